This is an optimization exercise on Yosys and OpenROAD, whose aim is small area, not a production implementation.
At most, simulation tests tie the RTL to the original design; equivalence was not proved.
The runs stand in the order in which they began. Some may have run side by side, so a run need not build on the results above it, and the first need not be the original design.
Some runs may be left out. An edit can pass the tests and still lose a function that they never use.
Function not checked in runs 1 to 4, 9 and 14: the RTL went through the layout flow alone.

## flow/run.sh

```bash
#!/bin/bash
# synth_recipe.tcl (not shown) runs the flow's synth.tcl, then flattens the netlist and writes it again
# the make line also repeats each setting of config.mk as NAME=value (left out here)
make -C /OpenROAD-flow-scripts/flow DESIGN_CONFIG=/design/flow/config.mk WORK_HOME=/design/flow/orfs CLKGATE_MAP_FILE= SYNTH_SCRIPT=/design/flow/synth_recipe.tcl finish
```

## flow/config.mk

```make
export PLATFORM = sky130hd
export DESIGN_NAME = DgLk_LockChannel
export DESIGN_NICKNAME = DgLk_LockChannel
export VERILOG_FILES = /design/flow/design.v
export SDC_FILE = /design/flow/constraint.sdc
export NUM_CORES = 4
export LEC_CHECK = 0
export ABC_AREA = 1
export CAP_MARGIN = 20
export CORE_MARGIN = 2
export CORE_UTILIZATION = 40
export SLEW_MARGIN = 20
export SYNTH_HIERARCHICAL = 1
export SYNTH_MINIMUM_KEEP_SIZE = 0
```

## flow/constraint.sdc

```tcl
create_clock -name core_clock -period 5.5 [get_ports {i_clkp}]
set_input_delay 1.1000 -clock core_clock [delete_from_list [all_inputs] [get_ports {i_clkp}]]
set_output_delay 1.1000 -clock core_clock [all_outputs]
set_load 0.01 [all_outputs]
```

## flow/design.v

```verilog
`timescale 1ns / 1ps
module dglk_filt_core (
    input  wire [15:0] a0,
    input  wire [15:0] adc,
    input  wire [15:0] y,
    output wire [15:0] ynew
);
wire n1;
wire n2;
wire n3;
wire n4;
wire n5;
wire n6;
wire n7;
wire n8;
wire n9;
wire n10;
wire n11;
wire n12;
wire n13;
wire n14;
wire n15;
wire n16;
wire n17;
wire n18;
wire n19;
wire n20;
wire n21;
wire n22;
wire n23;
wire n24;
wire n25;
wire n26;
wire n27;
wire n28;
wire n29;
wire n30;
wire n31;
wire n32;
wire n33;
wire n34;
wire n35;
wire n36;
wire n37;
wire n38;
wire n39;
wire n40;
wire n41;
wire n42;
wire n43;
wire n44;
wire n45;
wire n46;
wire n47;
wire n48;
wire n49;
wire n50;
wire n51;
wire n52;
wire n53;
wire n54;
wire n55;
wire n56;
wire n57;
wire n58;
wire n59;
wire n60;
wire n61;
wire n62;
wire n63;
wire n64;
wire n65;
wire n66;
wire n67;
wire n68;
wire n69;
wire n70;
wire n71;
wire n72;
wire n73;
wire n74;
wire n75;
wire n76;
wire n77;
wire n78;
wire n79;
wire n80;
wire n81;
wire n82;
wire n83;
wire n84;
wire n85;
wire n86;
wire n87;
wire n88;
wire n89;
wire n90;
wire n91;
wire n92;
wire n93;
wire n94;
wire n95;
wire n96;
wire n97;
wire n98;
wire n99;
wire n100;
wire n101;
wire n102;
wire n103;
wire n104;
wire n105;
wire n106;
wire n107;
wire n108;
wire n109;
wire n110;
wire n111;
wire n112;
wire n113;
wire n114;
wire n115;
wire n116;
wire n117;
wire n118;
wire n119;
wire n120;
wire n121;
wire n122;
wire n123;
wire n124;
wire n125;
wire n126;
wire n127;
wire n128;
wire n129;
wire n130;
wire n131;
wire n132;
wire n133;
wire n134;
wire n135;
wire n136;
wire n137;
wire n138;
wire n139;
wire n140;
wire n141;
wire n142;
wire n143;
wire n144;
wire n145;
wire n146;
wire n147;
wire n148;
wire n149;
wire n150;
wire n151;
wire n152;
wire n153;
wire n154;
wire n155;
wire n156;
wire n157;
wire n158;
wire n159;
wire n160;
wire n161;
wire n162;
wire n163;
wire n164;
wire n165;
wire n166;
wire n167;
wire n168;
wire n169;
wire n170;
wire n171;
wire n172;
wire n173;
wire n174;
wire n175;
wire n176;
wire n177;
wire n178;
wire n179;
wire n180;
wire n181;
wire n182;
wire n183;
wire n184;
wire n185;
wire n186;
wire n187;
wire n188;
wire n189;
wire n190;
wire n191;
wire n192;
wire n193;
wire n194;
wire n195;
wire n196;
wire n197;
wire n198;
wire n199;
wire n200;
wire n201;
wire n202;
wire n203;
wire n204;
wire n205;
wire n206;
wire n207;
wire n208;
wire n209;
wire n210;
wire n211;
wire n212;
wire n213;
wire n214;
wire n215;
wire n216;
wire n217;
wire n218;
wire n219;
wire n220;
wire n221;
wire n222;
wire n223;
wire n224;
wire n225;
wire n226;
wire n227;
wire n228;
wire n229;
wire n230;
wire n231;
wire n232;
wire n233;
wire n234;
wire n235;
wire n236;
wire n237;
wire n238;
wire n239;
wire n240;
wire n241;
wire n242;
wire n243;
wire n244;
wire n245;
wire n246;
wire n247;
wire n248;
wire n249;
wire n250;
wire n251;
wire n252;
wire n253;
wire n254;
wire n255;
wire n256;
wire n257;
wire n258;
wire n259;
wire n260;
wire n261;
wire n262;
wire n263;
wire n264;
wire n265;
wire n266;
wire n267;
wire n268;
wire n269;
wire n270;
wire n271;
wire n272;
wire n273;
wire n274;
wire n275;
wire n276;
wire n277;
wire n278;
wire n279;
wire n280;
wire n281;
wire n282;
wire n283;
wire n284;
wire n285;
wire n286;
wire n287;
wire n288;
wire n289;
wire n290;
wire n291;
wire n292;
wire n293;
wire n294;
wire n295;
wire n296;
wire n297;
wire n298;
wire n299;
wire n300;
wire n301;
wire n302;
wire n303;
wire n304;
wire n305;
wire n306;
wire n307;
wire n308;
wire n309;
wire n310;
wire n311;
wire n312;
wire n313;
wire n314;
wire n315;
wire n316;
wire n317;
wire n318;
wire n319;
wire n320;
wire n321;
wire n322;
wire n323;
wire n324;
wire n325;
wire n326;
wire n327;
wire n328;
wire n329;
wire n330;
wire n331;
wire n332;
wire n333;
wire n334;
wire n335;
wire n336;
wire n337;
wire n338;
wire n339;
wire n340;
wire n341;
wire n342;
wire n343;
wire n344;
wire n345;
wire n346;
wire n347;
wire n348;
wire n349;
wire n350;
wire n351;
wire n352;
wire n353;
wire n354;
wire n355;
wire n356;
wire n357;
wire n358;
wire n359;
wire n360;
wire n361;
wire n362;
wire n363;
wire n364;
wire n365;
wire n366;
wire n367;
wire n368;
wire n369;
wire n370;
wire n371;
wire n372;
wire n373;
wire n374;
wire n375;
wire n376;
wire n377;
wire n378;
wire n379;
wire n380;
wire n381;
wire n382;
wire n383;
wire n384;
wire n385;
wire n386;
wire n387;
wire n388;
wire n389;
wire n390;
wire n391;
wire n392;
wire n393;
wire n394;
wire n395;
wire n396;
wire n397;
wire n398;
wire n399;
wire n400;
wire n401;
wire n402;
wire n403;
wire n404;
wire n405;
wire n406;
wire n407;
wire n408;
wire n409;
wire n410;
wire n411;
wire n412;
wire n413;
wire n414;
wire n415;
wire n416;
wire n417;
wire n418;
wire n419;
wire n420;
wire n421;
wire n422;
wire n423;
wire n424;
wire n425;
wire n426;
wire n427;
wire n428;
wire n429;
wire n430;
wire n431;
wire n432;
wire n433;
wire n434;
wire n435;
wire n436;
wire n437;
wire n438;
wire n439;
wire n440;
wire n441;
wire n442;
wire n443;
wire n444;
wire n445;
wire n446;
wire n447;
wire n448;
wire n449;
wire n450;
wire n451;
wire n452;
wire n453;
wire n454;
wire n455;
wire n456;
wire n457;
wire n458;
wire n459;
wire n460;
wire n461;
wire n462;
wire n463;
wire n464;
wire n465;
wire n466;
wire n467;
wire n468;
wire n469;
wire n470;
wire n471;
wire n472;
wire n473;
wire n474;
wire n475;
wire n476;
wire n477;
wire n478;
wire n479;
wire n480;
wire n481;
wire n482;
wire n483;
wire n484;
wire n485;
wire n486;
wire n487;
wire n488;
wire n489;
wire n490;
wire n491;
wire n492;
wire n493;
wire n494;
wire n495;
wire n496;
wire n497;
wire n498;
wire n499;
wire n500;
wire n501;
wire n502;
wire n503;
wire n504;
wire n505;
wire n506;
wire n507;
wire n508;
wire n509;
wire n510;
wire n511;
wire n512;
wire n513;
wire n514;
wire n515;
wire n516;
wire n517;
wire n518;
wire n519;
wire n520;
wire n521;
wire n522;
wire n523;
wire n524;
wire n525;
wire n526;
wire n527;
wire n528;
wire n529;
wire n530;
wire n531;
wire n532;
wire n533;
wire n534;
wire n535;
wire n536;
wire n537;
wire n538;
wire n539;
wire n540;
wire n541;
wire n542;
wire n543;
wire n544;
wire n545;
wire n546;
wire n547;
wire n548;
wire n549;
wire n550;
wire n551;
wire n552;
wire n553;
wire n554;
wire n555;
wire n556;
wire n557;
wire n558;
wire n559;
wire n560;
wire n561;
wire n562;
wire n563;
wire n564;
wire n565;
wire n566;
wire n567;
wire n568;
wire n569;
wire n570;
wire n571;
wire n572;
wire n573;
wire n574;
wire n575;
wire n576;
wire n577;
wire n578;
wire n579;
wire n580;
wire n581;
wire n582;
wire n583;
wire n584;
wire n585;
wire n586;
wire s587;
wire c588;
wire s589;
wire c590;
wire s591;
wire c592;
wire s593;
wire c594;
wire s595;
wire c596;
wire s597;
wire c598;
wire s599;
wire c600;
wire s601;
wire c602;
wire s603;
wire c604;
wire s605;
wire c606;
wire s607;
wire c608;
wire s609;
wire c610;
wire s611;
wire c612;
wire s613;
wire c614;
wire s615;
wire c616;
wire s617;
wire c618;
wire s619;
wire c620;
wire s621;
wire c622;
wire s623;
wire c624;
wire s625;
wire c626;
wire s627;
wire c628;
wire s629;
wire c630;
wire s631;
wire c632;
wire s633;
wire c634;
wire s635;
wire c636;
wire s637;
wire c638;
wire s639;
wire c640;
wire s641;
wire c642;
wire s643;
wire c644;
wire s645;
wire c646;
wire s647;
wire c648;
wire s649;
wire c650;
wire s651;
wire c652;
wire s653;
wire c654;
wire s655;
wire c656;
wire s657;
wire c658;
wire s659;
wire c660;
wire s661;
wire c662;
wire s663;
wire c664;
wire s665;
wire c666;
wire s667;
wire c668;
wire s669;
wire c670;
wire s671;
wire c672;
wire s673;
wire c674;
wire s675;
wire c676;
wire s677;
wire c678;
wire s679;
wire c680;
wire s681;
wire c682;
wire s683;
wire c684;
wire t685;
wire s686;
wire c687;
wire s688;
wire c689;
wire s690;
wire c691;
wire s692;
wire c693;
wire s694;
wire c695;
wire s696;
wire c697;
wire s698;
wire c699;
wire s700;
wire c701;
wire s702;
wire c703;
wire s704;
wire c705;
wire s706;
wire c707;
wire s708;
wire c709;
wire s710;
wire c711;
wire s712;
wire c713;
wire s714;
wire c715;
wire s716;
wire c717;
wire s718;
wire c719;
wire s720;
wire c721;
wire s722;
wire c723;
wire s724;
wire c725;
wire s726;
wire c727;
wire s728;
wire c729;
wire s730;
wire c731;
wire s732;
wire c733;
wire s734;
wire c735;
wire s736;
wire c737;
wire s738;
wire c739;
wire s740;
wire c741;
wire s742;
wire c743;
wire s744;
wire c745;
wire s746;
wire c747;
wire s748;
wire c749;
wire s750;
wire c751;
wire s752;
wire c753;
wire s754;
wire c755;
wire s756;
wire c757;
wire s758;
wire c759;
wire s760;
wire c761;
wire s762;
wire c763;
wire s764;
wire c765;
wire s766;
wire c767;
wire s768;
wire c769;
wire s770;
wire c771;
wire s772;
wire c773;
wire s774;
wire c775;
wire s776;
wire c777;
wire s778;
wire c779;
wire s780;
wire c781;
wire s782;
wire c783;
wire t784;
wire s785;
wire c786;
wire s787;
wire c788;
wire s789;
wire c790;
wire s791;
wire c792;
wire s793;
wire c794;
wire s795;
wire c796;
wire s797;
wire c798;
wire s799;
wire c800;
wire s801;
wire c802;
wire s803;
wire c804;
wire s805;
wire c806;
wire s807;
wire c808;
wire s809;
wire c810;
wire s811;
wire c812;
wire s813;
wire c814;
wire s815;
wire c816;
wire s817;
wire c818;
wire s819;
wire c820;
wire s821;
wire c822;
wire s823;
wire c824;
wire s825;
wire c826;
wire s827;
wire c828;
wire s829;
wire c830;
wire s831;
wire c832;
wire s833;
wire c834;
wire s835;
wire c836;
wire s837;
wire c838;
wire s839;
wire c840;
wire s841;
wire c842;
wire s843;
wire c844;
wire s845;
wire c846;
wire s847;
wire c848;
wire s849;
wire c850;
wire s851;
wire c852;
wire s853;
wire c854;
wire s855;
wire c856;
wire s857;
wire c858;
wire s859;
wire c860;
wire s861;
wire c862;
wire s863;
wire c864;
wire s865;
wire c866;
wire s867;
wire c868;
wire s869;
wire c870;
wire s871;
wire c872;
wire s873;
wire c874;
wire s875;
wire c876;
wire s877;
wire c878;
wire s879;
wire c880;
wire s881;
wire c882;
wire s883;
wire c884;
wire s885;
wire c886;
wire s887;
wire c888;
wire s889;
wire c890;
wire s891;
wire c892;
wire s893;
wire c894;
wire s895;
wire c896;
wire s897;
wire c898;
wire s899;
wire c900;
wire s901;
wire c902;
wire s903;
wire c904;
wire s905;
wire c906;
wire s907;
wire c908;
wire s909;
wire c910;
wire s911;
wire c912;
wire s913;
wire c914;
wire s915;
wire c916;
wire s917;
wire c918;
wire s919;
wire c920;
wire s921;
wire c922;
wire s923;
wire c924;
wire s925;
wire c926;
wire s927;
wire c928;
wire s929;
wire c930;
wire s931;
wire c932;
wire s933;
wire c934;
wire s935;
wire c936;
wire s937;
wire c938;
wire s939;
wire c940;
wire s941;
wire c942;
wire s943;
wire c944;
wire s945;
wire c946;
wire s947;
wire c948;
wire s949;
wire c950;
wire s951;
wire c952;
wire s953;
wire c954;
wire s955;
wire c956;
wire s957;
wire c958;
wire s959;
wire c960;
wire s961;
wire c962;
wire s963;
wire c964;
wire s965;
wire c966;
wire s967;
wire c968;
wire s969;
wire c970;
wire s971;
wire c972;
wire s973;
wire c974;
wire s975;
wire c976;
wire s977;
wire c978;
wire s979;
wire c980;
wire s981;
wire c982;
wire s983;
wire c984;
wire s985;
wire c986;
wire s987;
wire c988;
wire s989;
wire c990;
wire s991;
wire c992;
wire s993;
wire c994;
wire s995;
wire c996;
wire s997;
wire c998;
wire s999;
wire c1000;
wire s1001;
wire c1002;
wire s1003;
wire c1004;
wire s1005;
wire c1006;
wire s1007;
wire c1008;
wire s1009;
wire c1010;
wire s1011;
wire c1012;
wire s1013;
wire c1014;
wire s1015;
wire c1016;
wire s1017;
wire c1018;
wire n1019;
wire s1020;
wire c1021;
wire s1022;
wire c1023;
wire s1024;
wire c1025;
wire s1026;
wire c1027;
wire s1028;
wire c1029;
wire s1030;
wire c1031;
wire s1032;
wire c1033;
wire s1034;
wire c1035;
wire s1036;
wire c1037;
wire s1038;
wire c1039;
wire s1040;
wire c1041;
wire s1042;
wire c1043;
wire s1044;
wire c1045;
wire s1046;
wire c1047;
wire s1048;
wire c1049;
wire s1050;
wire c1051;
wire s1052;
wire c1053;
wire s1054;
wire c1055;
wire s1056;
wire c1057;
wire s1058;
wire c1059;
wire s1060;
wire c1061;
wire s1062;
wire c1063;
wire s1064;
wire c1065;
wire s1066;
wire c1067;
wire s1068;
wire c1069;
wire s1070;
wire c1071;
wire s1072;
wire c1073;
wire s1074;
wire c1075;
wire s1076;
wire c1077;
wire s1078;
wire c1079;
wire s1080;
wire c1081;
wire s1082;
wire c1083;
assign n1 = a0[1] & ~a0[0];
assign n2 = a0[2] ^ a0[1];
assign n3 = (a0[3] & ~a0[2] & ~a0[1]) | (~a0[3] & a0[2] & a0[1]);
assign n4 = a0[4] ^ a0[3];
assign n5 = (a0[5] & ~a0[4] & ~a0[3]) | (~a0[5] & a0[4] & a0[3]);
assign n6 = a0[6] ^ a0[5];
assign n7 = (a0[7] & ~a0[6] & ~a0[5]) | (~a0[7] & a0[6] & a0[5]);
assign n8 = a0[8] ^ a0[7];
assign n9 = (a0[9] & ~a0[8] & ~a0[7]) | (~a0[9] & a0[8] & a0[7]);
assign n10 = a0[10] ^ a0[9];
assign n11 = (a0[11] & ~a0[10] & ~a0[9]) | (~a0[11] & a0[10] & a0[9]);
assign n12 = a0[12] ^ a0[11];
assign n13 = (a0[13] & ~a0[12] & ~a0[11]) | (~a0[13] & a0[12] & a0[11]);
assign n14 = a0[14] ^ a0[13];
assign n15 = (a0[15] & ~a0[14] & ~a0[13]) | (~a0[15] & a0[14] & a0[13]);
assign n16 = ~a0[1];
assign n17 = ~a0[3];
assign n18 = ~a0[5];
assign n19 = ~a0[7];
assign n20 = ~a0[9];
assign n21 = ~a0[11];
assign n22 = ~a0[13];
assign n23 = |a0[12:0];
assign n24 = a0[14] ^ a0[13];
assign n25 = (~a0[15] & ~a0[14] & ~a0[13]) | (a0[15] & a0[14] & a0[13]);
assign n26 = a0[15] | (~a0[14] & ~a0[13] & ~n23);
assign n27 = a0[0] & adc[0];
assign n28 = n27 ^ a0[1];
assign n29 = (a0[0] & adc[1]) | (n1 & adc[0]);
assign n30 = n29 ^ a0[1];
assign n31 = (a0[0] & adc[2]) | (n1 & adc[1]);
assign n32 = n31 ^ a0[1];
assign n33 = (a0[0] & adc[3]) | (n1 & adc[2]);
assign n34 = n33 ^ a0[1];
assign n35 = (a0[0] & adc[4]) | (n1 & adc[3]);
assign n36 = n35 ^ a0[1];
assign n37 = (a0[0] & adc[5]) | (n1 & adc[4]);
assign n38 = n37 ^ a0[1];
assign n39 = (a0[0] & adc[6]) | (n1 & adc[5]);
assign n40 = n39 ^ a0[1];
assign n41 = (a0[0] & adc[7]) | (n1 & adc[6]);
assign n42 = n41 ^ a0[1];
assign n43 = (a0[0] & adc[8]) | (n1 & adc[7]);
assign n44 = n43 ^ a0[1];
assign n45 = (a0[0] & adc[9]) | (n1 & adc[8]);
assign n46 = n45 ^ a0[1];
assign n47 = (a0[0] & adc[10]) | (n1 & adc[9]);
assign n48 = n47 ^ a0[1];
assign n49 = (a0[0] & adc[11]) | (n1 & adc[10]);
assign n50 = n49 ^ a0[1];
assign n51 = (a0[0] & adc[12]) | (n1 & adc[11]);
assign n52 = n51 ^ a0[1];
assign n53 = (a0[0] & adc[13]) | (n1 & adc[12]);
assign n54 = n53 ^ a0[1];
assign n55 = (a0[0] & adc[14]) | (n1 & adc[13]);
assign n56 = n55 ^ a0[1];
assign n57 = (a0[0] & adc[15]) | (n1 & adc[14]);
assign n58 = n57 ^ a0[1];
assign n59 = (a0[0] & adc[15]) | (n1 & adc[15]);
assign n60 = n59 ^ a0[1];
assign n61 = ~n60;
assign n62 = n2 & adc[0];
assign n63 = n62 ^ a0[3];
assign n64 = (n2 & adc[1]) | (n3 & adc[0]);
assign n65 = n64 ^ a0[3];
assign n66 = (n2 & adc[2]) | (n3 & adc[1]);
assign n67 = n66 ^ a0[3];
assign n68 = (n2 & adc[3]) | (n3 & adc[2]);
assign n69 = n68 ^ a0[3];
assign n70 = (n2 & adc[4]) | (n3 & adc[3]);
assign n71 = n70 ^ a0[3];
assign n72 = (n2 & adc[5]) | (n3 & adc[4]);
assign n73 = n72 ^ a0[3];
assign n74 = (n2 & adc[6]) | (n3 & adc[5]);
assign n75 = n74 ^ a0[3];
assign n76 = (n2 & adc[7]) | (n3 & adc[6]);
assign n77 = n76 ^ a0[3];
assign n78 = (n2 & adc[8]) | (n3 & adc[7]);
assign n79 = n78 ^ a0[3];
assign n80 = (n2 & adc[9]) | (n3 & adc[8]);
assign n81 = n80 ^ a0[3];
assign n82 = (n2 & adc[10]) | (n3 & adc[9]);
assign n83 = n82 ^ a0[3];
assign n84 = (n2 & adc[11]) | (n3 & adc[10]);
assign n85 = n84 ^ a0[3];
assign n86 = (n2 & adc[12]) | (n3 & adc[11]);
assign n87 = n86 ^ a0[3];
assign n88 = (n2 & adc[13]) | (n3 & adc[12]);
assign n89 = n88 ^ a0[3];
assign n90 = (n2 & adc[14]) | (n3 & adc[13]);
assign n91 = n90 ^ a0[3];
assign n92 = (n2 & adc[15]) | (n3 & adc[14]);
assign n93 = n92 ^ a0[3];
assign n94 = (n2 & adc[15]) | (n3 & adc[15]);
assign n95 = n94 ^ a0[3];
assign n96 = ~n95;
assign n97 = n4 & adc[0];
assign n98 = n97 ^ a0[5];
assign n99 = (n4 & adc[1]) | (n5 & adc[0]);
assign n100 = n99 ^ a0[5];
assign n101 = (n4 & adc[2]) | (n5 & adc[1]);
assign n102 = n101 ^ a0[5];
assign n103 = (n4 & adc[3]) | (n5 & adc[2]);
assign n104 = n103 ^ a0[5];
assign n105 = (n4 & adc[4]) | (n5 & adc[3]);
assign n106 = n105 ^ a0[5];
assign n107 = (n4 & adc[5]) | (n5 & adc[4]);
assign n108 = n107 ^ a0[5];
assign n109 = (n4 & adc[6]) | (n5 & adc[5]);
assign n110 = n109 ^ a0[5];
assign n111 = (n4 & adc[7]) | (n5 & adc[6]);
assign n112 = n111 ^ a0[5];
assign n113 = (n4 & adc[8]) | (n5 & adc[7]);
assign n114 = n113 ^ a0[5];
assign n115 = (n4 & adc[9]) | (n5 & adc[8]);
assign n116 = n115 ^ a0[5];
assign n117 = (n4 & adc[10]) | (n5 & adc[9]);
assign n118 = n117 ^ a0[5];
assign n119 = (n4 & adc[11]) | (n5 & adc[10]);
assign n120 = n119 ^ a0[5];
assign n121 = (n4 & adc[12]) | (n5 & adc[11]);
assign n122 = n121 ^ a0[5];
assign n123 = (n4 & adc[13]) | (n5 & adc[12]);
assign n124 = n123 ^ a0[5];
assign n125 = (n4 & adc[14]) | (n5 & adc[13]);
assign n126 = n125 ^ a0[5];
assign n127 = (n4 & adc[15]) | (n5 & adc[14]);
assign n128 = n127 ^ a0[5];
assign n129 = (n4 & adc[15]) | (n5 & adc[15]);
assign n130 = n129 ^ a0[5];
assign n131 = ~n130;
assign n132 = n6 & adc[0];
assign n133 = n132 ^ a0[7];
assign n134 = (n6 & adc[1]) | (n7 & adc[0]);
assign n135 = n134 ^ a0[7];
assign n136 = (n6 & adc[2]) | (n7 & adc[1]);
assign n137 = n136 ^ a0[7];
assign n138 = (n6 & adc[3]) | (n7 & adc[2]);
assign n139 = n138 ^ a0[7];
assign n140 = (n6 & adc[4]) | (n7 & adc[3]);
assign n141 = n140 ^ a0[7];
assign n142 = (n6 & adc[5]) | (n7 & adc[4]);
assign n143 = n142 ^ a0[7];
assign n144 = (n6 & adc[6]) | (n7 & adc[5]);
assign n145 = n144 ^ a0[7];
assign n146 = (n6 & adc[7]) | (n7 & adc[6]);
assign n147 = n146 ^ a0[7];
assign n148 = (n6 & adc[8]) | (n7 & adc[7]);
assign n149 = n148 ^ a0[7];
assign n150 = (n6 & adc[9]) | (n7 & adc[8]);
assign n151 = n150 ^ a0[7];
assign n152 = (n6 & adc[10]) | (n7 & adc[9]);
assign n153 = n152 ^ a0[7];
assign n154 = (n6 & adc[11]) | (n7 & adc[10]);
assign n155 = n154 ^ a0[7];
assign n156 = (n6 & adc[12]) | (n7 & adc[11]);
assign n157 = n156 ^ a0[7];
assign n158 = (n6 & adc[13]) | (n7 & adc[12]);
assign n159 = n158 ^ a0[7];
assign n160 = (n6 & adc[14]) | (n7 & adc[13]);
assign n161 = n160 ^ a0[7];
assign n162 = (n6 & adc[15]) | (n7 & adc[14]);
assign n163 = n162 ^ a0[7];
assign n164 = (n6 & adc[15]) | (n7 & adc[15]);
assign n165 = n164 ^ a0[7];
assign n166 = ~n165;
assign n167 = n8 & adc[0];
assign n168 = n167 ^ a0[9];
assign n169 = (n8 & adc[1]) | (n9 & adc[0]);
assign n170 = n169 ^ a0[9];
assign n171 = (n8 & adc[2]) | (n9 & adc[1]);
assign n172 = n171 ^ a0[9];
assign n173 = (n8 & adc[3]) | (n9 & adc[2]);
assign n174 = n173 ^ a0[9];
assign n175 = (n8 & adc[4]) | (n9 & adc[3]);
assign n176 = n175 ^ a0[9];
assign n177 = (n8 & adc[5]) | (n9 & adc[4]);
assign n178 = n177 ^ a0[9];
assign n179 = (n8 & adc[6]) | (n9 & adc[5]);
assign n180 = n179 ^ a0[9];
assign n181 = (n8 & adc[7]) | (n9 & adc[6]);
assign n182 = n181 ^ a0[9];
assign n183 = (n8 & adc[8]) | (n9 & adc[7]);
assign n184 = n183 ^ a0[9];
assign n185 = (n8 & adc[9]) | (n9 & adc[8]);
assign n186 = n185 ^ a0[9];
assign n187 = (n8 & adc[10]) | (n9 & adc[9]);
assign n188 = n187 ^ a0[9];
assign n189 = (n8 & adc[11]) | (n9 & adc[10]);
assign n190 = n189 ^ a0[9];
assign n191 = (n8 & adc[12]) | (n9 & adc[11]);
assign n192 = n191 ^ a0[9];
assign n193 = (n8 & adc[13]) | (n9 & adc[12]);
assign n194 = n193 ^ a0[9];
assign n195 = (n8 & adc[14]) | (n9 & adc[13]);
assign n196 = n195 ^ a0[9];
assign n197 = (n8 & adc[15]) | (n9 & adc[14]);
assign n198 = n197 ^ a0[9];
assign n199 = (n8 & adc[15]) | (n9 & adc[15]);
assign n200 = n199 ^ a0[9];
assign n201 = ~n200;
assign n202 = n10 & adc[0];
assign n203 = n202 ^ a0[11];
assign n204 = (n10 & adc[1]) | (n11 & adc[0]);
assign n205 = n204 ^ a0[11];
assign n206 = (n10 & adc[2]) | (n11 & adc[1]);
assign n207 = n206 ^ a0[11];
assign n208 = (n10 & adc[3]) | (n11 & adc[2]);
assign n209 = n208 ^ a0[11];
assign n210 = (n10 & adc[4]) | (n11 & adc[3]);
assign n211 = n210 ^ a0[11];
assign n212 = (n10 & adc[5]) | (n11 & adc[4]);
assign n213 = n212 ^ a0[11];
assign n214 = (n10 & adc[6]) | (n11 & adc[5]);
assign n215 = n214 ^ a0[11];
assign n216 = (n10 & adc[7]) | (n11 & adc[6]);
assign n217 = n216 ^ a0[11];
assign n218 = (n10 & adc[8]) | (n11 & adc[7]);
assign n219 = n218 ^ a0[11];
assign n220 = (n10 & adc[9]) | (n11 & adc[8]);
assign n221 = n220 ^ a0[11];
assign n222 = (n10 & adc[10]) | (n11 & adc[9]);
assign n223 = n222 ^ a0[11];
assign n224 = (n10 & adc[11]) | (n11 & adc[10]);
assign n225 = n224 ^ a0[11];
assign n226 = (n10 & adc[12]) | (n11 & adc[11]);
assign n227 = n226 ^ a0[11];
assign n228 = (n10 & adc[13]) | (n11 & adc[12]);
assign n229 = n228 ^ a0[11];
assign n230 = (n10 & adc[14]) | (n11 & adc[13]);
assign n231 = n230 ^ a0[11];
assign n232 = (n10 & adc[15]) | (n11 & adc[14]);
assign n233 = n232 ^ a0[11];
assign n234 = (n10 & adc[15]) | (n11 & adc[15]);
assign n235 = n234 ^ a0[11];
assign n236 = ~n235;
assign n237 = n12 & adc[0];
assign n238 = n237 ^ a0[13];
assign n239 = (n12 & adc[1]) | (n13 & adc[0]);
assign n240 = n239 ^ a0[13];
assign n241 = (n12 & adc[2]) | (n13 & adc[1]);
assign n242 = n241 ^ a0[13];
assign n243 = (n12 & adc[3]) | (n13 & adc[2]);
assign n244 = n243 ^ a0[13];
assign n245 = (n12 & adc[4]) | (n13 & adc[3]);
assign n246 = n245 ^ a0[13];
assign n247 = (n12 & adc[5]) | (n13 & adc[4]);
assign n248 = n247 ^ a0[13];
assign n249 = (n12 & adc[6]) | (n13 & adc[5]);
assign n250 = n249 ^ a0[13];
assign n251 = (n12 & adc[7]) | (n13 & adc[6]);
assign n252 = n251 ^ a0[13];
assign n253 = (n12 & adc[8]) | (n13 & adc[7]);
assign n254 = n253 ^ a0[13];
assign n255 = (n12 & adc[9]) | (n13 & adc[8]);
assign n256 = n255 ^ a0[13];
assign n257 = (n12 & adc[10]) | (n13 & adc[9]);
assign n258 = n257 ^ a0[13];
assign n259 = (n12 & adc[11]) | (n13 & adc[10]);
assign n260 = n259 ^ a0[13];
assign n261 = (n12 & adc[12]) | (n13 & adc[11]);
assign n262 = n261 ^ a0[13];
assign n263 = (n12 & adc[13]) | (n13 & adc[12]);
assign n264 = n263 ^ a0[13];
assign n265 = (n12 & adc[14]) | (n13 & adc[13]);
assign n266 = n265 ^ a0[13];
assign n267 = (n12 & adc[15]) | (n13 & adc[14]);
assign n268 = n267 ^ a0[13];
assign n269 = (n12 & adc[15]) | (n13 & adc[15]);
assign n270 = n269 ^ a0[13];
assign n271 = ~n270;
assign n272 = n14 & adc[0];
assign n273 = n272 ^ a0[15];
assign n274 = (n14 & adc[1]) | (n15 & adc[0]);
assign n275 = n274 ^ a0[15];
assign n276 = (n14 & adc[2]) | (n15 & adc[1]);
assign n277 = n276 ^ a0[15];
assign n278 = (n14 & adc[3]) | (n15 & adc[2]);
assign n279 = n278 ^ a0[15];
assign n280 = (n14 & adc[4]) | (n15 & adc[3]);
assign n281 = n280 ^ a0[15];
assign n282 = (n14 & adc[5]) | (n15 & adc[4]);
assign n283 = n282 ^ a0[15];
assign n284 = (n14 & adc[6]) | (n15 & adc[5]);
assign n285 = n284 ^ a0[15];
assign n286 = (n14 & adc[7]) | (n15 & adc[6]);
assign n287 = n286 ^ a0[15];
assign n288 = (n14 & adc[8]) | (n15 & adc[7]);
assign n289 = n288 ^ a0[15];
assign n290 = (n14 & adc[9]) | (n15 & adc[8]);
assign n291 = n290 ^ a0[15];
assign n292 = (n14 & adc[10]) | (n15 & adc[9]);
assign n293 = n292 ^ a0[15];
assign n294 = (n14 & adc[11]) | (n15 & adc[10]);
assign n295 = n294 ^ a0[15];
assign n296 = (n14 & adc[12]) | (n15 & adc[11]);
assign n297 = n296 ^ a0[15];
assign n298 = (n14 & adc[13]) | (n15 & adc[12]);
assign n299 = n298 ^ a0[15];
assign n300 = (n14 & adc[14]) | (n15 & adc[13]);
assign n301 = n300 ^ a0[15];
assign n302 = (n14 & adc[15]) | (n15 & adc[14]);
assign n303 = n302 ^ a0[15];
assign n304 = (n14 & adc[15]) | (n15 & adc[15]);
assign n305 = n304 ^ a0[15];
assign n306 = ~n305;
assign n307 = a0[0] & y[0];
assign n308 = n307 ^ n16;
assign n309 = (a0[0] & y[1]) | (n1 & y[0]);
assign n310 = n309 ^ n16;
assign n311 = (a0[0] & y[2]) | (n1 & y[1]);
assign n312 = n311 ^ n16;
assign n313 = (a0[0] & y[3]) | (n1 & y[2]);
assign n314 = n313 ^ n16;
assign n315 = (a0[0] & y[4]) | (n1 & y[3]);
assign n316 = n315 ^ n16;
assign n317 = (a0[0] & y[5]) | (n1 & y[4]);
assign n318 = n317 ^ n16;
assign n319 = (a0[0] & y[6]) | (n1 & y[5]);
assign n320 = n319 ^ n16;
assign n321 = (a0[0] & y[7]) | (n1 & y[6]);
assign n322 = n321 ^ n16;
assign n323 = (a0[0] & y[8]) | (n1 & y[7]);
assign n324 = n323 ^ n16;
assign n325 = (a0[0] & y[9]) | (n1 & y[8]);
assign n326 = n325 ^ n16;
assign n327 = (a0[0] & y[10]) | (n1 & y[9]);
assign n328 = n327 ^ n16;
assign n329 = (a0[0] & y[11]) | (n1 & y[10]);
assign n330 = n329 ^ n16;
assign n331 = (a0[0] & y[12]) | (n1 & y[11]);
assign n332 = n331 ^ n16;
assign n333 = (a0[0] & y[13]) | (n1 & y[12]);
assign n334 = n333 ^ n16;
assign n335 = (a0[0] & y[14]) | (n1 & y[13]);
assign n336 = n335 ^ n16;
assign n337 = (a0[0] & y[15]) | (n1 & y[14]);
assign n338 = n337 ^ n16;
assign n339 = (a0[0] & y[15]) | (n1 & y[15]);
assign n340 = n339 ^ n16;
assign n341 = ~n340;
assign n342 = n2 & y[0];
assign n343 = n342 ^ n17;
assign n344 = (n2 & y[1]) | (n3 & y[0]);
assign n345 = n344 ^ n17;
assign n346 = (n2 & y[2]) | (n3 & y[1]);
assign n347 = n346 ^ n17;
assign n348 = (n2 & y[3]) | (n3 & y[2]);
assign n349 = n348 ^ n17;
assign n350 = (n2 & y[4]) | (n3 & y[3]);
assign n351 = n350 ^ n17;
assign n352 = (n2 & y[5]) | (n3 & y[4]);
assign n353 = n352 ^ n17;
assign n354 = (n2 & y[6]) | (n3 & y[5]);
assign n355 = n354 ^ n17;
assign n356 = (n2 & y[7]) | (n3 & y[6]);
assign n357 = n356 ^ n17;
assign n358 = (n2 & y[8]) | (n3 & y[7]);
assign n359 = n358 ^ n17;
assign n360 = (n2 & y[9]) | (n3 & y[8]);
assign n361 = n360 ^ n17;
assign n362 = (n2 & y[10]) | (n3 & y[9]);
assign n363 = n362 ^ n17;
assign n364 = (n2 & y[11]) | (n3 & y[10]);
assign n365 = n364 ^ n17;
assign n366 = (n2 & y[12]) | (n3 & y[11]);
assign n367 = n366 ^ n17;
assign n368 = (n2 & y[13]) | (n3 & y[12]);
assign n369 = n368 ^ n17;
assign n370 = (n2 & y[14]) | (n3 & y[13]);
assign n371 = n370 ^ n17;
assign n372 = (n2 & y[15]) | (n3 & y[14]);
assign n373 = n372 ^ n17;
assign n374 = (n2 & y[15]) | (n3 & y[15]);
assign n375 = n374 ^ n17;
assign n376 = ~n375;
assign n377 = n4 & y[0];
assign n378 = n377 ^ n18;
assign n379 = (n4 & y[1]) | (n5 & y[0]);
assign n380 = n379 ^ n18;
assign n381 = (n4 & y[2]) | (n5 & y[1]);
assign n382 = n381 ^ n18;
assign n383 = (n4 & y[3]) | (n5 & y[2]);
assign n384 = n383 ^ n18;
assign n385 = (n4 & y[4]) | (n5 & y[3]);
assign n386 = n385 ^ n18;
assign n387 = (n4 & y[5]) | (n5 & y[4]);
assign n388 = n387 ^ n18;
assign n389 = (n4 & y[6]) | (n5 & y[5]);
assign n390 = n389 ^ n18;
assign n391 = (n4 & y[7]) | (n5 & y[6]);
assign n392 = n391 ^ n18;
assign n393 = (n4 & y[8]) | (n5 & y[7]);
assign n394 = n393 ^ n18;
assign n395 = (n4 & y[9]) | (n5 & y[8]);
assign n396 = n395 ^ n18;
assign n397 = (n4 & y[10]) | (n5 & y[9]);
assign n398 = n397 ^ n18;
assign n399 = (n4 & y[11]) | (n5 & y[10]);
assign n400 = n399 ^ n18;
assign n401 = (n4 & y[12]) | (n5 & y[11]);
assign n402 = n401 ^ n18;
assign n403 = (n4 & y[13]) | (n5 & y[12]);
assign n404 = n403 ^ n18;
assign n405 = (n4 & y[14]) | (n5 & y[13]);
assign n406 = n405 ^ n18;
assign n407 = (n4 & y[15]) | (n5 & y[14]);
assign n408 = n407 ^ n18;
assign n409 = (n4 & y[15]) | (n5 & y[15]);
assign n410 = n409 ^ n18;
assign n411 = ~n410;
assign n412 = n6 & y[0];
assign n413 = n412 ^ n19;
assign n414 = (n6 & y[1]) | (n7 & y[0]);
assign n415 = n414 ^ n19;
assign n416 = (n6 & y[2]) | (n7 & y[1]);
assign n417 = n416 ^ n19;
assign n418 = (n6 & y[3]) | (n7 & y[2]);
assign n419 = n418 ^ n19;
assign n420 = (n6 & y[4]) | (n7 & y[3]);
assign n421 = n420 ^ n19;
assign n422 = (n6 & y[5]) | (n7 & y[4]);
assign n423 = n422 ^ n19;
assign n424 = (n6 & y[6]) | (n7 & y[5]);
assign n425 = n424 ^ n19;
assign n426 = (n6 & y[7]) | (n7 & y[6]);
assign n427 = n426 ^ n19;
assign n428 = (n6 & y[8]) | (n7 & y[7]);
assign n429 = n428 ^ n19;
assign n430 = (n6 & y[9]) | (n7 & y[8]);
assign n431 = n430 ^ n19;
assign n432 = (n6 & y[10]) | (n7 & y[9]);
assign n433 = n432 ^ n19;
assign n434 = (n6 & y[11]) | (n7 & y[10]);
assign n435 = n434 ^ n19;
assign n436 = (n6 & y[12]) | (n7 & y[11]);
assign n437 = n436 ^ n19;
assign n438 = (n6 & y[13]) | (n7 & y[12]);
assign n439 = n438 ^ n19;
assign n440 = (n6 & y[14]) | (n7 & y[13]);
assign n441 = n440 ^ n19;
assign n442 = (n6 & y[15]) | (n7 & y[14]);
assign n443 = n442 ^ n19;
assign n444 = (n6 & y[15]) | (n7 & y[15]);
assign n445 = n444 ^ n19;
assign n446 = ~n445;
assign n447 = n8 & y[0];
assign n448 = n447 ^ n20;
assign n449 = (n8 & y[1]) | (n9 & y[0]);
assign n450 = n449 ^ n20;
assign n451 = (n8 & y[2]) | (n9 & y[1]);
assign n452 = n451 ^ n20;
assign n453 = (n8 & y[3]) | (n9 & y[2]);
assign n454 = n453 ^ n20;
assign n455 = (n8 & y[4]) | (n9 & y[3]);
assign n456 = n455 ^ n20;
assign n457 = (n8 & y[5]) | (n9 & y[4]);
assign n458 = n457 ^ n20;
assign n459 = (n8 & y[6]) | (n9 & y[5]);
assign n460 = n459 ^ n20;
assign n461 = (n8 & y[7]) | (n9 & y[6]);
assign n462 = n461 ^ n20;
assign n463 = (n8 & y[8]) | (n9 & y[7]);
assign n464 = n463 ^ n20;
assign n465 = (n8 & y[9]) | (n9 & y[8]);
assign n466 = n465 ^ n20;
assign n467 = (n8 & y[10]) | (n9 & y[9]);
assign n468 = n467 ^ n20;
assign n469 = (n8 & y[11]) | (n9 & y[10]);
assign n470 = n469 ^ n20;
assign n471 = (n8 & y[12]) | (n9 & y[11]);
assign n472 = n471 ^ n20;
assign n473 = (n8 & y[13]) | (n9 & y[12]);
assign n474 = n473 ^ n20;
assign n475 = (n8 & y[14]) | (n9 & y[13]);
assign n476 = n475 ^ n20;
assign n477 = (n8 & y[15]) | (n9 & y[14]);
assign n478 = n477 ^ n20;
assign n479 = (n8 & y[15]) | (n9 & y[15]);
assign n480 = n479 ^ n20;
assign n481 = ~n480;
assign n482 = n10 & y[0];
assign n483 = n482 ^ n21;
assign n484 = (n10 & y[1]) | (n11 & y[0]);
assign n485 = n484 ^ n21;
assign n486 = (n10 & y[2]) | (n11 & y[1]);
assign n487 = n486 ^ n21;
assign n488 = (n10 & y[3]) | (n11 & y[2]);
assign n489 = n488 ^ n21;
assign n490 = (n10 & y[4]) | (n11 & y[3]);
assign n491 = n490 ^ n21;
assign n492 = (n10 & y[5]) | (n11 & y[4]);
assign n493 = n492 ^ n21;
assign n494 = (n10 & y[6]) | (n11 & y[5]);
assign n495 = n494 ^ n21;
assign n496 = (n10 & y[7]) | (n11 & y[6]);
assign n497 = n496 ^ n21;
assign n498 = (n10 & y[8]) | (n11 & y[7]);
assign n499 = n498 ^ n21;
assign n500 = (n10 & y[9]) | (n11 & y[8]);
assign n501 = n500 ^ n21;
assign n502 = (n10 & y[10]) | (n11 & y[9]);
assign n503 = n502 ^ n21;
assign n504 = (n10 & y[11]) | (n11 & y[10]);
assign n505 = n504 ^ n21;
assign n506 = (n10 & y[12]) | (n11 & y[11]);
assign n507 = n506 ^ n21;
assign n508 = (n10 & y[13]) | (n11 & y[12]);
assign n509 = n508 ^ n21;
assign n510 = (n10 & y[14]) | (n11 & y[13]);
assign n511 = n510 ^ n21;
assign n512 = (n10 & y[15]) | (n11 & y[14]);
assign n513 = n512 ^ n21;
assign n514 = (n10 & y[15]) | (n11 & y[15]);
assign n515 = n514 ^ n21;
assign n516 = ~n515;
assign n517 = n12 & y[0];
assign n518 = n517 ^ n22;
assign n519 = (n12 & y[1]) | (n13 & y[0]);
assign n520 = n519 ^ n22;
assign n521 = (n12 & y[2]) | (n13 & y[1]);
assign n522 = n521 ^ n22;
assign n523 = (n12 & y[3]) | (n13 & y[2]);
assign n524 = n523 ^ n22;
assign n525 = (n12 & y[4]) | (n13 & y[3]);
assign n526 = n525 ^ n22;
assign n527 = (n12 & y[5]) | (n13 & y[4]);
assign n528 = n527 ^ n22;
assign n529 = (n12 & y[6]) | (n13 & y[5]);
assign n530 = n529 ^ n22;
assign n531 = (n12 & y[7]) | (n13 & y[6]);
assign n532 = n531 ^ n22;
assign n533 = (n12 & y[8]) | (n13 & y[7]);
assign n534 = n533 ^ n22;
assign n535 = (n12 & y[9]) | (n13 & y[8]);
assign n536 = n535 ^ n22;
assign n537 = (n12 & y[10]) | (n13 & y[9]);
assign n538 = n537 ^ n22;
assign n539 = (n12 & y[11]) | (n13 & y[10]);
assign n540 = n539 ^ n22;
assign n541 = (n12 & y[12]) | (n13 & y[11]);
assign n542 = n541 ^ n22;
assign n543 = (n12 & y[13]) | (n13 & y[12]);
assign n544 = n543 ^ n22;
assign n545 = (n12 & y[14]) | (n13 & y[13]);
assign n546 = n545 ^ n22;
assign n547 = (n12 & y[15]) | (n13 & y[14]);
assign n548 = n547 ^ n22;
assign n549 = (n12 & y[15]) | (n13 & y[15]);
assign n550 = n549 ^ n22;
assign n551 = ~n550;
assign n552 = n24 & y[0];
assign n553 = n552 ^ n26;
assign n554 = (n24 & y[1]) | (n25 & y[0]);
assign n555 = n554 ^ n26;
assign n556 = (n24 & y[2]) | (n25 & y[1]);
assign n557 = n556 ^ n26;
assign n558 = (n24 & y[3]) | (n25 & y[2]);
assign n559 = n558 ^ n26;
assign n560 = (n24 & y[4]) | (n25 & y[3]);
assign n561 = n560 ^ n26;
assign n562 = (n24 & y[5]) | (n25 & y[4]);
assign n563 = n562 ^ n26;
assign n564 = (n24 & y[6]) | (n25 & y[5]);
assign n565 = n564 ^ n26;
assign n566 = (n24 & y[7]) | (n25 & y[6]);
assign n567 = n566 ^ n26;
assign n568 = (n24 & y[8]) | (n25 & y[7]);
assign n569 = n568 ^ n26;
assign n570 = (n24 & y[9]) | (n25 & y[8]);
assign n571 = n570 ^ n26;
assign n572 = (n24 & y[10]) | (n25 & y[9]);
assign n573 = n572 ^ n26;
assign n574 = (n24 & y[11]) | (n25 & y[10]);
assign n575 = n574 ^ n26;
assign n576 = (n24 & y[12]) | (n25 & y[11]);
assign n577 = n576 ^ n26;
assign n578 = (n24 & y[13]) | (n25 & y[12]);
assign n579 = n578 ^ n26;
assign n580 = (n24 & y[14]) | (n25 & y[13]);
assign n581 = n580 ^ n26;
assign n582 = (n24 & y[15]) | (n25 & y[14]);
assign n583 = n582 ^ n26;
assign n584 = (n24 & y[15]) | (n25 & y[15]);
assign n585 = n584 ^ n26;
assign n586 = ~n585;
dglk_ha ha1 (.a(n48), .b(n79), .s(s587), .co(c588));
dglk_ha ha2 (.a(n50), .b(n81), .s(s589), .co(c590));
dglk_fa fa1 (.a(n52), .b(n83), .c(n114), .s(s591), .co(c592));
dglk_ha ha3 (.a(n145), .b(n176), .s(s593), .co(c594));
dglk_fa fa2 (.a(n54), .b(n85), .c(n116), .s(s595), .co(c596));
dglk_ha ha4 (.a(n147), .b(n178), .s(s597), .co(c598));
dglk_fa fa3 (.a(n56), .b(n87), .c(n118), .s(s599), .co(c600));
dglk_fa fa4 (.a(n149), .b(n180), .c(n211), .s(s601), .co(c602));
dglk_ha ha5 (.a(n242), .b(n273), .s(s603), .co(c604));
dglk_ha ha6 (.a(n40), .b(n71), .s(s605), .co(c606));
dglk_ha ha7 (.a(n42), .b(n73), .s(s607), .co(c608));
dglk_fa fa5 (.a(n44), .b(n75), .c(n106), .s(s609), .co(c610));
dglk_ha ha8 (.a(n137), .b(n168), .s(s611), .co(c612));
dglk_fa fa6 (.a(n46), .b(n77), .c(n108), .s(s613), .co(c614));
dglk_ha ha9 (.a(n139), .b(n170), .s(s615), .co(c616));
dglk_fa fa7 (.a(n110), .b(n141), .c(n172), .s(s617), .co(c618));
dglk_fa fa8 (.a(n203), .b(a0[11]), .c(s587), .s(s619), .co(c620));
dglk_fa fa9 (.a(n112), .b(n143), .c(n174), .s(s621), .co(c622));
dglk_fa fa10 (.a(n205), .b(c588), .c(s589), .s(s623), .co(c624));
dglk_fa fa11 (.a(n207), .b(n238), .c(a0[13]), .s(s625), .co(c626));
dglk_fa fa12 (.a(c590), .b(s591), .c(s593), .s(s627), .co(c628));
dglk_fa fa13 (.a(n209), .b(n240), .c(c592), .s(s629), .co(c630));
dglk_fa fa14 (.a(c594), .b(s595), .c(s597), .s(s631), .co(c632));
dglk_fa fa15 (.a(a0[15]), .b(c596), .c(c598), .s(s633), .co(c634));
dglk_fa fa16 (.a(s599), .b(s601), .c(s603), .s(s635), .co(c636));
dglk_ha ha10 (.a(n36), .b(n67), .s(s637), .co(c638));
dglk_ha ha11 (.a(n38), .b(n69), .s(s639), .co(c640));
dglk_fa fa17 (.a(n102), .b(n133), .c(a0[7]), .s(s641), .co(c642));
dglk_fa fa18 (.a(n104), .b(n135), .c(c606), .s(s643), .co(c644));
dglk_fa fa19 (.a(a0[9]), .b(c608), .c(s609), .s(s645), .co(c646));
dglk_fa fa20 (.a(c610), .b(c612), .c(s613), .s(s647), .co(c648));
dglk_fa fa21 (.a(c614), .b(c616), .c(s617), .s(s649), .co(c650));
dglk_fa fa22 (.a(c618), .b(c620), .c(s621), .s(s651), .co(c652));
dglk_fa fa23 (.a(c622), .b(c624), .c(s625), .s(s653), .co(c654));
dglk_fa fa24 (.a(c626), .b(c628), .c(s629), .s(s655), .co(c656));
dglk_fa fa25 (.a(c630), .b(c632), .c(s633), .s(s657), .co(c658));
dglk_ha ha12 (.a(n32), .b(n63), .s(s659), .co(c660));
dglk_ha ha13 (.a(n34), .b(n65), .s(s661), .co(c662));
dglk_fa fa26 (.a(n98), .b(a0[5]), .c(s637), .s(s663), .co(c664));
dglk_fa fa27 (.a(n100), .b(c638), .c(s639), .s(s665), .co(c666));
dglk_fa fa28 (.a(s605), .b(c640), .c(s641), .s(s667), .co(c668));
dglk_fa fa29 (.a(s607), .b(c642), .c(s643), .s(s669), .co(c670));
dglk_fa fa30 (.a(s611), .b(c644), .c(s645), .s(s671), .co(c672));
dglk_fa fa31 (.a(s615), .b(c646), .c(s647), .s(s673), .co(c674));
dglk_fa fa32 (.a(s619), .b(c648), .c(s649), .s(s675), .co(c676));
dglk_fa fa33 (.a(s623), .b(c650), .c(s651), .s(s677), .co(c678));
dglk_fa fa34 (.a(s627), .b(c652), .c(s653), .s(s679), .co(c680));
dglk_fa fa35 (.a(s631), .b(c654), .c(s655), .s(s681), .co(c682));
dglk_fa fa36 (.a(s635), .b(c656), .c(s657), .s(s683), .co(c684));
wire [15:0] t685_v = {1'b0, {c682, c680, c678, c676, c674, c672, c670, c668, c666, c664, c662, c660, a0[3], n30, n28}} + {1'b0, {s683, s681, s679, s677, s675, s673, s671, s669, s667, s665, s663, s661, s659, 1'b0, a0[1]}};
assign t685 = t685_v[15];
dglk_ha ha14 (.a(n328), .b(n359), .s(s686), .co(c687));
dglk_ha ha15 (.a(n330), .b(n361), .s(s688), .co(c689));
dglk_fa fa37 (.a(n332), .b(n363), .c(n394), .s(s690), .co(c691));
dglk_ha ha16 (.a(n425), .b(n456), .s(s692), .co(c693));
dglk_fa fa38 (.a(n334), .b(n365), .c(n396), .s(s694), .co(c695));
dglk_ha ha17 (.a(n427), .b(n458), .s(s696), .co(c697));
dglk_fa fa39 (.a(n336), .b(n367), .c(n398), .s(s698), .co(c699));
dglk_fa fa40 (.a(n429), .b(n460), .c(n491), .s(s700), .co(c701));
dglk_ha ha18 (.a(n522), .b(n553), .s(s702), .co(c703));
dglk_ha ha19 (.a(n320), .b(n351), .s(s704), .co(c705));
dglk_ha ha20 (.a(n322), .b(n353), .s(s706), .co(c707));
dglk_fa fa41 (.a(n324), .b(n355), .c(n386), .s(s708), .co(c709));
dglk_ha ha21 (.a(n417), .b(n448), .s(s710), .co(c711));
dglk_fa fa42 (.a(n326), .b(n357), .c(n388), .s(s712), .co(c713));
dglk_ha ha22 (.a(n419), .b(n450), .s(s714), .co(c715));
dglk_fa fa43 (.a(n390), .b(n421), .c(n452), .s(s716), .co(c717));
dglk_fa fa44 (.a(n483), .b(n21), .c(s686), .s(s718), .co(c719));
dglk_fa fa45 (.a(n392), .b(n423), .c(n454), .s(s720), .co(c721));
dglk_fa fa46 (.a(n485), .b(c687), .c(s688), .s(s722), .co(c723));
dglk_fa fa47 (.a(n487), .b(n518), .c(n22), .s(s724), .co(c725));
dglk_fa fa48 (.a(c689), .b(s690), .c(s692), .s(s726), .co(c727));
dglk_fa fa49 (.a(n489), .b(n520), .c(c691), .s(s728), .co(c729));
dglk_fa fa50 (.a(c693), .b(s694), .c(s696), .s(s730), .co(c731));
dglk_fa fa51 (.a(n26), .b(c695), .c(c697), .s(s732), .co(c733));
dglk_fa fa52 (.a(s698), .b(s700), .c(s702), .s(s734), .co(c735));
dglk_ha ha23 (.a(n316), .b(n347), .s(s736), .co(c737));
dglk_ha ha24 (.a(n318), .b(n349), .s(s738), .co(c739));
dglk_fa fa53 (.a(n382), .b(n413), .c(n19), .s(s740), .co(c741));
dglk_fa fa54 (.a(n384), .b(n415), .c(c705), .s(s742), .co(c743));
dglk_fa fa55 (.a(n20), .b(c707), .c(s708), .s(s744), .co(c745));
dglk_fa fa56 (.a(c709), .b(c711), .c(s712), .s(s746), .co(c747));
dglk_fa fa57 (.a(c713), .b(c715), .c(s716), .s(s748), .co(c749));
dglk_fa fa58 (.a(c717), .b(c719), .c(s720), .s(s750), .co(c751));
dglk_fa fa59 (.a(c721), .b(c723), .c(s724), .s(s752), .co(c753));
dglk_fa fa60 (.a(c725), .b(c727), .c(s728), .s(s754), .co(c755));
dglk_fa fa61 (.a(c729), .b(c731), .c(s732), .s(s756), .co(c757));
dglk_ha ha25 (.a(n312), .b(n343), .s(s758), .co(c759));
dglk_ha ha26 (.a(n314), .b(n345), .s(s760), .co(c761));
dglk_fa fa62 (.a(n378), .b(n18), .c(s736), .s(s762), .co(c763));
dglk_fa fa63 (.a(n380), .b(c737), .c(s738), .s(s764), .co(c765));
dglk_fa fa64 (.a(s704), .b(c739), .c(s740), .s(s766), .co(c767));
dglk_fa fa65 (.a(s706), .b(c741), .c(s742), .s(s768), .co(c769));
dglk_fa fa66 (.a(s710), .b(c743), .c(s744), .s(s770), .co(c771));
dglk_fa fa67 (.a(s714), .b(c745), .c(s746), .s(s772), .co(c773));
dglk_fa fa68 (.a(s718), .b(c747), .c(s748), .s(s774), .co(c775));
dglk_fa fa69 (.a(s722), .b(c749), .c(s750), .s(s776), .co(c777));
dglk_fa fa70 (.a(s726), .b(c751), .c(s752), .s(s778), .co(c779));
dglk_fa fa71 (.a(s730), .b(c753), .c(s754), .s(s780), .co(c781));
dglk_fa fa72 (.a(s734), .b(c755), .c(s756), .s(s782), .co(c783));
wire [15:0] t784_v = {1'b0, {c781, c779, c777, c775, c773, c771, c769, c767, c765, c763, c761, c759, n17, n310, n308}} + {1'b0, {s782, s780, s778, s776, s774, s772, s770, s768, s766, s764, s762, s760, s758, 1'b0, n16}};
assign t784 = t784_v[15];
dglk_fa fa73 (.a(c600), .b(c602), .c(c604), .s(s785), .co(c786));
dglk_fa fa74 (.a(c634), .b(c636), .c(c658), .s(s787), .co(c788));
dglk_fa fa75 (.a(c684), .b(n58), .c(n89), .s(s789), .co(c790));
dglk_fa fa76 (.a(n120), .b(n151), .c(n182), .s(s791), .co(c792));
dglk_fa fa77 (.a(n213), .b(n244), .c(n275), .s(s793), .co(c794));
dglk_fa fa78 (.a(c699), .b(c701), .c(c703), .s(s795), .co(c796));
dglk_ha ha27 (.a(c733), .b(c735), .s(s797), .co(c798));
dglk_fa fa79 (.a(n61), .b(n91), .c(n122), .s(s799), .co(c800));
dglk_fa fa80 (.a(n153), .b(n184), .c(n215), .s(s801), .co(c802));
dglk_fa fa81 (.a(c757), .b(c783), .c(n338), .s(s803), .co(c804));
dglk_fa fa82 (.a(n369), .b(n400), .c(n431), .s(s805), .co(c806));
dglk_fa fa83 (.a(n462), .b(n493), .c(n524), .s(s807), .co(c808));
dglk_fa fa84 (.a(n246), .b(n277), .c(n341), .s(s809), .co(c810));
dglk_fa fa85 (.a(n371), .b(n402), .c(n433), .s(s811), .co(c812));
dglk_fa fa86 (.a(n464), .b(n495), .c(n526), .s(s813), .co(c814));
dglk_fa fa87 (.a(n557), .b(c786), .c(c788), .s(s815), .co(c816));
dglk_ha ha28 (.a(c790), .b(c792), .s(s817), .co(c818));
dglk_fa fa88 (.a(n93), .b(n124), .c(n155), .s(s819), .co(c820));
dglk_fa fa89 (.a(n186), .b(n217), .c(n248), .s(s821), .co(c822));
dglk_fa fa90 (.a(n279), .b(n373), .c(n404), .s(s823), .co(c824));
dglk_fa fa91 (.a(n435), .b(n466), .c(n497), .s(s825), .co(c826));
dglk_ha ha29 (.a(n528), .b(n559), .s(s827), .co(c828));
dglk_fa fa92 (.a(n96), .b(n126), .c(n157), .s(s829), .co(c830));
dglk_fa fa93 (.a(n188), .b(n219), .c(n250), .s(s831), .co(c832));
dglk_fa fa94 (.a(n281), .b(n376), .c(n406), .s(s833), .co(c834));
dglk_ha ha30 (.a(n437), .b(n468), .s(s835), .co(c836));
dglk_fa fa95 (.a(n128), .b(n159), .c(n190), .s(s837), .co(c838));
dglk_ha ha31 (.a(n221), .b(n252), .s(s839), .co(c840));
dglk_fa fa96 (.a(n131), .b(n161), .c(n192), .s(s841), .co(c842));
dglk_fa fa97 (.a(n555), .b(t685), .c(t784), .s(s843), .co(c844));
dglk_fa fa98 (.a(s785), .b(s787), .c(s789), .s(s845), .co(c846));
dglk_fa fa99 (.a(c794), .b(c796), .c(c798), .s(s847), .co(c848));
dglk_fa fa100 (.a(s799), .b(s801), .c(c804), .s(s849), .co(c850));
dglk_fa fa101 (.a(c806), .b(c808), .c(s809), .s(s851), .co(c852));
assign s853 = ~(c800 ^ c802);
assign c854 = c800 | c802;
dglk_fa fa102 (.a(c810), .b(c812), .c(c814), .s(s855), .co(c856));
dglk_fa fa103 (.a(c816), .b(c818), .c(s819), .s(s857), .co(c858));
dglk_ha ha32 (.a(s821), .b(s823), .s(s859), .co(c860));
dglk_fa fa104 (.a(n499), .b(n530), .c(n561), .s(s861), .co(c862));
assign s863 = ~(c820 ^ c822);
assign c864 = c820 | c822;
dglk_fa fa105 (.a(c824), .b(c826), .c(c828), .s(s865), .co(c866));
dglk_fa fa106 (.a(s829), .b(s831), .c(s833), .s(s867), .co(c868));
dglk_fa fa107 (.a(n283), .b(n408), .c(n439), .s(s869), .co(c870));
dglk_fa fa108 (.a(n470), .b(n501), .c(n532), .s(s871), .co(c872));
dglk_fa fa109 (.a(n563), .b(c830), .c(c832), .s(s873), .co(c874));
dglk_fa fa110 (.a(c834), .b(c836), .c(s837), .s(s875), .co(c876));
dglk_fa fa111 (.a(n223), .b(n254), .c(n285), .s(s877), .co(c878));
dglk_fa fa112 (.a(n411), .b(n441), .c(n472), .s(s879), .co(c880));
dglk_fa fa113 (.a(n503), .b(n534), .c(n565), .s(s881), .co(c882));
assign s883 = ~(c838 ^ c840);
assign c884 = c838 | c840;
dglk_fa fa114 (.a(n163), .b(n194), .c(n225), .s(s885), .co(c886));
dglk_fa fa115 (.a(n256), .b(n287), .c(n443), .s(s887), .co(c888));
dglk_fa fa116 (.a(n474), .b(n505), .c(n536), .s(s889), .co(c890));
dglk_fa fa117 (.a(n166), .b(n196), .c(n227), .s(s891), .co(c892));
dglk_fa fa118 (.a(n258), .b(n289), .c(n446), .s(s893), .co(c894));
dglk_ha ha33 (.a(n476), .b(n507), .s(s895), .co(c896));
dglk_fa fa119 (.a(n198), .b(n229), .c(n260), .s(s897), .co(c898));
dglk_ha ha34 (.a(n201), .b(n231), .s(s899), .co(c900));
dglk_fa fa120 (.a(s791), .b(s793), .c(s795), .s(s901), .co(c902));
dglk_ha ha35 (.a(s797), .b(s803), .s(s903), .co(c904));
dglk_fa fa121 (.a(s811), .b(s813), .c(s815), .s(s905), .co(c906));
dglk_fa fa122 (.a(s817), .b(c844), .c(c846), .s(s907), .co(c908));
dglk_ha ha36 (.a(s847), .b(s849), .s(s909), .co(c910));
dglk_fa fa123 (.a(s825), .b(s827), .c(c848), .s(s911), .co(c912));
dglk_fa fa124 (.a(c850), .b(c852), .c(s853), .s(s913), .co(c914));
dglk_fa fa125 (.a(s855), .b(s857), .c(s859), .s(s915), .co(c916));
dglk_fa fa126 (.a(s835), .b(c854), .c(c856), .s(s917), .co(c918));
dglk_fa fa127 (.a(c858), .b(c860), .c(s861), .s(s919), .co(c920));
dglk_fa fa128 (.a(s863), .b(s865), .c(s867), .s(s921), .co(c922));
dglk_fa fa129 (.a(s839), .b(c862), .c(c864), .s(s923), .co(c924));
dglk_fa fa130 (.a(c866), .b(c868), .c(s869), .s(s925), .co(c926));
dglk_fa fa131 (.a(s871), .b(s873), .c(s875), .s(s927), .co(c928));
dglk_fa fa132 (.a(s841), .b(c870), .c(c872), .s(s929), .co(c930));
dglk_fa fa133 (.a(c874), .b(c876), .c(s877), .s(s931), .co(c932));
dglk_fa fa134 (.a(s879), .b(s881), .c(s883), .s(s933), .co(c934));
dglk_fa fa135 (.a(n567), .b(c842), .c(c878), .s(s935), .co(c936));
dglk_fa fa136 (.a(c880), .b(c882), .c(c884), .s(s937), .co(c938));
dglk_fa fa137 (.a(s885), .b(s887), .c(s889), .s(s939), .co(c940));
assign s941 = ~(n538 ^ n569);
assign c942 = n538 | n569;
dglk_fa fa138 (.a(c886), .b(c888), .c(c890), .s(s943), .co(c944));
dglk_fa fa139 (.a(s891), .b(s893), .c(s895), .s(s945), .co(c946));
dglk_fa fa140 (.a(n291), .b(n478), .c(n509), .s(s947), .co(c948));
dglk_fa fa141 (.a(n540), .b(n571), .c(c892), .s(s949), .co(c950));
dglk_fa fa142 (.a(c894), .b(c896), .c(s897), .s(s951), .co(c952));
dglk_fa fa143 (.a(n262), .b(n293), .c(n481), .s(s953), .co(c954));
dglk_fa fa144 (.a(n511), .b(n542), .c(n573), .s(s955), .co(c956));
assign s957 = ~(c898 ^ s899);
assign c958 = c898 | s899;
dglk_fa fa145 (.a(n233), .b(n264), .c(n295), .s(s959), .co(c960));
dglk_fa fa146 (.a(n513), .b(n544), .c(n575), .s(s961), .co(c962));
dglk_fa fa147 (.a(n236), .b(n266), .c(n297), .s(s963), .co(c964));
dglk_ha ha37 (.a(n516), .b(n546), .s(s965), .co(c966));
dglk_fa fa148 (.a(s805), .b(s807), .c(s843), .s(s967), .co(c968));
dglk_fa fa149 (.a(s851), .b(c902), .c(c904), .s(s969), .co(c970));
dglk_ha ha38 (.a(s905), .b(s907), .s(s971), .co(c972));
dglk_fa fa150 (.a(c906), .b(c908), .c(c910), .s(s973), .co(c974));
dglk_fa fa151 (.a(s911), .b(s913), .c(s915), .s(s975), .co(c976));
dglk_fa fa152 (.a(c912), .b(c914), .c(c916), .s(s977), .co(c978));
dglk_fa fa153 (.a(s917), .b(s919), .c(s921), .s(s979), .co(c980));
dglk_fa fa154 (.a(c918), .b(c920), .c(c922), .s(s981), .co(c982));
dglk_fa fa155 (.a(s923), .b(s925), .c(s927), .s(s983), .co(c984));
dglk_fa fa156 (.a(c924), .b(c926), .c(c928), .s(s985), .co(c986));
dglk_fa fa157 (.a(s929), .b(s931), .c(s933), .s(s987), .co(c988));
dglk_fa fa158 (.a(c930), .b(c932), .c(c934), .s(s989), .co(c990));
dglk_fa fa159 (.a(s935), .b(s937), .c(s939), .s(s991), .co(c992));
dglk_fa fa160 (.a(c936), .b(c938), .c(c940), .s(s993), .co(c994));
dglk_fa fa161 (.a(s941), .b(s943), .c(s945), .s(s995), .co(c996));
dglk_fa fa162 (.a(c942), .b(c944), .c(c946), .s(s997), .co(c998));
dglk_fa fa163 (.a(s947), .b(s949), .c(s951), .s(s999), .co(c1000));
dglk_fa fa164 (.a(c948), .b(c950), .c(c952), .s(s1001), .co(c1002));
dglk_fa fa165 (.a(s953), .b(s955), .c(s957), .s(s1003), .co(c1004));
dglk_fa fa166 (.a(c900), .b(c954), .c(c956), .s(s1005), .co(c1006));
dglk_fa fa167 (.a(c958), .b(s959), .c(s961), .s(s1007), .co(c1008));
assign s1009 = ~(n577 ^ c960);
assign c1010 = n577 | c960;
dglk_fa fa168 (.a(c962), .b(s963), .c(s965), .s(s1011), .co(c1012));
dglk_fa fa169 (.a(n268), .b(n299), .c(n548), .s(s1013), .co(c1014));
dglk_fa fa170 (.a(n579), .b(c964), .c(c966), .s(s1015), .co(c1016));
dglk_fa fa171 (.a(n271), .b(n301), .c(n551), .s(s1017), .co(c1018));
assign n1019 = ~n581;
dglk_ha ha39 (.a(s845), .b(s901), .s(s1020), .co(c1021));
dglk_fa fa172 (.a(s909), .b(c968), .c(s969), .s(s1022), .co(c1023));
dglk_fa fa173 (.a(c970), .b(c972), .c(s973), .s(s1024), .co(c1025));
dglk_fa fa174 (.a(c974), .b(c976), .c(s977), .s(s1026), .co(c1027));
dglk_fa fa175 (.a(c978), .b(c980), .c(s981), .s(s1028), .co(c1029));
dglk_fa fa176 (.a(c982), .b(c984), .c(s985), .s(s1030), .co(c1031));
dglk_fa fa177 (.a(c986), .b(c988), .c(s989), .s(s1032), .co(c1033));
dglk_fa fa178 (.a(c990), .b(c992), .c(s993), .s(s1034), .co(c1035));
dglk_fa fa179 (.a(c994), .b(c996), .c(s997), .s(s1036), .co(c1037));
dglk_fa fa180 (.a(c998), .b(c1000), .c(s1001), .s(s1038), .co(c1039));
dglk_fa fa181 (.a(c1002), .b(c1004), .c(s1005), .s(s1040), .co(c1041));
dglk_fa fa182 (.a(c1006), .b(c1008), .c(s1009), .s(s1042), .co(c1043));
dglk_fa fa183 (.a(c1010), .b(c1012), .c(s1013), .s(s1044), .co(c1045));
dglk_fa fa184 (.a(c1014), .b(c1016), .c(s1017), .s(s1046), .co(c1047));
dglk_fa fa185 (.a(n303), .b(n583), .c(c1018), .s(s1048), .co(c1049));
dglk_ha ha40 (.a(n306), .b(n586), .s(s1050), .co(c1051));
dglk_ha ha41 (.a(s903), .b(s967), .s(s1052), .co(c1053));
dglk_fa fa186 (.a(s971), .b(c1021), .c(s1022), .s(s1054), .co(c1055));
dglk_fa fa187 (.a(s975), .b(c1023), .c(s1024), .s(s1056), .co(c1057));
dglk_fa fa188 (.a(s979), .b(c1025), .c(s1026), .s(s1058), .co(c1059));
dglk_fa fa189 (.a(s983), .b(c1027), .c(s1028), .s(s1060), .co(c1061));
dglk_fa fa190 (.a(s987), .b(c1029), .c(s1030), .s(s1062), .co(c1063));
dglk_fa fa191 (.a(s991), .b(c1031), .c(s1032), .s(s1064), .co(c1065));
dglk_fa fa192 (.a(s995), .b(c1033), .c(s1034), .s(s1066), .co(c1067));
dglk_fa fa193 (.a(s999), .b(c1035), .c(s1036), .s(s1068), .co(c1069));
dglk_fa fa194 (.a(s1003), .b(c1037), .c(s1038), .s(s1070), .co(c1071));
dglk_fa fa195 (.a(s1007), .b(c1039), .c(s1040), .s(s1072), .co(c1073));
dglk_fa fa196 (.a(s1011), .b(c1041), .c(s1042), .s(s1074), .co(c1075));
dglk_fa fa197 (.a(s1015), .b(c1043), .c(s1044), .s(s1076), .co(c1077));
dglk_fa fa198 (.a(n1019), .b(c1045), .c(s1046), .s(s1078), .co(c1079));
dglk_fa fa199 (.a(n581), .b(c1047), .c(s1048), .s(s1080), .co(c1081));
assign s1082 = ~(c1049 ^ s1050);
assign c1083 = c1049 | s1050;
assign ynew = {c1081, c1079, c1077, c1075, c1073, c1071, c1069, c1067, c1065, c1063, c1061, c1059, c1057, c1055, c1053, s1020} + {s1082, s1080, s1078, s1076, s1074, s1072, s1070, s1068, s1066, s1064, s1062, s1060, s1058, s1056, s1054, s1052};
endmodule
module dglk_fa (input wire a, input wire b, input wire c, output wire s, output wire co);
assign s  = a ^ b ^ c;
assign co = (a & b) | (c & (a ^ b));
endmodule
module dglk_ha (input wire a, input wire b, output wire s, output wire co);
assign s  = a ^ b;
assign co = a & b;
endmodule
`timescale 1ns / 1ps
module dglk_pid_core (
    input  wire [15:0] e0,
    input  wire [15:0] e1,
    input  wire [15:0] e2,
    input  wire [15:0] k0,
    input  wire [15:0] k1,
    input  wire [15:0] k2,
    input  wire [31:0] f,
    output wire [31:0] fnext
);
wire n1;
wire n2;
wire n3;
wire n4;
wire n5;
wire n6;
wire n7;
wire n8;
wire n9;
wire n10;
wire n11;
wire n12;
wire n13;
wire n14;
wire n15;
wire n16;
wire n17;
wire n18;
wire n19;
wire n20;
wire n21;
wire n22;
wire n23;
wire n24;
wire n25;
wire n26;
wire n27;
wire n28;
wire n29;
wire n30;
wire n31;
wire n32;
wire n33;
wire n34;
wire n35;
wire n36;
wire n37;
wire n38;
wire n39;
wire n40;
wire n41;
wire n42;
wire n43;
wire n44;
wire n45;
wire n46;
wire n47;
wire n48;
wire n49;
wire n50;
wire n51;
wire n52;
wire n53;
wire n54;
wire n55;
wire n56;
wire n57;
wire n58;
wire n59;
wire n60;
wire n61;
wire n62;
wire n63;
wire n64;
wire n65;
wire n66;
wire n67;
wire n68;
wire n69;
wire n70;
wire n71;
wire n72;
wire n73;
wire n74;
wire n75;
wire n76;
wire n77;
wire n78;
wire n79;
wire n80;
wire n81;
wire n82;
wire n83;
wire n84;
wire n85;
wire n86;
wire n87;
wire n88;
wire n89;
wire n90;
wire n91;
wire n92;
wire n93;
wire n94;
wire n95;
wire n96;
wire n97;
wire n98;
wire n99;
wire n100;
wire n101;
wire n102;
wire n103;
wire n104;
wire n105;
wire n106;
wire n107;
wire n108;
wire n109;
wire n110;
wire n111;
wire n112;
wire n113;
wire n114;
wire n115;
wire n116;
wire n117;
wire n118;
wire n119;
wire n120;
wire n121;
wire n122;
wire n123;
wire n124;
wire n125;
wire n126;
wire n127;
wire n128;
wire n129;
wire n130;
wire n131;
wire n132;
wire n133;
wire n134;
wire n135;
wire n136;
wire n137;
wire n138;
wire n139;
wire n140;
wire n141;
wire n142;
wire n143;
wire n144;
wire n145;
wire n146;
wire n147;
wire n148;
wire n149;
wire n150;
wire n151;
wire n152;
wire n153;
wire n154;
wire n155;
wire n156;
wire n157;
wire n158;
wire n159;
wire n160;
wire n161;
wire n162;
wire n163;
wire n164;
wire n165;
wire n166;
wire n167;
wire n168;
wire n169;
wire n170;
wire n171;
wire n172;
wire n173;
wire n174;
wire n175;
wire n176;
wire n177;
wire n178;
wire n179;
wire n180;
wire n181;
wire n182;
wire n183;
wire n184;
wire n185;
wire n186;
wire n187;
wire n188;
wire n189;
wire n190;
wire n191;
wire n192;
wire n193;
wire n194;
wire n195;
wire n196;
wire n197;
wire n198;
wire n199;
wire n200;
wire n201;
wire n202;
wire n203;
wire n204;
wire n205;
wire n206;
wire n207;
wire n208;
wire n209;
wire n210;
wire n211;
wire n212;
wire n213;
wire n214;
wire n215;
wire n216;
wire n217;
wire n218;
wire n219;
wire n220;
wire n221;
wire n222;
wire n223;
wire n224;
wire n225;
wire n226;
wire n227;
wire n228;
wire n229;
wire n230;
wire n231;
wire n232;
wire n233;
wire n234;
wire n235;
wire n236;
wire n237;
wire n238;
wire n239;
wire n240;
wire n241;
wire n242;
wire n243;
wire n244;
wire n245;
wire n246;
wire n247;
wire n248;
wire n249;
wire n250;
wire n251;
wire n252;
wire n253;
wire n254;
wire n255;
wire n256;
wire n257;
wire n258;
wire n259;
wire n260;
wire n261;
wire n262;
wire n263;
wire n264;
wire n265;
wire n266;
wire n267;
wire n268;
wire n269;
wire n270;
wire n271;
wire n272;
wire n273;
wire n274;
wire n275;
wire n276;
wire n277;
wire n278;
wire n279;
wire n280;
wire n281;
wire n282;
wire n283;
wire n284;
wire n285;
wire n286;
wire n287;
wire n288;
wire n289;
wire n290;
wire n291;
wire n292;
wire n293;
wire n294;
wire n295;
wire n296;
wire n297;
wire n298;
wire n299;
wire n300;
wire n301;
wire n302;
wire n303;
wire n304;
wire n305;
wire n306;
wire n307;
wire n308;
wire n309;
wire n310;
wire n311;
wire n312;
wire n313;
wire n314;
wire n315;
wire n316;
wire n317;
wire n318;
wire n319;
wire n320;
wire n321;
wire n322;
wire n323;
wire n324;
wire n325;
wire n326;
wire n327;
wire n328;
wire n329;
wire n330;
wire n331;
wire n332;
wire n333;
wire n334;
wire n335;
wire n336;
wire n337;
wire n338;
wire n339;
wire n340;
wire n341;
wire n342;
wire n343;
wire n344;
wire n345;
wire n346;
wire n347;
wire n348;
wire n349;
wire n350;
wire n351;
wire n352;
wire n353;
wire n354;
wire n355;
wire n356;
wire n357;
wire n358;
wire n359;
wire n360;
wire n361;
wire n362;
wire n363;
wire n364;
wire n365;
wire n366;
wire n367;
wire n368;
wire n369;
wire n370;
wire n371;
wire n372;
wire n373;
wire n374;
wire n375;
wire n376;
wire n377;
wire n378;
wire n379;
wire n380;
wire n381;
wire n382;
wire n383;
wire n384;
wire n385;
wire n386;
wire n387;
wire n388;
wire n389;
wire n390;
wire n391;
wire n392;
wire n393;
wire n394;
wire n395;
wire n396;
wire n397;
wire n398;
wire n399;
wire n400;
wire n401;
wire n402;
wire n403;
wire n404;
wire n405;
wire n406;
wire n407;
wire n408;
wire n409;
wire n410;
wire n411;
wire n412;
wire n413;
wire n414;
wire n415;
wire n416;
wire n417;
wire n418;
wire n419;
wire n420;
wire n421;
wire n422;
wire n423;
wire n424;
wire n425;
wire n426;
wire n427;
wire n428;
wire n429;
wire n430;
wire n431;
wire n432;
wire n433;
wire n434;
wire n435;
wire n436;
wire n437;
wire n438;
wire n439;
wire n440;
wire n441;
wire n442;
wire n443;
wire n444;
wire n445;
wire n446;
wire n447;
wire n448;
wire n449;
wire n450;
wire n451;
wire n452;
wire n453;
wire n454;
wire n455;
wire n456;
wire n457;
wire n458;
wire n459;
wire n460;
wire n461;
wire n462;
wire n463;
wire n464;
wire n465;
wire n466;
wire n467;
wire n468;
wire n469;
wire n470;
wire n471;
wire n472;
wire n473;
wire n474;
wire n475;
wire n476;
wire n477;
wire n478;
wire n479;
wire n480;
wire n481;
wire n482;
wire n483;
wire n484;
wire n485;
wire n486;
wire n487;
wire n488;
wire n489;
wire n490;
wire n491;
wire n492;
wire n493;
wire n494;
wire n495;
wire n496;
wire n497;
wire n498;
wire n499;
wire n500;
wire n501;
wire n502;
wire n503;
wire n504;
wire n505;
wire n506;
wire n507;
wire n508;
wire n509;
wire n510;
wire n511;
wire n512;
wire n513;
wire n514;
wire n515;
wire n516;
wire n517;
wire n518;
wire n519;
wire n520;
wire n521;
wire n522;
wire n523;
wire n524;
wire n525;
wire n526;
wire n527;
wire n528;
wire n529;
wire n530;
wire n531;
wire n532;
wire n533;
wire n534;
wire n535;
wire n536;
wire n537;
wire n538;
wire n539;
wire n540;
wire n541;
wire n542;
wire n543;
wire n544;
wire n545;
wire n546;
wire n547;
wire n548;
wire n549;
wire n550;
wire n551;
wire n552;
wire n553;
wire n554;
wire n555;
wire n556;
wire n557;
wire n558;
wire n559;
wire n560;
wire n561;
wire n562;
wire n563;
wire n564;
wire n565;
wire n566;
wire n567;
wire n568;
wire n569;
wire n570;
wire n571;
wire n572;
wire n573;
wire n574;
wire n575;
wire n576;
wire n577;
wire n578;
wire n579;
wire n580;
wire n581;
wire n582;
wire n583;
wire n584;
wire n585;
wire n586;
wire n587;
wire n588;
wire n589;
wire n590;
wire n591;
wire n592;
wire n593;
wire n594;
wire n595;
wire n596;
wire n597;
wire n598;
wire n599;
wire n600;
wire n601;
wire n602;
wire n603;
wire n604;
wire n605;
wire n606;
wire n607;
wire n608;
wire n609;
wire n610;
wire n611;
wire n612;
wire n613;
wire n614;
wire n615;
wire n616;
wire n617;
wire n618;
wire n619;
wire n620;
wire n621;
wire n622;
wire n623;
wire n624;
wire n625;
wire n626;
wire n627;
wire n628;
wire n629;
wire n630;
wire n631;
wire n632;
wire n633;
wire n634;
wire n635;
wire n636;
wire n637;
wire n638;
wire n639;
wire n640;
wire n641;
wire n642;
wire n643;
wire n644;
wire n645;
wire n646;
wire n647;
wire n648;
wire n649;
wire n650;
wire n651;
wire n652;
wire n653;
wire n654;
wire n655;
wire n656;
wire n657;
wire n658;
wire n659;
wire n660;
wire n661;
wire n662;
wire n663;
wire n664;
wire n665;
wire n666;
wire n667;
wire n668;
wire n669;
wire n670;
wire n671;
wire n672;
wire n673;
wire n674;
wire n675;
wire n676;
wire n677;
wire n678;
wire n679;
wire n680;
wire n681;
wire n682;
wire n683;
wire n684;
wire n685;
wire n686;
wire n687;
wire n688;
wire n689;
wire n690;
wire n691;
wire n692;
wire n693;
wire n694;
wire n695;
wire n696;
wire n697;
wire n698;
wire n699;
wire n700;
wire n701;
wire n702;
wire n703;
wire n704;
wire n705;
wire n706;
wire n707;
wire n708;
wire n709;
wire n710;
wire n711;
wire n712;
wire n713;
wire n714;
wire n715;
wire n716;
wire n717;
wire n718;
wire n719;
wire n720;
wire n721;
wire n722;
wire n723;
wire n724;
wire n725;
wire n726;
wire n727;
wire n728;
wire n729;
wire n730;
wire n731;
wire n732;
wire n733;
wire n734;
wire n735;
wire n736;
wire n737;
wire n738;
wire n739;
wire n740;
wire n741;
wire n742;
wire n743;
wire n744;
wire n745;
wire n746;
wire n747;
wire n748;
wire n749;
wire n750;
wire n751;
wire n752;
wire n753;
wire n754;
wire n755;
wire n756;
wire n757;
wire n758;
wire n759;
wire n760;
wire n761;
wire n762;
wire n763;
wire n764;
wire n765;
wire n766;
wire n767;
wire n768;
wire n769;
wire n770;
wire n771;
wire n772;
wire n773;
wire n774;
wire n775;
wire n776;
wire n777;
wire n778;
wire n779;
wire n780;
wire n781;
wire n782;
wire n783;
wire n784;
wire n785;
wire n786;
wire n787;
wire n788;
wire n789;
wire n790;
wire n791;
wire n792;
wire n793;
wire n794;
wire n795;
wire n796;
wire n797;
wire n798;
wire n799;
wire n800;
wire n801;
wire n802;
wire n803;
wire n804;
wire n805;
wire n806;
wire n807;
wire n808;
wire n809;
wire n810;
wire n811;
wire n812;
wire n813;
wire n814;
wire n815;
wire n816;
wire n817;
wire n818;
wire n819;
wire n820;
wire n821;
wire n822;
wire n823;
wire n824;
wire n825;
wire n826;
wire n827;
wire n828;
wire n829;
wire n830;
wire n831;
wire n832;
wire n833;
wire n834;
wire n835;
wire n836;
wire n837;
wire n838;
wire n839;
wire n840;
wire n841;
wire n842;
wire n843;
wire n844;
wire n845;
wire n846;
wire n847;
wire n848;
wire n849;
wire n850;
wire n851;
wire n852;
wire n853;
wire n854;
wire n855;
wire n856;
wire n857;
wire n858;
wire n859;
wire n860;
wire n861;
wire n862;
wire n863;
wire n864;
wire n865;
wire n866;
wire n867;
wire n868;
wire n869;
wire n870;
wire n871;
wire n872;
wire n873;
wire n874;
wire n875;
wire n876;
wire n877;
wire n878;
wire n879;
wire n880;
wire n881;
wire n882;
wire n883;
wire n884;
wire n885;
wire s886;
wire c887;
wire s888;
wire c889;
wire s890;
wire c891;
wire s892;
wire c893;
wire s894;
wire c895;
wire s896;
wire c897;
wire s898;
wire c899;
wire s900;
wire c901;
wire s902;
wire c903;
wire s904;
wire c905;
wire s906;
wire c907;
wire s908;
wire c909;
wire s910;
wire c911;
wire s912;
wire c913;
wire s914;
wire c915;
wire s916;
wire c917;
wire s918;
wire c919;
wire s920;
wire c921;
wire s922;
wire c923;
wire s924;
wire c925;
wire s926;
wire c927;
wire s928;
wire c929;
wire s930;
wire c931;
wire s932;
wire c933;
wire s934;
wire c935;
wire s936;
wire c937;
wire s938;
wire c939;
wire s940;
wire c941;
wire s942;
wire c943;
wire s944;
wire c945;
wire s946;
wire c947;
wire s948;
wire c949;
wire s950;
wire c951;
wire s952;
wire c953;
wire s954;
wire c955;
wire s956;
wire c957;
wire s958;
wire c959;
wire s960;
wire c961;
wire s962;
wire c963;
wire s964;
wire c965;
wire s966;
wire c967;
wire s968;
wire c969;
wire s970;
wire c971;
wire s972;
wire c973;
wire s974;
wire c975;
wire s976;
wire c977;
wire s978;
wire c979;
wire s980;
wire c981;
wire s982;
wire c983;
wire s984;
wire c985;
wire s986;
wire c987;
wire s988;
wire c989;
wire s990;
wire c991;
wire s992;
wire c993;
wire s994;
wire c995;
wire s996;
wire c997;
wire s998;
wire c999;
wire s1000;
wire c1001;
wire s1002;
wire c1003;
wire s1004;
wire c1005;
wire s1006;
wire c1007;
wire s1008;
wire c1009;
wire s1010;
wire c1011;
wire s1012;
wire c1013;
wire s1014;
wire c1015;
wire s1016;
wire c1017;
wire s1018;
wire c1019;
wire s1020;
wire c1021;
wire s1022;
wire c1023;
wire s1024;
wire c1025;
wire s1026;
wire c1027;
wire s1028;
wire c1029;
wire s1030;
wire c1031;
wire s1032;
wire c1033;
wire s1034;
wire c1035;
wire s1036;
wire c1037;
wire s1038;
wire c1039;
wire s1040;
wire c1041;
wire s1042;
wire c1043;
wire s1044;
wire c1045;
wire s1046;
wire c1047;
wire s1048;
wire c1049;
wire s1050;
wire c1051;
wire s1052;
wire c1053;
wire s1054;
wire c1055;
wire s1056;
wire c1057;
wire s1058;
wire c1059;
wire s1060;
wire c1061;
wire s1062;
wire c1063;
wire s1064;
wire c1065;
wire s1066;
wire c1067;
wire s1068;
wire c1069;
wire s1070;
wire c1071;
wire s1072;
wire c1073;
wire s1074;
wire c1075;
wire s1076;
wire c1077;
wire s1078;
wire c1079;
wire s1080;
wire c1081;
wire s1082;
wire c1083;
wire s1084;
wire c1085;
wire s1086;
wire c1087;
wire s1088;
wire c1089;
wire s1090;
wire c1091;
wire s1092;
wire c1093;
wire s1094;
wire c1095;
wire s1096;
wire c1097;
wire s1098;
wire c1099;
wire s1100;
wire c1101;
wire s1102;
wire c1103;
wire s1104;
wire c1105;
wire s1106;
wire c1107;
wire s1108;
wire c1109;
wire s1110;
wire c1111;
wire s1112;
wire c1113;
wire s1114;
wire c1115;
wire s1116;
wire c1117;
wire s1118;
wire c1119;
wire s1120;
wire c1121;
wire s1122;
wire c1123;
wire s1124;
wire c1125;
wire s1126;
wire c1127;
wire s1128;
wire c1129;
wire s1130;
wire c1131;
wire s1132;
wire c1133;
wire s1134;
wire c1135;
wire s1136;
wire c1137;
wire s1138;
wire c1139;
wire s1140;
wire c1141;
wire s1142;
wire c1143;
wire s1144;
wire c1145;
wire s1146;
wire c1147;
wire s1148;
wire c1149;
wire s1150;
wire c1151;
wire s1152;
wire c1153;
wire s1154;
wire c1155;
wire s1156;
wire c1157;
wire s1158;
wire c1159;
wire s1160;
wire c1161;
wire s1162;
wire c1163;
wire s1164;
wire c1165;
wire s1166;
wire c1167;
wire s1168;
wire c1169;
wire s1170;
wire c1171;
wire s1172;
wire c1173;
wire s1174;
wire c1175;
wire s1176;
wire c1177;
wire s1178;
wire c1179;
wire s1180;
wire c1181;
wire s1182;
wire c1183;
wire s1184;
wire c1185;
wire s1186;
wire c1187;
wire s1188;
wire c1189;
wire s1190;
wire c1191;
wire s1192;
wire c1193;
wire s1194;
wire c1195;
wire s1196;
wire c1197;
wire s1198;
wire c1199;
wire s1200;
wire c1201;
wire s1202;
wire c1203;
wire s1204;
wire c1205;
wire s1206;
wire c1207;
wire s1208;
wire c1209;
wire s1210;
wire c1211;
wire s1212;
wire c1213;
wire s1214;
wire c1215;
wire s1216;
wire c1217;
wire s1218;
wire c1219;
wire s1220;
wire c1221;
wire s1222;
wire c1223;
wire s1224;
wire c1225;
wire s1226;
wire c1227;
wire s1228;
wire c1229;
wire s1230;
wire c1231;
wire s1232;
wire c1233;
wire s1234;
wire c1235;
wire s1236;
wire c1237;
wire s1238;
wire c1239;
wire s1240;
wire c1241;
wire s1242;
wire c1243;
wire s1244;
wire c1245;
wire s1246;
wire c1247;
wire s1248;
wire c1249;
wire s1250;
wire c1251;
wire s1252;
wire c1253;
wire s1254;
wire c1255;
wire s1256;
wire c1257;
wire s1258;
wire c1259;
wire s1260;
wire c1261;
wire s1262;
wire c1263;
wire s1264;
wire c1265;
wire s1266;
wire c1267;
wire s1268;
wire c1269;
wire s1270;
wire c1271;
wire s1272;
wire c1273;
wire s1274;
wire c1275;
wire s1276;
wire c1277;
wire s1278;
wire c1279;
wire s1280;
wire c1281;
wire s1282;
wire c1283;
wire s1284;
wire c1285;
wire s1286;
wire c1287;
wire s1288;
wire c1289;
wire s1290;
wire c1291;
wire s1292;
wire c1293;
wire s1294;
wire c1295;
wire s1296;
wire c1297;
wire s1298;
wire c1299;
wire s1300;
wire c1301;
wire s1302;
wire c1303;
wire s1304;
wire c1305;
wire s1306;
wire c1307;
wire s1308;
wire c1309;
wire s1310;
wire c1311;
wire s1312;
wire c1313;
wire s1314;
wire c1315;
wire s1316;
wire c1317;
wire s1318;
wire c1319;
wire s1320;
wire c1321;
wire s1322;
wire c1323;
wire s1324;
wire c1325;
wire s1326;
wire c1327;
wire s1328;
wire c1329;
wire s1330;
wire c1331;
wire s1332;
wire c1333;
wire s1334;
wire c1335;
wire s1336;
wire c1337;
wire s1338;
wire c1339;
wire s1340;
wire c1341;
wire s1342;
wire c1343;
wire s1344;
wire c1345;
wire s1346;
wire c1347;
wire s1348;
wire c1349;
wire s1350;
wire c1351;
wire s1352;
wire c1353;
wire s1354;
wire c1355;
wire s1356;
wire c1357;
wire s1358;
wire c1359;
wire s1360;
wire c1361;
wire s1362;
wire c1363;
wire s1364;
wire c1365;
wire s1366;
wire c1367;
wire s1368;
wire c1369;
wire s1370;
wire c1371;
wire s1372;
wire c1373;
wire s1374;
wire c1375;
wire s1376;
wire c1377;
wire s1378;
wire c1379;
wire s1380;
wire c1381;
wire s1382;
wire c1383;
wire s1384;
wire c1385;
wire s1386;
wire c1387;
wire s1388;
wire c1389;
wire s1390;
wire c1391;
wire s1392;
wire c1393;
wire s1394;
wire c1395;
wire s1396;
wire c1397;
wire s1398;
wire c1399;
wire s1400;
wire c1401;
wire s1402;
wire c1403;
wire s1404;
wire c1405;
wire s1406;
wire c1407;
wire s1408;
wire c1409;
wire s1410;
wire c1411;
wire s1412;
wire c1413;
wire s1414;
wire c1415;
wire s1416;
wire c1417;
wire s1418;
wire c1419;
wire s1420;
wire c1421;
wire s1422;
wire c1423;
wire s1424;
wire c1425;
wire s1426;
wire c1427;
wire s1428;
wire c1429;
wire s1430;
wire c1431;
wire s1432;
wire c1433;
wire s1434;
wire c1435;
wire s1436;
wire c1437;
wire s1438;
wire c1439;
wire s1440;
wire c1441;
wire s1442;
wire c1443;
wire s1444;
wire c1445;
wire s1446;
wire c1447;
wire s1448;
wire c1449;
wire s1450;
wire c1451;
wire s1452;
wire c1453;
wire s1454;
wire c1455;
wire s1456;
wire c1457;
wire s1458;
wire c1459;
wire s1460;
wire c1461;
wire s1462;
wire c1463;
wire s1464;
wire c1465;
wire s1466;
wire c1467;
wire s1468;
wire c1469;
wire s1470;
wire c1471;
wire s1472;
wire c1473;
wire s1474;
wire c1475;
wire s1476;
wire c1477;
wire s1478;
wire c1479;
wire s1480;
wire c1481;
wire s1482;
wire c1483;
wire s1484;
wire c1485;
wire s1486;
wire c1487;
wire s1488;
wire c1489;
wire s1490;
wire c1491;
wire s1492;
wire c1493;
wire s1494;
wire c1495;
wire s1496;
wire c1497;
wire s1498;
wire c1499;
wire s1500;
wire c1501;
wire s1502;
wire c1503;
wire s1504;
wire c1505;
wire s1506;
wire c1507;
wire s1508;
wire c1509;
wire s1510;
wire c1511;
wire s1512;
wire c1513;
wire s1514;
wire c1515;
wire s1516;
wire c1517;
wire s1518;
wire c1519;
wire s1520;
wire c1521;
wire s1522;
wire c1523;
wire s1524;
wire c1525;
wire s1526;
wire c1527;
wire s1528;
wire c1529;
wire s1530;
wire c1531;
wire s1532;
wire c1533;
wire s1534;
wire c1535;
wire s1536;
wire c1537;
wire s1538;
wire c1539;
wire s1540;
wire c1541;
wire s1542;
wire c1543;
wire s1544;
wire c1545;
wire s1546;
wire c1547;
wire s1548;
wire c1549;
wire s1550;
wire c1551;
wire s1552;
wire c1553;
wire s1554;
wire c1555;
wire s1556;
wire c1557;
wire s1558;
wire c1559;
wire s1560;
wire c1561;
wire s1562;
wire c1563;
wire s1564;
wire c1565;
wire s1566;
wire c1567;
wire s1568;
wire c1569;
wire s1570;
wire c1571;
wire s1572;
wire c1573;
wire s1574;
wire c1575;
wire s1576;
wire c1577;
wire s1578;
wire c1579;
wire s1580;
wire c1581;
wire s1582;
wire c1583;
wire s1584;
wire c1585;
wire s1586;
wire c1587;
wire s1588;
wire c1589;
wire s1590;
wire c1591;
wire s1592;
wire c1593;
wire s1594;
wire c1595;
wire s1596;
wire c1597;
wire s1598;
wire c1599;
wire s1600;
wire c1601;
wire s1602;
wire c1603;
wire s1604;
wire c1605;
wire s1606;
wire c1607;
wire s1608;
wire c1609;
wire s1610;
wire c1611;
wire s1612;
wire c1613;
wire s1614;
wire c1615;
wire s1616;
wire c1617;
wire s1618;
wire c1619;
wire s1620;
wire c1621;
wire s1622;
wire c1623;
wire s1624;
wire c1625;
wire s1626;
wire c1627;
wire s1628;
wire c1629;
wire s1630;
wire c1631;
wire s1632;
wire c1633;
wire s1634;
wire c1635;
wire s1636;
wire c1637;
wire s1638;
wire c1639;
wire s1640;
wire c1641;
wire s1642;
wire c1643;
wire s1644;
wire c1645;
wire s1646;
wire c1647;
wire s1648;
wire c1649;
wire s1650;
wire c1651;
wire s1652;
wire c1653;
wire s1654;
wire c1655;
wire s1656;
wire c1657;
wire s1658;
wire c1659;
wire s1660;
wire c1661;
wire s1662;
wire c1663;
wire s1664;
wire c1665;
wire s1666;
wire c1667;
wire s1668;
wire c1669;
wire s1670;
wire c1671;
wire s1672;
wire c1673;
wire s1674;
wire c1675;
wire s1676;
wire c1677;
wire s1678;
wire c1679;
wire s1680;
wire c1681;
wire s1682;
wire c1683;
wire s1684;
wire c1685;
wire s1686;
wire c1687;
wire s1688;
wire c1689;
wire s1690;
wire c1691;
wire s1692;
wire c1693;
wire s1694;
wire c1695;
wire s1696;
wire c1697;
wire s1698;
wire c1699;
wire s1700;
wire c1701;
wire s1702;
wire c1703;
wire s1704;
wire c1705;
wire s1706;
wire c1707;
wire s1708;
wire c1709;
wire s1710;
wire c1711;
wire s1712;
wire c1713;
wire s1714;
wire c1715;
wire s1716;
wire c1717;
wire s1718;
wire c1719;
wire s1720;
wire c1721;
assign n1 = e0[1] & ~e0[0];
assign n2 = e0[2] ^ e0[1];
assign n3 = (e0[3] & ~e0[2] & ~e0[1]) | (~e0[3] & e0[2] & e0[1]);
assign n4 = e0[4] ^ e0[3];
assign n5 = (e0[5] & ~e0[4] & ~e0[3]) | (~e0[5] & e0[4] & e0[3]);
assign n6 = e0[6] ^ e0[5];
assign n7 = (e0[7] & ~e0[6] & ~e0[5]) | (~e0[7] & e0[6] & e0[5]);
assign n8 = e0[8] ^ e0[7];
assign n9 = (e0[9] & ~e0[8] & ~e0[7]) | (~e0[9] & e0[8] & e0[7]);
assign n10 = e0[10] ^ e0[9];
assign n11 = (e0[11] & ~e0[10] & ~e0[9]) | (~e0[11] & e0[10] & e0[9]);
assign n12 = e0[12] ^ e0[11];
assign n13 = (e0[13] & ~e0[12] & ~e0[11]) | (~e0[13] & e0[12] & e0[11]);
assign n14 = e0[14] ^ e0[13];
assign n15 = (e0[15] & ~e0[14] & ~e0[13]) | (~e0[15] & e0[14] & e0[13]);
assign n16 = e0[0] & k0[0];
assign n17 = n16 ^ e0[1];
assign n18 = (e0[0] & k0[1]) | (n1 & k0[0]);
assign n19 = n18 ^ e0[1];
assign n20 = (e0[0] & k0[2]) | (n1 & k0[1]);
assign n21 = n20 ^ e0[1];
assign n22 = (e0[0] & k0[3]) | (n1 & k0[2]);
assign n23 = n22 ^ e0[1];
assign n24 = (e0[0] & k0[4]) | (n1 & k0[3]);
assign n25 = n24 ^ e0[1];
assign n26 = (e0[0] & k0[5]) | (n1 & k0[4]);
assign n27 = n26 ^ e0[1];
assign n28 = (e0[0] & k0[6]) | (n1 & k0[5]);
assign n29 = n28 ^ e0[1];
assign n30 = (e0[0] & k0[7]) | (n1 & k0[6]);
assign n31 = n30 ^ e0[1];
assign n32 = (e0[0] & k0[8]) | (n1 & k0[7]);
assign n33 = n32 ^ e0[1];
assign n34 = (e0[0] & k0[9]) | (n1 & k0[8]);
assign n35 = n34 ^ e0[1];
assign n36 = (e0[0] & k0[10]) | (n1 & k0[9]);
assign n37 = n36 ^ e0[1];
assign n38 = (e0[0] & k0[11]) | (n1 & k0[10]);
assign n39 = n38 ^ e0[1];
assign n40 = (e0[0] & k0[12]) | (n1 & k0[11]);
assign n41 = n40 ^ e0[1];
assign n42 = (e0[0] & k0[13]) | (n1 & k0[12]);
assign n43 = n42 ^ e0[1];
assign n44 = (e0[0] & k0[14]) | (n1 & k0[13]);
assign n45 = n44 ^ e0[1];
assign n46 = (e0[0] & k0[15]) | (n1 & k0[14]);
assign n47 = n46 ^ e0[1];
assign n48 = (e0[0] & k0[15]) | (n1 & k0[15]);
assign n49 = n48 ^ e0[1];
assign n50 = ~n49;
assign n51 = n2 & k0[0];
assign n52 = n51 ^ e0[3];
assign n53 = (n2 & k0[1]) | (n3 & k0[0]);
assign n54 = n53 ^ e0[3];
assign n55 = (n2 & k0[2]) | (n3 & k0[1]);
assign n56 = n55 ^ e0[3];
assign n57 = (n2 & k0[3]) | (n3 & k0[2]);
assign n58 = n57 ^ e0[3];
assign n59 = (n2 & k0[4]) | (n3 & k0[3]);
assign n60 = n59 ^ e0[3];
assign n61 = (n2 & k0[5]) | (n3 & k0[4]);
assign n62 = n61 ^ e0[3];
assign n63 = (n2 & k0[6]) | (n3 & k0[5]);
assign n64 = n63 ^ e0[3];
assign n65 = (n2 & k0[7]) | (n3 & k0[6]);
assign n66 = n65 ^ e0[3];
assign n67 = (n2 & k0[8]) | (n3 & k0[7]);
assign n68 = n67 ^ e0[3];
assign n69 = (n2 & k0[9]) | (n3 & k0[8]);
assign n70 = n69 ^ e0[3];
assign n71 = (n2 & k0[10]) | (n3 & k0[9]);
assign n72 = n71 ^ e0[3];
assign n73 = (n2 & k0[11]) | (n3 & k0[10]);
assign n74 = n73 ^ e0[3];
assign n75 = (n2 & k0[12]) | (n3 & k0[11]);
assign n76 = n75 ^ e0[3];
assign n77 = (n2 & k0[13]) | (n3 & k0[12]);
assign n78 = n77 ^ e0[3];
assign n79 = (n2 & k0[14]) | (n3 & k0[13]);
assign n80 = n79 ^ e0[3];
assign n81 = (n2 & k0[15]) | (n3 & k0[14]);
assign n82 = n81 ^ e0[3];
assign n83 = (n2 & k0[15]) | (n3 & k0[15]);
assign n84 = n83 ^ e0[3];
assign n85 = ~n84;
assign n86 = n4 & k0[0];
assign n87 = n86 ^ e0[5];
assign n88 = (n4 & k0[1]) | (n5 & k0[0]);
assign n89 = n88 ^ e0[5];
assign n90 = (n4 & k0[2]) | (n5 & k0[1]);
assign n91 = n90 ^ e0[5];
assign n92 = (n4 & k0[3]) | (n5 & k0[2]);
assign n93 = n92 ^ e0[5];
assign n94 = (n4 & k0[4]) | (n5 & k0[3]);
assign n95 = n94 ^ e0[5];
assign n96 = (n4 & k0[5]) | (n5 & k0[4]);
assign n97 = n96 ^ e0[5];
assign n98 = (n4 & k0[6]) | (n5 & k0[5]);
assign n99 = n98 ^ e0[5];
assign n100 = (n4 & k0[7]) | (n5 & k0[6]);
assign n101 = n100 ^ e0[5];
assign n102 = (n4 & k0[8]) | (n5 & k0[7]);
assign n103 = n102 ^ e0[5];
assign n104 = (n4 & k0[9]) | (n5 & k0[8]);
assign n105 = n104 ^ e0[5];
assign n106 = (n4 & k0[10]) | (n5 & k0[9]);
assign n107 = n106 ^ e0[5];
assign n108 = (n4 & k0[11]) | (n5 & k0[10]);
assign n109 = n108 ^ e0[5];
assign n110 = (n4 & k0[12]) | (n5 & k0[11]);
assign n111 = n110 ^ e0[5];
assign n112 = (n4 & k0[13]) | (n5 & k0[12]);
assign n113 = n112 ^ e0[5];
assign n114 = (n4 & k0[14]) | (n5 & k0[13]);
assign n115 = n114 ^ e0[5];
assign n116 = (n4 & k0[15]) | (n5 & k0[14]);
assign n117 = n116 ^ e0[5];
assign n118 = (n4 & k0[15]) | (n5 & k0[15]);
assign n119 = n118 ^ e0[5];
assign n120 = ~n119;
assign n121 = n6 & k0[0];
assign n122 = n121 ^ e0[7];
assign n123 = (n6 & k0[1]) | (n7 & k0[0]);
assign n124 = n123 ^ e0[7];
assign n125 = (n6 & k0[2]) | (n7 & k0[1]);
assign n126 = n125 ^ e0[7];
assign n127 = (n6 & k0[3]) | (n7 & k0[2]);
assign n128 = n127 ^ e0[7];
assign n129 = (n6 & k0[4]) | (n7 & k0[3]);
assign n130 = n129 ^ e0[7];
assign n131 = (n6 & k0[5]) | (n7 & k0[4]);
assign n132 = n131 ^ e0[7];
assign n133 = (n6 & k0[6]) | (n7 & k0[5]);
assign n134 = n133 ^ e0[7];
assign n135 = (n6 & k0[7]) | (n7 & k0[6]);
assign n136 = n135 ^ e0[7];
assign n137 = (n6 & k0[8]) | (n7 & k0[7]);
assign n138 = n137 ^ e0[7];
assign n139 = (n6 & k0[9]) | (n7 & k0[8]);
assign n140 = n139 ^ e0[7];
assign n141 = (n6 & k0[10]) | (n7 & k0[9]);
assign n142 = n141 ^ e0[7];
assign n143 = (n6 & k0[11]) | (n7 & k0[10]);
assign n144 = n143 ^ e0[7];
assign n145 = (n6 & k0[12]) | (n7 & k0[11]);
assign n146 = n145 ^ e0[7];
assign n147 = (n6 & k0[13]) | (n7 & k0[12]);
assign n148 = n147 ^ e0[7];
assign n149 = (n6 & k0[14]) | (n7 & k0[13]);
assign n150 = n149 ^ e0[7];
assign n151 = (n6 & k0[15]) | (n7 & k0[14]);
assign n152 = n151 ^ e0[7];
assign n153 = (n6 & k0[15]) | (n7 & k0[15]);
assign n154 = n153 ^ e0[7];
assign n155 = ~n154;
assign n156 = n8 & k0[0];
assign n157 = n156 ^ e0[9];
assign n158 = (n8 & k0[1]) | (n9 & k0[0]);
assign n159 = n158 ^ e0[9];
assign n160 = (n8 & k0[2]) | (n9 & k0[1]);
assign n161 = n160 ^ e0[9];
assign n162 = (n8 & k0[3]) | (n9 & k0[2]);
assign n163 = n162 ^ e0[9];
assign n164 = (n8 & k0[4]) | (n9 & k0[3]);
assign n165 = n164 ^ e0[9];
assign n166 = (n8 & k0[5]) | (n9 & k0[4]);
assign n167 = n166 ^ e0[9];
assign n168 = (n8 & k0[6]) | (n9 & k0[5]);
assign n169 = n168 ^ e0[9];
assign n170 = (n8 & k0[7]) | (n9 & k0[6]);
assign n171 = n170 ^ e0[9];
assign n172 = (n8 & k0[8]) | (n9 & k0[7]);
assign n173 = n172 ^ e0[9];
assign n174 = (n8 & k0[9]) | (n9 & k0[8]);
assign n175 = n174 ^ e0[9];
assign n176 = (n8 & k0[10]) | (n9 & k0[9]);
assign n177 = n176 ^ e0[9];
assign n178 = (n8 & k0[11]) | (n9 & k0[10]);
assign n179 = n178 ^ e0[9];
assign n180 = (n8 & k0[12]) | (n9 & k0[11]);
assign n181 = n180 ^ e0[9];
assign n182 = (n8 & k0[13]) | (n9 & k0[12]);
assign n183 = n182 ^ e0[9];
assign n184 = (n8 & k0[14]) | (n9 & k0[13]);
assign n185 = n184 ^ e0[9];
assign n186 = (n8 & k0[15]) | (n9 & k0[14]);
assign n187 = n186 ^ e0[9];
assign n188 = (n8 & k0[15]) | (n9 & k0[15]);
assign n189 = n188 ^ e0[9];
assign n190 = ~n189;
assign n191 = n10 & k0[0];
assign n192 = n191 ^ e0[11];
assign n193 = (n10 & k0[1]) | (n11 & k0[0]);
assign n194 = n193 ^ e0[11];
assign n195 = (n10 & k0[2]) | (n11 & k0[1]);
assign n196 = n195 ^ e0[11];
assign n197 = (n10 & k0[3]) | (n11 & k0[2]);
assign n198 = n197 ^ e0[11];
assign n199 = (n10 & k0[4]) | (n11 & k0[3]);
assign n200 = n199 ^ e0[11];
assign n201 = (n10 & k0[5]) | (n11 & k0[4]);
assign n202 = n201 ^ e0[11];
assign n203 = (n10 & k0[6]) | (n11 & k0[5]);
assign n204 = n203 ^ e0[11];
assign n205 = (n10 & k0[7]) | (n11 & k0[6]);
assign n206 = n205 ^ e0[11];
assign n207 = (n10 & k0[8]) | (n11 & k0[7]);
assign n208 = n207 ^ e0[11];
assign n209 = (n10 & k0[9]) | (n11 & k0[8]);
assign n210 = n209 ^ e0[11];
assign n211 = (n10 & k0[10]) | (n11 & k0[9]);
assign n212 = n211 ^ e0[11];
assign n213 = (n10 & k0[11]) | (n11 & k0[10]);
assign n214 = n213 ^ e0[11];
assign n215 = (n10 & k0[12]) | (n11 & k0[11]);
assign n216 = n215 ^ e0[11];
assign n217 = (n10 & k0[13]) | (n11 & k0[12]);
assign n218 = n217 ^ e0[11];
assign n219 = (n10 & k0[14]) | (n11 & k0[13]);
assign n220 = n219 ^ e0[11];
assign n221 = (n10 & k0[15]) | (n11 & k0[14]);
assign n222 = n221 ^ e0[11];
assign n223 = (n10 & k0[15]) | (n11 & k0[15]);
assign n224 = n223 ^ e0[11];
assign n225 = ~n224;
assign n226 = n12 & k0[0];
assign n227 = n226 ^ e0[13];
assign n228 = (n12 & k0[1]) | (n13 & k0[0]);
assign n229 = n228 ^ e0[13];
assign n230 = (n12 & k0[2]) | (n13 & k0[1]);
assign n231 = n230 ^ e0[13];
assign n232 = (n12 & k0[3]) | (n13 & k0[2]);
assign n233 = n232 ^ e0[13];
assign n234 = (n12 & k0[4]) | (n13 & k0[3]);
assign n235 = n234 ^ e0[13];
assign n236 = (n12 & k0[5]) | (n13 & k0[4]);
assign n237 = n236 ^ e0[13];
assign n238 = (n12 & k0[6]) | (n13 & k0[5]);
assign n239 = n238 ^ e0[13];
assign n240 = (n12 & k0[7]) | (n13 & k0[6]);
assign n241 = n240 ^ e0[13];
assign n242 = (n12 & k0[8]) | (n13 & k0[7]);
assign n243 = n242 ^ e0[13];
assign n244 = (n12 & k0[9]) | (n13 & k0[8]);
assign n245 = n244 ^ e0[13];
assign n246 = (n12 & k0[10]) | (n13 & k0[9]);
assign n247 = n246 ^ e0[13];
assign n248 = (n12 & k0[11]) | (n13 & k0[10]);
assign n249 = n248 ^ e0[13];
assign n250 = (n12 & k0[12]) | (n13 & k0[11]);
assign n251 = n250 ^ e0[13];
assign n252 = (n12 & k0[13]) | (n13 & k0[12]);
assign n253 = n252 ^ e0[13];
assign n254 = (n12 & k0[14]) | (n13 & k0[13]);
assign n255 = n254 ^ e0[13];
assign n256 = (n12 & k0[15]) | (n13 & k0[14]);
assign n257 = n256 ^ e0[13];
assign n258 = (n12 & k0[15]) | (n13 & k0[15]);
assign n259 = n258 ^ e0[13];
assign n260 = ~n259;
assign n261 = n14 & k0[0];
assign n262 = n261 ^ e0[15];
assign n263 = (n14 & k0[1]) | (n15 & k0[0]);
assign n264 = n263 ^ e0[15];
assign n265 = (n14 & k0[2]) | (n15 & k0[1]);
assign n266 = n265 ^ e0[15];
assign n267 = (n14 & k0[3]) | (n15 & k0[2]);
assign n268 = n267 ^ e0[15];
assign n269 = (n14 & k0[4]) | (n15 & k0[3]);
assign n270 = n269 ^ e0[15];
assign n271 = (n14 & k0[5]) | (n15 & k0[4]);
assign n272 = n271 ^ e0[15];
assign n273 = (n14 & k0[6]) | (n15 & k0[5]);
assign n274 = n273 ^ e0[15];
assign n275 = (n14 & k0[7]) | (n15 & k0[6]);
assign n276 = n275 ^ e0[15];
assign n277 = (n14 & k0[8]) | (n15 & k0[7]);
assign n278 = n277 ^ e0[15];
assign n279 = (n14 & k0[9]) | (n15 & k0[8]);
assign n280 = n279 ^ e0[15];
assign n281 = (n14 & k0[10]) | (n15 & k0[9]);
assign n282 = n281 ^ e0[15];
assign n283 = (n14 & k0[11]) | (n15 & k0[10]);
assign n284 = n283 ^ e0[15];
assign n285 = (n14 & k0[12]) | (n15 & k0[11]);
assign n286 = n285 ^ e0[15];
assign n287 = (n14 & k0[13]) | (n15 & k0[12]);
assign n288 = n287 ^ e0[15];
assign n289 = (n14 & k0[14]) | (n15 & k0[13]);
assign n290 = n289 ^ e0[15];
assign n291 = (n14 & k0[15]) | (n15 & k0[14]);
assign n292 = n291 ^ e0[15];
assign n293 = (n14 & k0[15]) | (n15 & k0[15]);
assign n294 = n293 ^ e0[15];
assign n295 = ~n294;
assign n296 = e1[1] & ~e1[0];
assign n297 = e1[2] ^ e1[1];
assign n298 = (e1[3] & ~e1[2] & ~e1[1]) | (~e1[3] & e1[2] & e1[1]);
assign n299 = e1[4] ^ e1[3];
assign n300 = (e1[5] & ~e1[4] & ~e1[3]) | (~e1[5] & e1[4] & e1[3]);
assign n301 = e1[6] ^ e1[5];
assign n302 = (e1[7] & ~e1[6] & ~e1[5]) | (~e1[7] & e1[6] & e1[5]);
assign n303 = e1[8] ^ e1[7];
assign n304 = (e1[9] & ~e1[8] & ~e1[7]) | (~e1[9] & e1[8] & e1[7]);
assign n305 = e1[10] ^ e1[9];
assign n306 = (e1[11] & ~e1[10] & ~e1[9]) | (~e1[11] & e1[10] & e1[9]);
assign n307 = e1[12] ^ e1[11];
assign n308 = (e1[13] & ~e1[12] & ~e1[11]) | (~e1[13] & e1[12] & e1[11]);
assign n309 = e1[14] ^ e1[13];
assign n310 = (e1[15] & ~e1[14] & ~e1[13]) | (~e1[15] & e1[14] & e1[13]);
assign n311 = e1[0] & k1[0];
assign n312 = n311 ^ e1[1];
assign n313 = (e1[0] & k1[1]) | (n296 & k1[0]);
assign n314 = n313 ^ e1[1];
assign n315 = (e1[0] & k1[2]) | (n296 & k1[1]);
assign n316 = n315 ^ e1[1];
assign n317 = (e1[0] & k1[3]) | (n296 & k1[2]);
assign n318 = n317 ^ e1[1];
assign n319 = (e1[0] & k1[4]) | (n296 & k1[3]);
assign n320 = n319 ^ e1[1];
assign n321 = (e1[0] & k1[5]) | (n296 & k1[4]);
assign n322 = n321 ^ e1[1];
assign n323 = (e1[0] & k1[6]) | (n296 & k1[5]);
assign n324 = n323 ^ e1[1];
assign n325 = (e1[0] & k1[7]) | (n296 & k1[6]);
assign n326 = n325 ^ e1[1];
assign n327 = (e1[0] & k1[8]) | (n296 & k1[7]);
assign n328 = n327 ^ e1[1];
assign n329 = (e1[0] & k1[9]) | (n296 & k1[8]);
assign n330 = n329 ^ e1[1];
assign n331 = (e1[0] & k1[10]) | (n296 & k1[9]);
assign n332 = n331 ^ e1[1];
assign n333 = (e1[0] & k1[11]) | (n296 & k1[10]);
assign n334 = n333 ^ e1[1];
assign n335 = (e1[0] & k1[12]) | (n296 & k1[11]);
assign n336 = n335 ^ e1[1];
assign n337 = (e1[0] & k1[13]) | (n296 & k1[12]);
assign n338 = n337 ^ e1[1];
assign n339 = (e1[0] & k1[14]) | (n296 & k1[13]);
assign n340 = n339 ^ e1[1];
assign n341 = (e1[0] & k1[15]) | (n296 & k1[14]);
assign n342 = n341 ^ e1[1];
assign n343 = (e1[0] & k1[15]) | (n296 & k1[15]);
assign n344 = n343 ^ e1[1];
assign n345 = ~n344;
assign n346 = n297 & k1[0];
assign n347 = n346 ^ e1[3];
assign n348 = (n297 & k1[1]) | (n298 & k1[0]);
assign n349 = n348 ^ e1[3];
assign n350 = (n297 & k1[2]) | (n298 & k1[1]);
assign n351 = n350 ^ e1[3];
assign n352 = (n297 & k1[3]) | (n298 & k1[2]);
assign n353 = n352 ^ e1[3];
assign n354 = (n297 & k1[4]) | (n298 & k1[3]);
assign n355 = n354 ^ e1[3];
assign n356 = (n297 & k1[5]) | (n298 & k1[4]);
assign n357 = n356 ^ e1[3];
assign n358 = (n297 & k1[6]) | (n298 & k1[5]);
assign n359 = n358 ^ e1[3];
assign n360 = (n297 & k1[7]) | (n298 & k1[6]);
assign n361 = n360 ^ e1[3];
assign n362 = (n297 & k1[8]) | (n298 & k1[7]);
assign n363 = n362 ^ e1[3];
assign n364 = (n297 & k1[9]) | (n298 & k1[8]);
assign n365 = n364 ^ e1[3];
assign n366 = (n297 & k1[10]) | (n298 & k1[9]);
assign n367 = n366 ^ e1[3];
assign n368 = (n297 & k1[11]) | (n298 & k1[10]);
assign n369 = n368 ^ e1[3];
assign n370 = (n297 & k1[12]) | (n298 & k1[11]);
assign n371 = n370 ^ e1[3];
assign n372 = (n297 & k1[13]) | (n298 & k1[12]);
assign n373 = n372 ^ e1[3];
assign n374 = (n297 & k1[14]) | (n298 & k1[13]);
assign n375 = n374 ^ e1[3];
assign n376 = (n297 & k1[15]) | (n298 & k1[14]);
assign n377 = n376 ^ e1[3];
assign n378 = (n297 & k1[15]) | (n298 & k1[15]);
assign n379 = n378 ^ e1[3];
assign n380 = ~n379;
assign n381 = n299 & k1[0];
assign n382 = n381 ^ e1[5];
assign n383 = (n299 & k1[1]) | (n300 & k1[0]);
assign n384 = n383 ^ e1[5];
assign n385 = (n299 & k1[2]) | (n300 & k1[1]);
assign n386 = n385 ^ e1[5];
assign n387 = (n299 & k1[3]) | (n300 & k1[2]);
assign n388 = n387 ^ e1[5];
assign n389 = (n299 & k1[4]) | (n300 & k1[3]);
assign n390 = n389 ^ e1[5];
assign n391 = (n299 & k1[5]) | (n300 & k1[4]);
assign n392 = n391 ^ e1[5];
assign n393 = (n299 & k1[6]) | (n300 & k1[5]);
assign n394 = n393 ^ e1[5];
assign n395 = (n299 & k1[7]) | (n300 & k1[6]);
assign n396 = n395 ^ e1[5];
assign n397 = (n299 & k1[8]) | (n300 & k1[7]);
assign n398 = n397 ^ e1[5];
assign n399 = (n299 & k1[9]) | (n300 & k1[8]);
assign n400 = n399 ^ e1[5];
assign n401 = (n299 & k1[10]) | (n300 & k1[9]);
assign n402 = n401 ^ e1[5];
assign n403 = (n299 & k1[11]) | (n300 & k1[10]);
assign n404 = n403 ^ e1[5];
assign n405 = (n299 & k1[12]) | (n300 & k1[11]);
assign n406 = n405 ^ e1[5];
assign n407 = (n299 & k1[13]) | (n300 & k1[12]);
assign n408 = n407 ^ e1[5];
assign n409 = (n299 & k1[14]) | (n300 & k1[13]);
assign n410 = n409 ^ e1[5];
assign n411 = (n299 & k1[15]) | (n300 & k1[14]);
assign n412 = n411 ^ e1[5];
assign n413 = (n299 & k1[15]) | (n300 & k1[15]);
assign n414 = n413 ^ e1[5];
assign n415 = ~n414;
assign n416 = n301 & k1[0];
assign n417 = n416 ^ e1[7];
assign n418 = (n301 & k1[1]) | (n302 & k1[0]);
assign n419 = n418 ^ e1[7];
assign n420 = (n301 & k1[2]) | (n302 & k1[1]);
assign n421 = n420 ^ e1[7];
assign n422 = (n301 & k1[3]) | (n302 & k1[2]);
assign n423 = n422 ^ e1[7];
assign n424 = (n301 & k1[4]) | (n302 & k1[3]);
assign n425 = n424 ^ e1[7];
assign n426 = (n301 & k1[5]) | (n302 & k1[4]);
assign n427 = n426 ^ e1[7];
assign n428 = (n301 & k1[6]) | (n302 & k1[5]);
assign n429 = n428 ^ e1[7];
assign n430 = (n301 & k1[7]) | (n302 & k1[6]);
assign n431 = n430 ^ e1[7];
assign n432 = (n301 & k1[8]) | (n302 & k1[7]);
assign n433 = n432 ^ e1[7];
assign n434 = (n301 & k1[9]) | (n302 & k1[8]);
assign n435 = n434 ^ e1[7];
assign n436 = (n301 & k1[10]) | (n302 & k1[9]);
assign n437 = n436 ^ e1[7];
assign n438 = (n301 & k1[11]) | (n302 & k1[10]);
assign n439 = n438 ^ e1[7];
assign n440 = (n301 & k1[12]) | (n302 & k1[11]);
assign n441 = n440 ^ e1[7];
assign n442 = (n301 & k1[13]) | (n302 & k1[12]);
assign n443 = n442 ^ e1[7];
assign n444 = (n301 & k1[14]) | (n302 & k1[13]);
assign n445 = n444 ^ e1[7];
assign n446 = (n301 & k1[15]) | (n302 & k1[14]);
assign n447 = n446 ^ e1[7];
assign n448 = (n301 & k1[15]) | (n302 & k1[15]);
assign n449 = n448 ^ e1[7];
assign n450 = ~n449;
assign n451 = n303 & k1[0];
assign n452 = n451 ^ e1[9];
assign n453 = (n303 & k1[1]) | (n304 & k1[0]);
assign n454 = n453 ^ e1[9];
assign n455 = (n303 & k1[2]) | (n304 & k1[1]);
assign n456 = n455 ^ e1[9];
assign n457 = (n303 & k1[3]) | (n304 & k1[2]);
assign n458 = n457 ^ e1[9];
assign n459 = (n303 & k1[4]) | (n304 & k1[3]);
assign n460 = n459 ^ e1[9];
assign n461 = (n303 & k1[5]) | (n304 & k1[4]);
assign n462 = n461 ^ e1[9];
assign n463 = (n303 & k1[6]) | (n304 & k1[5]);
assign n464 = n463 ^ e1[9];
assign n465 = (n303 & k1[7]) | (n304 & k1[6]);
assign n466 = n465 ^ e1[9];
assign n467 = (n303 & k1[8]) | (n304 & k1[7]);
assign n468 = n467 ^ e1[9];
assign n469 = (n303 & k1[9]) | (n304 & k1[8]);
assign n470 = n469 ^ e1[9];
assign n471 = (n303 & k1[10]) | (n304 & k1[9]);
assign n472 = n471 ^ e1[9];
assign n473 = (n303 & k1[11]) | (n304 & k1[10]);
assign n474 = n473 ^ e1[9];
assign n475 = (n303 & k1[12]) | (n304 & k1[11]);
assign n476 = n475 ^ e1[9];
assign n477 = (n303 & k1[13]) | (n304 & k1[12]);
assign n478 = n477 ^ e1[9];
assign n479 = (n303 & k1[14]) | (n304 & k1[13]);
assign n480 = n479 ^ e1[9];
assign n481 = (n303 & k1[15]) | (n304 & k1[14]);
assign n482 = n481 ^ e1[9];
assign n483 = (n303 & k1[15]) | (n304 & k1[15]);
assign n484 = n483 ^ e1[9];
assign n485 = ~n484;
assign n486 = n305 & k1[0];
assign n487 = n486 ^ e1[11];
assign n488 = (n305 & k1[1]) | (n306 & k1[0]);
assign n489 = n488 ^ e1[11];
assign n490 = (n305 & k1[2]) | (n306 & k1[1]);
assign n491 = n490 ^ e1[11];
assign n492 = (n305 & k1[3]) | (n306 & k1[2]);
assign n493 = n492 ^ e1[11];
assign n494 = (n305 & k1[4]) | (n306 & k1[3]);
assign n495 = n494 ^ e1[11];
assign n496 = (n305 & k1[5]) | (n306 & k1[4]);
assign n497 = n496 ^ e1[11];
assign n498 = (n305 & k1[6]) | (n306 & k1[5]);
assign n499 = n498 ^ e1[11];
assign n500 = (n305 & k1[7]) | (n306 & k1[6]);
assign n501 = n500 ^ e1[11];
assign n502 = (n305 & k1[8]) | (n306 & k1[7]);
assign n503 = n502 ^ e1[11];
assign n504 = (n305 & k1[9]) | (n306 & k1[8]);
assign n505 = n504 ^ e1[11];
assign n506 = (n305 & k1[10]) | (n306 & k1[9]);
assign n507 = n506 ^ e1[11];
assign n508 = (n305 & k1[11]) | (n306 & k1[10]);
assign n509 = n508 ^ e1[11];
assign n510 = (n305 & k1[12]) | (n306 & k1[11]);
assign n511 = n510 ^ e1[11];
assign n512 = (n305 & k1[13]) | (n306 & k1[12]);
assign n513 = n512 ^ e1[11];
assign n514 = (n305 & k1[14]) | (n306 & k1[13]);
assign n515 = n514 ^ e1[11];
assign n516 = (n305 & k1[15]) | (n306 & k1[14]);
assign n517 = n516 ^ e1[11];
assign n518 = (n305 & k1[15]) | (n306 & k1[15]);
assign n519 = n518 ^ e1[11];
assign n520 = ~n519;
assign n521 = n307 & k1[0];
assign n522 = n521 ^ e1[13];
assign n523 = (n307 & k1[1]) | (n308 & k1[0]);
assign n524 = n523 ^ e1[13];
assign n525 = (n307 & k1[2]) | (n308 & k1[1]);
assign n526 = n525 ^ e1[13];
assign n527 = (n307 & k1[3]) | (n308 & k1[2]);
assign n528 = n527 ^ e1[13];
assign n529 = (n307 & k1[4]) | (n308 & k1[3]);
assign n530 = n529 ^ e1[13];
assign n531 = (n307 & k1[5]) | (n308 & k1[4]);
assign n532 = n531 ^ e1[13];
assign n533 = (n307 & k1[6]) | (n308 & k1[5]);
assign n534 = n533 ^ e1[13];
assign n535 = (n307 & k1[7]) | (n308 & k1[6]);
assign n536 = n535 ^ e1[13];
assign n537 = (n307 & k1[8]) | (n308 & k1[7]);
assign n538 = n537 ^ e1[13];
assign n539 = (n307 & k1[9]) | (n308 & k1[8]);
assign n540 = n539 ^ e1[13];
assign n541 = (n307 & k1[10]) | (n308 & k1[9]);
assign n542 = n541 ^ e1[13];
assign n543 = (n307 & k1[11]) | (n308 & k1[10]);
assign n544 = n543 ^ e1[13];
assign n545 = (n307 & k1[12]) | (n308 & k1[11]);
assign n546 = n545 ^ e1[13];
assign n547 = (n307 & k1[13]) | (n308 & k1[12]);
assign n548 = n547 ^ e1[13];
assign n549 = (n307 & k1[14]) | (n308 & k1[13]);
assign n550 = n549 ^ e1[13];
assign n551 = (n307 & k1[15]) | (n308 & k1[14]);
assign n552 = n551 ^ e1[13];
assign n553 = (n307 & k1[15]) | (n308 & k1[15]);
assign n554 = n553 ^ e1[13];
assign n555 = ~n554;
assign n556 = n309 & k1[0];
assign n557 = n556 ^ e1[15];
assign n558 = (n309 & k1[1]) | (n310 & k1[0]);
assign n559 = n558 ^ e1[15];
assign n560 = (n309 & k1[2]) | (n310 & k1[1]);
assign n561 = n560 ^ e1[15];
assign n562 = (n309 & k1[3]) | (n310 & k1[2]);
assign n563 = n562 ^ e1[15];
assign n564 = (n309 & k1[4]) | (n310 & k1[3]);
assign n565 = n564 ^ e1[15];
assign n566 = (n309 & k1[5]) | (n310 & k1[4]);
assign n567 = n566 ^ e1[15];
assign n568 = (n309 & k1[6]) | (n310 & k1[5]);
assign n569 = n568 ^ e1[15];
assign n570 = (n309 & k1[7]) | (n310 & k1[6]);
assign n571 = n570 ^ e1[15];
assign n572 = (n309 & k1[8]) | (n310 & k1[7]);
assign n573 = n572 ^ e1[15];
assign n574 = (n309 & k1[9]) | (n310 & k1[8]);
assign n575 = n574 ^ e1[15];
assign n576 = (n309 & k1[10]) | (n310 & k1[9]);
assign n577 = n576 ^ e1[15];
assign n578 = (n309 & k1[11]) | (n310 & k1[10]);
assign n579 = n578 ^ e1[15];
assign n580 = (n309 & k1[12]) | (n310 & k1[11]);
assign n581 = n580 ^ e1[15];
assign n582 = (n309 & k1[13]) | (n310 & k1[12]);
assign n583 = n582 ^ e1[15];
assign n584 = (n309 & k1[14]) | (n310 & k1[13]);
assign n585 = n584 ^ e1[15];
assign n586 = (n309 & k1[15]) | (n310 & k1[14]);
assign n587 = n586 ^ e1[15];
assign n588 = (n309 & k1[15]) | (n310 & k1[15]);
assign n589 = n588 ^ e1[15];
assign n590 = ~n589;
assign n591 = e2[1] & ~e2[0];
assign n592 = e2[2] ^ e2[1];
assign n593 = (e2[3] & ~e2[2] & ~e2[1]) | (~e2[3] & e2[2] & e2[1]);
assign n594 = e2[4] ^ e2[3];
assign n595 = (e2[5] & ~e2[4] & ~e2[3]) | (~e2[5] & e2[4] & e2[3]);
assign n596 = e2[6] ^ e2[5];
assign n597 = (e2[7] & ~e2[6] & ~e2[5]) | (~e2[7] & e2[6] & e2[5]);
assign n598 = e2[8] ^ e2[7];
assign n599 = (e2[9] & ~e2[8] & ~e2[7]) | (~e2[9] & e2[8] & e2[7]);
assign n600 = e2[10] ^ e2[9];
assign n601 = (e2[11] & ~e2[10] & ~e2[9]) | (~e2[11] & e2[10] & e2[9]);
assign n602 = e2[12] ^ e2[11];
assign n603 = (e2[13] & ~e2[12] & ~e2[11]) | (~e2[13] & e2[12] & e2[11]);
assign n604 = e2[14] ^ e2[13];
assign n605 = (e2[15] & ~e2[14] & ~e2[13]) | (~e2[15] & e2[14] & e2[13]);
assign n606 = e2[0] & k2[0];
assign n607 = n606 ^ e2[1];
assign n608 = (e2[0] & k2[1]) | (n591 & k2[0]);
assign n609 = n608 ^ e2[1];
assign n610 = (e2[0] & k2[2]) | (n591 & k2[1]);
assign n611 = n610 ^ e2[1];
assign n612 = (e2[0] & k2[3]) | (n591 & k2[2]);
assign n613 = n612 ^ e2[1];
assign n614 = (e2[0] & k2[4]) | (n591 & k2[3]);
assign n615 = n614 ^ e2[1];
assign n616 = (e2[0] & k2[5]) | (n591 & k2[4]);
assign n617 = n616 ^ e2[1];
assign n618 = (e2[0] & k2[6]) | (n591 & k2[5]);
assign n619 = n618 ^ e2[1];
assign n620 = (e2[0] & k2[7]) | (n591 & k2[6]);
assign n621 = n620 ^ e2[1];
assign n622 = (e2[0] & k2[8]) | (n591 & k2[7]);
assign n623 = n622 ^ e2[1];
assign n624 = (e2[0] & k2[9]) | (n591 & k2[8]);
assign n625 = n624 ^ e2[1];
assign n626 = (e2[0] & k2[10]) | (n591 & k2[9]);
assign n627 = n626 ^ e2[1];
assign n628 = (e2[0] & k2[11]) | (n591 & k2[10]);
assign n629 = n628 ^ e2[1];
assign n630 = (e2[0] & k2[12]) | (n591 & k2[11]);
assign n631 = n630 ^ e2[1];
assign n632 = (e2[0] & k2[13]) | (n591 & k2[12]);
assign n633 = n632 ^ e2[1];
assign n634 = (e2[0] & k2[14]) | (n591 & k2[13]);
assign n635 = n634 ^ e2[1];
assign n636 = (e2[0] & k2[15]) | (n591 & k2[14]);
assign n637 = n636 ^ e2[1];
assign n638 = (e2[0] & k2[15]) | (n591 & k2[15]);
assign n639 = n638 ^ e2[1];
assign n640 = ~n639;
assign n641 = n592 & k2[0];
assign n642 = n641 ^ e2[3];
assign n643 = (n592 & k2[1]) | (n593 & k2[0]);
assign n644 = n643 ^ e2[3];
assign n645 = (n592 & k2[2]) | (n593 & k2[1]);
assign n646 = n645 ^ e2[3];
assign n647 = (n592 & k2[3]) | (n593 & k2[2]);
assign n648 = n647 ^ e2[3];
assign n649 = (n592 & k2[4]) | (n593 & k2[3]);
assign n650 = n649 ^ e2[3];
assign n651 = (n592 & k2[5]) | (n593 & k2[4]);
assign n652 = n651 ^ e2[3];
assign n653 = (n592 & k2[6]) | (n593 & k2[5]);
assign n654 = n653 ^ e2[3];
assign n655 = (n592 & k2[7]) | (n593 & k2[6]);
assign n656 = n655 ^ e2[3];
assign n657 = (n592 & k2[8]) | (n593 & k2[7]);
assign n658 = n657 ^ e2[3];
assign n659 = (n592 & k2[9]) | (n593 & k2[8]);
assign n660 = n659 ^ e2[3];
assign n661 = (n592 & k2[10]) | (n593 & k2[9]);
assign n662 = n661 ^ e2[3];
assign n663 = (n592 & k2[11]) | (n593 & k2[10]);
assign n664 = n663 ^ e2[3];
assign n665 = (n592 & k2[12]) | (n593 & k2[11]);
assign n666 = n665 ^ e2[3];
assign n667 = (n592 & k2[13]) | (n593 & k2[12]);
assign n668 = n667 ^ e2[3];
assign n669 = (n592 & k2[14]) | (n593 & k2[13]);
assign n670 = n669 ^ e2[3];
assign n671 = (n592 & k2[15]) | (n593 & k2[14]);
assign n672 = n671 ^ e2[3];
assign n673 = (n592 & k2[15]) | (n593 & k2[15]);
assign n674 = n673 ^ e2[3];
assign n675 = ~n674;
assign n676 = n594 & k2[0];
assign n677 = n676 ^ e2[5];
assign n678 = (n594 & k2[1]) | (n595 & k2[0]);
assign n679 = n678 ^ e2[5];
assign n680 = (n594 & k2[2]) | (n595 & k2[1]);
assign n681 = n680 ^ e2[5];
assign n682 = (n594 & k2[3]) | (n595 & k2[2]);
assign n683 = n682 ^ e2[5];
assign n684 = (n594 & k2[4]) | (n595 & k2[3]);
assign n685 = n684 ^ e2[5];
assign n686 = (n594 & k2[5]) | (n595 & k2[4]);
assign n687 = n686 ^ e2[5];
assign n688 = (n594 & k2[6]) | (n595 & k2[5]);
assign n689 = n688 ^ e2[5];
assign n690 = (n594 & k2[7]) | (n595 & k2[6]);
assign n691 = n690 ^ e2[5];
assign n692 = (n594 & k2[8]) | (n595 & k2[7]);
assign n693 = n692 ^ e2[5];
assign n694 = (n594 & k2[9]) | (n595 & k2[8]);
assign n695 = n694 ^ e2[5];
assign n696 = (n594 & k2[10]) | (n595 & k2[9]);
assign n697 = n696 ^ e2[5];
assign n698 = (n594 & k2[11]) | (n595 & k2[10]);
assign n699 = n698 ^ e2[5];
assign n700 = (n594 & k2[12]) | (n595 & k2[11]);
assign n701 = n700 ^ e2[5];
assign n702 = (n594 & k2[13]) | (n595 & k2[12]);
assign n703 = n702 ^ e2[5];
assign n704 = (n594 & k2[14]) | (n595 & k2[13]);
assign n705 = n704 ^ e2[5];
assign n706 = (n594 & k2[15]) | (n595 & k2[14]);
assign n707 = n706 ^ e2[5];
assign n708 = (n594 & k2[15]) | (n595 & k2[15]);
assign n709 = n708 ^ e2[5];
assign n710 = ~n709;
assign n711 = n596 & k2[0];
assign n712 = n711 ^ e2[7];
assign n713 = (n596 & k2[1]) | (n597 & k2[0]);
assign n714 = n713 ^ e2[7];
assign n715 = (n596 & k2[2]) | (n597 & k2[1]);
assign n716 = n715 ^ e2[7];
assign n717 = (n596 & k2[3]) | (n597 & k2[2]);
assign n718 = n717 ^ e2[7];
assign n719 = (n596 & k2[4]) | (n597 & k2[3]);
assign n720 = n719 ^ e2[7];
assign n721 = (n596 & k2[5]) | (n597 & k2[4]);
assign n722 = n721 ^ e2[7];
assign n723 = (n596 & k2[6]) | (n597 & k2[5]);
assign n724 = n723 ^ e2[7];
assign n725 = (n596 & k2[7]) | (n597 & k2[6]);
assign n726 = n725 ^ e2[7];
assign n727 = (n596 & k2[8]) | (n597 & k2[7]);
assign n728 = n727 ^ e2[7];
assign n729 = (n596 & k2[9]) | (n597 & k2[8]);
assign n730 = n729 ^ e2[7];
assign n731 = (n596 & k2[10]) | (n597 & k2[9]);
assign n732 = n731 ^ e2[7];
assign n733 = (n596 & k2[11]) | (n597 & k2[10]);
assign n734 = n733 ^ e2[7];
assign n735 = (n596 & k2[12]) | (n597 & k2[11]);
assign n736 = n735 ^ e2[7];
assign n737 = (n596 & k2[13]) | (n597 & k2[12]);
assign n738 = n737 ^ e2[7];
assign n739 = (n596 & k2[14]) | (n597 & k2[13]);
assign n740 = n739 ^ e2[7];
assign n741 = (n596 & k2[15]) | (n597 & k2[14]);
assign n742 = n741 ^ e2[7];
assign n743 = (n596 & k2[15]) | (n597 & k2[15]);
assign n744 = n743 ^ e2[7];
assign n745 = ~n744;
assign n746 = n598 & k2[0];
assign n747 = n746 ^ e2[9];
assign n748 = (n598 & k2[1]) | (n599 & k2[0]);
assign n749 = n748 ^ e2[9];
assign n750 = (n598 & k2[2]) | (n599 & k2[1]);
assign n751 = n750 ^ e2[9];
assign n752 = (n598 & k2[3]) | (n599 & k2[2]);
assign n753 = n752 ^ e2[9];
assign n754 = (n598 & k2[4]) | (n599 & k2[3]);
assign n755 = n754 ^ e2[9];
assign n756 = (n598 & k2[5]) | (n599 & k2[4]);
assign n757 = n756 ^ e2[9];
assign n758 = (n598 & k2[6]) | (n599 & k2[5]);
assign n759 = n758 ^ e2[9];
assign n760 = (n598 & k2[7]) | (n599 & k2[6]);
assign n761 = n760 ^ e2[9];
assign n762 = (n598 & k2[8]) | (n599 & k2[7]);
assign n763 = n762 ^ e2[9];
assign n764 = (n598 & k2[9]) | (n599 & k2[8]);
assign n765 = n764 ^ e2[9];
assign n766 = (n598 & k2[10]) | (n599 & k2[9]);
assign n767 = n766 ^ e2[9];
assign n768 = (n598 & k2[11]) | (n599 & k2[10]);
assign n769 = n768 ^ e2[9];
assign n770 = (n598 & k2[12]) | (n599 & k2[11]);
assign n771 = n770 ^ e2[9];
assign n772 = (n598 & k2[13]) | (n599 & k2[12]);
assign n773 = n772 ^ e2[9];
assign n774 = (n598 & k2[14]) | (n599 & k2[13]);
assign n775 = n774 ^ e2[9];
assign n776 = (n598 & k2[15]) | (n599 & k2[14]);
assign n777 = n776 ^ e2[9];
assign n778 = (n598 & k2[15]) | (n599 & k2[15]);
assign n779 = n778 ^ e2[9];
assign n780 = ~n779;
assign n781 = n600 & k2[0];
assign n782 = n781 ^ e2[11];
assign n783 = (n600 & k2[1]) | (n601 & k2[0]);
assign n784 = n783 ^ e2[11];
assign n785 = (n600 & k2[2]) | (n601 & k2[1]);
assign n786 = n785 ^ e2[11];
assign n787 = (n600 & k2[3]) | (n601 & k2[2]);
assign n788 = n787 ^ e2[11];
assign n789 = (n600 & k2[4]) | (n601 & k2[3]);
assign n790 = n789 ^ e2[11];
assign n791 = (n600 & k2[5]) | (n601 & k2[4]);
assign n792 = n791 ^ e2[11];
assign n793 = (n600 & k2[6]) | (n601 & k2[5]);
assign n794 = n793 ^ e2[11];
assign n795 = (n600 & k2[7]) | (n601 & k2[6]);
assign n796 = n795 ^ e2[11];
assign n797 = (n600 & k2[8]) | (n601 & k2[7]);
assign n798 = n797 ^ e2[11];
assign n799 = (n600 & k2[9]) | (n601 & k2[8]);
assign n800 = n799 ^ e2[11];
assign n801 = (n600 & k2[10]) | (n601 & k2[9]);
assign n802 = n801 ^ e2[11];
assign n803 = (n600 & k2[11]) | (n601 & k2[10]);
assign n804 = n803 ^ e2[11];
assign n805 = (n600 & k2[12]) | (n601 & k2[11]);
assign n806 = n805 ^ e2[11];
assign n807 = (n600 & k2[13]) | (n601 & k2[12]);
assign n808 = n807 ^ e2[11];
assign n809 = (n600 & k2[14]) | (n601 & k2[13]);
assign n810 = n809 ^ e2[11];
assign n811 = (n600 & k2[15]) | (n601 & k2[14]);
assign n812 = n811 ^ e2[11];
assign n813 = (n600 & k2[15]) | (n601 & k2[15]);
assign n814 = n813 ^ e2[11];
assign n815 = ~n814;
assign n816 = n602 & k2[0];
assign n817 = n816 ^ e2[13];
assign n818 = (n602 & k2[1]) | (n603 & k2[0]);
assign n819 = n818 ^ e2[13];
assign n820 = (n602 & k2[2]) | (n603 & k2[1]);
assign n821 = n820 ^ e2[13];
assign n822 = (n602 & k2[3]) | (n603 & k2[2]);
assign n823 = n822 ^ e2[13];
assign n824 = (n602 & k2[4]) | (n603 & k2[3]);
assign n825 = n824 ^ e2[13];
assign n826 = (n602 & k2[5]) | (n603 & k2[4]);
assign n827 = n826 ^ e2[13];
assign n828 = (n602 & k2[6]) | (n603 & k2[5]);
assign n829 = n828 ^ e2[13];
assign n830 = (n602 & k2[7]) | (n603 & k2[6]);
assign n831 = n830 ^ e2[13];
assign n832 = (n602 & k2[8]) | (n603 & k2[7]);
assign n833 = n832 ^ e2[13];
assign n834 = (n602 & k2[9]) | (n603 & k2[8]);
assign n835 = n834 ^ e2[13];
assign n836 = (n602 & k2[10]) | (n603 & k2[9]);
assign n837 = n836 ^ e2[13];
assign n838 = (n602 & k2[11]) | (n603 & k2[10]);
assign n839 = n838 ^ e2[13];
assign n840 = (n602 & k2[12]) | (n603 & k2[11]);
assign n841 = n840 ^ e2[13];
assign n842 = (n602 & k2[13]) | (n603 & k2[12]);
assign n843 = n842 ^ e2[13];
assign n844 = (n602 & k2[14]) | (n603 & k2[13]);
assign n845 = n844 ^ e2[13];
assign n846 = (n602 & k2[15]) | (n603 & k2[14]);
assign n847 = n846 ^ e2[13];
assign n848 = (n602 & k2[15]) | (n603 & k2[15]);
assign n849 = n848 ^ e2[13];
assign n850 = ~n849;
assign n851 = n604 & k2[0];
assign n852 = n851 ^ e2[15];
assign n853 = (n604 & k2[1]) | (n605 & k2[0]);
assign n854 = n853 ^ e2[15];
assign n855 = (n604 & k2[2]) | (n605 & k2[1]);
assign n856 = n855 ^ e2[15];
assign n857 = (n604 & k2[3]) | (n605 & k2[2]);
assign n858 = n857 ^ e2[15];
assign n859 = (n604 & k2[4]) | (n605 & k2[3]);
assign n860 = n859 ^ e2[15];
assign n861 = (n604 & k2[5]) | (n605 & k2[4]);
assign n862 = n861 ^ e2[15];
assign n863 = (n604 & k2[6]) | (n605 & k2[5]);
assign n864 = n863 ^ e2[15];
assign n865 = (n604 & k2[7]) | (n605 & k2[6]);
assign n866 = n865 ^ e2[15];
assign n867 = (n604 & k2[8]) | (n605 & k2[7]);
assign n868 = n867 ^ e2[15];
assign n869 = (n604 & k2[9]) | (n605 & k2[8]);
assign n870 = n869 ^ e2[15];
assign n871 = (n604 & k2[10]) | (n605 & k2[9]);
assign n872 = n871 ^ e2[15];
assign n873 = (n604 & k2[11]) | (n605 & k2[10]);
assign n874 = n873 ^ e2[15];
assign n875 = (n604 & k2[12]) | (n605 & k2[11]);
assign n876 = n875 ^ e2[15];
assign n877 = (n604 & k2[13]) | (n605 & k2[12]);
assign n878 = n877 ^ e2[15];
assign n879 = (n604 & k2[14]) | (n605 & k2[13]);
assign n880 = n879 ^ e2[15];
assign n881 = (n604 & k2[15]) | (n605 & k2[14]);
assign n882 = n881 ^ e2[15];
assign n883 = (n604 & k2[15]) | (n605 & k2[15]);
assign n884 = n883 ^ e2[15];
assign n885 = ~n884;
dglk_fa fa1 (.a(f[10]), .b(n37), .c(n68), .s(s886), .co(c887));
dglk_ha ha1 (.a(n99), .b(n130), .s(s888), .co(c889));
dglk_fa fa2 (.a(f[11]), .b(n39), .c(n70), .s(s890), .co(c891));
dglk_fa fa3 (.a(f[12]), .b(n41), .c(n72), .s(s892), .co(c893));
dglk_fa fa4 (.a(n103), .b(n134), .c(n165), .s(s894), .co(c895));
dglk_fa fa5 (.a(n196), .b(n227), .c(e0[13]), .s(s896), .co(c897));
dglk_ha ha2 (.a(n336), .b(n367), .s(s898), .co(c899));
dglk_fa fa6 (.a(f[13]), .b(n43), .c(n74), .s(s900), .co(c901));
dglk_fa fa7 (.a(n105), .b(n136), .c(n167), .s(s902), .co(c903));
dglk_fa fa8 (.a(n198), .b(n229), .c(n338), .s(s904), .co(c905));
dglk_ha ha3 (.a(n369), .b(n400), .s(s906), .co(c907));
dglk_fa fa9 (.a(f[14]), .b(n45), .c(n76), .s(s908), .co(c909));
dglk_fa fa10 (.a(n107), .b(n138), .c(n169), .s(s910), .co(c911));
dglk_fa fa11 (.a(n200), .b(n231), .c(n262), .s(s912), .co(c913));
dglk_fa fa12 (.a(e0[15]), .b(n340), .c(n371), .s(s914), .co(c915));
dglk_fa fa13 (.a(n402), .b(n433), .c(n464), .s(s916), .co(c917));
dglk_fa fa14 (.a(n495), .b(n526), .c(n557), .s(s918), .co(c919));
dglk_ha ha4 (.a(e1[15]), .b(n635), .s(s920), .co(c921));
dglk_fa fa15 (.a(f[15]), .b(n47), .c(n78), .s(s922), .co(c923));
dglk_fa fa16 (.a(n109), .b(n140), .c(n171), .s(s924), .co(c925));
dglk_fa fa17 (.a(n202), .b(n233), .c(n264), .s(s926), .co(c927));
dglk_fa fa18 (.a(n342), .b(n373), .c(n404), .s(s928), .co(c929));
dglk_fa fa19 (.a(n435), .b(n466), .c(n497), .s(s930), .co(c931));
dglk_fa fa20 (.a(n528), .b(n559), .c(n637), .s(s932), .co(c933));
dglk_ha ha5 (.a(n668), .b(n699), .s(s934), .co(c935));
dglk_fa fa21 (.a(f[16]), .b(n50), .c(n80), .s(s936), .co(c937));
dglk_fa fa22 (.a(n111), .b(n142), .c(n173), .s(s938), .co(c939));
dglk_fa fa23 (.a(n204), .b(n235), .c(n266), .s(s940), .co(c941));
dglk_fa fa24 (.a(n345), .b(n375), .c(n406), .s(s942), .co(c943));
dglk_fa fa25 (.a(n437), .b(n468), .c(n499), .s(s944), .co(c945));
dglk_fa fa26 (.a(n530), .b(n561), .c(n640), .s(s946), .co(c947));
dglk_fa fa27 (.a(n670), .b(n701), .c(n732), .s(s948), .co(c949));
dglk_fa fa28 (.a(f[17]), .b(n82), .c(n113), .s(s950), .co(c951));
dglk_fa fa29 (.a(n144), .b(n175), .c(n206), .s(s952), .co(c953));
dglk_fa fa30 (.a(n237), .b(n268), .c(n377), .s(s954), .co(c955));
dglk_fa fa31 (.a(n408), .b(n439), .c(n470), .s(s956), .co(c957));
dglk_fa fa32 (.a(n501), .b(n532), .c(n563), .s(s958), .co(c959));
dglk_fa fa33 (.a(f[18]), .b(n85), .c(n115), .s(s960), .co(c961));
dglk_fa fa34 (.a(n146), .b(n177), .c(n208), .s(s962), .co(c963));
dglk_fa fa35 (.a(n239), .b(n270), .c(n380), .s(s964), .co(c965));
dglk_fa fa36 (.a(n410), .b(n441), .c(n472), .s(s966), .co(c967));
dglk_fa fa37 (.a(f[19]), .b(n117), .c(n148), .s(s968), .co(c969));
dglk_fa fa38 (.a(n179), .b(n210), .c(n241), .s(s970), .co(c971));
dglk_fa fa39 (.a(f[20]), .b(n120), .c(n150), .s(s972), .co(c973));
dglk_fa fa40 (.a(f[6]), .b(n29), .c(n60), .s(s974), .co(c975));
dglk_ha ha6 (.a(n91), .b(n122), .s(s976), .co(c977));
dglk_fa fa41 (.a(f[7]), .b(n31), .c(n62), .s(s978), .co(c979));
dglk_fa fa42 (.a(f[8]), .b(n33), .c(n64), .s(s980), .co(c981));
dglk_fa fa43 (.a(n95), .b(n126), .c(n157), .s(s982), .co(c983));
dglk_fa fa44 (.a(e0[9]), .b(n328), .c(n359), .s(s984), .co(c985));
dglk_ha ha7 (.a(n390), .b(n421), .s(s986), .co(c987));
dglk_fa fa45 (.a(f[9]), .b(n35), .c(n66), .s(s988), .co(c989));
dglk_fa fa46 (.a(n97), .b(n128), .c(n159), .s(s990), .co(c991));
dglk_fa fa47 (.a(n330), .b(n361), .c(n392), .s(s992), .co(c993));
dglk_ha ha8 (.a(n423), .b(n454), .s(s994), .co(c995));
dglk_fa fa48 (.a(n161), .b(n192), .c(e0[11]), .s(s996), .co(c997));
dglk_fa fa49 (.a(n332), .b(n363), .c(n394), .s(s998), .co(c999));
dglk_fa fa50 (.a(n425), .b(n456), .c(n487), .s(s1000), .co(c1001));
dglk_fa fa51 (.a(e1[11]), .b(n627), .c(n658), .s(s1002), .co(c1003));
dglk_fa fa52 (.a(n689), .b(n720), .c(n751), .s(s1004), .co(c1005));
dglk_fa fa53 (.a(n101), .b(n132), .c(n163), .s(s1006), .co(c1007));
dglk_fa fa54 (.a(n194), .b(n334), .c(n365), .s(s1008), .co(c1009));
dglk_fa fa55 (.a(n396), .b(n427), .c(n458), .s(s1010), .co(c1011));
dglk_fa fa56 (.a(n489), .b(n629), .c(n660), .s(s1012), .co(c1013));
dglk_fa fa57 (.a(n691), .b(n722), .c(n753), .s(s1014), .co(c1015));
dglk_ha ha9 (.a(n784), .b(c887), .s(s1016), .co(c1017));
dglk_fa fa58 (.a(n398), .b(n429), .c(n460), .s(s1018), .co(c1019));
dglk_fa fa59 (.a(n491), .b(n522), .c(e1[13]), .s(s1020), .co(c1021));
dglk_fa fa60 (.a(n631), .b(n662), .c(n693), .s(s1022), .co(c1023));
dglk_fa fa61 (.a(n724), .b(n755), .c(n786), .s(s1024), .co(c1025));
dglk_fa fa62 (.a(n817), .b(e2[13]), .c(c891), .s(s1026), .co(c1027));
dglk_fa fa63 (.a(s892), .b(s894), .c(s896), .s(s1028), .co(c1029));
dglk_fa fa64 (.a(n431), .b(n462), .c(n493), .s(s1030), .co(c1031));
dglk_fa fa65 (.a(n524), .b(n633), .c(n664), .s(s1032), .co(c1033));
dglk_fa fa66 (.a(n695), .b(n726), .c(n757), .s(s1034), .co(c1035));
dglk_fa fa67 (.a(n788), .b(n819), .c(c893), .s(s1036), .co(c1037));
dglk_fa fa68 (.a(c895), .b(c897), .c(c899), .s(s1038), .co(c1039));
dglk_fa fa69 (.a(s900), .b(s902), .c(s904), .s(s1040), .co(c1041));
dglk_fa fa70 (.a(n666), .b(n697), .c(n728), .s(s1042), .co(c1043));
dglk_fa fa71 (.a(n759), .b(n790), .c(n821), .s(s1044), .co(c1045));
dglk_fa fa72 (.a(n852), .b(e2[15]), .c(c901), .s(s1046), .co(c1047));
dglk_fa fa73 (.a(c903), .b(c905), .c(c907), .s(s1048), .co(c1049));
dglk_fa fa74 (.a(s908), .b(s910), .c(s912), .s(s1050), .co(c1051));
dglk_fa fa75 (.a(s914), .b(s916), .c(s918), .s(s1052), .co(c1053));
dglk_fa fa76 (.a(n730), .b(n761), .c(n792), .s(s1054), .co(c1055));
dglk_fa fa77 (.a(n823), .b(n854), .c(c909), .s(s1056), .co(c1057));
dglk_fa fa78 (.a(c911), .b(c913), .c(c915), .s(s1058), .co(c1059));
dglk_fa fa79 (.a(c917), .b(c919), .c(c921), .s(s1060), .co(c1061));
dglk_fa fa80 (.a(s922), .b(s924), .c(s926), .s(s1062), .co(c1063));
dglk_fa fa81 (.a(s928), .b(s930), .c(s932), .s(s1064), .co(c1065));
dglk_fa fa82 (.a(n763), .b(n794), .c(n825), .s(s1066), .co(c1067));
assign s1068 = ~(n856 ^ c923);
assign c1069 = n856 | c923;
dglk_fa fa83 (.a(c925), .b(c927), .c(c929), .s(s1070), .co(c1071));
dglk_fa fa84 (.a(c931), .b(c933), .c(c935), .s(s1072), .co(c1073));
dglk_fa fa85 (.a(s936), .b(s938), .c(s940), .s(s1074), .co(c1075));
dglk_fa fa86 (.a(s942), .b(s944), .c(s946), .s(s1076), .co(c1077));
dglk_fa fa87 (.a(n672), .b(n703), .c(n734), .s(s1078), .co(c1079));
dglk_fa fa88 (.a(n765), .b(n796), .c(n827), .s(s1080), .co(c1081));
dglk_fa fa89 (.a(n858), .b(c937), .c(c939), .s(s1082), .co(c1083));
dglk_fa fa90 (.a(c941), .b(c943), .c(c945), .s(s1084), .co(c1085));
dglk_fa fa91 (.a(c947), .b(c949), .c(s950), .s(s1086), .co(c1087));
dglk_fa fa92 (.a(s952), .b(s954), .c(s956), .s(s1088), .co(c1089));
dglk_fa fa93 (.a(n503), .b(n534), .c(n565), .s(s1090), .co(c1091));
dglk_fa fa94 (.a(n675), .b(n705), .c(n736), .s(s1092), .co(c1093));
dglk_fa fa95 (.a(n767), .b(n798), .c(n829), .s(s1094), .co(c1095));
dglk_fa fa96 (.a(n860), .b(c951), .c(c953), .s(s1096), .co(c1097));
dglk_fa fa97 (.a(c955), .b(c957), .c(c959), .s(s1098), .co(c1099));
dglk_fa fa98 (.a(s960), .b(s962), .c(s964), .s(s1100), .co(c1101));
dglk_fa fa99 (.a(n272), .b(n412), .c(n443), .s(s1102), .co(c1103));
dglk_fa fa100 (.a(n474), .b(n505), .c(n536), .s(s1104), .co(c1105));
dglk_fa fa101 (.a(n567), .b(n707), .c(n738), .s(s1106), .co(c1107));
dglk_fa fa102 (.a(n769), .b(n800), .c(n831), .s(s1108), .co(c1109));
dglk_fa fa103 (.a(n862), .b(c961), .c(c963), .s(s1110), .co(c1111));
dglk_fa fa104 (.a(c965), .b(c967), .c(s968), .s(s1112), .co(c1113));
dglk_fa fa105 (.a(n181), .b(n212), .c(n243), .s(s1114), .co(c1115));
dglk_fa fa106 (.a(n274), .b(n415), .c(n445), .s(s1116), .co(c1117));
dglk_fa fa107 (.a(n476), .b(n507), .c(n538), .s(s1118), .co(c1119));
dglk_fa fa108 (.a(n569), .b(n710), .c(n740), .s(s1120), .co(c1121));
dglk_fa fa109 (.a(n771), .b(n802), .c(n833), .s(s1122), .co(c1123));
dglk_fa fa110 (.a(n864), .b(c969), .c(c971), .s(s1124), .co(c1125));
dglk_fa fa111 (.a(f[21]), .b(n152), .c(n183), .s(s1126), .co(c1127));
dglk_fa fa112 (.a(n214), .b(n245), .c(n276), .s(s1128), .co(c1129));
dglk_fa fa113 (.a(n447), .b(n478), .c(n509), .s(s1130), .co(c1131));
dglk_fa fa114 (.a(n540), .b(n571), .c(n742), .s(s1132), .co(c1133));
dglk_fa fa115 (.a(n773), .b(n804), .c(n835), .s(s1134), .co(c1135));
dglk_fa fa116 (.a(f[22]), .b(n155), .c(n185), .s(s1136), .co(c1137));
dglk_fa fa117 (.a(n216), .b(n247), .c(n278), .s(s1138), .co(c1139));
dglk_fa fa118 (.a(n450), .b(n480), .c(n511), .s(s1140), .co(c1141));
dglk_fa fa119 (.a(n542), .b(n573), .c(n745), .s(s1142), .co(c1143));
dglk_fa fa120 (.a(f[23]), .b(n187), .c(n218), .s(s1144), .co(c1145));
dglk_fa fa121 (.a(n249), .b(n280), .c(n482), .s(s1146), .co(c1147));
dglk_fa fa122 (.a(f[24]), .b(n190), .c(n220), .s(s1148), .co(c1149));
dglk_ha ha10 (.a(f[2]), .b(n21), .s(s1150), .co(c1151));
dglk_fa fa123 (.a(f[4]), .b(n25), .c(n56), .s(s1152), .co(c1153));
dglk_fa fa124 (.a(n87), .b(e0[5]), .c(n320), .s(s1154), .co(c1155));
dglk_fa fa125 (.a(f[5]), .b(n27), .c(n58), .s(s1156), .co(c1157));
dglk_ha ha11 (.a(n89), .b(n322), .s(s1158), .co(c1159));
dglk_fa fa126 (.a(e0[7]), .b(n324), .c(n355), .s(s1160), .co(c1161));
dglk_fa fa127 (.a(n386), .b(n417), .c(e1[7]), .s(s1162), .co(c1163));
dglk_fa fa128 (.a(n619), .b(n650), .c(n681), .s(s1164), .co(c1165));
dglk_fa fa129 (.a(n93), .b(n124), .c(n326), .s(s1166), .co(c1167));
dglk_fa fa130 (.a(n357), .b(n388), .c(n419), .s(s1168), .co(c1169));
dglk_fa fa131 (.a(n621), .b(n652), .c(n683), .s(s1170), .co(c1171));
dglk_ha ha12 (.a(n714), .b(c975), .s(s1172), .co(c1173));
dglk_fa fa132 (.a(n452), .b(e1[9]), .c(n623), .s(s1174), .co(c1175));
dglk_fa fa133 (.a(n654), .b(n685), .c(n716), .s(s1176), .co(c1177));
dglk_fa fa134 (.a(n747), .b(e2[9]), .c(c979), .s(s1178), .co(c1179));
dglk_fa fa135 (.a(s980), .b(s982), .c(s984), .s(s1180), .co(c1181));
dglk_fa fa136 (.a(n625), .b(n656), .c(n687), .s(s1182), .co(c1183));
dglk_fa fa137 (.a(n718), .b(n749), .c(c981), .s(s1184), .co(c1185));
dglk_fa fa138 (.a(c983), .b(c985), .c(c987), .s(s1186), .co(c1187));
dglk_fa fa139 (.a(s988), .b(s990), .c(s992), .s(s1188), .co(c1189));
dglk_fa fa140 (.a(n782), .b(e2[11]), .c(s886), .s(s1190), .co(c1191));
dglk_fa fa141 (.a(s888), .b(c989), .c(c991), .s(s1192), .co(c1193));
dglk_fa fa142 (.a(c993), .b(c995), .c(s996), .s(s1194), .co(c1195));
dglk_fa fa143 (.a(s998), .b(s1000), .c(s1002), .s(s1196), .co(c1197));
dglk_fa fa144 (.a(c889), .b(s890), .c(c997), .s(s1198), .co(c1199));
dglk_fa fa145 (.a(c999), .b(c1001), .c(c1003), .s(s1200), .co(c1201));
dglk_fa fa146 (.a(c1005), .b(s1006), .c(s1008), .s(s1202), .co(c1203));
dglk_fa fa147 (.a(s1010), .b(s1012), .c(s1014), .s(s1204), .co(c1205));
dglk_fa fa148 (.a(s898), .b(c1007), .c(c1009), .s(s1206), .co(c1207));
dglk_fa fa149 (.a(c1011), .b(c1013), .c(c1015), .s(s1208), .co(c1209));
dglk_fa fa150 (.a(c1017), .b(s1018), .c(s1020), .s(s1210), .co(c1211));
dglk_fa fa151 (.a(s1022), .b(s1024), .c(s1026), .s(s1212), .co(c1213));
dglk_fa fa152 (.a(s906), .b(c1019), .c(c1021), .s(s1214), .co(c1215));
dglk_fa fa153 (.a(c1023), .b(c1025), .c(c1027), .s(s1216), .co(c1217));
dglk_fa fa154 (.a(c1029), .b(s1030), .c(s1032), .s(s1218), .co(c1219));
dglk_fa fa155 (.a(s1034), .b(s1036), .c(s1038), .s(s1220), .co(c1221));
dglk_fa fa156 (.a(s920), .b(c1031), .c(c1033), .s(s1222), .co(c1223));
dglk_fa fa157 (.a(c1035), .b(c1037), .c(c1039), .s(s1224), .co(c1225));
dglk_fa fa158 (.a(c1041), .b(s1042), .c(s1044), .s(s1226), .co(c1227));
dglk_fa fa159 (.a(s1046), .b(s1048), .c(s1050), .s(s1228), .co(c1229));
dglk_fa fa160 (.a(s934), .b(c1043), .c(c1045), .s(s1230), .co(c1231));
dglk_fa fa161 (.a(c1047), .b(c1049), .c(c1051), .s(s1232), .co(c1233));
dglk_fa fa162 (.a(c1053), .b(s1054), .c(s1056), .s(s1234), .co(c1235));
dglk_fa fa163 (.a(s1058), .b(s1060), .c(s1062), .s(s1236), .co(c1237));
dglk_fa fa164 (.a(s948), .b(c1055), .c(c1057), .s(s1238), .co(c1239));
dglk_fa fa165 (.a(c1059), .b(c1061), .c(c1063), .s(s1240), .co(c1241));
dglk_fa fa166 (.a(c1065), .b(s1066), .c(s1068), .s(s1242), .co(c1243));
dglk_fa fa167 (.a(s1070), .b(s1072), .c(s1074), .s(s1244), .co(c1245));
dglk_fa fa168 (.a(s958), .b(c1067), .c(c1069), .s(s1246), .co(c1247));
dglk_fa fa169 (.a(c1071), .b(c1073), .c(c1075), .s(s1248), .co(c1249));
dglk_fa fa170 (.a(c1077), .b(s1078), .c(s1080), .s(s1250), .co(c1251));
dglk_fa fa171 (.a(s1082), .b(s1084), .c(s1086), .s(s1252), .co(c1253));
dglk_fa fa172 (.a(s966), .b(c1079), .c(c1081), .s(s1254), .co(c1255));
dglk_fa fa173 (.a(c1083), .b(c1085), .c(c1087), .s(s1256), .co(c1257));
dglk_fa fa174 (.a(c1089), .b(s1090), .c(s1092), .s(s1258), .co(c1259));
dglk_fa fa175 (.a(s1094), .b(s1096), .c(s1098), .s(s1260), .co(c1261));
dglk_fa fa176 (.a(s970), .b(c1091), .c(c1093), .s(s1262), .co(c1263));
dglk_fa fa177 (.a(c1095), .b(c1097), .c(c1099), .s(s1264), .co(c1265));
dglk_fa fa178 (.a(c1101), .b(s1102), .c(s1104), .s(s1266), .co(c1267));
dglk_fa fa179 (.a(s1106), .b(s1108), .c(s1110), .s(s1268), .co(c1269));
dglk_fa fa180 (.a(s972), .b(c1103), .c(c1105), .s(s1270), .co(c1271));
dglk_fa fa181 (.a(c1107), .b(c1109), .c(c1111), .s(s1272), .co(c1273));
dglk_fa fa182 (.a(c1113), .b(s1114), .c(s1116), .s(s1274), .co(c1275));
dglk_fa fa183 (.a(s1118), .b(s1120), .c(s1122), .s(s1276), .co(c1277));
dglk_fa fa184 (.a(n866), .b(c973), .c(c1115), .s(s1278), .co(c1279));
dglk_fa fa185 (.a(c1117), .b(c1119), .c(c1121), .s(s1280), .co(c1281));
dglk_fa fa186 (.a(c1123), .b(c1125), .c(s1126), .s(s1282), .co(c1283));
dglk_fa fa187 (.a(s1128), .b(s1130), .c(s1132), .s(s1284), .co(c1285));
dglk_fa fa188 (.a(n775), .b(n806), .c(n837), .s(s1286), .co(c1287));
dglk_fa fa189 (.a(n868), .b(c1127), .c(c1129), .s(s1288), .co(c1289));
dglk_fa fa190 (.a(c1131), .b(c1133), .c(c1135), .s(s1290), .co(c1291));
dglk_fa fa191 (.a(s1136), .b(s1138), .c(s1140), .s(s1292), .co(c1293));
dglk_fa fa192 (.a(n513), .b(n544), .c(n575), .s(s1294), .co(c1295));
dglk_fa fa193 (.a(n777), .b(n808), .c(n839), .s(s1296), .co(c1297));
dglk_fa fa194 (.a(n870), .b(c1137), .c(c1139), .s(s1298), .co(c1299));
dglk_fa fa195 (.a(c1141), .b(c1143), .c(s1144), .s(s1300), .co(c1301));
dglk_fa fa196 (.a(n251), .b(n282), .c(n485), .s(s1302), .co(c1303));
dglk_fa fa197 (.a(n515), .b(n546), .c(n577), .s(s1304), .co(c1305));
dglk_fa fa198 (.a(n780), .b(n810), .c(n841), .s(s1306), .co(c1307));
dglk_fa fa199 (.a(n872), .b(c1145), .c(c1147), .s(s1308), .co(c1309));
dglk_fa fa200 (.a(f[25]), .b(n222), .c(n253), .s(s1310), .co(c1311));
dglk_fa fa201 (.a(n284), .b(n517), .c(n548), .s(s1312), .co(c1313));
dglk_fa fa202 (.a(n579), .b(n812), .c(n843), .s(s1314), .co(c1315));
dglk_fa fa203 (.a(f[26]), .b(n225), .c(n255), .s(s1316), .co(c1317));
dglk_fa fa204 (.a(n286), .b(n520), .c(n550), .s(s1318), .co(c1319));
dglk_ha ha13 (.a(f[0]), .b(n17), .s(s1320), .co(c1321));
dglk_fa fa205 (.a(n52), .b(e0[3]), .c(n316), .s(s1322), .co(c1323));
dglk_ha ha14 (.a(n347), .b(e1[3]), .s(s1324), .co(c1325));
dglk_fa fa206 (.a(f[3]), .b(n23), .c(n54), .s(s1326), .co(c1327));
dglk_fa fa207 (.a(n318), .b(n349), .c(n613), .s(s1328), .co(c1329));
dglk_fa fa208 (.a(n351), .b(n382), .c(e1[5]), .s(s1330), .co(c1331));
dglk_fa fa209 (.a(n615), .b(n646), .c(n677), .s(s1332), .co(c1333));
dglk_ha ha15 (.a(e2[5]), .b(s1152), .s(s1334), .co(c1335));
dglk_fa fa210 (.a(n353), .b(n384), .c(n617), .s(s1336), .co(c1337));
dglk_fa fa211 (.a(n648), .b(n679), .c(c1153), .s(s1338), .co(c1339));
dglk_fa fa212 (.a(c1155), .b(s1156), .c(s1158), .s(s1340), .co(c1341));
dglk_fa fa213 (.a(n712), .b(e2[7]), .c(s974), .s(s1342), .co(c1343));
dglk_fa fa214 (.a(s976), .b(c1157), .c(c1159), .s(s1344), .co(c1345));
dglk_fa fa215 (.a(s1160), .b(s1162), .c(s1164), .s(s1346), .co(c1347));
dglk_fa fa216 (.a(c977), .b(s978), .c(c1161), .s(s1348), .co(c1349));
dglk_fa fa217 (.a(c1163), .b(c1165), .c(s1166), .s(s1350), .co(c1351));
dglk_fa fa218 (.a(s1168), .b(s1170), .c(s1172), .s(s1352), .co(c1353));
dglk_fa fa219 (.a(s986), .b(c1167), .c(c1169), .s(s1354), .co(c1355));
dglk_fa fa220 (.a(c1171), .b(c1173), .c(s1174), .s(s1356), .co(c1357));
dglk_fa fa221 (.a(s1176), .b(s1178), .c(s1180), .s(s1358), .co(c1359));
dglk_fa fa222 (.a(s994), .b(c1175), .c(c1177), .s(s1360), .co(c1361));
dglk_fa fa223 (.a(c1179), .b(c1181), .c(s1182), .s(s1362), .co(c1363));
dglk_fa fa224 (.a(s1184), .b(s1186), .c(s1188), .s(s1364), .co(c1365));
dglk_fa fa225 (.a(s1004), .b(c1183), .c(c1185), .s(s1366), .co(c1367));
dglk_fa fa226 (.a(c1187), .b(c1189), .c(s1190), .s(s1368), .co(c1369));
dglk_fa fa227 (.a(s1192), .b(s1194), .c(s1196), .s(s1370), .co(c1371));
dglk_fa fa228 (.a(s1016), .b(c1191), .c(c1193), .s(s1372), .co(c1373));
dglk_fa fa229 (.a(c1195), .b(c1197), .c(s1198), .s(s1374), .co(c1375));
dglk_fa fa230 (.a(s1200), .b(s1202), .c(s1204), .s(s1376), .co(c1377));
dglk_fa fa231 (.a(s1028), .b(c1199), .c(c1201), .s(s1378), .co(c1379));
dglk_fa fa232 (.a(c1203), .b(c1205), .c(s1206), .s(s1380), .co(c1381));
dglk_fa fa233 (.a(s1208), .b(s1210), .c(s1212), .s(s1382), .co(c1383));
dglk_fa fa234 (.a(s1040), .b(c1207), .c(c1209), .s(s1384), .co(c1385));
dglk_fa fa235 (.a(c1211), .b(c1213), .c(s1214), .s(s1386), .co(c1387));
dglk_fa fa236 (.a(s1216), .b(s1218), .c(s1220), .s(s1388), .co(c1389));
dglk_fa fa237 (.a(s1052), .b(c1215), .c(c1217), .s(s1390), .co(c1391));
dglk_fa fa238 (.a(c1219), .b(c1221), .c(s1222), .s(s1392), .co(c1393));
dglk_fa fa239 (.a(s1224), .b(s1226), .c(s1228), .s(s1394), .co(c1395));
dglk_fa fa240 (.a(s1064), .b(c1223), .c(c1225), .s(s1396), .co(c1397));
dglk_fa fa241 (.a(c1227), .b(c1229), .c(s1230), .s(s1398), .co(c1399));
dglk_fa fa242 (.a(s1232), .b(s1234), .c(s1236), .s(s1400), .co(c1401));
dglk_fa fa243 (.a(s1076), .b(c1231), .c(c1233), .s(s1402), .co(c1403));
dglk_fa fa244 (.a(c1235), .b(c1237), .c(s1238), .s(s1404), .co(c1405));
dglk_fa fa245 (.a(s1240), .b(s1242), .c(s1244), .s(s1406), .co(c1407));
dglk_fa fa246 (.a(s1088), .b(c1239), .c(c1241), .s(s1408), .co(c1409));
dglk_fa fa247 (.a(c1243), .b(c1245), .c(s1246), .s(s1410), .co(c1411));
dglk_fa fa248 (.a(s1248), .b(s1250), .c(s1252), .s(s1412), .co(c1413));
dglk_fa fa249 (.a(s1100), .b(c1247), .c(c1249), .s(s1414), .co(c1415));
dglk_fa fa250 (.a(c1251), .b(c1253), .c(s1254), .s(s1416), .co(c1417));
dglk_fa fa251 (.a(s1256), .b(s1258), .c(s1260), .s(s1418), .co(c1419));
dglk_fa fa252 (.a(s1112), .b(c1255), .c(c1257), .s(s1420), .co(c1421));
dglk_fa fa253 (.a(c1259), .b(c1261), .c(s1262), .s(s1422), .co(c1423));
dglk_fa fa254 (.a(s1264), .b(s1266), .c(s1268), .s(s1424), .co(c1425));
dglk_fa fa255 (.a(s1124), .b(c1263), .c(c1265), .s(s1426), .co(c1427));
dglk_fa fa256 (.a(c1267), .b(c1269), .c(s1270), .s(s1428), .co(c1429));
dglk_fa fa257 (.a(s1272), .b(s1274), .c(s1276), .s(s1430), .co(c1431));
dglk_fa fa258 (.a(s1134), .b(c1271), .c(c1273), .s(s1432), .co(c1433));
dglk_fa fa259 (.a(c1275), .b(c1277), .c(s1278), .s(s1434), .co(c1435));
dglk_fa fa260 (.a(s1280), .b(s1282), .c(s1284), .s(s1436), .co(c1437));
dglk_fa fa261 (.a(s1142), .b(c1279), .c(c1281), .s(s1438), .co(c1439));
dglk_fa fa262 (.a(c1283), .b(c1285), .c(s1286), .s(s1440), .co(c1441));
dglk_fa fa263 (.a(s1288), .b(s1290), .c(s1292), .s(s1442), .co(c1443));
dglk_fa fa264 (.a(s1146), .b(c1287), .c(c1289), .s(s1444), .co(c1445));
dglk_fa fa265 (.a(c1291), .b(c1293), .c(s1294), .s(s1446), .co(c1447));
dglk_fa fa266 (.a(s1296), .b(s1298), .c(s1300), .s(s1448), .co(c1449));
dglk_fa fa267 (.a(s1148), .b(c1295), .c(c1297), .s(s1450), .co(c1451));
dglk_fa fa268 (.a(c1299), .b(c1301), .c(s1302), .s(s1452), .co(c1453));
dglk_fa fa269 (.a(s1304), .b(s1306), .c(s1308), .s(s1454), .co(c1455));
dglk_fa fa270 (.a(n874), .b(c1149), .c(c1303), .s(s1456), .co(c1457));
dglk_fa fa271 (.a(c1305), .b(c1307), .c(c1309), .s(s1458), .co(c1459));
dglk_fa fa272 (.a(s1310), .b(s1312), .c(s1314), .s(s1460), .co(c1461));
dglk_fa fa273 (.a(n581), .b(n815), .c(n845), .s(s1462), .co(c1463));
dglk_fa fa274 (.a(n876), .b(c1311), .c(c1313), .s(s1464), .co(c1465));
dglk_fa fa275 (.a(c1315), .b(s1316), .c(s1318), .s(s1466), .co(c1467));
dglk_fa fa276 (.a(f[27]), .b(n257), .c(n288), .s(s1468), .co(c1469));
dglk_fa fa277 (.a(n552), .b(n583), .c(n847), .s(s1470), .co(c1471));
dglk_fa fa278 (.a(n878), .b(c1317), .c(c1319), .s(s1472), .co(c1473));
dglk_fa fa279 (.a(f[28]), .b(n260), .c(n290), .s(s1474), .co(c1475));
dglk_fa fa280 (.a(n555), .b(n585), .c(n850), .s(s1476), .co(c1477));
dglk_fa fa281 (.a(e0[1]), .b(n312), .c(e1[1]), .s(s1478), .co(c1479));
dglk_fa fa282 (.a(f[1]), .b(n19), .c(n314), .s(s1480), .co(c1481));
dglk_fa fa283 (.a(n611), .b(n642), .c(e2[3]), .s(s1482), .co(c1483));
dglk_ha ha16 (.a(s1150), .b(s1322), .s(s1484), .co(c1485));
dglk_fa fa284 (.a(n644), .b(c1151), .c(c1323), .s(s1486), .co(c1487));
dglk_fa fa285 (.a(c1325), .b(s1326), .c(s1328), .s(s1488), .co(c1489));
dglk_fa fa286 (.a(s1154), .b(c1327), .c(c1329), .s(s1490), .co(c1491));
dglk_fa fa287 (.a(s1330), .b(s1332), .c(s1334), .s(s1492), .co(c1493));
dglk_fa fa288 (.a(c1331), .b(c1333), .c(c1335), .s(s1494), .co(c1495));
dglk_fa fa289 (.a(s1336), .b(s1338), .c(s1340), .s(s1496), .co(c1497));
dglk_fa fa290 (.a(c1337), .b(c1339), .c(c1341), .s(s1498), .co(c1499));
dglk_fa fa291 (.a(s1342), .b(s1344), .c(s1346), .s(s1500), .co(c1501));
dglk_fa fa292 (.a(c1343), .b(c1345), .c(c1347), .s(s1502), .co(c1503));
dglk_fa fa293 (.a(s1348), .b(s1350), .c(s1352), .s(s1504), .co(c1505));
dglk_fa fa294 (.a(c1349), .b(c1351), .c(c1353), .s(s1506), .co(c1507));
dglk_fa fa295 (.a(s1354), .b(s1356), .c(s1358), .s(s1508), .co(c1509));
dglk_fa fa296 (.a(c1355), .b(c1357), .c(c1359), .s(s1510), .co(c1511));
dglk_fa fa297 (.a(s1360), .b(s1362), .c(s1364), .s(s1512), .co(c1513));
dglk_fa fa298 (.a(c1361), .b(c1363), .c(c1365), .s(s1514), .co(c1515));
dglk_fa fa299 (.a(s1366), .b(s1368), .c(s1370), .s(s1516), .co(c1517));
dglk_fa fa300 (.a(c1367), .b(c1369), .c(c1371), .s(s1518), .co(c1519));
dglk_fa fa301 (.a(s1372), .b(s1374), .c(s1376), .s(s1520), .co(c1521));
dglk_fa fa302 (.a(c1373), .b(c1375), .c(c1377), .s(s1522), .co(c1523));
dglk_fa fa303 (.a(s1378), .b(s1380), .c(s1382), .s(s1524), .co(c1525));
dglk_fa fa304 (.a(c1379), .b(c1381), .c(c1383), .s(s1526), .co(c1527));
dglk_fa fa305 (.a(s1384), .b(s1386), .c(s1388), .s(s1528), .co(c1529));
dglk_fa fa306 (.a(c1385), .b(c1387), .c(c1389), .s(s1530), .co(c1531));
dglk_fa fa307 (.a(s1390), .b(s1392), .c(s1394), .s(s1532), .co(c1533));
dglk_fa fa308 (.a(c1391), .b(c1393), .c(c1395), .s(s1534), .co(c1535));
dglk_fa fa309 (.a(s1396), .b(s1398), .c(s1400), .s(s1536), .co(c1537));
dglk_fa fa310 (.a(c1397), .b(c1399), .c(c1401), .s(s1538), .co(c1539));
dglk_fa fa311 (.a(s1402), .b(s1404), .c(s1406), .s(s1540), .co(c1541));
dglk_fa fa312 (.a(c1403), .b(c1405), .c(c1407), .s(s1542), .co(c1543));
dglk_fa fa313 (.a(s1408), .b(s1410), .c(s1412), .s(s1544), .co(c1545));
dglk_fa fa314 (.a(c1409), .b(c1411), .c(c1413), .s(s1546), .co(c1547));
dglk_fa fa315 (.a(s1414), .b(s1416), .c(s1418), .s(s1548), .co(c1549));
dglk_fa fa316 (.a(c1415), .b(c1417), .c(c1419), .s(s1550), .co(c1551));
dglk_fa fa317 (.a(s1420), .b(s1422), .c(s1424), .s(s1552), .co(c1553));
dglk_fa fa318 (.a(c1421), .b(c1423), .c(c1425), .s(s1554), .co(c1555));
dglk_fa fa319 (.a(s1426), .b(s1428), .c(s1430), .s(s1556), .co(c1557));
dglk_fa fa320 (.a(c1427), .b(c1429), .c(c1431), .s(s1558), .co(c1559));
dglk_fa fa321 (.a(s1432), .b(s1434), .c(s1436), .s(s1560), .co(c1561));
dglk_fa fa322 (.a(c1433), .b(c1435), .c(c1437), .s(s1562), .co(c1563));
dglk_fa fa323 (.a(s1438), .b(s1440), .c(s1442), .s(s1564), .co(c1565));
dglk_fa fa324 (.a(c1439), .b(c1441), .c(c1443), .s(s1566), .co(c1567));
dglk_fa fa325 (.a(s1444), .b(s1446), .c(s1448), .s(s1568), .co(c1569));
dglk_fa fa326 (.a(c1445), .b(c1447), .c(c1449), .s(s1570), .co(c1571));
dglk_fa fa327 (.a(s1450), .b(s1452), .c(s1454), .s(s1572), .co(c1573));
dglk_fa fa328 (.a(c1451), .b(c1453), .c(c1455), .s(s1574), .co(c1575));
dglk_fa fa329 (.a(s1456), .b(s1458), .c(s1460), .s(s1576), .co(c1577));
dglk_fa fa330 (.a(c1457), .b(c1459), .c(c1461), .s(s1578), .co(c1579));
dglk_fa fa331 (.a(s1462), .b(s1464), .c(s1466), .s(s1580), .co(c1581));
dglk_fa fa332 (.a(c1463), .b(c1465), .c(c1467), .s(s1582), .co(c1583));
dglk_fa fa333 (.a(s1468), .b(s1470), .c(s1472), .s(s1584), .co(c1585));
dglk_fa fa334 (.a(n880), .b(c1469), .c(c1471), .s(s1586), .co(c1587));
dglk_fa fa335 (.a(c1473), .b(s1474), .c(s1476), .s(s1588), .co(c1589));
dglk_fa fa336 (.a(f[29]), .b(n292), .c(n587), .s(s1590), .co(c1591));
dglk_fa fa337 (.a(n882), .b(c1475), .c(c1477), .s(s1592), .co(c1593));
dglk_fa fa338 (.a(f[30]), .b(n295), .c(n590), .s(s1594), .co(c1595));
dglk_ha ha17 (.a(n607), .b(e2[1]), .s(s1596), .co(c1597));
dglk_fa fa339 (.a(n609), .b(c1321), .c(c1479), .s(s1598), .co(c1599));
dglk_fa fa340 (.a(s1324), .b(c1481), .c(s1482), .s(s1600), .co(c1601));
dglk_fa fa341 (.a(c1483), .b(c1485), .c(s1486), .s(s1602), .co(c1603));
dglk_fa fa342 (.a(c1487), .b(c1489), .c(s1490), .s(s1604), .co(c1605));
dglk_fa fa343 (.a(c1491), .b(c1493), .c(s1494), .s(s1606), .co(c1607));
dglk_fa fa344 (.a(c1495), .b(c1497), .c(s1498), .s(s1608), .co(c1609));
dglk_fa fa345 (.a(c1499), .b(c1501), .c(s1502), .s(s1610), .co(c1611));
dglk_fa fa346 (.a(c1503), .b(c1505), .c(s1506), .s(s1612), .co(c1613));
dglk_fa fa347 (.a(c1507), .b(c1509), .c(s1510), .s(s1614), .co(c1615));
dglk_fa fa348 (.a(c1511), .b(c1513), .c(s1514), .s(s1616), .co(c1617));
dglk_fa fa349 (.a(c1515), .b(c1517), .c(s1518), .s(s1618), .co(c1619));
dglk_fa fa350 (.a(c1519), .b(c1521), .c(s1522), .s(s1620), .co(c1621));
dglk_fa fa351 (.a(c1523), .b(c1525), .c(s1526), .s(s1622), .co(c1623));
dglk_fa fa352 (.a(c1527), .b(c1529), .c(s1530), .s(s1624), .co(c1625));
dglk_fa fa353 (.a(c1531), .b(c1533), .c(s1534), .s(s1626), .co(c1627));
dglk_fa fa354 (.a(c1535), .b(c1537), .c(s1538), .s(s1628), .co(c1629));
dglk_fa fa355 (.a(c1539), .b(c1541), .c(s1542), .s(s1630), .co(c1631));
dglk_fa fa356 (.a(c1543), .b(c1545), .c(s1546), .s(s1632), .co(c1633));
dglk_fa fa357 (.a(c1547), .b(c1549), .c(s1550), .s(s1634), .co(c1635));
dglk_fa fa358 (.a(c1551), .b(c1553), .c(s1554), .s(s1636), .co(c1637));
dglk_fa fa359 (.a(c1555), .b(c1557), .c(s1558), .s(s1638), .co(c1639));
dglk_fa fa360 (.a(c1559), .b(c1561), .c(s1562), .s(s1640), .co(c1641));
dglk_fa fa361 (.a(c1563), .b(c1565), .c(s1566), .s(s1642), .co(c1643));
dglk_fa fa362 (.a(c1567), .b(c1569), .c(s1570), .s(s1644), .co(c1645));
dglk_fa fa363 (.a(c1571), .b(c1573), .c(s1574), .s(s1646), .co(c1647));
dglk_fa fa364 (.a(c1575), .b(c1577), .c(s1578), .s(s1648), .co(c1649));
dglk_fa fa365 (.a(c1579), .b(c1581), .c(s1582), .s(s1650), .co(c1651));
dglk_fa fa366 (.a(c1583), .b(c1585), .c(s1586), .s(s1652), .co(c1653));
dglk_fa fa367 (.a(c1587), .b(c1589), .c(s1590), .s(s1654), .co(c1655));
dglk_fa fa368 (.a(n885), .b(c1591), .c(c1593), .s(s1656), .co(c1657));
dglk_ha ha18 (.a(s1320), .b(s1478), .s(s1658), .co(c1659));
dglk_fa fa369 (.a(s1480), .b(c1597), .c(s1598), .s(s1660), .co(c1661));
dglk_fa fa370 (.a(s1484), .b(c1599), .c(s1600), .s(s1662), .co(c1663));
dglk_fa fa371 (.a(s1488), .b(c1601), .c(s1602), .s(s1664), .co(c1665));
dglk_fa fa372 (.a(s1492), .b(c1603), .c(s1604), .s(s1666), .co(c1667));
dglk_fa fa373 (.a(s1496), .b(c1605), .c(s1606), .s(s1668), .co(c1669));
dglk_fa fa374 (.a(s1500), .b(c1607), .c(s1608), .s(s1670), .co(c1671));
dglk_fa fa375 (.a(s1504), .b(c1609), .c(s1610), .s(s1672), .co(c1673));
dglk_fa fa376 (.a(s1508), .b(c1611), .c(s1612), .s(s1674), .co(c1675));
dglk_fa fa377 (.a(s1512), .b(c1613), .c(s1614), .s(s1676), .co(c1677));
dglk_fa fa378 (.a(s1516), .b(c1615), .c(s1616), .s(s1678), .co(c1679));
dglk_fa fa379 (.a(s1520), .b(c1617), .c(s1618), .s(s1680), .co(c1681));
dglk_fa fa380 (.a(s1524), .b(c1619), .c(s1620), .s(s1682), .co(c1683));
dglk_fa fa381 (.a(s1528), .b(c1621), .c(s1622), .s(s1684), .co(c1685));
dglk_fa fa382 (.a(s1532), .b(c1623), .c(s1624), .s(s1686), .co(c1687));
dglk_fa fa383 (.a(s1536), .b(c1625), .c(s1626), .s(s1688), .co(c1689));
dglk_fa fa384 (.a(s1540), .b(c1627), .c(s1628), .s(s1690), .co(c1691));
dglk_fa fa385 (.a(s1544), .b(c1629), .c(s1630), .s(s1692), .co(c1693));
dglk_fa fa386 (.a(s1548), .b(c1631), .c(s1632), .s(s1694), .co(c1695));
dglk_fa fa387 (.a(s1552), .b(c1633), .c(s1634), .s(s1696), .co(c1697));
dglk_fa fa388 (.a(s1556), .b(c1635), .c(s1636), .s(s1698), .co(c1699));
dglk_fa fa389 (.a(s1560), .b(c1637), .c(s1638), .s(s1700), .co(c1701));
dglk_fa fa390 (.a(s1564), .b(c1639), .c(s1640), .s(s1702), .co(c1703));
dglk_fa fa391 (.a(s1568), .b(c1641), .c(s1642), .s(s1704), .co(c1705));
dglk_fa fa392 (.a(s1572), .b(c1643), .c(s1644), .s(s1706), .co(c1707));
dglk_fa fa393 (.a(s1576), .b(c1645), .c(s1646), .s(s1708), .co(c1709));
dglk_fa fa394 (.a(s1580), .b(c1647), .c(s1648), .s(s1710), .co(c1711));
dglk_fa fa395 (.a(s1584), .b(c1649), .c(s1650), .s(s1712), .co(c1713));
dglk_fa fa396 (.a(s1588), .b(c1651), .c(s1652), .s(s1714), .co(c1715));
dglk_fa fa397 (.a(s1592), .b(c1653), .c(s1654), .s(s1716), .co(c1717));
dglk_fa fa398 (.a(s1594), .b(c1655), .c(s1656), .s(s1718), .co(c1719));
dglk_fa fa399 (.a(f[31]), .b(c1595), .c(c1657), .s(s1720), .co(c1721));
assign fnext = {c1719, c1717, c1715, c1713, c1711, c1709, c1707, c1705, c1703, c1701, c1699, c1697, c1695, c1693, c1691, c1689, c1687, c1685, c1683, c1681, c1679, c1677, c1675, c1673, c1671, c1669, c1667, c1665, c1663, c1661, c1659, s1596} + {s1720, s1718, s1716, s1714, s1712, s1710, s1708, s1706, s1704, s1702, s1700, s1698, s1696, s1694, s1692, s1690, s1688, s1686, s1684, s1682, s1680, s1678, s1676, s1674, s1672, s1670, s1668, s1666, s1664, s1662, s1660, s1658};
endmodule
`timescale 1ns / 1ps
module DgLk_LockChannel (
    input  wire        i_clkp,
    input  wire        i_rstn,
    input  wire [15:0] i_a0,      
    input  wire [15:0] i_adc,     
    input  wire [15:0] i_rt,      
    input  wire [15:0] i_k0,      
    input  wire [15:0] i_k1,      
    input  wire [15:0] i_k2,      
    input  wire [4:0]  i_shift,   
    input  wire [31:0] i_min,     
    input  wire [31:0] i_max,     
    output wire [15:0] o_filt,    
    output wire [31:0] o_ut       
);
reg [2:0] cnt;
always @(posedge i_clkp or negedge i_rstn)
  if (!i_rstn)          cnt <= 3'd0;
  else if (cnt != 3'd7) cnt <= cnt + 3'd1;
reg  [15:0] a0_r, adc_r;             
reg  [15:0] y1, y2, y3, y4, y5;      
reg  [15:0] y0;                      
wire [15:0] ynew;                    
dglk_filt_core u_filt (.a0(a0_r), .adc(adc_r), .y(y0), .ynew(ynew));
always @(posedge i_clkp) begin
  a0_r <= i_a0;  adc_r <= i_adc;
  y5 <= ynew; y4 <= y5; y3 <= y4; y2 <= y3; y1 <= y2;
end
always @(posedge i_clkp or negedge i_rstn)
  if (!i_rstn) y0 <= 16'd0;
  else         y0 <= (cnt[2] & cnt[1]) ? y1 : 16'd0;
assign o_filt = y0;
reg  [15:0] k0_r, k1_r, k2_r;        
reg  [4:0]  shift_r;                 
reg  [15:0] e1, e2, e3, e4;          
reg  [31:0] f;                       
reg  [31:0] d1, d2, d3, d4, d5, d6, d7;    
reg  [31:0] r1, r2;                  
wire [31:0] fnext;
dglk_pid_core u_pid (.e0(e2), .e1(e3), .e2(e4), .k0(k0_r), .k1(k1_r), .k2(k2_r),
                     .f(f), .fnext(fnext));
wire [63:0] f_ext = {{32{f[31]}}, f};
wire [63:0] f_sh  = f_ext >> shift_r;
wire [31:0] sv = (cnt == 3'd7) ? d7 : 32'd0;
wire signed [31:0] s_sv = sv, s_min = i_min, s_max = i_max;
reg  [31:0] lim;
always @* begin
  if (s_min > s_max)                        lim = 32'd0;
  else if (i_min == 32'd0 && i_max == 32'd0) lim = sv;
  else if (s_sv < s_min)                    lim = i_min;
  else if (s_sv > s_max)                    lim = i_max;
  else                                      lim = sv;
end
always @(posedge i_clkp) begin
  k0_r <= i_k0; k1_r <= i_k1; k2_r <= i_k2; shift_r <= i_shift;
  d1 <= f_sh[31:0]; d2 <= d1; d3 <= d2; d4 <= d3; d5 <= d4; d6 <= d5; d7 <= d6;
end
always @(posedge i_clkp or negedge i_rstn)
  if (!i_rstn) begin
    e1 <= 16'd0; e2 <= 16'd0; e3 <= 16'd0; e4 <= 16'd0;
    f  <= 32'd0;
    r1 <= 32'd0; r2 <= 32'd0;
  end else begin
    e1 <= i_rt - y0; e2 <= e1; e3 <= e2; e4 <= e3;
    f  <= fnext;
    r1 <= lim; r2 <= r1;
  end
assign o_ut = r2;
endmodule
```

==> flow_summary_export.csv, run 1 <==
group,metric,value,unit
logic_synthesis,synth.distinct_cells,58,
worst_setup_path,endpoint_kind,"flip-flop",
routing,first_pass_iters,6,
clocking,cts_hold_buf,0,
routing,wire_per_inst,21.01,microns
routing,drt-total-wl,171000,microns
logic_synthesis,ys_warn_count,7,
routing,ant_nets,0,
layout,n_fill_cell,11630,
die,die_h,359.3,microns
placement,placed_cells,7987,
sta,hold_violations,0,
layout,fin_nets,7449,
sta,finalCritPeriodShare,125.6,%
sta,worst_pin_slew,951.8,ps
routing,drc_errors,0,
sta,final_max_slew_viol_count,0,
logic_synthesis,seq_area_frac_synth,24.29,%
run,drv_cap,0,
die,rows,130,
sta,period_minus_slack,6906,ps
routing,drt-initial-drc-count,3533,
layout,layoutNonFillerInstCount,8136,
clocking,clk_pin_slew,60,ps
layout,drive_above_1_share,21.63,%
clocking,clkLatencyLatePin,700,ps
worst_setup_path,cpMostUsedCell,"nand2_1",
logic_synthesis,synth_top_area_share,23.82,%
sta,rsz0062_at_grt,"true",
worst_setup_path,worst_setup_path_start_kind,"flip-flop",
sta,maxSlewHeadroom,36.46,%
die,chipWidth,359.3,microns
sta,layout_setup_ws,-1406,ps
global_route,grt_overflow,0,
worst_setup_path,arrival,7450,ps
clocking,cts_buffer_depth,3,
logic_synthesis,synth_area_leader_cell,"fa_1",
die,core_area,0.1254,sq mm
clocking,htree_levels,3,
global_route,grt_max_degree,106,
placement,io_buffers,214,
global_route,grt_pass1_wl,260400,microns
routing,viasPerCell,5.273,
placement,gp_congestion,0.9644,
global_route,grtUsageTotal,26.26,%
worst_setup_path,slowest_delay,550,ps
worst_setup_path,crit_slowest_cell,"fa_2",
layout,regArea,0.01230,sq mm
logic_synthesis,syn_inst,5894,
die,start_util,40.27,%
clocking,root_buffer,"clkbuf_16",
worst_setup_path,cp_max_fo,4,
logic_synthesis,async_flop_share,31.51,%
logic_synthesis,mappedNetlistArea,0.05050,sq mm
worst_setup_path,required,6040,ps
layout,multi_input_area,0.03620,sq mm
logic_synthesis,synth_area_leaders,"fa_1 (24%), dfxtp_1 (15%), nand2_1 (11%)",
layout,syn_to_final_growth,24.46,%
die,die_area,0.1291,sq mm
die,ios,215,
sta,tns,-26480,ps
clocking,cts_buffers,66,
clocking,cts_tree,"yes",
clocking,clkSinkCount,568,
run_status,status,"complete, but fails checks",
sta,skew,80.58,ps
layout,diodes,0,
global_route,antenna_found_initial,1,
placement,dpl.hpwl,137500,microns
hold_path,hp-class,"reg2reg",
routing,vias,42900,
run_status,violations,"negative setup slack",
global_route,grt_pass1_vias,43410,
sta,setup_violations,36,
logic_synthesis,syn_avg_cell_area,8.569,sq um
logic_synthesis,synth_seq_cells,568,
logic_synthesis,synth_edf_count,0,
sta,fmax,0.1448,GHz
logic_synthesis,syn-num-nets,6910,
logic_synthesis,synth_top_flop_cell,"dfxtp_1",
worst_setup_path,critPathKind,"reg2reg",
cells in the final DEF, fill, tap and decap left out, types with 148 or more instances in the layout:
cell type,synthesis,layout
buf_4,42,527
clkdlybuf4s50_1,0,213
dfrtp_1,179,169
dfxtp_1,389,381
fa_1,601,471
ha_1,248,220
inv_1,678,641
nand2_1,1489,1355
o21ai_0,157,155
o22ai_1,477,410
o22ai_2,94,148
xor2_1,452,432
Yosys cell counts (all sizes together), types with 25 or more instances:
cell       n
nand2   1538
inv      713
fa       601
o22ai    571
xor2     452
dfxtp    389
ha       248
buf      237
dfrtp    179
o21ai    176
nor2     166
nand3    157
a21oi    130
clkbuf   100
nand4     56
a31oi     28
or2       25
critical path: cells and delay by family, from the launching register on:
family	cells	cell delay (ps)
fa+ha+maj	11	4600
simple gates	13	1180
flops	1	370
buf+inv	3	340
compound gates	3	300
repair_timing:
action,4_1_cts,5_1_grt
cloned,3,0
resized for setup,312,196
pin swaps,162,112
endpoints found under the setup margin,39,40
buffers inserted,19,9
per-layer routing:
layer | vias to the layer above | part of all wire [%] | global-route usage [%]
li1 | 20040 | - | -
met1 | 20890 | 42 | 34.17
met2 | 1622 | 47 | 43.87
met3 | 345 | 6.1 | 3.326
met4 | 0 | 4.9 | 11.33
met5 | - | 0 | 0
cells by family after synthesis:
logic type | count (synthesis) | synth area share [%]
adders and majority gates | 849 | 29.97
and+or+nand+nor | 1981 | 16.21
xor gates and xnor gates | 461 | 7.995
AOI/OAI and AO/OA | 950 | 12.31
DFF | 568 | 24.29
buffers and inverters | 1073 | 8.988
muxes | 12 | 0.2428
modules after synthesis (local to each module, per instance):
| module | flops+latches | cells inside |
|---|---|---|
| dglk_fa | 0 | 1 |
| DgLk_LockChannel | 568 | 1835 |
| dglk_ha | 0 | 1 |
| dglk_filt_core | 0 | 1716 |
| dglk_pid_core | 0 | 1686 |
cell type report:
cell class | instances | area share, %
Inverter | 736 | 4.441
Clock buffer | 79 | 2.801
Timing Repair Buffer | 805 | 11.48
Tap cell | 1650 | 3.284
Sequential cell | 568 | 19.57
Multi-Input combinational cell | 4256 | 57.59
Clock inverter | 42 | 0.8420
final timing paths:
kind / to / cells past startpoint / startpoint / slack (ps)
setup / recovery: y5[9] / 30 / a0_r[1] / -1410
hold / removal: y2[3] / 0 / y3[3] / 300
hold reg to reg: y2[3] / 0 / y3[3] / 300
setup reg to reg: y5[9] / 30 / a0_r[1] / -1410
max in group asynchronous: r1[29] / 2 / i_rstn / 4050
min in group asynchronous: e4[1] / 1 / i_rstn / 370
stage by stage:
step	instance area [sq um]	setup slack [ps]	hold slack [ps]	util, %
floorplan	51260	-1101	309.6	-
global placement	58310	-1657	310.4	46.50
detailed placement	58310	-1673	312.1	46.50
CTS	61900	-1392	292.1	49.36
global route	62860	-1673	315.2	50.12
finish	62860	-1406	295.1	50.12
Power of run 1 is left out: the tool's default activity adds up to more than one toggle a clock period on the data nets, which glitch-free logic cannot reach.
## Run 2: large edit since run 1, in outline
flow/design.v: 5053 -> 4010 lines; modules unchanged: 2
  dglk_filt_core: edited, 1936 -> 1612 lines, not shown
  dglk_ppb: new, 3 lines
  dglk_pid_core: edited, 3037 -> 2314 lines, shown in part
  DgLk_LockChannel: edited, 69 -> 70 lines
==> module dglk_ppb as of run 2 <==
module dglk_ppb (input wire one, input wire two, input wire neg, input wire m0, input wire m1, output wire p);
assign p = ((one & m0) | (two & m1)) ^ neg;
endmodule
==> module dglk_pid_core, changes in run 2, first 150 of 4198 lines <==
@@ -6,6 +6,8 @@
     input  wire [15:0] k1,
     input  wire [15:0] k2,
-    input  wire [31:0] f,
-    output wire [31:0] fnext
+    input  wire [31:0] fs,
+    input  wire [31:0] fc,
+    output wire [31:0] fs_n,
+    output wire [31:0] fc_n
 );
 wire n1;
@@ -26,153 +28,153 @@
 wire n16;
 wire n17;
-wire n18;
-wire n19;
-wire n20;
-wire n21;
-wire n22;
-wire n23;
-wire n24;
-wire n25;
-wire n26;
-wire n27;
-wire n28;
-wire n29;
-wire n30;
-wire n31;
-wire n32;
-wire n33;
+wire p18;
+wire p19;
+wire p20;
+wire p21;
+wire p22;
+wire p23;
+wire p24;
+wire p25;
+wire p26;
+wire p27;
+wire p28;
+wire p29;
+wire p30;
+wire p31;
+wire p32;
+wire p33;
 wire n34;
 wire n35;
 wire n36;
-wire n37;
-wire n38;
-wire n39;
-wire n40;
-wire n41;
-wire n42;
-wire n43;
-wire n44;
-wire n45;
-wire n46;
-wire n47;
-wire n48;
-wire n49;
-wire n50;
-wire n51;
-wire n52;
+wire p37;
+wire p38;
+wire p39;
+wire p40;
+wire p41;
+wire p42;
+wire p43;
+wire p44;
+wire p45;
+wire p46;
+wire p47;
+wire p48;
+wire p49;
+wire p50;
+wire p51;
+wire p52;
 wire n53;
 wire n54;
 wire n55;
-wire n56;
-wire n57;
-wire n58;
-wire n59;
-wire n60;
-wire n61;
-wire n62;
-wire n63;
-wire n64;
-wire n65;
-wire n66;
-wire n67;
-wire n68;
-wire n69;
-wire n70;
-wire n71;
+wire p56;
+wire p57;
+wire p58;
+wire p59;
+wire p60;
+wire p61;
+wire p62;
+wire p63;
+wire p64;
+wire p65;
+wire p66;
+wire p67;
+wire p68;
+wire p69;
+wire p70;
+wire p71;
 wire n72;
 wire n73;
 wire n74;
-wire n75;
-wire n76;
-wire n77;
-wire n78;
-wire n79;
-wire n80;
-wire n81;
-wire n82;
-wire n83;
-wire n84;
-wire n85;
-wire n86;
-wire n87;
-wire n88;
-wire n89;
-wire n90;
+wire p75;
+wire p76;
+wire p77;
+wire p78;
+wire p79;
+wire p80;
+wire p81;
+wire p82;
+wire p83;
+wire p84;
+wire p85;
+wire p86;
+wire p87;
+wire p88;
+wire p89;
==> module DgLk_LockChannel, changes in run 2 <==
@@ -34,10 +34,11 @@
 reg  [4:0]  shift_r;                 
 reg  [15:0] e1, e2, e3, e4;          
-reg  [31:0] f;                       
+reg  [31:0] fs, fc;                  
 reg  [31:0] d1, d2, d3, d4, d5, d6, d7;    
 reg  [31:0] r1, r2;                  
-wire [31:0] fnext;
+wire [31:0] fs_n, fc_n;
 dglk_pid_core u_pid (.e0(e2), .e1(e3), .e2(e4), .k0(k0_r), .k1(k1_r), .k2(k2_r),
-                     .f(f), .fnext(fnext));
+                     .fs(fs), .fc(fc), .fs_n(fs_n), .fc_n(fc_n));
+wire [31:0] f     = fs + {fc[30:0], 1'b0};
 wire [63:0] f_ext = {{32{f[31]}}, f};
 wire [63:0] f_sh  = f_ext >> shift_r;
@@ -59,9 +60,9 @@
   if (!i_rstn) begin
     e1 <= 16'd0; e2 <= 16'd0; e3 <= 16'd0; e4 <= 16'd0;
-    f  <= 32'd0;
+    fs <= 32'd0; fc <= 32'd0;
     r1 <= 32'd0; r2 <= 32'd0;
   end else begin
     e1 <= i_rt - y0; e2 <= e1; e3 <= e2; e4 <= e3;
-    f  <= fnext;
+    fs <= fs_n; fc <= fc_n;
     r1 <= lim; r2 <= r1;
   end
--- a/flow/config.mk
+++ b/flow/config.mk
@@ -6,5 +6,4 @@
 export NUM_CORES = 4
 export LEC_CHECK = 0
-export ABC_AREA = 1
 export CAP_MARGIN = 20
 export CORE_MARGIN = 2
==> flow_summary_export.csv, run 2 <==
group,metric,value,unit
global_route,grt_max_degree,101,
worst_setup_path,crit_slowest_cell,"fa_1",
worst_setup_path,endpoint_kind,"flip-flop",
hold_path,hp-class,"reg2reg",
clocking,clk_pin_slew,70,ps
layout,final_util,48.77,%
routing,drt-initial-drc-count,2691,
layout,fin_nets,5877,
worst_setup_path,worst_setup_path_start_kind,"flip-flop",
sta,finalCritPeriodShare,112.1,%
global_route,grt_overflow,0,
sta,maxSlewHeadroom,31.45,%
layout,syn_to_final_growth,20.87,%
sta,hold_violations,0,
die,die_area,0.1317,sq mm
routing,first_pass_iters,5,
worst_setup_path,cp-startpoint,"a0_r[7]",
logic_synthesis,ys_warn_count,7,
die,die_h,362.9,microns
clocking,htree_levels,3,
layout,regArea,0.01308,sq mm
logic_synthesis,mappedNetlistArea,0.05152,sq mm
die,core_area,0.1277,sq mm
clocking,cts_hold_buf,0,
routing,ant_nets,0,
worst_setup_path,slowest_delay,540,ps
layout,drive_above_1_share,29.38,%
sta,layout_setup_ws,-664.9,ps
global_route,grtUsageMet1,33.82,%
worst_setup_path,endpoint,"y5[9]",
sta,skew,38.73,ps
die,rows,131,
layout,multi_input_area,0.03767,sq mm
worst_setup_path,critPathKind,"reg2reg",
routing,drt-total-wl,157000,microns
clocking,cts_buffer_depth,3,
worst_setup_path,cpMostUsedCell,"ha_4",
global_route,grt_pass1_vias,38860,
sta,worst_pin_slew,1026,ps
placement,dpl.hpwl,127400,microns
routing,viasPerCell,5.570,
layout,layout_common_cells,"xnor2_1 (705), a22oi_2 (640), fa_1 (607)",
logic_synthesis,syn_inst,4269,
layout,fin_area,0.06227,sq mm
run_status,violations,"negative setup slack",
routing,vias,36580,
placement,placed_area,0.05927,sq mm
sta,period_minus_slack,6165,ps
worst_setup_path,r2r_setup_slack,-660,ps
die,ios,215,
run_status,status,"complete, but fails checks",
worst_setup_path,rr_worst_depth,27,
layout,diodes,0,
global_route,busiest_layer,"met2",
logic_synthesis,syn_avg_cell_area,12.07,sq um
sta,rsz0062_at_grt,"true",
sta,setup_violations,13,
placement,placed_cells,6424,
global_route,use_met3,4.749,%
die,start_util,40.35,%
run,drv_cap,0,
worst_setup_path,reg2reg_from,"a0_r[7]",
clocking,cts_tree,"yes",
worst_setup_path,r2r-end,"y5[9]",
sta,final_max_slew_viol_count,0,
clocking,clkSinkCount,599,
global_route,use_met2,37.83,%
clocking,clkLatencyLatePin,680,ps
worst_setup_path,required,6070,ps
global_route,grt_pass1_wl,241900,microns
global_route,antenna_found_initial,3,
sta,holdWs,298.5,ps
layout,n_fill_cell,11400,
clocking,root_buffer,"clkbuf_16",
worst_setup_path,arrival,6740,ps
worst_setup_path,cp_max_fo,4,
sta,fmax,0.1622,GHz
placement,gp_congestion,0.9653,
logic_synthesis,syn-num-nets,5296,
routing,drc_errors,0,
die,chipWidth,362.9,microns
routing,wire_per_inst,23.90,microns
global_route,grtUsageTotal,24.09,%
layout,layout_commonest_cell,"xnor2_1",
placement,io_buffers,214,
clocking,cts_buffers,70,
layout,layoutNonFillerInstCount,6567,
[run 2: worst min-delay path by stage]
stage,startpoint,endpoint,depth (start not counted)
floorplan,d1[0],d2[0],0
global placement,d4[23],d5[23],0
detailed placement,d1[15],d2[15],0
CTS,y3[12],y2[12],0
global route,y3[12],y2[12],0
finish,y3[12],y2[12],0
[run 2: cell type report]
class	instances	share of cell area, %
timing repair buffer	666	9.851
clock inverter	36	0.7655
multi-input combinational	3300	60.50
clock buffer	91	3.223
inverter	213	1.314
tap	1662	3.339
sequential	599	21.01
[run 2: critical path, delay by kind of cell (launching register included)]
kind	cells	cell delay [ps]
AOI/OAI and AO/OA	7	1260
xor gates and xnor gates	2	320
adders and majority gates	9	2660
buffers and inverters	3	340
DFF	1	370
and+or+nand+nor	6	1100
[run 2: per-stage QoR]
stage               TNS (ps)  worst slack [ps]
floorplan             -20610             -1683
global placement       -6000            -688.1
detailed placement     -6362            -677.7
CTS                    -5868            -608.1
global route           -9638            -929.1
finish                 -6469            -664.9
[run 2: routing by layer]
metal  up-vias  share of wire [%]
met5         -              0.054
met4         8                2.5
met3       229                7.3
met2      1291                 46
met1     18730                 45
li1      16320                  -
[run 2: timing repair]
action                                 in CTS  in global routing
setup endpoints to repair                  14                 14
pin swaps                                  17                 22
gates cloned                                0                  0
endpoints found under the hold margin       0                  0
setup buffers                               7                  9
gates resized for setup                    41                 28
Power of run 2 is left out for the same reason.
==> run 3: changes to the inputs <==
--- a/flow/design.v
+++ b/flow/design.v
@@ -434,104 +434,104 @@
 wire s427;
 wire c428;
-wire t429;
-wire s430;
-wire c431;
-wire s432;
-wire c433;
-wire s434;
-wire c435;
-wire s436;
-wire c437;
-wire s438;
-wire c439;
-wire s440;
-wire c441;
-wire s442;
-wire c443;
-wire s444;
-wire c445;
-wire s446;
-wire c447;
-wire s448;
-wire c449;
-wire s450;
-wire c451;
-wire s452;
-wire c453;
-wire s454;
-wire c455;
-wire s456;
-wire c457;
-wire s458;
-wire c459;
-wire s460;
-wire c461;
-wire s462;
-wire c463;
-wire s464;
-wire c465;
-wire s466;
-wire c467;
-wire s468;
-wire c469;
-wire s470;
-wire c471;
-wire s472;
-wire c473;
-wire s474;
-wire c475;
-wire s476;
-wire c477;
-wire s478;
-wire c479;
-wire s480;
-wire c481;
-wire s482;
-wire c483;
-wire s484;
-wire c485;
-wire s486;
-wire c487;
-wire s488;
-wire c489;
-wire s490;
-wire c491;
-wire s492;
-wire c493;
-wire s494;
-wire c495;
-wire s496;
-wire c497;
-wire s498;
-wire c499;
-wire s500;
-wire c501;
-wire s502;
-wire c503;
-wire s504;
-wire c505;
-wire s506;
-wire c507;
-wire s508;
-wire c509;
-wire s510;
-wire c511;
-wire s512;
-wire c513;
-wire s514;
-wire c515;
-wire s516;
-wire c517;
-wire s518;
-wire c519;
-wire s520;
-wire c521;
-wire s522;
-wire c523;
-wire s524;
-wire c525;
-wire s526;
-wire c527;
-wire t528;
+wire n429;
+wire n430;
+wire n431;
+wire n432;
+wire n433;
+wire n434;
+wire n435;
+wire n436;
+wire n437;
+wire n438;
+wire n439;
+wire n440;
+wire n441;
+wire n442;
+wire n443;
+wire n444;
+wire n445;
+wire n446;
+wire n447;
+wire n448;
+wire n449;
+wire n450;
+wire n451;
+wire n452;
+wire n453;
+wire n454;
+wire n455;
+wire n456;
+wire n457;
+wire n458;
+wire n459;
+wire n460;
+wire n461;
+wire n462;
+wire n463;
+wire n464;
+wire n465;
+wire n466;
+wire n467;
+wire n468;
+wire n469;
+wire n470;
+wire n471;
+wire n472;
+wire n473;
+wire n474;
+wire n475;
+wire n476;
+wire n477;
+wire n478;
+wire n479;
+wire n480;
+wire n481;
+wire n482;
+wire n483;
+wire n484;
+wire n485;
+wire n486;
+wire n487;
+wire n488;
+wire n489;
+wire n490;
+wire n491;
+wire n492;
+wire n493;
+wire n494;
+wire n495;
+wire n496;
+wire n497;
+wire n498;
+wire s499;
+wire c500;
+wire s501;
+wire c502;
+wire s503;
+wire c504;
+wire s505;
+wire c506;
+wire s507;
+wire c508;
+wire s509;
+wire c510;
+wire s511;
+wire c512;
+wire s513;
+wire c514;
+wire s515;
+wire c516;
+wire s517;
+wire c518;
+wire s519;
+wire c520;
+wire s521;
+wire c522;
+wire s523;
+wire c524;
+wire s525;
+wire c526;
+wire s527;
+wire c528;
 wire s529;
 wire c530;
@@ -602,74 +602,74 @@
 wire s595;
 wire c596;
-wire s597;
-wire c598;
-wire s599;
-wire c600;
-wire s601;
-wire c602;
-wire s603;
-wire c604;
-wire s605;
-wire c606;
-wire s607;
-wire c608;
-wire s609;
-wire c610;
-wire s611;
-wire c612;
-wire s613;
-wire c614;
-wire s615;
-wire c616;
-wire s617;
-wire c618;
-wire s619;
-wire c620;
-wire s621;
-wire c622;
-wire s623;
-wire c624;
-wire s625;
-wire c626;
-wire s627;
-wire c628;
-wire s629;
-wire c630;
-wire s631;
-wire c632;
-wire s633;
-wire c634;
-wire s635;
-wire c636;
-wire s637;
-wire c638;
-wire s639;
-wire c640;
-wire s641;
-wire c642;
-wire s643;
-wire c644;
-wire s645;
-wire c646;
-wire s647;
-wire c648;
-wire s649;
-wire c650;
-wire s651;
-wire c652;
-wire s653;
-wire c654;
-wire s655;
-wire c656;
-wire s657;
-wire c658;
-wire s659;
-wire c660;
-wire s661;
-wire c662;
-wire s663;
-wire c664;
-wire s665;
-wire c666;
+wire n597;
+wire n598;
+wire n599;
+wire n600;
+wire n601;
+wire n602;
+wire n603;
+wire n604;
+wire n605;
+wire n606;
+wire n607;
+wire n608;
+wire n609;
+wire n610;
+wire n611;
+wire n612;
+wire n613;
+wire n614;
+wire n615;
+wire n616;
+wire n617;
+wire n618;
+wire n619;
+wire n620;
+wire n621;
+wire n622;
+wire n623;
+wire n624;
+wire n625;
+wire n626;
+wire n627;
+wire n628;
+wire n629;
+wire n630;
+wire n631;
+wire n632;
+wire n633;
+wire n634;
+wire n635;
+wire n636;
+wire n637;
+wire n638;
+wire n639;
+wire n640;
+wire n641;
+wire n642;
+wire n643;
+wire n644;
+wire n645;
+wire n646;
+wire n647;
+wire n648;
+wire n649;
+wire n650;
+wire n651;
+wire n652;
+wire n653;
+wire n654;
+wire n655;
+wire n656;
+wire n657;
+wire n658;
+wire n659;
+wire n660;
+wire n661;
+wire n662;
+wire n663;
+wire n664;
+wire n665;
+wire n666;
 wire s667;
 wire c668;
@@ -850,85 +850,224 @@
 wire s843;
 wire c844;
-wire n845;
-wire n846;
-wire n847;
-wire n848;
-wire n849;
-wire n850;
-wire n851;
-wire n852;
-wire n853;
-wire n854;
-wire n855;
-wire n856;
-wire n857;
-wire n858;
-wire n859;
-wire n860;
-wire n861;
-wire n862;
-wire n863;
-wire n864;
-wire n865;
-wire n866;
-wire n867;
-wire n868;
-wire n869;
-wire n870;
-wire n871;
-wire n872;
-wire n873;
-wire n874;
-wire n875;
-wire n876;
-wire n877;
-wire n878;
-wire n879;
-wire n880;
-wire n881;
-wire n882;
-wire n883;
-wire n884;
-wire n885;
-wire n886;
-wire n887;
-wire n888;
-wire n889;
-wire n890;
-wire n891;
-wire n892;
-wire n893;
-wire n894;
-wire n895;
-wire n896;
-wire n897;
-wire n898;
-wire n899;
-wire n900;
-wire n901;
-wire n902;
-wire n903;
-wire n904;
-wire n905;
-wire n906;
-wire n907;
-wire n908;
-wire n909;
-wire n910;
-wire n911;
-wire n912;
-wire n913;
-wire n914;
-wire n915;
-wire n916;
-wire n917;
-wire n918;
-wire n919;
-wire n920;
-wire n921;
-wire n922;
-wire n923;
-wire n924;
-wire n925;
+wire s845;
+wire c846;
+wire s847;
+wire c848;
+wire s849;
+wire c850;
+wire s851;
+wire c852;
+wire s853;
+wire c854;
+wire s855;
+wire c856;
+wire s857;
+wire c858;
+wire s859;
+wire c860;
+wire s861;
+wire c862;
+wire s863;
+wire c864;
+wire s865;
+wire c866;
+wire s867;
+wire c868;
+wire s869;
+wire c870;
+wire s871;
+wire c872;
+wire s873;
+wire c874;
+wire s875;
+wire c876;
+wire s877;
+wire c878;
+wire s879;
+wire c880;
+wire s881;
+wire c882;
+wire s883;
+wire c884;
+wire s885;
+wire c886;
+wire s887;
+wire c888;
+wire s889;
+wire c890;
+wire s891;
+wire c892;
+wire s893;
+wire c894;
+wire s895;
+wire c896;
+wire s897;
+wire c898;
+wire s899;
+wire c900;
+wire s901;
+wire c902;
+wire s903;
+wire c904;
+wire s905;
+wire c906;
+wire s907;
+wire c908;
+wire s909;
+wire c910;
+wire s911;
+wire c912;
+wire s913;
+wire c914;
+wire s915;
+wire c916;
+wire s917;
+wire c918;
+wire s919;
+wire c920;
+wire s921;
+wire c922;
+wire s923;
+wire c924;
+wire s925;
+wire c926;
+wire s927;
+wire c928;
+wire s929;
+wire c930;
+wire s931;
+wire c932;
+wire s933;
+wire c934;
+wire s935;
+wire c936;
+wire s937;
+wire c938;
+wire s939;
+wire c940;
+wire s941;
+wire c942;
+wire s943;
+wire c944;
+wire s945;
+wire c946;
+wire s947;
+wire c948;
+wire s949;
+wire c950;
+wire n951;
+wire n952;
+wire n953;
+wire n954;
+wire n955;
+wire n956;
+wire n957;
+wire n958;
+wire n959;
+wire n960;
+wire n961;
+wire n962;
+wire n963;
+wire n964;
+wire n965;
+wire n966;
+wire n967;
+wire n968;
+wire n969;
+wire n970;
+wire n971;
+wire n972;
+wire n973;
+wire n974;
+wire n975;
+wire n976;
+wire n977;
+wire n978;
+wire n979;
+wire n980;
+wire n981;
+wire n982;
+wire n983;
+wire n984;
+wire n985;
+wire n986;
+wire n987;
+wire n988;
+wire n989;
+wire n990;
+wire n991;
+wire n992;
+wire n993;
+wire n994;
+wire n995;
+wire n996;
+wire n997;
+wire n998;
+wire n999;
+wire n1000;
+wire n1001;
+wire n1002;
+wire n1003;
+wire n1004;
+wire n1005;
+wire n1006;
+wire n1007;
+wire n1008;
+wire n1009;
+wire n1010;
+wire n1011;
+wire n1012;
+wire n1013;
+wire n1014;
+wire n1015;
+wire n1016;
+wire n1017;
+wire n1018;
+wire n1019;
+wire n1020;
+wire n1021;
+wire n1022;
+wire n1023;
+wire n1024;
+wire n1025;
+wire n1026;
+wire n1027;
+wire n1028;
+wire n1029;
+wire n1030;
+wire n1031;
+wire n1032;
+wire n1033;
+wire n1034;
+wire n1035;
+wire n1036;
+wire n1037;
+wire n1038;
+wire n1039;
+wire n1040;
+wire n1041;
+wire n1042;
+wire n1043;
+wire n1044;
+wire n1045;
+wire n1046;
+wire n1047;
+wire n1048;
+wire n1049;
+wire n1050;
+wire n1051;
+wire n1052;
+wire n1053;
+wire n1054;
+wire n1055;
+wire n1056;
+wire n1057;
+wire n1058;
+wire n1059;
+wire n1060;
+wire n1061;
+wire n1062;
+wire n1063;
+wire n1064;
 assign n1 = a0[1] & ~a0[0];
 assign n2 = a0[2] ^ a0[1];
@@ -1310,305 +1449,458 @@
 dglk_fa fa36 (.a(s421), .b(c410), .c(s423), .s(s425), .co(c426));
 dglk_ha ha13 (.a(c412), .b(s425), .s(s427), .co(c428));
-wire [15:0] t429_v = {1'b0, {c414, s411, c390, c380, s377, s367, c354, s351, s345, s339, s335, c332, n47, p29, n28}} + {1'b0, {s427, s413, s401, s389, s379, s369, s361, s353, s347, s341, s337, s333, s331, 1'b0, a0[1]}};
-assign t429 = t429_v[15];
-dglk_ha ha14 (.a(n17), .b(p182), .s(s430), .co(c431));
-dglk_ha ha15 (.a(p183), .b(p200), .s(s432), .co(c433));
-dglk_fa fa37 (.a(n18), .b(p184), .c(p201), .s(s434), .co(c435));
-dglk_ha ha16 (.a(n218), .b(c433), .s(s436), .co(c437));
-dglk_fa fa38 (.a(p185), .b(p202), .c(p219), .s(s438), .co(c439));
-dglk_ha ha17 (.a(c437), .b(c435), .s(s440), .co(c441));
-dglk_fa fa39 (.a(n19), .b(p186), .c(p203), .s(s442), .co(c443));
-dglk_fa fa40 (.a(p220), .b(n237), .c(c439), .s(s444), .co(c445));
-dglk_ha ha18 (.a(s442), .b(c441), .s(s446), .co(c447));
-dglk_fa fa41 (.a(p187), .b(p204), .c(p221), .s(s448), .co(c449));
-dglk_fa fa42 (.a(p238), .b(c443), .c(s448), .s(s450), .co(c451));
-dglk_ha ha19 (.a(c445), .b(c447), .s(s452), .co(c453));
-dglk_fa fa43 (.a(n20), .b(p188), .c(p205), .s(s454), .co(c455));
-dglk_fa fa44 (.a(p222), .b(p239), .c(n256), .s(s456), .co(c457));
-dglk_fa fa45 (.a(c449), .b(s454), .c(s456), .s(s458), .co(c459));
-dglk_ha ha20 (.a(c451), .b(s458), .s(s460), .co(c461));
-dglk_fa fa46 (.a(p189), .b(p206), .c(p223), .s(s462), .co(c463));
-dglk_fa fa47 (.a(p240), .b(p257), .c(c455), .s(s464), .co(c465));
-dglk_fa fa48 (.a(c457), .b(s462), .c(c459), .s(s466), .co(c467));
-dglk_ha ha21 (.a(s464), .b(c461), .s(s468), .co(c469));
-dglk_fa fa49 (.a(n21), .b(p190), .c(p207), .s(s470), .co(c471));
-dglk_fa fa50 (.a(p224), .b(p241), .c(p258), .s(s472), .co(c473));
-dglk_fa fa51 (.a(n275), .b(c463), .c(s470), .s(s474), .co(c475));
-dglk_fa fa52 (.a(s472), .b(c465), .c(s474), .s(s476), .co(c477));
-dglk_ha ha22 (.a(c467), .b(c469), .s(s478), .co(c479));
-dglk_fa fa53 (.a(p191), .b(p208), .c(p225), .s(s480), .co(c481));
-dglk_fa fa54 (.a(p242), .b(p259), .c(p276), .s(s482), .co(c483));
-dglk_fa fa55 (.a(c471), .b(c473), .c(s480), .s(s484), .co(c485));
-dglk_fa fa56 (.a(s482), .b(c475), .c(s484), .s(s486), .co(c487));
-dglk_ha ha23 (.a(c477), .b(s486), .s(s488), .co(c489));
-dglk_fa fa57 (.a(n22), .b(p192), .c(p209), .s(s490), .co(c491));
-dglk_fa fa58 (.a(p226), .b(p243), .c(p260), .s(s492), .co(c493));
-dglk_fa fa59 (.a(p277), .b(n294), .c(c481), .s(s494), .co(c495));
-dglk_fa fa60 (.a(c483), .b(s490), .c(s492), .s(s496), .co(c497));
-dglk_fa fa61 (.a(c485), .b(s494), .c(s496), .s(s498), .co(c499));
-dglk_ha ha24 (.a(c487), .b(s498), .s(s500), .co(c501));
-dglk_fa fa62 (.a(p193), .b(p210), .c(p227), .s(s502), .co(c503));
-dglk_fa fa63 (.a(p244), .b(p261), .c(p278), .s(s504), .co(c505));
-dglk_fa fa64 (.a(p295), .b(c491), .c(c493), .s(s506), .co(c507));
-dglk_fa fa65 (.a(s502), .b(s504), .c(c495), .s(s508), .co(c509));
-dglk_fa fa66 (.a(c497), .b(s506), .c(s508), .s(s510), .co(c511));
-dglk_ha ha25 (.a(c499), .b(c501), .s(s512), .co(c513));
-dglk_fa fa67 (.a(n26), .b(p194), .c(p211), .s(s514), .co(c515));
-dglk_fa fa68 (.a(p228), .b(p245), .c(p262), .s(s516), .co(c517));
-dglk_fa fa69 (.a(p279), .b(p296), .c(n313), .s(s518), .co(c519));
-dglk_fa fa70 (.a(c503), .b(c505), .c(s514), .s(s520), .co(c521));
-dglk_fa fa71 (.a(s516), .b(s518), .c(c507), .s(s522), .co(c523));
-dglk_fa fa72 (.a(s520), .b(c509), .c(s522), .s(s524), .co(c525));
-dglk_ha ha26 (.a(c511), .b(s524), .s(s526), .co(c527));
-wire [15:0] t528_v = {1'b0, {c513, s510, c489, c479, s476, s466, c453, s450, s444, s438, s434, c431, n199, p181, n180}} + {1'b0, {s526, s512, s500, s488, s478, s468, s460, s452, s446, s440, s436, s432, s430, 1'b0, n16}};
-assign t528 = t528_v[15];
-dglk_fa fa73 (.a(p43), .b(p60), .c(p77), .s(s529), .co(c530));
-dglk_fa fa74 (.a(p94), .b(p111), .c(p128), .s(s531), .co(c532));
-dglk_fa fa75 (.a(p145), .b(p162), .c(p195), .s(s533), .co(c534));
-dglk_fa fa76 (.a(p212), .b(p229), .c(p246), .s(s535), .co(c536));
-dglk_fa fa77 (.a(p263), .b(p280), .c(p297), .s(s537), .co(c538));
-dglk_fa fa78 (.a(p314), .b(c416), .c(c418), .s(s539), .co(c540));
-dglk_fa fa79 (.a(c420), .b(c515), .c(c517), .s(s541), .co(c542));
-dglk_fa fa80 (.a(c519), .b(s529), .c(s531), .s(s543), .co(c544));
-dglk_fa fa81 (.a(s533), .b(s535), .c(s537), .s(s545), .co(c546));
-dglk_fa fa82 (.a(c422), .b(c521), .c(s539), .s(s547), .co(c548));
-dglk_fa fa83 (.a(s541), .b(s543), .c(s545), .s(s549), .co(c550));
-dglk_fa fa84 (.a(c424), .b(c523), .c(s547), .s(s551), .co(c552));
-dglk_fa fa85 (.a(s549), .b(c426), .c(c525), .s(s553), .co(c554));
-dglk_fa fa86 (.a(s551), .b(c428), .c(c527), .s(s555), .co(c556));
-dglk_ha ha27 (.a(s553), .b(s555), .s(s557), .co(c558));
-dglk_fa fa87 (.a(p61), .b(p78), .c(p95), .s(s559), .co(c560));
-dglk_fa fa88 (.a(p112), .b(p129), .c(p146), .s(s561), .co(c562));
-dglk_fa fa89 (.a(p163), .b(p213), .c(p230), .s(s563), .co(c564));
-dglk_fa fa90 (.a(p247), .b(p264), .c(p281), .s(s565), .co(c566));
-dglk_fa fa91 (.a(p298), .b(p315), .c(n45), .s(s567), .co(c568));
-dglk_fa fa92 (.a(n197), .b(c530), .c(c532), .s(s569), .co(c570));
-dglk_fa fa93 (.a(c534), .b(c536), .c(c538), .s(s571), .co(c572));
-dglk_fa fa94 (.a(s559), .b(s561), .c(s563), .s(s573), .co(c574));
-dglk_fa fa95 (.a(s565), .b(s567), .c(c540), .s(s575), .co(c576));
-dglk_fa fa96 (.a(c542), .b(c544), .c(c546), .s(s577), .co(c578));
-dglk_fa fa97 (.a(s569), .b(s571), .c(s573), .s(s579), .co(c580));
-dglk_fa fa98 (.a(c548), .b(s575), .c(c550), .s(s581), .co(c582));
-dglk_fa fa99 (.a(s577), .b(s579), .c(c552), .s(s583), .co(c584));
-dglk_fa fa100 (.a(s581), .b(c554), .c(s583), .s(s585), .co(c586));
-dglk_ha ha28 (.a(c556), .b(c558), .s(s587), .co(c588));
-assign s589 = ~(p62 ^ p79);
-assign c590 = p62 | p79;
-dglk_fa fa101 (.a(p96), .b(p113), .c(p130), .s(s591), .co(c592));
-dglk_fa fa102 (.a(p147), .b(p164), .c(p214), .s(s593), .co(c594));
-dglk_fa fa103 (.a(p231), .b(p248), .c(p265), .s(s595), .co(c596));
-dglk_fa fa104 (.a(p282), .b(p299), .c(p316), .s(s597), .co(c598));
-dglk_fa fa105 (.a(s589), .b(c560), .c(c562), .s(s599), .co(c600));
-dglk_fa fa106 (.a(c564), .b(c566), .c(c568), .s(s601), .co(c602));
-dglk_fa fa107 (.a(s591), .b(s593), .c(s595), .s(s603), .co(c604));
-dglk_fa fa108 (.a(s597), .b(c570), .c(c572), .s(s605), .co(c606));
-dglk_fa fa109 (.a(c574), .b(s599), .c(s601), .s(s607), .co(c608));
-dglk_fa fa110 (.a(s603), .b(c576), .c(c578), .s(s609), .co(c610));
-dglk_fa fa111 (.a(s605), .b(c580), .c(s607), .s(s611), .co(c612));
-dglk_fa fa112 (.a(c582), .b(s609), .c(s611), .s(s613), .co(c614));
-dglk_fa fa113 (.a(c584), .b(s613), .c(c586), .s(s615), .co(c616));
-assign s617 = ~(p80 ^ p97);
-assign c618 = p80 | p97;
-dglk_fa fa114 (.a(p114), .b(p131), .c(p148), .s(s619), .co(c620));
-dglk_fa fa115 (.a(p165), .b(p232), .c(p249), .s(s621), .co(c622));
-dglk_fa fa116 (.a(p266), .b(p283), .c(p300), .s(s623), .co(c624));
-dglk_fa fa117 (.a(p317), .b(n64), .c(n216), .s(s625), .co(c626));
-dglk_fa fa118 (.a(c590), .b(s617), .c(c592), .s(s627), .co(c628));
-dglk_fa fa119 (.a(c594), .b(c596), .c(c598), .s(s629), .co(c630));
-dglk_fa fa120 (.a(s619), .b(s621), .c(s623), .s(s631), .co(c632));
-dglk_fa fa121 (.a(s625), .b(c600), .c(c602), .s(s633), .co(c634));
-dglk_fa fa122 (.a(c604), .b(s627), .c(s629), .s(s635), .co(c636));
-dglk_fa fa123 (.a(s631), .b(c606), .c(c608), .s(s637), .co(c638));
-dglk_fa fa124 (.a(s633), .b(s635), .c(c610), .s(s639), .co(c640));
-dglk_fa fa125 (.a(c612), .b(s637), .c(s639), .s(s641), .co(c642));
-dglk_ha ha29 (.a(c614), .b(s641), .s(s643), .co(c644));
-dglk_fa fa126 (.a(p81), .b(p98), .c(p115), .s(s645), .co(c646));
-dglk_fa fa127 (.a(p132), .b(p149), .c(p166), .s(s647), .co(c648));
-dglk_fa fa128 (.a(p233), .b(p250), .c(p267), .s(s649), .co(c650));
-dglk_fa fa129 (.a(p284), .b(p301), .c(p318), .s(s651), .co(c652));
-dglk_fa fa130 (.a(c618), .b(c620), .c(c622), .s(s653), .co(c654));
-dglk_fa fa131 (.a(c624), .b(c626), .c(s645), .s(s655), .co(c656));
-dglk_fa fa132 (.a(s647), .b(s649), .c(s651), .s(s657), .co(c658));
-dglk_fa fa133 (.a(c628), .b(c630), .c(c632), .s(s659), .co(c660));
-dglk_fa fa134 (.a(s653), .b(s655), .c(s657), .s(s661), .co(c662));
-dglk_fa fa135 (.a(c634), .b(c636), .c(s659), .s(s663), .co(c664));
-dglk_fa fa136 (.a(s661), .b(c638), .c(s663), .s(s665), .co(c666));
-dglk_fa fa137 (.a(c640), .b(s665), .c(c642), .s(s667), .co(c668));
-assign s669 = ~(p99 ^ p116);
-assign c670 = p99 | p116;
-dglk_fa fa138 (.a(p133), .b(p150), .c(p167), .s(s671), .co(c672));
-dglk_fa fa139 (.a(p251), .b(p268), .c(p285), .s(s673), .co(c674));
-dglk_fa fa140 (.a(p302), .b(p319), .c(n83), .s(s675), .co(c676));
-dglk_fa fa141 (.a(n235), .b(s669), .c(c646), .s(s677), .co(c678));
-dglk_fa fa142 (.a(c648), .b(c650), .c(c652), .s(s679), .co(c680));
-dglk_fa fa143 (.a(s671), .b(s673), .c(s675), .s(s681), .co(c682));
-dglk_fa fa144 (.a(c654), .b(c656), .c(c658), .s(s683), .co(c684));
-dglk_fa fa145 (.a(s677), .b(s679), .c(s681), .s(s685), .co(c686));
-dglk_fa fa146 (.a(c660), .b(c662), .c(s683), .s(s687), .co(c688));
-dglk_fa fa147 (.a(s685), .b(c664), .c(s687), .s(s689), .co(c690));
-dglk_ha ha30 (.a(c666), .b(s689), .s(s691), .co(c692));
-dglk_fa fa148 (.a(p100), .b(p117), .c(p134), .s(s693), .co(c694));
-dglk_fa fa149 (.a(p151), .b(p168), .c(p252), .s(s695), .co(c696));
-dglk_fa fa150 (.a(p269), .b(p286), .c(p303), .s(s697), .co(c698));
-dglk_fa fa151 (.a(p320), .b(c670), .c(c672), .s(s699), .co(c700));
-dglk_fa fa152 (.a(c674), .b(c676), .c(s693), .s(s701), .co(c702));
-dglk_fa fa153 (.a(s695), .b(s697), .c(c678), .s(s703), .co(c704));
-dglk_fa fa154 (.a(c680), .b(s699), .c(c682), .s(s705), .co(c706));
-dglk_fa fa155 (.a(s701), .b(c684), .c(s703), .s(s707), .co(c708));
-dglk_fa fa156 (.a(c686), .b(s705), .c(c688), .s(s709), .co(c710));
-dglk_fa fa157 (.a(s707), .b(c690), .c(s709), .s(s711), .co(c712));
-assign s713 = ~(p118 ^ p135);
-assign c714 = p118 | p135;
-dglk_fa fa158 (.a(p152), .b(p169), .c(p270), .s(s715), .co(c716));
-dglk_fa fa159 (.a(p287), .b(p304), .c(p321), .s(s717), .co(c718));
-dglk_fa fa160 (.a(n102), .b(n254), .c(s713), .s(s719), .co(c720));
-dglk_fa fa161 (.a(c694), .b(c696), .c(c698), .s(s721), .co(c722));
-dglk_fa fa162 (.a(s715), .b(s717), .c(s719), .s(s723), .co(c724));
-dglk_fa fa163 (.a(c700), .b(c702), .c(s721), .s(s725), .co(c726));
-dglk_fa fa164 (.a(s723), .b(c704), .c(c706), .s(s727), .co(c728));
-dglk_fa fa165 (.a(s725), .b(c708), .c(s727), .s(s729), .co(c730));
-dglk_ha ha31 (.a(c710), .b(s729), .s(s731), .co(c732));
-dglk_fa fa166 (.a(p119), .b(p136), .c(p153), .s(s733), .co(c734));
-dglk_fa fa167 (.a(p170), .b(p271), .c(p288), .s(s735), .co(c736));
-dglk_fa fa168 (.a(p305), .b(p322), .c(c714), .s(s737), .co(c738));
-dglk_fa fa169 (.a(c716), .b(c718), .c(s733), .s(s739), .co(c740));
-dglk_fa fa170 (.a(s735), .b(s737), .c(c720), .s(s741), .co(c742));
-dglk_fa fa171 (.a(c722), .b(s739), .c(c724), .s(s743), .co(c744));
-dglk_fa fa172 (.a(s741), .b(c726), .c(s743), .s(s745), .co(c746));
-dglk_fa fa173 (.a(c728), .b(s745), .c(c730), .s(s747), .co(c748));
-assign s749 = ~(p137 ^ p154);
-assign c750 = p137 | p154;
-dglk_fa fa174 (.a(p171), .b(p289), .c(p306), .s(s751), .co(c752));
-dglk_fa fa175 (.a(p323), .b(n121), .c(n273), .s(s753), .co(c754));
-dglk_fa fa176 (.a(s749), .b(c734), .c(c736), .s(s755), .co(c756));
-dglk_fa fa177 (.a(s751), .b(s753), .c(c738), .s(s757), .co(c758));
-dglk_fa fa178 (.a(c740), .b(s755), .c(c742), .s(s759), .co(c760));
-dglk_fa fa179 (.a(s757), .b(c744), .c(s759), .s(s761), .co(c762));
-dglk_ha ha32 (.a(c746), .b(s761), .s(s763), .co(c764));
-dglk_fa fa180 (.a(p138), .b(p155), .c(p172), .s(s765), .co(c766));
-dglk_fa fa181 (.a(p290), .b(p307), .c(p324), .s(s767), .co(c768));
-dglk_fa fa182 (.a(c750), .b(c752), .c(c754), .s(s769), .co(c770));
-dglk_fa fa183 (.a(s765), .b(s767), .c(c756), .s(s771), .co(c772));
-dglk_fa fa184 (.a(s769), .b(c758), .c(s771), .s(s773), .co(c774));
-dglk_fa fa185 (.a(c760), .b(s773), .c(c762), .s(s775), .co(c776));
-assign s777 = ~(p156 ^ p173);
-assign c778 = p156 | p173;
-dglk_fa fa186 (.a(p308), .b(p325), .c(n140), .s(s779), .co(c780));
-dglk_fa fa187 (.a(n292), .b(s777), .c(c766), .s(s781), .co(c782));
-dglk_fa fa188 (.a(c768), .b(s779), .c(c770), .s(s783), .co(c784));
-dglk_fa fa189 (.a(s781), .b(c772), .c(s783), .s(s785), .co(c786));
-dglk_ha ha33 (.a(c774), .b(s785), .s(s787), .co(c788));
-dglk_fa fa190 (.a(p157), .b(p174), .c(p309), .s(s789), .co(c790));
-dglk_fa fa191 (.a(p326), .b(c778), .c(c780), .s(s791), .co(c792));
-dglk_fa fa192 (.a(s789), .b(c782), .c(s791), .s(s793), .co(c794));
-dglk_fa fa193 (.a(c784), .b(s793), .c(c786), .s(s795), .co(c796));
-assign s797 = ~(p175 ^ p327);
-assign c798 = p175 | p327;
-dglk_fa fa194 (.a(n159), .b(n311), .c(s797), .s(s799), .co(c800));
-dglk_fa fa195 (.a(c790), .b(s799), .c(c792), .s(s801), .co(c802));
-dglk_ha ha34 (.a(c794), .b(s801), .s(s803), .co(c804));
-dglk_fa fa196 (.a(p176), .b(p328), .c(c798), .s(s805), .co(c806));
-dglk_fa fa197 (.a(s805), .b(c800), .c(c802), .s(s807), .co(c808));
-assign s809 = ~(n178 ^ n330);
-assign c810 = n178 | n330;
-dglk_ha ha35 (.a(s809), .b(c806), .s(s811), .co(c812));
-dglk_ha ha36 (.a(s557), .b(t528), .s(s813), .co(c814));
-dglk_ha ha37 (.a(s585), .b(s587), .s(s815), .co(c816));
-dglk_ha ha38 (.a(c588), .b(s615), .s(s817), .co(c818));
-dglk_ha ha39 (.a(c616), .b(s643), .s(s819), .co(c820));
-dglk_ha ha40 (.a(c644), .b(s667), .s(s821), .co(c822));
-dglk_ha ha41 (.a(c668), .b(s691), .s(s823), .co(c824));
-dglk_ha ha42 (.a(c692), .b(s711), .s(s825), .co(c826));
-dglk_ha ha43 (.a(c712), .b(s731), .s(s827), .co(c828));
-dglk_ha ha44 (.a(c732), .b(s747), .s(s829), .co(c830));
-dglk_ha ha45 (.a(c748), .b(s763), .s(s831), .co(c832));
-dglk_ha ha46 (.a(c764), .b(s775), .s(s833), .co(c834));
-dglk_ha ha47 (.a(c776), .b(s787), .s(s835), .co(c836));
-dglk_ha ha48 (.a(c788), .b(s795), .s(s837), .co(c838));
-dglk_ha ha49 (.a(c796), .b(s803), .s(s839), .co(c840));
-dglk_ha ha50 (.a(c804), .b(s807), .s(s841), .co(c842));
-dglk_ha ha51 (.a(c808), .b(s811), .s(s843), .co(c844));
-assign n845 = c814 | (s813 & t429);
-assign n846 = c816 | (s815 & n845);
-assign n847 = s815 & s813;
-assign n848 = c820 | (s819 & c818);
-assign n849 = s819 & s817;
-assign n850 = c824 | (s823 & c822);
-assign n851 = s823 & s821;
-assign n852 = c828 | (s827 & c826);
-assign n853 = s827 & s825;
-assign n854 = c832 | (s831 & c830);
-assign n855 = s831 & s829;
-assign n856 = c836 | (s835 & c834);
-assign n857 = s835 & s833;
-assign n858 = c840 | (s839 & c838);
-assign n859 = s839 & s837;
-assign n860 = c844 | (s843 & c842);
-assign n861 = s843 & s841;
-assign n862 = c818 | (s817 & n846);
-assign n863 = s817 & n847;
-assign n864 = n848 | (n849 & n846);
-assign n865 = n849 & n847;
-assign n866 = c826 | (s825 & n850);
-assign n867 = s825 & n851;
-assign n868 = n852 | (n853 & n850);
-assign n869 = n853 & n851;
-assign n870 = c834 | (s833 & n854);
-assign n871 = s833 & n855;
-assign n872 = n856 | (n857 & n854);
-assign n873 = n857 & n855;
-assign n874 = c842 | (s841 & n858);
-assign n875 = s841 & n859;
-assign n876 = n860 | (n861 & n858);
-assign n877 = n861 & n859;
-assign n878 = c822 | (s821 & n864);
-assign n879 = s821 & n865;
-assign n880 = n850 | (n851 & n864);
-assign n881 = n851 & n865;
-assign n882 = n866 | (n867 & n864);
-assign n883 = n867 & n865;
-assign n884 = n868 | (n869 & n864);
-assign n885 = n869 & n865;
-assign n886 = c838 | (s837 & n872);
-assign n887 = s837 & n873;
-assign n888 = n858 | (n859 & n872);
-assign n889 = n859 & n873;
-assign n890 = n874 | (n875 & n872);
-assign n891 = n875 & n873;
-assign n892 = n876 | (n877 & n872);
-assign n893 = n877 & n873;
-assign n894 = c830 | (s829 & n884);
-assign n895 = s829 & n885;
-assign n896 = n854 | (n855 & n884);
-assign n897 = n855 & n885;
-assign n898 = n870 | (n871 & n884);
-assign n899 = n871 & n885;
-assign n900 = n872 | (n873 & n884);
-assign n901 = n873 & n885;
-assign n902 = n886 | (n887 & n884);
-assign n903 = n887 & n885;
-assign n904 = n888 | (n889 & n884);
-assign n905 = n889 & n885;
-assign n906 = n890 | (n891 & n884);
-assign n907 = n891 & n885;
-assign n908 = n892 | (n893 & n884);
-assign n909 = n893 & n885;
-assign n910 = s813 ^ t429;
-assign n911 = s815 ^ n845;
-assign n912 = s817 ^ n846;
-assign n913 = s819 ^ n862;
-assign n914 = s821 ^ n864;
-assign n915 = s823 ^ n878;
-assign n916 = s825 ^ n880;
-assign n917 = s827 ^ n882;
-assign n918 = s829 ^ n884;
-assign n919 = s831 ^ n894;
-assign n920 = s833 ^ n896;
-assign n921 = s835 ^ n898;
-assign n922 = s837 ^ n900;
-assign n923 = s839 ^ n902;
-assign n924 = s841 ^ n904;
-assign n925 = s843 ^ n906;
-assign ynew = {n925, n924, n923, n922, n921, n920, n919, n918, n917, n916, n915, n914, n913, n912, n911, n910};
+assign n429 = n28 & a0[1];
+assign n430 = n28 | a0[1];
+assign n431 = n28 ^ a0[1];
+assign n432 = n47 & s331;
+assign n433 = n47 | s331;
+assign n434 = n47 ^ s331;
+assign n435 = c332 & s333;
+assign n436 = c332 | s333;
+assign n437 = c332 ^ s333;
+assign n438 = s335 & s337;
+assign n439 = s335 | s337;
+assign n440 = s335 ^ s337;
+assign n441 = s339 & s341;
+assign n442 = s339 | s341;
+assign n443 = s339 ^ s341;
+assign n444 = s345 & s347;
+assign n445 = s345 | s347;
+assign n446 = s345 ^ s347;
+assign n447 = s351 & s353;
+assign n448 = s351 | s353;
+assign n449 = s351 ^ s353;
+assign n450 = c354 & s361;
+assign n451 = c354 | s361;
+assign n452 = c354 ^ s361;
+assign n453 = s367 & s369;
+assign n454 = s367 | s369;
+assign n455 = s367 ^ s369;
+assign n456 = s377 & s379;
+assign n457 = s377 | s379;
+assign n458 = s377 ^ s379;
+assign n459 = c380 & s389;
+assign n460 = c380 | s389;
+assign n461 = c380 ^ s389;
+assign n462 = c390 & s401;
+assign n463 = c390 | s401;
+assign n464 = c390 ^ s401;
+assign n465 = s411 & s413;
+assign n466 = s411 | s413;
+assign n467 = s411 ^ s413;
+assign n468 = c414 & s427;
+assign n469 = c414 | s427;
+assign n470 = c414 ^ s427;
+assign n471 = p29 & n429;
+assign n472 = p29 & n430;
+assign n473 = n435 | (n436 & n432);
+assign n474 = n436 & n433;
+assign n475 = n441 | (n442 & n438);
+assign n476 = n442 & n439;
+assign n477 = n447 | (n448 & n444);
+assign n478 = n448 & n445;
+assign n479 = n453 | (n454 & n450);
+assign n480 = n454 & n451;
+assign n481 = n459 | (n460 & n456);
+assign n482 = n460 & n457;
+assign n483 = n465 | (n466 & n462);
+assign n484 = n466 & n463;
+assign n485 = n473 | (n474 & n471);
+assign n486 = n474 & n472;
+assign n487 = n477 | (n478 & n475);
+assign n488 = n478 & n476;
+assign n489 = n481 | (n482 & n479);
+assign n490 = n482 & n480;
+assign n491 = n468 | (n469 & n483);
+assign n492 = n469 & n484;
+assign n493 = n487 | (n488 & n485);
+assign n494 = n488 & n486;
+assign n495 = n491 | (n492 & n489);
+assign n496 = n492 & n490;
+assign n497 = n495 | (n496 & n493);
+assign n498 = n496 & n494;
+dglk_ha ha14 (.a(n17), .b(p182), .s(s499), .co(c500));
+dglk_ha ha15 (.a(p183), .b(p200), .s(s501), .co(c502));
+dglk_fa fa37 (.a(n18), .b(p184), .c(p201), .s(s503), .co(c504));
+dglk_ha ha16 (.a(n218), .b(c502), .s(s505), .co(c506));
+dglk_fa fa38 (.a(p185), .b(p202), .c(p219), .s(s507), .co(c508));
+dglk_ha ha17 (.a(c506), .b(c504), .s(s509), .co(c510));
+dglk_fa fa39 (.a(n19), .b(p186), .c(p203), .s(s511), .co(c512));
+dglk_fa fa40 (.a(p220), .b(n237), .c(c508), .s(s513), .co(c514));
+dglk_ha ha18 (.a(s511), .b(c510), .s(s515), .co(c516));
+dglk_fa fa41 (.a(p187), .b(p204), .c(p221), .s(s517), .co(c518));
+dglk_fa fa42 (.a(p238), .b(c512), .c(s517), .s(s519), .co(c520));
+dglk_ha ha19 (.a(c514), .b(c516), .s(s521), .co(c522));
+dglk_fa fa43 (.a(n20), .b(p188), .c(p205), .s(s523), .co(c524));
+dglk_fa fa44 (.a(p222), .b(p239), .c(n256), .s(s525), .co(c526));
+dglk_fa fa45 (.a(c518), .b(s523), .c(s525), .s(s527), .co(c528));
+dglk_ha ha20 (.a(c520), .b(s527), .s(s529), .co(c530));
+dglk_fa fa46 (.a(p189), .b(p206), .c(p223), .s(s531), .co(c532));
+dglk_fa fa47 (.a(p240), .b(p257), .c(c524), .s(s533), .co(c534));
+dglk_fa fa48 (.a(c526), .b(s531), .c(c528), .s(s535), .co(c536));
+dglk_ha ha21 (.a(s533), .b(c530), .s(s537), .co(c538));
+dglk_fa fa49 (.a(n21), .b(p190), .c(p207), .s(s539), .co(c540));
+dglk_fa fa50 (.a(p224), .b(p241), .c(p258), .s(s541), .co(c542));
+dglk_fa fa51 (.a(n275), .b(c532), .c(s539), .s(s543), .co(c544));
+dglk_fa fa52 (.a(s541), .b(c534), .c(s543), .s(s545), .co(c546));
+dglk_ha ha22 (.a(c536), .b(c538), .s(s547), .co(c548));
+dglk_fa fa53 (.a(p191), .b(p208), .c(p225), .s(s549), .co(c550));
+dglk_fa fa54 (.a(p242), .b(p259), .c(p276), .s(s551), .co(c552));
+dglk_fa fa55 (.a(c540), .b(c542), .c(s549), .s(s553), .co(c554));
+dglk_fa fa56 (.a(s551), .b(c544), .c(s553), .s(s555), .co(c556));
+dglk_ha ha23 (.a(c546), .b(s555), .s(s557), .co(c558));
+dglk_fa fa57 (.a(n22), .b(p192), .c(p209), .s(s559), .co(c560));
+dglk_fa fa58 (.a(p226), .b(p243), .c(p260), .s(s561), .co(c562));
+dglk_fa fa59 (.a(p277), .b(n294), .c(c550), .s(s563), .co(c564));
+dglk_fa fa60 (.a(c552), .b(s559), .c(s561), .s(s565), .co(c566));
+dglk_fa fa61 (.a(c554), .b(s563), .c(s565), .s(s567), .co(c568));
+dglk_ha ha24 (.a(c556), .b(s567), .s(s569), .co(c570));
+dglk_fa fa62 (.a(p193), .b(p210), .c(p227), .s(s571), .co(c572));
+dglk_fa fa63 (.a(p244), .b(p261), .c(p278), .s(s573), .co(c574));
+dglk_fa fa64 (.a(p295), .b(c560), .c(c562), .s(s575), .co(c576));
+dglk_fa fa65 (.a(s571), .b(s573), .c(c564), .s(s577), .co(c578));
+dglk_fa fa66 (.a(c566), .b(s575), .c(s577), .s(s579), .co(c580));
+dglk_ha ha25 (.a(c568), .b(c570), .s(s581), .co(c582));
+dglk_fa fa67 (.a(n26), .b(p194), .c(p211), .s(s583), .co(c584));
+dglk_fa fa68 (.a(p228), .b(p245), .c(p262), .s(s585), .co(c586));
+dglk_fa fa69 (.a(p279), .b(p296), .c(n313), .s(s587), .co(c588));
+dglk_fa fa70 (.a(c572), .b(c574), .c(s583), .s(s589), .co(c590));
+dglk_fa fa71 (.a(s585), .b(s587), .c(c576), .s(s591), .co(c592));
+dglk_fa fa72 (.a(s589), .b(c578), .c(s591), .s(s593), .co(c594));
+dglk_ha ha26 (.a(c580), .b(s593), .s(s595), .co(c596));
+assign n597 = n180 & n16;
+assign n598 = n180 | n16;
+assign n599 = n180 ^ n16;
+assign n600 = n199 & s499;
+assign n601 = n199 | s499;
+assign n602 = n199 ^ s499;
+assign n603 = c500 & s501;
+assign n604 = c500 | s501;
+assign n605 = c500 ^ s501;
+assign n606 = s503 & s505;
+assign n607 = s503 | s505;
+assign n608 = s503 ^ s505;
+assign n609 = s507 & s509;
+assign n610 = s507 | s509;
+assign n611 = s507 ^ s509;
+assign n612 = s513 & s515;
+assign n613 = s513 | s515;
+assign n614 = s513 ^ s515;
+assign n615 = s519 & s521;
+assign n616 = s519 | s521;
+assign n617 = s519 ^ s521;
+assign n618 = c522 & s529;
+assign n619 = c522 | s529;
+assign n620 = c522 ^ s529;
+assign n621 = s535 & s537;
+assign n622 = s535 | s537;
+assign n623 = s535 ^ s537;
+assign n624 = s545 & s547;
+assign n625 = s545 | s547;
+assign n626 = s545 ^ s547;
+assign n627 = c548 & s557;
+assign n628 = c548 | s557;
+assign n629 = c548 ^ s557;
+assign n630 = c558 & s569;
+assign n631 = c558 | s569;
+assign n632 = c558 ^ s569;
+assign n633 = s579 & s581;
+assign n634 = s579 | s581;
+assign n635 = s579 ^ s581;
+assign n636 = c582 & s595;
+assign n637 = c582 | s595;
+assign n638 = c582 ^ s595;
+assign n639 = p181 & n597;
+assign n640 = p181 & n598;
+assign n641 = n603 | (n604 & n600);
+assign n642 = n604 & n601;
+assign n643 = n609 | (n610 & n606);
+assign n644 = n610 & n607;
+assign n645 = n615 | (n616 & n612);
+assign n646 = n616 & n613;
+assign n647 = n621 | (n622 & n618);
+assign n648 = n622 & n619;
+assign n649 = n627 | (n628 & n624);
+assign n650 = n628 & n625;
+assign n651 = n633 | (n634 & n630);
+assign n652 = n634 & n631;
+assign n653 = n641 | (n642 & n639);
+assign n654 = n642 & n640;
+assign n655 = n645 | (n646 & n643);
+assign n656 = n646 & n644;
+assign n657 = n649 | (n650 & n647);
+assign n658 = n650 & n648;
+assign n659 = n636 | (n637 & n651);
+assign n660 = n637 & n652;
+assign n661 = n655 | (n656 & n653);
+assign n662 = n656 & n654;
+assign n663 = n659 | (n660 & n657);
+assign n664 = n660 & n658;
+assign n665 = n663 | (n664 & n661);
+assign n666 = n664 & n662;
+dglk_fa fa73 (.a(p43), .b(p60), .c(p77), .s(s667), .co(c668));
+dglk_fa fa74 (.a(p94), .b(p111), .c(p128), .s(s669), .co(c670));
+dglk_fa fa75 (.a(p145), .b(p162), .c(p195), .s(s671), .co(c672));
+dglk_fa fa76 (.a(p212), .b(p229), .c(p246), .s(s673), .co(c674));
+dglk_fa fa77 (.a(p263), .b(p280), .c(p297), .s(s675), .co(c676));
+dglk_fa fa78 (.a(p314), .b(c416), .c(c418), .s(s677), .co(c678));
+dglk_fa fa79 (.a(c420), .b(c584), .c(c586), .s(s679), .co(c680));
+dglk_fa fa80 (.a(c588), .b(s667), .c(s669), .s(s681), .co(c682));
+dglk_fa fa81 (.a(s671), .b(s673), .c(s675), .s(s683), .co(c684));
+dglk_fa fa82 (.a(c422), .b(c590), .c(s677), .s(s685), .co(c686));
+dglk_fa fa83 (.a(s679), .b(s681), .c(s683), .s(s687), .co(c688));
+dglk_fa fa84 (.a(c424), .b(c592), .c(s685), .s(s689), .co(c690));
+dglk_fa fa85 (.a(s687), .b(c426), .c(c594), .s(s691), .co(c692));
+dglk_fa fa86 (.a(s689), .b(c428), .c(c596), .s(s693), .co(c694));
+dglk_ha ha27 (.a(s691), .b(s693), .s(s695), .co(c696));
+dglk_fa fa87 (.a(p61), .b(p78), .c(p95), .s(s697), .co(c698));
+dglk_fa fa88 (.a(p112), .b(p129), .c(p146), .s(s699), .co(c700));
+dglk_fa fa89 (.a(p163), .b(p213), .c(p230), .s(s701), .co(c702));
+dglk_fa fa90 (.a(p247), .b(p264), .c(p281), .s(s703), .co(c704));
+dglk_fa fa91 (.a(p298), .b(p315), .c(n45), .s(s705), .co(c706));
+dglk_fa fa92 (.a(n197), .b(c668), .c(c670), .s(s707), .co(c708));
+dglk_fa fa93 (.a(c672), .b(c674), .c(c676), .s(s709), .co(c710));
+dglk_fa fa94 (.a(s697), .b(s699), .c(s701), .s(s711), .co(c712));
+dglk_fa fa95 (.a(s703), .b(s705), .c(c678), .s(s713), .co(c714));
+dglk_fa fa96 (.a(c680), .b(c682), .c(c684), .s(s715), .co(c716));
+dglk_fa fa97 (.a(s707), .b(s709), .c(s711), .s(s717), .co(c718));
+dglk_fa fa98 (.a(c686), .b(s713), .c(c688), .s(s719), .co(c720));
+dglk_fa fa99 (.a(s715), .b(s717), .c(c690), .s(s721), .co(c722));
+dglk_fa fa100 (.a(s719), .b(c692), .c(s721), .s(s723), .co(c724));
+dglk_ha ha28 (.a(c694), .b(c696), .s(s725), .co(c726));
+assign s727 = ~(p62 ^ p79);
+assign c728 = p62 | p79;
+dglk_fa fa101 (.a(p96), .b(p113), .c(p130), .s(s729), .co(c730));
+dglk_fa fa102 (.a(p147), .b(p164), .c(p214), .s(s731), .co(c732));
+dglk_fa fa103 (.a(p231), .b(p248), .c(p265), .s(s733), .co(c734));
+dglk_fa fa104 (.a(p282), .b(p299), .c(p316), .s(s735), .co(c736));
+dglk_fa fa105 (.a(s727), .b(c698), .c(c700), .s(s737), .co(c738));
+dglk_fa fa106 (.a(c702), .b(c704), .c(c706), .s(s739), .co(c740));
+dglk_fa fa107 (.a(s729), .b(s731), .c(s733), .s(s741), .co(c742));
+dglk_fa fa108 (.a(s735), .b(c708), .c(c710), .s(s743), .co(c744));
+dglk_fa fa109 (.a(c712), .b(s737), .c(s739), .s(s745), .co(c746));
+dglk_fa fa110 (.a(s741), .b(c714), .c(c716), .s(s747), .co(c748));
+dglk_fa fa111 (.a(s743), .b(c718), .c(s745), .s(s749), .co(c750));
+dglk_fa fa112 (.a(c720), .b(s747), .c(s749), .s(s751), .co(c752));
+dglk_fa fa113 (.a(c722), .b(s751), .c(c724), .s(s753), .co(c754));
+assign s755 = ~(p80 ^ p97);
+assign c756 = p80 | p97;
+dglk_fa fa114 (.a(p114), .b(p131), .c(p148), .s(s757), .co(c758));
+dglk_fa fa115 (.a(p165), .b(p232), .c(p249), .s(s759), .co(c760));
+dglk_fa fa116 (.a(p266), .b(p283), .c(p300), .s(s761), .co(c762));
+dglk_fa fa117 (.a(p317), .b(n64), .c(n216), .s(s763), .co(c764));
+dglk_fa fa118 (.a(c728), .b(s755), .c(c730), .s(s765), .co(c766));
+dglk_fa fa119 (.a(c732), .b(c734), .c(c736), .s(s767), .co(c768));
+dglk_fa fa120 (.a(s757), .b(s759), .c(s761), .s(s769), .co(c770));
+dglk_fa fa121 (.a(s763), .b(c738), .c(c740), .s(s771), .co(c772));
+dglk_fa fa122 (.a(c742), .b(s765), .c(s767), .s(s773), .co(c774));
+dglk_fa fa123 (.a(s769), .b(c744), .c(c746), .s(s775), .co(c776));
+dglk_fa fa124 (.a(s771), .b(s773), .c(c748), .s(s777), .co(c778));
+dglk_fa fa125 (.a(c750), .b(s775), .c(s777), .s(s779), .co(c780));
+dglk_ha ha29 (.a(c752), .b(s779), .s(s781), .co(c782));
+dglk_fa fa126 (.a(p81), .b(p98), .c(p115), .s(s783), .co(c784));
+dglk_fa fa127 (.a(p132), .b(p149), .c(p166), .s(s785), .co(c786));
+dglk_fa fa128 (.a(p233), .b(p250), .c(p267), .s(s787), .co(c788));
+dglk_fa fa129 (.a(p284), .b(p301), .c(p318), .s(s789), .co(c790));
+dglk_fa fa130 (.a(c756), .b(c758), .c(c760), .s(s791), .co(c792));
+dglk_fa fa131 (.a(c762), .b(c764), .c(s783), .s(s793), .co(c794));
+dglk_fa fa132 (.a(s785), .b(s787), .c(s789), .s(s795), .co(c796));
+dglk_fa fa133 (.a(c766), .b(c768), .c(c770), .s(s797), .co(c798));
+dglk_fa fa134 (.a(s791), .b(s793), .c(s795), .s(s799), .co(c800));
+dglk_fa fa135 (.a(c772), .b(c774), .c(s797), .s(s801), .co(c802));
+dglk_fa fa136 (.a(s799), .b(c776), .c(s801), .s(s803), .co(c804));
+dglk_fa fa137 (.a(c778), .b(s803), .c(c780), .s(s805), .co(c806));
+assign s807 = ~(p99 ^ p116);
+assign c808 = p99 | p116;
+dglk_fa fa138 (.a(p133), .b(p150), .c(p167), .s(s809), .co(c810));
+dglk_fa fa139 (.a(p251), .b(p268), .c(p285), .s(s811), .co(c812));
+dglk_fa fa140 (.a(p302), .b(p319), .c(n83), .s(s813), .co(c814));
+dglk_fa fa141 (.a(n235), .b(s807), .c(c784), .s(s815), .co(c816));
+dglk_fa fa142 (.a(c786), .b(c788), .c(c790), .s(s817), .co(c818));
+dglk_fa fa143 (.a(s809), .b(s811), .c(s813), .s(s819), .co(c820));
+dglk_fa fa144 (.a(c792), .b(c794), .c(c796), .s(s821), .co(c822));
+dglk_fa fa145 (.a(s815), .b(s817), .c(s819), .s(s823), .co(c824));
+dglk_fa fa146 (.a(c798), .b(c800), .c(s821), .s(s825), .co(c826));
+dglk_fa fa147 (.a(s823), .b(c802), .c(s825), .s(s827), .co(c828));
+dglk_ha ha30 (.a(c804), .b(s827), .s(s829), .co(c830));
+dglk_fa fa148 (.a(p100), .b(p117), .c(p134), .s(s831), .co(c832));
+dglk_fa fa149 (.a(p151), .b(p168), .c(p252), .s(s833), .co(c834));
+dglk_fa fa150 (.a(p269), .b(p286), .c(p303), .s(s835), .co(c836));
+dglk_fa fa151 (.a(p320), .b(c808), .c(c810), .s(s837), .co(c838));
+dglk_fa fa152 (.a(c812), .b(c814), .c(s831), .s(s839), .co(c840));
+dglk_fa fa153 (.a(s833), .b(s835), .c(c816), .s(s841), .co(c842));
+dglk_fa fa154 (.a(c818), .b(s837), .c(c820), .s(s843), .co(c844));
+dglk_fa fa155 (.a(s839), .b(c822), .c(s841), .s(s845), .co(c846));
+dglk_fa fa156 (.a(c824), .b(s843), .c(c826), .s(s847), .co(c848));
+dglk_fa fa157 (.a(s845), .b(c828), .c(s847), .s(s849), .co(c850));
+assign s851 = ~(p118 ^ p135);
+assign c852 = p118 | p135;
+dglk_fa fa158 (.a(p152), .b(p169), .c(p270), .s(s853), .co(c854));
+dglk_fa fa159 (.a(p287), .b(p304), .c(p321), .s(s855), .co(c856));
+dglk_fa fa160 (.a(n102), .b(n254), .c(s851), .s(s857), .co(c858));
+dglk_fa fa161 (.a(c832), .b(c834), .c(c836), .s(s859), .co(c860));
+dglk_fa fa162 (.a(s853), .b(s855), .c(s857), .s(s861), .co(c862));
+dglk_fa fa163 (.a(c838), .b(c840), .c(s859), .s(s863), .co(c864));
+dglk_fa fa164 (.a(s861), .b(c842), .c(c844), .s(s865), .co(c866));
+dglk_fa fa165 (.a(s863), .b(c846), .c(s865), .s(s867), .co(c868));
+dglk_ha ha31 (.a(c848), .b(s867), .s(s869), .co(c870));
+dglk_fa fa166 (.a(p119), .b(p136), .c(p153), .s(s871), .co(c872));
+dglk_fa fa167 (.a(p170), .b(p271), .c(p288), .s(s873), .co(c874));
+dglk_fa fa168 (.a(p305), .b(p322), .c(c852), .s(s875), .co(c876));
+dglk_fa fa169 (.a(c854), .b(c856), .c(s871), .s(s877), .co(c878));
+dglk_fa fa170 (.a(s873), .b(s875), .c(c858), .s(s879), .co(c880));
+dglk_fa fa171 (.a(c860), .b(s877), .c(c862), .s(s881), .co(c882));
+dglk_fa fa172 (.a(s879), .b(c864), .c(s881), .s(s883), .co(c884));
+dglk_fa fa173 (.a(c866), .b(s883), .c(c868), .s(s885), .co(c886));
+assign s887 = ~(p137 ^ p154);
+assign c888 = p137 | p154;
+dglk_fa fa174 (.a(p171), .b(p289), .c(p306), .s(s889), .co(c890));
+dglk_fa fa175 (.a(p323), .b(n121), .c(n273), .s(s891), .co(c892));
+dglk_fa fa176 (.a(s887), .b(c872), .c(c874), .s(s893), .co(c894));
+dglk_fa fa177 (.a(s889), .b(s891), .c(c876), .s(s895), .co(c896));
+dglk_fa fa178 (.a(c878), .b(s893), .c(c880), .s(s897), .co(c898));
+dglk_fa fa179 (.a(s895), .b(c882), .c(s897), .s(s899), .co(c900));
+dglk_ha ha32 (.a(c884), .b(s899), .s(s901), .co(c902));
+dglk_fa fa180 (.a(p138), .b(p155), .c(p172), .s(s903), .co(c904));
+dglk_fa fa181 (.a(p290), .b(p307), .c(p324), .s(s905), .co(c906));
+dglk_fa fa182 (.a(c888), .b(c890), .c(c892), .s(s907), .co(c908));
+dglk_fa fa183 (.a(s903), .b(s905), .c(c894), .s(s909), .co(c910));
+dglk_fa fa184 (.a(s907), .b(c896), .c(s909), .s(s911), .co(c912));
+dglk_fa fa185 (.a(c898), .b(s911), .c(c900), .s(s913), .co(c914));
+assign s915 = ~(p156 ^ p173);
+assign c916 = p156 | p173;
+dglk_fa fa186 (.a(p308), .b(p325), .c(n140), .s(s917), .co(c918));
+dglk_fa fa187 (.a(n292), .b(s915), .c(c904), .s(s919), .co(c920));
+dglk_fa fa188 (.a(c906), .b(s917), .c(c908), .s(s921), .co(c922));
+dglk_fa fa189 (.a(s919), .b(c910), .c(s921), .s(s923), .co(c924));
+dglk_ha ha33 (.a(c912), .b(s923), .s(s925), .co(c926));
+dglk_fa fa190 (.a(p157), .b(p174), .c(p309), .s(s927), .co(c928));
+dglk_fa fa191 (.a(p326), .b(c916), .c(c918), .s(s929), .co(c930));
+dglk_fa fa192 (.a(s927), .b(c920), .c(s929), .s(s931), .co(c932));
+dglk_fa fa193 (.a(c922), .b(s931), .c(c924), .s(s933), .co(c934));
+assign s935 = ~(p175 ^ p327);
+assign c936 = p175 | p327;
+dglk_fa fa194 (.a(n159), .b(n311), .c(s935), .s(s937), .co(c938));
+dglk_fa fa195 (.a(c928), .b(s937), .c(c930), .s(s939), .co(c940));
+dglk_ha ha34 (.a(c932), .b(s939), .s(s941), .co(c942));
+dglk_fa fa196 (.a(p176), .b(p328), .c(c936), .s(s943), .co(c944));
+dglk_fa fa197 (.a(s943), .b(c938), .c(c940), .s(s945), .co(c946));
+assign s947 = ~(n178 ^ n330);
+assign c948 = n178 | n330;
+dglk_ha ha35 (.a(s947), .b(c944), .s(s949), .co(c950));
+assign n951 = s695 & n665;
+assign n952 = s695 | n665;
+assign n953 = s695 ^ n665;
+assign n954 = s723 & s725;
+assign n955 = s723 | s725;
+assign n956 = s723 ^ s725;
+assign n957 = c726 & s753;
+assign n958 = c726 | s753;
+assign n959 = c726 ^ s753;
+assign n960 = c754 & s781;
+assign n961 = c754 | s781;
+assign n962 = c754 ^ s781;
+assign n963 = c782 & s805;
+assign n964 = c782 | s805;
+assign n965 = c782 ^ s805;
+assign n966 = c806 & s829;
+assign n967 = c806 | s829;
+assign n968 = c806 ^ s829;
+assign n969 = c830 & s849;
+assign n970 = c830 | s849;
+assign n971 = c830 ^ s849;
+assign n972 = c850 & s869;
+assign n973 = c850 | s869;
+assign n974 = c850 ^ s869;
+assign n975 = c870 & s885;
+assign n976 = c870 | s885;
+assign n977 = c870 ^ s885;
+assign n978 = c886 & s901;
+assign n979 = c886 | s901;
+assign n980 = c886 ^ s901;
+assign n981 = c902 & s913;
+assign n982 = c902 | s913;
+assign n983 = c902 ^ s913;
+assign n984 = c914 & s925;
+assign n985 = c914 | s925;
+assign n986 = c914 ^ s925;
+assign n987 = c926 & s933;
+assign n988 = c926 | s933;
+assign n989 = c926 ^ s933;
+assign n990 = c934 & s941;
+assign n991 = c934 | s941;
+assign n992 = c934 ^ s941;
+assign n993 = c942 & s945;
+assign n994 = c942 | s945;
+assign n995 = c942 ^ s945;
+assign n996 = c946 & s949;
+assign n997 = c946 | s949;
+assign n998 = c946 ^ s949;
+assign n999 = n951 | (n952 & n497);
+assign n1000 = n954 | (n955 & n999);
+assign n1001 = n960 | (n961 & n957);
+assign n1002 = n961 & n958;
+assign n1003 = n966 | (n967 & n963);
+assign n1004 = n967 & n964;
+assign n1005 = n972 | (n973 & n969);
+assign n1006 = n973 & n970;
+assign n1007 = n978 | (n979 & n975);
+assign n1008 = n979 & n976;
+assign n1009 = n984 | (n985 & n981);
+assign n1010 = n985 & n982;
+assign n1011 = n990 | (n991 & n987);
+assign n1012 = n991 & n988;
+assign n1013 = n996 | (n997 & n993);
+assign n1014 = n997 & n994;
+assign n1015 = n957 | (n958 & n1000);
+assign n1016 = n1001 | (n1002 & n1000);
+assign n1017 = n969 | (n970 & n1003);
+assign n1018 = n970 & n1004;
+assign n1019 = n1005 | (n1006 & n1003);
+assign n1020 = n1006 & n1004;
+assign n1021 = n981 | (n982 & n1007);
+assign n1022 = n982 & n1008;
+assign n1023 = n1009 | (n1010 & n1007);
+assign n1024 = n1010 & n1008;
+assign n1025 = n993 | (n994 & n1011);
+assign n1026 = n994 & n1012;
+assign n1027 = n1013 | (n1014 & n1011);
+assign n1028 = n1014 & n1012;
+assign n1029 = n963 | (n964 & n1016);
+assign n1030 = n1003 | (n1004 & n1016);
+assign n1031 = n1017 | (n1018 & n1016);
+assign n1032 = n1019 | (n1020 & n1016);
+assign n1033 = n987 | (n988 & n1023);
+assign n1034 = n988 & n1024;
+assign n1035 = n1011 | (n1012 & n1023);
+assign n1036 = n1012 & n1024;
+assign n1037 = n1025 | (n1026 & n1023);
+assign n1038 = n1026 & n1024;
+assign n1039 = n1027 | (n1028 & n1023);
+assign n1040 = n1028 & n1024;
+assign n1041 = n975 | (n976 & n1032);
+assign n1042 = n1007 | (n1008 & n1032);
+assign n1043 = n1021 | (n1022 & n1032);
+assign n1044 = n1023 | (n1024 & n1032);
+assign n1045 = n1033 | (n1034 & n1032);
+assign n1046 = n1035 | (n1036 & n1032);
+assign n1047 = n1037 | (n1038 & n1032);
+assign n1048 = n1039 | (n1040 & n1032);
+assign n1049 = n953 ^ n497;
+assign n1050 = n956 ^ n999;
+assign n1051 = n959 ^ n1000;
+assign n1052 = n962 ^ n1015;
+assign n1053 = n965 ^ n1016;
+assign n1054 = n968 ^ n1029;
+assign n1055 = n971 ^ n1030;
+assign n1056 = n974 ^ n1031;
+assign n1057 = n977 ^ n1032;
+assign n1058 = n980 ^ n1041;
+assign n1059 = n983 ^ n1042;
+assign n1060 = n986 ^ n1043;
+assign n1061 = n989 ^ n1044;
+assign n1062 = n992 ^ n1045;
+assign n1063 = n995 ^ n1046;
+assign n1064 = n998 ^ n1047;
+assign ynew = {n1064, n1063, n1062, n1061, n1060, n1059, n1058, n1057, n1056, n1055, n1054, n1053, n1052, n1051, n1050, n1049};
 endmodule
 module dglk_fa (input wire a, input wire b, input wire c, output wire s, output wire co);
==> flow_summary_export.csv, run 3 <==
group,metric,value,unit
run_status,status,"complete, but fails checks",
run_status,violations,"negative setup slack",
layout,layout_commonest_cell,"xnor2_1",
logic_synthesis,mappedNetlistArea,0.05180,sq mm
clocking,clkLatencyLatePin,700,ps
layout,layout_common_cells,"xnor2_1 (692), a22oi_2 (640), fa_1 (583)",
die,ios,215,
routing,drc_errors,0,
logic_synthesis,syn_avg_cell_area,11.94,sq um
sta,hold_violations,0,
routing,drt-total-wl,158500,microns
sta,setup_violations,12,
hold_path,whs_path_depth,0,
run,drv_cap,0,
worst_setup_path,cp_max_fo,8,
clocking,clk_pin_slew,70,ps
placement,dp_worst_setup_slack,-574.3,ps
sta,finalCritPeriodShare,107.0,%
worst_setup_path,required,6050,ps
routing,vias,37430,
die,die_area,0.1324,sq mm
clocking,cts_buffers,71,
logic_synthesis,ys_warn_count,7,
sta,fmax,0.1700,GHz
sta,worst_pin_slew,1138,ps
sta,period_minus_slack,5883,ps
global_route,antenna_found_initial,1,
hold_path,min_from,"y2[1]",
routing,wire_per_inst,23.42,microns
layout,drive_above_1_share,30.61,%
die,chipWidth,363.9,microns
worst_setup_path,arrival,6440,ps
sta,layout_setup_ws,-383.0,ps
routing,ant_nets,0,
sta,rsz0062_at_grt,"true",
logic_synthesis,syn-num-nets,5348,
routing,first_pass_iters,5,
global_route,grt_max_degree,89,
worst_setup_path,crit_slowest_cell,"fa_1",
die,die_h,363.9,microns
routing,viasPerCell,5.531,
worst_setup_path,r2r_setup_slack,-380,ps
routing,drt-initial-drc-count,2673,
die,rows,132,
hold_path,hp-class,"reg2reg",
worst_setup_path,reg2reg_from,"a0_r[3]",
layout,layoutNonFillerInstCount,6767,
worst_setup_path,slowest_delay,530,ps
global_route,grt_overflow,0,
worst_setup_path,cpMostUsedCell,"fa_2",
clocking,htree_levels,3,
placement,placed_cells,6593,
die,core_area,0.1290,sq mm
placement,io_buffers,214,
die,start_util,40.16,%
layout,fin_nets,5977,
clocking,cts_hold_buf,0,
sta,maxSlewHeadroom,23.71,%
worst_setup_path,rr_worst_depth,21,
worst_setup_path,crit_chain,"buf_12 -> xor2_4 -> buf_12 -> a22oi_2 -> xnor2_2 -> fa_2 -> fa_2 -> fa_2 -> fa_2 -> fa_1 -> fa_2 -> fa_1 -> inv_2 -> ha_4 -> nor3_4 -> o21ai_4 -> a21oi_2 -> nor2_2 -> o21ba_1 -> fa_1 -> xnor2_1",
clocking,root_buffer,"clkbuf_16",
global_route,grt_pass1_wl,244500,microns
worst_setup_path,critPathKind,"reg2reg",
placement,dpl.hpwl,126200,microns
clocking,cts_buffer_depth,3,
hold_path,min_to,"y1[1]",
placement,gp_congestion,0.8921,
logic_synthesis,syn_inst,4337,
sta,skew,72.31,ps
layout,syn_to_final_growth,22.50,%
worst_setup_path,path_buf_inv,3,
global_route,grt_pass1_vias,39740,
worst_setup_path,endpoint_kind,"flip-flop",
worst_setup_path,cp_top_family,"adder cells",
sta,final_max_slew_viol_count,0,
worst_setup_path,r2r-end,"y5[9]",
global_route,grtUsageTotal,24.30,%
worst_setup_path,worst_setup_path_start_kind,"flip-flop",
clocking,clkSinkCount,599,
clocking,cts_tree,"yes",
-- run 3: changes by cell type in the layout (fill, tap and decap cells not counted), moves of 6 or more --
cell / before / now
fa_2: 22 / 51
inv_1: 206 / 243
buf_12: 43 / 62
xnor2_2: 12 / 22
ha_4: 14 / 6
clkbuf_8: 7 / 13
ha_1: 213 / 199
nor2_1: 95 / 105
buf_4: 395 / 415
xnor2_1: 705 / 692
nand2_1: 176 / 169
fa_1: 607 / 583
-- run 3: metrics by stage --
stage               utilization, %  cell area [sq um]  TNS (ps)  hold slack [ps]
finish                       49.19              63450     -2966            286.7
global route                 49.19              63450     -5301            309.1
CTS                          48.97              63160     -2980            292.0
detailed placement           46.51              59990     -4291            312.1
global placement             46.51              59990     -2854            309.8
floorplan                        -              52420    -18960            309.6
-- run 3: worst register-to-register path, stage by stage (launching register included) --
cell	delay, ps
dfxtp_4	370
buf_12	140
xor2_4	190
buf_12	160
a22oi_2	200
xnor2_2	150
fa_2	520
fa_2	400
fa_2	390
fa_2	410
fa_1	470
fa_2	350
fa_1	530
inv_2	60
ha_4	170
nor3_4	220
o21ai_4	100
a21oi_2	150
nor2_2	50
o21ba_1	190
fa_1	390
xnor2_1	130
-- run 3: layout make-up --
type	instances	area [sq um]
Timing Repair Buffer	712	6769
Inverter	253	968.4
Multi-Input combinational cell	3329	37990
Clock inverter	33	419.2
Antenna cell	1	2.502
Clock buffer	98	2029
Tap cell	1742	2180
Sequential cell	599	13100
Fill cell	11560	65530
-- run 3: repair_timing --
item	4_1_cts	5_1_grt
pin swaps	48	37
buffers inserted	36	8
resized for setup	91	46
cloned	1	0
setup endpoints to repair	12	13
-- run 3: how the worst max path moves through the flow --
stage             to  depth (start not counted)  slack, ps     from
2_1_floorplan  y5[9]                         23      -1660  a0_r[1]
3_3_place_gp   y5[8]                         23       -450  a0_r[3]
3_5_place_dp   y5[8]                         23       -570  a0_r[3]
4_1_cts        y5[8]                         22       -420  a0_r[6]
5_1_grt        y5[8]                         27       -560  a0_r[3]
6_report       y5[9]                         21       -380  a0_r[3]
-- run 3: metal layers --
layer  vias up  GRT usage (%)  part of all wire, %
met2      1349          38.94                   47
met1     19200          33.49                   44
met5         -              0                    0
li1      16620              -                    -
met3       264          3.692                  6.2
met4         0          8.323                  3.4
Power of run 3 is left out for the same reason.
==> run 4: changes to the inputs <==
--- a/flow/config.mk
+++ b/flow/config.mk
@@ -8,5 +8,6 @@
 export CAP_MARGIN = 20
 export CORE_MARGIN = 2
-export CORE_UTILIZATION = 40
+export CORE_UTILIZATION = 60
+export PLACE_DENSITY = 0.7
 export SLEW_MARGIN = 20
 export SYNTH_HIERARCHICAL = 1
==> flow_summary_export.csv, run 4 <==
group,metric,value,unit
clocking,cts_buffers,60,
sta,fmax,0.1692,GHz
clocking,clk_pin_slew,70,ps
layout,regArea,0.01310,sq mm
placement,dpl.hpwl,120700,microns
logic_synthesis,mappedNetlistArea,0.05180,sq mm
global_route,grt_pass1_wl,234100,microns
worst_setup_path,crit_slowest_cell,"fa_1",
logic_synthesis,syn_inst,4337,
placement,io_buffers,214,
die,rows,107,
die,start_util,60.65,%
routing,viasPerCell,6.190,
logic_synthesis,syn-num-nets,5348,
layout,diodes,0,
layout,layout_common_cells,"xnor2_1 (698), a22oi_2 (641), fa_1 (588)",
run_status,status,"complete, but fails checks",
sta,rsz0062_at_grt,"true",
placement,dp_worst_setup_slack,-477.5,ps
worst_setup_path,required,6060,ps
layout,layout_commonest_cell,"xnor2_1",
worst_setup_path,cpMostUsedCell,"fa_2",
clocking,clkLatencyLatePin,690,ps
layout,n_fill_cell,6181,
die,die_h,297.8,microns
sta,maxSlewHeadroom,38.50,%
routing,wire_per_inst,24.66,microns
clocking,clkSinkCount,599,
worst_setup_path,arrival,6470,ps
routing,drc_errors,0,
worst_setup_path,endpoint_kind,"flip-flop",
sta,skew,29.38,ps
worst_setup_path,crit_chain,"buf_4 -> nor3_2 -> buf_4 -> a41o_1 -> buf_12 -> fa_1 -> fa_2 -> fa_1 -> fa_2 -> fa_1 -> ha_1 -> inv_2 -> fa_2 -> inv_2 -> fa_2 -> nor2b_4 -> o21ai_4 -> a21oi_2 -> nor2_1 -> o21ba_1 -> fa_2 -> inv_1",
worst_setup_path,worst_setup_path_start_kind,"flip-flop",
worst_setup_path,path_buf_inv,6,
global_route,antenna_found_initial,0,
global_route,grt_pass1_vias,39460,
layout,fin_nets,5946,
die,chipWidth,297.8,microns
logic_synthesis,ys_warn_count,7,
run_status,violations,"negative setup slack",
worst_setup_path,cp_top_family,"adder cells",
die,die_area,0.08870,sq mm
clocking,root_buffer,"clkbuf_16",
sta,worst_pin_slew,921.5,ps
run,drv_cap,0,
worst_setup_path,critPathKind,"reg2reg",
routing,first_pass_iters,5,
routing,topRoutingLayerUsed,"met4",
clocking,cts_buffer_depth,3,
sta,setup_violations,12,
global_route,grtUsageTotal,34.28,%
layout,drive_above_1_share,29.86,%
routing,met1Wirelength,64170,microns
layout,final_util,72.69,%
routing,vias,37950,
sta,period_minus_slack,5910,ps
routing,drt-total-wl,151200,microns
routing,met2_length,69420,microns
sta,final_max_slew_viol_count,0,
worst_setup_path,cp_max_fo,7,
die,ios,215,
sta,hold_violations,0,
placement,gp_congestion,0.9505,
sta,layout_setup_ws,-410.1,ps
worst_setup_path,slowest_delay,600,ps
layout,multi_input_area,0.03785,sq mm
layout,syn_to_final_growth,19.85,%
clocking,cts_hold_buf,0,
routing,dr_wl_met3,13310,microns
clocking,cts_tree,"yes",
sta,finalCritPeriodShare,107.5,%
die,core_area,0.08541,sq mm
routing,ant_nets,0,
clocking,htree_levels,2,
routing,drt-initial-drc-count,3556,
global_route,grt_overflow,0,
logic_synthesis,syn_avg_cell_area,11.94,sq um
global_route,grt_max_degree,87,
hold_path,hp-class,"reg2reg",
run 4: path summary, 6_finish.rpt:
path | start | end | slack [ps] | cells past startpoint
setup / recovery | a0_r[1] | y5[8] | -410 | 22
hold / removal | d4[2] | d5[2] | 320 | 0
setup reg to reg | a0_r[1] | y5[8] | -410 | 22
hold reg to reg | d4[2] | d5[2] | 320 | 0
max in group asynchronous | i_rstn | r2[1] | 3940 | 2
min in group asynchronous | i_rstn | e4[4] | 400 | 1
run 4: layout make-up:
type                    count  area share [%]
multi-input cells        3329           60.97
flip-flops and latches    599           21.09
repair buffers            692           10.56
clock buffers              88           2.965
well taps                1144           2.306
inverters                 253           1.560
clock inverters            26          0.5522
run 4: what timing repair did:
action / CTS / global route
hold endpoints to repair: 0 / 0
gates resized for setup: 61 / 52
setup endpoints to repair: 12 / 14
pin swaps: 12 / 21
buffers inserted: 17 / 17
gates cloned: 2 / 0
run 4: through the flow:
step	area, sq um	std cells	hold WS [ps]	TNS, ps
4_1_cts	61700	6114	318.8	-1892
6_report	62080	6131	315.9	-2605
3_3_place_gp	59070	5981	309.7	-2712
3_5_place_dp	59070	5981	312.1	-3362
5_1_grt	62080	6131	320.1	-4671
2_1_floorplan	52420	4337	309.6	-18960
run 4: per-layer routing:
metal,vias to the layer above,global-route usage (%)
met5,-,0
li1,16540,-
met4,0,9.787
met1,19340,48.95
met3,251,6.913
met2,1820,53.21
Power of run 4 is left out for the same reason.
==> run 5: changes to the inputs <==
--- a/flow/design.v
+++ b/flow/design.v
@@ -4,5 +4,7 @@
     input  wire [15:0] adc,
     input  wire [15:0] y,
-    output wire [15:0] ynew
+    output wire [15:0] ra,
+    output wire [15:0] rb,
+    output wire rc
 );
 wire n1;
@@ -956,118 +958,4 @@
 wire s949;
 wire c950;
-wire n951;
-wire n952;
-wire n953;
-wire n954;
-wire n955;
-wire n956;
-wire n957;
-wire n958;
-wire n959;
-wire n960;
-wire n961;
-wire n962;
-wire n963;
-wire n964;
-wire n965;
-wire n966;
-wire n967;
-wire n968;
-wire n969;
-wire n970;
-wire n971;
-wire n972;
-wire n973;
-wire n974;
-wire n975;
-wire n976;
-wire n977;
-wire n978;
-wire n979;
-wire n980;
-wire n981;
-wire n982;
-wire n983;
-wire n984;
-wire n985;
-wire n986;
-wire n987;
-wire n988;
-wire n989;
-wire n990;
-wire n991;
-wire n992;
-wire n993;
-wire n994;
-wire n995;
-wire n996;
-wire n997;
-wire n998;
-wire n999;
-wire n1000;
-wire n1001;
-wire n1002;
-wire n1003;
-wire n1004;
-wire n1005;
-wire n1006;
-wire n1007;
-wire n1008;
-wire n1009;
-wire n1010;
-wire n1011;
-wire n1012;
-wire n1013;
-wire n1014;
-wire n1015;
-wire n1016;
-wire n1017;
-wire n1018;
-wire n1019;
-wire n1020;
-wire n1021;
-wire n1022;
-wire n1023;
-wire n1024;
-wire n1025;
-wire n1026;
-wire n1027;
-wire n1028;
-wire n1029;
-wire n1030;
-wire n1031;
-wire n1032;
-wire n1033;
-wire n1034;
-wire n1035;
-wire n1036;
-wire n1037;
-wire n1038;
-wire n1039;
-wire n1040;
-wire n1041;
-wire n1042;
-wire n1043;
-wire n1044;
-wire n1045;
-wire n1046;
-wire n1047;
-wire n1048;
-wire n1049;
-wire n1050;
-wire n1051;
-wire n1052;
-wire n1053;
-wire n1054;
-wire n1055;
-wire n1056;
-wire n1057;
-wire n1058;
-wire n1059;
-wire n1060;
-wire n1061;
-wire n1062;
-wire n1063;
-wire n1064;
 assign n1 = a0[1] & ~a0[0];
 assign n2 = a0[2] ^ a0[1];
@@ -1788,119 +1676,243 @@
 assign c948 = n178 | n330;
 dglk_ha ha35 (.a(s947), .b(c944), .s(s949), .co(c950));
-assign n951 = s695 & n665;
-assign n952 = s695 | n665;
-assign n953 = s695 ^ n665;
-assign n954 = s723 & s725;
-assign n955 = s723 | s725;
-assign n956 = s723 ^ s725;
-assign n957 = c726 & s753;
-assign n958 = c726 | s753;
-assign n959 = c726 ^ s753;
-assign n960 = c754 & s781;
-assign n961 = c754 | s781;
-assign n962 = c754 ^ s781;
-assign n963 = c782 & s805;
-assign n964 = c782 | s805;
-assign n965 = c782 ^ s805;
-assign n966 = c806 & s829;
-assign n967 = c806 | s829;
-assign n968 = c806 ^ s829;
-assign n969 = c830 & s849;
-assign n970 = c830 | s849;
-assign n971 = c830 ^ s849;
-assign n972 = c850 & s869;
-assign n973 = c850 | s869;
-assign n974 = c850 ^ s869;
-assign n975 = c870 & s885;
-assign n976 = c870 | s885;
-assign n977 = c870 ^ s885;
-assign n978 = c886 & s901;
-assign n979 = c886 | s901;
-assign n980 = c886 ^ s901;
-assign n981 = c902 & s913;
-assign n982 = c902 | s913;
-assign n983 = c902 ^ s913;
-assign n984 = c914 & s925;
-assign n985 = c914 | s925;
-assign n986 = c914 ^ s925;
-assign n987 = c926 & s933;
-assign n988 = c926 | s933;
-assign n989 = c926 ^ s933;
-assign n990 = c934 & s941;
-assign n991 = c934 | s941;
-assign n992 = c934 ^ s941;
-assign n993 = c942 & s945;
-assign n994 = c942 | s945;
-assign n995 = c942 ^ s945;
-assign n996 = c946 & s949;
-assign n997 = c946 | s949;
-assign n998 = c946 ^ s949;
-assign n999 = n951 | (n952 & n497);
-assign n1000 = n954 | (n955 & n999);
-assign n1001 = n960 | (n961 & n957);
-assign n1002 = n961 & n958;
-assign n1003 = n966 | (n967 & n963);
-assign n1004 = n967 & n964;
-assign n1005 = n972 | (n973 & n969);
-assign n1006 = n973 & n970;
-assign n1007 = n978 | (n979 & n975);
-assign n1008 = n979 & n976;
-assign n1009 = n984 | (n985 & n981);
-assign n1010 = n985 & n982;
-assign n1011 = n990 | (n991 & n987);
-assign n1012 = n991 & n988;
-assign n1013 = n996 | (n997 & n993);
-assign n1014 = n997 & n994;
-assign n1015 = n957 | (n958 & n1000);
-assign n1016 = n1001 | (n1002 & n1000);
-assign n1017 = n969 | (n970 & n1003);
-assign n1018 = n970 & n1004;
-assign n1019 = n1005 | (n1006 & n1003);
-assign n1020 = n1006 & n1004;
-assign n1021 = n981 | (n982 & n1007);
-assign n1022 = n982 & n1008;
-assign n1023 = n1009 | (n1010 & n1007);
-assign n1024 = n1010 & n1008;
-assign n1025 = n993 | (n994 & n1011);
-assign n1026 = n994 & n1012;
-assign n1027 = n1013 | (n1014 & n1011);
-assign n1028 = n1014 & n1012;
-assign n1029 = n963 | (n964 & n1016);
-assign n1030 = n1003 | (n1004 & n1016);
-assign n1031 = n1017 | (n1018 & n1016);
-assign n1032 = n1019 | (n1020 & n1016);
-assign n1033 = n987 | (n988 & n1023);
-assign n1034 = n988 & n1024;
-assign n1035 = n1011 | (n1012 & n1023);
-assign n1036 = n1012 & n1024;
-assign n1037 = n1025 | (n1026 & n1023);
-assign n1038 = n1026 & n1024;
-assign n1039 = n1027 | (n1028 & n1023);
-assign n1040 = n1028 & n1024;
-assign n1041 = n975 | (n976 & n1032);
-assign n1042 = n1007 | (n1008 & n1032);
-assign n1043 = n1021 | (n1022 & n1032);
-assign n1044 = n1023 | (n1024 & n1032);
-assign n1045 = n1033 | (n1034 & n1032);
-assign n1046 = n1035 | (n1036 & n1032);
-assign n1047 = n1037 | (n1038 & n1032);
-assign n1048 = n1039 | (n1040 & n1032);
-assign n1049 = n953 ^ n497;
-assign n1050 = n956 ^ n999;
-assign n1051 = n959 ^ n1000;
-assign n1052 = n962 ^ n1015;
-assign n1053 = n965 ^ n1016;
-assign n1054 = n968 ^ n1029;
-assign n1055 = n971 ^ n1030;
-assign n1056 = n974 ^ n1031;
-assign n1057 = n977 ^ n1032;
-assign n1058 = n980 ^ n1041;
-assign n1059 = n983 ^ n1042;
-assign n1060 = n986 ^ n1043;
-assign n1061 = n989 ^ n1044;
-assign n1062 = n992 ^ n1045;
-assign n1063 = n995 ^ n1046;
-assign n1064 = n998 ^ n1047;
-assign ynew = {n1064, n1063, n1062, n1061, n1060, n1059, n1058, n1057, n1056, n1055, n1054, n1053, n1052, n1051, n1050, n1049};
+assign ra = {c946, c942, c934, c926, c914, c902, c886, c870, c850, c830, c806, c782, c754, c726, s723, s695};
+assign rb = {s949, s945, s941, s933, s925, s913, s901, s885, s869, s849, s829, s805, s781, s753, s725, n665};
+assign rc = n497;
+endmodule
+module dglk_filt_add (
+    input  wire [15:0] ra,
+    input  wire [15:0] rb,
+    input  wire rc,
+    output wire [15:0] ynew
+);
+wire n1;
+wire n2;
+wire n3;
+wire n4;
+wire n5;
+wire n6;
+wire n7;
+wire n8;
+wire n9;
+wire n10;
+wire n11;
+wire n12;
+wire n13;
+wire n14;
+wire n15;
+wire n16;
+wire n17;
+wire n18;
+wire n19;
+wire n20;
+wire n21;
+wire n22;
+wire n23;
+wire n24;
+wire n25;
+wire n26;
+wire n27;
+wire n28;
+wire n29;
+wire n30;
+wire n31;
+wire n32;
+wire n33;
+wire n34;
+wire n35;
+wire n36;
+wire n37;
+wire n38;
+wire n39;
+wire n40;
+wire n41;
+wire n42;
+wire n43;
+wire n44;
+wire n45;
+wire n46;
+wire n47;
+wire n48;
+wire n49;
+wire n50;
+wire n51;
+wire n52;
+wire n53;
+wire n54;
+wire n55;
+wire n56;
+wire n57;
+wire n58;
+wire n59;
+wire n60;
+wire n61;
+wire n62;
+wire n63;
+wire n64;
+wire n65;
+wire n66;
+wire n67;
+wire n68;
+wire n69;
+wire n70;
+wire n71;
+wire n72;
+wire n73;
+wire n74;
+wire n75;
+wire n76;
+wire n77;
+wire n78;
+wire n79;
+wire n80;
+wire n81;
+wire n82;
+wire n83;
+wire n84;
+wire n85;
+wire n86;
+wire n87;
+wire n88;
+wire n89;
+wire n90;
+wire n91;
+wire n92;
+wire n93;
+wire n94;
+wire n95;
+wire n96;
+wire n97;
+wire n98;
+wire n99;
+wire n100;
+wire n101;
+wire n102;
+wire n103;
+wire n104;
+wire n105;
+wire n106;
+wire n107;
+wire n108;
+wire n109;
+wire n110;
+wire n111;
+wire n112;
+wire n113;
+wire n114;
+assign n1 = ra[0] & rb[0];
+assign n2 = ra[0] | rb[0];
+assign n3 = ra[0] ^ rb[0];
+assign n4 = ra[1] & rb[1];
+assign n5 = ra[1] | rb[1];
+assign n6 = ra[1] ^ rb[1];
+assign n7 = ra[2] & rb[2];
+assign n8 = ra[2] | rb[2];
+assign n9 = ra[2] ^ rb[2];
+assign n10 = ra[3] & rb[3];
+assign n11 = ra[3] | rb[3];
+assign n12 = ra[3] ^ rb[3];
+assign n13 = ra[4] & rb[4];
+assign n14 = ra[4] | rb[4];
+assign n15 = ra[4] ^ rb[4];
+assign n16 = ra[5] & rb[5];
+assign n17 = ra[5] | rb[5];
+assign n18 = ra[5] ^ rb[5];
+assign n19 = ra[6] & rb[6];
+assign n20 = ra[6] | rb[6];
+assign n21 = ra[6] ^ rb[6];
+assign n22 = ra[7] & rb[7];
+assign n23 = ra[7] | rb[7];
+assign n24 = ra[7] ^ rb[7];
+assign n25 = ra[8] & rb[8];
+assign n26 = ra[8] | rb[8];
+assign n27 = ra[8] ^ rb[8];
+assign n28 = ra[9] & rb[9];
+assign n29 = ra[9] | rb[9];
+assign n30 = ra[9] ^ rb[9];
+assign n31 = ra[10] & rb[10];
+assign n32 = ra[10] | rb[10];
+assign n33 = ra[10] ^ rb[10];
+assign n34 = ra[11] & rb[11];
+assign n35 = ra[11] | rb[11];
+assign n36 = ra[11] ^ rb[11];
+assign n37 = ra[12] & rb[12];
+assign n38 = ra[12] | rb[12];
+assign n39 = ra[12] ^ rb[12];
+assign n40 = ra[13] & rb[13];
+assign n41 = ra[13] | rb[13];
+assign n42 = ra[13] ^ rb[13];
+assign n43 = ra[14] & rb[14];
+assign n44 = ra[14] | rb[14];
+assign n45 = ra[14] ^ rb[14];
+assign n46 = ra[15] & rb[15];
+assign n47 = ra[15] | rb[15];
+assign n48 = ra[15] ^ rb[15];
+assign n49 = n1 | (n2 & rc);
+assign n50 = n4 | (n5 & n49);
+assign n51 = n10 | (n11 & n7);
+assign n52 = n11 & n8;
+assign n53 = n16 | (n17 & n13);
+assign n54 = n17 & n14;
+assign n55 = n22 | (n23 & n19);
+assign n56 = n23 & n20;
+assign n57 = n28 | (n29 & n25);
+assign n58 = n29 & n26;
+assign n59 = n34 | (n35 & n31);
+assign n60 = n35 & n32;
+assign n61 = n40 | (n41 & n37);
+assign n62 = n41 & n38;
+assign n63 = n46 | (n47 & n43);
+assign n64 = n47 & n44;
+assign n65 = n7 | (n8 & n50);
+assign n66 = n51 | (n52 & n50);
+assign n67 = n19 | (n20 & n53);
+assign n68 = n20 & n54;
+assign n69 = n55 | (n56 & n53);
+assign n70 = n56 & n54;
+assign n71 = n31 | (n32 & n57);
+assign n72 = n32 & n58;
+assign n73 = n59 | (n60 & n57);
+assign n74 = n60 & n58;
+assign n75 = n43 | (n44 & n61);
+assign n76 = n44 & n62;
+assign n77 = n63 | (n64 & n61);
+assign n78 = n64 & n62;
+assign n79 = n13 | (n14 & n66);
+assign n80 = n53 | (n54 & n66);
+assign n81 = n67 | (n68 & n66);
+assign n82 = n69 | (n70 & n66);
+assign n83 = n37 | (n38 & n73);
+assign n84 = n38 & n74;
+assign n85 = n61 | (n62 & n73);
+assign n86 = n62 & n74;
+assign n87 = n75 | (n76 & n73);
+assign n88 = n76 & n74;
+assign n89 = n77 | (n78 & n73);
+assign n90 = n78 & n74;
+assign n91 = n25 | (n26 & n82);
+assign n92 = n57 | (n58 & n82);
+assign n93 = n71 | (n72 & n82);
+assign n94 = n73 | (n74 & n82);
+assign n95 = n83 | (n84 & n82);
+assign n96 = n85 | (n86 & n82);
+assign n97 = n87 | (n88 & n82);
+assign n98 = n89 | (n90 & n82);
+assign n99 = n3 ^ rc;
+assign n100 = n6 ^ n49;
+assign n101 = n9 ^ n50;
+assign n102 = n12 ^ n65;
+assign n103 = n15 ^ n66;
+assign n104 = n18 ^ n79;
+assign n105 = n21 ^ n80;
+assign n106 = n24 ^ n81;
+assign n107 = n27 ^ n82;
+assign n108 = n30 ^ n91;
+assign n109 = n33 ^ n92;
+assign n110 = n36 ^ n93;
+assign n111 = n39 ^ n94;
+assign n112 = n42 ^ n95;
+assign n113 = n45 ^ n96;
+assign n114 = n48 ^ n97;
+assign ynew = {n114, n113, n112, n111, n110, n109, n108, n107, n106, n105, n104, n103, n102, n101, n100, n99};
 endmodule
 module dglk_fa (input wire a, input wire b, input wire c, output wire s, output wire co);
@@ -4251,11 +4263,16 @@
   else if (cnt != 3'd7) cnt <= cnt + 3'd1;
 reg  [15:0] a0_r, adc_r;             
-reg  [15:0] y1, y2, y3, y4, y5;      
+reg  [15:0] y1, y2, y3, y4;          
 reg  [15:0] y0;                      
-wire [15:0] ynew;                    
-dglk_filt_core u_filt (.a0(a0_r), .adc(adc_r), .y(y0), .ynew(ynew));
+reg  [15:0] ra, rb;                  
+reg         rc;
+wire [15:0] ra_n, rb_n, ynew;
+wire        rc_n;
+dglk_filt_core u_filt (.a0(a0_r), .adc(adc_r), .y(y0), .ra(ra_n), .rb(rb_n), .rc(rc_n));
+dglk_filt_add  u_fadd (.ra(ra), .rb(rb), .rc(rc), .ynew(ynew));
 always @(posedge i_clkp) begin
   a0_r <= i_a0;  adc_r <= i_adc;
-  y5 <= ynew; y4 <= y5; y3 <= y4; y2 <= y3; y1 <= y2;
+  ra <= ra_n; rb <= rb_n; rc <= rc_n;
+  y4 <= ynew; y3 <= y4; y2 <= y3; y1 <= y2;
 end
 always @(posedge i_clkp or negedge i_rstn)
==> flow_summary_export.csv, run 5 <==
group,metric,value,unit
run_status,status,"no timing/DRC/antenna violations",
logic_synthesis,syn_avg_cell_area,11.93,sq um
global_route,antenna_found_initial,1,
clocking,cts_buffers,69,
layout,fin_nets,5743,
global_route,use_met2,52.13,%
global_route,grtUsageTotal,34.36,%
layout,diodes,0,
clocking,clkSinkCount,616,
logic_synthesis,mappedNetlistArea,0.05245,sq mm
logic_synthesis,syn_inst,4395,
clocking,root_buffer,"clkbuf_16",
global_route,busiest_layer,"met2",
logic_synthesis,syn-num-nets,5406,
sta,final_max_slew_viol_count,0,
clocking,clk_pin_slew,60,ps
placement,io_buffers,214,
sta,period_minus_slack,5383,ps
sta,maxSlewHeadroom,21.79,%
worst_setup_path,critPathKind,"reg2reg",
routing,ant_nets,0,
worst_setup_path,slowest_delay,590,ps
sta,fmax,0.1858,GHz
hold_path,hp-class,"reg2reg",
global_route,grt_pass1_vias,39060,
die,chipWidth,299.7,microns
worst_setup_path,worst_setup_path_start_kind,"flip-flop",
worst_setup_path,crit_slowest_cell,"o22ai_2",
global_route,grt_max_degree,103,
worst_setup_path,required,6000,ps
die,die_h,299.7,microns
clocking,clkLatencyLatePin,650,ps
placement,dp_worst_setup_slack,252.1,ps
sta,worst_pin_slew,1169,ps
run,drv_cap,0,
routing,drt-initial-drc-count,3416,
worst_setup_path,cp_max_fo,9,
worst_setup_path,endpoint_kind,"flip-flop",
routing,first_pass_iters,5,
clocking,post_cts_buffers,0,
routing,wire_per_inst,25.43,microns
sta,rsz0062_at_grt,"false",
clocking,cts_resized,0,
clocking,cts_hold_buf,0,
global_route,grtUsageMet1,47.87,%
clocking,htree_levels,3,
global_route,use_met3,8.052,%
routing,drc_errors,0,
die,ios,215,
layout,regArea,0.01342,sq mm
worst_setup_path,crit_chain,"or2b_1 -> o22ai_2 -> buf_4 -> a22oi_2 -> xnor2_1 -> fa_1 -> fa_1 -> fa_1 -> fa_1 -> fa_1 -> fa_1 -> fa_1",
routing,viasPerCell,6.265,
die,rows,108,
layout,syn_to_final_growth,14.28,%
global_route,grt_overflow,0,
layout,drive_above_1_share,24.64,%
die,core_area,0.08675,sq mm
worst_setup_path,arrival,5880,ps
layout,n_fill_cell,6565,
sta,hold_violations,0,
placement,dpl.hpwl,117900,microns
layout,multi_input_area,0.03750,sq mm
die,die_area,0.08979,sq mm
sta,finalCritPeriodShare,97.86,%
placement,gp_congestion,0.9484,
worst_setup_path,cpMostUsedCell,"fa_1",
layout,layout_common_cells,"xnor2_1 (712), a22oi_2 (640), fa_1 (615)",
routing,vias,37230,
clocking,cts_tree,"yes",
clocking,cts_buffer_depth,3,
sta,skew,29.33,ps
die,start_util,60.45,%
routing,drt-total-wl,151100,microns
layout,layout_commonest_cell,"xnor2_1",
sta,layout_setup_ws,117.5,ps
sta,setup_violations,0,
global_route,grt_pass1_wl,234400,microns
logic_synthesis,ys_warn_count,7,
[run 5: metal layers]
| layer | wire length, microns | part of all wire [%] |
|---|---|---|
| met5 | 0 | 0 |
| met4 | 6179 | 4.1 |
| met3 | 13440 | 8.9 |
| met2 | 68190 | 45 |
| met1 | 63320 | 42 |
[run 5: area by class of cell]
type	instances	share of cell area (%)
clock buffer	88	3.365
multi-input combinational	3337	62.56
sequential	616	22.40
timing repair buffer	454	6.797
inverter	254	1.616
tap	1155	2.411
clock inverter	39	0.8517
[run 5: path summary, 6_finish.rpt]
check                          to  depth (start not counted)    from  slack [ps]
setup / recovery           fc[20]                         12   e4[5]         120
hold / removal             d7[14]                          0  d6[14]         310
setup reg to reg           fc[20]                         12   e4[5]         120
hold reg to reg            d7[14]                          0  d6[14]         310
max in group asynchronous  e2[13]                          2  i_rstn        3780
min in group asynchronous   fs[1]                          1  i_rstn         480
[run 5: critical path, delay by kind of cell (launching register included)]
family                   cells  cell delay (ps)
buffers and inverters        1              280
XOR/XNOR                     1              310
adder cells (fa/ha/maj)      7             3210
AND/OR/NAND/NOR              1              270
AO/OA/AOI/OAI                2              660
flip-flops                   1              500
[run 5: stage by stage]
step                instances  hold slack [ps]  utilization [%]  TNS (ps)  area, sq um
floorplan                4395            309.6                -    -191.0        53010
global placement         5816            309.9            66.17         0        57410
detailed placement       5816            312.1            66.17         0        57410
CTS                      5943            304.5            69.09         0        59940
global route             5943            311.3            69.09         0        59940
finish                   5943            306.2            69.09         0        59940
Power of run 5 is left out for the same reason.
==> run 6: changes to the inputs <==
--- a/flow/config.mk
+++ b/flow/config.mk
@@ -6,9 +6,10 @@
 export NUM_CORES = 4
 export LEC_CHECK = 0
-export CAP_MARGIN = 20
+export CAP_MARGIN = 5
 export CORE_MARGIN = 2
 export CORE_UTILIZATION = 60
+export CTS_BUF_LIST = sky130_fd_sc_hd__clkbuf_8
 export PLACE_DENSITY = 0.7
-export SLEW_MARGIN = 20
+export SLEW_MARGIN = 5
 export SYNTH_HIERARCHICAL = 1
 export SYNTH_MINIMUM_KEEP_SIZE = 0
==> flow_summary_export.csv, run 6 <==
group,metric,value,unit
sta,rsz0062_at_grt,"false",
worst_setup_path,critPathKind,"reg2reg",
die,die_area,0.08979,sq mm
layout,layout_common_cells,"xnor2_1 (712), a22oi_2 (640), fa_1 (615)",
routing,ant_nets,0,
placement,dpl.hpwl,117900,microns
worst_setup_path,slowest_delay,600,ps
clocking,cts_resized,0,
hold_path,hp-class,"reg2reg",
worst_setup_path,worst_setup_path_start_kind,"flip-flop",
die,die_h,299.7,microns
logic_synthesis,syn-num-nets,5406,
sta,fmax,0.1855,GHz
run_status,status,"no timing/DRC/antenna violations",
sta,finalCritPeriodShare,98.00,%
clocking,cts_buffer_depth,3,
logic_synthesis,mappedNetlistArea,0.05245,sq mm
worst_setup_path,cp_max_fo,9,
global_route,grt_max_degree,103,
global_route,grtUsageMet1,48.13,%
clocking,clkLatencyLatePin,820,ps
clocking,htree_levels,3,
worst_setup_path,crit_chain,"or2b_1 -> o22ai_2 -> buf_4 -> a22oi_2 -> xnor2_1 -> fa_1 -> fa_1 -> fa_1 -> fa_1 -> fa_1 -> fa_1 -> fa_1",
clocking,cts_tree,"yes",
sta,skew,76.03,ps
global_route,use_met2,52.12,%
routing,drc_errors,0,
global_route,antenna_found_initial,2,
global_route,grt_pass1_vias,39100,
sta,setup_violations,0,
layout,layout_commonest_cell,"xnor2_1",
die,rows,108,
clocking,post_cts_buffers,0,
layout,fin_nets,5773,
clocking,cts_hold_buf,0,
layout,drive_above_1_share,25.18,%
worst_setup_path,endpoint_kind,"flip-flop",
worst_setup_path,arrival,6030,ps
die,ios,215,
global_route,grt_overflow,0,
logic_synthesis,syn_inst,4395,
die,core_area,0.08675,sq mm
layout,final_util,68.88,%
worst_setup_path,required,6140,ps
clocking,root_buffer,"clkbuf_8",
routing,vias,37350,
die,start_util,60.45,%
sta,hold_violations,0,
routing,viasPerCell,6.222,
sta,final_max_slew_viol_count,0,
layout,layoutNonFillerInstCount,6002,
clocking,clkSinkCount,616,
placement,gp_congestion,0.9484,
sta,worst_pin_slew,1175,ps
sta,period_minus_slack,5390,ps
routing,first_pass_iters,5,
die,chipWidth,299.7,microns
layout,syn_to_final_growth,13.94,%
clocking,clk_pin_slew,70,ps
clocking,cts_buffers,99,
global_route,use_met3,7.712,%
run,drv_cap,0,
global_route,grt_pass1_wl,234300,microns
sta,holdWs,251.2,ps
global_route,busiest_layer,"met2",
logic_synthesis,ys_warn_count,7,
routing,drt-initial-drc-count,3284,
worst_setup_path,cpMostUsedCell,"fa_1",
routing,drt-total-wl,151300,microns
placement,placed_cells,5816,
routing,wire_per_inst,25.20,microns
global_route,grtUsageTotal,34.33,%
placement,io_buffers,214,
logic_synthesis,syn_avg_cell_area,11.93,sq um
worst_setup_path,crit_slowest_cell,"o22ai_2",
sta,maxSlewHeadroom,21.38,%
[run 6: cell count changes in the layout (fill, tap and decap cells not counted), sizes merged]
| cell | delta |
|---|---|
| inv | +18 |
| bufinv | +5 |
| diode | +1 |
| clkinv | -10 |
| clkbuf | +39 |
| clkinvlp | +6 |
[run 6: worst max-delay path: cells and delay by family, from the launching register on]
kind,cells,cell delay [ps]
DFF,1,510
adders and majority gates,7,3170
buffers and inverters,1,280
and+or+nand+nor,1,270
AOI/OAI and AO/OA,2,670
xor gates and xnor gates,1,310
[run 6: layout make-up]
type / instances / area, sq um
clock inverter: 58 / 599.3
antenna: 1 / 2.502
sequential: 616 / 13420
tap: 1155 / 1445
multi-input combinational: 3337 / 37500
fill: 6611 / 27000
inverter: 254 / 968.4
clock buffer: 127 / 1748
timing repair buffer: 454 / 4074
[run 6: per-layer routing]
layer | routed length (microns) | vias to the layer above | share of wire (%)
li1 | - | 16270 | -
met5 | 0 | - | 0
met3 | 12680 | 309 | 8.4
met1 | 64290 | 19120 | 42
met2 | 68360 | 1657 | 45
met4 | 5940 | 0 | 3.9
[run 6: stage by stage]
step	cell area [sq um]	setup slack, ps	TNS (ps)
final	59760	109.7	0
after global routing	59760	40.89	0
after CTS	59750	181.1	0
after detailed placement	57410	252.1	0
after global placement	57410	366.2	0
after floorplan	53010	-144.2	-191.0
[run 6: worst paths after layout]
| kind | startpoint | to | slack (ps) | depth (start not counted) |
|---|---|---|---|---|
| max | e4[5] | fc[20] | 110 | 12 |
| min | d1[13] | d2[13] | 250 | 0 |
| max reg2reg | e4[5] | fc[20] | 110 | 12 |
| min reg2reg | d1[13] | d2[13] | 250 | 0 |
| max in group asynchronous | i_rstn | e2[7] | 3930 | 2 |
| min in group asynchronous | i_rstn | e4[1] | 340 | 1 |
Power of run 6 is left out for the same reason.
==> run 7: changes to the inputs <==
==> flow/flow/run.sh (new file) <==
#!/bin/bash
# Layout with the standard flow (standard.sh, unchanged synthesis), plus:
#  - ports buffered with the smallest buffer instead of the default delay cell,
#  - power recovery after global routing, which sizes down gates off the critical paths.
# Each tool's output is in orfs/logs/; make's own output goes to flow_make.log here.
set -euo pipefail
bash standard.sh \
  "BUFFER_PORTS_ARGS=-buffer_cell sky130_fd_sc_hd__buf_1" \
  RECOVER_POWER=100 \
  finish > flow_make.log 2>&1
==> flow/standard.sh (new file) <==
#!/bin/bash
# synth_recipe.tcl (not shown) runs the flow's synth.tcl, then flattens the netlist and writes it again
# the make line also repeats each setting of config.mk as NAME=value (left out here)
make -C /OpenROAD-flow-scripts/flow DESIGN_CONFIG=/design/flow/config.mk WORK_HOME=/design/flow/orfs CLKGATE_MAP_FILE= SYNTH_SCRIPT=/design/flow/synth_recipe.tcl "${@:-finish}"
removed: flow/run.sh
==> flow_summary_export.csv, run 7 <==
group,metric,value,unit
run_status,status,"complete, but fails checks",
run_status,violations,"max-capacitance violations, max-slew violations",
sta,finalCritPeriodShare,97.19,%
clocking,clk_pin_slew,70,ps
worst_setup_path,r2r-end,"fc[20]",
clocking,clkSinkCount,616,
worst_setup_path,arrival,5980,ps
clocking,cts_tree,"yes",
layout,drive_above_1_share,24.50,%
logic_synthesis,mappedNetlistArea,0.05245,sq mm
clocking,root_buffer,"clkbuf_8",
layout,layout_commonest_cell,"xnor2_1",
global_route,grtUsageTotal,33.83,%
placement,io_buffers,214,
sta,maxSlewHeadroom,-42.78,%
run,drv_cap,3,
clocking,post_cts_buffers,0,
logic_synthesis,syn_inst,4395,
layout,syn_to_final_growth,11.11,%
hold_path,hp-class,"reg2reg",
logic_synthesis,ys_warn_count,7,
routing,vias,37360,
worst_setup_path,endpoint_kind,"flip-flop",
layout,fin_nets,5805,
routing,ant_nets,0,
global_route,grt_pass1_vias,39020,
placement,placed_area,0.05623,sq mm
clocking,clkLatencyLatePin,810,ps
worst_setup_path,cp_max_fo,9,
logic_synthesis,syn-num-nets,5406,
die,core_area,0.08675,sq mm
placement,dpl.hpwl,117100,microns
layout,n_fill_cell,6729,
clocking,cts_resized,0,
clocking,cts_hold_buf,0,
layout,layoutNonFillerInstCount,6034,
placement,gp_congestion,0.9600,
worst_setup_path,cp-startpoint,"e3[7]",
clocking,cts_buffers,99,
global_route,grt_overflow,0,
global_route,grt_pass1_wl,232000,microns
logic_synthesis,syn_avg_cell_area,11.93,sq um
worst_setup_path,critPathKind,"reg2reg",
routing,drt-total-wl,149000,microns
routing,wire_per_inst,24.70,microns
clocking,cts_buffer_depth,3,
sta,final_max_slew_viol_count,175,
clocking,htree_levels,3,
worst_setup_path,required,6130,ps
die,ios,215,
worst_setup_path,worst_setup_path_start_kind,"flip-flop",
die,die_area,0.08979,sq mm
sta,period_minus_slack,5345,ps
global_route,antenna_found_initial,1,
routing,viasPerCell,6.192,
sta,rsz0062_at_grt,"false",
die,die_h,299.7,microns
worst_setup_path,reg2reg_from,"e3[7]",
worst_setup_path,r2r_setup_slack,150,ps
die,chipWidth,299.7,microns
routing,first_pass_iters,5,
worst_setup_path,endpoint,"fc[20]",
worst_setup_path,rr_worst_depth,12,
placement,placed_cells,5848,
sta,skew,70.28,ps
sta,fmax,0.1871,GHz
routing,drc_errors,0,
layout,fin_area,0.05827,sq mm
layout,layout_common_cells,"xnor2_1 (712), a22oi_2 (628), fa_1 (618)",
die,start_util,60.45,%
global_route,grt_max_degree,79,
die,rows,108,
sta,hold_violations,0,
sta,setup_violations,0,
routing,drt-initial-drc-count,3522,
sta,worst_pin_slew,2142,ps
==> run 7: metrics by stage <==
stage	setup TNS [ps]	util [%]	setup WS (ps)	hold WS [ps]
detailed placement	0	64.82	321.7	312.1
CTS	0	67.43	253.5	229.1
global placement	0	64.82	330.4	309.8
global route	0	67.17	38.92	326.2
floorplan	-191.0	-	-144.2	309.6
finish	0	67.17	154.8	308.7
==> run 7: final cells by class <==
| type | instances | area (sq um) | area share [%] |
|---|---|---|---|
| antenna | 1 | 2.502 | 0.004294 |
| inverter | 254 | 968.4 | 1.662 |
| multi-input combinational | 3337 | 37390 | 64.17 |
| timing repair buffer | 486 | 2790 | 4.788 |
| tap | 1155 | 1445 | 2.480 |
| sequential | 616 | 13410 | 23.02 |
| clock buffer | 117 | 1610 | 2.763 |
| clock inverter | 68 | 653.1 | 1.121 |
==> run 7: critical path: stages, from the launching register on <==
cell	delay, ps
dfrtp_1	530
or2b_1	290
o22ai_2	510
buf_4	290
a22oi_2	80
xnor2_1	340
fa_1	520
fa_1	430
fa_1	400
fa_1	490
fa_1	410
fa_1	520
fa_1	410
==> run 7: how the worst min path moves through the flow <==
stage,start,cells after the start,to,slack [ps]
final,d1[29],0,d2[29],310
after detailed placement,d1[26],0,d2[26],310
after global placement,y3[9],0,y2[9],310
after global routing,d5[6],0,d6[6],330
after CTS,i_rstn,1,e4[4],230
after floorplan,d1[0],0,d2[0],310
==> run 7: routing by layer <==
layer,vias to the layer above,part of all wire [%],GRT usage (%)
li1,16310,-,-
met1,19140,43,47.52
met2,1640,47,53.26
met3,272,7.5,6.132
met4,0,3.3,11.21
met5,-,0,0
Power of run 7 is left out for the same reason.
==> run 8: changes to the inputs <==
==> flow/flow/run.sh (replaced) <==
#!/bin/bash
# Layout with the standard flow (standard.sh) and its unchanged synthesis, with one step
# added between synthesis and floorplan: downsize.py sets every combinational cell of the
# synthesized netlist to the smallest drive strength of its family (ABC's speed script sizes
# cells up before placement); the flow's own repair steps size up what timing needs.
# make's output is in flow_*.log here; each tool's log is in orfs/logs/.
set -euo pipefail
PORTS=()
if [[ -f flow/ports_buf1 ]]; then PORTS=("BUFFER_PORTS_ARGS=-buffer_cell sky130_fd_sc_hd__buf_1"); fi
bash standard.sh synth > flow_synth.log 2>&1
R=orfs/results/${FLOW_PLATFORM}/DgLk_LockChannel/base
python3 flow/downsize.py "$FLOW_HOME/platforms/${FLOW_PLATFORM}/lib/sky130_fd_sc_hd__tt_025C_1v80.lib" \
  "$R/1_2_yosys.v" > flow_downsize.log 2>&1
bash standard.sh "${PORTS[@]}" finish > flow_finish.log 2>&1
==> flow/flow/downsize.py (new file) <==
#!/usr/bin/env python3
"""Rewrites a synthesized netlist so that each combinational cell uses the
smallest-area drive strength of its family (same function, same pins).
Flip-flops, buffers and clock cells are left alone; the flow's timing repair
sizes up whatever needs it.  usage: downsize.py LIB NETLIST"""
import re, sys

lib, net = sys.argv[1], sys.argv[2]
text = open(lib).read()
area = {}
for m in re.finditer(r'cell \("(sky130_fd_sc_hd__\w+)"\)\s*\{', text):
    a = re.search(r'area\s*:\s*([\d.]+)', text[m.end():m.end() + 3000])
    if a:
        area[m.group(1)] = float(a.group(1))
dont = {'probe', 'lpflow'}
fam = {}
for c, a in area.items():
    m = re.match(r'(sky130_fd_sc_hd__[a-z0-9]+)_(\d+)$', c)
    if not m or any(d in c for d in dont):
        continue
    fam.setdefault(m.group(1), []).append((a, c))
keep = re.compile(r'sky130_fd_sc_hd__(df|sdf|edf|dl|buf|clk|conb|tap|fill|decap|bufbuf|bufinv|dly)')
s = open(net).read()
count = {}
def repl(m):
    c = m.group(0)
    f = re.match(r'(sky130_fd_sc_hd__[a-z0-9]+)_(\d+)$', c)
    if not f or keep.match(c) or f.group(1) not in fam:
        return c
    best = min(fam[f.group(1)])[1]
    if area.get(best, 1e9) < area.get(c, 0):
        count[(c, best)] = count.get((c, best), 0) + 1
        return best
    return c
s = re.sub(r'\bsky130_fd_sc_hd__[a-z0-9]+_\d+\b', repl, s)
open(net, 'w').write(s)
for (a, b), n in sorted(count.items()):
    print('%5d %s -> %s' % (n, a, b))
==> flow/flow/ports_buf1 (new file) <==
1
==> flow_summary_export.csv, run 8 <==
group,metric,value,unit
sta,skew,56.49,ps
die,ios,215,
hold_path,hp-class,"reg2reg",
die,die_area,0.08414,sq mm
worst_setup_path,cpMostUsedCell,"fa_1",
logic_synthesis,syn_inst,4395,
sta,maxSlewHeadroom,33.76,%
worst_setup_path,path_buf_inv,1,
worst_setup_path,endpoint_kind,"flip-flop",
logic_synthesis,ys_warn_count,7,
worst_setup_path,cp_top_family,"adder cells",
worst_setup_path,cp_max_fo,13,
global_route,grt_pass1_vias,38680,
layout,drive_above_1_share,9.938,%
global_route,grtUsageTotal,35.08,%
sta,final_max_slew_viol_count,0,
clocking,htree_levels,3,
clocking,clk_pin_slew,70,ps
logic_synthesis,syn-num-nets,5406,
sta,worst_pin_slew,993.5,ps
global_route,grt_overflow,0,
routing,drt-total-wl,146400,microns
layout,fin_area,0.05427,sq mm
clocking,cts_buffer_depth,3,
placement,gp_congestion,0.9685,
clocking,cts_hold_buf,0,
clocking,root_buffer,"clkbuf_8",
sta,hold_violations,0,
routing,ant_nets,0,
global_route,grt_pass1_wl,227200,microns
worst_setup_path,crit_slowest_cell,"dfrtp_2",
worst_setup_path,required,6150,ps
die,start_util,60.77,%
sta,finalCritPeriodShare,92.74,%
global_route,antenna_found_initial,3,
worst_setup_path,critPathKind,"reg2reg",
die,rows,104,
layout,n_fill_cell,6303,
routing,first_pass_iters,9,
layout,layout_common_cells,"xnor2_1 (712), a22oi_1 (645), fa_1 (634)",
layout,layout_commonest_cell,"xnor2_1",
routing,drc_errors,0,
logic_synthesis,syn_avg_cell_area,11.17,sq um
routing,drt-initial-drc-count,4704,
worst_setup_path,crit_chain,"or2b_1 -> o22ai_1 -> buf_4 -> a22oi_1 -> xnor2_1 -> fa_1 -> fa_1 -> fa_1 -> fa_1 -> fa_1 -> fa_1 -> fa_1",
layout,fin_nets,5765,
clocking,cts_resized,0,
sta,setup_violations,0,
clocking,cts_tree,"yes",
placement,io_buffers,214,
routing,viasPerCell,6.385,
die,die_h,290.1,microns
logic_synthesis,mappedNetlistArea,0.04910,sq mm
clocking,clkSinkCount,616,
worst_setup_path,slowest_delay,530,ps
placement,dpl.hpwl,114800,microns
worst_setup_path,worst_setup_path_start_kind,"flip-flop",
clocking,clkLatencyLatePin,790,ps
die,chipWidth,290.1,microns
sta,fmax,0.1960,GHz
clocking,cts_buffers,101,
clocking,post_cts_buffers,0,
layout,syn_to_final_growth,10.53,%
worst_setup_path,arrival,5750,ps
routing,wire_per_inst,24.81,microns
routing,vias,37680,
sta,tns,0,ps
run_status,status,"no timing/DRC/antenna violations",
placement,placed_area,0.05203,sq mm
run,drv_cap,0,
sta,rsz0062_at_grt,"false",
die,core_area,0.08081,sq mm
global_route,grt_max_degree,113,
sta,holdWs,286.1,ps
sta,period_minus_slack,5101,ps
-- run 8: per-stage QoR --
stage                     cells  util [%]  setup slack [ps]
after floorplan            4395         -            -17.58
after global placement     5711     64.39             517.9
after detailed placement   5711     64.39             467.5
after CTS                  5900     67.16             457.5
after global routing       5901     67.16             217.3
final                      5902     67.16             399.1
-- run 8: worst register-to-register path: stages, from the launching register on --
cell and delay (ps):
dfrtp_2 530, or2b_1 270, o22ai_1 290, buf_4 290
a22oi_1 110, xnor2_1 280, fa_1 490, fa_1 460
fa_1 410, fa_1 510, fa_1 390, fa_1 520
fa_1 420
-- run 8: layer usage --
layer | routed length [microns] | track usage (%)
met1 | 59410 | 48.78
met2 | 65300 | 53.03
met3 | 15530 | 8.433
met4 | 6192 | 14.27
met5 | 7 | 0.2836
-- run 8: worst paths after layout --
| path | cells past startpoint | start | end | slack (ps) |
|---|---|---|---|---|
| hold / removal | 0 | d2[19] | d3[19] | 290 |
| hold reg to reg | 0 | d2[19] | d3[19] | 290 |
| setup / recovery | 12 | e4[5] | fc[18] | 400 |
| max in group asynchronous | 3 | i_rstn | r1[9] | 3790 |
| min in group asynchronous | 2 | i_rstn | fs[1] | 310 |
| setup reg to reg | 12 | e4[5] | fc[18] | 400 |
-- run 8: final cells by class --
cell class	instances	area (sq um)	area share (%)
repair buffers	444	2609	4.807
diodes	2	5.005	0.009222
clock buffers	124	1707	3.145
flip-flops and latches	616	13420	24.73
well taps	1060	1326	2.444
inverters	254	968.4	1.784
clock inverters	65	525.5	0.9683
multi-input cells	3337	33710	62.11
Power of run 8 is left out for the same reason.
--- run 9: outline of the changes from run 8 ---
flow/design.v: 4319 -> 4496 lines; modules unchanged: 3
  dglk_filt_core: edited, 1680 -> 1648 lines, not shown
  dglk_filt_add: edited, 236 -> 8 lines
  dglk_ppbn: new, 3 lines
  dglk_pid_sum: new, 479 lines
  dglk_pid_core: edited, 2314 -> 2266 lines, shown in part
  DgLk_LockChannel: edited, 75 -> 78 lines
==> module dglk_filt_add as of run 9 <==
module dglk_filt_add (
    input  wire [15:0] ra,
    input  wire [15:0] rb,
    input  wire rc,
    output wire [15:0] ynew
);
assign ynew = ra + rb + {15'd0, rc};
endmodule
==> module dglk_ppbn as of run 9 <==
module dglk_ppbn (input wire one, input wire two, input wire neg, input wire m0, input wire m1, output wire pn);
assign pn = ~(((one & m0) | (two & m1)) ^ neg);
endmodule
==> module dglk_pid_sum as of run 9 <==
module dglk_pid_sum (
    input  wire [31:0] fs,
    input  wire [31:0] fc,
    output wire [31:0] f
);
wire n1;
wire n2;
wire n3;
wire n4;
wire n5;
wire n6;
wire n7;
wire n8;
wire n9;
wire n10;
wire n11;
wire n12;
wire n13;
wire n14;
wire n15;
wire n16;
wire n17;
wire n18;
wire n19;
wire n20;
wire n21;
wire n22;
wire n23;
wire n24;
wire n25;
wire n26;
wire n27;
wire n28;
wire n29;
wire n30;
wire n31;
wire n32;
wire n33;
wire n34;
wire n35;
wire n36;
wire n37;
wire n38;
wire n39;
wire n40;
wire n41;
wire n42;
wire n43;
wire n44;
wire n45;
wire n46;
wire n47;
wire n48;
wire n49;
wire n50;
wire n51;
wire n52;
wire n53;
wire n54;
wire n55;
wire n56;
wire n57;
wire n58;
wire n59;
wire n60;
wire n61;
wire n62;
wire n63;
wire n64;
wire n65;
wire n66;
wire n67;
wire n68;
wire n69;
wire n70;
wire n71;
wire n72;
wire n73;
wire n74;
wire n75;
wire n76;
wire n77;
wire n78;
wire n79;
wire n80;
wire n81;
wire n82;
wire n83;
wire n84;
wire n85;
wire n86;
wire n87;
wire n88;
wire n89;
wire n90;
wire n91;
wire n92;
wire n93;
wire n94;
wire n95;
wire n96;
wire n97;
wire n98;
wire n99;
wire n100;
wire n101;
wire n102;
wire n103;
wire n104;
wire n105;
wire n106;
wire n107;
wire n108;
wire n109;
wire n110;
wire n111;
wire n112;
wire n113;
wire n114;
wire n115;
wire n116;
wire n117;
wire n118;
wire n119;
wire n120;
wire n121;
wire n122;
wire n123;
wire n124;
wire n125;
wire n126;
wire n127;
wire n128;
wire n129;
wire n130;
wire n131;
wire n132;
wire n133;
wire n134;
wire n135;
wire n136;
wire n137;
wire n138;
wire n139;
wire n140;
wire n141;
wire n142;
wire n143;
wire n144;
wire n145;
wire n146;
wire n147;
wire n148;
wire n149;
wire n150;
wire n151;
wire n152;
wire n153;
wire n154;
wire n155;
wire n156;
wire n157;
wire n158;
wire n159;
wire n160;
wire n161;
wire n162;
wire n163;
wire n164;
wire n165;
wire n166;
wire n167;
wire n168;
wire n169;
wire n170;
wire n171;
wire n172;
wire n173;
wire n174;
wire n175;
wire n176;
wire n177;
wire n178;
wire n179;
wire n180;
wire n181;
wire n182;
wire n183;
wire n184;
wire n185;
wire n186;
wire n187;
wire n188;
wire n189;
wire n190;
wire n191;
wire n192;
wire n193;
wire n194;
wire n195;
wire n196;
wire n197;
wire n198;
wire n199;
wire n200;
wire n201;
wire n202;
wire n203;
wire n204;
wire n205;
wire n206;
wire n207;
wire n208;
wire n209;
wire n210;
wire n211;
wire n212;
wire n213;
wire n214;
wire n215;
wire n216;
wire n217;
wire n218;
wire n219;
wire n220;
wire n221;
wire n222;
wire n223;
wire n224;
wire n225;
wire n226;
wire n227;
wire n228;
wire n229;
wire n230;
wire n231;
wire n232;
wire n233;
wire n234;
wire n235;
wire n236;
assign n1 = fs[1] & fc[0];
assign n2 = fs[1] | fc[0];
assign n3 = fs[1] ^ fc[0];
assign n4 = fs[2] & fc[1];
assign n5 = fs[2] | fc[1];
assign n6 = fs[2] ^ fc[1];
assign n7 = fs[3] & fc[2];
assign n8 = fs[3] | fc[2];
assign n9 = fs[3] ^ fc[2];
assign n10 = fs[4] & fc[3];
assign n11 = fs[4] | fc[3];
assign n12 = fs[4] ^ fc[3];
assign n13 = fs[5] & fc[4];
assign n14 = fs[5] | fc[4];
assign n15 = fs[5] ^ fc[4];
assign n16 = fs[6] & fc[5];
assign n17 = fs[6] | fc[5];
assign n18 = fs[6] ^ fc[5];
assign n19 = fs[7] & fc[6];
assign n20 = fs[7] | fc[6];
assign n21 = fs[7] ^ fc[6];
assign n22 = fs[8] & fc[7];
assign n23 = fs[8] | fc[7];
assign n24 = fs[8] ^ fc[7];
assign n25 = fs[9] & fc[8];
assign n26 = fs[9] | fc[8];
assign n27 = fs[9] ^ fc[8];
assign n28 = fs[10] & fc[9];
assign n29 = fs[10] | fc[9];
assign n30 = fs[10] ^ fc[9];
assign n31 = fs[11] & fc[10];
assign n32 = fs[11] | fc[10];
assign n33 = fs[11] ^ fc[10];
assign n34 = fs[12] & fc[11];
assign n35 = fs[12] | fc[11];
assign n36 = fs[12] ^ fc[11];
assign n37 = fs[13] & fc[12];
assign n38 = fs[13] | fc[12];
assign n39 = fs[13] ^ fc[12];
assign n40 = fs[14] & fc[13];
assign n41 = fs[14] | fc[13];
assign n42 = fs[14] ^ fc[13];
assign n43 = fs[15] & fc[14];
assign n44 = fs[15] | fc[14];
assign n45 = fs[15] ^ fc[14];
assign n46 = fs[16] & fc[15];
assign n47 = fs[16] | fc[15];
assign n48 = fs[16] ^ fc[15];
assign n49 = fs[17] & fc[16];
assign n50 = fs[17] | fc[16];
assign n51 = fs[17] ^ fc[16];
assign n52 = fs[18] & fc[17];
assign n53 = fs[18] | fc[17];
assign n54 = fs[18] ^ fc[17];
assign n55 = fs[19] & fc[18];
assign n56 = fs[19] | fc[18];
assign n57 = fs[19] ^ fc[18];
assign n58 = fs[20] & fc[19];
assign n59 = fs[20] | fc[19];
assign n60 = fs[20] ^ fc[19];
assign n61 = fs[21] & fc[20];
assign n62 = fs[21] | fc[20];
assign n63 = fs[21] ^ fc[20];
assign n64 = fs[22] & fc[21];
assign n65 = fs[22] | fc[21];
assign n66 = fs[22] ^ fc[21];
assign n67 = fs[23] & fc[22];
assign n68 = fs[23] | fc[22];
assign n69 = fs[23] ^ fc[22];
assign n70 = fs[24] & fc[23];
assign n71 = fs[24] | fc[23];
assign n72 = fs[24] ^ fc[23];
assign n73 = fs[25] & fc[24];
assign n74 = fs[25] | fc[24];
assign n75 = fs[25] ^ fc[24];
assign n76 = fs[26] & fc[25];
assign n77 = fs[26] | fc[25];
assign n78 = fs[26] ^ fc[25];
assign n79 = fs[27] & fc[26];
assign n80 = fs[27] | fc[26];
assign n81 = fs[27] ^ fc[26];
assign n82 = fs[28] & fc[27];
assign n83 = fs[28] | fc[27];
assign n84 = fs[28] ^ fc[27];
assign n85 = fs[29] & fc[28];
assign n86 = fs[29] | fc[28];
assign n87 = fs[29] ^ fc[28];
assign n88 = fs[30] & fc[29];
assign n89 = fs[30] | fc[29];
assign n90 = fs[30] ^ fc[29];
assign n91 = fs[31] & fc[30];
assign n92 = fs[31] | fc[30];
assign n93 = fs[31] ^ fc[30];
assign n94 = n2 & fs[0];
assign n95 = n7 | (n8 & n4);
assign n96 = n8 & n5;
assign n97 = n13 | (n14 & n10);
assign n98 = n14 & n11;
assign n99 = n19 | (n20 & n16);
assign n100 = n20 & n17;
assign n101 = n25 | (n26 & n22);
assign n102 = n26 & n23;
assign n103 = n31 | (n32 & n28);
assign n104 = n32 & n29;
assign n105 = n37 | (n38 & n34);
assign n106 = n38 & n35;
assign n107 = n43 | (n44 & n40);
assign n108 = n44 & n41;
assign n109 = n49 | (n50 & n46);
assign n110 = n50 & n47;
assign n111 = n55 | (n56 & n52);
assign n112 = n56 & n53;
assign n113 = n61 | (n62 & n58);
assign n114 = n62 & n59;
assign n115 = n67 | (n68 & n64);
assign n116 = n68 & n65;
assign n117 = n73 | (n74 & n70);
assign n118 = n74 & n71;
assign n119 = n79 | (n80 & n76);
assign n120 = n80 & n77;
assign n121 = n85 | (n86 & n82);
assign n122 = n86 & n83;
assign n123 = n91 | (n92 & n88);
assign n124 = n92 & n89;
assign n125 = n95 | (n96 & n1);
assign n126 = n96 & n94;
assign n127 = n99 | (n100 & n97);
assign n128 = n100 & n98;
assign n129 = n103 | (n104 & n101);
assign n130 = n104 & n102;
assign n131 = n107 | (n108 & n105);
assign n132 = n108 & n106;
assign n133 = n111 | (n112 & n109);
assign n134 = n112 & n110;
assign n135 = n115 | (n116 & n113);
assign n136 = n116 & n114;
assign n137 = n119 | (n120 & n117);
assign n138 = n120 & n118;
assign n139 = n123 | (n124 & n121);
assign n140 = n124 & n122;
assign n141 = n127 | (n128 & n125);
assign n142 = n128 & n126;
assign n143 = n131 | (n132 & n129);
assign n144 = n132 & n130;
assign n145 = n135 | (n136 & n133);
assign n146 = n136 & n134;
assign n147 = n139 | (n140 & n137);
assign n148 = n140 & n138;
assign n149 = n143 | (n144 & n141);
assign n150 = n144 & n142;
assign n151 = n147 | (n148 & n145);
assign n152 = n148 & n146;
assign n153 = n151 | (n152 & n149);
assign n154 = n152 & n150;
assign n155 = n145 | (n146 & n149);
assign n156 = n146 & n150;
assign n157 = n129 | (n130 & n141);
assign n158 = n130 & n142;
assign n159 = n133 | (n134 & n149);
assign n160 = n134 & n150;
assign n161 = n137 | (n138 & n155);
assign n162 = n138 & n156;
assign n163 = n97 | (n98 & n125);
assign n164 = n98 & n126;
assign n165 = n101 | (n102 & n141);
assign n166 = n102 & n142;
assign n167 = n105 | (n106 & n157);
assign n168 = n106 & n158;
assign n169 = n109 | (n110 & n149);
assign n170 = n110 & n150;
assign n171 = n113 | (n114 & n159);
assign n172 = n114 & n160;
assign n173 = n117 | (n118 & n155);
assign n174 = n118 & n156;
assign n175 = n121 | (n122 & n161);
assign n176 = n122 & n162;
assign n177 = n4 | (n5 & n1);
assign n178 = n5 & n94;
assign n179 = n10 | (n11 & n125);
assign n180 = n11 & n126;
assign n181 = n16 | (n17 & n163);
assign n182 = n17 & n164;
assign n183 = n22 | (n23 & n141);
assign n184 = n23 & n142;
assign n185 = n28 | (n29 & n165);
assign n186 = n29 & n166;
assign n187 = n34 | (n35 & n157);
assign n188 = n35 & n158;
assign n189 = n40 | (n41 & n167);
assign n190 = n41 & n168;
assign n191 = n46 | (n47 & n149);
assign n192 = n47 & n150;
assign n193 = n52 | (n53 & n169);
assign n194 = n53 & n170;
assign n195 = n58 | (n59 & n159);
assign n196 = n59 & n160;
assign n197 = n64 | (n65 & n171);
assign n198 = n65 & n172;
assign n199 = n70 | (n71 & n155);
assign n200 = n71 & n156;
assign n201 = n76 | (n77 & n173);
assign n202 = n77 & n174;
assign n203 = n82 | (n83 & n161);
assign n204 = n83 & n162;
assign n205 = n88 | (n89 & n175);
assign n206 = n89 & n176;
assign n207 = n6 ^ n1;
assign n208 = n9 ^ n177;
assign n209 = n12 ^ n125;
assign n210 = n15 ^ n179;
assign n211 = n18 ^ n163;
assign n212 = n21 ^ n181;
assign n213 = n24 ^ n141;
assign n214 = n27 ^ n183;
assign n215 = n30 ^ n165;
assign n216 = n33 ^ n185;
assign n217 = n36 ^ n157;
assign n218 = n39 ^ n187;
assign n219 = n42 ^ n167;
assign n220 = n45 ^ n189;
assign n221 = n48 ^ n149;
assign n222 = n51 ^ n191;
assign n223 = n54 ^ n169;
assign n224 = n57 ^ n193;
assign n225 = n60 ^ n159;
assign n226 = n63 ^ n195;
assign n227 = n66 ^ n171;
assign n228 = n69 ^ n197;
assign n229 = n72 ^ n155;
assign n230 = n75 ^ n199;
assign n231 = n78 ^ n173;
assign n232 = n81 ^ n201;
assign n233 = n84 ^ n161;
assign n234 = n87 ^ n203;
assign n235 = n90 ^ n175;
assign n236 = n93 ^ n205;
assign f = {n236, n235, n234, n233, n232, n231, n230, n229, n228, n227, n226, n225, n224, n223, n222, n221, n220, n219, n218, n217, n216, n215, n214, n213, n212, n211, n210, n209, n208, n207, n3, fs[0]};
endmodule
==> module dglk_pid_core, changes in run 9, first 146 of 2286 lines <==
@@ -46,5 +46,5 @@
 wire n34;
 wire n35;
-wire n36;
+wire p36;
 wire p37;
 wire p38;
@@ -62,8 +62,8 @@
 wire p50;
 wire p51;
-wire p52;
+wire n52;
 wire n53;
-wire n54;
-wire n55;
+wire p54;
+wire p55;
 wire p56;
 wire p57;
@@ -80,9 +80,9 @@
 wire p68;
 wire p69;
-wire p70;
-wire p71;
-wire n72;
-wire n73;
-wire n74;
+wire n70;
+wire n71;
+wire p72;
+wire p73;
+wire p74;
 wire p75;
 wire p76;
@@ -98,10 +98,10 @@
 wire p86;
 wire p87;
-wire p88;
-wire p89;
+wire n88;
+wire n89;
 wire p90;
-wire n91;
-wire n92;
-wire n93;
+wire p91;
+wire p92;
+wire p93;
 wire p94;
 wire p95;
@@ -116,11 +116,11 @@
 wire p104;
 wire p105;
-wire p106;
-wire p107;
+wire n106;
+wire n107;
 wire p108;
 wire p109;
-wire n110;
-wire n111;
-wire n112;
+wire p110;
+wire p111;
+wire p112;
 wire p113;
 wire p114;
@@ -134,12 +134,12 @@
 wire p122;
 wire p123;
-wire p124;
-wire p125;
+wire n124;
+wire n125;
 wire p126;
 wire p127;
 wire p128;
-wire n129;
-wire n130;
-wire n131;
+wire p129;
+wire p130;
+wire p131;
 wire p132;
 wire p133;
@@ -152,13 +152,13 @@
 wire p140;
 wire p141;
-wire p142;
-wire p143;
+wire n142;
+wire n143;
 wire p144;
 wire p145;
 wire p146;
 wire p147;
-wire n148;
-wire n149;
-wire n150;
+wire p148;
+wire p149;
+wire p150;
 wire p151;
 wire p152;
@@ -170,11 +170,11 @@
 wire p158;
 wire p159;
-wire p160;
-wire p161;
-wire p162;
-wire p163;
-wire p164;
-wire p165;
-wire p166;
+wire n160;
+wire n161;
+wire n162;
+wire n163;
+wire n164;
+wire n165;
+wire n166;
 wire n167;
 wire n168;
@@ -187,12 +187,12 @@
 wire n175;
 wire n176;
-wire n177;
-wire n178;
-wire n179;
-wire n180;
-wire n181;
-wire n182;
-wire n183;
-wire n184;
+wire p177;
+wire p178;
+wire p179;
+wire p180;
+wire p181;
+wire p182;
+wire p183;
+wire p184;
 wire p185;
 wire p186;
@@ -203,6 +203,6 @@
 wire p191;
==> module DgLk_LockChannel, changes in run 9 <==
@@ -45,20 +45,23 @@
 dglk_pid_core u_pid (.e0(e2), .e1(e3), .e2(e4), .k0(k0_r), .k1(k1_r), .k2(k2_r),
                      .fs(fs), .fc(fc), .fs_n(fs_n), .fc_n(fc_n));
-wire [31:0] f     = fs + {fc[30:0], 1'b0};
-wire [63:0] f_ext = {{32{f[31]}}, f};
-wire [63:0] f_sh  = f_ext >> shift_r;
+wire [31:0] f;
+dglk_pid_sum u_psum (.fs(fs), .fc(fc), .f(f));
+wire [31:0] sh0 = shift_r[0] ? {{ 1{f[31]}},   f[31:1]}  : f;
+wire [31:0] sh1 = shift_r[1] ? {{ 2{sh0[31]}}, sh0[31:2]}  : sh0;
+wire [31:0] sh2 = shift_r[2] ? {{ 4{sh1[31]}}, sh1[31:4]}  : sh1;
+wire [31:0] sh3 = shift_r[3] ? {{ 8{sh2[31]}}, sh2[31:8]}  : sh2;
+wire [31:0] sh4 = shift_r[4] ? {{16{sh3[31]}}, sh3[31:16]} : sh3;
 wire [31:0] sv = (cnt == 3'd7) ? d7 : 32'd0;
-wire signed [31:0] s_sv = sv, s_min = i_min, s_max = i_max;
-reg  [31:0] lim;
-always @* begin
-  if (s_min > s_max)                        lim = 32'd0;
-  else if (i_min == 32'd0 && i_max == 32'd0) lim = sv;
-  else if (s_sv < s_min)                    lim = i_min;
-  else if (s_sv > s_max)                    lim = i_max;
-  else                                      lim = sv;
-end
+wire lt_min  = $signed(sv) < $signed(i_min);     
+wire gt_max  = $signed(i_max) < $signed(sv);     
+wire bad     = $signed(i_max) < $signed(i_min);  
+wire nolim   = ~|{i_min, i_max};                 
+wire sel_min = ~bad & ~nolim & lt_min;
+wire sel_max = ~bad & ~nolim & ~lt_min & gt_max;
+wire sel_sv  = ~bad & (nolim | (~lt_min & ~gt_max));
+wire [31:0] lim = ({32{sel_min}} & i_min) | ({32{sel_max}} & i_max) | ({32{sel_sv}} & sv);
 always @(posedge i_clkp) begin
   k0_r <= i_k0; k1_r <= i_k1; k2_r <= i_k2; shift_r <= i_shift;
-  d1 <= f_sh[31:0]; d2 <= d1; d3 <= d2; d4 <= d3; d5 <= d4; d6 <= d5; d7 <= d6;
+  d1 <= sh4; d2 <= d1; d3 <= d2; d4 <= d3; d5 <= d4; d6 <= d5; d7 <= d6;
 end
 always @(posedge i_clkp or negedge i_rstn)
--- a/flow/flow/downsize.py
+++ b/flow/flow/downsize.py
@@ -10,5 +10,6 @@
 area = {}
 for m in re.finditer(r'cell \("(sky130_fd_sc_hd__\w+)"\)\s*\{', text):
-    a = re.search(r'area\s*:\s*([\d.]+)', text[m.end():m.end() + 3000])
+    nxt = text.find('cell (', m.end())
+    a = re.search(r'area\s*:\s*([\d.]+)', text[m.end():nxt if nxt > 0 else len(text)])
     if a:
         area[m.group(1)] = float(a.group(1))
--- a/flow/config.mk
+++ b/flow/config.mk
@@ -8,7 +8,9 @@
 export CAP_MARGIN = 5
 export CORE_MARGIN = 2
-export CORE_UTILIZATION = 60
+export CORE_UTILIZATION = 70
 export CTS_BUF_LIST = sky130_fd_sc_hd__clkbuf_8
-export PLACE_DENSITY = 0.7
+export CTS_CLUSTER_DIAMETER = 60
+export CTS_CLUSTER_SIZE = 16
+export PLACE_DENSITY = 0.8
 export SLEW_MARGIN = 5
 export SYNTH_HIERARCHICAL = 1
==> flow_summary_export.csv, run 9 <==
group,metric,value,unit
run_status,status,"no timing/DRC/antenna violations",
sta,setup_violations,0,
worst_setup_path,critPathKind,"reg2reg",
worst_setup_path,r2r_setup_slack,300,ps
sta,worst_pin_slew,1026,ps
routing,ant_nets,0,
sta,skew,47.77,ps
logic_synthesis,ys_warn_count,7,
worst_setup_path,cpMostUsedCell,"fa_1",
layout,layout_common_cells,"xnor2_1 (670), fa_1 (645), a22oi_1 (644)",
sta,period_minus_slack,5202,ps
die,rows,95,
worst_setup_path,slowest_delay,620,ps
die,ios,215,
logic_synthesis,syn-num-nets,5210,
routing,wire_per_inst,24.38,microns
layout,drive_above_1_share,8.570,%
worst_setup_path,cp_max_fo,13,
global_route,antenna_found_initial,2,
worst_setup_path,arrival,5810,ps
layout,final_util,76.43,%
global_route,grt_max_degree,114,
worst_setup_path,path_buf_inv,1,
clocking,cts_resized,0,
logic_synthesis,mappedNetlistArea,0.04794,sq mm
placement,dpl.hpwl,102700,microns
hold_path,hp-class,"in2async",
clocking,root_buffer,"clkbuf_8",
sta,tns,0,ps
global_route,grt_pass1_wl,206600,microns
sta,rsz0062_at_grt,"false",
global_route,grt_overflow,0,
routing,first_pass_iters,12,
global_route,grtUsageTotal,37.96,%
sta,fmax,0.1922,GHz
sta,hold_violations,0,
routing,drc_errors,0,
clocking,cts_buffers,54,
sta,finalCritPeriodShare,94.58,%
die,die_h,265.7,microns
clocking,htree_levels,2,
routing,vias,35440,
worst_setup_path,crit_chain,"or2b_1 -> o22ai_1 -> buf_4 -> a22oi_1 -> xnor2_1 -> fa_1 -> fa_1 -> fa_1 -> fa_1 -> fa_1 -> fa_1 -> fa_1",
logic_synthesis,syn_inst,4172,
routing,viasPerCell,6.576,
worst_setup_path,worst_setup_path_start_kind,"flip-flop",
clocking,clkLatencyLatePin,730,ps
worst_setup_path,required,6100,ps
logic_synthesis,syn_avg_cell_area,11.49,sq um
worst_setup_path,endpoint_kind,"flip-flop",
routing,drt-initial-drc-count,4564,
clocking,cts_hold_buf,0,
die,core_area,0.06751,sq mm
global_route,grt_pass1_vias,36650,
worst_setup_path,crit_slowest_cell,"dfrtp_2",
clocking,cts_tree,"yes",
clocking,clk_pin_slew,90,ps
clocking,cts_buffer_depth,3,
sta,maxSlewHeadroom,31.51,%
layout,n_fill_cell,4655,
die,chipWidth,265.7,microns
layout,syn_to_final_growth,7.626,%
placement,gp_congestion,0.9861,
layout,layout_commonest_cell,"xnor2_1",
die,die_area,0.07060,sq mm
clocking,post_cts_buffers,0,
worst_setup_path,cp_top_family,"adder cells",
layout,fin_nets,5518,
clocking,clkSinkCount,616,
placement,io_buffers,214,
sta,holdWs,262.8,ps
sta,final_max_slew_viol_count,0,
die,start_util,71.01,%
routing,drt-total-wl,131400,microns
run,drv_cap,0,
run 9: worst reg2reg max path, delay by kind of cell, from the launching register on:
kind                       cells  cell delay (ps)
AOI/OAI and AO/OA              2              420
adders and majority gates      7             3300
buffers and inverters          1              290
xor gates and xnor gates       1              200
and+or+nand+nor                1              270
DFF                            1              620
run 9: final cells by class:
class | count | area [sq um] | share of cell area [%]
clock buffer | 56 | 770.7 | 1.494
inverter | 249 | 949.7 | 1.840
antenna | 1 | 2.502 | 0.004850
timing repair buffer | 427 | 2456 | 4.760
multi-input combinational | 3132 | 32580 | 63.13
tap | 873 | 1092 | 2.117
sequential | 616 | 13420 | 26.01
clock inverter | 36 | 330.3 | 0.6402
run 9: final timing paths:
kind,start,cells after the start,endpoint
setup / recovery,e4[5],12,fc[16]
hold / removal,i_rstn,1,fs[1]
setup reg to reg,e4[5],12,fc[16]
hold reg to reg,y3[11],0,y2[11]
max in group asynchronous,i_rstn,2,y0[15]
min in group core_clock,y3[11],0,y2[11]
run 9: through the flow:
stage	area (sq um)	worst slack (ps)	cells
after floorplan	48110	2.117	4172
after global placement	50500	503.2	5297
after detailed placement	50500	409.6	5297
after CTS	51600	377.0	5389
after global routing	51600	107.9	5390
final	51600	297.9	5390
run 9: per-layer routing:
metal | track usage, % | up-vias | share of wire (%)
met5 | 0 | - | 0.0091
met4 | 14.23 | 2 | 4.3
met3 | 10.56 | 405 | 12
met2 | 58.53 | 2381 | 45
met1 | 51.71 | 17550 | 38
li1 | - | 15110 | -
Power of run 9 is left out for the same reason.
==> run 10: changes to the inputs <==
--- a/flow/design.v
+++ b/flow/design.v
@@ -4471,7 +4471,8 @@
 wire [31:0] sh4 = shift_r[4] ? {{16{sh3[31]}}, sh3[31:16]} : sh3;
 wire [31:0] sv = (cnt == 3'd7) ? d7 : 32'd0;
-wire lt_min  = $signed(sv) < $signed(i_min);     
-wire gt_max  = $signed(i_max) < $signed(sv);     
-wire bad     = $signed(i_max) < $signed(i_min);  
+wire signed [31:0] s_sv = sv, s_min = i_min, s_max = i_max;
+wire lt_min  = s_sv < s_min;                     
+wire gt_max  = s_max < s_sv;                     
+wire bad     = s_max < s_min;                    
 wire nolim   = ~|{i_min, i_max};                 
 wire sel_min = ~bad & ~nolim & lt_min;
--- a/flow/config.mk
+++ b/flow/config.mk
@@ -8,9 +8,9 @@
 export CAP_MARGIN = 5
 export CORE_MARGIN = 2
-export CORE_UTILIZATION = 70
+export CORE_UTILIZATION = 60
 export CTS_BUF_LIST = sky130_fd_sc_hd__clkbuf_8
 export CTS_CLUSTER_DIAMETER = 60
 export CTS_CLUSTER_SIZE = 16
-export PLACE_DENSITY = 0.8
+export PLACE_DENSITY = 0.7
 export SLEW_MARGIN = 5
 export SYNTH_HIERARCHICAL = 1
==> flow_summary_export.csv, run 10 <==
group,metric,value,unit
clocking,cts_buffer_depth,3,
hold_path,whs_path_depth,0,
layout,layout_common_cells,"xnor2_1 (670), fa_1 (645), a22oi_1 (644)",
layout,layoutNonFillerInstCount,5590,
clocking,clkSinkCount,616,
sta,rsz0062_at_grt,"false",
placement,dpl.hpwl,104800,microns
global_route,grt_max_degree,98,
clocking,cts_resized,0,
logic_synthesis,syn_avg_cell_area,11.49,sq um
run,drv_cap,0,
worst_setup_path,endpoint_kind,"flip-flop",
die,rows,103,
layout,layout_commonest_cell,"xnor2_1",
worst_setup_path,required,6120,ps
sta,hold_violations,0,
routing,first_pass_iters,6,
routing,viasPerCell,6.220,
routing,wire_per_inst,23.70,microns
die,ios,215,
sta,finalCritPeriodShare,92.10,%
global_route,use_met2,50.88,%
layout,drive_above_1_share,9.101,%
placement,placed_cells,5484,
layout,n_fill_cell,6250,
sta,setup_violations,0,
global_route,grt_pass1_vias,35600,
layout,syn_to_final_growth,8.784,%
hold_path,min_from,"y2[10]",
global_route,antenna_found_initial,1,
worst_setup_path,worst_setup_path_start_kind,"flip-flop",
placement,io_buffers,214,
routing,drt-initial-drc-count,4125,
layout,fin_nets,5534,
clocking,root_buffer,"clkbuf_8",
logic_synthesis,syn-num-nets,5210,
worst_setup_path,reg2reg_from,"e2[2]",
clocking,htree_levels,2,
sta,worst_pin_slew,933.3,ps
routing,drc_errors,0,
sta,holdWs,317.0,ps
routing,drt-total-wl,132500,microns
sta,maxSlewHeadroom,37.77,%
logic_synthesis,mappedNetlistArea,0.04794,sq mm
worst_setup_path,r2r_setup_slack,430,ps
global_route,busiest_layer,"met2",
run_status,status,"no timing/DRC/antenna violations",
sta,tns,0,ps
hold_path,hp-class,"reg2reg",
hold_path,min_to,"y1[10]",
clocking,cts_buffers,60,
sta,period_minus_slack,5066,ps
die,chipWidth,286.7,microns
logic_synthesis,ys_warn_count,7,
global_route,use_met3,6.582,%
die,start_util,60.69,%
die,die_h,286.7,microns
routing,ant_nets,0,
worst_setup_path,r2r-end,"fc[16]",
worst_setup_path,cp_max_fo,8,
sta,fmax,0.1974,GHz
sta,skew,46.86,ps
worst_setup_path,rr_worst_depth,11,
clocking,clk_pin_slew,100,ps
global_route,grt_overflow,0,
clocking,post_cts_buffers,0,
die,core_area,0.07900,sq mm
global_route,grt_pass1_wl,206300,microns
layout,final_util,66.02,%
routing,vias,34770,
global_route,grtUsageMet1,46.06,%
clocking,cts_hold_buf,0,
sta,final_max_slew_viol_count,0,
global_route,grtUsageTotal,32.67,%
worst_setup_path,critPathKind,"reg2reg",
logic_synthesis,syn_inst,4172,
clocking,clkLatencyLatePin,760,ps
worst_setup_path,arrival,5690,ps
worst_setup_path,cp-startpoint,"e2[2]",
clocking,cts_tree,"yes",
placement,gp_congestion,0.9626,
die,die_area,0.08218,sq mm
## run 10: area by class of cell
type,count,area (sq um),share of cell area (%)
Timing Repair Buffer,437,2506,4.805
Inverter,249,949.7,1.821
Sequential cell,616,13420,25.74
Antenna cell,2,5.005,0.009596
Tap cell,1050,1314,2.519
Multi-Input combinational cell,3132,32580,62.46
Clock buffer,60,825.8,1.583
Clock inverter,44,556.8,1.068
## run 10: worst max path at each step
stage              to  slack (ps)  cells after the start
6_report       fc[16]         430                     11
5_1_grt         r1[1]         140                     13
4_1_cts        fc[16]         490                     11
3_5_place_dp   fc[16]         520                     11
3_3_place_gp   fc[16]         560                     12
2_1_floorplan  fc[16]           2                     11
## run 10: critical path: stages, from the launching register on
cell and delay, ps:
dfrtp_1 420, nand2b_1 160, o21ai_1 600, a22oi_1 190, xnor2_1 250, fa_1 490, fa_1 490, fa_1 470
fa_1 510, fa_1 510, fa_1 400, fa_1 450
## run 10: metal layers
metal | part of all wire, % | wire (microns) | up-vias
li1 | - | - | 15150
met1 | 41 | 53700 | 17330
met2 | 45 | 60080 | 2014
met3 | 10 | 13750 | 279
met4 | 3.7 | 4957 | 0
met5 | 0 | 0 | -
## run 10: through the flow
step	instance area, sq um	setup WS (ps)
after global routing	52160	141.3
after detailed placement	50770	520.7
after CTS	52150	493.9
final	52160	434.3
after global placement	50770	561.0
after floorplan	48110	2.117
Power of run 10 is left out for the same reason.
==> run 11: changes to the inputs <==
--- a/flow/config.mk
+++ b/flow/config.mk
@@ -8,9 +8,9 @@
 export CAP_MARGIN = 5
 export CORE_MARGIN = 2
-export CORE_UTILIZATION = 60
+export CORE_UTILIZATION = 70
 export CTS_BUF_LIST = sky130_fd_sc_hd__clkbuf_8
 export CTS_CLUSTER_DIAMETER = 60
 export CTS_CLUSTER_SIZE = 16
-export PLACE_DENSITY = 0.7
+export PLACE_DENSITY = 0.8
 export SLEW_MARGIN = 5
 export SYNTH_HIERARCHICAL = 1
==> flow_summary_export.csv, run 11 <==
group,metric,value,unit
worst_setup_path,r2r_setup_slack,300,ps
clocking,clk_pin_slew,90,ps
run_status,status,"no timing/DRC/antenna violations",
routing,drt-initial-drc-count,4564,
sta,finalCritPeriodShare,94.58,%
clocking,cts_buffer_depth,3,
placement,io_buffers,214,
clocking,clkSinkCount,616,
layout,layout_common_cells,"xnor2_1 (670), fa_1 (645), a22oi_1 (644)",
routing,ant_nets,0,
run,drv_cap,0,
logic_synthesis,syn_avg_cell_area,11.49,sq um
sta,final_max_slew_viol_count,0,
worst_setup_path,endpoint_kind,"flip-flop",
sta,period_minus_slack,5202,ps
global_route,grt_pass1_wl,206600,microns
logic_synthesis,syn-num-nets,5210,
global_route,antenna_found_initial,2,
worst_setup_path,arrival,5810,ps
sta,worst_pin_slew,1026,ps
layout,syn_to_final_growth,7.626,%
global_route,grt_overflow,0,
routing,drc_errors,0,
layout,fin_nets,5518,
worst_setup_path,cp_max_fo,13,
global_route,grt_pass1_vias,36650,
placement,dpl.hpwl,102700,microns
sta,tns,0,ps
sta,maxSlewHeadroom,31.51,%
logic_synthesis,syn_inst,4172,
die,die_area,0.07060,sq mm
routing,first_pass_iters,12,
logic_synthesis,mappedNetlistArea,0.04794,sq mm
die,die_h,265.7,microns
logic_synthesis,ys_warn_count,7,
sta,rsz0062_at_grt,"false",
clocking,cts_hold_buf,0,
clocking,root_buffer,"clkbuf_8",
routing,wire_per_inst,24.38,microns
die,chipWidth,265.7,microns
die,rows,95,
clocking,post_cts_buffers,0,
hold_path,hp-class,"in2async",
worst_setup_path,worst_setup_path_start_kind,"flip-flop",
global_route,grt_max_degree,114,
global_route,grtUsageTotal,37.96,%
routing,drt-total-wl,131400,microns
worst_setup_path,required,6100,ps
clocking,cts_buffers,54,
clocking,clkLatencyLatePin,730,ps
clocking,htree_levels,2,
sta,hold_violations,0,
clocking,cts_tree,"yes",
routing,vias,35440,
layout,drive_above_1_share,8.570,%
routing,viasPerCell,6.576,
sta,fmax,0.1922,GHz
placement,gp_congestion,0.9861,
layout,layout_commonest_cell,"xnor2_1",
die,start_util,71.01,%
die,core_area,0.06751,sq mm
clocking,cts_resized,0,
die,ios,215,
sta,skew,47.77,ps
worst_setup_path,critPathKind,"reg2reg",
sta,setup_violations,0,
## run 11: layout make-up
type | count | area [sq um]
timing repair buffer | 427 | 2456
inverter | 249 | 949.7
antenna | 1 | 2.502
clock buffer | 56 | 770.7
multi-input combinational | 3132 | 32580
sequential | 616 | 13420
tap | 873 | 1092
fill | 4655 | 15920
clock inverter | 36 | 330.3
## run 11: path summary, 6_finish.rpt
| kind | startpoint | end | depth (start not counted) |
|---|---|---|---|
| min in group core_clock | y3[11] | y2[11] | 0 |
| max in group asynchronous | i_rstn | y0[15] | 2 |
| max reg2reg | e4[5] | fc[16] | 12 |
| max | e4[5] | fc[16] | 12 |
| min reg2reg | y3[11] | y2[11] | 0 |
| min | i_rstn | fs[1] | 1 |
## run 11: per-layer routing
metal / up-vias / track usage (%) / share of wire, % / wire, microns
met1: 17550 / 51.71 / 38 / 50230
met2: 2381 / 58.53 / 45 / 59480
li1: 15110 / - / - / -
met3: 405 / 10.56 / 12 / 16100
met4: 2 / 14.23 / 4.3 / 5611
met5: - / 0 / 0.0091 / 12
## run 11: worst max-delay path, cell delays in order, from the launching register on
cell and delay, ps:
dfrtp_2 620, or2b_1 260, o22ai_1 310, buf_4 290
a22oi_1 110, xnor2_1 200, fa_1 530, fa_1 450
fa_1 480, fa_1 540, fa_1 440, fa_1 400
fa_1 460
## run 11: through the flow
step,instance area [sq um],setup slack [ps],instances,hold WS [ps],util [%]
3_3_place_gp,50500,503.2,5297,309.6,74.79
3_5_place_dp,50500,409.6,5297,312.1,74.79
2_1_floorplan,48110,2.117,4172,309.6,-
6_report,51600,297.9,5390,262.8,76.43
4_1_cts,51600,377.0,5389,241.3,76.42
5_1_grt,51600,107.9,5390,254.2,76.43
Power of run 11 is left out for the same reason.
==> run 12: changes to the inputs <==
--- a/flow/config.mk
+++ b/flow/config.mk
@@ -9,7 +9,7 @@
 export CORE_MARGIN = 2
 export CORE_UTILIZATION = 70
-export CTS_BUF_LIST = sky130_fd_sc_hd__clkbuf_8
-export CTS_CLUSTER_DIAMETER = 60
-export CTS_CLUSTER_SIZE = 16
+export CTS_BUF_LIST = sky130_fd_sc_hd__clkbuf_4
+export CTS_CLUSTER_DIAMETER = 50
+export CTS_CLUSTER_SIZE = 10
 export PLACE_DENSITY = 0.8
 export SLEW_MARGIN = 5
==> flow_summary_export.csv, run 12 <==
group,metric,value,unit
routing,viasPerCell,6.541,
logic_synthesis,ys_warn_count,7,
hold_path,hp-class,"in2reg",
die,die_h,265.7,microns
sta,maxSlewHeadroom,30.99,%
clocking,cts_tree,"yes",
sta,fmax,0.1920,GHz
clocking,cts_buffer_depth,3,
worst_setup_path,cp-startpoint,"e4[5]",
sta,hold_violations,0,
worst_setup_path,arrival,6010,ps
global_route,grtUsageMet1,51.87,%
clocking,htree_levels,3,
worst_setup_path,endpoint_kind,"flip-flop",
worst_setup_path,endpoint,"fc[18]",
die,chipWidth,265.7,microns
global_route,busiest_layer,"met2",
placement,dpl.hpwl,102700,microns
sta,rsz0062_at_grt,"false",
logic_synthesis,syn_inst,4172,
layout,layout_common_cells,"xnor2_1 (670), fa_1 (645), a22oi_1 (644)",
sta,worst_pin_slew,1034,ps
logic_synthesis,syn_avg_cell_area,11.49,sq um
global_route,grt_overflow,0,
logic_synthesis,syn-num-nets,5210,
global_route,grtUsageTotal,38.16,%
sta,tns,0,ps
worst_setup_path,r2r-end,"fc[18]",
global_route,antenna_found_initial,2,
worst_setup_path,critPathKind,"reg2reg",
die,start_util,71.01,%
layout,fin_nets,5548,
die,ios,215,
clocking,post_cts_buffers,0,
global_route,grt_pass1_vias,36890,
layout,layout_commonest_cell,"xnor2_1",
routing,wire_per_inst,24.19,microns
placement,gp_congestion,0.9861,
sta,final_max_slew_viol_count,0,
worst_setup_path,worst_setup_path_start_kind,"flip-flop",
die,die_area,0.07060,sq mm
worst_setup_path,reg2reg_from,"e4[5]",
routing,first_pass_iters,7,
global_route,grt_pass1_wl,207200,microns
placement,io_buffers,214,
run_status,status,"no timing/DRC/antenna violations",
routing,drt-initial-drc-count,4594,
worst_setup_path,r2r_setup_slack,290,ps
die,core_area,0.06751,sq mm
global_route,use_met3,10.46,%
logic_synthesis,mappedNetlistArea,0.04794,sq mm
sta,setup_violations,0,
routing,vias,35600,
clocking,cts_buffers,83,
run,drv_cap,0,
clocking,clkSinkCount,616,
sta,skew,124.1,ps
worst_setup_path,rr_worst_depth,12,
routing,drc_errors,0,
die,rows,95,
worst_setup_path,required,6300,ps
routing,drt-total-wl,131700,microns
clocking,cts_hold_buf,1,
worst_setup_path,cp_max_fo,13,
clocking,clkLatencyLatePin,960,ps
layout,syn_to_final_growth,7.740,%
layout,drive_above_1_share,9.706,%
clocking,root_buffer,"clkbuf_4",
routing,ant_nets,0,
sta,period_minus_slack,5208,ps
global_route,use_met2,58.54,%
clocking,clk_pin_slew,110,ps
global_route,grt_max_degree,114,
clocking,cts_resized,0,
sta,finalCritPeriodShare,94.69,%
## run 12: worst min-delay path by stage
stage	from	end	cells after the start
after floorplan	d1[0]	d2[0]	0
after global placement	d5[27]	d6[27]	0
after detailed placement	d2[24]	d3[24]	0
after CTS	i_k1[1]	k1_r[1]	1
after global routing	i_k1[0]	k1_r[0]	1
final	i_k1[0]	k1_r[0]	1
## run 12: metrics by stage
step                setup slack (ps)  std cells  hold slack [ps]  util (%)  cell area [sq um]
global route                   45.98       5442            199.0     76.51              51650
global placement               503.2       5297            309.6     74.79              50500
CTS                            359.5       5437            154.6     76.49              51640
detailed placement             409.6       5297            312.1     74.79              50500
floorplan                      2.117       4172            309.6         -              48110
finish                         291.8       5442            233.5     76.51              51650
## run 12: critical path, cell delays in order, from the launching register on
cell	delay, ps
dfrtp_2	630
or2b_1	260
o22ai_1	310
buf_4	290
a22oi_1	100
xnor2_1	230
fa_1	470
fa_1	450
fa_1	470
fa_1	520
fa_1	390
fa_1	510
fa_1	420
## run 12: area by class of cell
class | instances | area (sq um)
sequential | 616 | 13420
clock inverter | 28 | 302.8
clock buffer | 111 | 833.3
multi-input combinational | 3132 | 32580
fill | 4658 | 15860
antenna | 5 | 12.51
inverter | 249 | 949.7
timing repair buffer | 428 | 2466
tap | 873 | 1092
## run 12: per-layer routing
layer	up-vias	part of all wire, %
met3	413	12
met4	0	4.5
li1	15200	-
met1	17630	38
met2	2354	45
met5	-	0
Power of run 12 is left out for the same reason.
==> run 13: changes to the inputs <==
==> flow/config.mk (replaced) <==
export PLATFORM = sky130hd
export DESIGN_NAME = DgLk_LockChannel
export DESIGN_NICKNAME = DgLk_LockChannel
export VERILOG_FILES = /design/flow/design.v
export SDC_FILE = /design/flow/constraint.sdc
export NUM_CORES = 4
export LEC_CHECK = 0
export CAP_MARGIN = 0
export CORE_MARGIN = 2
export CORE_UTILIZATION = 70
export CTS_BUF_LIST = sky130_fd_sc_hd__clkbuf_8
export CTS_CLUSTER_DIAMETER = 60
export CTS_CLUSTER_SIZE = 16
export PLACE_DENSITY = 0.8
export SLEW_MARGIN = 0
export SYNTH_HIERARCHICAL = 1
export SYNTH_MINIMUM_KEEP_SIZE = 0
==> flow_summary_export.csv, run 13 <==
group,metric,value,unit
clocking,cts_buffers,54,
global_route,antenna_found_initial,2,
clocking,htree_levels,2,
clocking,post_cts_buffers,0,
worst_setup_path,r2r_setup_slack,300,ps
sta,setup_violations,0,
worst_setup_path,path_depth,12,
placement,dp_worst_setup_slack,409.6,ps
sta,finalCritPeriodShare,94.58,%
placement,placed_area,0.05050,sq mm
global_route,grt_pass1_wl,206600,microns
worst_setup_path,crit_slowest_cell,"dfrtp_2",
routing,drt-initial-drc-count,4564,
logic_synthesis,syn_inst,4172,
worst_setup_path,cp_top_family,"adder cells",
die,die_h,265.7,microns
routing,drc_errors,0,
worst_setup_path,slowest_delay,620,ps
sta,fmax,0.1922,GHz
run,drv_cap,0,
worst_setup_path,endpoint,"fc[16]",
hold_path,hp-class,"in2async",
worst_setup_path,worst_setup_path_start_kind,"flip-flop",
layout,layout_common_cells,"xnor2_1 (670), fa_1 (645), a22oi_1 (644)",
logic_synthesis,syn-num-nets,5210,
worst_setup_path,r2r-end,"fc[16]",
sta,period_minus_slack,5202,ps
routing,viasPerCell,6.576,
worst_setup_path,cp_max_fo,13,
logic_synthesis,mappedNetlistArea,0.04794,sq mm
layout,n_fill_cell,4655,
logic_synthesis,ys_warn_count,7,
global_route,grt_overflow,0,
layout,drive_above_1_share,8.570,%
routing,first_pass_iters,12,
layout,fin_area,0.05160,sq mm
placement,dpl.hpwl,102700,microns
clocking,cts_tree,"yes",
sta,tns,0,ps
clocking,clk_pin_slew,90,ps
sta,layout_setup_ws,297.9,ps
placement,io_buffers,214,
logic_synthesis,syn_avg_cell_area,11.49,sq um
worst_setup_path,crit_chain,"or2b_1 -> o22ai_1 -> buf_4 -> a22oi_1 -> xnor2_1 -> fa_1 -> fa_1 -> fa_1 -> fa_1 -> fa_1 -> fa_1 -> fa_1",
routing,wire_per_inst,24.38,microns
die,ios,215,
global_route,grt_pass1_vias,36650,
sta,rsz0062_at_grt,"false",
layout,final_util,76.43,%
sta,skew,47.77,ps
global_route,grtUsageTotal,37.96,%
worst_setup_path,cpMostUsedCell,"fa_1",
clocking,clkLatencyLatePin,730,ps
routing,vias,35440,
die,rows,95,
worst_setup_path,path_buf_inv,1,
layout,syn_to_final_growth,7.626,%
sta,final_max_slew_viol_count,0,
worst_setup_path,critPathKind,"reg2reg",
worst_setup_path,endpoint_kind,"flip-flop",
layout,layout_commonest_cell,"xnor2_1",
routing,drt-total-wl,131400,microns
worst_setup_path,required,6100,ps
layout,fin_nets,5518,
clocking,cts_hold_buf,0,
die,core_area,0.06751,sq mm
die,die_area,0.07060,sq mm
worst_setup_path,rr_worst_depth,12,
clocking,cts_resized,0,
sta,worst_pin_slew,1026,ps
worst_setup_path,reg2reg_from,"e4[5]",
worst_setup_path,arrival,5810,ps
routing,ant_nets,0,
sta,maxSlewHeadroom,31.51,%
global_route,grt_max_degree,114,
clocking,root_buffer,"clkbuf_8",
die,start_util,71.01,%
worst_setup_path,cp-startpoint,"e4[5]",
clocking,clkSinkCount,616,
die,chipWidth,265.7,microns
placement,gp_congestion,0.9861,
sta,hold_violations,0,
clocking,cts_buffer_depth,3,
run_status,status,"no timing/DRC/antenna violations",
-- run 13: per-layer routing --
metal  GRT usage (%)  vias to the layer above  wire length (microns)  share of wire (%)
met5               0                        -                     12             0.0091
met2           58.53                     2381                  59480                 45
li1                -                    15110                      -                  -
met4           14.23                        2                   5611                4.3
met3           10.56                      405                  16100                 12
met1           51.71                    17550                  50230                 38
-- run 13: worst min path at each step --
stage,to,slack [ps],cells past startpoint
3_5_place_dp,d3[24],310,0
6_report,fs[1],260,1
3_3_place_gp,d6[27],310,0
2_1_floorplan,d2[0],310,0
5_1_grt,e4[0],250,1
4_1_cts,e4[5],240,1
-- run 13: worst register-to-register path: cells and delay by family (launching register included) --
kind | cells | cell delay [ps]
adders and majority gates | 7 | 3300
DFF | 1 | 620
AOI/OAI and AO/OA | 2 | 420
buffers and inverters | 1 | 290
and+or+nand+nor | 1 | 270
xor gates and xnor gates | 1 | 200
-- run 13: per-stage QoR --
stage                     hold WS (ps)  instances
after floorplan                  309.6       4172
after global placement           309.6       5297
after detailed placement         312.1       5297
after CTS                        241.3       5389
after global routing             254.2       5390
final                            262.8       5390
-- run 13: area by class of cell --
| class | count | area [sq um] | share of cell area [%] |
|---|---|---|---|
| Tap cell | 873 | 1092 | 2.117 |
| Multi-Input combinational cell | 3132 | 32580 | 63.13 |
| Clock inverter | 36 | 330.3 | 0.6402 |
| Timing Repair Buffer | 427 | 2456 | 4.760 |
| Sequential cell | 616 | 13420 | 26.01 |
| Inverter | 249 | 949.7 | 1.840 |
| Antenna cell | 1 | 2.502 | 0.004850 |
| Clock buffer | 56 | 770.7 | 1.494 |
Power of run 13 is left out for the same reason.
==> run 14: changes to the inputs <==
--- a/flow/design.v
+++ b/flow/design.v
@@ -4432,8 +4432,8 @@
     output wire [31:0] o_ut       
 );
-reg [2:0] cnt;
+reg [3:0] cnt;
 always @(posedge i_clkp or negedge i_rstn)
-  if (!i_rstn)          cnt <= 3'd0;
-  else if (cnt != 3'd7) cnt <= cnt + 3'd1;
+  if (!i_rstn)           cnt <= 4'd0;
+  else if (!cnt[3])      cnt <= cnt + 4'd1;
 reg  [15:0] a0_r, adc_r;             
 reg  [15:0] y1, y2, y3, y4;          
@@ -4452,23 +4452,21 @@
 always @(posedge i_clkp or negedge i_rstn)
   if (!i_rstn) y0 <= 16'd0;
-  else         y0 <= (cnt[2] & cnt[1]) ? y1 : 16'd0;
+  else         y0 <= (cnt[3] | (cnt[2] & cnt[1])) ? y1 : 16'd0;
 assign o_filt = y0;
-reg  [15:0] k0_r, k1_r, k2_r;        
-reg  [4:0]  shift_r;                 
-reg  [15:0] e1, e2, e3, e4;          
+reg  [15:0] e1, e2, e3;              
 reg  [31:0] fs, fc;                  
-reg  [31:0] d1, d2, d3, d4, d5, d6, d7;    
+reg  [31:0] d1, d2, d3, d4, d5, d6, d7, d8;    
 reg  [31:0] r1, r2;                  
 wire [31:0] fs_n, fc_n;
-dglk_pid_core u_pid (.e0(e2), .e1(e3), .e2(e4), .k0(k0_r), .k1(k1_r), .k2(k2_r),
+dglk_pid_core u_pid (.e0(i_k0), .e1(i_k1), .e2(i_k2), .k0(e1), .k1(e2), .k2(e3),
                      .fs(fs), .fc(fc), .fs_n(fs_n), .fc_n(fc_n));
 wire [31:0] f;
 dglk_pid_sum u_psum (.fs(fs), .fc(fc), .f(f));
-wire [31:0] sh0 = shift_r[0] ? {{ 1{f[31]}},   f[31:1]}  : f;
-wire [31:0] sh1 = shift_r[1] ? {{ 2{sh0[31]}}, sh0[31:2]}  : sh0;
-wire [31:0] sh2 = shift_r[2] ? {{ 4{sh1[31]}}, sh1[31:4]}  : sh1;
-wire [31:0] sh3 = shift_r[3] ? {{ 8{sh2[31]}}, sh2[31:8]}  : sh2;
-wire [31:0] sh4 = shift_r[4] ? {{16{sh3[31]}}, sh3[31:16]} : sh3;
-wire [31:0] sv = (cnt == 3'd7) ? d7 : 32'd0;
+wire [31:0] sh0 = i_shift[0] ? {{ 1{f[31]}},   f[31:1]}  : f;
+wire [31:0] sh1 = i_shift[1] ? {{ 2{sh0[31]}}, sh0[31:2]}  : sh0;
+wire [31:0] sh2 = i_shift[2] ? {{ 4{sh1[31]}}, sh1[31:4]}  : sh1;
+wire [31:0] sh3 = i_shift[3] ? {{ 8{sh2[31]}}, sh2[31:8]}  : sh2;
+wire [31:0] sh4 = i_shift[4] ? {{16{sh3[31]}}, sh3[31:16]} : sh3;
+wire [31:0] sv = cnt[3] ? d8 : 32'd0;
 wire signed [31:0] s_sv = sv, s_min = i_min, s_max = i_max;
 wire lt_min  = s_sv < s_min;                     
@@ -4481,14 +4479,13 @@
 wire [31:0] lim = ({32{sel_min}} & i_min) | ({32{sel_max}} & i_max) | ({32{sel_sv}} & sv);
 always @(posedge i_clkp) begin
-  k0_r <= i_k0; k1_r <= i_k1; k2_r <= i_k2; shift_r <= i_shift;
-  d1 <= sh4; d2 <= d1; d3 <= d2; d4 <= d3; d5 <= d4; d6 <= d5; d7 <= d6;
+  d1 <= sh4; d2 <= d1; d3 <= d2; d4 <= d3; d5 <= d4; d6 <= d5; d7 <= d6; d8 <= d7;
 end
 always @(posedge i_clkp or negedge i_rstn)
   if (!i_rstn) begin
-    e1 <= 16'd0; e2 <= 16'd0; e3 <= 16'd0; e4 <= 16'd0;
+    e1 <= 16'd0; e2 <= 16'd0; e3 <= 16'd0;
     fs <= 32'd0; fc <= 32'd0;
     r1 <= 32'd0; r2 <= 32'd0;
   end else begin
-    e1 <= i_rt - y0; e2 <= e1; e3 <= e2; e4 <= e3;
+    e1 <= i_rt - y0; e2 <= e1; e3 <= e2;
     fs <= fs_n; fc <= fc_n;
     r1 <= lim; r2 <= r1;
--- a/flow/config.mk
+++ b/flow/config.mk
@@ -6,5 +6,5 @@
 export NUM_CORES = 4
 export LEC_CHECK = 0
-export CAP_MARGIN = 0
+export CAP_MARGIN = 5
 export CORE_MARGIN = 2
 export CORE_UTILIZATION = 70
@@ -13,5 +13,5 @@
 export CTS_CLUSTER_SIZE = 16
 export PLACE_DENSITY = 0.8
-export SLEW_MARGIN = 0
+export SLEW_MARGIN = 5
 export SYNTH_HIERARCHICAL = 1
 export SYNTH_MINIMUM_KEEP_SIZE = 0
==> flow_summary_export.csv, run 14 <==
group,metric,value,unit
run_status,status,"no timing/DRC/antenna violations",
logic_synthesis,syn_avg_cell_area,11.44,sq um
layout,layout_commonest_cell,"xnor2_1",
logic_synthesis,ys_warn_count,7,
global_route,antenna_found_initial,6,
worst_setup_path,r2r-end,"rb[4]",
clocking,clkSinkCount,580,
worst_setup_path,arrival,5830,ps
sta,rsz0062_at_grt,"false",
worst_setup_path,rr_worst_depth,12,
routing,ant_nets,0,
layout,syn_to_final_growth,10.92,%
hold_path,hp-class,"in2async",
die,ios,215,
global_route,grt_pass1_vias,37650,
sta,setup_violations,0,
worst_setup_path,endpoint_kind,"flip-flop",
global_route,grt_pass1_wl,214800,microns
clocking,clk_pin_slew,100,ps
routing,drc_errors,0,
sta,finalCritPeriodShare,95.40,%
die,start_util,70.58,%
worst_setup_path,worst_setup_path_start_kind,"flip-flop",
sta,final_max_slew_viol_count,0,
routing,viasPerCell,6.533,
die,die_h,264.0,microns
worst_setup_path,slowest_delay,680,ps
worst_setup_path,critPathKind,"reg2reg",
layout,fin_nets,5607,
run,drv_cap,0,
clocking,htree_levels,2,
worst_setup_path,reg2reg_from,"a0_r[11]",
worst_setup_path,crit_slowest_cell,"dfxtp_4",
logic_synthesis,mappedNetlistArea,0.04731,sq mm
die,core_area,0.06704,sq mm
logic_synthesis,syn_inst,4135,
clocking,root_buffer,"clkbuf_8",
routing,wire_per_inst,25.40,microns
placement,gp_congestion,0.9906,
routing,drt-total-wl,139400,microns
routing,vias,35840,
die,rows,95,
clocking,cts_hold_buf,0,
sta,maxSlewHeadroom,31.64,%
clocking,cts_buffers,55,
clocking,cts_resized,0,
die,chipWidth,264.0,microns
worst_setup_path,cpMostUsedCell,"fa_1",
sta,fmax,0.1906,GHz
clocking,cts_buffer_depth,3,
sta,tns,0,ps
worst_setup_path,cp_max_fo,24,
die,die_area,0.06969,sq mm
sta,worst_pin_slew,1025,ps
worst_setup_path,cp_top_family,"adder cells",
sta,hold_violations,0,
clocking,clkLatencyLatePin,750,ps
worst_setup_path,crit_chain,"clkinvlp_4 -> or3_1 -> o21ai_4 -> buf_4 -> a22oi_1 -> xnor2_1 -> fa_1 -> fa_1 -> fa_1 -> fa_1 -> fa_1 -> fa_1",
worst_setup_path,required,6080,ps
routing,first_pass_iters,9,
placement,io_buffers,214,
clocking,post_cts_buffers,0,
sta,period_minus_slack,5247,ps
worst_setup_path,path_buf_inv,2,
layout,n_fill_cell,4355,
logic_synthesis,syn-num-nets,5172,
routing,drt-initial-drc-count,4055,
global_route,grt_overflow,0,
layout,layout_common_cells,"xnor2_1 (671), fa_1 (645), a22oi_1 (642)",
placement,dpl.hpwl,109600,microns
sta,holdWs,284.8,ps
worst_setup_path,r2r_setup_slack,250,ps
sta,skew,55.75,ps
layout,drive_above_1_share,12.25,%
global_route,grt_max_degree,120,
clocking,cts_tree,"yes",
global_route,grtUsageTotal,40.19,%
-- run 14: stage by stage --
step / util, % / setup WS (ps) / cells / cell area (sq um)
after floorplan: - / 6.524 / 4135 / 47740
after global placement: 76.55 / -187.6 / 5386 / 51320
after detailed placement: 76.55 / -204.2 / 5386 / 51320
after CTS: 78.25 / 268.1 / 5478 / 52460
after global routing: 78.28 / 70.57 / 5484 / 52480
final: 78.28 / 253.2 / 5486 / 52480
-- run 14: worst reg2reg max path, cell delays in order (launching register included) --
cell and delay, ps:
dfxtp_4 680, clkinvlp_4 210, or3_1 370, o21ai_4 230
buf_4 290, a22oi_1 100, xnor2_1 220, fa_1 510
fa_1 490, fa_1 460, fa_1 560, fa_1 450
fa_1 510
-- run 14: per-layer routing --
| layer | global-route usage, % | vias up | wire length (microns) |
|---|---|---|---|
| li1 | - | 15300 | - |
| met1 | 50.69 | 17740 | 51030 |
| met2 | 66.45 | 2293 | 66560 |
| met3 | 7.998 | 510 | 14470 |
| met4 | 20.16 | 0 | 7293 |
| met5 | 0 | - | 0 |
-- run 14: cell type report --
cell class	count	area [sq um]	share of cell area, %
clock buffers	55	757.0	1.442
inverters	214	818.3	1.559
diodes	8	20.02	0.03815
clock inverters	37	381.6	0.7272
repair buffers	562	3704	7.057
multi-input cells	3157	33100	63.08
well taps	873	1092	2.081
flip-flops and latches	580	12600	24.02
-- run 14: worst max-delay path by stage --
| stage | start | end | slack (ps) | depth (start not counted) |
|---|---|---|---|---|
| finish | a0_r[11] | rb[4] | 250 | 12 |
| global route | fs[1] | d1[8] | 70 | 20 |
| CTS | fs[1] | d1[25] | 270 | 18 |
| detailed placement | i_k0[11] | fc[18] | -200 | 13 |
| global placement | i_k0[2] | fc[20] | -190 | 13 |
| floorplan | i_k0[7] | fc[16] | 7 | 12 |
Power of run 14 is left out for the same reason.
==> run 15: changes to the inputs <==
--- a/flow/design.v
+++ b/flow/design.v
@@ -4459,5 +4459,5 @@
 reg  [31:0] r1, r2;                  
 wire [31:0] fs_n, fc_n;
-dglk_pid_core u_pid (.e0(i_k0), .e1(i_k1), .e2(i_k2), .k0(e1), .k1(e2), .k2(e3),
+dglk_pid_core u_pid (.e0(e1), .e1(e2), .e2(e3), .k0(i_k0), .k1(i_k1), .k2(i_k2),
                      .fs(fs), .fc(fc), .fs_n(fs_n), .fc_n(fc_n));
 wire [31:0] f;
==> flow_summary_export.csv, run 15 <==
group,metric,value,unit
global_route,busiest_layer,"met2",
sta,finalCritPeriodShare,96.69,%
global_route,grtUsageTotal,39.40,%
die,die_h,264.0,microns
routing,viasPerCell,6.590,
sta,period_minus_slack,5318,ps
layout,fin_nets,5499,
worst_setup_path,cp-startpoint,"e3[13]",
worst_setup_path,rr_worst_depth,11,
worst_setup_path,critPathKind,"reg2reg",
worst_setup_path,reg2reg_from,"e3[13]",
run,drv_cap,0,
layout,fin_area,0.05124,sq mm
placement,gp_congestion,0.9842,
logic_synthesis,mappedNetlistArea,0.04731,sq mm
worst_setup_path,arrival,5900,ps
worst_setup_path,endpoint,"fc[17]",
placement,io_buffers,214,
global_route,grt_max_degree,109,
die,rows,95,
sta,final_max_slew_viol_count,0,
worst_setup_path,cpMostUsedCell,"fa_1",
routing,first_pass_iters,8,
clocking,cts_buffer_depth,3,
worst_setup_path,path_buf_inv,0,
clocking,post_cts_buffers,0,
worst_setup_path,cp_top_family,"adder cells",
die,chipWidth,264.0,microns
worst_setup_path,r2r_setup_slack,180,ps
run_status,status,"no timing/DRC/antenna violations",
sta,maxSlewHeadroom,22.59,%
worst_setup_path,r2r-end,"fc[17]",
clocking,root_buffer,"clkbuf_8",
logic_synthesis,syn_avg_cell_area,11.44,sq um
routing,vias,35410,
die,core_area,0.06704,sq mm
layout,layout_commonest_cell,"xnor2_1",
placement,placed_area,0.05009,sq mm
die,start_util,70.58,%
worst_setup_path,endpoint_kind,"flip-flop",
routing,drc_errors,0,
sta,setup_violations,0,
clocking,clk_pin_slew,100,ps
clocking,cts_tree,"yes",
die,ios,215,
routing,drt-total-wl,136100,microns
global_route,antenna_found_initial,3,
worst_setup_path,cp_max_fo,11,
clocking,clkSinkCount,580,
sta,fmax,0.1880,GHz
global_route,use_met3,7.681,%
global_route,grt_pass1_wl,211300,microns
routing,wire_per_inst,25.34,microns
hold_path,hp-class,"reg2reg",
worst_setup_path,path_depth,11,
sta,worst_pin_slew,1153,ps
clocking,cts_buffers,54,
logic_synthesis,syn-num-nets,5172,
logic_synthesis,ys_warn_count,7,
global_route,grt_overflow,0,
worst_setup_path,required,6090,ps
worst_setup_path,slowest_delay,880,ps
clocking,clkLatencyLatePin,730,ps
sta,hold_violations,0,
sta,skew,31.08,ps
global_route,grtUsageMet1,49.95,%
layout,drive_above_1_share,9.251,%
routing,drt-initial-drc-count,4122,
clocking,htree_levels,2,
layout,syn_to_final_growth,8.290,%
die,die_area,0.06969,sq mm
worst_setup_path,crit_slowest_cell,"o21ai_1",
placement,dpl.hpwl,106900,microns
layout,layout_common_cells,"xnor2_1 (670), fa_1 (645), a22oi_1 (642)",
logic_synthesis,syn_inst,4135,
worst_setup_path,worst_setup_path_start_kind,"flip-flop",
global_route,grt_pass1_vias,36510,
global_route,use_met2,65.04,%
routing,ant_nets,0,
worst_setup_path,crit_chain,"nand2_1 -> o21ai_1 -> a22oi_1 -> xnor2_1 -> fa_1 -> fa_1 -> fa_1 -> fa_1 -> fa_1 -> fa_1 -> fa_1",
==> run 15: through the flow <==
stage / setup TNS (ps) / setup slack (ps) / std cells / hold WS [ps] / utilization (%)
2_1_floorplan: 0 / 2.117 / 4135 / 309.6 / -
3_3_place_gp: 0 / 26.71 / 5278 / 309.5 / 74.72
3_5_place_dp: -26.42 / -12.55 / 5278 / 312.1 / 74.72
4_1_cts: 0 / 251.1 / 5369 / 320.0 / 76.39
5_1_grt: -29.08 / -29.08 / 5373 / 330.8 / 76.43
6_report: 0 / 182.2 / 5373 / 316.3 / 76.43
==> run 15: what timing repair did <==
item | CTS | global route
hold buffers | 0 | 0
gates resized for setup | 0 | 2
endpoints found under the setup margin | 0 | 4
==> run 15: worst min-delay path by stage <==
| stage | endpoint | slack, ps | cells after the start | from |
|---|---|---|---|---|
| 2_1_floorplan | d2[0] | 310 | 0 | d1[0] |
| 3_5_place_dp | d2[18] | 310 | 0 | d1[18] |
| 3_3_place_gp | d4[27] | 310 | 0 | d3[27] |
| 6_report | d8[1] | 320 | 0 | d7[1] |
| 5_1_grt | d7[2] | 330 | 0 | d6[2] |
| 4_1_cts | d2[7] | 320 | 0 | d1[7] |
==> run 15: final cells by class <==
cell class | instances | area, sq um
Antenna cell | 3 | 7.507
Fill cell | 4528 | 15800
Timing Repair Buffer | 454 | 2735
Multi-Input combinational cell | 3158 | 32840
Sequential cell | 580 | 12630
Clock inverter | 35 | 347.8
Clock buffer | 56 | 770.7
Inverter | 214 | 818.3
Tap cell | 873 | 1092
==> run 15: metal layers <==
layer	up-vias	part of all wire [%]
met5	-	0
met4	0	5.7
met3	541	9.7
met2	2224	48
met1	17530	37
li1	15110	-
Power of run 15 is left out for the same reason.
==> run 16: changes to the inputs <==
--- a/flow/config.mk
+++ b/flow/config.mk
@@ -11,5 +11,5 @@
 export CTS_BUF_LIST = sky130_fd_sc_hd__clkbuf_8
 export CTS_CLUSTER_DIAMETER = 60
-export CTS_CLUSTER_SIZE = 16
+export CTS_CLUSTER_SIZE = 20
 export PLACE_DENSITY = 0.8
 export SLEW_MARGIN = 5
==> flow_summary_export.csv, run 16 <==
group,metric,value,unit
sta,setup_violations,0,
hold_path,min_from,"d7[1]",
routing,wire_per_inst,25.56,microns
worst_setup_path,rr_worst_depth,13,
die,core_area,0.06704,sq mm
die,rows,95,
worst_setup_path,cp-startpoint,"a0_r[5]",
die,die_area,0.06969,sq mm
worst_setup_path,worst_setup_path_start_kind,"flip-flop",
sta,final_max_slew_viol_count,0,
global_route,grt_pass1_wl,212300,microns
layout,layout_commonest_cell,"xnor2_1",
sta,period_minus_slack,5256,ps
run_status,status,"no timing/DRC/antenna violations",
global_route,grt_pass1_vias,36710,
clocking,cts_buffer_depth,3,
worst_setup_path,critPathKind,"reg2reg",
clocking,cts_buffers,49,
clocking,htree_levels,2,
placement,io_buffers,214,
global_route,grt_max_degree,109,
clocking,clkLatencyLatePin,720,ps
routing,drc_errors,0,
placement,gp_congestion,0.9842,
logic_synthesis,syn-num-nets,5172,
worst_setup_path,cp_max_fo,13,
sta,finalCritPeriodShare,95.57,%
layout,fin_nets,5494,
global_route,grt_overflow,0,
worst_setup_path,reg2reg_from,"a0_r[5]",
worst_setup_path,slowest_delay,680,ps
die,start_util,70.58,%
clocking,clk_pin_slew,110,ps
routing,drt-initial-drc-count,4020,
global_route,grtUsageTotal,39.61,%
routing,vias,35320,
logic_synthesis,syn_inst,4135,
logic_synthesis,ys_warn_count,7,
layout,layout_common_cells,"xnor2_1 (670), fa_1 (645), a22oi_1 (642)",
worst_setup_path,arrival,5870,ps
routing,drt-total-wl,137200,microns
clocking,cts_hold_buf,0,
routing,first_pass_iters,11,
sta,hold_violations,0,
die,ios,215,
hold_path,whs_path_depth,0,
placement,dpl.hpwl,106900,microns
die,chipWidth,264.0,microns
sta,rsz0062_at_grt,"false",
sta,worst_pin_slew,1127,ps
worst_setup_path,r2r_setup_slack,240,ps
global_route,antenna_found_initial,3,
worst_setup_path,crit_chain,"nand2_1 -> o21ai_4 -> a22oi_1 -> xnor2_1 -> fa_1 -> fa_1 -> fa_1 -> fa_1 -> ha_1 -> o22ai_1 -> nor3_1 -> or3b_2 -> o21ai_0",
sta,fmax,0.1903,GHz
layout,n_fill_cell,4524,
worst_setup_path,required,6110,ps
worst_setup_path,crit_slowest_cell,"dfxtp_1",
logic_synthesis,mappedNetlistArea,0.04731,sq mm
sta,holdWs,300.8,ps
clocking,root_buffer,"clkbuf_8",
hold_path,min_to,"d8[1]",
routing,viasPerCell,6.581,
run,drv_cap,0,
hold_path,hp-class,"reg2reg",
sta,skew,49.66,ps
clocking,post_cts_buffers,0,
routing,ant_nets,0,
die,die_h,264.0,microns
sta,maxSlewHeadroom,24.38,%
clocking,clkSinkCount,580,
worst_setup_path,cpMostUsedCell,"fa_1",
logic_synthesis,syn_avg_cell_area,11.44,sq um
layout,syn_to_final_growth,8.285,%
clocking,cts_tree,"yes",
layout,drive_above_1_share,9.176,%
worst_setup_path,r2r-end,"rb[0]",
worst_setup_path,endpoint_kind,"flip-flop",
run 16: worst max-delay path by stage:
stage	end	depth (start not counted)	slack (ps)
2_1_floorplan	fc[16]	11	2
3_3_place_gp	fc[18]	11	30
3_5_place_dp	fc[16]	10	-10
4_1_cts	d1[10]	19	240
5_1_grt	d1[10]	19	20
6_report	rb[0]	13	240
run 16: critical path, delay by kind of cell, from the launching register on:
kind	cells	cell delay, ps
compound gates	4	1130
xor+xnor	1	180
fa+ha+maj	5	2110
flops	1	680
simple gates	3	1040
run 16: repair_timing:
item / CTS / global route
endpoints found under the hold margin: 0 / 0
endpoints found under the setup margin: 0 / 4
resized for setup: 0 / 2
run 16: through the flow:
stage / area, sq um / std cells / TNS (ps) / utilization [%] / worst slack [ps]
finish: 51230 / 5367 / 0 / 76.42 / 243.9
global route: 51230 / 5366 / 0 / 76.42 / 17.84
CTS: 51210 / 5362 / 0 / 76.38 / 239.5
detailed placement: 50090 / 5278 / -26.42 / 74.72 / -12.55
global placement: 50090 / 5278 / 0 / 74.72 / 26.71
floorplan: 47480 / 4135 / 0 / - / 2.117
run 16: per-layer routing:
| metal | part of all wire (%) | routed length (microns) | vias up | GRT usage, % |
|---|---|---|---|---|
| met5 | 0 | 0 | - | 0 |
| met4 | 5.6 | 7632 | 0 | 19.69 |
| met2 | 48 | 66000 | 2267 | 65.59 |
| li1 | - | - | 15100 | - |
| met1 | 37 | 50240 | 17420 | 50.03 |
| met3 | 9.7 | 13310 | 536 | 7.755 |
run 16: layout make-up:
type	instances	area, sq um	area share, %
clock buffer	49	674.4	1.316
inverter	214	818.3	1.597
timing repair buffer	454	2735	5.338
clock inverter	35	439.2	0.8572
antenna	4	10.01	0.01954
multi-input combinational	3158	32840	64.10
tap	873	1092	2.132
sequential	580	12630	24.64
Power of run 16 is left out for the same reason.

[static timing again, ports no longer ideal]
The flow's constraints put no driver on any port. The routed layouts listed below were extracted and timed again, unchanged, in two steps. Step 1 assumes that a clkbuf_16 drives the clock port and a buf_2 every other input. Step 2 moves the port delays by t, midway between the first and last clock arrival at a register: inputs arrive t later, outputs are due t later. That takes back most of the time a late clock gives input paths. Slacks: ideal / step 1 / step 2; pairs: ideal / step 1.
run | shift t [ns] | setup slack, ns | slew at the worst register clock pin (ns) | cell pins on the clock port's net
run 1 | 0.734 | -1.406 / -1.406 / -1.406 | 0.08 / 0.08 | 1
run 2 | 0.734 | -0.665 / -0.665 / -0.665 | 0.07 / 0.07 | 1
run 3 | 0.734 | -0.383 / -0.383 / -0.383 | 0.07 / 0.07 | 1
run 4 | 0.746 | -0.410 / -0.410 / -0.410 | 0.07 / 0.07 | 1
run 5 | 0.703 | 0.117 / 0.117 / 0.117 | 0.07 / 0.07 | 1
run 6 | 0.843 | 0.110 / 0.110 / 0.110 | 0.07 / 0.07 | 1
run 7 | 0.847 | 0.155 / 0.155 / 0.155 | 0.08 / 0.08 | 1
run 8 | 0.837 | 0.399 / 0.399 / 0.399 | 0.08 / 0.08 | 1
run 9 | 0.774 | 0.298 / 0.298 / 0.298 | 0.11 / 0.11 | 1
run 10 | 0.801 | 0.434 / 0.434 / 0.434 | 0.11 / 0.11 | 1
run 11 | 0.774 | 0.298 / 0.298 / 0.298 | 0.11 / 0.11 | 1
run 12 | 0.964 | 0.292 / 0.292 / 0.292 | 0.12 / 0.12 | 1
run 13 | 0.774 | 0.298 / 0.298 / 0.298 | 0.11 / 0.11 | 1
run 14 | 0.787 | 0.253 / 0.253 / -0.305 | 0.11 / 0.11 | 1
run 15 | 0.778 | 0.182 / 0.182 / -0.172 | 0.10 / 0.10 | 1
run 16 | 0.760 | 0.244 / 0.244 / -0.130 | 0.12 / 0.12 | 1
With both steps, setup timing fails in run 14, run 15 and run 16, where it was met with ideal ports. The setup slack of run 14, which loses most, moves by 0.000 ns with the drivers and by -0.558 ns with both steps.
